This design comes from an exercise in tuning for small area, a short achievable clock period and few clock cycles per item on the open sky130 flow, not from production work. The RTL was checked by simulation tests, not by an equivalence proof against the original design. The runs stand in the order in which they began. Some may have run side by side, so a run need not build on the results above it, and the first need not be the original design. Not every run is shown, and edits may drop behaviour that the tests do not exercise. Power and IR drop assume default switching activity.

<file path="design.v">
module binary_adder(a, b, c);
input [15:0] a, b;
output [15:0] c;
assign c = a ^ b;
endmodule
module adder_subtracter(a, b, carry_in, add_sub, s, carry_out);
input [15:0] a, b;
input carry_in;
input add_sub; 			 
output [15:0] s;
output carry_out;
wire [15:0] w1;
wire [16:0] w2;
assign w1 = (add_sub==0) ? b : ~b;
assign w2 = a + w1 + (carry_in ^ add_sub);
assign carry_out = w2[16] ^ add_sub;
assign s = w2[15:0];
endmodule
module mux2(in1, in2, sel, out);
input [15:0] in1, in2;
input sel;
output [15:0] out;
assign out = (sel) ? in2 : in1;
endmodule
module sb16(a,b,c);
input wire [15:0]a;
input wire [15:0]b;
output wire [30:0]c;
assign c[0]=(a[0] & b[0]);
assign c[1]=(a[0] & b[1])^(a[1] & b[0]);
assign c[2]=(a[0] & b[2])^(a[1] & b[1])^(a[2] & b[0]);
assign c[3]=(a[0] & b[3])^(a[1] & b[2])^(a[2] & b[1])^(a[3] & b[0]);
assign c[4]=(a[0] & b[4])^(a[1] & b[3])^(a[2] & b[2])^(a[3] & b[1])^(a[4] & b[0]);
assign c[5]=(a[0] & b[5])^(a[1] & b[4])^(a[2] & b[3])^(a[3] & b[2])^(a[4] & b[1])^(a[5] & b[0]);
assign c[6]=(a[0] & b[6])^(a[1] & b[5])^(a[2] & b[4])^(a[3] & b[3])^(a[4] & b[2])^(a[5] & b[1])^(a[6] & b[0]);
assign c[7]=(a[0] & b[7])^(a[1] & b[6])^(a[2] & b[5])^(a[3] & b[4])^(a[4] & b[3])^(a[5] & b[2])^(a[6] & b[1])^(a[7] & b[0]);
assign c[8]=(a[0] & b[8])^(a[1] & b[7])^(a[2] & b[6])^(a[3] & b[5])^(a[4] & b[4])^(a[5] & b[3])^(a[6] & b[2])^(a[7] & b[1])^(a[8] & b[0]);
assign c[9]=(a[0] & b[9])^(a[1] & b[8])^(a[2] & b[7])^(a[3] & b[6])^(a[4] & b[5])^(a[5] & b[4])^(a[6] & b[3])^(a[7] & b[2])^(a[8] & b[1])^(a[9] & b[0]);
assign c[10]=(a[0] & b[10])^(a[1] & b[9])^(a[2] & b[8])^(a[3] & b[7])^(a[4] & b[6])^(a[5] & b[5])^(a[6] & b[4])^(a[7] & b[3])^(a[8] & b[2])^(a[9] & b[1])^(a[10] & b[0]);
assign c[11]=(a[0] & b[11])^(a[1] & b[10])^(a[2] & b[9])^(a[3] & b[8])^(a[4] & b[7])^(a[5] & b[6])^(a[6] & b[5])^(a[7] & b[4])^(a[8] & b[3])^(a[9] & b[2])^(a[10] & b[1])^(a[11] & b[0]);
assign c[12]=(a[0] & b[12])^(a[1] & b[11])^(a[2] & b[10])^(a[3] & b[9])^(a[4] & b[8])^(a[5] & b[7])^(a[6] & b[6])^(a[7] & b[5])^(a[8] & b[4])^(a[9] & b[3])^(a[10] & b[2])^(a[11] & b[1])^(a[12] & b[0]);
assign c[13]=(a[0] & b[13])^(a[1] & b[12])^(a[2] & b[11])^(a[3] & b[10])^(a[4] & b[9])^(a[5] & b[8])^(a[6] & b[7])^(a[7] & b[6])^(a[8] & b[5])^(a[9] & b[4])^(a[10] & b[3])^(a[11] & b[2])^(a[12] & b[1])^(a[13] & b[0]);
assign c[14]=(a[0] & b[14])^(a[1] & b[13])^(a[2] & b[12])^(a[3] & b[11])^(a[4] & b[10])^(a[5] & b[9])^(a[6] & b[8])^(a[7] & b[7])^(a[8] & b[6])^(a[9] & b[5])^(a[10] & b[4])^(a[11] & b[3])^(a[12] & b[2])^(a[13] & b[1])^(a[14] & b[0]);
assign c[15]=(a[0] & b[15])^(a[1] & b[14])^(a[2] & b[13])^(a[3] & b[12])^(a[4] & b[11])^(a[5] & b[10])^(a[6] & b[9])^(a[7] & b[8])^(a[8] & b[7])^(a[9] & b[6])^(a[10] & b[5])^(a[11] & b[4])^(a[12] & b[3])^(a[13] & b[2])^(a[14] & b[1])^(a[15] & b[0]);
assign c[16]=(a[1] & b[15])^(a[2] & b[14])^(a[3] & b[13])^(a[4] & b[12])^(a[5] & b[11])^(a[6] & b[10])^(a[7] & b[9])^(a[8] & b[8])^(a[9] & b[7])^(a[10] & b[6])^(a[11] & b[5])^(a[12] & b[4])^(a[13] & b[3])^(a[14] & b[2])^(a[15] & b[1]);
assign c[17]=(a[2] & b[15])^(a[3] & b[14])^(a[4] & b[13])^(a[5] & b[12])^(a[6] & b[11])^(a[7] & b[10])^(a[8] & b[9])^(a[9] & b[8])^(a[10] & b[7])^(a[11] & b[6])^(a[12] & b[5])^(a[13] & b[4])^(a[14] & b[3])^(a[15] & b[2]);
assign c[18]=(a[3] & b[15])^(a[4] & b[14])^(a[5] & b[13])^(a[6] & b[12])^(a[7] & b[11])^(a[8] & b[10])^(a[9] & b[9])^(a[10] & b[8])^(a[11] & b[7])^(a[12] & b[6])^(a[13] & b[5])^(a[14] & b[4])^(a[15] & b[3]);
assign c[19]=(a[4] & b[15])^(a[5] & b[14])^(a[6] & b[13])^(a[7] & b[12])^(a[8] & b[11])^(a[9] & b[10])^(a[10] & b[9])^(a[11] & b[8])^(a[12] & b[7])^(a[13] & b[6])^(a[14] & b[5])^(a[15] & b[4]);
assign c[20]=(a[5] & b[15])^(a[6] & b[14])^(a[7] & b[13])^(a[8] & b[12])^(a[9] & b[11])^(a[10] & b[10])^(a[11] & b[9])^(a[12] & b[8])^(a[13] & b[7])^(a[14] & b[6])^(a[15] & b[5]);
assign c[21]=(a[6] & b[15])^(a[7] & b[14])^(a[8] & b[13])^(a[9] & b[12])^(a[10] & b[11])^(a[11] & b[10])^(a[12] & b[9])^(a[13] & b[8])^(a[14] & b[7])^(a[15] & b[6]);
assign c[22]=(a[7] & b[15])^(a[8] & b[14])^(a[9] & b[13])^(a[10] & b[12])^(a[11] & b[11])^(a[12] & b[10])^(a[13] & b[9])^(a[14] & b[8])^(a[15] & b[7]);
assign c[23]=(a[8] & b[15])^(a[9] & b[14])^(a[10] & b[13])^(a[11] & b[12])^(a[12] & b[11])^(a[13] & b[10])^(a[14] & b[9])^(a[15] & b[8]);
assign c[24]=(a[9] & b[15])^(a[10] & b[14])^(a[11] & b[13])^(a[12] & b[12])^(a[13] & b[11])^(a[14] & b[10])^(a[15] & b[9]);
assign c[25]=(a[10] & b[15])^(a[11] & b[14])^(a[12] & b[13])^(a[13] & b[12])^(a[14] & b[11])^(a[15] & b[10]);
assign c[26]=(a[11] & b[15])^(a[12] & b[14])^(a[13] & b[13])^(a[14] & b[12])^(a[15] & b[11]);
assign c[27]=(a[12] & b[15])^(a[13] & b[14])^(a[14] & b[13])^(a[15] & b[12]);
assign c[28]=(a[13] & b[15])^(a[14] & b[14])^(a[15] & b[13]);
assign c[29]=(a[14] & b[15])^(a[15] & b[14]);
assign c[30]=(a[15] & b[15]);
endmodule
module ROM1(address, dout);
input [2:0] address;
output reg [15:0] dout;
always @*
begin
	case(address)
	3'd0 : dout <= 16'd0;
	3'd1 : dout <= 16'd1;
	3'd2 : dout <= 16'd32;
	3'd3 : dout <= 16'd128;		
	3'd4 : dout <= 16'd4096;
	default : dout <= 16'd0;
	endcase
end	
endmodule
module ROM2(address, dout);
input [3:0] address;
output reg [7:0] dout;
always @*
begin
	case(address)
	4'd0 : dout <= 8'd00;
	4'd1 : dout <= 8'd18;
	4'd2 : dout <= 8'd36;
	4'd3 : dout <= 8'd54;
	4'd4 : dout <= 8'd72;
	4'd5 : dout <= 8'd90;
	4'd6 : dout <= 8'd108;
	4'd7 : dout <= 8'd126;
	4'd8 : dout <= 8'd144;
	4'd9 : dout <= 8'd162;	
	4'd10 : dout <= 8'd180;
	4'd11 : dout <= 8'd198;
	4'd12 : dout <= 8'd216;
	4'd13 : dout <= 8'd234;	
	default : dout <= 8'd0;
	endcase
end	
endmodule
module mask_d(clk, rst, mask_d_en, R2_1, R1_0, dout_lsb, Tbit_sign, terminal_condition,
				  R2_1_masked, R1_0_masked, d_carry, Tbit, Tbit_no_sign);
input clk, rst;
input mask_d_en;
input R2_1, R1_0, dout_lsb, Tbit_sign, terminal_condition;
output R2_1_masked, R1_0_masked;
output reg d_carry;
output reg Tbit, Tbit_no_sign;
wire Tbit_wire;
wire d_carry_wire;
reg mask_d_en_delayed;
assign R2_1_masked = (mask_d_en & (!R2_1) & (!(dout_lsb^d_carry))) ? 1'b1 : R2_1;
assign d_carry_wire = (mask_d_en & R2_1 & (dout_lsb^d_carry));
assign R1_0_masked = (d_carry_wire) ? 1'b0 : R1_0;
assign Tbit_wire = (mask_d_en & (R2_1^dout_lsb^d_carry)) ? 1'b1 : 1'b0;
always @(posedge clk)
begin
	if(rst)
		d_carry <= 1'b0;
	else if(mask_d_en & mask_d_en_delayed)	 
		d_carry <= d_carry_wire;
	else 
		d_carry <= d_carry;
end
always @(posedge clk)
begin
	if(rst)
		Tbit<=1'b0;
	else if((mask_d_en & mask_d_en_delayed) | (mask_d_en & terminal_condition))	
		Tbit<=Tbit_wire^Tbit_sign;
	else
		Tbit<=Tbit;
end
always @(posedge clk)
begin
	if(mask_d_en & mask_d_en_delayed)
		Tbit_no_sign <= Tbit_wire;
	else 	
		Tbit_no_sign <= Tbit_no_sign;
end
always @(posedge clk)	
mask_d_en_delayed <= mask_d_en;
endmodule
module ACC(clk, rst, rst_d_carry, en1, en2, clr1, clr2, R1set, lsb_en, lsb_en_mode, carry_en, mode, sel1, sel2, add, 
			  sel3, sel4, sel5, sel6, sel7, Tbit_sign,  mask, mask_d_en, Cen, Cshift, 
			  terminal_condition, ROM_sel, enable_flag_adjustment,
			  LSB_store, Tbit_no_sign, doutb, dina, b0_one, b1_zero, Tbit_pair, M4_out0, flag_adjustment,
			  CL, R2, R1);
input clk, rst, rst_d_carry;
input en1, en2, clr1, clr2, R1set, lsb_en, lsb_en_mode;
input [1:0] sel2, carry_en, mode;
input sel1, sel3, sel4, sel5, sel6, sel7, Tbit_sign, mask, mask_d_en, add, Cen, Cshift, terminal_condition, enable_flag_adjustment;
input [2:0] ROM_sel;
output LSB_store;				 
output Tbit_no_sign; 				 
input [15:0] doutb;
output [15:0] dina;
output b0_one, b1_zero; 	 
output [1:0] Tbit_pair;		 
output M4_out0;				 
output reg [1:0] flag_adjustment;	 
output [15:0] CL, R2, R1;
reg [15:0] R1, R2, CL, CU;
reg [4:0] T;
reg LSB_store, LSB_store_delayed, carryout1, carryout2;
reg d0_even;
wire [15:0] M1_out, M2_out, M3_out, M4_out, M5_out, sum_out, badd_out1, badd_out2, ROM_out;
wire [30:0] mult_out;
wire carry_in, carry_out, R1_lsb, R2_1_masked, R1_0_masked, R_carry, Tbit, Tbit_R_carry, Tbit_R_carry_d0_even, M4_out_lsb, en_T;
wire [4:0] masked_CL;
always @(posedge clk)
begin
	if(clr1) R1<=16'd0;
	else if(en1) R1<=doutb;
	else R1<=R1;
end	
always @(posedge clk)
begin
	if(clr2) R2<=16'd0;
	else if(en2) R2<=doutb;
	else R2<=R2;
end
always @(posedge clk)
begin
	if(lsb_en)
		LSB_store <= (lsb_en_mode) ? doutb[15] : doutb[0];
	else
		LSB_store <= LSB_store;
end
always @(posedge clk)
begin
	if(lsb_en)
		LSB_store_delayed <= LSB_store;
	else
		LSB_store_delayed <= LSB_store_delayed;
end
always @(posedge clk)
begin
	if(carry_en[0]==1'b1) carryout1<=carry_out;
	else carryout1<=carryout1;
end
always @(posedge clk)
begin
	if(carry_en==2'd2) carryout2<=carry_out;
	else carryout2<=carryout2;
end
always @(posedge clk)
begin
	if(carry_en==2'd3) d0_even <= ~doutb[0];
	else d0_even<=d0_even;
end
mask_d	mskd(clk, rst_d_carry, mask_d_en, R2[1], R1[0], doutb[0], Tbit_sign, terminal_condition,
				  R2_1_masked, R1_0_masked, R_carry, Tbit, Tbit_no_sign);
mux2 M1({R2[15:2],R2_1_masked,R2[0]}, {LSB_store,R2[15:2],R2_1_masked}, sel1, M1_out);
assign Tbit_R_carry = (sel7) ? Tbit : R_carry;
assign Tbit_R_carry_d0_even = ((sel7==1'b1) && (carry_en==2'd3)) ? d0_even : Tbit_R_carry;
assign carry_in = (sel2==2'd2) ? carryout2 
		 :(sel2==2'd1) ? carryout1
		 :(sel2==2'd0) ? 1'b0
		 :Tbit_R_carry_d0_even;
assign R1_lsb = (R1set) ? 1'b1 : R1_0_masked;
adder_subtracter	AS(M1_out, {R1[15:1],R1_lsb}, carry_in, add, sum_out, carry_out);
ROM1 RM(ROM_sel, ROM_out);
mux2 M2(R1, ROM_out, sel4, M2_out);
sb16 sb(R2, M2_out, mult_out);
mux2 M3(16'd0, CL, sel5, M3_out);
binary_adder badd1(mult_out[15:0], M3_out, badd_out1);
mux2 M4(sum_out, badd_out1, sel3, M4_out);
assign M4_out0 = M4_out[0];
assign M4_out_lsb = M4_out[0]^enable_flag_adjustment;
mux2 M5(16'd0, CU, sel5, M5_out);
binary_adder badd2({1'b0,mult_out[30:16]}, M5_out, badd_out2);
assign b0_one = (R2[7:0]==8'd1 || R2[7:0]==8'd255) ? 1'b1 : 1'b0;
assign b1_zero = ((R1[7:0]==8'd0)&(R_carry==1'b0))||((R1[7:0]==8'd255)&(R_carry==1'b1)) ? 1'b1 : 1'b0;
always @(posedge clk)
begin
	if(Cshift)
		{CU, CL} <= {16'd0, CU};
	else if (Cen)	
		{CU, CL} <= {badd_out2, M4_out[15:1], M4_out_lsb};
	else
		{CU, CL} <= {CU, CL};
end	
assign en_T = ((mode==2'd1) & (Cshift|Cen)) | ((mode==2'd0) & (Cshift));
always @(posedge clk)
begin
	if(en_T)
		T <= CL[15:11];
	else
		T <= T;
end		
always @(posedge clk)
begin
	if(rst)
		flag_adjustment <= 2'd0;
	else if(enable_flag_adjustment)
		flag_adjustment <= {flag_adjustment[0],M4_out_lsb};
	else	
		flag_adjustment <= flag_adjustment;
end
assign masked_CL = (mask) ? 5'd0 : CL[15:11];
assign dina = (sel6) ? {CL[10:0],T} : {masked_CL,CL[10:0]};
assign Tbit_pair = {LSB_store, LSB_store_delayed};
endmodule
module top_ALU(clk, rst, rst_d_carry, control_group1, control_group2, mode, sel4, sel5, ROM_sel, 
	       LSB_store, Tbit_no_sign, doutb, dina, b0_one, b1_zero, Tbit_pair, M4_out0, flag_adjustment,
		CL, R2, R1);
input clk, rst, rst_d_carry;
input [8:0] control_group1;
input [13:0] control_group2;
input sel4, sel5;
input [1:0] mode;
input [2:0] ROM_sel;
output LSB_store;				 
output Tbit_no_sign;
input [15:0] doutb;
output [15:0] dina;
output b0_one, b1_zero; 	 
output [1:0] Tbit_pair;		 
output M4_out0;				 
output [1:0] flag_adjustment;	 
output [15:0] CL, R2, R1;
wire en1, en2, clr1, clr2, R1set, lsb_en, lsb_en_mode;
wire [1:0] sel2, carry_en;
wire sel1, sel3, sel4, sel5, sel6, sel7, Tbit_sign, mask, mask_d_en, add_sub, Cen, Cshift, terminal_condition, enable_flag_adjustment;
wire [2:0] ROM_sel;
assign {en1, en2, clr1, clr2, sel3, sel6, mask, Cen, Cshift}= control_group1; 
assign {sel1, sel2, sel7, Tbit_sign, mask_d_en, enable_flag_adjustment, add_sub, 
		  carry_en, lsb_en, lsb_en_mode, R1set, terminal_condition} = control_group2;
ACC		AL(clk, rst, rst_d_carry, en1, en2, clr1, clr2, R1set, lsb_en, lsb_en_mode, carry_en, mode, sel1, sel2, add_sub, 
			  sel3, sel4, sel5, sel6, sel7, Tbit_sign,  mask, mask_d_en, Cen, Cshift, 
			  terminal_condition, ROM_sel, enable_flag_adjustment,
			  LSB_store, Tbit_no_sign, doutb, dina, b0_one, b1_zero, Tbit_pair, M4_out0, flag_adjustment,
			  CL, R2, R1);
endmodule
module addressb(clk, rst, RdOffset, WtOffset, SCOffset, suspend,
					ROMBaseSel, BaseSel, OffsetSel, Baseen, address_carryin, 
					address);
input clk;
input rst;			 
input [4:0] RdOffset;
input [5:0] WtOffset;
input [4:0] SCOffset;
input suspend;
input [3:0] ROMBaseSel;
input [2:0] BaseSel;
input OffsetSel;
input [1:0] Baseen;
input address_carryin;		 
output [7:0] address;
reg [7:0] RdBase1, RdBase2;
wire [7:0] BasePointer, BaseAddress;
wire [5:0] Offset;
ROM2 BASEPOINTER(ROMBaseSel, BasePointer);
always @(posedge clk)
begin
	if(rst)
		RdBase1 <= 8'd0;
	else if(Baseen==2'd1)
		RdBase1 <= BasePointer;
	else 	
		RdBase1 <= RdBase1;
end
always @(posedge clk)
begin
	if(rst)
		RdBase2 <= 8'd0;
	else if(Baseen==2'd2)
		RdBase2 <= BasePointer;
	else 	
		RdBase2 <= RdBase2;
end
assign BaseAddress = (BaseSel==3'd0) ? RdBase1
                    :(BaseSel==3'd1) ? RdBase2
                    :(BaseSel==3'd2) ? 8'd234
						  :(BaseSel==3'd3) ? BasePointer
                    :(BaseSel==3'd4) ? 8'd243
						  :(BaseSel==3'd5) ? 8'd63
						  :(BaseSel==3'd6) ? 8'd72
						  : 8'd81;						  
assign Offset = (suspend==1'b0) ? {1'b0,SCOffset} 
					:(OffsetSel) ? WtOffset 
					: {1'b0,RdOffset};						  
assign address = BaseAddress + Offset + address_carryin; 
endmodule
module primitives(clk, rst, mode,
						en1, en2, clr1, clr2, sel3, sel6, mask, Cen, Cshift, wea, BaseSel,
					   sel4, sel5, OffsetSel, RdOffset, WtOffset, ROM_sel, done, state);
input clk, rst;
input [1:0] mode;		 
output reg en1, en2, clr1, clr2, sel3, sel4, sel5, sel6, mask, Cen, Cshift, wea;
output reg [2:0] ROM_sel;
output reg [1:0] BaseSel;
output reg OffsetSel;
output [4:0] RdOffset;
output [5:0] WtOffset;
output done;
output [5:0] state;
reg [5:0] C1;
reg [4:0] C2;
reg C1inc, C2inc, C2init, RdOffsetSel, C1sel;
reg [5:0] state, nextstate;
reg [3:0] C2initR;
reg C1rst, C2rst;
reg flag;
wire [5:0] C1_plus1, C1_wire;
wire [4:0] C1_sub_17, C1_sub_C2, C2_initial, C1_minus18;
wire carry, C1_half, C1_full, C2_full, C1_minus18_carry;
assign {carry, C1_sub_17} = C1_plus1 - 5'd17;
assign C2_initial = (carry) ? 5'd0 : C1_sub_17;
assign C1_wire = (C1sel) ? C1_plus1 : C1;
assign C1_sub_C2 = C1_wire - C2;
assign RdOffset = (RdOffsetSel) ? C1_sub_C2 : C2;
assign {C1_minus18_carry,C1_minus18} = C1 - 5'd18;
assign WtOffset = (C1_minus18_carry) ? C1 : C1_minus18;
assign C1_plus1 = C1 + 1'b1;
always @(posedge clk)
begin
	if(C2rst)
		C2 <= 5'd0;
	else if(C2init)
		C2 <= C2_initial;
	else if(C2inc)
		C2 <= C2 + 1'b1;
	else
		C2 <= C2;
end
always @(posedge clk)
begin
	if(C1rst)
		C1 <= 6'd0;
	else if(C1inc)
		C1 <= C1_plus1;
	else
		C1 <= C1;
end		
always @(posedge clk)
begin
	if(rst)
		C2initR <= 4'b0000;
	else
		C2initR <= {C2initR[2:0],C2init};
end		
always @(posedge clk)
begin
	if(rst || (state==6'd4))
		flag <= 1'b0;
	else if(state==6'd7 || state==6'd27 || state==6'd33)
		flag <= 1'b1;
	else
		flag <= flag;
end
always @(posedge clk)
begin
	if(rst)
		state <= 6'd0;
	else
		state <= nextstate;
end		
assign C1_full = (C1==6'd34) ? 1'b1 : 1'b0;
assign C2_full = ((C2==5'd17) | (C2==C1)) ? 1'b1 : 1'b0;
assign C1_half = (C1==6'd17) ? 1'b1 : 1'b0;
always @(state or C1_half or C2_full or C2initR or C1_minus18_carry or flag or mode)
begin
	case(state)
	6'd0: begin   
				C1inc<=1'b0; C2inc<=1'b0; C2init<=1'b0; C1rst<=1'b1; C2rst<=1'b1;
				RdOffsetSel<=1'b0; BaseSel<=2'd0; OffsetSel<=1'b0; C1sel<=1'b0;
				en1<=1'b0; en2<=1'b0; clr1<=1'b1; clr2<=1'b1; ROM_sel<=3'd0;
				sel3<=1'b1; sel4<=1'b1; sel5<=1'b0; sel6<=1'b0; mask<=1'b0; Cen<=1'b1; Cshift<=1'b0; wea<=1'b0;
			end
	6'd1: begin   
				C1inc<=1'b0; C2inc<=1'b0; C2init<=1'b0; C1rst<=1'b0; C2rst<=1'b0;
				RdOffsetSel<=1'b0; BaseSel<=2'd0; OffsetSel<=1'b0; C1sel<=1'b0;
				en1<=1'b0; clr1<=1'b0; clr2<=1'b0; ROM_sel<=3'd0;
				sel3<=1'b1; sel4<=1'b1; sel5<=1'b0; sel6<=1'b0; mask<=1'b0; Cen<=1'b0; Cshift<=1'b0; wea<=1'b0;
				if(C2initR[3]) en2<=1'b0; else en2<=1'b1;
			end
	6'd2: begin   
				C1inc<=1'b0;  C1rst<=1'b0; C2rst<=1'b0;
				RdOffsetSel<=1'b1; BaseSel<=2'd1; OffsetSel<=1'b0;
				en1<=1'b1; en2<=1'b0; clr1<=1'b0; clr2<=1'b0; ROM_sel<=3'd1;
				sel3<=1'b1; sel4<=1'b0; sel5<=1'b1; sel6<=1'b0; mask<=1'b0; Cen<=1'b1; Cshift<=1'b0; wea<=1'b0;
				if(C2_full && C2initR[1]==1'b0) begin C2inc<=1'b0; C2init<=1'b1; end
				else begin C2inc<=1'b1; C2init<=1'b0; end
				if(C2initR[1]) C1sel<=1'b1; else C1sel<=1'b0;
			end
	6'd3: begin   
				C1inc<=1'b1; C2inc<=1'b0; C2init<=1'b0;  C1rst<=1'b0; C2rst<=1'b0;
				RdOffsetSel<=1'b0; OffsetSel<=1'b1; C1sel<=1'b0;
				en1<=1'b0; en2<=1'b1; clr1<=1'b0; clr2<=1'b0; ROM_sel<=3'd0;
				sel3<=1'b1; sel4<=1'b1; sel5<=1'b0; Cen<=1'b0; Cshift<=1'b1; wea<=1'b1;
				if(C1_minus18_carry) begin BaseSel<=2'd2; sel6<=1'b0; end 
				else begin BaseSel<=2'd3; sel6<=1'b1; end 
				if(C1_half) mask<=1'b1; else mask<=1'b0; 
			end
	6'd4: begin   
				C1inc<=1'b0; C2inc<=1'b0; C2init<=1'b0;  C1rst<=1'b0; C2rst<=1'b0;
				RdOffsetSel<=1'b1; BaseSel<=2'd3; OffsetSel<=1'b1; C1sel<=1'b0;
				en1<=1'b0; en2<=1'b0; clr1<=1'b0; clr2<=1'b0; ROM_sel<=3'd0;
				sel3<=1'b1; sel4<=1'b1; sel5<=1'b0; sel6<=1'b1; mask<=1'b0; Cen<=1'b0; Cshift<=1'b1; wea<=1'b1;
			end
	6'd5: begin   
				C1inc<=1'b0; C2inc<=1'b0; C2init<=1'b0;  C1rst<=1'b1; C2rst<=1'b1;
				RdOffsetSel<=1'b0; BaseSel<=2'd3; OffsetSel<=1'b0; C1sel<=1'b0;
				en1<=1'b0; en2<=1'b0; clr1<=1'b0; clr2<=1'b0; ROM_sel<=3'd0;
				sel3<=1'b1; sel4<=1'b1; sel5<=1'b0; sel6<=1'b0; mask<=1'b0; Cen<=1'b1; Cshift<=1'b0; wea<=1'b0;
			end
	6'd6: begin   
				C1inc<=1'b0; C2inc<=1'b0; C2init<=1'b0;  C1rst<=1'b0; C2rst<=1'b0;
				RdOffsetSel<=1'b0; BaseSel<=2'd2; OffsetSel<=1'b0; C1sel<=1'b0;
				en1<=1'b0; en2<=1'b0; clr1<=1'b0; clr2<=1'b0; ROM_sel<=3'd0;
				sel3<=1'b1; sel4<=1'b1; sel5<=1'b1; sel6<=1'b0; mask<=1'b0; Cen<=1'b0; Cshift<=1'b0; wea<=1'b0;
			end			
	6'd7: begin   
				C1inc<=1'b0; C2inc<=1'b0; C2init<=1'b0;  C1rst<=1'b0; C2rst<=1'b0;
				RdOffsetSel<=1'b0; BaseSel<=2'd3; OffsetSel<=1'b0; C1sel<=1'b0;
				en1<=1'b0; clr1<=1'b0; clr2<=1'b0; ROM_sel<=3'd0;
				sel3<=1'b1; sel4<=1'b1; sel5<=1'b1; sel6<=1'b0; mask<=1'b0; Cen<=1'b0; Cshift<=1'b0; wea<=1'b0;
				if(flag) en2<=1'b0; else en2<=1'b1; 
			end			
	6'd8: begin   
				C1inc<=1'b0; C2inc<=1'b0; C2init<=1'b0;  C1rst<=1'b0; C2rst<=1'b0;
				RdOffsetSel<=1'b0; BaseSel<=2'd3; OffsetSel<=1'b0; C1sel<=1'b0;
				en1<=1'b0; en2<=1'b1; clr1<=1'b0; clr2<=1'b0; ROM_sel<=3'd1;
				sel3<=1'b1; sel4<=1'b1; sel5<=1'b1; sel6<=1'b0; mask<=1'b0; Cen<=1'b1; Cshift<=1'b0; wea<=1'b0;
			end			
	6'd9: begin   
				C1inc<=1'b0; C2inc<=1'b0; C2init<=1'b0;  C1rst<=1'b0; C2rst<=1'b0;
				RdOffsetSel<=1'b0; BaseSel<=2'd3; OffsetSel<=1'b0; C1sel<=1'b0;
				en1<=1'b0; en2<=1'b0; clr1<=1'b0; clr2<=1'b0; ROM_sel<=3'd1;
				sel3<=1'b1; sel4<=1'b1; sel5<=1'b1; sel6<=1'b0; mask<=1'b0; Cen<=1'b1; Cshift<=1'b0; wea<=1'b0;
			end
	6'd10: begin   
				C1inc<=1'b0; C2inc<=1'b0; C2init<=1'b0;  C1rst<=1'b0; C2rst<=1'b0;
				RdOffsetSel<=1'b0; BaseSel<=2'd3; OffsetSel<=1'b0; C1sel<=1'b0;
				en1<=1'b0; en2<=1'b0; clr1<=1'b0; clr2<=1'b0; ROM_sel<=3'd2;
				sel3<=1'b1; sel4<=1'b1; sel5<=1'b1; sel6<=1'b0; mask<=1'b0; Cen<=1'b1; Cshift<=1'b0; wea<=1'b0;
			end
	6'd11: begin   
				C1inc<=1'b0; C2inc<=1'b1; C2init<=1'b0;  C1rst<=1'b0; C2rst<=1'b0;
				RdOffsetSel<=1'b0; BaseSel<=2'd3; OffsetSel<=1'b0; C1sel<=1'b0;
				en1<=1'b0; en2<=1'b0; clr1<=1'b0; clr2<=1'b0; ROM_sel<=3'd3;
				sel3<=1'b1; sel4<=1'b1; sel5<=1'b1; sel6<=1'b0; mask<=1'b0; Cen<=1'b1; Cshift<=1'b0; wea<=1'b0;
			end			
	6'd12: begin   
				C1inc<=1'b0; C2inc<=1'b0; C2init<=1'b0;  C1rst<=1'b0; C2rst<=1'b0;
				RdOffsetSel<=1'b0; BaseSel<=2'd2; OffsetSel<=1'b0; C1sel<=1'b0;
				en1<=1'b0; en2<=1'b0; clr1<=1'b0; clr2<=1'b0; ROM_sel<=3'd4;
				sel3<=1'b1; sel4<=1'b1; sel5<=1'b1; sel6<=1'b0; mask<=1'b0; Cen<=1'b1; Cshift<=1'b0; wea<=1'b0;
			end
	6'd13: begin   
				C1inc<=1'b1; C2inc<=1'b0; C2init<=1'b0; 
				RdOffsetSel<=1'b0; BaseSel<=2'd3; OffsetSel<=1'b1; C1sel<=1'b0;	 
				en1<=1'b0; en2<=1'b1; clr1<=1'b0; clr2<=1'b0; ROM_sel<=3'd4;
				sel3<=1'b1; sel4<=1'b1; sel5<=1'b1; sel6<=1'b0; Cen<=1'b0; Cshift<=1'b1; wea<=1'b1;
				if(C1_half) begin mask<=1'b1; C1rst<=1'b1; C2rst<=1'b1; end
				else begin mask<=1'b0; C1rst<=1'b0; C2rst<=1'b0; end
			end
	6'd14: begin   
				C1inc<=1'b0; C2inc<=1'b0; C2init<=1'b0; C1rst<=1'b0; C2rst<=1'b0;
				RdOffsetSel<=1'b0; BaseSel<=2'd2; OffsetSel<=1'b1; C1sel<=1'b0;	 
				en1<=1'b0; en2<=1'b0; clr1<=1'b0; clr2<=1'b0; ROM_sel<=3'd0;
				sel3<=1'b1; sel4<=1'b1; sel5<=1'b0; sel6<=1'b1; mask<=1'b0; Cen<=1'b1; Cshift<=1'b0; wea<=1'b1;
			end
	6'd15: begin   
				C1inc<=1'b0; C2inc<=1'b0; C2init<=1'b0; C1rst<=1'b0; C2rst<=1'b0;
				RdOffsetSel<=1'b0; BaseSel<=2'd3; OffsetSel<=1'b0; C1sel<=1'b0;	 
				en1<=1'b0; en2<=1'b0; clr1<=1'b0; clr2<=1'b0; ROM_sel<=3'd0;
				sel3<=1'b1; sel4<=1'b1; sel5<=1'b1; sel6<=1'b0; mask<=1'b0; Cen<=1'b0; Cshift<=1'b0; wea<=1'b0;
			end
	6'd16: begin   
				C1inc<=1'b0; C2inc<=1'b0; C2init<=1'b0; C1rst<=1'b0; C2rst<=1'b0;
				RdOffsetSel<=1'b0; BaseSel<=2'd2; OffsetSel<=1'b0; C1sel<=1'b0;	 
				en1<=1'b0; en2<=1'b1; clr1<=1'b0; clr2<=1'b0; ROM_sel<=3'd0;
				sel3<=1'b1; sel4<=1'b1; sel5<=1'b1; sel6<=1'b0; mask<=1'b0; Cen<=1'b0; Cshift<=1'b0; wea<=1'b0;
			end
	6'd17: begin   
				C1inc<=1'b0; C2inc<=1'b0; C2init<=1'b0; C1rst<=1'b0; C2rst<=1'b0;
				RdOffsetSel<=1'b0; BaseSel<=2'd3; OffsetSel<=1'b0; C1sel<=1'b0;
				en1<=1'b0; en2<=1'b1; clr1<=1'b0; clr2<=1'b0; ROM_sel<=3'd1;
				sel3<=1'b1; sel4<=1'b1; sel5<=1'b1; sel6<=1'b0; mask<=1'b0; Cen<=1'b1; Cshift<=1'b0; wea<=1'b0;
			end
	6'd18: begin   
				C1inc<=1'b0; C2inc<=1'b0; C2init<=1'b0; C1rst<=1'b0; C2rst<=1'b0;
				RdOffsetSel<=1'b0; BaseSel<=2'd3; OffsetSel<=1'b0; C1sel<=1'b0;
				en1<=1'b0; en2<=1'b0; clr1<=1'b0; clr2<=1'b0; ROM_sel<=3'd1;
				sel3<=1'b1; sel4<=1'b1; sel5<=1'b1; sel6<=1'b0; mask<=1'b0; Cen<=1'b1; Cshift<=1'b0; wea<=1'b0;
			end
	6'd19: begin   
				C1inc<=1'b0; C2inc<=1'b0; C2init<=1'b0; C1rst<=1'b0; C2rst<=1'b0;
				RdOffsetSel<=1'b0; BaseSel<=2'd3; OffsetSel<=1'b0; C1sel<=1'b0;
				en1<=1'b0; en2<=1'b0; clr1<=1'b0; clr2<=1'b0; ROM_sel<=3'd2;
				sel3<=1'b1; sel4<=1'b1; sel5<=1'b1; sel6<=1'b0; mask<=1'b0; Cen<=1'b1; Cshift<=1'b0; wea<=1'b0;
			end
	6'd20: begin   
				C1inc<=1'b0; C2inc<=1'b1; C2init<=1'b0; C1rst<=1'b0; C2rst<=1'b0;
				RdOffsetSel<=1'b0; BaseSel<=2'd3; OffsetSel<=1'b0; C1sel<=1'b0;
				en1<=1'b0; en2<=1'b0; clr1<=1'b0; clr2<=1'b0; ROM_sel<=3'd3;
				sel3<=1'b1; sel4<=1'b1; sel5<=1'b1; sel6<=1'b0; mask<=1'b0; Cen<=1'b1; Cshift<=1'b0; wea<=1'b0;
			end
	6'd21: begin   
				C1inc<=1'b0; C2inc<=1'b0; C2init<=1'b0; C1rst<=1'b0; C2rst<=1'b0;
				RdOffsetSel<=1'b0; BaseSel<=2'd3; OffsetSel<=1'b0; C1sel<=1'b0;	 
				en1<=1'b0; en2<=1'b0; clr1<=1'b0; clr2<=1'b0; ROM_sel<=3'd4;
				sel3<=1'b1; sel4<=1'b1; sel5<=1'b1; sel6<=1'b0; mask<=1'b0; Cen<=1'b1; Cshift<=1'b0; wea<=1'b0;
			end
	6'd22: begin   
				C1inc<=1'b1; C2inc<=1'b0; C2init<=1'b0; C1rst<=1'b0; C2rst<=1'b0;
				RdOffsetSel<=1'b0; BaseSel<=2'd3; OffsetSel<=1'b1; C1sel<=1'b0;	 
				en1<=1'b0; en2<=1'b1; clr1<=1'b0; clr2<=1'b0; ROM_sel<=3'd4;
				sel3<=1'b1; sel4<=1'b1; sel5<=1'b1; sel6<=1'b0; mask<=1'b0; Cen<=1'b0; Cshift<=1'b1; wea<=1'b1;
			end			
	6'd23: begin   
				C1inc<=1'b0; C2inc<=1'b0; C2init<=1'b0; C1rst<=1'b0; C2rst<=1'b0;
				RdOffsetSel<=1'b0; BaseSel<=2'd3; OffsetSel<=1'b0; C1sel<=1'b0;
				en1<=1'b0; en2<=1'b0; clr1<=1'b0; clr2<=1'b0; ROM_sel<=3'd1;
				sel3<=1'b1; sel4<=1'b1; sel5<=1'b1; sel6<=1'b0; mask<=1'b0; Cen<=1'b1; Cshift<=1'b0; wea<=1'b0;
			end
	6'd24: begin   
				C1inc<=1'b0; C2inc<=1'b0; C2init<=1'b0; C1rst<=1'b1; C2rst<=1'b1;
				RdOffsetSel<=1'b0; BaseSel<=2'd3; OffsetSel<=1'b1; C1sel<=1'b0;	 
				en1<=1'b0; en2<=1'b1; clr1<=1'b0; clr2<=1'b0; ROM_sel<=3'd0;
				sel3<=1'b1; sel4<=1'b1; sel5<=1'b1; sel6<=1'b0; mask<=1'b0; Cen<=1'b1; Cshift<=1'b0; wea<=1'b1;
			end			
	6'd25: begin   
 				C1inc<=1'b0; C2inc<=1'b0; C2init<=1'b0; C1rst<=1'b0; C2rst<=1'b0;
				RdOffsetSel<=1'b0; BaseSel<=2'd0; OffsetSel<=1'b0; C1sel<=1'b0;
				en1<=1'b0; en2<=1'b0; clr1<=1'b0; clr2<=1'b0; ROM_sel<=3'd0;
				sel3<=1'b1; sel4<=1'b0; sel5<=1'b0; sel6<=1'b1; mask<=1'b0; Cen<=1'b0; Cshift<=1'b0; wea<=1'b0;
			end
	6'd26: begin   
 				C2inc<=1'b0; C2init<=1'b0; C1rst<=1'b0; C2rst<=1'b0;
				RdOffsetSel<=1'b0; OffsetSel<=1'b1; C1sel<=1'b0;
				en1<=1'b1; en2<=1'b1; clr1<=1'b0; clr2<=1'b0; ROM_sel<=3'd0;
				sel3<=1'b1; sel4<=1'b0; sel5<=1'b0; Cen<=1'b0; 
				if(flag) begin wea<=1'b1; C1inc<=1'b1; Cshift<=1'b1; end 
				else begin wea<=1'b0; C1inc<=1'b0; Cshift<=1'b0; end		
				if(C1_minus18_carry) begin BaseSel<=2'd2; sel6<=1'b0; end 
				else begin BaseSel<=2'd3; sel6<=1'b1; end 
				if(C1_half) mask<=1'b1; else mask<=1'b0; 				
			end
	6'd27: begin   
 				C2inc<=1'b1; C2init<=1'b0; C1rst<=1'b0; C2rst<=1'b0;
				RdOffsetSel<=1'b0; OffsetSel<=1'b1; C1sel<=1'b0;
				en1<=1'b0; en2<=1'b0; clr1<=1'b0; clr2<=1'b0; ROM_sel<=3'd0;
				sel3<=1'b1; sel4<=1'b0; sel5<=1'b0; Cen<=1'b1; Cshift<=1'b0;
				if(flag) begin wea<=1'b1; C1inc<=1'b1; end
				else begin wea<=1'b0; C1inc<=1'b0; end
				if(C1_minus18_carry) begin BaseSel<=2'd2; sel6<=1'b0; end 
				else begin BaseSel<=2'd3; sel6<=1'b1; end 
				if(C1_half) mask<=1'b1; else mask<=1'b0; 				
			end
	6'd28: begin   
 				C1inc<=1'b0; C2inc<=1'b0; C2init<=1'b0; C1rst<=1'b0; C2rst<=1'b0;
				RdOffsetSel<=1'b0; BaseSel<=2'd0; OffsetSel<=1'b0; C1sel<=1'b0;
				en1<=1'b0; en2<=1'b0; clr1<=1'b0; clr2<=1'b0; ROM_sel<=3'd1;
				sel3<=1'b1; sel4<=1'b1; sel5<=1'b1; sel6<=1'b0; mask<=1'b0; Cen<=1'b1; Cshift<=1'b0; wea<=1'b0;
			end
	6'd29: begin   
 				C2init<=1'b0; C1rst<=1'b0; C2rst<=1'b0;
				RdOffsetSel<=1'b0; BaseSel<=2'd3; OffsetSel<=1'b1; C1sel<=1'b0;	 
				en1<=1'b0; en2<=1'b1; clr1<=1'b0; clr2<=1'b0; ROM_sel<=3'd1;
				sel3<=1'b1; sel4<=1'b1; sel5<=1'b0; sel6<=1'b0; mask<=1'b0; Cen<=1'b0; Cshift<=1'b0; 
				if(flag & (mode==2'd2)) begin wea<=1'b1; C1inc<=1'b1; end
				else begin wea<=1'b0; C1inc<=1'b0; end
				if(mode==2'd3) C2inc<=1'b1; else C2inc<=1'b0;  
			end
	6'd30: begin   
 				C1inc<=1'b0; C2inc<=1'b1; C2init<=1'b0; C1rst<=1'b0; C2rst<=1'b0;
				RdOffsetSel<=1'b0; BaseSel<=2'd1; OffsetSel<=1'b0; C1sel<=1'b0;
				en1<=1'b0; en2<=1'b0; clr1<=1'b0; clr2<=1'b0; ROM_sel<=3'd1;
				sel3<=1'b1; sel4<=1'b1; sel5<=1'b0; sel6<=1'b0; mask<=1'b0; Cen<=1'b0; Cshift<=1'b0; wea<=1'b0;
			end			
	6'd31: begin   
 				C1inc<=1'b0; C2inc<=1'b0; C2init<=1'b0; C1rst<=1'b0; C2rst<=1'b0;
				RdOffsetSel<=1'b0; BaseSel<=2'd0; OffsetSel<=1'b0; C1sel<=1'b0;
				en1<=1'b0; en2<=1'b1; clr1<=1'b0; clr2<=1'b0; ROM_sel<=3'd1;
				sel3<=1'b1; sel4<=1'b1; sel5<=1'b0; sel6<=1'b0; mask<=1'b0; Cen<=1'b1; Cshift<=1'b0; wea<=1'b0;
			end
	6'd32: begin   
 				C1inc<=1'b0; C2init<=1'b0; C1rst<=1'b0; C2rst<=1'b0;
				RdOffsetSel<=1'b0; BaseSel<=2'd1; OffsetSel<=1'b0; C1sel<=1'b0;
				en1<=1'b0; en2<=1'b1; clr1<=1'b0; clr2<=1'b0; ROM_sel<=3'd1;
				sel3<=1'b1; sel4<=1'b1; sel6<=1'b0; mask<=1'b0; Cen<=1'b1; Cshift<=1'b0; wea<=1'b0;
				if(mode==2'd2) begin C2inc<=1'b1;  sel5<=1'b1; end
				else begin C2inc<=1'b0; sel5<=1'b0; end
			end
	6'd33: begin   
 				C1inc<=1'b1; C2inc<=1'b0; C2init<=1'b0; C1rst<=1'b0; C2rst<=1'b0;
				RdOffsetSel<=1'b0; BaseSel<=2'd3; OffsetSel<=1'b1; C1sel<=1'b0;	 
				en1<=1'b0; en2<=1'b1; clr1<=1'b0; clr2<=1'b0; ROM_sel<=3'd1;
				sel3<=1'b1; sel4<=1'b1; sel5<=1'b0; sel6<=1'b0; mask<=1'b0; Cen<=1'b1; Cshift<=1'b0; wea<=1'b1;
			end			
	6'd63: begin   
				C1inc<=1'b0; C2inc<=1'b0; C2init<=1'b0;  C1rst<=1'b0; C2rst<=1'b0;
				RdOffsetSel<=1'b1; BaseSel<=2'd0; OffsetSel<=1'b0; C1sel<=1'b1; 
				en1<=1'b0; en2<=1'b0; clr1<=1'b0; clr2<=1'b0; ROM_sel<=3'd0;
				sel3<=1'b1; sel4<=1'b1; sel5<=1'b1; sel6<=1'b0; mask<=1'b0; Cen<=1'b0; Cshift<=1'b0; wea<=1'b0;
			end
	default: begin
				C1inc<=1'b0; C2inc<=1'b0; C2init<=1'b0; C1rst<=1'b0; C2rst<=1'b0;
				RdOffsetSel<=1'b1; BaseSel<=2'd0; OffsetSel<=1'b0; C1sel<=1'b1; 
				en1<=1'b0; en2<=1'b0; clr1<=1'b0; clr2<=1'b0; ROM_sel<=3'd0;
				sel3<=1'b1; sel4<=1'b1; sel5<=1'b1; sel6<=1'b0; mask<=1'b0; Cen<=1'b0; Cshift<=1'b0; wea<=1'b0;
			end
	endcase
end
always @(state or mode or C1_full or C2initR or C1_half or flag)
begin	
	case(state)
	6'd0 : begin 
				if(mode==2'd0) 
					nextstate <= 6'd1;
				else if(mode==2'd1)
					nextstate <= 6'd25;
				else	 
					nextstate <= 6'd28;
			end		
	6'd1 : nextstate <= 6'd2;
	6'd2 : begin
				if(C2initR[1] | C1_full)
					nextstate <= 6'd3;
				else
					nextstate <= 6'd1;
			end
	6'd3 : begin
				if(C1_full)
					nextstate <= 6'd4;
				else
					nextstate <= 6'd1;
			end		
	6'd4: nextstate <= 6'd5;
	6'd5: nextstate <= 6'd6;
	6'd6: nextstate <= 6'd7;
	6'd7: nextstate <= 6'd8;
	6'd8: nextstate <= 6'd9;
	6'd9: nextstate <= 6'd10;
	6'd10: nextstate <= 6'd11;	
	6'd11: nextstate <= 6'd12;
	6'd12: nextstate <= 6'd13;
	6'd13 : begin
				if(C1_half)
					nextstate <= 6'd14;
				else
					nextstate <= 6'd7;
			end
	6'd14: nextstate <= 6'd15;	
	6'd15: nextstate <= 6'd16;	
	6'd16: nextstate <= 6'd17;	
	6'd17: nextstate <= 6'd18;	
	6'd18: nextstate <= 6'd19;	
	6'd19: nextstate <= 6'd20;		
	6'd20: nextstate <= 6'd21;	
	6'd21: nextstate <= 6'd22;	
	6'd22: nextstate <= 6'd23;
	6'd23: nextstate <= 6'd24;
	6'd24: nextstate <= 6'd63;
	6'd25: nextstate <= 6'd26;	
	6'd26: begin
				if(C1_full)
					nextstate <= 6'd4;	 
				else
					nextstate <= 6'd27;
			end	
	6'd27: nextstate <= 6'd25;
	6'd28: nextstate <= 6'd29;
	6'd29: begin
				if(C1_half & (mode==2'd2))
					nextstate <= 6'd63;
				else if(mode==2'd3)
					nextstate <= 6'd32;
				else
					nextstate <= 6'd30;
			end		
	6'd30: nextstate <= 6'd31;
	6'd31: nextstate <= 6'd32;
	6'd32: nextstate <= 6'd33;
	6'd33: begin
				if(C1_half & (mode==2'd3))
					nextstate <= 6'd63;
				else
					nextstate <= 6'd28;
			end
	6'd63: nextstate <= 6'd63;	
	default: nextstate <= 6'd63;
	endcase
end
assign done = (state==6'd63) ? 1'b1 : 1'b0;	
endmodule
module top_primitives(clk, rst, mode,
							ALU_control_group1, sel4, sel5, ROM_sel, wea, BaseSel,
							RdOffset, WtOffset, OffsetSel, done, state);
input clk, rst;
input [1:0] mode;		 
output [8:0] ALU_control_group1;
output sel4, sel5;
output [2:0] ROM_sel;
output wea; 
output [2:0] BaseSel;
output [4:0] RdOffset;
output [5:0] WtOffset;
output OffsetSel;
output done;
output [5:0] state;
wire en1, en2, clr1, clr2, sel3, sel6, mask, Cen, Cshift, wea;
wire [1:0] BaseSel1;
wire [2:0] BaseSel;
assign BaseSel = {1'b0, BaseSel1};
primitives	 prim(clk, rst, mode,
						en1, en2, clr1, clr2, sel3, sel6, mask, Cen, Cshift, wea, BaseSel1,
					   sel4, sel5, OffsetSel, RdOffset, WtOffset, ROM_sel, done, state);
assign ALU_control_group1 = {en1, en2, clr1, clr2, sel3, sel6, mask, Cen, Cshift};
endmodule
module inversion_rom(address, dout);
input [3:0] address;
output reg [7:0] dout;
always @*
begin
	case(address)
	4'd0 : dout <= 8'd1;
	4'd1 : dout <= 8'd2;
	4'd2 : dout <= 8'd4;
	4'd3 : dout <= 8'd8;
	4'd4 : dout <= 8'd1;
	4'd5 : dout <= 8'd17;
	4'd6 : dout <= 8'd1;
	4'd7 : dout <= 8'd35;
	4'd8 : dout <= 8'd70;
	4'd9 : dout <= 8'd1;
	4'd10 : dout <= 8'd141;	
	default : dout <= 8'd1;
	endcase
end
endmodule
module inversion_new(clk, rst, done_primitive, 
							control_group3, done_inversion, 
							state, inv_rom_dout, count);
input clk, rst;
input done_primitive;	 
output [8:0] control_group3;
output done_inversion;		
output [2:0] state;
output [7:0] inv_rom_dout;
output [7:0] count;
wire [3:0] BasePtSel;
reg [1:0] Base_en, mode;
reg en_primitive;
reg [3:0] inv_rom_address;
wire [7:0] inv_rom_dout;
reg [7:0] count;
wire count_one, chain_end, inv_rom_dout_one;
reg [2:0] BasePtSel1;
reg inc_rom_address, count_init, count_dec;
reg [2:0] state, nextstate;
reg first_run;
inversion_rom	inv_rom(inv_rom_address, inv_rom_dout);
assign BasePtSel = {1'b0, BasePtSel1};
assign control_group3 = {BasePtSel, Base_en, mode, en_primitive};
always @(posedge clk)
begin
	if(rst)
		inv_rom_address <= 4'd0;
	else if(inc_rom_address)
		inv_rom_address <= inv_rom_address + 1'b1;
	else
		inv_rom_address <= inv_rom_address;
end
always @(posedge clk)
begin
	if(count_init)
		count <= inv_rom_dout;
	else if(count_dec)
		count <= count - 1'b1;
	else
		count <= count;
end		
assign count_one = (count==8'd1) ? 1'b1 : 1'b0;
assign chain_end = (inv_rom_address==4'd11) ? 1'b1 : 1'b0;
assign inv_rom_dout_one = (inv_rom_dout==4'd1) ? 1'b1 : 1'b0;
always @(posedge clk)
begin
	if(rst)
		state<=3'd0;
	else
		state<=nextstate;
end		
always @(posedge clk)
begin
	if(rst)
		first_run<=1'b1;
	else if(state==3'd5)
		first_run<=1'b0;
	else
		first_run<=first_run;
end		
always @(state or first_run or inv_rom_dout_one)
begin
	case(state)
	3'd0: begin  
				BasePtSel1<=3'd0; Base_en<=2'd0; mode<=2'd0; en_primitive<=1'b0;
				inc_rom_address<=1'b0; count_init<=1'b0; count_dec<=1'b0;
			end
	3'd1: begin  
				Base_en<=2'd1; mode<=2'd0; en_primitive<=1'b0;
				inc_rom_address<=1'b0; count_init<=1'b1; count_dec<=1'b0;
				if(first_run) BasePtSel1<=3'd6; else BasePtSel1<=3'd7;  
			end
	3'd2: begin  
				BasePtSel1<=3'd1; Base_en<=2'd0; mode<=2'd1; en_primitive<=1'b1;
				inc_rom_address<=1'b0; count_init<=1'b0; count_dec<=1'b0;
			end			
	3'd3: begin  
				BasePtSel1<=3'd1; Base_en<=2'd1; mode<=2'd1; en_primitive<=1'b0;
				inc_rom_address<=1'b0; count_init<=1'b0; count_dec<=1'b1;
			end			
	3'd4: begin  
				Base_en<=2'd2; mode<=2'd0; en_primitive<=1'b0;
				inc_rom_address<=1'b1; count_init<=1'b0; count_dec<=1'b0;
				if(inv_rom_dout_one) BasePtSel1<=3'd6; else BasePtSel1<=3'd7;
			end
	3'd5: begin  
				BasePtSel1<=3'd7; Base_en<=2'd0; mode<=2'd0; en_primitive<=1'b1;
				inc_rom_address<=1'b0; count_init<=1'b0; count_dec<=1'b0;
			end
	3'd6: begin  
				BasePtSel1<=3'd7; Base_en<=2'd0; mode<=2'd1; en_primitive<=1'b1;
				inc_rom_address<=1'b0; count_init<=1'b0; count_dec<=1'b0;
			end			
	3'd7: begin  
				BasePtSel1<=3'd1; Base_en<=2'd0; mode<=2'd0; en_primitive<=1'b0;
				inc_rom_address<=1'b0; count_init<=1'b0; count_dec<=1'b0;
			end
	default: begin  
				BasePtSel1<=3'd1; Base_en<=2'd0; mode<=2'd0; en_primitive<=1'b0;
				inc_rom_address<=1'b0; count_init<=1'b0; count_dec<=1'b0;
			end	
	endcase
end
always @(state or done_primitive or count_one or chain_end)
begin
	case(state)
	3'd0: nextstate<=3'd1;
	3'd1: begin
				if(chain_end & done_primitive)
					nextstate<=3'd6;
				else
					nextstate<=3'd2;
			end
	3'd2: begin
				if(done_primitive)
					nextstate<=3'd3;
				else
					nextstate<=3'd2;
			end		
	3'd3: begin
				if(count_one)
					nextstate<=3'd4;
				else
					nextstate<=3'd2;
			end		
	3'd4: nextstate<=3'd5;
	3'd5: begin
				if(done_primitive)
					nextstate<=3'd1;
				else
					nextstate<=3'd5;
			end
	3'd6: begin
				if(done_primitive)
					nextstate<=3'd7;
				else
					nextstate<=3'd6;			
			end
	3'd7: nextstate<=3'd7;
	default: nextstate<=3'd1;	
	endcase
end	
assign done_inversion = (state==3'd7) ? 1'b1 : 1'b0;
endmodule
module instruction_decoder(clk, rst, instruction_ready, Tbit_ready, 
									instruction, op0, op1, op2, done_primitive, done_inversion,
									control_group3, en_invert, suspend,
									instruction_executed);
input clk, rst;
input instruction_ready, Tbit_ready;
input [2:0] instruction;
input [3:0] op0, op1, op2;
input done_primitive, done_inversion;
output [8:0] control_group3;	 
output en_invert, suspend;
output instruction_executed;
wire [3:0] BasePtSel;
reg [1:0] base_en;
wire [1:0] mode;
wire en_primitive;
reg [1:0] op_sel;
reg decode_enable;
wire move_to_done_state;
assign control_group3 = {BasePtSel, base_en, mode, en_primitive};
assign BasePtSel = (op_sel==2'd0) ? op0 : (op_sel==2'd1) ? op1 : op2;
assign en_primitive = ((instruction==3'd1||instruction==3'd2||instruction==3'd3||instruction==3'd5)&decode_enable) ? 1'b1 : 1'b0; 
assign en_invert = (instruction==3'd4 && decode_enable==1'b1) ? 1'b1 : 1'b0;
assign move_to_done_state = (en_primitive & done_primitive) | (en_invert & done_inversion) | (Tbit_ready & suspend==1'b0);
assign mode =   (instruction==3'd1) ? 2'd2	 
					:(instruction==3'd2) ? 2'd0    
					:(instruction==3'd3) ? 2'd1    
					: 2'd3;								 
assign suspend = ((instruction==3'd7) & decode_enable) ? 1'b0 : 1'b1;
reg [1:0] state, nextstate;
always @(posedge clk)
begin
	if(rst)
		state<=2'd0;
	else
		state<=nextstate;
end		
always @(state)
begin	
	case(state)
	2'd0: begin	op_sel<=2'd0; base_en<=2'd0; decode_enable<=1'b0; end
	2'd1: begin	op_sel<=2'd1; base_en<=2'd1; decode_enable<=1'b0; end	 
	2'd2: begin	op_sel<=2'd2; base_en<=2'd2; decode_enable<=1'b0; end	 
	2'd3: begin	op_sel<=2'd0; base_en<=2'd0; decode_enable<=1'b1; end	 
	default: begin	op_sel<=2'd0; base_en<=2'd0; decode_enable<=1'b0; end
	endcase
end
always @(state or instruction_ready or move_to_done_state)
begin
	case(state)
	2'd0: begin
				if(instruction_ready)
					nextstate <= 2'd1;
				else
					nextstate <= 2'd0;
			end			
	2'd1: nextstate <= 2'd2;
	2'd2: nextstate <= 2'd3;
	2'd3: begin
				if(move_to_done_state)
					nextstate <= 3'd0;
				else
					nextstate <= 2'd3;
			end	
	default: nextstate <= 2'd0;
	endcase
end
assign instruction_executed = move_to_done_state;
endmodule
module scalarconv_tnaf(clk, rst, suspend, Tbit_no_sign, b0_one, b1_zero, M4_out0, flag_adjustment,
			rst_d_carry, en1, en2, clr1, clr2, sel1, sel2, sel3, sel6, sel7, Tbit_sign, mask, mask_d_en, enable_flag_adjustment,
			add_sub, carry_en, lsb_en, lsb_en_mode, address_carryin, R1set, Cen, Cshift, terminal_condition,
			BaseSel, SCOffset, wea, length_even, Tbit_ready, done, 
			state, length_counter);
input clk, rst;
input suspend;		 
input Tbit_no_sign;	 
input b0_one, b1_zero;  
input M4_out0;				 
input [1:0] flag_adjustment;
output reg rst_d_carry, en1, en2, clr1, clr2, sel1, sel7, R1set, Cen, Cshift;
output terminal_condition, enable_flag_adjustment;
output reg add_sub, lsb_en, address_carryin, wea, mask_d_en;
output reg [1:0] sel2, carry_en;
output reg [2:0] BaseSel; 
output [4:0] SCOffset;
output sel3, sel6, Tbit_sign, mask, lsb_en_mode;
output reg length_even;	 
output Tbit_ready;
output reg done;
output [5:0] state;
output [8:0] length_counter;
assign {sel3, sel6, mask} = 3'b000;
reg [4:0] word_counter;
reg [8:0] length_counter;
reg [5:0] state, nextstate;
reg clr_wc, inc_wc, dec_length;
wire wc_full, wc_half, wc_zero, lc_full;
wire length_counter_large, terminal_condition_wire;	 
reg terminal_condition;
wire done_wire;
wire rst_or_state_is30;
always @(posedge clk)
begin
	if(clr_wc)
		word_counter<=5'd0;
	else if(inc_wc)
		word_counter<=word_counter+1'b1;
	else
		word_counter<=word_counter;
end
always @(posedge clk)
begin
	if(rst_or_state_is30)
		length_counter <= 9'd0;
	else if(dec_length)
		length_counter <= length_counter - 1'b1;	
	else if((state==6'd22 || state==6'd35) & wc_half)
		length_counter <= length_counter + 1'b1;
	else
		length_counter <= length_counter;
end
assign wc_full = (word_counter==6'd17) ? 1'b1 : 1'b0;
assign wc_half = (word_counter==6'd8) ? 1'b1 : 1'b0;
assign wc_zero = (word_counter==6'd0) ? 1'b1 : 1'b0;
assign lc_full = (length_counter==9'd282) ? 1'b1 : 1'b0;
assign lsb_en_mode = (wc_full & (state==6'd13)) | (wc_half & (state==6'd32));
assign length_counter_large = (length_counter>9'd280) ? 1'b1 : 1'b0;
assign terminal_condition_wire = wc_zero & length_counter_large & b0_one & b1_zero & (state==6'd35);
assign Tbit_sign = length_counter[0];
assign enable_flag_adjustment = (((state==6'd26 && M4_out0==1'b0)|(state==6'd28 && flag_adjustment[0]==1'b1)) & wc_zero)? 1'b1 : 1'b0;
assign rst_or_state_is30 = (rst | (state==6'd30)) ? 1'b1 : 1'b0;
always @(posedge clk)
rst_d_carry <= rst_or_state_is30;
always @(posedge clk)	 
begin
	if(rst_or_state_is30)
		terminal_condition<=1'b0;
	else if(terminal_condition_wire)
		terminal_condition<=1'b1;
	else 
		terminal_condition<=terminal_condition;
end
always @(posedge clk)
begin
	if(clr_wc)	 
		length_even<=length_counter[0];
	else	
		length_even<=length_even;
end
always @(posedge clk)
begin
	if(rst)
		state<=6'd0;
	else if(suspend)
		state<=state;
	else
		state<=nextstate;
end		
always @(state or wc_full or wc_half or wc_zero or M4_out0 or flag_adjustment[0] or Tbit_no_sign)
begin
	case(state)
	6'd0: begin		 
			en1<=1'b0; en2<=1'b0; clr1<=1'b1; clr2<=1'b1; clr_wc<=1'b1; inc_wc<=1'b0; dec_length<=1'b0;
			BaseSel<=3'd0; sel1<=1'b0; sel2<=2'd0; sel7<=1'b0; add_sub<=1'b0; carry_en<=2'd0; lsb_en<=1'b0;
			R1set<=1'b0; Cen<=1'b1; Cshift<=1'b0; address_carryin<=1'b0; wea<=1'b0; mask_d_en<=1'b0;
			end
	6'd1: begin		 
			en1<=1'b0; en2<=1'b0; clr1<=1'b0; clr2<=1'b0; inc_wc<=1'b1; dec_length<=1'b0;
			BaseSel<=3'd1; sel1<=1'b0; sel2<=2'd0; sel7<=1'b0; add_sub<=1'b0; carry_en<=2'd0; lsb_en<=1'b0;
			R1set<=1'b0; Cen<=1'b0; Cshift<=1'b0; address_carryin<=1'b0; wea<=1'b1; mask_d_en<=1'b0;
			if(wc_full) clr_wc<=1'b1; else clr_wc<=1'b0;
			end
	6'd2: begin		 
			en1<=1'b0; en2<=1'b0; clr1<=1'b0; clr2<=1'b0; inc_wc<=1'b1; dec_length<=1'b0;
			BaseSel<=3'd2; sel1<=1'b0; sel2<=2'd0; sel7<=1'b0; add_sub<=1'b0; carry_en<=2'd0; lsb_en<=1'b0;
			R1set<=1'b0; Cen<=1'b1; Cshift<=1'b0; address_carryin<=1'b0; wea<=1'b1; mask_d_en<=1'b0;
			if(wc_full) begin clr_wc<=1'b1; R1set<=1'b1; end
			else begin clr_wc<=1'b0; R1set<=1'b0; end
			end
	6'd3: begin		 
			en1<=1'b0; en2<=1'b0; clr1<=1'b0; clr2<=1'b0; inc_wc<=1'b1; clr_wc<=1'b0; dec_length<=1'b0;
			BaseSel<=3'd3; sel1<=1'b0; sel2<=2'd0; sel7<=1'b0; add_sub<=1'b0; carry_en<=2'd0; lsb_en<=1'b0;
			R1set<=1'b0; Cen<=1'b1; Cshift<=1'b0; address_carryin<=1'b0; wea<=1'b1; mask_d_en<=1'b0;
			if(wc_full) clr_wc<=1'b1; else clr_wc<=1'b0;
			end
	6'd4: begin		 
			en1<=1'b0; en2<=1'b0; clr1<=1'b0; clr2<=1'b0; clr_wc<=1'b0; inc_wc<=1'b0; dec_length<=1'b0;
			BaseSel<=3'd0; sel1<=1'b0; sel2<=2'd0; sel7<=1'b0; add_sub<=1'b0; carry_en<=2'd0; lsb_en<=1'b0;
			R1set<=1'b0; Cen<=1'b0; Cshift<=1'b0; address_carryin<=1'b0; wea<=1'b0; mask_d_en<=1'b0;
			end
	6'd62: begin	 
			en1<=1'b0; en2<=1'b0; clr1<=1'b0; clr2<=1'b0; clr_wc<=1'b0; inc_wc<=1'b0; dec_length<=1'b0;
			BaseSel<=3'd0; sel1<=1'b0; sel2<=2'd0; sel7<=1'b0; add_sub<=1'b0; carry_en<=2'd3; lsb_en<=1'b0;
			R1set<=1'b0; Cen<=1'b0; Cshift<=1'b0; address_carryin<=1'b0; wea<=1'b0; mask_d_en<=1'b0;
			end
	6'd5: begin		 
			en1<=1'b0; en2<=1'b0; clr1<=1'b0; clr2<=1'b0; clr_wc<=1'b0; inc_wc<=1'b0; dec_length<=1'b0;
			BaseSel<=3'd2; sel1<=1'b0; sel2<=2'd0; sel7<=1'b0; add_sub<=1'b0; carry_en<=2'd0; lsb_en<=1'b0;
			R1set<=1'b0; Cen<=1'b0; Cshift<=1'b0; address_carryin<=1'b0; wea<=1'b0; mask_d_en<=1'b0;
			end
	6'd6: begin		 
			en1<=1'b0; en2<=1'b1; clr1<=1'b0; clr2<=1'b0; clr_wc<=1'b0; inc_wc<=1'b0; dec_length<=1'b0;
			BaseSel<=3'd3; sel1<=1'b0; sel2<=2'd0; sel7<=1'b0; add_sub<=1'b0; carry_en<=2'd0; lsb_en<=1'b0;
			R1set<=1'b0; Cen<=1'b0; Cshift<=1'b0; address_carryin<=1'b0; wea<=1'b0; mask_d_en<=1'b0;
			end
	6'd7: begin		 
			en1<=1'b1; en2<=1'b0; clr1<=1'b0; clr2<=1'b0; clr_wc<=1'b0; inc_wc<=1'b0; dec_length<=1'b0;
			BaseSel<=3'd4; sel1<=1'b0; sel2<=2'd0; sel7<=1'b0; add_sub<=1'b0; carry_en<=2'd0; lsb_en<=1'b0;
			R1set<=1'b0; Cen<=1'b0; Cshift<=1'b0; address_carryin<=1'b0; wea<=1'b0; mask_d_en<=1'b0;
			end
	6'd8: begin		 
			en1<=1'b0; en2<=1'b1; clr1<=1'b0; clr2<=1'b0; clr_wc<=1'b0; inc_wc<=1'b0; dec_length<=1'b0;
			BaseSel<=3'd5; sel1<=1'b0; sel7<=1'b0; carry_en<=2'd1; lsb_en<=1'b0;
			R1set<=1'b0; Cen<=1'b1; Cshift<=1'b0; address_carryin<=1'b0; wea<=1'b0; mask_d_en<=1'b0;
			if(wc_zero) sel2<=2'd0; else sel2<=2'd1;
			if(Tbit_no_sign) add_sub<=1'b0; else add_sub<=1'b1;
			end
	6'd9: begin		 
			en1<=1'b1; en2<=1'b0; clr1<=1'b0; clr2<=1'b0; clr_wc<=1'b0; inc_wc<=1'b0; dec_length<=1'b0;
			BaseSel<=3'd2; sel1<=1'b0; sel2<=2'd0; sel7<=1'b0; add_sub<=1'b0; carry_en<=2'd0; lsb_en<=1'b0;
			R1set<=1'b0; Cen<=1'b0; Cshift<=1'b0; address_carryin<=1'b0; wea<=1'b1; mask_d_en<=1'b0;
			end
	6'd10:begin		 
			en1<=1'b0; en2<=1'b0; clr1<=1'b0; clr2<=1'b0; clr_wc<=1'b0; inc_wc<=1'b0; dec_length<=1'b0;
			BaseSel<=3'd5; sel1<=1'b0; sel7<=1'b0; carry_en<=2'd2; lsb_en<=1'b0;
			R1set<=1'b0; Cen<=1'b1; Cshift<=1'b0; address_carryin<=1'b0; wea<=1'b0; mask_d_en<=1'b0;
			if(wc_zero) sel2<=2'd0; else sel2<=2'd2;
			if(Tbit_no_sign) add_sub<=1'b0; else add_sub<=1'b1;
			end
	6'd11:begin		 
			en1<=1'b0; en2<=1'b0; clr1<=1'b0; clr2<=1'b0; inc_wc<=1'b1; dec_length<=1'b0;
			BaseSel<=3'd4; sel1<=1'b0; sel2<=2'd0; sel7<=1'b0; add_sub<=1'b0; carry_en<=2'd0; lsb_en<=1'b0;
			R1set<=1'b0; Cen<=1'b0; Cshift<=1'b0; address_carryin<=1'b0; wea<=1'b1; mask_d_en<=1'b0;
			if(wc_half) clr_wc<=1'b1; else clr_wc<=1'b0; 	
			end
	6'd12: begin		 
			en1<=1'b0; en2<=1'b0; clr1<=1'b0; clr2<=1'b0; clr_wc<=1'b0; inc_wc<=1'b0; dec_length<=1'b0;
			BaseSel<=3'd0; sel1<=1'b0; sel2<=2'd0; sel7<=1'b0; add_sub<=1'b0; carry_en<=2'd0; lsb_en<=1'b0;
			R1set<=1'b0; Cen<=1'b0; Cshift<=1'b0; address_carryin<=1'b0; wea<=1'b0; mask_d_en<=1'b0;
			end
	6'd13: begin		 
			en1<=1'b0; en2<=1'b1; clr1<=1'b0; clr2<=1'b0; clr_wc<=1'b0; inc_wc<=1'b0; dec_length<=1'b0;
			BaseSel<=3'd0; sel1<=1'b0; sel2<=2'd0; sel7<=1'b0; add_sub<=1'b0; carry_en<=2'd0; lsb_en<=1'b0^wc_full;
			R1set<=1'b0; Cen<=1'b0; Cshift<=1'b0; address_carryin<=1'b1; wea<=1'b0; mask_d_en<=1'b0;
			end
	6'd14: begin		 
			en1<=1'b0; en2<=1'b0; clr1<=1'b1; clr2<=1'b0; clr_wc<=1'b0; inc_wc<=1'b0; dec_length<=1'b0;
			BaseSel<=3'd1; sel1<=1'b0; sel2<=2'd0; sel7<=1'b0; add_sub<=1'b0; carry_en<=2'd0; lsb_en<=1'b1^wc_full;
			R1set<=1'b0; Cen<=1'b0; Cshift<=1'b0; address_carryin<=1'b0; wea<=1'b0; mask_d_en<=1'b0;
			end
	6'd15: begin		 
			en1<=1'b1; en2<=1'b0; clr1<=1'b0; clr2<=1'b0; clr_wc<=1'b0; inc_wc<=1'b0; dec_length<=1'b0;
			BaseSel<=3'd1; sel1<=1'b1; sel2<=2'd0; sel7<=1'b0; add_sub<=1'b0; carry_en<=2'd0; lsb_en<=1'b0;
			R1set<=1'b0; Cen<=1'b1; Cshift<=1'b0; address_carryin<=1'b0; wea<=1'b0;
				if(wc_zero) mask_d_en<=1'b1; else mask_d_en<=1'b0;
			end
	6'd16: begin		 
			en1<=1'b0; en2<=1'b0; clr1<=1'b0; clr2<=1'b0; clr_wc<=1'b0; inc_wc<=1'b0; dec_length<=1'b0;
			BaseSel<=3'd1; sel1<=1'b1; sel7<=1'b0; add_sub<=1'b1; carry_en<=2'd1; lsb_en<=1'b0;
			R1set<=1'b0; Cen<=1'b1; Cshift<=1'b0; address_carryin<=1'b0; wea<=1'b1;
			if(wc_zero) begin mask_d_en<=1'b1; sel2<=2'd3;	end
			else begin mask_d_en<=1'b0; sel2<=2'd1;	end
			end
	6'd17: begin		 
			en1<=1'b0; en2<=1'b0; clr1<=1'b0; clr2<=1'b0; inc_wc<=1'b1; dec_length<=1'b0;
			BaseSel<=3'd0; sel1<=1'b1; sel7<=1'b0; add_sub<=1'b1; carry_en<=2'd0; lsb_en<=1'b0;
			R1set<=1'b0; Cen<=1'b0; Cshift<=1'b0; address_carryin<=1'b0; wea<=1'b1; mask_d_en<=1'b0;
			if(wc_full) clr_wc<=1'b1; else clr_wc<=1'b0;
			if(wc_zero) sel2<=2'd0;	else sel2<=2'd1;
			end
	6'd18:begin		 
			en1<=1'b0; en2<=1'b0; clr1<=1'b0; clr2<=1'b0; clr_wc<=1'b0; inc_wc<=1'b0; dec_length<=1'b0;
			BaseSel<=3'd5; sel1<=1'b0; sel2<=2'd0; sel7<=1'b0; add_sub<=1'b0; carry_en<=2'd0; lsb_en<=1'b0;
			R1set<=1'b0; Cen<=1'b0; Cshift<=1'b0; address_carryin<=1'b0; wea<=1'b0; mask_d_en<=1'b0;
			end
	6'd19:begin		 
			en1<=1'b1; en2<=1'b1; clr1<=1'b0; clr2<=1'b0; clr_wc<=1'b0; inc_wc<=1'b0; dec_length<=1'b0;
			BaseSel<=3'd3; sel1<=1'b0; sel2<=2'd0; sel7<=1'b0; add_sub<=1'b0; carry_en<=2'd0; lsb_en<=1'b0;
			R1set<=1'b0; Cen<=1'b0; Cshift<=1'b0; address_carryin<=1'b0; wea<=1'b0; mask_d_en<=1'b0;
			end
	6'd20:begin		 
			en1<=1'b1; en2<=1'b0; clr1<=1'b0; clr2<=1'b0; clr_wc<=1'b0; inc_wc<=1'b0; dec_length<=1'b0;
			BaseSel<=3'd3; sel1<=1'b0; sel7<=1'b0; add_sub<=1'b0; carry_en<=2'd1; lsb_en<=1'b0;
			R1set<=1'b0; Cen<=1'b1; Cshift<=1'b0; address_carryin<=1'b0; wea<=1'b0; mask_d_en<=1'b0;
			if(wc_zero) sel2<=2'd0; else sel2<=2'd1;
			end
	6'd21:begin		 
			en1<=1'b0; en2<=1'b0; clr1<=1'b0; clr2<=1'b0; clr_wc<=1'b0; inc_wc<=1'b0; dec_length<=1'b0;
			BaseSel<=3'd3; sel1<=1'b0; sel7<=1'b0; add_sub<=1'b1; carry_en<=2'd2; lsb_en<=1'b0;
			R1set<=1'b0; Cen<=1'b1; Cshift<=1'b0; address_carryin<=1'b0; wea<=1'b1; mask_d_en<=1'b0;
			if(wc_zero) sel2<=2'd0; else sel2<=2'd2;
			end
	6'd22:begin		 
			en1<=1'b0; en2<=1'b0; clr1<=1'b0; clr2<=1'b0; inc_wc<=1'b1; dec_length<=1'b0;
			BaseSel<=3'd5; sel1<=1'b0; sel2<=2'd0; sel7<=1'b0; add_sub<=1'b1; carry_en<=2'd0; lsb_en<=1'b0;
			R1set<=1'b0; Cen<=1'b0; Cshift<=1'b0; address_carryin<=1'b0; wea<=1'b1; mask_d_en<=1'b0;
			if(wc_half) clr_wc<=1'b1; else clr_wc<=1'b0;
			end			
	6'd23:begin		 
			en1<=1'b0; en2<=1'b0; clr1<=1'b0; clr2<=1'b0; clr_wc<=1'b0; inc_wc<=1'b0; dec_length<=1'b0;
			BaseSel<=3'd2; sel1<=1'b0; sel2<=2'd0; sel7<=1'b0; add_sub<=1'b0; carry_en<=2'd0; lsb_en<=1'b0;
			R1set<=1'b0; Cen<=1'b0; Cshift<=1'b0; address_carryin<=1'b0; wea<=1'b0; mask_d_en<=1'b0;
			end
	6'd24:begin		 
			en1<=1'b0; en2<=1'b1; clr1<=1'b0; clr2<=1'b0; clr_wc<=1'b0; inc_wc<=1'b0; dec_length<=1'b0;
			BaseSel<=3'd0; sel1<=1'b0; sel2<=2'd0; sel7<=1'b0; add_sub<=1'b0; carry_en<=2'd0; lsb_en<=1'b0;
			R1set<=1'b0; Cen<=1'b0; Cshift<=1'b0; address_carryin<=1'b0; wea<=1'b0; mask_d_en<=1'b0;
			end
	6'd25:begin		 
			en1<=1'b1; en2<=1'b0; clr1<=1'b0; clr2<=1'b0; clr_wc<=1'b0; inc_wc<=1'b0; dec_length<=1'b0;
			BaseSel<=3'd4; sel1<=1'b0; sel2<=2'd0; sel7<=1'b0; add_sub<=1'b0; carry_en<=2'd0; lsb_en<=1'b0; 
			R1set<=1'b0; Cen<=1'b0; Cshift<=1'b0; address_carryin<=1'b0; wea<=1'b0; mask_d_en<=1'b0;
			end
	6'd26:begin		 
			en1<=1'b0; en2<=1'b1; clr1<=1'b0; clr2<=1'b0; clr_wc<=1'b0; inc_wc<=1'b0; dec_length<=1'b0;
			BaseSel<=3'd1; sel1<=1'b0; sel7<=1'b1; add_sub<=1'b1; lsb_en<=1'b0;
			R1set<=1'b0; Cen<=1'b1; Cshift<=1'b0; address_carryin<=1'b0; wea<=1'b0; mask_d_en<=1'b0;
			if(wc_zero) begin sel2<=2'd3; carry_en<=2'd3; end
			else begin sel2<=2'd1; carry_en<=2'd1; end
			end
	6'd27:begin		 
			en1<=1'b1; en2<=1'b0; clr1<=1'b0; clr2<=1'b0; clr_wc<=1'b0; inc_wc<=1'b0; dec_length<=1'b0;
			BaseSel<=3'd2; sel1<=1'b0; sel2<=2'd0; sel7<=1'b0; add_sub<=1'b0; carry_en<=2'd0; lsb_en<=1'b0;
			R1set<=1'b0; Cen<=1'b0; Cshift<=1'b0; address_carryin<=1'b0; wea<=1'b1; mask_d_en<=1'b0;
			end
	6'd28:begin		 
			en1<=1'b0; en2<=1'b0; clr1<=1'b0; clr2<=1'b0; clr_wc<=1'b0; inc_wc<=1'b0; dec_length<=1'b0;
			BaseSel<=3'd5; sel1<=1'b0; sel7<=1'b0; add_sub<=1'b1; carry_en<=2'd2; lsb_en<=1'b0;
			R1set<=1'b0; Cen<=1'b1; Cshift<=1'b0; address_carryin<=1'b0; wea<=1'b0; mask_d_en<=1'b0;
			if(wc_zero) sel2<=2'd0; else sel2<=2'd2;
			end
	6'd29:begin		 
			en1<=1'b0; en2<=1'b0; clr1<=1'b0; clr2<=1'b0; inc_wc<=1'b1; dec_length<=1'b0;
			BaseSel<=3'd4; sel1<=1'b0; sel2<=2'd0; sel7<=1'b0; add_sub<=1'b0; carry_en<=2'd0; lsb_en<=1'b0;
			R1set<=1'b0; Cen<=1'b0; Cshift<=1'b0; address_carryin<=1'b0; wea<=1'b1; mask_d_en<=1'b0;
			if(wc_half) clr_wc<=1'b1; else clr_wc<=1'b0; 	
			end
	6'd30:begin		 
			en1<=1'b0; en2<=1'b0; clr1<=1'b1; clr2<=1'b1; clr_wc<=1'b1; inc_wc<=1'b0; dec_length<=1'b0;
			BaseSel<=3'd2; sel1<=1'b0; sel2<=2'd0; sel7<=1'b0; add_sub<=1'b0; carry_en<=2'd0; lsb_en<=1'b0;
			R1set<=1'b0; Cen<=1'b0; Cshift<=1'b1; address_carryin<=1'b0; wea<=1'b0; mask_d_en<=1'b0;
			end
	6'd31:begin		 
			en1<=1'b0; en2<=1'b0; clr1<=1'b0; clr2<=1'b0; clr_wc<=1'b0; inc_wc<=1'b0; dec_length<=1'b0;
			BaseSel<=3'd2; sel1<=1'b0; sel2<=2'd0; sel7<=1'b0; add_sub<=1'b0; carry_en<=2'd0; lsb_en<=1'b0;
			R1set<=1'b0; Cen<=1'b0; Cshift<=1'b0; address_carryin<=1'b0; wea<=1'b0; mask_d_en<=1'b0;
			end
	6'd32:begin		 
			en1<=1'b0; en2<=1'b1; clr1<=1'b0; clr2<=1'b0; clr_wc<=1'b0; inc_wc<=1'b0; dec_length<=1'b0;
			BaseSel<=3'd2; sel1<=1'b0; sel2<=2'd0; sel7<=1'b0; add_sub<=1'b0; carry_en<=2'd0; lsb_en<=1'b0^wc_half;
			R1set<=1'b0; Cen<=1'b0; Cshift<=1'b0; address_carryin<=1'b1; wea<=1'b0; mask_d_en<=1'b0;
			end
	6'd33:begin		 
			en1<=1'b0; en2<=1'b0; clr1<=1'b1; clr2<=1'b0; clr_wc<=1'b0; inc_wc<=1'b0; dec_length<=1'b0;
			BaseSel<=3'd4; sel1<=1'b0; sel2<=2'd0; sel7<=1'b0; add_sub<=1'b0; carry_en<=2'd0; lsb_en<=1'b1^wc_half;
			R1set<=1'b0; Cen<=1'b0; Cshift<=1'b0; address_carryin<=1'b0; wea<=1'b0; mask_d_en<=1'b0;
			end
	6'd34:begin		 
			en1<=1'b1; en2<=1'b0; clr1<=1'b0; clr2<=1'b0; clr_wc<=1'b0; inc_wc<=1'b0; dec_length<=1'b0;
			BaseSel<=3'd4; sel1<=1'b1; sel2<=2'd0; sel7<=1'b0; add_sub<=1'b0; carry_en<=2'd0; lsb_en<=1'b0;
			R1set<=1'b0; Cen<=1'b1; Cshift<=1'b0; address_carryin<=1'b0; wea<=1'b0;
				if(wc_zero) mask_d_en<=1'b1; else mask_d_en<=1'b0; 
			end
	6'd35:begin		 
			en1<=1'b0; en2<=1'b0; clr1<=1'b0; clr2<=1'b0; clr_wc<=1'b0; inc_wc<=1'b0; dec_length<=1'b0;
			BaseSel<=3'd4; sel1<=1'b1; sel7<=1'b0; add_sub<=1'b1; carry_en<=2'd1; lsb_en<=1'b0;
			R1set<=1'b0; Cen<=1'b1; Cshift<=1'b0; address_carryin<=1'b0; wea<=1'b1;
				if(wc_zero) begin mask_d_en<=1'b1; sel2<=2'd3; end
				else begin mask_d_en<=1'b0; sel2<=2'd1; end
			end
	6'd36:begin		 
			en1<=1'b0; en2<=1'b0; clr1<=1'b0; clr2<=1'b0; dec_length<=1'b0;
			BaseSel<=3'd2; sel1<=1'b1; sel7<=1'b0; add_sub<=1'b1; carry_en<=2'd0; lsb_en<=1'b0;
			R1set<=1'b0; Cen<=1'b0; Cshift<=1'b0; address_carryin<=1'b0; wea<=1'b1; mask_d_en<=1'b0;
			if(wc_half) clr_wc<=1'b1; else clr_wc<=1'b0;
			if(wc_zero) begin sel2<=2'd0; inc_wc<=1'b0; end 
			else begin sel2<=2'd1; inc_wc<=1'b1; end
			end
	6'd37:begin		 
			en1<=1'b0; en2<=1'b0; clr1<=1'b0; clr2<=1'b0; clr_wc<=1'b1; inc_wc<=1'b0; dec_length<=1'b0;
			BaseSel<=3'd2; sel1<=1'b1; sel2<=2'd0; sel7<=1'b0; add_sub<=1'b1; carry_en<=2'd0; lsb_en<=1'b0;
			R1set<=1'b0; Cen<=1'b0; Cshift<=1'b0; address_carryin<=1'b0; wea<=1'b0; mask_d_en<=1'b1;
			end
	6'd38: begin		 
			en1<=1'b0; en2<=1'b0; clr1<=1'b0; clr2<=1'b0; clr_wc<=1'b0; inc_wc<=1'b0; dec_length<=1'b0;
			BaseSel<=3'd0; sel1<=1'b0; sel2<=2'd0; sel7<=1'b0; add_sub<=1'b0; carry_en<=2'd0; lsb_en<=1'b0;
			R1set<=1'b0; Cen<=1'b0; Cshift<=1'b0; address_carryin<=1'b0; wea<=1'b0; mask_d_en<=1'b0;
			end
	6'd39: begin		 
			en1<=1'b1; en2<=1'b1; clr1<=1'b0; clr2<=1'b0; clr_wc<=1'b0; inc_wc<=1'b0; dec_length<=1'b0;
			BaseSel<=3'd0; sel1<=1'b0; sel2<=2'd0; sel7<=1'b0; add_sub<=1'b0; carry_en<=2'd0; lsb_en<=1'b0;
			R1set<=1'b0; Cen<=1'b0; Cshift<=1'b0; address_carryin<=1'b0; wea<=1'b0; mask_d_en<=1'b0;
			end
	6'd40: begin		 
			en1<=1'b0; en2<=1'b0; clr1<=1'b0; clr2<=1'b0; clr_wc<=1'b0; inc_wc<=1'b0; dec_length<=1'b0;
			BaseSel<=3'd0; sel1<=1'b0; sel2<=2'd3; sel7<=1'b1; add_sub<=1'b0; carry_en<=2'd0; lsb_en<=1'b0;
			R1set<=1'b0; Cen<=1'b1; Cshift<=1'b0; address_carryin<=1'b0; wea<=1'b0; mask_d_en<=1'b0;
			end
	6'd41: begin		 
			en1<=1'b0; en2<=1'b0; clr1<=1'b0; clr2<=1'b0; clr_wc<=1'b0; inc_wc<=1'b1; dec_length<=1'b0;
			BaseSel<=3'd0; sel1<=1'b1; sel2<=2'd0; sel7<=1'b0; add_sub<=1'b0; carry_en<=2'd0; lsb_en<=1'b0;
			R1set<=1'b0; Cen<=1'b1; Cshift<=1'b0; address_carryin<=1'b0; wea<=1'b1; mask_d_en<=1'b0;
			end
	6'd42: begin		 
			en1<=1'b0; en2<=1'b0; clr1<=1'b0; clr2<=1'b0; clr_wc<=1'b1; inc_wc<=1'b0; dec_length<=1'b0;
			BaseSel<=3'd0; sel1<=1'b0; sel2<=2'd0; sel7<=1'b0; add_sub<=1'b0; carry_en<=2'd0; lsb_en<=1'b0;
			R1set<=1'b0; Cen<=1'b0; Cshift<=1'b0; address_carryin<=1'b0; wea<=1'b0; mask_d_en<=1'b0;
			end
	6'd47:begin		 
			en1<=1'b0; en2<=1'b0; clr1<=1'b1; clr2<=1'b0; clr_wc<=1'b0; inc_wc<=1'b0; dec_length<=1'b0;
			BaseSel<=3'd0; sel1<=1'b0; sel2<=2'd0; sel7<=1'b0; add_sub<=1'b0; carry_en<=2'd0; lsb_en<=1'b0;
			R1set<=1'b0; Cen<=1'b0; Cshift<=1'b0; address_carryin<=1'b0; wea<=1'b0; mask_d_en<=1'b0;
			end
	6'd48:begin		 
			en1<=1'b0; en2<=1'b1; clr1<=1'b0; clr2<=1'b0; clr_wc<=1'b0; inc_wc<=1'b0; dec_length<=1'b0;
			BaseSel<=3'd0; sel1<=1'b0; sel2<=2'd0; sel7<=1'b0; add_sub<=1'b0; carry_en<=2'd0; lsb_en<=1'b1;
			R1set<=1'b0; Cen<=1'b0; Cshift<=1'b0; address_carryin<=1'b0; wea<=1'b0; mask_d_en<=1'b0;
			end
	6'd49:begin		 
			en1<=1'b0; en2<=1'b0; clr1<=1'b0; clr2<=1'b0; clr_wc<=1'b0; inc_wc<=1'b0; dec_length<=1'b0;
			BaseSel<=3'd0; sel1<=1'b1; sel2<=2'd0; sel7<=1'b1; add_sub<=1'b0; carry_en<=2'd0; lsb_en<=1'b0;
			R1set<=1'b0; Cen<=1'b1; Cshift<=1'b0; address_carryin<=1'b0; wea<=1'b0; mask_d_en<=1'b0;
			end
	6'd50:begin		 
			en1<=1'b0; en2<=1'b0; clr1<=1'b0; clr2<=1'b0; clr_wc<=1'b0; inc_wc<=1'b0; dec_length<=1'b1;
			BaseSel<=3'd0; sel1<=1'b1; sel2<=2'd0; sel7<=1'b0; add_sub<=1'b0; carry_en<=2'd0; lsb_en<=1'b0;
			R1set<=1'b0; Cen<=1'b1; Cshift<=1'b0; address_carryin<=1'b0; wea<=1'b1; mask_d_en<=1'b0;
			end	
	6'd51:begin		 
			en1<=1'b0; en2<=1'b0; clr1<=1'b0; clr2<=1'b0; clr_wc<=1'b0; inc_wc<=1'b0; dec_length<=1'b0;
			BaseSel<=3'd0; sel1<=1'b0; sel2<=2'd0; sel7<=1'b0; add_sub<=1'b0; carry_en<=2'd0; lsb_en<=1'b0;
			R1set<=1'b0; Cen<=1'b0; Cshift<=1'b0; address_carryin<=1'b0; wea<=1'b0; mask_d_en<=1'b0;
			end
	6'd52:begin		 
			en1<=1'b0; en2<=1'b1; clr1<=1'b0; clr2<=1'b0; clr_wc<=1'b0; inc_wc<=1'b0; dec_length<=1'b0;
			BaseSel<=3'd0; sel1<=1'b0; sel2<=2'd0; sel7<=1'b0; add_sub<=1'b0; carry_en<=2'd0; lsb_en<=1'b1;
			R1set<=1'b0; Cen<=1'b0; Cshift<=1'b0; address_carryin<=1'b0; wea<=1'b0; mask_d_en<=1'b0;
			end
	6'd53:begin		 
			en1<=1'b0; en2<=1'b0; clr1<=1'b0; clr2<=1'b0; clr_wc<=1'b0; inc_wc<=1'b0; dec_length<=1'b0;
			BaseSel<=3'd0; sel1<=1'b1; sel2<=2'd0; sel7<=1'b1; add_sub<=1'b0; carry_en<=2'd0; lsb_en<=1'b0;
			R1set<=1'b0; Cen<=1'b1; Cshift<=1'b0; address_carryin<=1'b0; wea<=1'b0; mask_d_en<=1'b0;
			end
	6'd54:begin		 
			en1<=1'b0; en2<=1'b0; clr1<=1'b0; clr2<=1'b0; clr_wc<=1'b0; inc_wc<=1'b0; dec_length<=1'b1;
			BaseSel<=3'd0; sel1<=1'b1; sel2<=2'd0; sel7<=1'b0; add_sub<=1'b0; carry_en<=2'd0; lsb_en<=1'b0;
			R1set<=1'b0; Cen<=1'b1; Cshift<=1'b0; address_carryin<=1'b0; wea<=1'b1; mask_d_en<=1'b0;
			end
	6'd55:begin		 
			en1<=1'b0; en2<=1'b0; clr1<=1'b0; clr2<=1'b0; clr_wc<=1'b0; inc_wc<=1'b0; dec_length<=1'b0;
			BaseSel<=3'd0; sel1<=1'b1; sel2<=2'd0; sel7<=1'b0; add_sub<=1'b0; carry_en<=2'd0; lsb_en<=1'b0;
			R1set<=1'b0; Cen<=1'b0; Cshift<=1'b0; address_carryin<=1'b0; wea<=1'b0; mask_d_en<=1'b0;
			end
	6'd63:begin		 
			en1<=1'b0; en2<=1'b0; clr1<=1'b0; clr2<=1'b0; clr_wc<=1'b0; inc_wc<=1'b0; dec_length<=1'b0;
			BaseSel<=3'd0; sel1<=1'b0; sel2<=2'd0; sel7<=1'b0; add_sub<=1'b0; carry_en<=2'd0; lsb_en<=1'b0;
			R1set<=1'b0; Cen<=1'b0; Cshift<=1'b0; address_carryin<=1'b0; wea<=1'b0; mask_d_en<=1'b0;
			end
	default: begin		 
			en1<=1'b0; en2<=1'b0; clr1<=1'b0; clr2<=1'b0; clr_wc<=1'b0; inc_wc<=1'b0; dec_length<=1'b0;
			BaseSel<=3'd0; sel1<=1'b0; sel2<=2'd0; sel7<=1'b0; add_sub<=1'b0; carry_en<=2'd0; lsb_en<=1'b0;
			R1set<=1'b0; Cen<=1'b0; Cshift<=1'b0; address_carryin<=1'b0; wea<=1'b0; mask_d_en<=1'b0;
			end
	endcase
end	
always @(state or wc_zero or wc_full or wc_half or lc_full or terminal_condition
			or length_even or length_counter[0])
begin
	case(state)
	6'd0: nextstate<=6'd1;
	6'd1: begin	 
				if(wc_full)
					nextstate<=6'd2;
				else	
					nextstate<=6'd1;
			end	
	6'd2: begin  
				if(wc_full)
					nextstate<=6'd3;
				else
					nextstate<=6'd2;
			end
	6'd3: begin  
				if(wc_full)
					nextstate<=6'd4;
				else
					nextstate<=6'd3;
			end	
	6'd4: nextstate<=6'd62;
	6'd62: nextstate<=6'd12;
	6'd5: nextstate<=6'd6;
	6'd6: nextstate<=6'd7;
	6'd7: nextstate<=6'd8;
	6'd8: nextstate<=6'd9;
	6'd9: nextstate<=6'd10;
	6'd10: nextstate<=6'd11;
	6'd11: begin
				if(wc_half)
					nextstate<=6'd18;
				else
					nextstate<=6'd5;
			end
	6'd12: nextstate<=6'd13;
	6'd13: nextstate<=6'd14;
	6'd14: nextstate<=6'd15;
	6'd15: nextstate<=6'd16;
	6'd16: nextstate<=6'd17;
	6'd17: begin
				if(wc_full)
					nextstate<=6'd5;
				else	
					nextstate<=6'd12;
			end	
	6'd18: nextstate<=6'd19;
	6'd19: nextstate<=6'd20;
	6'd20: nextstate<=6'd21;
	6'd21: nextstate<=6'd22;	
	6'd22: begin
				if(lc_full & wc_half)
					nextstate<=6'd23;
				else if(wc_half)
					nextstate<=6'd12;
				else	
					nextstate<=6'd18;
			end
	6'd23: nextstate<=6'd24;
	6'd24: nextstate<=6'd25;
	6'd25: nextstate<=6'd26;
	6'd26: nextstate<=6'd27;
	6'd27: nextstate<=6'd28;
	6'd28: nextstate<=6'd29;
	6'd29: begin
				if(wc_half)
					nextstate<=6'd30;
				else
					nextstate<=6'd23;
			end
	6'd30: nextstate<=6'd31;
	6'd31: nextstate<=6'd32;
	6'd32: nextstate<=6'd33;
	6'd33: nextstate<=6'd34;
	6'd34: nextstate<=6'd35;
	6'd35: nextstate<=6'd36;
	6'd36: begin
				if(terminal_condition)
					nextstate<=6'd37;
				else if(wc_zero)
					nextstate<=6'd38;
				else
					nextstate<=6'd31;
			end
	6'd37: nextstate<=6'd38;
	6'd38: nextstate<=6'd39;
	6'd39: nextstate<=6'd40;
	6'd40: nextstate<=6'd41;
	6'd41: begin
				if(terminal_condition)
					nextstate<=6'd42;
				else
					nextstate<=6'd31;
			end
	6'd42: nextstate<=6'd47;			
	6'd47: begin
				if(length_even)
					nextstate<=6'd51;	
				else			
					nextstate<=6'd48;
			end			
	6'd48: nextstate<=6'd49;
	6'd49: nextstate<=6'd50;
	6'd50: nextstate<=6'd63;			 
	6'd51: nextstate<=6'd52;
	6'd52: nextstate<=6'd53;
	6'd53: nextstate<=6'd54;
	6'd54: nextstate<=6'd55;
	6'd55: begin
				if(length_counter[0])
					nextstate<=6'd63;		 
				else			
					nextstate<=6'd51;
			end
	6'd63: nextstate<=6'd51;
	default: nextstate<=6'd63;
	endcase
end
assign SCOffset = (state>6'd37) ? length_counter[8:4] : word_counter;
assign Tbit_ready = (state==6'd63) ? 1'b1 : 1'b0;
assign done_wire = (Tbit_ready & (length_counter==9'd511)) ? 1'b1 : 1'b0;
always @(posedge clk)
begin
	if(rst)
		done<=1'b0;
	else
		done<= done_wire | done;
end		
endmodule
module scalarconv_top(clk, rst, suspend, Tbit_no_sign, b0_one, b1_zero, M4_out0, flag_adjustment,
         		rst_d_carry, control_group1, control_group2, wea, address_carryin, BaseSel, SCOffset,
			length_even, Tbit_ready, done,
			state, length_counter);
input clk, rst;
input suspend;		 
input Tbit_no_sign;
input b0_one, b1_zero;  
input M4_out0;				 
input [1:0] flag_adjustment;
output rst_d_carry;
output [8:0] control_group1;
output [13:0] control_group2;
output wea, address_carryin;
output [2:0] BaseSel;
output [4:0] SCOffset;
output length_even;
output Tbit_ready, done;
output [5:0] state;
output [8:0] length_counter;
wire en1, en2, clr1, clr2, sel1, sel7, R1set, Cen, Cshift;
wire terminal_condition, enable_flag_adjustment;
wire add_sub, lsb_en, address_carryin, wea, mask_d_en;
wire [1:0] sel2, carry_en;
wire [2:0] BaseSel; 
wire sel3, sel6, Tbit_sign, mask, lsb_en_mode;
wire length_even;	 
wire Tbit_ready, done;
scalarconv_tnaf	SC(clk, rst, suspend, Tbit_no_sign, b0_one, b1_zero, M4_out0, flag_adjustment,
			rst_d_carry, en1, en2, clr1, clr2, sel1, sel2, sel3, sel6, sel7, Tbit_sign, mask, mask_d_en, enable_flag_adjustment,
			add_sub, carry_en, lsb_en, lsb_en_mode, address_carryin, R1set, Cen, Cshift, terminal_condition,
			BaseSel, SCOffset, wea, length_even, Tbit_ready, done,
			state, length_counter);
assign control_group1 = {en1, en2, clr1, clr2, sel3, sel6, mask, Cen, Cshift}; 
assign control_group2 = {sel1, sel2, sel7, Tbit_sign, mask_d_en, enable_flag_adjustment, add_sub, 
									  carry_en, lsb_en, lsb_en_mode, R1set, terminal_condition};
endmodule
module 	processor(clk, rst, instruction_ready, instruction, op0, op1, op2,
			address, doutb, dina, wea, length_even, done_SC, Tbit_pair, flag_adjustment, instruction_executed,
			state_SC);
input clk, rst;
input instruction_ready;
input [2:0] instruction;
input [3:0] op0, op1, op2;
output [7:0] address;
input [15:0] doutb;
output [15:0] dina;
output wea;
output length_even, done_SC;
output [1:0] Tbit_pair, flag_adjustment;
output instruction_executed;
output [5:0] state_SC;
wire [5:0] state_SC, state_PR;
wire [8:0] length_counter;
wire [15:0] CL, R2, R1;
wire [2:0]state_inv;
wire [7:0] inv_rom_dout;
wire [7:0] count;
wire done_primitive, done_inversion;
wire [8:0] control_group3, control_group3_ins, control_group3_inv;
wire [3:0] BasePtSel;
wire [1:0] Base_en, mode;
wire en_primitive, en_invert, suspend;
wire sel4, sel5, OffsetSel;
wire [4:0] RdOffset, SCOffset;
wire [5:0] WtOffset;
wire [2:0] ROM_sel;
wire [2:0] BaseSel, BaseSel_SC, BaseSel_PR;
wire [8:0] control_group1, control_group1_SC, control_group1_PR;
wire [13:0] control_group2, control_group2_SC;
wire b0_one, b1_zero, M4_out0;				
wire [1:0] Tbit_pair, flag_adjustment;
wire wea, wea_SC, wea_PR, address_carryin;
wire Tbit_no_sign, rst_d_carry, LSB_store;
instruction_decoder  INS_DEC(clk, rst, instruction_ready, Tbit_ready,
									  instruction, op0, op1, op2, done_primitive, done_inversion,
							 		  control_group3_ins, en_invert, suspend,
									  instruction_executed);
scalarconv_top	 SC(clk, rst, suspend, Tbit_no_sign, b0_one, b1_zero, M4_out0, flag_adjustment,
	  	 rst_d_carry, control_group1_SC, control_group2_SC, wea_SC, address_carryin, BaseSel_SC, SCOffset,
		 length_even, Tbit_ready, done_SC,
		 state_SC, length_counter);
inversion_new	IN(clk, ~en_invert, done_primitive, 
							control_group3_inv, done_inversion, 
							state_inv, inv_rom_dout, count);
top_primitives	 PR(clk, ~en_primitive, mode,
							control_group1_PR, sel4, sel5, ROM_sel, wea_PR, BaseSel_PR,
							RdOffset, WtOffset, OffsetSel, done_primitive, state_PR);
top_ALU			ALU(clk, rst, rst_d_carry, control_group1, control_group2, mode, sel4, sel5, ROM_sel, 
			    LSB_store, Tbit_no_sign, doutb, dina, b0_one, b1_zero, Tbit_pair, M4_out0, flag_adjustment,
       			    CL, R2, R1);
addressb		ADDR(clk, rst, RdOffset, WtOffset, SCOffset, suspend,
			     BasePtSel, BaseSel, OffsetSel, Base_en, address_carryin, address);					  
assign control_group1 = (suspend==1'b0) ? control_group1_SC : control_group1_PR;
assign control_group2 = control_group2_SC;
assign control_group3 = (en_invert) ? control_group3_inv : control_group3_ins;
assign wea = (suspend==1'b0) ? wea_SC: wea_PR;					  
assign BaseSel = (suspend==1'b0) ? BaseSel_SC : BaseSel_PR;
assign {BasePtSel, Base_en, mode, en_primitive} = control_group3;
endmodule
module program_rom(prog_addr, inst, addr_opa, addr_opb, addr_res);
input  [6:0] prog_addr;
output [2:0] inst;
output [3:0] addr_opa, addr_opb, addr_res;
reg [14:0] word;
always @*
begin
  case(prog_addr)
    7'd0: word = {3'b111, 4'd3, 4'd0, 4'd1};  
    7'd1: word = {3'b011, 4'd6, 4'd10, 4'd0};  
    7'd2: word = {3'b011, 4'd8, 4'd11, 4'd0};  
    7'd3: word = {3'b001, 4'd6, 4'd10, 4'd6};  
    7'd4: word = {3'b100, 4'd7, 4'd6, 4'd0};  
    7'd5: word = {3'b001, 4'd1, 4'd11, 4'd8};  
    7'd6: word = {3'b010, 4'd9, 4'd1, 4'd7};  
    7'd7: word = {3'b011, 4'd1, 4'd9, 4'd0};  
    7'd8: word = {3'b001, 4'd1, 4'd1, 4'd9};  
    7'd9: word = {3'b001, 4'd6, 4'd6, 4'd1};  
    7'd10: word = {3'b001, 4'd1, 4'd6, 4'd10};  
    7'd11: word = {3'b010, 4'd8, 4'd9, 4'd1};  
    7'd12: word = {3'b001, 4'd8, 4'd8, 4'd6};  
    7'd13: word = {3'b001, 4'd8, 4'd8, 4'd11};  
    7'd14: word = {3'b010, 4'd7, 4'd7, 4'd10};  
    7'd15: word = {3'b001, 4'd9, 4'd9, 4'd7};  
    7'd16: word = {3'b011, 4'd1, 4'd7, 4'd0};  
    7'd17: word = {3'b001, 4'd7, 4'd7, 4'd1};  
    7'd18: word = {3'b001, 4'd7, 4'd7, 4'd6};  
    7'd19: word = {3'b001, 4'd1, 4'd7, 4'd10};  
    7'd20: word = {3'b010, 4'd9, 4'd9, 4'd1};  
    7'd21: word = {3'b001, 4'd9, 4'd9, 4'd7};  
    7'd22: word = {3'b001, 4'd9, 4'd9, 4'd11};  
    7'd23: word = {3'b001, 4'd9, 4'd9, 4'd10};  
    7'd24: word = {3'b001, 4'd11, 4'd10, 4'd11};  
    7'd25: word = {3'b001, 4'd1, 4'd10, 4'd11};  
    7'd26: word = {3'b010, 4'd10, 4'd10, 4'd12};  
    7'd27: word = {3'b011, 4'd1, 4'd12, 4'd0};  
    7'd28: word = {3'b010, 4'd11, 4'd11, 4'd1};  
    7'd29: word = {3'b011, 4'd11, 4'd11, 4'd0};  
    7'd30: word = {3'b011, 4'd11, 4'd11, 4'd0};  
    7'd31: word = {3'b011, 4'd10, 4'd10, 4'd0};  
    7'd32: word = {3'b011, 4'd10, 4'd10, 4'd0};  
    7'd33: word = {3'b011, 4'd12, 4'd12, 4'd0};  
    7'd34: word = {3'b011, 4'd12, 4'd12, 4'd0};  
    7'd35: word = {3'b101, 4'd3, 4'd6, 4'd0};  
    7'd36: word = {3'b101, 4'd4, 4'd8, 4'd0};  
    7'd37: word = {3'b001, 4'd5, 4'd6, 4'd8};  
    7'd38: word = {3'b101, 4'd3, 4'd7, 4'd0};  
    7'd39: word = {3'b101, 4'd4, 4'd9, 4'd0};  
    7'd40: word = {3'b001, 4'd5, 4'd7, 4'd9};  
    7'd41: word = {3'b101, 4'd3, 4'd6, 4'd0};  
    7'd42: word = {3'b101, 4'd5, 4'd8, 4'd0};  
    7'd43: word = {3'b001, 4'd4, 4'd6, 4'd8};  
    7'd44: word = {3'b101, 4'd3, 4'd7, 4'd0};  
    7'd45: word = {3'b101, 4'd5, 4'd9, 4'd0};  
    7'd46: word = {3'b001, 4'd4, 4'd7, 4'd9};  
    7'd47: word = {3'b011, 4'd1, 4'd12, 4'd0};  
    7'd48: word = {3'b010, 4'd1, 4'd1, 4'd4};  
    7'd49: word = {3'b001, 4'd1, 4'd1, 4'd11};  
    7'd50: word = {3'b010, 4'd2, 4'd12, 4'd3};  
    7'd51: word = {3'b001, 4'd2, 4'd2, 4'd10};  
    7'd52: word = {3'b011, 4'd10, 4'd2, 4'd0};  
    7'd53: word = {3'b001, 4'd10, 4'd10, 4'd1};  
    7'd54: word = {3'b010, 4'd2, 4'd2, 4'd12};  
    7'd55: word = {3'b010, 4'd10, 4'd10, 4'd2};  
    7'd56: word = {3'b010, 4'd11, 4'd1, 4'd2};  
    7'd57: word = {3'b011, 4'd1, 4'd1, 4'd0};  
    7'd58: word = {3'b001, 4'd10, 4'd10, 4'd1};  
    7'd59: word = {3'b011, 4'd12, 4'd2, 4'd0};  
    7'd60: word = {3'b010, 4'd2, 4'd3, 4'd12};  
    7'd61: word = {3'b001, 4'd2, 4'd2, 4'd10};  
    7'd62: word = {3'b001, 4'd11, 4'd11, 4'd12};  
    7'd63: word = {3'b010, 4'd11, 4'd11, 4'd2};  
    7'd64: word = {3'b011, 4'd1, 4'd12, 4'd0};  
    7'd65: word = {3'b010, 4'd1, 4'd1, 4'd5};  
    7'd66: word = {3'b001, 4'd11, 4'd11, 4'd1};  
    7'd67: word = {3'b101, 4'd6, 4'd12, 4'd0};  
    7'd68: word = {3'b100, 4'd7, 4'd6, 4'd0};  
    7'd69: word = {3'b010, 4'd10, 4'd10, 4'd7};  
    7'd70: word = {3'b011, 4'd7, 4'd7, 4'd0};  
    7'd71: word = {3'b010, 4'd11, 4'd11, 4'd7};  
    7'd72: word = {3'b101, 4'd10, 4'd6, 4'd0};  
    7'd73: word = {3'b101, 4'd11, 4'd8, 4'd0};  
    7'd74: word = {3'b101, 4'd10, 4'd7, 4'd0};  
    7'd75: word = {3'b101, 4'd11, 4'd9, 4'd0};  
    7'd76: word = {3'b101, 4'd1, 4'd6, 4'd0};  
    7'd77: word = {3'b101, 4'd2, 4'd8, 4'd0};  
    default: word = 15'd0;
  endcase
end
assign inst     = word[14:12];
assign addr_res = word[11:8];
assign addr_opa = word[7:4];
assign addr_opb = word[3:0];
endmodule
module ecsm_fsm(clk, rst, en_ecsm, en_primitive, done_primitive, done_ecsm,
                k_even, done_k, k_bits, k_end, prog_addr);
input clk, rst;
input en_ecsm;
output reg en_primitive;
input done_primitive;
output done_ecsm;
input k_even, done_k;
input [1:0] k_bits, k_end;
output [6:0] prog_addr;
localparam [6:0] PNTR_GET_K         = 7'd0;
localparam [6:0] PNTR_PRECOMP_B     = 7'd1;
localparam [6:0] PNTR_PRECOMP_E     = 7'd23;
localparam [6:0] PNTR_FLIP_R_B      = 7'd24;
localparam [6:0] PNTR_FLIP_D_B      = 7'd25;
localparam [6:0] PNTR_RANDBASE_B    = 7'd26;
localparam [6:0] PNTR_RANDBASE_E    = 7'd28;
localparam [6:0] PNTR_FROBMAP_B     = 7'd29;
localparam [6:0] PNTR_FROBMAP_E     = 7'd34;
localparam [6:0] PNTR_ADDINIT_P_B   = 7'd35;
localparam [6:0] PNTR_ADDINIT_P_E   = 7'd37;
localparam [6:0] PNTR_ADDINIT_M_B   = 7'd38;
localparam [6:0] PNTR_ADDINIT_M_E   = 7'd40;
localparam [6:0] PNTR_SUBINIT_P_B   = 7'd41;
localparam [6:0] PNTR_SUBINIT_P_E   = 7'd43;
localparam [6:0] PNTR_SUBINIT_M_B   = 7'd44;
localparam [6:0] PNTR_SUBINIT_M_E   = 7'd46;
localparam [6:0] PNTR_ADDSUB_B      = 7'd47;
localparam [6:0] PNTR_ADDSUB_E      = 7'd66;
localparam [6:0] PNTR_AFFINE_B      = 7'd67;
localparam [6:0] PNTR_AFFINE_E      = 7'd71;
localparam [6:0] PNTR_CHGBASE_P_R_B = 7'd72;
localparam [6:0] PNTR_CHGBASE_P_R_E = 7'd73;
localparam [6:0] PNTR_CHGBASE_M_R_B = 7'd74;
localparam [6:0] PNTR_CHGBASE_M_R_E = 7'd75;
localparam [6:0] PNTR_CHGBASE_D_B   = 7'd76;
localparam [6:0] PNTR_CHGBASE_D_E   = 7'd77;
localparam [5:0] ST_IDLE = 6'd0, ST_GET_MSB_E = 6'd1,
  ST_PRECOMP_B = 6'd2, ST_PRECOMP_C = 6'd3, ST_PRECOMP_E = 6'd4,
  ST_CHGBASE_P_R_B = 6'd5, ST_CHGBASE_P_R_C = 6'd6, ST_CHGBASE_P_R_E = 6'd7,
  ST_CHGBASE_M_R_B = 6'd8, ST_CHGBASE_M_R_C = 6'd9, ST_CHGBASE_M_R_E = 6'd10,
  ST_CHGBASE_D_B = 6'd11, ST_CHGBASE_D_C = 6'd12, ST_CHGBASE_D_E = 6'd13,
  ST_FLIP_R_B = 6'd14, ST_FLIP_R_E = 6'd15,
  ST_FLIP_D_B = 6'd16, ST_FLIP_D_E = 6'd17,
  ST_RANDBASE_B = 6'd18, ST_RANDBASE_C = 6'd19, ST_RANDBASE_E = 6'd20,
  ST_GET_K_B = 6'd21, ST_GET_K_E = 6'd22,
  ST_FROB_B = 6'd23, ST_FROB_C = 6'd24, ST_FROB_E = 6'd25,
  ST_PADD_P_B = 6'd26, ST_PADD_P_C = 6'd27, ST_PADD_P_E = 6'd28,
  ST_PADD_M_B = 6'd29, ST_PADD_M_C = 6'd30, ST_PADD_M_E = 6'd31,
  ST_PSUB_P_B = 6'd32, ST_PSUB_P_C = 6'd33, ST_PSUB_P_E = 6'd34,
  ST_PSUB_M_B = 6'd35, ST_PSUB_M_C = 6'd36, ST_PSUB_M_E = 6'd37,
  ST_PADDSUB_B = 6'd38, ST_PADDSUB_C = 6'd39, ST_PADDSUB_E = 6'd40,
  ST_END = 6'd41,
  ST_AFFINE_B = 6'd42, ST_AFFINE_C = 6'd43, ST_AFFINE_E = 6'd44;
reg [5:0] state;
reg [6:0] cntr, cntr_value;
reg cntr_set, cntr_up;
reg final_proc;
always @(posedge clk)
begin
  if(rst)
    cntr <= 7'd0;
  else if(cntr_set)
    cntr <= cntr_value;
  else if(cntr_up)
    cntr <= cntr + 1'b1;
end
always @(posedge clk)
begin
  if(rst)
    final_proc <= 1'b1;
  else if(state == ST_IDLE)
    final_proc <= 1'b0;
  else if(state == ST_END)
    final_proc <= 1'b1;
end
always @*
begin
  en_primitive = 1'b0;
  cntr_value = PNTR_GET_K;
  cntr_set = 1'b0;
  cntr_up = 1'b0;
  case(state)
    ST_IDLE:          begin cntr_value = PNTR_GET_K; cntr_set = 1'b1; end
    ST_GET_MSB_E:     en_primitive = 1'b1;
    ST_PRECOMP_B:     begin cntr_value = PNTR_PRECOMP_B; cntr_set = 1'b1; end
    ST_CHGBASE_P_R_B: begin cntr_value = PNTR_CHGBASE_P_R_B; cntr_set = 1'b1; end
    ST_CHGBASE_M_R_B: begin cntr_value = PNTR_CHGBASE_M_R_B; cntr_set = 1'b1; end
    ST_CHGBASE_D_B:   begin cntr_value = PNTR_CHGBASE_D_B; cntr_set = 1'b1; end
    ST_FLIP_R_B:      begin cntr_value = PNTR_FLIP_R_B; cntr_set = 1'b1; end
    ST_FLIP_D_B:      begin cntr_value = PNTR_FLIP_D_B; cntr_set = 1'b1; end
    ST_RANDBASE_B:    begin cntr_value = PNTR_RANDBASE_B; cntr_set = 1'b1; end
    ST_FROB_B:        begin cntr_value = PNTR_FROBMAP_B; cntr_set = 1'b1; end
    ST_GET_K_B:       begin cntr_value = PNTR_GET_K; cntr_set = 1'b1; end
    ST_PADD_P_B:      begin cntr_value = PNTR_ADDINIT_P_B; cntr_set = 1'b1; end
    ST_PADD_M_B:      begin cntr_value = PNTR_ADDINIT_M_B; cntr_set = 1'b1; end
    ST_PSUB_P_B:      begin cntr_value = PNTR_SUBINIT_P_B; cntr_set = 1'b1; end
    ST_PSUB_M_B:      begin cntr_value = PNTR_SUBINIT_M_B; cntr_set = 1'b1; end
    ST_PADDSUB_B:     begin cntr_value = PNTR_ADDSUB_B; cntr_set = 1'b1; end
    ST_AFFINE_B:      begin cntr_value = PNTR_AFFINE_B; cntr_set = 1'b1; end
    ST_PRECOMP_C, ST_CHGBASE_P_R_C, ST_CHGBASE_M_R_C, ST_CHGBASE_D_C, ST_RANDBASE_C,
    ST_FROB_C, ST_PADD_P_C, ST_PADD_M_C, ST_PSUB_P_C, ST_PSUB_M_C, ST_PADDSUB_C,
    ST_AFFINE_C:      cntr_up = 1'b1;
    ST_PRECOMP_E, ST_CHGBASE_P_R_E, ST_CHGBASE_M_R_E, ST_CHGBASE_D_E, ST_FLIP_R_E,
    ST_FLIP_D_E, ST_RANDBASE_E, ST_GET_K_E, ST_FROB_E, ST_PADD_P_E, ST_PADD_M_E,
    ST_PSUB_P_E, ST_PSUB_M_E, ST_PADDSUB_E,
    ST_AFFINE_E:      en_primitive = 1'b1;
    default: ;
  endcase
end
always @(posedge clk)
begin
  if(rst)
    state <= ST_IDLE;
  else
    case(state)
      ST_IDLE:      if(en_ecsm) state <= ST_GET_MSB_E;
      ST_GET_MSB_E: if(done_primitive) state <= ST_PRECOMP_B;
      ST_PRECOMP_B, ST_PRECOMP_C: state <= ST_PRECOMP_E;
      ST_PRECOMP_E:
        if(done_primitive) begin
          if(cntr == PNTR_PRECOMP_E) begin
            if(k_even) begin
              if(k_bits[0] ^ k_bits[1]) state <= ST_CHGBASE_M_R_B;
              else state <= ST_CHGBASE_P_R_B;
            end else
              state <= ST_CHGBASE_D_B;
          end else
            state <= ST_PRECOMP_C;
        end
      ST_CHGBASE_P_R_B, ST_CHGBASE_P_R_C: state <= ST_CHGBASE_P_R_E;
      ST_CHGBASE_P_R_E:
        if(done_primitive) begin
          if(cntr == PNTR_CHGBASE_P_R_E) state <= k_bits[0] ? ST_FLIP_D_B : ST_FLIP_R_B;
          else state <= ST_CHGBASE_P_R_C;
        end
      ST_CHGBASE_M_R_B, ST_CHGBASE_M_R_C: state <= ST_CHGBASE_M_R_E;
      ST_CHGBASE_M_R_E:
        if(done_primitive) begin
          if(cntr == PNTR_CHGBASE_M_R_E) state <= k_bits[0] ? ST_FLIP_D_B : ST_FLIP_R_B;
          else state <= ST_CHGBASE_M_R_C;
        end
      ST_CHGBASE_D_B, ST_CHGBASE_D_C: state <= ST_CHGBASE_D_E;
      ST_CHGBASE_D_E:
        if(done_primitive) begin
          if(cntr == PNTR_CHGBASE_D_E) state <= k_bits[1] ? ST_FLIP_D_B : ST_FLIP_R_B;
          else state <= ST_CHGBASE_D_C;
        end
      ST_FLIP_R_B: state <= ST_FLIP_R_E;
      ST_FLIP_R_E: if(done_primitive) state <= ST_RANDBASE_B;
      ST_FLIP_D_B: state <= ST_FLIP_D_E;
      ST_FLIP_D_E: if(done_primitive) state <= ST_RANDBASE_B;
      ST_RANDBASE_B, ST_RANDBASE_C: state <= ST_RANDBASE_E;
      ST_RANDBASE_E:
        if(done_primitive) begin
          if(cntr == PNTR_RANDBASE_E) state <= ST_FROB_B;
          else state <= ST_RANDBASE_C;
        end
      ST_GET_K_B: state <= ST_GET_K_E;
      ST_GET_K_E:
        if(done_primitive) begin
          if(k_bits[0]) state <= k_bits[1] ? ST_PADD_P_B : ST_PADD_M_B;
          else          state <= k_bits[1] ? ST_PSUB_M_B : ST_PSUB_P_B;
        end
      ST_FROB_B, ST_FROB_C: state <= ST_FROB_E;
      ST_FROB_E:
        if(done_primitive) begin
          if(cntr == PNTR_FROBMAP_E) state <= ST_GET_K_B;
          else state <= ST_FROB_C;
        end
      ST_PADD_P_B, ST_PADD_P_C: state <= ST_PADD_P_E;
      ST_PADD_P_E:
        if(done_primitive) begin
          if(cntr == PNTR_ADDINIT_P_E) state <= ST_PADDSUB_B;
          else state <= ST_PADD_P_C;
        end
      ST_PADD_M_B, ST_PADD_M_C: state <= ST_PADD_M_E;
      ST_PADD_M_E:
        if(done_primitive) begin
          if(cntr == PNTR_ADDINIT_M_E) state <= ST_PADDSUB_B;
          else state <= ST_PADD_M_C;
        end
      ST_PSUB_P_B, ST_PSUB_P_C: state <= ST_PSUB_P_E;
      ST_PSUB_P_E:
        if(done_primitive) begin
          if(cntr == PNTR_SUBINIT_P_E) state <= ST_PADDSUB_B;
          else state <= ST_PSUB_P_C;
        end
      ST_PSUB_M_B, ST_PSUB_M_C: state <= ST_PSUB_M_E;
      ST_PSUB_M_E:
        if(done_primitive) begin
          if(cntr == PNTR_SUBINIT_M_E) state <= ST_PADDSUB_B;
          else state <= ST_PSUB_M_C;
        end
      ST_PADDSUB_B, ST_PADDSUB_C: state <= ST_PADDSUB_E;
      ST_PADDSUB_E:
        if(done_primitive) begin
          if(cntr == PNTR_ADDSUB_E) state <= done_k ? ST_END : ST_FROB_B;
          else state <= ST_PADDSUB_C;
        end
      ST_END:
        if(!final_proc && k_end[1]) state <= k_end[0] ? ST_PSUB_P_B : ST_PADD_M_B;
        else state <= ST_AFFINE_B;
      ST_AFFINE_B, ST_AFFINE_C: state <= ST_AFFINE_E;
      ST_AFFINE_E:
        if(done_primitive) begin
          if(cntr == PNTR_AFFINE_E) state <= ST_IDLE;
          else state <= ST_AFFINE_C;
        end
      default: state <= ST_IDLE;
    endcase
end
assign done_ecsm = (state == ST_IDLE);
assign prog_addr = cntr;
endmodule
module ecsm_processor(clk, rst, en_ecsm, done_ecsm, addr, doutb, dina, wea);
input clk, rst;
input en_ecsm;
output done_ecsm;
output [7:0] addr;
input [15:0] doutb;
output [15:0] dina;
output wea;
wire [6:0] prog_addr;
wire [2:0] inst;
wire [3:0] addr_opa, addr_opb, addr_res;
wire en_primitive, done_primitive;
wire done_k, k_even;
wire [1:0] k_bits, k_end;
wire [5:0] state_SC;
wire proc_rst = rst | done_ecsm;
ecsm_fsm i_ecsm_fsm(.clk(clk), .rst(rst), .en_ecsm(en_ecsm), .en_primitive(en_primitive),
                    .done_primitive(done_primitive), .done_ecsm(done_ecsm), .k_even(k_even),
                    .done_k(done_k), .k_bits(k_bits), .k_end(k_end), .prog_addr(prog_addr));
program_rom i_program_rom(.prog_addr(prog_addr), .inst(inst), .addr_opa(addr_opa),
                          .addr_opb(addr_opb), .addr_res(addr_res));
processor i_processor(clk, proc_rst, en_primitive, inst, addr_res, addr_opa, addr_opb, addr, doutb, dina, wea,
                      k_even, done_k, k_bits, k_end, done_primitive, state_SC);
endmodule
</file>
<file path="run.sh">
#!/bin/bash
# synth_recipe.tcl (not shown) runs the flow's synth.tcl, then flattens the netlist and writes it again
# the make line also repeats each setting of config.mk as NAME=value (left out here)
make -C /OpenROAD-flow-scripts/flow DESIGN_CONFIG=/design/flow/config.mk WORK_HOME=/design/flow/orfs CLKGATE_MAP_FILE= SYNTH_SCRIPT=/design/flow/synth_recipe.tcl finish
</file>
<file path="config.mk">
export PLATFORM = sky130hd
export DESIGN_NAME = ecsm_processor
export DESIGN_NICKNAME = ecsm_processor
export VERILOG_FILES = /design/flow/design.v
export SDC_FILE = /design/flow/constraint.sdc
export NUM_CORES = 4
export LEC_CHECK = 0
export CAP_MARGIN = 20
export CORE_MARGIN = 2
export CORE_UTILIZATION = 40
export SLEW_MARGIN = 20
</file>
<file path="constraint.sdc">
create_clock -name core_clock -period 10.0 [get_ports {clk}]
set_input_delay 2.0000 -clock core_clock [delete_from_list [all_inputs] [get_ports {clk}]]
set_output_delay 2.0000 -clock core_clock [all_outputs]
set_load 0.01 [all_outputs]
</file>
==> results of run 1 <==
-- cell families after synthesis --
kind of cell	Yosys count	synth area share
AO/OA/AOI/OAI	782	0.231
XOR/XNOR	322	0.141
adder cells (fa/ha/maj)	81	0.0486
buffers and inverters	350	0.0628
flip-flops	204	0.205
multiplexers	104	0.0497
AND/OR/NAND/NOR	1226	0.263
-- cell usage after synthesis (all sizes together), types with 16 or more instances --
cell      n  area share
a211oi   26      0.0090
a21o     21      0.0073
a21oi   197       0.045
a22oi    30       0.010
a31oi    42       0.012
a32oi    16      0.0068
and2     21      0.0061
and3     25      0.0072
buf      66       0.014
clkbuf  189       0.033
dfxtp   168        0.15
edfxtp   36       0.050
ha       74       0.043
inv      92       0.016
mux2     31       0.016
mux2i    73       0.034
nand2   502       0.087
nand2b   35       0.011
nand3   124       0.029
nand4    20      0.0061
nor2    276       0.048
nor2b    43       0.012
nor3     51       0.012
nor4     24      0.0072
o211ai   45       0.016
o21ai   202       0.047
o22ai    34      0.0098
o31ai    17      0.0059
or2      18      0.0052
xnor2   210       0.085
xor2     95       0.038
-- metal layers --
layer | vias to the layer above | part of all wire | GRT usage
met5 | - | 0 | 0
met2 | 1152 | 0.43 | 0.407
met1 | 10599 | 0.45 | 0.382
met4 | 0 | 0.024 | 0.0710
li1 | 10574 | - | -
met3 | 139 | 0.089 | 0.0419
-- flip-flops by register name, indices dropped and copies added, names as in the netlist, 6 cells and up --
signal / cells
i_processor.ALU.AL.R1: 16
i_processor.PR.prim.state: 6
i_processor.ADDR.RdBase2: 7
i_ecsm_fsm.state: 6
i_processor.SC.SC.length_counter: 9
i_processor.ALU.AL.CL: 16
i_processor.IN.inv_rom_dout: 8
i_processor.PR.prim.C1: 6
i_processor.ALU.AL.R2: 16
i_processor.ADDR.RdBase1: 7
i_processor.SC.SC.state: 6
i_ecsm_fsm.cntr: 7
i_program_rom.word: 15
i_processor.IN.count: 8
i_processor.ALU.AL.CU: 15
i_ecsm_fsm.cntr_value: 7
-- layout by cell type, fill, tap and decap left out, types with 27 or more instances in the layout --
master           instances
nand2_1                502
nand2b_1                33
buf_4                   64
ha_1                    74
dfxtp_1                167
xnor2_1                210
xor2_1                  95
a31oi_1                 42
a22oi_1                 30
o21ai_0                193
a21oi_1                195
o22ai_1                 34
nor2b_1                 43
mux2i_1                 73
clkbuf_16               27
mux2_2                  31
o211ai_1                44
inv_1                   88
nor3_1                  49
nor2_1                 275
nand3_1                124
clkdlybuf4s50_1         44
edfxtp_1                36
-- report_power, final --
part           total [mW]  internal, mW  leakage, nW  switching, mW
Combinational        1.48         0.525         6.23          0.953
Sequential          0.994         0.922         1.74         0.0723
Clock                1.02         0.628        0.448          0.395
Total                3.50          2.07         8.42           1.42
-- cell type report --
type	count	share of cell area
Clock buffer	36	0.0319
Tap cell	696	0.0371
Inverter	95	0.0152
Timing Repair Buffer	108	0.0392
Sequential cell	204	0.189
Multi-Input combinational cell	2515	0.679
Clock inverter	14	0.00778
-- worst min-delay path by stage --
stage / start / end / slack, ps / cells past startpoint
after CTS: i_processor.SC.SC.rst_d_carry$_DFF_P_ / i_processor.ALU.AL.mskd.Tbit$_SDFFE_PP0P_ / 420 / 1
after global placement: i_processor.SC.SC.rst_d_carry$_DFF_P_ / i_processor.ALU.AL.mskd.d_carry$_SDFFE_PP0P_ / 410 / 1
final: i_processor.SC.SC.rst_d_carry$_DFF_P_ / i_processor.ALU.AL.mskd.Tbit$_SDFFE_PP0P_ / 420 / 1
after floorplan: i_processor.SC.SC.rst_d_carry$_DFF_P_ / i_processor.ALU.AL.mskd.d_carry$_SDFFE_PP0P_ / 390 / 1
after global routing: i_processor.SC.SC.rst_d_carry$_DFF_P_ / i_processor.ALU.AL.mskd.Tbit$_SDFFE_PP0P_ / 420 / 1
after detailed placement: i_processor.SC.SC.rst_d_carry$_DFF_P_ / i_processor.ALU.AL.mskd.Tbit$_SDFFE_PP0P_ / 410 / 1
==> flow_metrics.py, run 1 <==
metrics = {
    "placed_design": {
        "dp.cells": 3618,
        "hpwl_um": 54300,
        "placed_area_mm2": 0.0225,
        "io_buffers": 44,
        "place_congestion": 0.952,
        "place_ws_ps": 1830,
    },
    "worst_setup_path": {
        "cp.depth": 23,
        "crit_chain": "or4b_2, a21oi_1, nor2_1, a21oi_1, mux2i_1, inv_1, fa_1, inv_1, a21o_1, a21oi_1, xor2_1, or3_1, a21oi_1, xnor2_1, a21o_1, o21ai_0, ha_1, inv_1, o21ai_0, a21oi_1, nor2b_1, xnor2_1, clkdlybuf4s50_1",
        "cp.required_ps": 8000,
        "ff2ff_setup_slack_ps": 3740,
        "cpPeakStageDelay_ps": 850,
        "critPathLaunchType": "flop",
        "r2r_end": "i_processor.ALU.AL.CL[14]$_DFFE_PN_",
        "rr_worst_depth": 19,
        "crit_buf_inv": 4,
        "critical_path_arrival_ps": 6740,
        "critical-path-top-delay-family": "compound AO/OA/AOI/OAI gates",
        "crit_end": "addr[7]",
        "critPathMostFrequentCell": "a21oi_1",
        "crit_start": "i_processor.PR.prim.state[5]$_SDFF_PN0_",
        "rr_startpoint": "i_processor.SC.SC.state[0]$_SDFFE_PP0P_",
        "cp_max_fo": 27,
        "cp-end-kind": "output port",
        "path_class": "flop to output port",
        "critPathSlowestCell": "or4b_2",
    },
    "sta": {
        "finClkSkew_ps": 29.5,
        "min_period_ps": 8740,
        "max_freq_ghz": 0.114,
        "fin_tns_setup_ps": 0,
        "whs_ps": 417,
        "finalSetupViolCount": 0,
        "post-route-period-util": 0.874,
        "finalHoldViolCount": 0,
        "rsz0062_at_grt": "no",
        "slew_headroom": 0.262,
        "setup_ws_ps": 1260,
        "slew_viol_final": 0,
        "tightestPinTransition_ps": 1090,
    },
    "die": {
        "die_h_um": 237,
        "chipWidth_um": 237,
        "core_mm2": 0.0537,
        "die-area_mm2": 0.0562,
        "io_pins": 45,
        "rows": 85,
        "initial_core_util": 0.404,
    },
    "layout": {
        "regArea_mm2": 0.00445,
        "utilization": 0.437,
        "nets": 3050,
        "drive_gt1_frac": 0.0646,
        "stdcell_area_mm2": 0.0235,
        "syn2layout_area_growth_pct": 8.14,
        "nFillCells": 5382,
        "stdcell_count": 3668,
        "multi_input_area_mm2": 0.0160,
        "antennaDiodeCount": 0,
    },
    "pwr": {
        "powerDensity_mw_per_mm2": 149,
        "p_leak_nw": 8.42,
        "peakVddDrop_v": 0.000161,
        "power.total_mw": 3.50,
    },
    "cts": {
        "cts_resized": 0,
        "cts_tree": "done",
        "clockBufferDepth": 3,
        "clock_latency_ps": 580,
        "clock-sinks": 204,
        "cts.clk_slew.worst_paths_ps": 70,
        "cts_buffers": 27,
        "clockRootBuffer": "clkbuf_16",
        "hold_buffers": 0,
        "cts-htree-levels": 1,
        "cts_setup_buffers": 0,
    },
    "route": {
        "drtIter0Drc": 2893,
        "viasPerCell": 6.12,
        "dr_total_vias": 22464,
        "antenna_left": 0,
        "first_pass_iters": 6,
        "wl_um": 76700,
        "post_drt_wl_per_cell_um": 20.9,
        "drc": 0,
    },
    "yosys": {
        "syn_inst": 3069,
        "synth-main-ff-cell": "dfxtp_1",
        "synth_fp_nets": 3168,
        "ys_seq_area_frac": 0.205,
        "yosysWarnings": 13,
        "synth_edf_count": 36,
        "synth_area_mm2": 0.0217,
        "synth_cell_types": 98,
        "syn_area_per_cell_um2": 7.08,
        "async_flop_share": 0,
        "synth_seq_cells": 204,
    },
    "global_routing": {
        "grt_use_total": 0.264,
        "grt_start_max_net_pins": 68,
        "grt_pass1_wl_um": 120000,
        "grt_overflow_total": 0,
        "antenna_found_initial": 3,
        "grt_pass1_vias": 20893,
    },
    "hold_path": {
        "min_path_type": "flop to flop",
    },
    "status": {
        "outcome": "timing/DRC/antenna clean",
    },
    "job": {
        "cap_violations": 0,
    },
}
Testbench counts, summed over its fixed seeds: cycles 18,784,258, items 12.
==> run 2: changes to the inputs <==
--- a/design.v
+++ b/design.v
@@ -296,3 +296,3 @@
 					ROMBaseSel, BaseSel, OffsetSel, Baseen, address_carryin, 
-					address);
+					address, RdBase1, RdBase2, BasePointer);
 input clk;
@@ -309,4 +309,5 @@
 output [7:0] address;
-reg [7:0] RdBase1, RdBase2;
-wire [7:0] BasePointer, BaseAddress;
+output reg [7:0] RdBase1, RdBase2;
+output [7:0] BasePointer;
+wire [7:0] BaseAddress;
 wire [5:0] Offset;
@@ -344,430 +345,263 @@
 endmodule
-module primitives(clk, rst, mode,
-						en1, en2, clr1, clr2, sel3, sel6, mask, Cen, Cshift, wea, BaseSel,
-					   sel4, sel5, OffsetSel, RdOffset, WtOffset, ROM_sel, done, state);
+module fau(clk, rst, mode, baseA, baseB, baseD, doutb, addr, dina, wea, done);
 input clk, rst;
-input [1:0] mode;		 
-output reg en1, en2, clr1, clr2, sel3, sel4, sel5, sel6, mask, Cen, Cshift, wea;
-output reg [2:0] ROM_sel;
-output reg [1:0] BaseSel;
-output reg OffsetSel;
-output [4:0] RdOffset;
-output [5:0] WtOffset;
+input [1:0] mode;
+input [7:0] baseA, baseB, baseD;
+input [15:0] doutb;
+output [7:0] addr;
+output reg [15:0] dina;
+output wea;
 output done;
-output [5:0] state;
-reg [5:0] C1;
-reg [4:0] C2;
-reg C1inc, C2inc, C2init, RdOffsetSel, C1sel;
-reg [5:0] state, nextstate;
-reg [3:0] C2initR;
-reg C1rst, C2rst;
-reg flag;
-wire [5:0] C1_plus1, C1_wire;
-wire [4:0] C1_sub_17, C1_sub_C2, C2_initial, C1_minus18;
-wire carry, C1_half, C1_full, C2_full, C1_minus18_carry;
-assign {carry, C1_sub_17} = C1_plus1 - 5'd17;
-assign C2_initial = (carry) ? 5'd0 : C1_sub_17;
-assign C1_wire = (C1sel) ? C1_plus1 : C1;
-assign C1_sub_C2 = C1_wire - C2;
-assign RdOffset = (RdOffsetSel) ? C1_sub_C2 : C2;
-assign {C1_minus18_carry,C1_minus18} = C1 - 5'd18;
-assign WtOffset = (C1_minus18_carry) ? C1 : C1_minus18;
-assign C1_plus1 = C1 + 1'b1;
-always @(posedge clk)
+localparam [7:0] TEMP = 8'd234;
+localparam [3:0] S_IDLE = 4'd0, S_MUL = 4'd1, S_MULEND = 4'd2, S_SQR = 4'd3, S_ADD = 4'd4,
+                 S_CPY = 4'd5, S_REDP = 4'd6, S_RED = 4'd7, S_DONE = 4'd8;
+localparam [3:0] T_NONE = 4'd0, T_RD = 4'd1, T_PE = 4'd2, T_PO = 4'd3, T_RDB = 4'd4,
+                 T_RDC = 4'd5, T_P34 = 4'd6, T_P35 = 4'd7, T_P17 = 4'd8, T_RH = 4'd9,
+                 T_MW0 = 4'd10, T_MW1 = 4'd11, T_SW0 = 4'd12, T_SW1 = 4'd13, T_SQL = 4'd14,
+                 T_WX = 4'd15;
+reg [3:0] state;
+reg [4:0] i, ia, jb, p;
+reg [1:0] slot;
+reg nxtA, bnd, podd, firstel;
+reg [1:0] wq;
+reg [7:0] addr_r;
+reg we_r;
+reg [3:0] tag1, tag2;
+reg [1:0] gs1, gs2;      
+reg [7:0] n_addr;
+reg n_we;
+reg [3:0] n_tag;
+reg [1:0] n_gs;
+assign addr = addr_r;
+assign wea = we_r;
+assign done = (state == S_DONE);
+function [7:0] loc;
+input [5:0] w;
+input [7:0] bd;
 begin
-	if(C2rst)
-		C2 <= 5'd0;
-	else if(C2init)
-		C2 <= C2_initial;
-	else if(C2inc)
-		C2 <= C2 + 1'b1;
-	else
-		C2 <= C2;
+  if (w < 6'd18) loc = TEMP + {2'b00, w};
+  else loc = bd + {2'b00, w} - 8'd18;
 end
-always @(posedge clk)
-begin
-	if(C1rst)
-		C1 <= 6'd0;
-	else if(C1inc)
-		C1 <= C1_plus1;
-	else
-		C1 <= C1;
-end		
-always @(posedge clk)
-begin
-	if(rst)
-		C2initR <= 4'b0000;
-	else
-		C2initR <= {C2initR[2:0],C2init};
-end		
-always @(posedge clk)
-begin
-	if(rst || (state==6'd4))
-		flag <= 1'b0;
-	else if(state==6'd7 || state==6'd27 || state==6'd33)
-		flag <= 1'b1;
-	else
-		flag <= flag;
+endfunction
+wire [5:0] cw = {p, 1'b0};              
+wire [4:0] pn = p + 5'd1;
+wire [5:0] cn = {pn, 1'b0} - 6'd17;    
+wire elemA = nxtA;
+wire is_bnd = nxtA ? (ia == 5'd17) : (jb == 5'd0);
+wire last_el = bnd;
+always @* begin
+  n_addr = addr_r;
+  n_we = 1'b0;
+  n_tag = T_NONE;
+  n_gs = 2'd0;
+  case (state)
+    S_MUL: begin
+      if (wq != 2'd0) begin
+        n_we = 1'b1;
+        if (wq == 2'd2) begin n_tag = T_MW0; n_addr = loc(cw - 6'd2, baseD); end
+        else begin n_tag = T_MW1; n_addr = loc(cw - 6'd1, baseD); end
+      end else begin
+        n_addr = nxtA ? (baseA + {3'b000, ia}) : (baseB + {3'b000, jb});
+        n_tag = firstel ? T_RD : (podd ? T_PO : T_PE);
+      end
+    end
+    S_MULEND: begin
+      if (slot == 2'd1) begin n_we = 1'b1; n_tag = T_MW0; n_addr = loc(cw, baseD); end
+      else if (slot == 2'd2) begin n_we = 1'b1; n_tag = T_MW1; n_addr = loc(cw + 6'd1, baseD); end
+    end
+    S_SQR: begin
+      if (slot == 2'd0) begin
+        if (i != 5'd18) begin n_tag = T_RD; n_addr = baseA + {3'b000, i}; end
+      end else if (slot == 2'd1) begin
+        if (i != 5'd0) begin n_we = 1'b1; n_tag = T_SW0; n_addr = loc({i, 1'b0} - 6'd2, baseD); end
+      end else begin
+        if (i != 5'd0) begin n_we = 1'b1; n_tag = T_SW1; n_addr = loc({i, 1'b0} - 6'd1, baseD); end
+        else n_tag = T_SQL;
+      end
+    end
+    S_ADD: begin
+      if (slot == 2'd0) begin
+        if (i != 5'd18) begin n_tag = T_RD; n_addr = baseA + {3'b000, i}; end
+      end else if (slot == 2'd1) begin
+        if (i != 5'd18) begin n_tag = T_RDB; n_addr = baseB + {3'b000, i}; end
+      end else begin
+        if (i != 5'd0) begin n_we = 1'b1; n_tag = T_WX; n_addr = baseD + {3'b000, i} - 8'd1; end
+      end
+    end
+    S_CPY: begin
+      if (slot == 2'd0) begin
+        if (i != 5'd18) begin n_tag = T_RDC; n_addr = baseA + {3'b000, i}; end
+      end else begin
+        if (i != 5'd0) begin n_we = 1'b1; n_tag = T_WX; n_addr = baseD + {3'b000, i} - 8'd1; end
+      end
+    end
+    S_REDP: begin
+      case (slot)
+        2'd0: begin n_tag = T_RD;  n_addr = baseD + 8'd15; end
+        2'd1: begin n_tag = T_P34; n_addr = baseD + 8'd16; end
+        2'd2: begin n_tag = T_P35; n_addr = baseD + 8'd17; end
+        default: begin n_tag = T_P17; n_addr = TEMP + 8'd17; end
+      endcase
+    end
+    S_RED: begin
+      if (slot == 2'd0) begin
+        if (i != 5'd18) begin n_tag = T_RD; n_addr = TEMP + {3'b000, i}; end
+      end else if (slot == 2'd1) begin
+        if (i != 5'd18) begin
+          n_tag = T_RH; n_addr = baseD + {3'b000, i};
+          n_gs = (i == 5'd0) ? 2'd1 : (i == 5'd1) ? 2'd2 : (i == 5'd17) ? 2'd3 : 2'd0;
+        end
+      end else begin
+        if (i != 5'd0) begin n_we = 1'b1; n_tag = T_WX; n_addr = baseD + {3'b000, i} - 8'd1; end
+      end
+    end
+    default: ;
+  endcase
 end
-always @(posedge clk)
-begin
-	if(rst)
-		state <= 6'd0;
-	else
-		state <= nextstate;
-end		
-assign C1_full = (C1==6'd34) ? 1'b1 : 1'b0;
-assign C2_full = ((C2==5'd17) | (C2==C1)) ? 1'b1 : 1'b0;
-assign C1_half = (C1==6'd17) ? 1'b1 : 1'b0;
-always @(state or C1_half or C2_full or C2initR or C1_minus18_carry or flag or mode)
+always @(posedge clk) begin
+  if (rst) begin
+    state <= S_IDLE;
+    i <= 5'd0; slot <= 2'd0; p <= 5'd0;
+    ia <= 5'd0; jb <= 5'd1; nxtA <= 1'b0; bnd <= 1'b0; podd <= 1'b1; firstel <= 1'b1;
+    wq <= 2'd0;
+  end else begin
+    case (state)
+      S_IDLE: begin
+        i <= 5'd0; slot <= 2'd0; p <= 5'd0;
+        ia <= 5'd0; jb <= 5'd1; nxtA <= 1'b0; bnd <= 1'b0; podd <= 1'b1; firstel <= 1'b1;
+        wq <= 2'd0;
+        case (mode)
+          2'd0: state <= S_MUL;
+          2'd1: state <= S_SQR;
+          2'd2: state <= S_ADD;
+          default: state <= S_CPY;
+        endcase
+      end
+      S_MUL: begin
+        if (wq != 2'd0) wq <= wq - 2'd1;
+        else begin
+          if (nxtA) ia <= ia + 5'd1; else jb <= jb - 5'd1;
+          nxtA <= ~nxtA;
+          if (!firstel) podd <= ~podd;
+          firstel <= 1'b0;
+          if (is_bnd) bnd <= 1'b1;
+          if (last_el) begin
+            bnd <= 1'b0;
+            firstel <= 1'b1;
+            if (p == 5'd17) begin
+              state <= S_MULEND; slot <= 2'd0;
+            end else begin
+              p <= p + 5'd1;
+              wq <= 2'd0;
+              if (pn <= 5'd8) begin
+                nxtA <= 1'b0; ia <= 5'd0; jb <= {pn[3:0], 1'b1}; podd <= 1'b1;
+              end else begin
+                nxtA <= 1'b1; ia <= cn[4:0]; jb <= 5'd17; podd <= 1'b0;
+              end
+            end
+          end else if (firstel && p != 5'd0) begin
+            wq <= 2'd2;
+          end
+        end
+      end
+      S_MULEND: begin
+        if (slot == 2'd2) begin state <= S_REDP; slot <= 2'd0; end
+        else slot <= slot + 2'd1;
+      end
+      S_SQR: begin
+        if (slot == 2'd2) begin
+          slot <= 2'd0;
+          if (i == 5'd18) begin state <= S_REDP; i <= 5'd0; end
+          else i <= i + 5'd1;
+        end else slot <= slot + 2'd1;
+      end
+      S_ADD: begin
+        if (slot == 2'd2) begin
+          slot <= 2'd0;
+          if (i == 5'd18) state <= S_DONE;
+          else i <= i + 5'd1;
+        end else slot <= slot + 2'd1;
+      end
+      S_CPY: begin
+        if (slot == 2'd1) begin
+          slot <= 2'd0;
+          if (i == 5'd18) state <= S_DONE;
+          else i <= i + 5'd1;
+        end else slot <= slot + 2'd1;
+      end
+      S_REDP: begin
+        if (slot == 2'd3) begin state <= S_RED; slot <= 2'd0; i <= 5'd0; end
+        else slot <= slot + 2'd1;
+      end
+      S_RED: begin
+        if (slot == 2'd2) begin
+          slot <= 2'd0;
+          if (i == 5'd18) state <= S_DONE;
+          else i <= i + 5'd1;
+        end else slot <= slot + 2'd1;
+      end
+      default: ;
+    endcase
+  end
+end
+always @(posedge clk) begin
+  if (rst) begin
+    we_r <= 1'b0; tag1 <= T_NONE; tag2 <= T_NONE; gs1 <= 2'd0; gs2 <= 2'd0;
+  end else begin
+    we_r <= n_we; tag1 <= n_tag; tag2 <= tag1; gs1 <= n_gs; gs2 <= gs1;
+  end
+  addr_r <= n_addr;
+end
+reg [15:0] W, X, SQ, Hm;
+reg [30:0] acc_e, acc_o;
+reg [14:0] prev_hi;
+reg [10:0] G;
+wire [30:0] prod;
+sb16 mul(W, doutb, prod);
+wire [15:0] Ht = {doutb[10:0], SQ[15:11]};             
+wire [15:0] Ft = Ht ^ {Ht[10:0], Hm[15:11]} ^ {Ht[8:0], Hm[15:9]} ^ {Ht[3:0], Hm[15:4]};
+wire [15:0] H17 = {doutb[10:0], W[15:11]};            
+wire [15:0] F17 = H17 ^ {H17[10:0], Hm[15:11]} ^ {H17[8:0], Hm[15:9]} ^ {H17[3:0], Hm[15:4]};
+wire [15:0] F18w = (H17 >> 11) ^ (H17 >> 9) ^ (H17 >> 4);
+wire [5:0]  F18 = F18w[5:0];
+wire [15:0] Gf0 = {5'd0, G} ^ {G, 5'd0} ^ {G[8:0], 7'd0} ^ {G[3:0], 12'd0};
+wire [15:0] Gf1 = {14'd0, G[10:9]} ^ {9'd0, G[10:4]};
+wire [15:0] Rt0 = W ^ Ft ^ ((gs2 == 2'd1) ? Gf0 : (gs2 == 2'd2) ? Gf1 : 16'd0);
+wire [15:0] Rt = (gs2 == 2'd3) ? {5'd0, Rt0[10:0]} : Rt0;
+always @(posedge clk) begin
+  case (tag2)
+    T_RD:  W <= doutb;
+    T_PE: begin acc_e <= acc_e ^ prod; W <= doutb; end
+    T_PO: begin acc_o <= acc_o ^ prod; W <= doutb; end
+    T_RDB: X <= W ^ doutb;
+    T_RDC: X <= doutb;
+    T_P34: begin Hm <= {doutb[10:0], W[15:11]}; W <= doutb; end
+    T_P35: G <= {F18, F17[15:11]};
+    T_P17: begin SQ <= doutb; Hm <= 16'd0; end
+    T_RH: begin X <= Rt; Hm <= Ht; SQ <= doutb; end
+    default: ;
+  endcase
+  if (tag1 == T_MW1 || rst) begin
+    acc_e <= 31'd0; acc_o <= 31'd0;
+    prev_hi <= rst ? 15'd0 : acc_o[30:16];
+  end
+  if (tag1 == T_SW1 || tag1 == T_SQL) SQ <= W;
+end
+function [15:0] spread8;
+input [7:0] a;
+integer k;
 begin
-	case(state)
-	6'd0: begin   
-				C1inc<=1'b0; C2inc<=1'b0; C2init<=1'b0; C1rst<=1'b1; C2rst<=1'b1;
-				RdOffsetSel<=1'b0; BaseSel<=2'd0; OffsetSel<=1'b0; C1sel<=1'b0;
-				en1<=1'b0; en2<=1'b0; clr1<=1'b1; clr2<=1'b1; ROM_sel<=3'd0;
-				sel3<=1'b1; sel4<=1'b1; sel5<=1'b0; sel6<=1'b0; mask<=1'b0; Cen<=1'b1; Cshift<=1'b0; wea<=1'b0;
-			end
-	6'd1: begin   
-				C1inc<=1'b0; C2inc<=1'b0; C2init<=1'b0; C1rst<=1'b0; C2rst<=1'b0;
-				RdOffsetSel<=1'b0; BaseSel<=2'd0; OffsetSel<=1'b0; C1sel<=1'b0;
-				en1<=1'b0; clr1<=1'b0; clr2<=1'b0; ROM_sel<=3'd0;
-				sel3<=1'b1; sel4<=1'b1; sel5<=1'b0; sel6<=1'b0; mask<=1'b0; Cen<=1'b0; Cshift<=1'b0; wea<=1'b0;
-				if(C2initR[3]) en2<=1'b0; else en2<=1'b1;
-			end
-	6'd2: begin   
-				C1inc<=1'b0;  C1rst<=1'b0; C2rst<=1'b0;
-				RdOffsetSel<=1'b1; BaseSel<=2'd1; OffsetSel<=1'b0;
-				en1<=1'b1; en2<=1'b0; clr1<=1'b0; clr2<=1'b0; ROM_sel<=3'd1;
-				sel3<=1'b1; sel4<=1'b0; sel5<=1'b1; sel6<=1'b0; mask<=1'b0; Cen<=1'b1; Cshift<=1'b0; wea<=1'b0;
-				if(C2_full && C2initR[1]==1'b0) begin C2inc<=1'b0; C2init<=1'b1; end
-				else begin C2inc<=1'b1; C2init<=1'b0; end
-				if(C2initR[1]) C1sel<=1'b1; else C1sel<=1'b0;
-			end
-	6'd3: begin   
-				C1inc<=1'b1; C2inc<=1'b0; C2init<=1'b0;  C1rst<=1'b0; C2rst<=1'b0;
-				RdOffsetSel<=1'b0; OffsetSel<=1'b1; C1sel<=1'b0;
-				en1<=1'b0; en2<=1'b1; clr1<=1'b0; clr2<=1'b0; ROM_sel<=3'd0;
-				sel3<=1'b1; sel4<=1'b1; sel5<=1'b0; Cen<=1'b0; Cshift<=1'b1; wea<=1'b1;
-				if(C1_minus18_carry) begin BaseSel<=2'd2; sel6<=1'b0; end 
-				else begin BaseSel<=2'd3; sel6<=1'b1; end 
-				if(C1_half) mask<=1'b1; else mask<=1'b0; 
-			end
-	6'd4: begin   
-				C1inc<=1'b0; C2inc<=1'b0; C2init<=1'b0;  C1rst<=1'b0; C2rst<=1'b0;
-				RdOffsetSel<=1'b1; BaseSel<=2'd3; OffsetSel<=1'b1; C1sel<=1'b0;
-				en1<=1'b0; en2<=1'b0; clr1<=1'b0; clr2<=1'b0; ROM_sel<=3'd0;
-				sel3<=1'b1; sel4<=1'b1; sel5<=1'b0; sel6<=1'b1; mask<=1'b0; Cen<=1'b0; Cshift<=1'b1; wea<=1'b1;
-			end
-	6'd5: begin   
-				C1inc<=1'b0; C2inc<=1'b0; C2init<=1'b0;  C1rst<=1'b1; C2rst<=1'b1;
-				RdOffsetSel<=1'b0; BaseSel<=2'd3; OffsetSel<=1'b0; C1sel<=1'b0;
-				en1<=1'b0; en2<=1'b0; clr1<=1'b0; clr2<=1'b0; ROM_sel<=3'd0;
-				sel3<=1'b1; sel4<=1'b1; sel5<=1'b0; sel6<=1'b0; mask<=1'b0; Cen<=1'b1; Cshift<=1'b0; wea<=1'b0;
-			end
-	6'd6: begin   
-				C1inc<=1'b0; C2inc<=1'b0; C2init<=1'b0;  C1rst<=1'b0; C2rst<=1'b0;
-				RdOffsetSel<=1'b0; BaseSel<=2'd2; OffsetSel<=1'b0; C1sel<=1'b0;
-				en1<=1'b0; en2<=1'b0; clr1<=1'b0; clr2<=1'b0; ROM_sel<=3'd0;
-				sel3<=1'b1; sel4<=1'b1; sel5<=1'b1; sel6<=1'b0; mask<=1'b0; Cen<=1'b0; Cshift<=1'b0; wea<=1'b0;
-			end			
-	6'd7: begin   
-				C1inc<=1'b0; C2inc<=1'b0; C2init<=1'b0;  C1rst<=1'b0; C2rst<=1'b0;
-				RdOffsetSel<=1'b0; BaseSel<=2'd3; OffsetSel<=1'b0; C1sel<=1'b0;
-				en1<=1'b0; clr1<=1'b0; clr2<=1'b0; ROM_sel<=3'd0;
-				sel3<=1'b1; sel4<=1'b1; sel5<=1'b1; sel6<=1'b0; mask<=1'b0; Cen<=1'b0; Cshift<=1'b0; wea<=1'b0;
-				if(flag) en2<=1'b0; else en2<=1'b1; 
-			end			
-	6'd8: begin   
-				C1inc<=1'b0; C2inc<=1'b0; C2init<=1'b0;  C1rst<=1'b0; C2rst<=1'b0;
-				RdOffsetSel<=1'b0; BaseSel<=2'd3; OffsetSel<=1'b0; C1sel<=1'b0;
-				en1<=1'b0; en2<=1'b1; clr1<=1'b0; clr2<=1'b0; ROM_sel<=3'd1;
-				sel3<=1'b1; sel4<=1'b1; sel5<=1'b1; sel6<=1'b0; mask<=1'b0; Cen<=1'b1; Cshift<=1'b0; wea<=1'b0;
-			end			
-	6'd9: begin   
-				C1inc<=1'b0; C2inc<=1'b0; C2init<=1'b0;  C1rst<=1'b0; C2rst<=1'b0;
-				RdOffsetSel<=1'b0; BaseSel<=2'd3; OffsetSel<=1'b0; C1sel<=1'b0;
-				en1<=1'b0; en2<=1'b0; clr1<=1'b0; clr2<=1'b0; ROM_sel<=3'd1;
-				sel3<=1'b1; sel4<=1'b1; sel5<=1'b1; sel6<=1'b0; mask<=1'b0; Cen<=1'b1; Cshift<=1'b0; wea<=1'b0;
-			end
-	6'd10: begin   
-				C1inc<=1'b0; C2inc<=1'b0; C2init<=1'b0;  C1rst<=1'b0; C2rst<=1'b0;
-				RdOffsetSel<=1'b0; BaseSel<=2'd3; OffsetSel<=1'b0; C1sel<=1'b0;
-				en1<=1'b0; en2<=1'b0; clr1<=1'b0; clr2<=1'b0; ROM_sel<=3'd2;
-				sel3<=1'b1; sel4<=1'b1; sel5<=1'b1; sel6<=1'b0; mask<=1'b0; Cen<=1'b1; Cshift<=1'b0; wea<=1'b0;
-			end
-	6'd11: begin   
-				C1inc<=1'b0; C2inc<=1'b1; C2init<=1'b0;  C1rst<=1'b0; C2rst<=1'b0;
-				RdOffsetSel<=1'b0; BaseSel<=2'd3; OffsetSel<=1'b0; C1sel<=1'b0;
-				en1<=1'b0; en2<=1'b0; clr1<=1'b0; clr2<=1'b0; ROM_sel<=3'd3;
-				sel3<=1'b1; sel4<=1'b1; sel5<=1'b1; sel6<=1'b0; mask<=1'b0; Cen<=1'b1; Cshift<=1'b0; wea<=1'b0;
-			end			
-	6'd12: begin   
-				C1inc<=1'b0; C2inc<=1'b0; C2init<=1'b0;  C1rst<=1'b0; C2rst<=1'b0;
-				RdOffsetSel<=1'b0; BaseSel<=2'd2; OffsetSel<=1'b0; C1sel<=1'b0;
-				en1<=1'b0; en2<=1'b0; clr1<=1'b0; clr2<=1'b0; ROM_sel<=3'd4;
-				sel3<=1'b1; sel4<=1'b1; sel5<=1'b1; sel6<=1'b0; mask<=1'b0; Cen<=1'b1; Cshift<=1'b0; wea<=1'b0;
-			end
-	6'd13: begin   
-				C1inc<=1'b1; C2inc<=1'b0; C2init<=1'b0; 
-				RdOffsetSel<=1'b0; BaseSel<=2'd3; OffsetSel<=1'b1; C1sel<=1'b0;	 
-				en1<=1'b0; en2<=1'b1; clr1<=1'b0; clr2<=1'b0; ROM_sel<=3'd4;
-				sel3<=1'b1; sel4<=1'b1; sel5<=1'b1; sel6<=1'b0; Cen<=1'b0; Cshift<=1'b1; wea<=1'b1;
-				if(C1_half) begin mask<=1'b1; C1rst<=1'b1; C2rst<=1'b1; end
-				else begin mask<=1'b0; C1rst<=1'b0; C2rst<=1'b0; end
-			end
-	6'd14: begin   
-				C1inc<=1'b0; C2inc<=1'b0; C2init<=1'b0; C1rst<=1'b0; C2rst<=1'b0;
-				RdOffsetSel<=1'b0; BaseSel<=2'd2; OffsetSel<=1'b1; C1sel<=1'b0;	 
-				en1<=1'b0; en2<=1'b0; clr1<=1'b0; clr2<=1'b0; ROM_sel<=3'd0;
-				sel3<=1'b1; sel4<=1'b1; sel5<=1'b0; sel6<=1'b1; mask<=1'b0; Cen<=1'b1; Cshift<=1'b0; wea<=1'b1;
-			end
-	6'd15: begin   
-				C1inc<=1'b0; C2inc<=1'b0; C2init<=1'b0; C1rst<=1'b0; C2rst<=1'b0;
-				RdOffsetSel<=1'b0; BaseSel<=2'd3; OffsetSel<=1'b0; C1sel<=1'b0;	 
-				en1<=1'b0; en2<=1'b0; clr1<=1'b0; clr2<=1'b0; ROM_sel<=3'd0;
-				sel3<=1'b1; sel4<=1'b1; sel5<=1'b1; sel6<=1'b0; mask<=1'b0; Cen<=1'b0; Cshift<=1'b0; wea<=1'b0;
-			end
-	6'd16: begin   
-				C1inc<=1'b0; C2inc<=1'b0; C2init<=1'b0; C1rst<=1'b0; C2rst<=1'b0;
-				RdOffsetSel<=1'b0; BaseSel<=2'd2; OffsetSel<=1'b0; C1sel<=1'b0;	 
-				en1<=1'b0; en2<=1'b1; clr1<=1'b0; clr2<=1'b0; ROM_sel<=3'd0;
-				sel3<=1'b1; sel4<=1'b1; sel5<=1'b1; sel6<=1'b0; mask<=1'b0; Cen<=1'b0; Cshift<=1'b0; wea<=1'b0;
-			end
-	6'd17: begin   
-				C1inc<=1'b0; C2inc<=1'b0; C2init<=1'b0; C1rst<=1'b0; C2rst<=1'b0;
-				RdOffsetSel<=1'b0; BaseSel<=2'd3; OffsetSel<=1'b0; C1sel<=1'b0;
-				en1<=1'b0; en2<=1'b1; clr1<=1'b0; clr2<=1'b0; ROM_sel<=3'd1;
-				sel3<=1'b1; sel4<=1'b1; sel5<=1'b1; sel6<=1'b0; mask<=1'b0; Cen<=1'b1; Cshift<=1'b0; wea<=1'b0;
-			end
-	6'd18: begin   
-				C1inc<=1'b0; C2inc<=1'b0; C2init<=1'b0; C1rst<=1'b0; C2rst<=1'b0;
-				RdOffsetSel<=1'b0; BaseSel<=2'd3; OffsetSel<=1'b0; C1sel<=1'b0;
-				en1<=1'b0; en2<=1'b0; clr1<=1'b0; clr2<=1'b0; ROM_sel<=3'd1;
-				sel3<=1'b1; sel4<=1'b1; sel5<=1'b1; sel6<=1'b0; mask<=1'b0; Cen<=1'b1; Cshift<=1'b0; wea<=1'b0;
-			end
-	6'd19: begin   
-				C1inc<=1'b0; C2inc<=1'b0; C2init<=1'b0; C1rst<=1'b0; C2rst<=1'b0;
-				RdOffsetSel<=1'b0; BaseSel<=2'd3; OffsetSel<=1'b0; C1sel<=1'b0;
-				en1<=1'b0; en2<=1'b0; clr1<=1'b0; clr2<=1'b0; ROM_sel<=3'd2;
-				sel3<=1'b1; sel4<=1'b1; sel5<=1'b1; sel6<=1'b0; mask<=1'b0; Cen<=1'b1; Cshift<=1'b0; wea<=1'b0;
-			end
-	6'd20: begin   
-				C1inc<=1'b0; C2inc<=1'b1; C2init<=1'b0; C1rst<=1'b0; C2rst<=1'b0;
-				RdOffsetSel<=1'b0; BaseSel<=2'd3; OffsetSel<=1'b0; C1sel<=1'b0;
-				en1<=1'b0; en2<=1'b0; clr1<=1'b0; clr2<=1'b0; ROM_sel<=3'd3;
-				sel3<=1'b1; sel4<=1'b1; sel5<=1'b1; sel6<=1'b0; mask<=1'b0; Cen<=1'b1; Cshift<=1'b0; wea<=1'b0;
-			end
-	6'd21: begin   
-				C1inc<=1'b0; C2inc<=1'b0; C2init<=1'b0; C1rst<=1'b0; C2rst<=1'b0;
-				RdOffsetSel<=1'b0; BaseSel<=2'd3; OffsetSel<=1'b0; C1sel<=1'b0;	 
-				en1<=1'b0; en2<=1'b0; clr1<=1'b0; clr2<=1'b0; ROM_sel<=3'd4;
-				sel3<=1'b1; sel4<=1'b1; sel5<=1'b1; sel6<=1'b0; mask<=1'b0; Cen<=1'b1; Cshift<=1'b0; wea<=1'b0;
-			end
-	6'd22: begin   
-				C1inc<=1'b1; C2inc<=1'b0; C2init<=1'b0; C1rst<=1'b0; C2rst<=1'b0;
-				RdOffsetSel<=1'b0; BaseSel<=2'd3; OffsetSel<=1'b1; C1sel<=1'b0;	 
-				en1<=1'b0; en2<=1'b1; clr1<=1'b0; clr2<=1'b0; ROM_sel<=3'd4;
-				sel3<=1'b1; sel4<=1'b1; sel5<=1'b1; sel6<=1'b0; mask<=1'b0; Cen<=1'b0; Cshift<=1'b1; wea<=1'b1;
-			end			
-	6'd23: begin   
-				C1inc<=1'b0; C2inc<=1'b0; C2init<=1'b0; C1rst<=1'b0; C2rst<=1'b0;
-				RdOffsetSel<=1'b0; BaseSel<=2'd3; OffsetSel<=1'b0; C1sel<=1'b0;
-				en1<=1'b0; en2<=1'b0; clr1<=1'b0; clr2<=1'b0; ROM_sel<=3'd1;
-				sel3<=1'b1; sel4<=1'b1; sel5<=1'b1; sel6<=1'b0; mask<=1'b0; Cen<=1'b1; Cshift<=1'b0; wea<=1'b0;
-			end
-	6'd24: begin   
-				C1inc<=1'b0; C2inc<=1'b0; C2init<=1'b0; C1rst<=1'b1; C2rst<=1'b1;
-				RdOffsetSel<=1'b0; BaseSel<=2'd3; OffsetSel<=1'b1; C1sel<=1'b0;	 
-				en1<=1'b0; en2<=1'b1; clr1<=1'b0; clr2<=1'b0; ROM_sel<=3'd0;
-				sel3<=1'b1; sel4<=1'b1; sel5<=1'b1; sel6<=1'b0; mask<=1'b0; Cen<=1'b1; Cshift<=1'b0; wea<=1'b1;
-			end			
-	6'd25: begin   
- 				C1inc<=1'b0; C2inc<=1'b0; C2init<=1'b0; C1rst<=1'b0; C2rst<=1'b0;
-				RdOffsetSel<=1'b0; BaseSel<=2'd0; OffsetSel<=1'b0; C1sel<=1'b0;
-				en1<=1'b0; en2<=1'b0; clr1<=1'b0; clr2<=1'b0; ROM_sel<=3'd0;
-				sel3<=1'b1; sel4<=1'b0; sel5<=1'b0; sel6<=1'b1; mask<=1'b0; Cen<=1'b0; Cshift<=1'b0; wea<=1'b0;
-			end
-	6'd26: begin   
- 				C2inc<=1'b0; C2init<=1'b0; C1rst<=1'b0; C2rst<=1'b0;
-				RdOffsetSel<=1'b0; OffsetSel<=1'b1; C1sel<=1'b0;
-				en1<=1'b1; en2<=1'b1; clr1<=1'b0; clr2<=1'b0; ROM_sel<=3'd0;
-				sel3<=1'b1; sel4<=1'b0; sel5<=1'b0; Cen<=1'b0; 
-				if(flag) begin wea<=1'b1; C1inc<=1'b1; Cshift<=1'b1; end 
-				else begin wea<=1'b0; C1inc<=1'b0; Cshift<=1'b0; end		
-				if(C1_minus18_carry) begin BaseSel<=2'd2; sel6<=1'b0; end 
-				else begin BaseSel<=2'd3; sel6<=1'b1; end 
-				if(C1_half) mask<=1'b1; else mask<=1'b0; 				
-			end
-	6'd27: begin   
- 				C2inc<=1'b1; C2init<=1'b0; C1rst<=1'b0; C2rst<=1'b0;
-				RdOffsetSel<=1'b0; OffsetSel<=1'b1; C1sel<=1'b0;
-				en1<=1'b0; en2<=1'b0; clr1<=1'b0; clr2<=1'b0; ROM_sel<=3'd0;
-				sel3<=1'b1; sel4<=1'b0; sel5<=1'b0; Cen<=1'b1; Cshift<=1'b0;
-				if(flag) begin wea<=1'b1; C1inc<=1'b1; end
-				else begin wea<=1'b0; C1inc<=1'b0; end
-				if(C1_minus18_carry) begin BaseSel<=2'd2; sel6<=1'b0; end 
-				else begin BaseSel<=2'd3; sel6<=1'b1; end 
-				if(C1_half) mask<=1'b1; else mask<=1'b0; 				
-			end
-	6'd28: begin   
- 				C1inc<=1'b0; C2inc<=1'b0; C2init<=1'b0; C1rst<=1'b0; C2rst<=1'b0;
-				RdOffsetSel<=1'b0; BaseSel<=2'd0; OffsetSel<=1'b0; C1sel<=1'b0;
-				en1<=1'b0; en2<=1'b0; clr1<=1'b0; clr2<=1'b0; ROM_sel<=3'd1;
-				sel3<=1'b1; sel4<=1'b1; sel5<=1'b1; sel6<=1'b0; mask<=1'b0; Cen<=1'b1; Cshift<=1'b0; wea<=1'b0;
-			end
-	6'd29: begin   
- 				C2init<=1'b0; C1rst<=1'b0; C2rst<=1'b0;
-				RdOffsetSel<=1'b0; BaseSel<=2'd3; OffsetSel<=1'b1; C1sel<=1'b0;	 
-				en1<=1'b0; en2<=1'b1; clr1<=1'b0; clr2<=1'b0; ROM_sel<=3'd1;
-				sel3<=1'b1; sel4<=1'b1; sel5<=1'b0; sel6<=1'b0; mask<=1'b0; Cen<=1'b0; Cshift<=1'b0; 
-				if(flag & (mode==2'd2)) begin wea<=1'b1; C1inc<=1'b1; end
-				else begin wea<=1'b0; C1inc<=1'b0; end
-				if(mode==2'd3) C2inc<=1'b1; else C2inc<=1'b0;  
-			end
-	6'd30: begin   
- 				C1inc<=1'b0; C2inc<=1'b1; C2init<=1'b0; C1rst<=1'b0; C2rst<=1'b0;
-				RdOffsetSel<=1'b0; BaseSel<=2'd1; OffsetSel<=1'b0; C1sel<=1'b0;
-				en1<=1'b0; en2<=1'b0; clr1<=1'b0; clr2<=1'b0; ROM_sel<=3'd1;
-				sel3<=1'b1; sel4<=1'b1; sel5<=1'b0; sel6<=1'b0; mask<=1'b0; Cen<=1'b0; Cshift<=1'b0; wea<=1'b0;
-			end			
-	6'd31: begin   
- 				C1inc<=1'b0; C2inc<=1'b0; C2init<=1'b0; C1rst<=1'b0; C2rst<=1'b0;
-				RdOffsetSel<=1'b0; BaseSel<=2'd0; OffsetSel<=1'b0; C1sel<=1'b0;
-				en1<=1'b0; en2<=1'b1; clr1<=1'b0; clr2<=1'b0; ROM_sel<=3'd1;
-				sel3<=1'b1; sel4<=1'b1; sel5<=1'b0; sel6<=1'b0; mask<=1'b0; Cen<=1'b1; Cshift<=1'b0; wea<=1'b0;
-			end
-	6'd32: begin   
- 				C1inc<=1'b0; C2init<=1'b0; C1rst<=1'b0; C2rst<=1'b0;
-				RdOffsetSel<=1'b0; BaseSel<=2'd1; OffsetSel<=1'b0; C1sel<=1'b0;
-				en1<=1'b0; en2<=1'b1; clr1<=1'b0; clr2<=1'b0; ROM_sel<=3'd1;
-				sel3<=1'b1; sel4<=1'b1; sel6<=1'b0; mask<=1'b0; Cen<=1'b1; Cshift<=1'b0; wea<=1'b0;
-				if(mode==2'd2) begin C2inc<=1'b1;  sel5<=1'b1; end
-				else begin C2inc<=1'b0; sel5<=1'b0; end
-			end
-	6'd33: begin   
- 				C1inc<=1'b1; C2inc<=1'b0; C2init<=1'b0; C1rst<=1'b0; C2rst<=1'b0;
-				RdOffsetSel<=1'b0; BaseSel<=2'd3; OffsetSel<=1'b1; C1sel<=1'b0;	 
-				en1<=1'b0; en2<=1'b1; clr1<=1'b0; clr2<=1'b0; ROM_sel<=3'd1;
-				sel3<=1'b1; sel4<=1'b1; sel5<=1'b0; sel6<=1'b0; mask<=1'b0; Cen<=1'b1; Cshift<=1'b0; wea<=1'b1;
-			end			
-	6'd63: begin   
-				C1inc<=1'b0; C2inc<=1'b0; C2init<=1'b0;  C1rst<=1'b0; C2rst<=1'b0;
-				RdOffsetSel<=1'b1; BaseSel<=2'd0; OffsetSel<=1'b0; C1sel<=1'b1; 
-				en1<=1'b0; en2<=1'b0; clr1<=1'b0; clr2<=1'b0; ROM_sel<=3'd0;
-				sel3<=1'b1; sel4<=1'b1; sel5<=1'b1; sel6<=1'b0; mask<=1'b0; Cen<=1'b0; Cshift<=1'b0; wea<=1'b0;
-			end
-	default: begin
-				C1inc<=1'b0; C2inc<=1'b0; C2init<=1'b0; C1rst<=1'b0; C2rst<=1'b0;
-				RdOffsetSel<=1'b1; BaseSel<=2'd0; OffsetSel<=1'b0; C1sel<=1'b1; 
-				en1<=1'b0; en2<=1'b0; clr1<=1'b0; clr2<=1'b0; ROM_sel<=3'd0;
-				sel3<=1'b1; sel4<=1'b1; sel5<=1'b1; sel6<=1'b0; mask<=1'b0; Cen<=1'b0; Cshift<=1'b0; wea<=1'b0;
-			end
-	endcase
+  spread8 = 16'd0;
+  for (k = 0; k < 8; k = k + 1) spread8[2*k] = a[k];
 end
-always @(state or mode or C1_full or C2initR or C1_half or flag)
-begin	
-	case(state)
-	6'd0 : begin 
-				if(mode==2'd0) 
-					nextstate <= 6'd1;
-				else if(mode==2'd1)
-					nextstate <= 6'd25;
-				else	 
-					nextstate <= 6'd28;
-			end		
-	6'd1 : nextstate <= 6'd2;
-	6'd2 : begin
-				if(C2initR[1] | C1_full)
-					nextstate <= 6'd3;
-				else
-					nextstate <= 6'd1;
-			end
-	6'd3 : begin
-				if(C1_full)
-					nextstate <= 6'd4;
-				else
-					nextstate <= 6'd1;
-			end		
-	6'd4: nextstate <= 6'd5;
-	6'd5: nextstate <= 6'd6;
-	6'd6: nextstate <= 6'd7;
-	6'd7: nextstate <= 6'd8;
-	6'd8: nextstate <= 6'd9;
-	6'd9: nextstate <= 6'd10;
-	6'd10: nextstate <= 6'd11;	
-	6'd11: nextstate <= 6'd12;
-	6'd12: nextstate <= 6'd13;
-	6'd13 : begin
-				if(C1_half)
-					nextstate <= 6'd14;
-				else
-					nextstate <= 6'd7;
-			end
-	6'd14: nextstate <= 6'd15;	
-	6'd15: nextstate <= 6'd16;	
-	6'd16: nextstate <= 6'd17;	
-	6'd17: nextstate <= 6'd18;	
-	6'd18: nextstate <= 6'd19;	
-	6'd19: nextstate <= 6'd20;		
-	6'd20: nextstate <= 6'd21;	
-	6'd21: nextstate <= 6'd22;	
-	6'd22: nextstate <= 6'd23;
-	6'd23: nextstate <= 6'd24;
-	6'd24: nextstate <= 6'd63;
-	6'd25: nextstate <= 6'd26;	
-	6'd26: begin
-				if(C1_full)
-					nextstate <= 6'd4;	 
-				else
-					nextstate <= 6'd27;
-			end	
-	6'd27: nextstate <= 6'd25;
-	6'd28: nextstate <= 6'd29;
-	6'd29: begin
-				if(C1_half & (mode==2'd2))
-					nextstate <= 6'd63;
-				else if(mode==2'd3)
-					nextstate <= 6'd32;
-				else
-					nextstate <= 6'd30;
-			end		
-	6'd30: nextstate <= 6'd31;
-	6'd31: nextstate <= 6'd32;
-	6'd32: nextstate <= 6'd33;
-	6'd33: begin
-				if(C1_half & (mode==2'd3))
-					nextstate <= 6'd63;
-				else
-					nextstate <= 6'd28;
-			end
-	6'd63: nextstate <= 6'd63;	
-	default: nextstate <= 6'd63;
-	endcase
+endfunction
+always @* begin
+  case (tag1)
+    T_MW0: dina = acc_e[15:0] ^ {1'b0, prev_hi};
+    T_MW1: dina = acc_o[15:0] ^ {1'b0, acc_e[30:16]};
+    T_SW0: dina = spread8(SQ[7:0]);
+    T_SW1: dina = spread8(SQ[15:8]);
+    default: dina = X;
+  endcase
 end
-assign done = (state==6'd63) ? 1'b1 : 1'b0;	
-endmodule
-module top_primitives(clk, rst, mode,
-							ALU_control_group1, sel4, sel5, ROM_sel, wea, BaseSel,
-							RdOffset, WtOffset, OffsetSel, done, state);
-input clk, rst;
-input [1:0] mode;		 
-output [8:0] ALU_control_group1;
-output sel4, sel5;
-output [2:0] ROM_sel;
-output wea; 
-output [2:0] BaseSel;
-output [4:0] RdOffset;
-output [5:0] WtOffset;
-output OffsetSel;
-output done;
-output [5:0] state;
-wire en1, en2, clr1, clr2, sel3, sel6, mask, Cen, Cshift, wea;
-wire [1:0] BaseSel1;
-wire [2:0] BaseSel;
-assign BaseSel = {1'b0, BaseSel1};
-primitives	 prim(clk, rst, mode,
-						en1, en2, clr1, clr2, sel3, sel6, mask, Cen, Cshift, wea, BaseSel1,
-					   sel4, sel5, OffsetSel, RdOffset, WtOffset, ROM_sel, done, state);
-assign ALU_control_group1 = {en1, en2, clr1, clr2, sel3, sel6, mask, Cen, Cshift};
 endmodule
@@ -1588,6 +1422,6 @@
 output [5:0] state_SC;
-wire [5:0] state_SC, state_PR;
+wire [5:0] state_SC;
 wire [8:0] length_counter;
 wire [15:0] CL, R2, R1;
-wire [2:0]state_inv;
+wire [2:0] state_inv;
 wire [7:0] inv_rom_dout;
@@ -1599,17 +1433,19 @@
 wire en_primitive, en_invert, suspend;
-wire sel4, sel5, OffsetSel;
-wire [4:0] RdOffset, SCOffset;
-wire [5:0] WtOffset;
-wire [2:0] ROM_sel;
-wire [2:0] BaseSel, BaseSel_SC, BaseSel_PR;
-wire [8:0] control_group1, control_group1_SC, control_group1_PR;
+wire [4:0] SCOffset;
+wire [2:0] BaseSel_SC;
+wire [8:0] control_group1, control_group1_SC;
 wire [13:0] control_group2, control_group2_SC;
-wire b0_one, b1_zero, M4_out0;				
+wire b0_one, b1_zero, M4_out0;
 wire [1:0] Tbit_pair, flag_adjustment;
-wire wea, wea_SC, wea_PR, address_carryin;
+wire wea_SC, address_carryin;
 wire Tbit_no_sign, rst_d_carry, LSB_store;
+wire [7:0] address_SC, RdBase1, RdBase2, BasePointer;
+wire [15:0] dina_ALU;
+wire [7:0] address_F;
+wire [15:0] dina_F;
+wire wea_F;
 instruction_decoder  INS_DEC(clk, rst, instruction_ready, Tbit_ready,
-									  instruction, op0, op1, op2, done_primitive, done_inversion,
-							 		  control_group3_ins, en_invert, suspend,
-									  instruction_executed);
+				  instruction, op0, op1, op2, done_primitive, done_inversion,
+				  control_group3_ins, en_invert, suspend,
+				  instruction_executed);
 scalarconv_top	 SC(clk, rst, suspend, Tbit_no_sign, b0_one, b1_zero, M4_out0, flag_adjustment,
@@ -1618,19 +1454,20 @@
 		 state_SC, length_counter);
-inversion_new	IN(clk, ~en_invert, done_primitive, 
-							control_group3_inv, done_inversion, 
-							state_inv, inv_rom_dout, count);
-top_primitives	 PR(clk, ~en_primitive, mode,
-							control_group1_PR, sel4, sel5, ROM_sel, wea_PR, BaseSel_PR,
-							RdOffset, WtOffset, OffsetSel, done_primitive, state_PR);
-top_ALU			ALU(clk, rst, rst_d_carry, control_group1, control_group2, mode, sel4, sel5, ROM_sel, 
-			    LSB_store, Tbit_no_sign, doutb, dina, b0_one, b1_zero, Tbit_pair, M4_out0, flag_adjustment,
+inversion_new	IN(clk, ~en_invert, done_primitive,
+				control_group3_inv, done_inversion,
+				state_inv, inv_rom_dout, count);
+fau		FU(clk, rst | ~en_primitive, mode, RdBase1, RdBase2, BasePointer,
+		   doutb, address_F, dina_F, wea_F, done_primitive);
+top_ALU			ALU(clk, rst, rst_d_carry, control_group1, control_group2, mode, 1'b1, 1'b0, 3'd0,
+			    LSB_store, Tbit_no_sign, doutb, dina_ALU, b0_one, b1_zero, Tbit_pair, M4_out0, flag_adjustment,
        			    CL, R2, R1);
-addressb		ADDR(clk, rst, RdOffset, WtOffset, SCOffset, suspend,
-			     BasePtSel, BaseSel, OffsetSel, Base_en, address_carryin, address);					  
-assign control_group1 = (suspend==1'b0) ? control_group1_SC : control_group1_PR;
+addressb		ADDR(clk, rst, 5'd0, 6'd0, SCOffset, suspend,
+			     BasePtSel, (suspend==1'b0) ? BaseSel_SC : 3'd0, 1'b0, Base_en, address_carryin, address_SC,
+			     RdBase1, RdBase2, BasePointer);
+assign control_group1 = (suspend==1'b0) ? control_group1_SC : 9'b001110010;
 assign control_group2 = control_group2_SC;
 assign control_group3 = (en_invert) ? control_group3_inv : control_group3_ins;
-assign wea = (suspend==1'b0) ? wea_SC: wea_PR;					  
-assign BaseSel = (suspend==1'b0) ? BaseSel_SC : BaseSel_PR;
 assign {BasePtSel, Base_en, mode, en_primitive} = control_group3;
+assign address = (suspend==1'b0) ? address_SC : address_F;
+assign dina = (suspend==1'b0) ? dina_ALU : dina_F;
+assign wea = (suspend==1'b0) ? wea_SC : wea_F;
 endmodule
==> run 2 against run 1 <==
Critical path type unchanged. Synthesized area rose by 43%. Synthesized cell count rose by 30%. Combinational power rose by 71%. Cell count rose by 34%. Flip-flop and latch count rose by 159. Largest power group unchanged. Maximum frequency rose by 8.8%. Sequential share of layout area rose by 6.4 points. Non-clock buffer count rose by 2. Register-to-register slack improved by 90 ps. Critical endpoint unchanged. Clock power rose by 65%. Still clean on timing, DRC and antenna.
==> flow_metrics.py, run 2 <==
metrics = {
    "die": {
        "die-area_mm2": 0.0798,
        "chipWidth_um": 283,
        "initial_core_util": 0.402,
        "io_pins": 45,
        "rows": 102,
        "die_h_um": 283,
        "core_mm2": 0.0771,
    },
    "hold_path": {
        "worstHoldPathCells": 1,
        "whs_endpoint": "i_processor.ALU.AL.mskd.d_carry$_SDFFE_PP0P_",
        "holdCritStartpoint": "i_processor.SC.SC.rst_d_carry$_DFF_P_",
        "min_path_type": "flop to flop",
    },
    "placed_design": {
        "place_congestion": 0.963,
        "hpwl_um": 72900,
        "dp.cells": 4843,
        "io_buffers": 44,
    },
    "layout": {
        "nets": 4036,
        "nFillCells": 7865,
        "syn2layout_area_growth_pct": 8.58,
        "drive_gt1_frac": 0.0641,
        "stdcell_count": 4927,
        "final_common_cell": "nand2_1",
        "final_cell_mix": "nand2_1, nor2_1, xnor2_1",
        "antennaDiodeCount": 0,
    },
    "pwr": {
        "sw_frac_of_total": 0.406,
        "seqPwrFrac": 0.285,
        "p_clk_frac": 0.285,
        "powerDensity_mw_per_mm2": 175,
        "p_switching_mw": 2.39,
        "internal-power_mw": 3.50,
        "peakVddDrop_v": 0.000176,
        "p_leak_nw": 12.8,
        "pwr-share-comb": 0.430,
    },
    "sta": {
        "finalHoldViolCount": 0,
        "post-route-period-util": 0.804,
        "fin_tns_setup_ps": 0,
        "tightestPinTransition_ps": 1100,
        "finalSetupViolCount": 0,
        "min_period_ps": 8040,
        "max_freq_ghz": 0.124,
        "slew_viol_final": 0,
        "finClkSkew_ps": 79.2,
        "slew_headroom": 0.265,
        "rsz0062_at_grt": "no",
    },
    "yosys": {
        "ys_seq_area_frac": 0.275,
        "yosysWarnings": 13,
        "synth.area.top_cells": "dfxtp_1, edfxtp_1, xnor2_1",
        "synth_fp_nets": 4163,
        "synth_seq_cells": 363,
        "synth_area_mm2": 0.0310,
        "async_flop_share": 0,
        "synth_common_cells": "nand2_1, nor2_1, xnor2_1",
        "syn_inst": 3977,
        "yosys.area.top_type_share": 0.154,
        "yosysTopAreaCell": "dfxtp_1",
        "yosysMostFrequentCell": "nand2_1",
        "synth-main-ff-cell": "dfxtp_1",
        "synth_cell_types": 109,
        "synth_edf_count": 125,
        "syn_area_per_cell_um2": 7.80,
    },
    "route": {
        "wl_um": 106000,
        "first_pass_iters": 8,
        "drc": 0,
        "drtIter0Drc": 3448,
        "antenna_left": 0,
        "dr_total_vias": 29349,
        "post_drt_wl_per_cell_um": 21.5,
        "viasPerCell": 5.96,
    },
    "global_routing": {
        "antenna_found_initial": 1,
        "grt_use_total": 0.260,
        "grt_overflow_total": 0,
        "grt_start_max_net_pins": 78,
        "grt_pass1_vias": 27026,
        "grt_pass1_wl_um": 163000,
    },
    "cts": {
        "cts_tree": "done",
        "clockBufferDepth": 3,
        "clock-sinks": 363,
        "clock_latency_ps": 630,
        "cts-htree-levels": 2,
        "hold_buffers": 0,
        "cts_resized": 0,
        "clockRootBuffer": "clkbuf_16",
        "cts_setup_buffers": 0,
        "cts_buffers": 45,
        "cts.clk_slew.worst_paths_ps": 60,
    },
    "job": {
        "cap_violations": 0,
    },
    "worst_setup_path": {
        "cp-end-kind": "output port",
        "rr_startpoint": "i_processor.SC.SC.state[1]$_SDFFE_PP0P_",
        "cp_max_fo": 17,
        "critPathMostFrequentCell": "a21o_1",
        "crit_chain": "ha_1, and4bb_1, o211ai_1, o21ai_1, inv_1, ha_1, a211o_1, o31ai_2, buf_4, a31oi_1, o21ai_0, nand2_1, ha_1, a21o_1, a21o_1, a21o_1, a21o_1, nor4b_1, xor2_1, o21ai_1, clkdlybuf4s50_1",
        "cpPeakStageDelay_ps": 620,
        "critPathSlowestCell": "and4bb_1",
        "path_class": "flop to output port",
        "r2r_end": "i_processor.ALU.AL.carryout1$_DFFE_PP_",
        "critPathLaunchType": "flop",
        "critical_path_arrival_ps": 6040,
        "rr_worst_depth": 19,
        "cp.required_ps": 8000,
        "ff2ff_setup_slack_ps": 3830,
    },
    "status": {
        "outcome": "timing/DRC/antenna clean",
    },
}
[run 2: cells by family (layout without fill, tap and decap cells)]
group                    count (synthesis)  after routing  share of synthesized area
AO/OA/AOI/OAI                          958            958                      0.199
XOR/XNOR                               531            531                      0.150
adder cells (fa/ha/maj)                168            168                     0.0708
buffers and inverters                  415            325                     0.0538
flip-flops                             363            363                      0.275
multiplexers                           109            109                     0.0369
AND/OR/NAND/NOR                       1433           1433                      0.215
[run 2: how the worst max path moves through the flow]
stage / startpoint / end / slack (ps) / cells past startpoint
finish: i_processor.INS_DEC.state[1]$_SDFF_PP0_ / addr[7] / 1960 / 21
global placement: i_processor.INS_DEC.state[1]$_SDFF_PP0_ / addr[7] / 2650 / 21
CTS: i_processor.INS_DEC.state[1]$_SDFF_PP0_ / addr[7] / 2030 / 21
detailed placement: i_processor.INS_DEC.state[1]$_SDFF_PP0_ / addr[7] / 2630 / 21
global route: i_processor.INS_DEC.state[1]$_SDFF_PP0_ / addr[6] / 1580 / 21
floorplan: i_processor.INS_DEC.state[1]$_SDFF_PP0_ / addr[7] / 3930 / 20
[run 2: metal layers]
layer  share of wire  global-route usage
met1            0.44               0.375
met2            0.43               0.394
met3           0.091              0.0395
met4           0.032              0.0836
met5               0                   0
[run 2: power by group through the flow]
stage | clock network [mW] | logic, mW | registers [mW]
6_report | 1.68 | 2.53 | 1.68
5_1_grt | 1.78 | 2.77 | 1.68
4_1_cts | 1.72 | 2.48 | 1.68
3_5_place_dp | 0 | 2.46 | 1.71
3_3_place_gp | 0 | 2.46 | 1.71
2_1_floorplan | 0 | 1.88 | 1.65
[run 2: worst max-delay path, delay by kind of cell (launching register included)]
family                   cells  cell delay [ps]
AO/OA/AOI/OAI               11             2250
XOR/XNOR                     1              180
flip-flops                   1              390
AND/OR/NAND/NOR              3              890
adder cells (fa/ha/maj)      3              820
buffers and inverters        3              940
[run 2: layout make-up]
class | count | area [um^2] | share of cell area
clock inverter | 27 | 288 | 0.00854
multi-input combinational | 3199 | 20900 | 0.621
inverter | 131 | 492 | 0.0146
tap | 1040 | 1300 | 0.0386
clock buffer | 57 | 1230 | 0.0366
timing repair buffer | 110 | 931 | 0.0276
sequential | 363 | 8520 | 0.253
[run 2: stage by stage]
stage | util | setup WS (ps) | power [mW] | cell area, um^2 | hold WS, ps
after floorplan | - | 3930 | 3.53 | 31000 | 389
after global placement | 0.417 | 2650 | 4.16 | 32100 | 406
after detailed placement | 0.417 | 2630 | 4.17 | 32100 | 406
after CTS | 0.437 | 2030 | 5.87 | 33700 | 423
after global routing | 0.437 | 1580 | 6.23 | 33700 | 439
final | 0.437 | 1960 | 5.88 | 33700 | 417
Testbench counts for the RTL of run 2, summed over its fixed seeds: cycles 11,328,828, items 12.
==> run 3: changes to the inputs <==
--- a/design.v
+++ b/design.v
@@ -356,7 +356,8 @@
 localparam [3:0] S_IDLE = 4'd0, S_MUL = 4'd1, S_MULEND = 4'd2, S_SQR = 4'd3, S_ADD = 4'd4,
-                 S_CPY = 4'd5, S_REDP = 4'd6, S_RED = 4'd7, S_DONE = 4'd8;
-localparam [3:0] T_NONE = 4'd0, T_RD = 4'd1, T_PE = 4'd2, T_PO = 4'd3, T_RDB = 4'd4,
-                 T_RDC = 4'd5, T_P34 = 4'd6, T_P35 = 4'd7, T_P17 = 4'd8, T_RH = 4'd9,
-                 T_MW0 = 4'd10, T_MW1 = 4'd11, T_SW0 = 4'd12, T_SW1 = 4'd13, T_SQL = 4'd14,
-                 T_WX = 4'd15;
+                 S_CPY = 4'd5, S_REDP = 4'd6, S_RED = 4'd7, S_DONE = 4'd8,
+                 S_SQP = 4'd9, S_SQC = 4'd10;
+localparam [4:0] T_NONE = 5'd0, T_RD = 5'd1, T_PE = 5'd2, T_PO = 5'd3, T_RDB = 5'd4,
+                 T_RDC = 5'd5, T_P34 = 5'd6, T_P35 = 5'd7, T_P17 = 5'd8, T_RH = 5'd9,
+                 T_MW0 = 5'd10, T_MW1 = 5'd11, T_WH = 5'd12, T_SG = 5'd13, T_SQH = 5'd14,
+                 T_WX = 5'd15;
 reg [3:0] state;
@@ -368,3 +369,3 @@
 reg we_r;
-reg [3:0] tag1, tag2;
+reg [4:0] tag1, tag2;
 reg [1:0] gs1, gs2;      
@@ -372,3 +373,3 @@
 reg n_we;
-reg [3:0] n_tag;
+reg [4:0] n_tag;
 reg [1:0] n_gs;
@@ -411,10 +412,34 @@
     end
+    S_SQP: begin
+      case (slot)
+        2'd0: begin n_tag = T_RD;  n_addr = baseA + 8'd16; end
+        2'd1: begin n_tag = T_SG;  n_addr = baseA + 8'd17; end
+        2'd2: begin n_tag = T_P17; n_addr = baseA + 8'd8; end
+        default: begin n_tag = T_RD; n_addr = baseA; end
+      endcase
+    end
     S_SQR: begin
+      case (slot)
+        2'd0: begin
+          n_tag = T_SQH; n_addr = baseA + 8'd9 + {3'b000, i};
+          n_gs = (i == 5'd0) ? 2'd1 : (i == 5'd8) ? 2'd3 : 2'd0;
+        end
+        2'd1: begin
+          if (i != 5'd8) begin n_tag = T_RD; n_addr = baseA + {3'b000, i} + 8'd1; end
+        end
+        2'd2: begin
+          n_we = 1'b1; n_tag = T_WX;
+          n_addr = ((i <= 5'd4) ? TEMP : baseD) + {2'b00, i, 1'b0};
+        end
+        default: begin
+          n_we = 1'b1; n_tag = T_WH;
+          n_addr = ((i <= 5'd4) ? TEMP : baseD) + {2'b00, i, 1'b1};
+        end
+      endcase
+    end
+    S_SQC: begin
       if (slot == 2'd0) begin
-        if (i != 5'd18) begin n_tag = T_RD; n_addr = baseA + {3'b000, i}; end
-      end else if (slot == 2'd1) begin
-        if (i != 5'd0) begin n_we = 1'b1; n_tag = T_SW0; n_addr = loc({i, 1'b0} - 6'd2, baseD); end
+        if (i != 5'd10) begin n_tag = T_RDC; n_addr = TEMP + {3'b000, i}; end
       end else begin
-        if (i != 5'd0) begin n_we = 1'b1; n_tag = T_SW1; n_addr = loc({i, 1'b0} - 6'd1, baseD); end
-        else n_tag = T_SQL;
+        if (i != 5'd0) begin n_we = 1'b1; n_tag = T_WX; n_addr = baseD + {3'b000, i} - 8'd1; end
       end
@@ -474,3 +499,3 @@
           2'd0: state <= S_MUL;
-          2'd1: state <= S_SQR;
+          2'd1: state <= S_SQP;
           2'd2: state <= S_ADD;
@@ -510,6 +535,17 @@
       end
+      S_SQP: begin
+        if (slot == 2'd3) begin state <= S_SQR; slot <= 2'd0; i <= 5'd0; end
+        else slot <= slot + 2'd1;
+      end
       S_SQR: begin
-        if (slot == 2'd2) begin
+        slot <= slot + 2'd1;
+        if (slot == 2'd3) begin
+          if (i == 5'd8) begin state <= S_SQC; i <= 5'd0; slot <= 2'd0; end
+          else i <= i + 5'd1;
+        end
+      end
+      S_SQC: begin
+        if (slot == 2'd1) begin
           slot <= 2'd0;
-          if (i == 5'd18) begin state <= S_REDP; i <= 5'd0; end
+          if (i == 5'd10) state <= S_DONE;
           else i <= i + 5'd1;
@@ -560,6 +596,33 @@
 sb16 mul(W, doutb, prod);
+function [15:0] fold;    
+input [15:0] h, hp;
+begin
+  fold = h ^ {h[10:0], hp[15:11]} ^ {h[8:0], hp[15:9]} ^ {h[3:0], hp[15:4]};
+end
+endfunction
+function [15:0] spread8;
+input [7:0] a;
+integer k;
+begin
+  spread8 = 16'd0;
+  for (k = 0; k < 8; k = k + 1) spread8[2*k] = a[k];
+end
+endfunction
+wire is_sq = (tag2 == T_SQH) || (tag2 == T_SG);
+wire [15:0] lo_in = spread8(doutb[7:0]);
+wire [15:0] hi_in = spread8(doutb[15:8]);
+wire [15:0] loS = spread8(SQ[7:0]);
+wire [15:0] hiS = spread8(SQ[15:8]);
+wire [15:0] loW = spread8(W[7:0]);
+wire [15:0] hiW = spread8(W[15:8]);
+wire [15:0] hiWv = spread8(W[15:8]);
+wire [15:0] Hsq_m1 = (gs2 == 2'd1) ? 16'd0 : {hiS[10:0], loS[15:11]};    
+wire [15:0] Hsq_0  = {lo_in[10:0], hiS[15:11]};                         
+wire [15:0] Hsq_1  = {hi_in[10:0], lo_in[15:11]};                       
 wire [15:0] Ht = {doutb[10:0], SQ[15:11]};             
-wire [15:0] Ft = Ht ^ {Ht[10:0], Hm[15:11]} ^ {Ht[8:0], Hm[15:9]} ^ {Ht[3:0], Hm[15:4]};
-wire [15:0] H17 = {doutb[10:0], W[15:11]};            
-wire [15:0] F17 = H17 ^ {H17[10:0], Hm[15:11]} ^ {H17[8:0], Hm[15:9]} ^ {H17[3:0], Hm[15:4]};
+wire [15:0] fa = is_sq ? fold(Hsq_0, Hsq_m1) : fold(Ht, Hm);
+wire [15:0] fb = fold(Hsq_1, Hsq_0);
+wire [15:0] H16 = is_sq ? {lo_in[10:0], hiWv[15:11]} : Hm;
+wire [15:0] H17 = is_sq ? {hi_in[10:0], lo_in[15:11]} : {doutb[10:0], W[15:11]};
+wire [15:0] F17 = fold(H17, H16);
 wire [15:0] F18w = (H17 >> 11) ^ (H17 >> 9) ^ (H17 >> 4);
@@ -568,4 +631,8 @@
 wire [15:0] Gf1 = {14'd0, G[10:9]} ^ {9'd0, G[10:4]};
-wire [15:0] Rt0 = W ^ Ft ^ ((gs2 == 2'd1) ? Gf0 : (gs2 == 2'd2) ? Gf1 : 16'd0);
+wire [15:0] g0 = (gs2 == 2'd1) ? Gf0 : (gs2 == 2'd2) ? Gf1 : 16'd0;
+wire [15:0] Rt0 = W ^ fa ^ g0;
 wire [15:0] Rt = (gs2 == 2'd3) ? {5'd0, Rt0[10:0]} : Rt0;
+wire [15:0] Rs0 = loW ^ fa ^ ((gs2 == 2'd1) ? Gf0 : 16'd0);
+wire [15:0] Rs1a = hiW ^ fb ^ ((gs2 == 2'd1) ? Gf1 : 16'd0);
+wire [15:0] Rs1 = (gs2 == 2'd3) ? {5'd0, Rs1a[10:0]} : Rs1a;
 always @(posedge clk) begin
@@ -578,3 +645,4 @@
     T_P34: begin Hm <= {doutb[10:0], W[15:11]}; W <= doutb; end
-    T_P35: G <= {F18, F17[15:11]};
+    T_P35, T_SG: G <= {F18, F17[15:11]};
+    T_SQH: begin X <= Rs0; Hm <= Rs1; SQ <= doutb; end
     T_P17: begin SQ <= doutb; Hm <= 16'd0; end
@@ -587,12 +655,3 @@
   end
-  if (tag1 == T_SW1 || tag1 == T_SQL) SQ <= W;
 end
-function [15:0] spread8;
-input [7:0] a;
-integer k;
-begin
-  spread8 = 16'd0;
-  for (k = 0; k < 8; k = k + 1) spread8[2*k] = a[k];
-end
-endfunction
 always @* begin
@@ -601,4 +660,3 @@
     T_MW1: dina = acc_o[15:0] ^ {1'b0, acc_e[30:16]};
-    T_SW0: dina = spread8(SQ[7:0]);
-    T_SW1: dina = spread8(SQ[15:8]);
+    T_WH: dina = Hm;
     default: dina = X;
==> run 3 against run 2 <==
Global-route usage up 0.62 points. Combinational power down 57%. Register-to-register slack better by 30 ps. Clock-buffer cell count down 4. Clock power up 2%. Critical endpoint unchanged. Largest cell class unchanged. Largest power group is now clock.
==> flow_metrics.py, run 3 <==
metrics = {
    "route": {
        "viasPerCell": 5.97,
        "first_pass_iters": 7,
        "drc": 0,
        "wl_um": 114000,
        "dr_total_vias": 31470,
        "post_drt_wl_per_cell_um": 21.7,
        "drtIter0Drc": 3914,
        "antenna_left": 0,
    },
    "worst_setup_path": {
        "rr_startpoint": "i_processor.SC.SC.state[0]$_SDFFE_PP0P_",
        "cpPeakStageDelay_ps": 680,
        "critical_path_arrival_ps": 5830,
        "cp-end-kind": "output port",
        "cp_max_fo": 50,
        "critical-path-top-delay-family": "compound AO/OA/AOI/OAI gates",
        "critPathLaunchType": "flop",
        "crit_chain": "buf_4, nor2b_1, o2bb2ai_1, mux2_2, a21oi_1, nand2_1, o21ai_1, nand2_1, o21ai_0, ha_1, a21o_1, a21oi_1, o21bai_1, a21oi_1, nor3_1, xor2_1, o21ai_1, clkdlybuf4s50_1",
        "ff2ff_setup_slack_ps": 3860,
        "r2r_end": "i_processor.ALU.AL.carryout1$_DFFE_PP_",
        "crit_buf_inv": 2,
        "rr_worst_depth": 24,
        "cp.required_ps": 8000,
        "critPathSlowestCell": "a21oi_1",
        "path_class": "flop to output port",
        "cp.depth": 18,
        "critPathMostFrequentCell": "a21oi_1",
    },
    "yosys": {
        "syn_area_per_cell_um2": 7.50,
        "synth_seq_cells": 359,
        "ys_seq_area_frac": 0.259,
        "yosys.area.top_type_share": 0.147,
        "synth_edf_count": 121,
        "synth_area_mm2": 0.0324,
        "yosysMostFrequentCell": "nand2_1",
        "synth_common_cells": "nand2_1, nor2_1, xnor2_1",
        "syn_inst": 4328,
        "yosysTopAreaCell": "dfxtp_1",
        "yosysWarnings": 13,
        "async_flop_share": 0,
        "synth_fp_nets": 4516,
        "synth-main-ff-cell": "dfxtp_1",
        "synth_cell_types": 97,
        "synth.area.top_cells": "dfxtp_1, edfxtp_1, xnor2_1",
    },
    "sta": {
        "min_period_ps": 7830,
        "max_freq_ghz": 0.128,
        "finalHoldViolCount": 0,
        "slew_viol_final": 0,
        "slew_headroom": 0.200,
        "rsz0062_at_grt": "no",
        "post-route-period-util": 0.783,
        "finClkSkew_ps": 50.2,
        "finalSetupViolCount": 0,
        "tightestPinTransition_ps": 1200,
        "fin_tns_setup_ps": 0,
    },
    "cts": {
        "hold_buffers": 0,
        "cts_setup_buffers": 0,
        "cts_buffers": 45,
        "clock_latency_ps": 620,
        "clockBufferDepth": 3,
        "cts_resized": 0,
        "cts.clk_slew.worst_paths_ps": 70,
        "clockRootBuffer": "clkbuf_16",
        "cts_tree": "done",
        "clock-sinks": 359,
        "cts-htree-levels": 2,
    },
    "status": {
        "outcome": "timing/DRC/antenna clean",
    },
    "global_routing": {
        "antenna_found_initial": 0,
        "grt_pass1_vias": 28859,
        "grt_start_max_net_pins": 72,
        "grt_overflow_total": 0,
        "grt_use_total": 0.266,
        "grt_pass1_wl_um": 175000,
    },
    "layout": {
        "regArea_mm2": 0.00840,
        "stdcell_area_mm2": 0.0351,
        "multi_input_area_mm2": 0.0223,
        "utilization": 0.437,
        "syn2layout_area_growth_pct": 8.31,
        "nets": 4359,
        "nFillCells": 8169,
        "antennaDiodeCount": 0,
        "stdcell_count": 5268,
        "final_cell_mix": "nand2_1, nor2_1, xnor2_1",
        "final_common_cell": "nand2_1",
        "drive_gt1_frac": 0.0558,
    },
    "hold_path": {
        "min_path_type": "flop to flop",
        "holdCritStartpoint": "i_processor.SC.SC.rst_d_carry$_DFF_P_",
        "whs_endpoint": "i_processor.ALU.AL.mskd.d_carry$_SDFFE_PP0P_",
        "worstHoldPathCells": 1,
    },
    "pwr": {
        "power.total_mw": 4.37,
        "p_leak_nw": 12.9,
        "peakVddDrop_v": 0.000172,
        "powerDensity_mw_per_mm2": 124,
    },
    "placed_design": {
        "placed_area_mm2": 0.0336,
        "hpwl_um": 79200,
        "dp.cells": 5183,
        "place_congestion": 1.01,
        "io_buffers": 44,
    },
    "die": {
        "rows": 104,
        "io_pins": 45,
        "die-area_mm2": 0.0834,
        "initial_core_util": 0.404,
        "chipWidth_um": 289,
        "core_mm2": 0.0804,
        "die_h_um": 289,
    },
    "job": {
        "cap_violations": 0,
    },
}
## run 3: worst max path at each step
stage / start / end / slack [ps]
floorplan: doutb[0] / i_processor.ALU.AL.carryout1$_DFFE_PP_ / 4030
global placement: i_processor.SC.SC.state[4]$_SDFFE_PP0P_ / addr[6] / 2930
detailed placement: i_processor.SC.SC.state[4]$_SDFFE_PP0P_ / addr[6] / 2820
CTS: i_processor.SC.SC.state[4]$_SDFFE_PP0P_ / addr[6] / 2180
global route: i_processor.SC.SC.state[0]$_SDFFE_PP0P_ / addr[6] / 1680
finish: i_processor.SC.SC.state[4]$_SDFFE_PP0P_ / addr[7] / 2170
## run 3: per-layer routing
metal | vias up | routed length [um] | track usage | share of wire
li1 | 14855 | - | - | -
met1 | 14936 | 50700 | 0.380 | 0.44
met2 | 1475 | 49800 | 0.409 | 0.44
met4 | 0 | 3470 | 0.0825 | 0.030
met5 | - | 0 | 0 | 0
met3 | 204 | 10100 | 0.0418 | 0.089
## run 3: final cells by class
| class | instances | area share |
|---|---|---|
| well taps | 1060 | 0.0377 |
| repair buffers | 124 | 0.0296 |
| clock buffers | 53 | 0.0344 |
| clock inverters | 31 | 0.0103 |
| multi-input cells | 3508 | 0.635 |
| inverters | 133 | 0.0142 |
| flip-flops and latches | 359 | 0.239 |
## run 3: worst reg2reg max path, stage by stage, from the launching register on
cell      delay [ps]
dfxtp_1          790
buf_4            400
clkinv_1         110
buf_4            210
nor2_1           320
nand3_1          160
a21o_1           200
o31a_1           100
o32ai_1          310
nand3_1          140
a22oi_1          190
xnor2_1          170
fa_1             220
inv_1             50
fa_1             400
a21o_1           170
a21o_1           190
a21oi_1          180
o21ai_0          150
a41oi_1          300
a21oi_1          150
a311o_1          420
a21o_1           190
a21oi_1          200
xor2_1           210
## run 3: kinds of logic after synthesis
kind of cell / after synthesis / synth area share
mux: 66 / 0.0213
simple gates: 1552 / 0.215
compound gates: 1111 / 0.216
flops: 359 / 0.259
buf+inv: 461 / 0.0550
fa+ha+maj: 169 / 0.0686
xor+xnor: 610 / 0.165
## run 3: report_power, final
group / switching (mW) / leakage (nW) / internal [mW] / total [mW]
clock network: 0.731 / 0.762 / 0.993 / 1.72
logic: 0.674 / 9.04 / 0.404 / 1.08
registers: 0.0390 / 3.15 / 1.53 / 1.57
total: 1.44 / 12.9 / 2.93 / 4.37
## run 3: per-stage QoR
| stage | hold WS, ps | setup WS (ps) |
|---|---|---|
| 2_1_floorplan | 389 | 4030 |
| 3_3_place_gp | 417 | 2930 |
| 3_5_place_dp | 424 | 2820 |
| 4_1_cts | 433 | 2180 |
| 5_1_grt | 457 | 1680 |
| 6_report | 430 | 2170 |
Testbench counts for the RTL of run 3, summed over its fixed seeds: cycles 9,902,116, items 12.
## Run 4: large edit since run 3, in outline
design.v: 1864 -> 1927 lines; modules unchanged: 12
  mask_d: edited, 43 -> 45 lines
  ACC: edited, 121 -> 122 lines
  top_ALU: edited, 31 -> 32 lines
  addressb: edited, 51 -> 54 lines
  instruction_decoder: edited, 69 -> 71 lines
  scalarconv_tnaf: edited, 528 -> 559 lines, shown in part
  scalarconv_top: edited, 37 -> 41 lines
  processor: edited, 66 -> 85 lines, not shown
==> module mask_d, changes in run 4 <==
@@ -1,3 +1,3 @@
 module mask_d(clk, rst, mask_d_en, R2_1, R1_0, dout_lsb, Tbit_sign, terminal_condition,
-				  R2_1_masked, R1_0_masked, d_carry, Tbit, Tbit_no_sign);
+				  R2_1_masked, R1_0_masked, d_carry, Tbit, Tbit_no_sign, Tbit_no_sign_n);
 input clk, rst;
@@ -8,2 +8,4 @@
 output reg Tbit, Tbit_no_sign;
+output Tbit_no_sign_n;
+assign Tbit_no_sign_n = (mask_d_en & mask_d_en_delayed) ? Tbit_wire : Tbit_no_sign;
 wire Tbit_wire;
==> module ACC, changes in run 4 <==
@@ -4,3 +4,3 @@
 			  LSB_store, Tbit_no_sign, doutb, dina, b0_one, b1_zero, Tbit_pair, M4_out0, flag_adjustment,
-			  CL, R2, R1);
+			  CL, R2, R1, Tbit_no_sign_n);
 input clk, rst, rst_d_carry;
@@ -19,2 +19,3 @@
 output [15:0] CL, R2, R1;
+output Tbit_no_sign_n;
 reg [15:0] R1, R2, CL, CU;
@@ -69,3 +70,3 @@
 mask_d	mskd(clk, rst_d_carry, mask_d_en, R2[1], R1[0], doutb[0], Tbit_sign, terminal_condition,
-				  R2_1_masked, R1_0_masked, R_carry, Tbit, Tbit_no_sign);
+				  R2_1_masked, R1_0_masked, R_carry, Tbit, Tbit_no_sign, Tbit_no_sign_n);
 mux2 M1({R2[15:2],R2_1_masked,R2[0]}, {LSB_store,R2[15:2],R2_1_masked}, sel1, M1_out);
==> module top_ALU, changes in run 4 <==
@@ -2,3 +2,3 @@
 	       LSB_store, Tbit_no_sign, doutb, dina, b0_one, b1_zero, Tbit_pair, M4_out0, flag_adjustment,
-		CL, R2, R1);
+		CL, R2, R1, Tbit_no_sign_n);
 input clk, rst, rst_d_carry;
@@ -18,2 +18,3 @@
 output [15:0] CL, R2, R1;
+output Tbit_no_sign_n;
 wire en1, en2, clr1, clr2, R1set, lsb_en, lsb_en_mode;
@@ -29,3 +30,3 @@
 			  LSB_store, Tbit_no_sign, doutb, dina, b0_one, b1_zero, Tbit_pair, M4_out0, flag_adjustment,
-			  CL, R2, R1);
+			  CL, R2, R1, Tbit_no_sign_n);
 endmodule
==> module addressb, changes in run 4 <==
@@ -2,3 +2,3 @@
 					ROMBaseSel, BaseSel, OffsetSel, Baseen, address_carryin, 
-					address, RdBase1, RdBase2, BasePointer);
+					address, RdBase1, RdBase2, BasePointer, RdBase1_n, RdBase2_n);
 input clk;
@@ -17,2 +17,5 @@
 output [7:0] BasePointer;
+output [7:0] RdBase1_n, RdBase2_n;	 
+assign RdBase1_n = rst ? 8'd0 : (Baseen==2'd1) ? BasePointer : RdBase1;
+assign RdBase2_n = rst ? 8'd0 : (Baseen==2'd2) ? BasePointer : RdBase2;
 wire [7:0] BaseAddress;
==> module instruction_decoder, changes in run 4 <==
@@ -3,3 +3,3 @@
 									control_group3, en_invert, suspend,
-									instruction_executed);
+									instruction_executed, suspend_n);
 input clk, rst;
@@ -12,2 +12,3 @@
 output instruction_executed;
+output suspend_n;		 
 wire [3:0] BasePtSel;
@@ -67,2 +68,3 @@
 end
+assign suspend_n = ~((instruction==3'd7) & (nextstate==2'd3) & ~rst);
 assign instruction_executed = move_to_done_state;
==> module scalarconv_tnaf, changes in run 4, first 40 of 557 lines <==
@@ -4,3 +4,3 @@
 			BaseSel, SCOffset, wea, length_even, Tbit_ready, done, 
-			state, length_counter);
+			state, length_counter, Tbit_no_sign_n, BaseSel_n, SCOffset_n, address_carryin_n);
 input clk, rst;
@@ -11,2 +11,6 @@
 input [1:0] flag_adjustment;
+input Tbit_no_sign_n;		 
+output [2:0] BaseSel_n;		 
+output [4:0] SCOffset_n;
+output address_carryin_n;
 output reg rst_d_carry, en1, en2, clr1, clr2, sel1, sel7, R1set, Cen, Cshift;
@@ -16,4 +20,5 @@
 output reg [2:0] BaseSel; 
-output [4:0] SCOffset;
-output sel3, sel6, Tbit_sign, mask, lsb_en_mode;
+output reg [4:0] SCOffset;
+output sel3, sel6, Tbit_sign, mask;
+output reg lsb_en_mode;
 output reg length_even;	 
@@ -57,3 +62,2 @@
 assign lc_full = (length_counter==9'd282) ? 1'b1 : 1'b0;
-assign lsb_en_mode = (wc_full & (state==6'd13)) | (wc_half & (state==6'd32));
 assign length_counter_large = (length_counter>9'd280) ? 1'b1 : 1'b0;
@@ -90,306 +94,334 @@
 end		
-always @(state or wc_full or wc_half or wc_zero or M4_out0 or flag_adjustment[0] or Tbit_no_sign)
+wire [5:0] ns_eff = rst ? 6'd0 : (suspend ? state : nextstate);
+wire [4:0] wc_n = clr_wc ? 5'd0 : (inc_wc ? word_counter + 1'b1 : word_counter);
+wire nwc_full = (wc_n == 5'd17);
+wire nwc_half = (wc_n == 5'd8);
+wire nwc_zero = (wc_n == 5'd0);
+wire [8:0] lc_n = rst_or_state_is30 ? 9'd0 :
+                  dec_length ? length_counter - 1'b1 :
+                  ((state==6'd22 || state==6'd35) & wc_half) ? length_counter + 1'b1 : length_counter;
+reg n_en1, n_en2, n_clr1, n_clr2, n_clr_wc, n_inc_wc, n_dec_length, n_sel1, n_sel7, n_add_sub, n_lsb_en,
+    n_R1set, n_Cen, n_Cshift, n_address_carryin, n_wea, n_mask_d_en;
+reg [2:0] n_BaseSel;
+reg [1:0] n_sel2, n_carry_en;
+wire n_lsb_en_mode = (nwc_full & (ns_eff==6'd13)) | (nwc_half & (ns_eff==6'd32));
==> module scalarconv_top, changes in run 4 <==
@@ -3,3 +3,3 @@
 			length_even, Tbit_ready, done,
-			state, length_counter);
+			state, length_counter, Tbit_no_sign_n, BaseSel_n, SCOffset_n, address_carryin_n);
 input clk, rst;
@@ -20,2 +20,6 @@
 output [8:0] length_counter;
+input Tbit_no_sign_n;
+output [2:0] BaseSel_n;
+output [4:0] SCOffset_n;
+output address_carryin_n;
 wire en1, en2, clr1, clr2, sel1, sel7, R1set, Cen, Cshift;
@@ -32,3 +36,3 @@
 			BaseSel, SCOffset, wea, length_even, Tbit_ready, done,
-			state, length_counter);
+			state, length_counter, Tbit_no_sign_n, BaseSel_n, SCOffset_n, address_carryin_n);
 assign control_group1 = {en1, en2, clr1, clr2, sel3, sel6, mask, Cen, Cshift}; 
==> run 4 against run 3 <==
Combinational power is 22% higher. Synthesized cell count grew 2.8%. Power is 12% higher. Clock power grew 8%. Die area is 4.7% higher. Wire length rose by 1.4%. Maximum frequency increased by 2.3%. Synthesized area up 4.8%. Core utilization is 0.16 points higher.
==> flow_metrics.py, run 4 <==
metrics = {
    "status": {
        "outcome": "timing/DRC/antenna clean",
    },
    "sta": {
        "rsz0062_at_grt": "no",
        "finalHoldViolCount": 0,
        "max_freq_ghz": 0.131,
        "finClkSkew_ps": 38.6,
        "tightestPinTransition_ps": 1120,
        "post-route-period-util": 0.765,
        "min_period_ps": 7650,
        "slew_viol_final": 0,
        "fin_tns_setup_ps": 0,
        "finalSetupViolCount": 0,
        "slew_headroom": 0.253,
    },
    "cts": {
        "cts_buffers": 49,
        "hold_buffers": 0,
        "cts_resized": 0,
        "cts-htree-levels": 2,
        "cts_tree": "done",
        "clockRootBuffer": "clkbuf_16",
        "clock_latency_ps": 630,
        "cts_setup_buffers": 0,
        "clock-sinks": 391,
        "cts.clk_slew.worst_paths_ps": 60,
        "clockBufferDepth": 3,
    },
    "yosys": {
        "synth.area.top_cells": "dfxtp_1, edfxtp_1, xnor2_1",
        "synth_seq_cells": 391,
        "yosysWarnings": 14,
        "synth_fp_nets": 4645,
        "async_flop_share": 0,
        "yosysMostFrequentCell": "nand2_1",
        "synth_cell_types": 111,
        "yosys.area.top_type_share": 0.160,
        "syn_area_per_cell_um2": 7.64,
        "synth_area_mm2": 0.0340,
        "synth-main-ff-cell": "dfxtp_1",
        "synth_common_cells": "nand2_1, nor2_1, xnor2_1",
        "yosysTopAreaCell": "dfxtp_1",
        "syn_inst": 4449,
        "synth_edf_count": 120,
        "ys_seq_area_frac": 0.266,
    },
    "pwr": {
        "peakVddDrop_v": 0.000120,
        "powerDensity_mw_per_mm2": 133,
        "p_leak_nw": 13.5,
    },
    "worst_setup_path": {
        "critPathSlowestCell": "a21bo_2",
        "critPathLaunchType": "input port",
        "cp_max_fo": 28,
        "path_class": "input port to flop",
        "crit_buf_inv": 4,
        "critical_path_arrival_ps": 8120,
        "cpPeakStageDelay_ps": 550,
        "cp.depth": 25,
        "cp.required_ps": 10470,
        "critical-path-top-delay-family": "compound AO/OA/AOI/OAI gates",
        "cp-end-kind": "flop",
        "rr_worst_depth": 24,
        "critPathMostFrequentCell": "a21oi_1",
    },
    "layout": {
        "final_common_cell": "nand2_1",
        "drive_gt1_frac": 0.0611,
        "stdcell_count": 5458,
        "nets": 4480,
        "antennaDiodeCount": 0,
        "syn2layout_area_growth_pct": 8.29,
        "final_cell_mix": "nand2_1, nor2_1, xnor2_1",
        "nFillCells": 8433,
    },
    "hold_path": {
        "worstHoldPathCells": 0,
        "min_path_type": "flop to flop",
    },
    "global_routing": {
        "grt_pass1_vias": 29384,
        "grt_use_total": 0.257,
        "grt_start_max_net_pins": 78,
        "grt_overflow_total": 0,
        "grt_pass1_wl_um": 178000,
        "antenna_found_initial": 0,
    },
    "route": {
        "wl_met2_um": 51100,
        "dr_total_vias": 32219,
        "wl_met1_um": 50900,
        "dr_wl_met3_um": 9460,
        "drc": 0,
        "viasPerCell": 5.90,
        "post_drt_wl_per_cell_um": 21.2,
        "first_pass_iters": 8,
        "top_layer_used": "met4",
        "wl_um": 116000,
        "antenna_left": 0,
        "drtIter0Drc": 3479,
    },
    "placed_design": {
        "hpwl_um": 79800,
        "place_congestion": 0.981,
        "dp.cells": 5367,
        "io_buffers": 44,
    },
    "die": {
        "initial_core_util": 0.405,
        "chipWidth_um": 296,
        "die_h_um": 296,
        "core_mm2": 0.0840,
        "die-area_mm2": 0.0874,
        "rows": 106,
        "io_pins": 45,
    },
    "job": {
        "cap_violations": 0,
    },
}
[run 4: cell count changes in the layout (fill, tap and decap cells not counted), sizes merged, moves of 16 or more]
cell / delta
a211oi: +22
o22ai: -20
nor3: +24
a31oi: -25
xnor2: -37
and2: +22
a21oi: +37
mux2i: +30
or3: +16
nand2: -43
dfxtp: +33
xor2: +20
[run 4: power by group]
part | internal (mW) | switching (mW)
Clock | 1.12 | 0.749
Combinational | 0.496 | 0.826
Sequential | 1.66 | 0.0513
Total | 3.27 | 1.63
[run 4: worst register-to-register path, stage by stage, from the launching register on]
cell	delay, ps
dfxtp_1	760
nor2b_1	300
and3_1	290
a21oi_1	240
nor4b_2	410
a21bo_2	570
clkinv_2	530
nor3_2	540
nor4_4	90
o21a_2	270
nor3_1	320
o21ai_0	130
a211oi_1	320
fa_1	290
a21o_1	130
a21oi_1	80
o21bai_1	140
a21oi_1	130
a211oi_1	330
o221ai_1	190
nor3b_1	240
nand4_1	180
a21oi_1	210
xor2_1	200
a211oi_2	50
[run 4: stage by stage]
stage	util	area [um^2]	hold slack, ps	total power, mW	setup WS [ps]
global route	0.439	36800	432	5.12	1870
CTS	0.438	36800	411	4.91	2480
floorplan	-	34000	373	2.69	3880
detailed placement	0.418	35100	409	3.04	1900
global placement	0.418	35100	405	3.04	1900
finish	0.439	36800	411	4.90	2350
[run 4: cell families (layout without fill, tap and decap cells)]
group / Yosys count / after routing / share of synthesized area
AO/OA/AOI/OAI: 1124 / 1124 / 0.211
buffers and inverters: 485 / 360 / 0.0561
multiplexers: 110 / 110 / 0.0336
AND/OR/NAND/NOR: 1570 / 1570 / 0.213
adder cells (fa/ha/maj): 177 / 177 / 0.0684
flip-flops: 391 / 391 / 0.266
XOR/XNOR: 592 / 592 / 0.152
[run 4: final timing paths]
path / startpoint / end / slack (ps)
setup / recovery: rst / i_processor.address_SC_r[7]$_DFF_P_ / 2350
hold / removal: i_processor.SC.SC.mask_d_en$_DFF_P_ / i_processor.ALU.AL.mskd.mask_d_en_delayed$_DFF_P_ / 410
setup reg to reg: i_processor.SC.SC.state[5]$_DFF_P_ / i_processor.address_SC_r[7]$_DFF_P_ / 2890
hold reg to reg: i_processor.SC.SC.mask_d_en$_DFF_P_ / i_processor.ALU.AL.mskd.mask_d_en_delayed$_DFF_P_ / 410
[run 4: area by class of cell]
type	count	area, um^2	area share
Inverter	151	577	0.0157
Tap cell	1134	1420	0.0385
Clock inverter	30	353	0.00958
Multi-Input combinational cell	3573	23100	0.627
Sequential cell	391	9030	0.245
Clock buffer	61	1340	0.0365
Timing Repair Buffer	118	996	0.0270
[run 4: layer usage]
metal | up-vias | GRT usage
met5 | - | 0
met4 | 0 | 0.0896
met3 | 276 | 0.0350
met2 | 1523 | 0.407
met1 | 15149 | 0.357
li1 | 15271 | -
Testbench counts for the RTL of run 4, summed over its fixed seeds: cycles 9,902,116, items 12.
==> run 5: changes to the inputs <==
--- a/design.v
+++ b/design.v
@@ -362,11 +362,14 @@
 localparam [7:0] TEMP = 8'd234;
-localparam [3:0] S_IDLE = 4'd0, S_MUL = 4'd1, S_MULEND = 4'd2, S_SQR = 4'd3, S_ADD = 4'd4,
-                 S_CPY = 4'd5, S_REDP = 4'd6, S_RED = 4'd7, S_DONE = 4'd8,
-                 S_SQP = 4'd9, S_SQC = 4'd10;
-localparam [4:0] T_NONE = 5'd0, T_RD = 5'd1, T_PE = 5'd2, T_PO = 5'd3, T_RDB = 5'd4,
-                 T_RDC = 5'd5, T_P34 = 5'd6, T_P35 = 5'd7, T_P17 = 5'd8, T_RH = 5'd9,
-                 T_MW0 = 5'd10, T_MW1 = 5'd11, T_WH = 5'd12, T_SG = 5'd13, T_SQH = 5'd14,
-                 T_WX = 5'd15;
+localparam [3:0] S_IDLE = 4'd0, S_MUL = 4'd1, S_MULEND = 4'd2, S_SQP = 4'd3, S_SQR = 4'd4,
+                 S_SQC = 4'd5, S_ADD = 4'd6, S_CPY = 4'd7, S_REDP = 4'd8, S_RED = 4'd9,
+                 S_DONE = 4'd10;
+localparam [3:0] T_NONE = 4'd0, T_RD = 4'd1, T_PE = 4'd2, T_PO = 4'd3, T_RDB = 4'd4,
+                 T_RDC = 4'd5, T_P34 = 4'd6, T_P35 = 4'd7, T_P17 = 4'd8, T_RH = 4'd9,
+                 T_MW0 = 4'd10, T_MW1 = 4'd11, T_WH = 4'd12, T_SG = 4'd13, T_SQH = 4'd14,
+                 T_WX = 4'd15;
+localparam [1:0] B_A = 2'd0, B_B = 2'd1, B_D = 2'd2, B_T = 2'd3;
+localparam [1:0] O_IA = 2'd0, O_JB = 2'd1, O_I = 2'd2, O_WC = 2'd3;
 reg [3:0] state;
-reg [4:0] i, ia, jb, p;
+reg [4:0] i, ia, jb, p, wc;
+reg whi;
 reg [1:0] slot;
@@ -376,7 +379,7 @@
 reg we_r;
-reg [4:0] tag1, tag2;
+reg [3:0] tag1, tag2;
 reg [1:0] gs1, gs2;      
-reg [7:0] n_addr;
+reg [1:0] n_bs, n_os;
 reg n_we;
-reg [4:0] n_tag;
+reg [3:0] n_tag;
 reg [1:0] n_gs;
@@ -385,18 +388,9 @@
 assign done = (state == S_DONE);
-function [7:0] loc;
-input [5:0] w;
-input [7:0] bd;
-begin
-  if (w < 6'd18) loc = TEMP + {2'b00, w};
-  else loc = bd + {2'b00, w} - 8'd18;
-end
-endfunction
-wire [5:0] cw = {p, 1'b0};              
+wire is_bnd = nxtA ? (ia == 5'd17) : (jb == 5'd0);
 wire [4:0] pn = p + 5'd1;
 wire [5:0] cn = {pn, 1'b0} - 6'd17;    
-wire elemA = nxtA;
-wire is_bnd = nxtA ? (ia == 5'd17) : (jb == 5'd0);
-wire last_el = bnd;
+wire wbs_hi = whi;
 always @* begin
-  n_addr = addr_r;
+  n_bs = B_D;
+  n_os = O_WC;
   n_we = 1'b0;
@@ -407,7 +401,6 @@
       if (wq != 2'd0) begin
-        n_we = 1'b1;
-        if (wq == 2'd2) begin n_tag = T_MW0; n_addr = loc(cw - 6'd2, baseD); end
-        else begin n_tag = T_MW1; n_addr = loc(cw - 6'd1, baseD); end
+        n_we = 1'b1; n_bs = whi ? B_D : B_T; n_os = O_WC;
+        n_tag = (wq == 2'd2) ? T_MW0 : T_MW1;
       end else begin
-        n_addr = nxtA ? (baseA + {3'b000, ia}) : (baseB + {3'b000, jb});
+        n_bs = nxtA ? B_A : B_B; n_os = nxtA ? O_IA : O_JB;
         n_tag = firstel ? T_RD : (podd ? T_PO : T_PE);
@@ -416,11 +409,14 @@
     S_MULEND: begin
-      if (slot == 2'd1) begin n_we = 1'b1; n_tag = T_MW0; n_addr = loc(cw, baseD); end
-      else if (slot == 2'd2) begin n_we = 1'b1; n_tag = T_MW1; n_addr = loc(cw + 6'd1, baseD); end
+      if (slot != 2'd0) begin
+        n_we = 1'b1; n_bs = B_D; n_os = O_WC;
+        n_tag = (slot == 2'd1) ? T_MW0 : T_MW1;
+      end
     end
     S_SQP: begin
+      n_bs = B_A;
       case (slot)
-        2'd0: begin n_tag = T_RD;  n_addr = baseA + 8'd16; end
-        2'd1: begin n_tag = T_SG;  n_addr = baseA + 8'd17; end
-        2'd2: begin n_tag = T_P17; n_addr = baseA + 8'd8; end
-        default: begin n_tag = T_RD; n_addr = baseA; end
+        2'd0: begin n_tag = T_RD;  n_os = O_IA; end    
+        2'd1: begin n_tag = T_SG;  n_os = O_IA; end    
+        2'd2: begin n_tag = T_P17; n_os = O_IA; end    
+        default: begin n_tag = T_RD; n_os = O_JB; end  
       endcase
@@ -430,3 +426,3 @@
         2'd0: begin
-          n_tag = T_SQH; n_addr = baseA + 8'd9 + {3'b000, i};
+          n_tag = T_SQH; n_bs = B_A; n_os = O_IA;
           n_gs = (i == 5'd0) ? 2'd1 : (i == 5'd8) ? 2'd3 : 2'd0;
@@ -434,12 +430,7 @@
         2'd1: begin
-          if (i != 5'd8) begin n_tag = T_RD; n_addr = baseA + {3'b000, i} + 8'd1; end
-        end
-        2'd2: begin
-          n_we = 1'b1; n_tag = T_WX;
-          n_addr = ((i <= 5'd4) ? TEMP : baseD) + {2'b00, i, 1'b0};
-        end
-        default: begin
-          n_we = 1'b1; n_tag = T_WH;
-          n_addr = ((i <= 5'd4) ? TEMP : baseD) + {2'b00, i, 1'b1};
+          n_bs = B_A; n_os = O_JB;
+          if (i != 5'd8) n_tag = T_RD;
         end
+        2'd2: begin n_we = 1'b1; n_tag = T_WX; n_bs = whi ? B_D : B_T; n_os = O_WC; end
+        default: begin n_we = 1'b1; n_tag = T_WH; n_bs = whi ? B_D : B_T; n_os = O_WC; end
       endcase
@@ -448,5 +439,6 @@
       if (slot == 2'd0) begin
-        if (i != 5'd10) begin n_tag = T_RDC; n_addr = TEMP + {3'b000, i}; end
+        n_bs = B_T; n_os = O_I;
+        if (i != 5'd10) n_tag = T_RDC;
       end else begin
-        if (i != 5'd0) begin n_we = 1'b1; n_tag = T_WX; n_addr = baseD + {3'b000, i} - 8'd1; end
+        if (i != 5'd0) begin n_we = 1'b1; n_tag = T_WX; end
       end
@@ -455,7 +447,9 @@
       if (slot == 2'd0) begin
-        if (i != 5'd18) begin n_tag = T_RD; n_addr = baseA + {3'b000, i}; end
+        n_bs = B_A; n_os = O_I;
+        if (i != 5'd18) n_tag = T_RD;
       end else if (slot == 2'd1) begin
-        if (i != 5'd18) begin n_tag = T_RDB; n_addr = baseB + {3'b000, i}; end
+        n_bs = B_B; n_os = O_I;
+        if (i != 5'd18) n_tag = T_RDB;
       end else begin
-        if (i != 5'd0) begin n_we = 1'b1; n_tag = T_WX; n_addr = baseD + {3'b000, i} - 8'd1; end
+        if (i != 5'd0) begin n_we = 1'b1; n_tag = T_WX; end
       end
@@ -464,5 +458,6 @@
       if (slot == 2'd0) begin
-        if (i != 5'd18) begin n_tag = T_RDC; n_addr = baseA + {3'b000, i}; end
+        n_bs = B_A; n_os = O_I;
+        if (i != 5'd18) n_tag = T_RDC;
       end else begin
-        if (i != 5'd0) begin n_we = 1'b1; n_tag = T_WX; n_addr = baseD + {3'b000, i} - 8'd1; end
+        if (i != 5'd0) begin n_we = 1'b1; n_tag = T_WX; end
       end
@@ -470,7 +465,8 @@
     S_REDP: begin
+      n_os = O_I;
       case (slot)
-        2'd0: begin n_tag = T_RD;  n_addr = baseD + 8'd15; end
-        2'd1: begin n_tag = T_P34; n_addr = baseD + 8'd16; end
-        2'd2: begin n_tag = T_P35; n_addr = baseD + 8'd17; end
-        default: begin n_tag = T_P17; n_addr = TEMP + 8'd17; end
+        2'd0: begin n_tag = T_RD;  n_bs = B_D; end    
+        2'd1: begin n_tag = T_P34; n_bs = B_D; end    
+        2'd2: begin n_tag = T_P35; n_bs = B_D; end    
+        default: begin n_tag = T_P17; n_bs = B_T; end  
       endcase
@@ -479,6 +475,8 @@
       if (slot == 2'd0) begin
-        if (i != 5'd18) begin n_tag = T_RD; n_addr = TEMP + {3'b000, i}; end
+        n_bs = B_T; n_os = O_I;
+        if (i != 5'd18) n_tag = T_RD;
       end else if (slot == 2'd1) begin
+        n_bs = B_D; n_os = O_I;
         if (i != 5'd18) begin
-          n_tag = T_RH; n_addr = baseD + {3'b000, i};
+          n_tag = T_RH;
           n_gs = (i == 5'd0) ? 2'd1 : (i == 5'd1) ? 2'd2 : (i == 5'd17) ? 2'd3 : 2'd0;
@@ -486,3 +484,3 @@
       end else begin
-        if (i != 5'd0) begin n_we = 1'b1; n_tag = T_WX; n_addr = baseD + {3'b000, i} - 8'd1; end
+        if (i != 5'd0) begin n_we = 1'b1; n_tag = T_WX; end
       end
@@ -492,2 +490,4 @@
 end
+wire [7:0] n_base = (n_bs == B_A) ? baseA : (n_bs == B_B) ? baseB : (n_bs == B_D) ? baseD : TEMP;
+wire [4:0] n_off = (n_os == O_IA) ? ia : (n_os == O_JB) ? jb : (n_os == O_I) ? i : wc;
 always @(posedge clk) begin
@@ -495,3 +495,3 @@
     state <= S_IDLE;
-    i <= 5'd0; slot <= 2'd0; p <= 5'd0;
+    i <= 5'd0; slot <= 2'd0; p <= 5'd0; wc <= 5'd0; whi <= 1'b0;
     ia <= 5'd0; jb <= 5'd1; nxtA <= 1'b0; bnd <= 1'b0; podd <= 1'b1; firstel <= 1'b1;
@@ -499,12 +499,10 @@
   end else begin
+    if (n_we) wc <= wc + 5'd1;
     case (state)
       S_IDLE: begin
-        i <= 5'd0; slot <= 2'd0; p <= 5'd0;
-        ia <= 5'd0; jb <= 5'd1; nxtA <= 1'b0; bnd <= 1'b0; podd <= 1'b1; firstel <= 1'b1;
-        wq <= 2'd0;
         case (mode)
-          2'd0: state <= S_MUL;
-          2'd1: state <= S_SQP;
-          2'd2: state <= S_ADD;
-          default: state <= S_CPY;
+          2'd0: begin state <= S_MUL; whi <= 1'b0; end
+          2'd1: begin state <= S_SQP; whi <= 1'b0; ia <= 5'd16; jb <= 5'd0; end
+          2'd2: begin state <= S_ADD; whi <= 1'b1; end
+          default: begin state <= S_CPY; whi <= 1'b1; end
         endcase
@@ -512,4 +510,6 @@
       S_MUL: begin
-        if (wq != 2'd0) wq <= wq - 2'd1;
-        else begin
+        if (wq != 2'd0) begin
+          wq <= wq - 2'd1;
+          if (wc == 5'd17) begin wc <= 5'd0; whi <= 1'b1; end
+        end else begin
           if (nxtA) ia <= ia + 5'd1; else jb <= jb - 5'd1;
@@ -519,3 +519,3 @@
           if (is_bnd) bnd <= 1'b1;
-          if (last_el) begin
+          if (bnd) begin
             bnd <= 1'b0;
@@ -525,4 +525,3 @@
             end else begin
-              p <= p + 5'd1;
-              wq <= 2'd0;
+              p <= pn;
               if (pn <= 5'd8) begin
@@ -539,3 +538,3 @@
       S_MULEND: begin
-        if (slot == 2'd2) begin state <= S_REDP; slot <= 2'd0; end
+        if (slot == 2'd2) begin state <= S_REDP; slot <= 2'd0; i <= 5'd15; wc <= 5'd0; end
         else slot <= slot + 2'd1;
@@ -543,4 +542,9 @@
       S_SQP: begin
-        if (slot == 2'd3) begin state <= S_SQR; slot <= 2'd0; i <= 5'd0; end
-        else slot <= slot + 2'd1;
+        slot <= slot + 2'd1;
+        case (slot)
+          2'd0: ia <= 5'd17;
+          2'd1: ia <= 5'd8;
+          2'd2: ia <= 5'd9;
+          default: begin jb <= 5'd1; state <= S_SQR; i <= 5'd0; end
+        endcase
       end
@@ -548,4 +552,7 @@
         slot <= slot + 2'd1;
+        if (slot == 2'd0) ia <= ia + 5'd1;
+        if (slot == 2'd1) jb <= jb + 5'd1;
+        if (slot == 2'd3 && wc == 5'd9) whi <= 1'b1;
         if (slot == 2'd3) begin
-          if (i == 5'd8) begin state <= S_SQC; i <= 5'd0; slot <= 2'd0; end
+          if (i == 5'd8) begin state <= S_SQC; i <= 5'd0; slot <= 2'd0; wc <= 5'd0; end
           else i <= i + 5'd1;
@@ -575,4 +582,5 @@
       S_REDP: begin
+        slot <= slot + 2'd1;
+        if (slot < 2'd2) i <= i + 5'd1;
         if (slot == 2'd3) begin state <= S_RED; slot <= 2'd0; i <= 5'd0; end
-        else slot <= slot + 2'd1;
       end
@@ -595,3 +603,3 @@
   end
-  addr_r <= n_addr;
+  addr_r <= n_base + {3'b000, n_off};
 end
@@ -599,3 +607,2 @@
 reg [30:0] acc_e, acc_o;
-reg [14:0] prev_hi;
 reg [10:0] G;
@@ -624,3 +631,2 @@
 wire [15:0] hiW = spread8(W[15:8]);
-wire [15:0] hiWv = spread8(W[15:8]);
 wire [15:0] Hsq_m1 = (gs2 == 2'd1) ? 16'd0 : {hiS[10:0], loS[15:11]};    
@@ -631,3 +637,3 @@
 wire [15:0] fb = fold(Hsq_1, Hsq_0);
-wire [15:0] H16 = is_sq ? {lo_in[10:0], hiWv[15:11]} : Hm;
+wire [15:0] H16 = is_sq ? {lo_in[10:0], hiW[15:11]} : Hm;
 wire [15:0] H17 = is_sq ? {hi_in[10:0], lo_in[15:11]} : {doutb[10:0], W[15:11]};
@@ -653,5 +659,5 @@
     T_P35, T_SG: G <= {F18, F17[15:11]};
-    T_SQH: begin X <= Rs0; Hm <= Rs1; SQ <= doutb; end
     T_P17: begin SQ <= doutb; Hm <= 16'd0; end
     T_RH: begin X <= Rt; Hm <= Ht; SQ <= doutb; end
+    T_SQH: begin X <= Rs0; Hm <= Rs1; SQ <= doutb; end
     default: ;
@@ -659,4 +665,4 @@
   if (tag1 == T_MW1 || rst) begin
-    acc_e <= 31'd0; acc_o <= 31'd0;
-    prev_hi <= rst ? 15'd0 : acc_o[30:16];
+    acc_e <= rst ? 31'd0 : {16'd0, acc_o[30:16]};
+    acc_o <= 31'd0;
   end
@@ -665,3 +671,3 @@
   case (tag1)
-    T_MW0: dina = acc_e[15:0] ^ {1'b0, prev_hi};
+    T_MW0: dina = acc_e[15:0];
     T_MW1: dina = acc_o[15:0] ^ {1'b0, acc_e[30:16]};
==> run 5 against run 4 <==
Combinational power is 14% lower. Cell count shrank 13%. Still clean on timing, DRC and antenna. Global-route usage is 1.4 points lower. Flip-flop and latch count down 9. Critical path depth decreased by 4. Die area fell by 11%. Sequential power about the same. Register-to-register slack improved by 940 ps.
==> flow_metrics.py, run 5 <==
metrics = {
    "status": {
        "outcome": "timing/DRC/antenna clean",
    },
    "placed_design": {
        "placed_area_mm2": 0.0311,
        "io_buffers": 44,
        "hpwl_um": 66000,
        "place_congestion": 0.923,
    },
    "job": {
        "cap_violations": 0,
    },
    "die": {
        "die_h_um": 279,
        "rows": 100,
        "io_pins": 45,
        "core_mm2": 0.0746,
        "die-area_mm2": 0.0776,
        "initial_core_util": 0.405,
        "chipWidth_um": 279,
    },
    "worst_setup_path": {
        "path_class": "input port to flop",
        "r2r_end": "i_processor.address_SC_r[7]$_DFF_P_",
        "crit_start": "rst",
        "cp-end-kind": "flop",
        "ff2ff_setup_slack_ps": 3830,
        "critPathLaunchType": "input port",
        "cp_max_fo": 28,
        "rr_startpoint": "i_processor.SC.SC.state[0]$_DFF_P_",
        "cp.required_ps": 10530,
        "crit_end": "i_processor.address_SC_r[7]$_DFF_P_",
        "rr_worst_depth": 19,
        "critical_path_arrival_ps": 7000,
    },
    "yosys": {
        "synth_cell_types": 97,
        "yosysWarnings": 14,
        "yosysMostFrequentCell": "nand2_1",
        "synth_common_cells": "nand2_1, nor2_1, xnor2_1",
        "async_flop_share": 0,
        "synth_edf_count": 128,
        "synth-main-ff-cell": "dfxtp_1",
        "synth_area_mm2": 0.0302,
        "syn_inst": 3892,
        "syn_area_per_cell_um2": 7.75,
        "yosysTopAreaCell": "dfxtp_1",
        "synth_seq_cells": 382,
        "ys_seq_area_frac": 0.296,
        "yosys.area.top_type_share": 0.169,
        "synth.area.top_cells": "dfxtp_1, edfxtp_1, xnor2_1",
        "synth_fp_nets": 4023,
    },
    "hold_path": {
        "worstHoldPathCells": 0,
        "min_path_type": "flop to flop",
    },
    "cts": {
        "cts.clk_slew.worst_paths_ps": 60,
        "hold_buffers": 0,
        "cts_resized": 0,
        "cts_buffers": 47,
        "clock_latency_ps": 610,
        "clockBufferDepth": 3,
        "clock-sinks": 382,
        "clockRootBuffer": "clkbuf_16",
        "cts_tree": "done",
        "cts-htree-levels": 2,
        "cts_setup_buffers": 0,
    },
    "route": {
        "first_pass_iters": 7,
        "wl_um": 97200,
        "antenna_left": 0,
        "drc": 0,
        "dr_total_vias": 27745,
        "drtIter0Drc": 3230,
        "viasPerCell": 5.83,
        "post_drt_wl_per_cell_um": 20.4,
    },
    "sta": {
        "finClkSkew_ps": 47.7,
        "finalSetupViolCount": 0,
        "max_freq_ghz": 0.155,
        "fin_tns_setup_ps": 0,
        "tightestPinTransition_ps": 1150,
        "slew_headroom": 0.233,
        "slew_viol_final": 0,
        "min_period_ps": 6470,
        "rsz0062_at_grt": "no",
        "post-route-period-util": 0.647,
        "whs_ps": 412,
        "finalHoldViolCount": 0,
    },
    "global_routing": {
        "antenna_found_initial": 3,
        "grt_use_total": 0.243,
        "grt_start_max_net_pins": 56,
        "grt_pass1_wl_um": 151000,
        "grt_pass1_vias": 25557,
        "grt_overflow_total": 0,
    },
    "layout": {
        "stdcell_area_mm2": 0.0328,
        "final_common_cell": "nand2_1",
        "antennaDiodeCount": 0,
        "syn2layout_area_growth_pct": 8.83,
        "nets": 3883,
        "final_cell_mix": "nand2_1, nor2_1, xnor2_1",
        "drive_gt1_frac": 0.0612,
    },
    "pwr": {
        "peakVddDrop_v": 0.000125,
        "p_leak_nw": 11.8,
        "power.total_mw": 4.69,
        "powerDensity_mw_per_mm2": 143,
    },
}
[run 5: worst min path at each step]
| stage | from | endpoint | slack (ps) |
|---|---|---|---|
| after global routing | i_processor.SC.SC.mask_d_en$_DFF_P_ | i_processor.ALU.AL.mskd.mask_d_en_delayed$_DFF_P_ | 430 |
| after CTS | i_processor.SC.SC.mask_d_en$_DFF_P_ | i_processor.ALU.AL.mskd.mask_d_en_delayed$_DFF_P_ | 410 |
| after floorplan | i_processor.SC.SC.mask_d_en$_DFF_P_ | i_processor.ALU.AL.mskd.mask_d_en_delayed$_DFF_P_ | 370 |
| after detailed placement | i_processor.SC.SC.mask_d_en$_DFF_P_ | i_processor.ALU.AL.mskd.mask_d_en_delayed$_DFF_P_ | 400 |
| after global placement | i_processor.SC.SC.mask_d_en$_DFF_P_ | i_processor.ALU.AL.mskd.mask_d_en_delayed$_DFF_P_ | 400 |
| final | i_processor.SC.SC.mask_d_en$_DFF_P_ | i_processor.ALU.AL.mskd.mask_d_en_delayed$_DFF_P_ | 410 |
[run 5: area by class of cell]
class                           count  area [um^2]
Timing Repair Buffer              107          913
Multi-Input combinational cell   3104        19700
Fill cell                        7563        41700
Clock inverter                     24          283
Clock buffer                       64         1410
Tap cell                          969         1210
Sequential cell                   382         8930
Inverter                          110          413
[run 5: metal layers]
metal	GRT usage	routed length [um]	vias up
met4	0.0742	2620	2
met1	0.354	44600	13065
met5	0	13	-
met2	0.367	41700	1243
li1	-	-	13244
met3	0.0370	8280	191
[run 5: worst max-delay path: stages]
cell and delay, ps:
clkdlybuf4s50_1 450, buf_4 310, nand2b_1 160, buf_4 320
a21oi_1 120, o31ai_4 240, inv_2 270, nand2_1 280
or3_1 190, a31o_2 190, nand3_1 160, or4_1 700
o221ai_1 310, fa_1 260, inv_1 50, a21o_1 160
a21oi_1 230, o21bai_1 90, a21o_1 200, o2111ai_1 120
xor2_1 160
[run 5: kinds of logic (layout without fill, tap and decap cells)]
logic type / Yosys count / in the layout / synth area share
flops: 382 / 382 / 0.296
buf+inv: 406 / 305 / 0.0524
simple gates: 1466 / 1466 / 0.221
mux: 112 / 112 / 0.0385
compound gates: 864 / 864 / 0.185
fa+ha+maj: 112 / 112 / 0.0477
xor+xnor: 550 / 550 / 0.160
[run 5: through the flow]
stage	utilization	instances	setup WS, ps
final	0.440	4760	3530
after global routing	0.440	4760	3250
after CTS	0.440	4760	3620
after detailed placement	0.418	4672	3000
after global placement	0.418	4672	3040
after floorplan	-	3892	3730
[run 5: power breakdown]
part	internal, mW	leakage [nW]	switching, mW
registers	1.66	3.37	0.0574
logic	0.440	7.64	0.700
clock network	1.10	0.833	0.735
total	3.20	11.8	1.49
Testbench counts for the RTL of run 5, summed over its fixed seeds: cycles 9,902,116, items 12.
==> run 6: changes to the inputs <==
--- a/design.v
+++ b/design.v
@@ -316,4 +316,4 @@
 output [7:0] RdBase1_n, RdBase2_n;	 
-assign RdBase1_n = rst ? 8'd0 : (Baseen==2'd1) ? BasePointer : RdBase1;
-assign RdBase2_n = rst ? 8'd0 : (Baseen==2'd2) ? BasePointer : RdBase2;
+assign RdBase1_n = (Baseen==2'd1) ? BasePointer : RdBase1;
+assign RdBase2_n = (Baseen==2'd2) ? BasePointer : RdBase2;
 wire [7:0] BaseAddress;
@@ -377,3 +377,4 @@
 reg [1:0] wq;
-reg [7:0] addr_r;
+reg [7:0] addr_r, bD;
+reg s_mw0, s_mw1, s_wh;    
 reg we_r;
@@ -490,3 +491,3 @@
 end
-wire [7:0] n_base = (n_bs == B_A) ? baseA : (n_bs == B_B) ? baseB : (n_bs == B_D) ? baseD : TEMP;
+wire [7:0] n_base = (n_bs == B_A) ? baseA : (n_bs == B_B) ? baseB : (n_bs == B_D) ? bD : TEMP;
 wire [4:0] n_off = (n_os == O_IA) ? ia : (n_os == O_JB) ? jb : (n_os == O_I) ? i : wc;
@@ -502,2 +503,3 @@
       S_IDLE: begin
+        bD <= baseD;
         case (mode)
@@ -603,2 +605,5 @@
   end
+  s_mw0 <= (n_tag == T_MW0);
+  s_mw1 <= (n_tag == T_MW1);
+  s_wh <= (n_tag == T_WH);
   addr_r <= n_base + {3'b000, n_off};
@@ -670,8 +675,6 @@
 always @* begin
-  case (tag1)
-    T_MW0: dina = acc_e[15:0];
-    T_MW1: dina = acc_o[15:0] ^ {1'b0, acc_e[30:16]};
-    T_WH: dina = Hm;
-    default: dina = X;
-  endcase
+  if (s_mw0) dina = acc_e[15:0];
+  else if (s_mw1) dina = acc_o[15:0] ^ {1'b0, acc_e[30:16]};
+  else if (s_wh) dina = Hm;
+  else dina = X;
 end
@@ -912,3 +915,3 @@
 end
-assign suspend_n = ~((instruction==3'd7) & (nextstate==2'd3) & ~rst);
+assign suspend_n = ~((instruction==3'd7) & (nextstate==2'd3));
 assign instruction_executed = move_to_done_state;
@@ -1009,3 +1012,3 @@
 end		
-wire [5:0] ns_eff = rst ? 6'd0 : (suspend ? state : nextstate);
+wire [5:0] ns_eff = suspend ? state : nextstate;
 wire [4:0] wc_n = clr_wc ? 5'd0 : (inc_wc ? word_counter + 1'b1 : word_counter);
@@ -1014,3 +1017,3 @@
 wire nwc_zero = (wc_n == 5'd0);
-wire [8:0] lc_n = rst_or_state_is30 ? 9'd0 :
+wire [8:0] lc_n = (state==6'd30) ? 9'd0 :
                   dec_length ? length_counter - 1'b1 :
@@ -1027,2 +1030,10 @@
 begin
+	if(rst) begin	 
+	{en1, en2, clr1, clr2, clr_wc, inc_wc, dec_length, sel1, sel7, add_sub, lsb_en,
+	 R1set, Cen, Cshift, address_carryin, wea, mask_d_en} <= 17'b00111000000010000;
+	BaseSel <= 3'd0;
+	sel2 <= 2'd0;
+	carry_en <= 2'd0;
+	lsb_en_mode <= 1'b0;
+	end else begin
 	{en1, en2, clr1, clr2, clr_wc, inc_wc, dec_length, sel1, sel7, add_sub, lsb_en,
@@ -1035,2 +1046,3 @@
 	lsb_en_mode <= n_lsb_en_mode;
+	end
 	SCOffset <= SCOffset_n;
@@ -1565,3 +1577,3 @@
 always @(posedge clk)
-	suspend_r <= suspend_n;
+	suspend_r <= rst | suspend_n;
 scalarconv_top	 SC(clk, rst, suspend_r, Tbit_no_sign, b0_one, b1_zero, M4_out0, flag_adjustment,
==> run 6 against run 5 <==
Clock power is essentially flat. Worst hold slack lost 35 ps. Wire length grew 3.9%. Non-clock buffer count grew 9. Via count grew 3.2%. Synthesized cell count grew 2.7%. Final area grew 3.0%. Critical path type unchanged.
==> flow_metrics.py, run 6 <==
metrics = {
    "global_routing": {
        "grt_use_total": 0.247,
        "grt_pass1_vias": 26194,
        "antenna_found_initial": 0,
        "grt_overflow_total": 0,
        "grt_start_max_net_pins": 54,
        "grt_pass1_wl_um": 156000,
    },
    "route": {
        "drc": 0,
        "viasPerCell": 5.80,
        "antenna_left": 0,
        "wl_um": 101000,
        "drtIter0Drc": 3012,
        "dr_total_vias": 28628,
        "first_pass_iters": 6,
        "post_drt_wl_per_cell_um": 20.5,
    },
    "sta": {
        "finalHoldViolCount": 0,
        "min_period_ps": 6550,
        "fin_tns_setup_ps": 0,
        "finalSetupViolCount": 0,
        "tightestPinTransition_ps": 1150,
        "slew_viol_final": 0,
        "rsz0062_at_grt": "no",
        "whs_ps": 377,
        "setup_ws_ps": 3450,
        "finClkSkew_ps": 42.2,
        "post-route-period-util": 0.655,
        "max_freq_ghz": 0.153,
        "slew_headroom": 0.230,
    },
    "worst_setup_path": {
        "rr_startpoint": "i_processor.SC.SC.length_counter[0]$_SDFF_PP0_",
        "crit_chain": "clkdlybuf4s50_1, buf_4, xnor2_1, nand3b_1, a21oi_1, xor2_1, fa_1, inv_1, fa_1, a21o_1, a21oi_1, o21ai_0, a21oi_1, o21ai_0, a21oi_1, o21ai_0, o41ai_1, o21ai_0, a21o_1, a21oi_1, xnor2_1",
        "rr_worst_depth": 23,
        "cp_max_fo": 29,
        "cpPeakStageDelay_ps": 460,
        "critPathSlowestCell": "clkdlybuf4s50_1",
        "critPathMostFrequentCell": "a21oi_1",
        "cp.required_ps": 10320,
        "ff2ff_setup_slack_ps": 4500,
        "critical_path_arrival_ps": 6870,
        "path_class": "input port to flop",
        "r2r_end": "i_processor.address_SC_r[6]$_DFF_P_",
        "critPathLaunchType": "input port",
        "cp-end-kind": "flop",
    },
    "die": {
        "core_mm2": 0.0772,
        "initial_core_util": 0.403,
        "rows": 102,
        "chipWidth_um": 283,
        "die_h_um": 283,
        "io_pins": 45,
        "die-area_mm2": 0.0800,
    },
    "yosys": {
        "ys_seq_area_frac": 0.296,
        "synth-main-ff-cell": "dfxtp_1",
        "syn_inst": 3998,
        "synth_area_mm2": 0.0311,
        "async_flop_share": 0,
        "yosysWarnings": 14,
        "yosys.area.top_type_share": 0.165,
        "synth_cell_types": 117,
        "yosysMostFrequentCell": "nand2_1",
        "yosysTopAreaCell": "dfxtp_1",
        "synth_common_cells": "nand2_1, nor2_1, xnor2_1",
        "synth_fp_nets": 4128,
        "synth.area.top_cells": "dfxtp_1, edfxtp_1, xnor2_1",
        "synth_seq_cells": 392,
        "synth_edf_count": 135,
        "syn_area_per_cell_um2": 7.78,
    },
    "cts": {
        "clock-sinks": 392,
        "cts_buffers": 47,
        "cts_setup_buffers": 0,
        "clockRootBuffer": "clkbuf_16",
        "cts_tree": "done",
        "cts.clk_slew.worst_paths_ps": 60,
        "cts_resized": 0,
        "cts-htree-levels": 2,
        "clock_latency_ps": 610,
        "clockBufferDepth": 3,
        "hold_buffers": 0,
    },
    "pwr": {
        "power.total_mw": 4.90,
        "powerDensity_mw_per_mm2": 145,
        "peakVddDrop_v": 0.000115,
        "p_leak_nw": 12.2,
    },
    "layout": {
        "regArea_mm2": 0.00920,
        "drive_gt1_frac": 0.0670,
        "final_cell_mix": "nand2_1, nor2_1, xnor2_1",
        "nFillCells": 7729,
        "syn2layout_area_growth_pct": 8.71,
        "stdcell_count": 4935,
        "nets": 3986,
        "final_common_cell": "nand2_1",
        "antennaDiodeCount": 0,
        "multi_input_area_mm2": 0.0203,
    },
    "placed_design": {
        "place_ws_ps": 2960,
        "io_buffers": 44,
        "place_congestion": 0.943,
        "hpwl_um": 68400,
        "dp.cells": 4847,
    },
    "hold_path": {
        "min_path_type": "flop to flop",
        "worstHoldPathCells": 1,
        "whs_endpoint": "i_processor.ALU.AL.mskd.d_carry$_SDFFE_PP0P_",
        "holdCritStartpoint": "i_processor.SC.SC.rst_d_carry$_DFF_P_",
    },
    "status": {
        "outcome": "timing/DRC/antenna clean",
    },
    "job": {
        "cap_violations": 0,
    },
}
## run 6: cell types whose count changed after synthesis, moves of 11 or more
cell / change
and3_1: +11
buf_1: +11
o22ai_1: +22
a22oi_1: +13
a221oi_1: -13
nor2b_1: +27
nand2_1: +15
nand4_1: -13
a21oi_1: +38
## run 6: final cells by class
type | instances | share of cell area
clock buffers | 64 | 0.0406
well taps | 1040 | 0.0385
multi-input cells | 3193 | 0.601
flip-flops and latches | 392 | 0.272
repair buffers | 116 | 0.0289
clock inverters | 24 | 0.00748
inverters | 106 | 0.0118
## run 6: cells by family (layout without fill, tap and decap cells)
kind of cell             Yosys count  count (layout)  synth area share
buffers and inverters            413             310            0.0527
multiplexers                     110             110            0.0377
adder cells (fa/ha/maj)          111             111            0.0459
AND/OR/NAND/NOR                 1481            1481             0.217
flip-flops                       392             392             0.296
XOR/XNOR                         547             547             0.154
AO/OA/AOI/OAI                    944             944             0.197
## run 6: stage by stage
stage	util	cell area, um^2
detailed placement	0.417	32200
floorplan	-	31100
global placement	0.417	32200
global route	0.438	33800
finish	0.438	33800
CTS	0.438	33800
## run 6: worst max-delay path, delay by kind of cell
| kind | cells | cell delay [ps] |
|---|---|---|
| buffers and inverters | 3 | 950 |
| AO/OA/AOI/OAI | 12 | 2550 |
| adder cells (fa/ha/maj) | 2 | 630 |
| AND/OR/NAND/NOR | 1 | 200 |
| XOR/XNOR | 3 | 510 |
## run 6: how the worst max path moves through the flow
stage | startpoint | cells after the start | endpoint
floorplan | doutb[0] | 20 | i_processor.ALU.AL.carryout1$_DFFE_PP_
global placement | doutb[0] | 21 | i_processor.ALU.AL.carryout1$_DFFE_PP_
detailed placement | doutb[0] | 21 | i_processor.ALU.AL.carryout1$_DFFE_PP_
CTS | doutb[0] | 21 | i_processor.ALU.AL.carryout2$_DFFE_PN_
global route | doutb[0] | 21 | i_processor.ALU.AL.carryout2$_DFFE_PN_
finish | doutb[0] | 21 | i_processor.ALU.AL.carryout2$_DFFE_PN_
## run 6: per-layer routing
metal,GRT usage,vias to the layer above,wire length [um]
li1,-,13625,-
met1,0.339,13496,44700
met2,0.388,1231,44400
met3,0.0369,276,7490
met4,0.0982,0,4330
met5,0,-,0
## run 6: where the power goes
group / internal, mW / leakage [nW] / switching, mW
clock network: 1.07 / 0.797 / 0.729
logic: 0.481 / 7.95 / 0.823
registers: 1.71 / 3.45 / 0.0848
total: 3.26 / 12.2 / 1.64
Testbench counts for the RTL of run 6, summed over its fixed seeds: cycles 9,902,116, items 12.
==> run 7: changes to the inputs <==
--- a/config.mk
+++ b/config.mk
@@ -7,2 +7,3 @@
 export LEC_CHECK = 0
+export ABC_AREA = 1
 export CAP_MARGIN = 20
==> run 7 against run 6 <==
Still clean. Setup slack improved by 850 ps. Global-route usage increased by 1.2 points. Sequential power about the same. Worst hold slack improved by 17 ps. Wire length increased by 2.0%. Final area decreased by 1.3%. Largest cell class unchanged.
==> flow_metrics.py, run 7 <==
metrics = {
    "status": {
        "outcome": "timing/DRC/antenna clean",
    },
    "worst_setup_path": {
        "cp-end-kind": "flop",
        "critPathLaunchType": "input port",
        "cp_max_fo": 26,
        "critPathMostFrequentCell": "nand2_1",
        "critPathSlowestCell": "clkdlybuf4s50_1",
        "critical_path_arrival_ps": 6040,
        "crit_buf_inv": 5,
        "cp.required_ps": 10340,
        "path_class": "input port to flop",
        "cpPeakStageDelay_ps": 450,
        "critical-path-top-delay-family": "compound AO/OA/AOI/OAI gates",
    },
    "route": {
        "first_pass_iters": 6,
        "antenna_left": 0,
        "wl_um": 103000,
        "dr_total_vias": 29926,
        "drtIter0Drc": 2927,
        "drc": 0,
        "post_drt_wl_per_cell_um": 18.8,
        "viasPerCell": 5.46,
    },
    "job": {
        "cap_violations": 0,
    },
    "pwr": {
        "p_leak_nw": 14.2,
        "powerDensity_mw_per_mm2": 137,
        "power.total_mw": 4.58,
        "peakVddDrop_v": 0.000165,
    },
    "layout": {
        "syn2layout_area_growth_pct": 9.38,
        "nets": 4589,
        "drive_gt1_frac": 0.0549,
        "final_common_cell": "nand2_1",
        "nFillCells": 7875,
        "final_cell_mix": "nand2_1, nor2_1, inv_1",
        "antennaDiodeCount": 0,
        "utilization": 0.441,
    },
    "yosys": {
        "synth_area_mm2": 0.0305,
        "synth_fp_nets": 4630,
        "yosysTopAreaCell": "dfxtp_1",
        "synth_seq_cells": 392,
        "async_flop_share": 0,
        "ys_seq_area_frac": 0.301,
        "syn_inst": 4500,
        "yosysWarnings": 14,
        "syn_area_per_cell_um2": 6.78,
        "yosys.area.top_type_share": 0.169,
        "synth_edf_count": 135,
        "synth-main-ff-cell": "dfxtp_1",
        "yosysMostFrequentCell": "nand2_1",
        "synth_cell_types": 73,
        "synth_common_cells": "nand2_1, nor2_1, inv_1",
        "synth.area.top_cells": "dfxtp_1, edfxtp_1, nand2_1",
    },
    "sta": {
        "finalHoldViolCount": 0,
        "tightestPinTransition_ps": 1110,
        "post-route-period-util": 0.570,
        "finClkSkew_ps": 43.8,
        "rsz0062_at_grt": "no",
        "finalSetupViolCount": 0,
        "slew_headroom": 0.258,
        "max_freq_ghz": 0.175,
        "fin_tns_setup_ps": 0,
        "slew_viol_final": 0,
        "whs_ps": 394,
        "min_period_ps": 5700,
    },
    "cts": {
        "clock-sinks": 392,
        "cts.clk_slew.worst_paths_ps": 60,
        "cts_buffers": 49,
        "cts_tree": "done",
        "clockBufferDepth": 3,
        "hold_buffers": 0,
        "clock_latency_ps": 610,
        "cts-htree-levels": 2,
        "cts_setup_buffers": 0,
        "cts_resized": 0,
        "clockRootBuffer": "clkbuf_16",
    },
    "placed_design": {
        "place_congestion": 0.974,
        "io_buffers": 44,
        "hpwl_um": 74600,
    },
    "die": {
        "rows": 101,
        "initial_core_util": 0.403,
        "die_h_um": 280,
        "die-area_mm2": 0.0785,
        "chipWidth_um": 280,
        "core_mm2": 0.0757,
        "io_pins": 45,
    },
    "global_routing": {
        "grt_use_total": 0.259,
        "grt_pass1_vias": 28297,
        "grt_overflow_total": 0,
        "antenna_found_initial": 0,
        "grt_pass1_wl_um": 161000,
        "grt_start_max_net_pins": 48,
    },
    "hold_path": {
        "min_path_type": "flop to flop",
    },
}
-- run 7: changes by cell type after synthesis, moves of 66 or more --
cell | previous run | this run
nand2_1 | 569 | 1065
inv_1 | 101 | 478
nand3_1 | 71 | 212
xnor2_1 | 359 | 236
nor2_1 | 429 | 543
o21ai_0 | 220 | 314
clkbuf_1 | 229 | 142
mux2i_1 | 74 | 4
nor2b_1 | 66 | 0
-- run 7: through the flow --
step,setup WS (ps),instances,cell area [um^2]
finish,4300,5477,33400
detailed placement,3630,5385,31800
floorplan,4890,4500,30500
CTS,4280,5476,33400
global placement,3710,5385,31800
global route,3780,5477,33400
-- run 7: area by class of cell --
| cell class | instances | area, um^2 | share of cell area |
|---|---|---|---|
| multi-input combinational | 3416 | 18700 | 0.560 |
| sequential | 392 | 9200 | 0.276 |
| inverter | 512 | 1920 | 0.0576 |
| clock buffer | 68 | 1400 | 0.0419 |
| tap | 978 | 1220 | 0.0367 |
| timing repair buffer | 88 | 791 | 0.0237 |
| clock inverter | 23 | 166 | 0.00498 |
-- run 7: path summary, 6_finish.rpt --
path,cells past startpoint,endpoint,startpoint,slack [ps]
worst max-delay path,26,i_processor.ALU.AL.CL[12]$_SDFFCE_PP0P_,doutb[0],4300
worst min register to register,0,i_processor.ALU.AL.mskd.mask_d_en_delayed$_DFF_P_,i_processor.SC.SC.mask_d_en$_SDFF_PP0_,390
worst max register to register,27,i_processor.address_SC_r[6]$_DFF_P_,i_processor.SC.SC.state[5]$_SDFF_PP0_,4900
worst min-delay path,0,i_processor.ALU.AL.mskd.mask_d_en_delayed$_DFF_P_,i_processor.SC.SC.mask_d_en$_SDFF_PP0_,390
-- run 7: routing by layer --
| layer | vias to the layer above | global-route usage | wire length, um | share of wire |
|---|---|---|---|---|
| met5 | - | 0 | 0 | 0 |
| met4 | 0 | 0.125 | 5210 | 0.051 |
| met3 | 244 | 0.0306 | 6810 | 0.066 |
| met2 | 1214 | 0.431 | 47300 | 0.46 |
| met1 | 13783 | 0.332 | 43600 | 0.42 |
| li1 | 14685 | - | - | - |
-- run 7: kinds of logic after synthesis --
group | share of synthesized area
buffers and inverters | 0.0873
xor gates and xnor gates | 0.119
and+or+nand+nor | 0.280
adders and majority gates | 0.0467
DFF | 0.301
muxes | 0.00131
AOI/OAI and AO/OA | 0.164
-- run 7: report_power, final --
part,internal (mW),leakage (nW),switching (mW)
logic,0.334,9.95,0.744
clock network,1.00,0.774,0.735
registers,1.71,3.45,0.0552
total,3.04,14.2,1.53
-- run 7: worst reg2reg max path, stage by stage (launching register included) --
cell and delay (ps):
dfxtp_1 590, inv_2 80, nor2_2 440, nand3_1 240, nand2_1 170, nor2_1 80
nand3_1 140, nor2_4 60, nand2_8 110, a21oi_4 90, nor2_2 470, inv_1 210
o21ai_1 260, inv_2 90, nand2_2 130, nor2_1 90, nand2_2 110, nor2_4 50
o21ai_1 70, nand2_1 90, inv_1 90, fa_1 190, inv_1 60, fa_1 390
o21ai_0 290, a21o_1 180, nand2_1 60, xor2_1 160
==> run 8: changes to the inputs <==
--- a/design.v
+++ b/design.v
@@ -363,8 +363,7 @@
 localparam [3:0] S_IDLE = 4'd0, S_MUL = 4'd1, S_MULEND = 4'd2, S_SQP = 4'd3, S_SQR = 4'd4,
-                 S_SQC = 4'd5, S_ADD = 4'd6, S_CPY = 4'd7, S_REDP = 4'd8, S_RED = 4'd9,
-                 S_DONE = 4'd10;
-localparam [3:0] T_NONE = 4'd0, T_RD = 4'd1, T_PE = 4'd2, T_PO = 4'd3, T_RDB = 4'd4,
-                 T_RDC = 4'd5, T_P34 = 4'd6, T_P35 = 4'd7, T_P17 = 4'd8, T_RH = 4'd9,
-                 T_MW0 = 4'd10, T_MW1 = 4'd11, T_WH = 4'd12, T_SG = 4'd13, T_SQH = 4'd14,
-                 T_WX = 4'd15;
+                 S_SQC = 4'd5, S_ADD = 4'd6, S_CPY = 4'd7, S_DONE = 4'd10;
+localparam [4:0] T_NONE = 5'd0, T_RD = 5'd1, T_PE = 5'd2, T_PO = 5'd3, T_RDB = 5'd4,
+                 T_RDC = 5'd5, T_L0 = 5'd6, T_L1 = 5'd7, T_FX0 = 5'd8, T_FX1 = 5'd9,
+                 T_MW0 = 5'd10, T_MW1 = 5'd11, T_WH = 5'd12, T_SG = 5'd13, T_SQH = 5'd14,
+                 T_WX = 5'd15, T_SQ8 = 5'd16;
 localparam [1:0] B_A = 2'd0, B_B = 2'd1, B_D = 2'd2, B_T = 2'd3;
@@ -376,3 +375,5 @@
 reg nxtA, bnd, podd, firstel;
-reg [1:0] wq;
+reg [2:0] wq;
+reg qhi;                 
+reg [3:0] ms;            
 reg [7:0] addr_r, bD;
@@ -380,3 +381,3 @@
 reg we_r;
-reg [3:0] tag1, tag2;
+reg [4:0] tag1, tag2;
 reg [1:0] gs1, gs2;      
@@ -384,3 +385,3 @@
 reg n_we;
-reg [3:0] n_tag;
+reg [4:0] n_tag;
 reg [1:0] n_gs;
@@ -401,5 +402,13 @@
     S_MUL: begin
-      if (wq != 2'd0) begin
-        n_we = 1'b1; n_bs = whi ? B_D : B_T; n_os = O_WC;
-        n_tag = (wq == 2'd2) ? T_MW0 : T_MW1;
+      if (wq != 3'd0) begin
+        if (!qhi) begin
+          n_we = 1'b1; n_bs = B_T; n_os = O_WC;
+          n_tag = (wq == 3'd2) ? T_MW0 : T_MW1;
+        end else if (wq[2]) begin
+          n_bs = B_T; n_os = O_I; n_tag = T_L0; n_gs = (i == 5'd0) ? 2'd1 : 2'd0;
+        end else if (wq == 3'd3) begin
+          n_bs = B_T; n_os = O_I; n_tag = T_L1;
+        end else begin
+          n_we = 1'b1; n_bs = B_D; n_os = O_WC; n_tag = (wq == 3'd2) ? T_WX : T_WH;
+        end
       end else begin
@@ -410,6 +419,13 @@
     S_MULEND: begin
-      if (slot != 2'd0) begin
-        n_we = 1'b1; n_bs = B_D; n_os = O_WC;
-        n_tag = (slot == 2'd1) ? T_MW0 : T_MW1;
-      end
+      case (ms)
+        4'd1: begin n_bs = B_T; n_os = O_I; n_tag = T_L0; end
+        4'd2: begin n_bs = B_T; n_os = O_I; n_tag = T_L1; n_gs = 2'd3; end
+        4'd3: begin n_we = 1'b1; n_tag = T_WX; end
+        4'd4: begin n_we = 1'b1; n_tag = T_WH; end
+        4'd5: begin n_bs = B_D; n_os = O_I; n_tag = T_FX0; end
+        4'd6: begin n_bs = B_D; n_os = O_I; n_tag = T_FX1; end
+        4'd7: begin n_we = 1'b1; n_tag = T_WX; end
+        4'd8: begin n_we = 1'b1; n_tag = T_WH; end
+        default: ;
+      endcase
     end
@@ -420,3 +436,3 @@
         2'd1: begin n_tag = T_SG;  n_os = O_IA; end    
-        2'd2: begin n_tag = T_P17; n_os = O_IA; end    
+        2'd2: begin n_tag = T_SQ8; n_os = O_IA; end    
         default: begin n_tag = T_RD; n_os = O_JB; end  
@@ -465,25 +481,2 @@
     end
-    S_REDP: begin
-      n_os = O_I;
-      case (slot)
-        2'd0: begin n_tag = T_RD;  n_bs = B_D; end    
-        2'd1: begin n_tag = T_P34; n_bs = B_D; end    
-        2'd2: begin n_tag = T_P35; n_bs = B_D; end    
-        default: begin n_tag = T_P17; n_bs = B_T; end  
-      endcase
-    end
-    S_RED: begin
-      if (slot == 2'd0) begin
-        n_bs = B_T; n_os = O_I;
-        if (i != 5'd18) n_tag = T_RD;
-      end else if (slot == 2'd1) begin
-        n_bs = B_D; n_os = O_I;
-        if (i != 5'd18) begin
-          n_tag = T_RH;
-          n_gs = (i == 5'd0) ? 2'd1 : (i == 5'd1) ? 2'd2 : (i == 5'd17) ? 2'd3 : 2'd0;
-        end
-      end else begin
-        if (i != 5'd0) begin n_we = 1'b1; n_tag = T_WX; end
-      end
-    end
     default: ;
@@ -498,3 +491,3 @@
     ia <= 5'd0; jb <= 5'd1; nxtA <= 1'b0; bnd <= 1'b0; podd <= 1'b1; firstel <= 1'b1;
-    wq <= 2'd0;
+    wq <= 3'd0; qhi <= 1'b0; ms <= 4'd0;
   end else begin
@@ -512,5 +505,6 @@
       S_MUL: begin
-        if (wq != 2'd0) begin
-          wq <= wq - 2'd1;
-          if (wc == 5'd17) begin wc <= 5'd0; whi <= 1'b1; end
+        if (wq != 3'd0) begin
+          wq <= wq - 3'd1;
+          if (!qhi && wc == 5'd17) wc <= 5'd0;
+          if (qhi && wq[2:1] != 2'd1) i <= i + 5'd1;
         end else begin
@@ -525,3 +519,3 @@
             if (p == 5'd17) begin
-              state <= S_MULEND; slot <= 2'd0;
+              state <= S_MULEND; ms <= 4'd0;
             end else begin
@@ -535,3 +529,4 @@
           end else if (firstel && p != 5'd0) begin
-            wq <= 2'd2;
+            wq <= (p >= 5'd10) ? 3'd4 : 3'd2;
+            qhi <= (p >= 5'd10);
           end
@@ -540,4 +535,8 @@
       S_MULEND: begin
-        if (slot == 2'd2) begin state <= S_REDP; slot <= 2'd0; i <= 5'd15; wc <= 5'd0; end
-        else slot <= slot + 2'd1;
+        ms <= ms + 4'd1;
+        if (ms == 4'd1) i <= i + 5'd1;
+        if (ms == 4'd2) i <= 5'd0;
+        if (ms == 4'd4) wc <= 5'd0;
+        if (ms == 4'd5) i <= i + 5'd1;
+        if (ms == 4'd8) state <= S_DONE;
       end
@@ -583,14 +582,2 @@
       end
-      S_REDP: begin
-        slot <= slot + 2'd1;
-        if (slot < 2'd2) i <= i + 5'd1;
-        if (slot == 2'd3) begin state <= S_RED; slot <= 2'd0; i <= 5'd0; end
-      end
-      S_RED: begin
-        if (slot == 2'd2) begin
-          slot <= 2'd0;
-          if (i == 5'd18) state <= S_DONE;
-          else i <= i + 5'd1;
-        end else slot <= slot + 2'd1;
-      end
       default: ;
@@ -610,3 +597,3 @@
 end
-reg [15:0] W, X, SQ, Hm;
+reg [15:0] W, X, SQ, Hm, Pm1, Pm2;
 reg [30:0] acc_e, acc_o;
@@ -636,2 +623,4 @@
 wire [15:0] hiW = spread8(W[15:8]);
+wire [15:0] Pw0 = acc_e[15:0];
+wire [15:0] Pw1 = acc_o[15:0] ^ {1'b0, acc_e[30:16]};
 wire [15:0] Hsq_m1 = (gs2 == 2'd1) ? 16'd0 : {hiS[10:0], loS[15:11]};    
@@ -639,7 +628,9 @@
 wire [15:0] Hsq_1  = {hi_in[10:0], lo_in[15:11]};                       
-wire [15:0] Ht = {doutb[10:0], SQ[15:11]};             
-wire [15:0] fa = is_sq ? fold(Hsq_0, Hsq_m1) : fold(Ht, Hm);
-wire [15:0] fb = fold(Hsq_1, Hsq_0);
-wire [15:0] H16 = is_sq ? {lo_in[10:0], hiW[15:11]} : Hm;
-wire [15:0] H17 = is_sq ? {hi_in[10:0], lo_in[15:11]} : {doutb[10:0], W[15:11]};
+wire [15:0] Hm_m1 = (gs2 == 2'd1) ? 16'd0 : {Pm1[10:0], Pm2[15:11]};    
+wire [15:0] Hm_0  = {Pw0[10:0], Pm1[15:11]};                            
+wire [15:0] Hm_1  = {Pw1[10:0], Pw0[15:11]};                            
+wire [15:0] fa = is_sq ? fold(Hsq_0, Hsq_m1) : fold(Hm_0, Hm_m1);
+wire [15:0] fb = is_sq ? fold(Hsq_1, Hsq_0) : fold(Hm_1, Hm_0);
+wire [15:0] H16 = is_sq ? {lo_in[10:0], hiW[15:11]} : Hm_0;
+wire [15:0] H17 = is_sq ? {hi_in[10:0], lo_in[15:11]} : Hm_1;
 wire [15:0] F17 = fold(H17, H16);
@@ -649,5 +640,4 @@
 wire [15:0] Gf1 = {14'd0, G[10:9]} ^ {9'd0, G[10:4]};
-wire [15:0] g0 = (gs2 == 2'd1) ? Gf0 : (gs2 == 2'd2) ? Gf1 : 16'd0;
-wire [15:0] Rt0 = W ^ fa ^ g0;
-wire [15:0] Rt = (gs2 == 2'd3) ? {5'd0, Rt0[10:0]} : Rt0;
+wire [15:0] Rm1a = doutb ^ fb;
+wire [15:0] Rm1 = (gs2 == 2'd3) ? {5'd0, Rm1a[10:0]} : Rm1a;
 wire [15:0] Rs0 = loW ^ fa ^ ((gs2 == 2'd1) ? Gf0 : 16'd0);
@@ -662,6 +652,8 @@
     T_RDC: X <= doutb;
-    T_P34: begin Hm <= {doutb[10:0], W[15:11]}; W <= doutb; end
-    T_P35, T_SG: G <= {F18, F17[15:11]};
-    T_P17: begin SQ <= doutb; Hm <= 16'd0; end
-    T_RH: begin X <= Rt; Hm <= Ht; SQ <= doutb; end
+    T_L0: begin X <= doutb ^ fa; G <= {F18, F17[15:11]}; end
+    T_L1: Hm <= Rm1;
+    T_FX0: X <= doutb ^ Gf0;
+    T_FX1: Hm <= doutb ^ Gf1;
+    T_SG: G <= {F18, F17[15:11]};
+    T_SQ8: SQ <= doutb;
     T_SQH: begin X <= Rs0; Hm <= Rs1; SQ <= doutb; end
@@ -669,5 +661,7 @@
   endcase
-  if (tag1 == T_MW1 || rst) begin
+  if (tag1 == T_MW1 || tag1 == T_WH || rst) begin
     acc_e <= rst ? 31'd0 : {16'd0, acc_o[30:16]};
     acc_o <= 31'd0;
+    Pm2 <= Pw0;
+    Pm1 <= Pw1;
   end
==> run 8 against run 7 <==
Highest routed layer is now met5. Cell count rose by 4.6%. Non-clock buffer count is 5 higher. Clock skew rose by 1.5 ps. Power rose by 4.9%. Die area increased by 4.6%. Wire length grew 6.2%. Sequential share of layout area rose by 0.91 points. Critical path depth grew 1. Largest power group is now clock. Clock power increased by 15%. Global-route usage grew 0.22 points.
==> flow_metrics.py, run 8 <==
metrics = {
    "status": {
        "outcome": "timing/DRC/antenna clean",
    },
    "pwr": {
        "p_leak_nw": 15.0,
        "sw_frac_of_total": 0.312,
        "peakVddDrop_v": 0.000135,
        "p_clk_frac": 0.417,
        "internal-power_mw": 3.30,
        "seqPwrFrac": 0.391,
        "pwr-share-comb": 0.192,
        "p_switching_mw": 1.50,
        "powerDensity_mw_per_mm2": 136,
    },
    "route": {
        "antenna_left": 0,
        "drc": 0,
        "first_pass_iters": 8,
        "wl_um": 109000,
        "dr_total_vias": 31379,
        "post_drt_wl_per_cell_um": 19.1,
        "viasPerCell": 5.48,
        "drtIter0Drc": 3237,
    },
    "yosys": {
        "yosys.area.top_type_share": 0.171,
        "yosysWarnings": 14,
        "synth-main-ff-cell": "dfxtp_1",
        "synth_area_mm2": 0.0319,
        "synth.area.top_cells": "dfxtp_1, edfxtp_1, nand2_1",
        "synth_seq_cells": 425,
        "syn_area_per_cell_um2": 6.84,
        "synth_edf_count": 152,
        "ys_seq_area_frac": 0.314,
        "synth_fp_nets": 4791,
        "synth_common_cells": "nand2_1, nor2_1, inv_1",
        "yosysMostFrequentCell": "nand2_1",
        "async_flop_share": 0,
        "syn_inst": 4667,
        "synth_cell_types": 63,
        "yosysTopAreaCell": "dfxtp_1",
    },
    "die": {
        "io_pins": 45,
        "chipWidth_um": 287,
        "initial_core_util": 0.404,
        "die_h_um": 287,
        "core_mm2": 0.0790,
        "rows": 103,
        "die-area_mm2": 0.0821,
    },
    "worst_setup_path": {
        "critical_path_arrival_ps": 6090,
        "cp_max_fo": 26,
        "path_class": "input port to flop",
        "critPathLaunchType": "input port",
        "rr_startpoint": "i_processor.SC.SC.state[1]$_SDFF_PP0_",
        "cpPeakStageDelay_ps": 450,
        "cp.required_ps": 10450,
        "crit_start": "doutb[0]",
        "critPathSlowestCell": "clkdlybuf4s50_1",
        "cp-end-kind": "flop",
        "critPathMostFrequentCell": "nand2_1",
    },
    "sta": {
        "max_freq_ghz": 0.177,
        "slew_headroom": 0.243,
        "tightestPinTransition_ps": 1130,
        "min_period_ps": 5640,
        "post-route-period-util": 0.564,
        "finClkSkew_ps": 45.3,
        "finalHoldViolCount": 0,
        "slew_viol_final": 0,
        "finalSetupViolCount": 0,
        "rsz0062_at_grt": "no",
        "fin_tns_setup_ps": 0,
    },
    "cts": {
        "cts.clk_slew.worst_paths_ps": 60,
        "cts_setup_buffers": 0,
        "hold_buffers": 0,
        "cts-htree-levels": 2,
        "clock-sinks": 425,
        "cts_resized": 0,
        "clock_latency_ps": 630,
        "cts_buffers": 51,
        "clockRootBuffer": "clkbuf_16",
        "cts_tree": "done",
        "clockBufferDepth": 3,
    },
    "layout": {
        "final_common_cell": "nand2_1",
        "stdcell_area_mm2": 0.0352,
        "drive_gt1_frac": 0.0498,
        "nets": 4761,
        "final_cell_mix": "nand2_1, nor2_1, inv_1",
        "nFillCells": 8216,
        "syn2layout_area_growth_pct": 10.3,
    },
    "hold_path": {
        "holdCritStartpoint": "i_processor.FU.gs1[0]$_SDFF_PP0_",
        "min_path_type": "flop to flop",
    },
    "global_routing": {
        "grt_start_max_net_pins": 52,
        "antenna_found_initial": 1,
        "grt_overflow_total": 0,
        "grt_pass1_wl_um": 170000,
        "grt_pass1_vias": 29323,
        "grt_use_total": 0.261,
    },
    "placed_design": {
        "io_buffers": 44,
        "place_congestion": 0.971,
        "placed_area_mm2": 0.0334,
        "hpwl_um": 79700,
    },
    "job": {
        "cap_violations": 0,
    },
}
-- run 8: cells by family (layout without fill, tap and decap cells) --
group | after synthesis | count (layout) | share of synthesized area
buffers and inverters | 715 | 728 | 0.0848
flip-flops | 425 | 425 | 0.314
AO/OA/AOI/OAI | 837 | 837 | 0.155
adder cells (fa/ha/maj) | 105 | 105 | 0.0423
AND/OR/NAND/NOR | 2121 | 2121 | 0.276
other | 0 | 1 | 0
multiplexers | 6 | 6 | 0.00188
XOR/XNOR | 458 | 458 | 0.126
-- run 8: area by class of cell --
cell class	instances	area (um^2)	share of cell area
Multi-Input combinational cell	3527	19200	0.546
Sequential cell	425	10000	0.285
Inverter	539	2020	0.0574
Clock buffer	75	1530	0.0434
Tap cell	1050	1310	0.0373
Timing Repair Buffer	93	816	0.0232
Clock inverter	21	295	0.00838
Antenna cell	1	2.50	0.0000710
-- run 8: power by group through the flow --
| stage | logic (mW) | clock network, mW | registers [mW] |
|---|---|---|---|
| global route | 1.02 | 2.10 | 1.88 |
| CTS | 0.902 | 2.04 | 1.88 |
| detailed placement | 0.897 | 0 | 1.92 |
| finish | 0.922 | 2.00 | 1.88 |
| global placement | 0.912 | 0 | 1.92 |
| floorplan | 0.641 | 0 | 1.90 |
-- run 8: path summary, 6_finish.rpt --
kind / endpoint / slack (ps) / cells after the start
worst max-delay path: i_processor.ALU.AL.CL[12]$_SDFFCE_PP0P_ / 4360 / 27
worst min-delay path: i_processor.FU.gs2[0]$_SDFF_PP0_ / 400 / 2
worst max register to register: i_processor.address_SC_r[5]$_DFF_P_ / 4980 / 27
worst min register to register: i_processor.FU.gs2[0]$_SDFF_PP0_ / 400 / 2
-- run 8: routing by layer --
layer	wire (um)	share of wire	global-route usage	up-vias
met5	13	0.00012	0	-
met4	3130	0.029	0.0758	2
met3	8510	0.078	0.0386	218
met2	48200	0.44	0.411	1311
met1	49500	0.45	0.369	14582
li1	-	-	-	15266
-- run 8: critical path: cells and delay by family --
kind	cells	cell delay, ps
adders and majority gates	2	590
and+or+nand+nor	11	860
buffers and inverters	4	960
AOI/OAI and AO/OA	8	1180
xor gates and xnor gates	2	510
-- run 8: stage by stage --
step	cells	setup slack [ps]	utilization	total power [mW]	hold WS, ps
after global routing	5730	3960	0.446	5.00	420
after detailed placement	5633	3850	0.423	2.81	403
after CTS	5729	4440	0.446	4.82	404
after floorplan	4667	4830	-	2.54	364
final	5731	4360	0.446	4.80	400
after global placement	5633	3830	0.423	2.83	405
Testbench counts for the RTL of run 8, summed over its fixed seeds: cycles 9,358,612, items 12.
==> run 9: changes to the inputs <==
--- a/design.v
+++ b/design.v
@@ -12,7 +12,21 @@
 wire [15:0] w1;
-wire [16:0] w2;
 assign w1 = (add_sub==0) ? b : ~b;
-assign w2 = a + w1 + (carry_in ^ add_sub);
-assign carry_out = w2[16] ^ add_sub;
-assign s = w2[15:0];
+reg [16:0] G, P;
+integer d, i;
+always @* begin
+  G[0] = carry_in ^ add_sub;
+  P[0] = 1'b0;
+  for (i = 0; i < 16; i = i + 1) begin
+    G[i+1] = a[i] & w1[i];
+    P[i+1] = a[i] ^ w1[i];
+  end
+  for (d = 1; d < 17; d = d * 2)
+    for (i = 16; i >= 1; i = i - 1)
+      if (i >= d) begin
+        G[i] = G[i] | (P[i] & G[i-d]);
+        P[i] = P[i] & P[i-d];
+      end
+end
+assign s = a ^ w1 ^ G[15:0];
+assign carry_out = G[16] ^ add_sub;
 endmodule
@@ -1760,5 +1774,3 @@
 begin
-  if(rst)
-    cntr <= 7'd0;
-  else if(cntr_set)
+  if(cntr_set)
     cntr <= cntr_value;
@@ -1930,3 +1942,3 @@
 wire [5:0] state_SC;
-wire proc_rst = rst | done_ecsm;
+wire proc_rst = done_ecsm;	 
 ecsm_fsm i_ecsm_fsm(.clk(clk), .rst(rst), .en_ecsm(en_ecsm), .en_primitive(en_primitive),
==> run 9 against run 8 <==
Still clean on timing, DRC and antenna. Clock power hardly changed. Clock skew decreased by 6.8 ps. Power increased by 32%. Global-route usage fell by 0.35 points. Sequential power increased by 6%. First-iteration DRC count rose by 7.5%. Cell count is 0.44% higher. Critical path depth grew 1. Sequential share of layout area increased by 0.051 points. Core utilization is 0.085 points higher. Largest cell class unchanged.
==> flow_metrics.py, run 9 <==
metrics = {
    "status": {
        "outcome": "timing/DRC/antenna clean",
    },
    "global_routing": {
        "grt_use_total": 0.258,
        "grt_pass1_wl_um": 170000,
        "grt_start_max_net_pins": 49,
        "antenna_found_initial": 1,
        "grt_overflow_total": 0,
        "grt_pass1_vias": 29219,
        "use_met2": 0.398,
        "gr-usage-met3": 0.0477,
        "top_usage_layer": "met2",
        "grtUsageMet1": 0.367,
    },
    "cts": {
        "hold_buffers": 0,
        "cts_resized": 0,
        "cts.clk_slew.worst_paths_ps": 60,
        "clockRootBuffer": "clkbuf_16",
        "clock_latency_ps": 630,
        "clock-sinks": 425,
        "cts_setup_buffers": 0,
        "cts_buffers": 51,
        "clockBufferDepth": 3,
        "cts-htree-levels": 2,
        "cts_tree": "done",
    },
    "die": {
        "core_mm2": 0.0793,
        "die_h_um": 288,
        "io_pins": 45,
        "chipWidth_um": 288,
        "die-area_mm2": 0.0827,
        "initial_core_util": 0.406,
        "rows": 103,
    },
    "worst_setup_path": {
        "critPathSlowestCell": "fa_1",
        "cp.required_ps": 10340,
        "cpPeakStageDelay_ps": 470,
        "r2r_end": "i_processor.address_SC_r[6]$_DFF_P_",
        "crit_start": "doutb[0]",
        "rr_worst_depth": 30,
        "critPathMostFrequentCell": "nand2_1",
        "crit_buf_inv": 3,
        "cp-end-kind": "flop",
        "critical_path_arrival_ps": 5920,
        "rr_startpoint": "i_processor.SC.SC.state[2]$_SDFF_PP0_",
        "path_class": "input port to flop",
        "cp_max_fo": 27,
        "ff2ff_setup_slack_ps": 4770,
        "critical-path-top-delay-family": "simple AND/OR/NAND/NOR gates",
        "critPathLaunchType": "input port",
    },
    "job": {
        "cap_violations": 0,
    },
    "placed_design": {
        "io_buffers": 44,
        "hpwl_um": 78900,
        "place_congestion": 1.01,
    },
    "sta": {
        "whs_ps": 369,
        "post-route-period-util": 0.558,
        "slew_headroom": 0.288,
        "rsz0062_at_grt": "no",
        "finalHoldViolCount": 0,
        "tightestPinTransition_ps": 1060,
        "finClkSkew_ps": 38.5,
        "finalSetupViolCount": 0,
        "fin_tns_setup_ps": 0,
        "max_freq_ghz": 0.179,
        "min_period_ps": 5580,
        "slew_viol_final": 0,
    },
    "route": {
        "viasPerCell": 5.49,
        "antenna_left": 0,
        "wl_um": 108000,
        "post_drt_wl_per_cell_um": 18.8,
        "drtIter0Drc": 3481,
        "drc": 0,
        "first_pass_iters": 9,
        "dr_total_vias": 31628,
    },
    "yosys": {
        "synth.area.top_cells": "dfxtp_1, edfxtp_1, nand2_1",
        "yosys.area.top_type_share": 0.166,
        "synth_edf_count": 159,
        "yosysTopAreaCell": "dfxtp_1",
        "syn_area_per_cell_um2": 6.84,
        "ys_seq_area_frac": 0.314,
        "synth_fp_nets": 4823,
        "synth_area_mm2": 0.0322,
        "synth_cell_types": 67,
        "synth-main-ff-cell": "dfxtp_1",
        "synth_seq_cells": 425,
        "async_flop_share": 0,
        "yosysWarnings": 15,
        "synth_common_cells": "nand2_1, nor2_1, inv_1",
        "syn_inst": 4702,
        "yosysMostFrequentCell": "nand2_1",
    },
    "layout": {
        "antennaDiodeCount": 0,
        "final_cell_mix": "nand2_1, nor2_1, inv_1",
        "syn2layout_area_growth_pct": 10.1,
        "final_common_cell": "nand2_1",
        "drive_gt1_frac": 0.0491,
        "nets": 4785,
    },
    "pwr": {
        "p_leak_nw": 15.0,
        "powerDensity_mw_per_mm2": 180,
        "peakVddDrop_v": 0.000184,
        "power.total_mw": 6.36,
    },
    "hold_path": {
        "whs_endpoint": "i_processor.ALU.AL.mskd.mask_d_en_delayed$_DFF_P_",
        "min_path_type": "flop to flop",
        "worstHoldPathCells": 0,
        "holdCritStartpoint": "i_processor.SC.SC.mask_d_en$_SDFF_PN0_",
    },
}
-- run 9: cell types whose count changed in the layout (fill, tap and decap cells not counted), moves of 7 or more --
cell	before	now
nand2_1	1096	1120
o21ai_0	308	318
nor4_1	18	27
dfxtp_1	273	266
edfxtp_1	152	159
nand3_1	249	222
o31ai_1	11	20
o21ai_1	4	18
o211ai_1	46	36
inv_2	20	13
nor3_1	81	92
-- run 9: per-layer routing --
metal / vias to the layer above / wire length (um)
met5: - / 11
met4: 2 / 2780
met2: 1339 / 46700
met1: 14676 / 49500
met3: 201 / 9420
li1: 15410 / -
-- run 9: cells by family (layout without fill, tap and decap cells) --
kind of cell    Yosys count  in the layout  share of synthesized area
simple gates           2137           2137                      0.277
compound gates          859            859                      0.158
buf+inv                 718            722                     0.0852
xor+xnor                458            458                      0.125
flops                   425            425                      0.314
fa+ha+maj               102            102                     0.0406
mux                       3              3                   0.000934
-- run 9: cell type report --
cell class / count / area (um^2)
clock inverters: 25 / 288
multi-input cells: 3559 / 19400
well taps: 1050 / 1310
clock buffers: 70 / 1520
fillers: 8237 / 43800
repair buffers: 97 / 838
inverters: 530 / 1990
flip-flops and latches: 425 / 10100
-- run 9: stage by stage --
step | area (um^2) | setup WS (ps) | util | cells
floorplan | 32200 | 4930 | - | 4702
global placement | 33600 | 3870 | 0.424 | 5660
detailed placement | 33600 | 3870 | 0.424 | 5661
CTS | 35400 | 4470 | 0.447 | 5756
global route | 35400 | 3980 | 0.447 | 5756
finish | 35400 | 4420 | 0.447 | 5756
-- run 9: power breakdown --
part,internal [mW],switching [mW]
Clock,1.19,0.782
Combinational,0.710,1.67
Sequential,1.92,0.0767
Total,3.83,2.53
-- run 9: how the worst max path moves through the flow --
stage,slack [ps],cells after the start,endpoint
after floorplan,4930,27,i_processor.ALU.AL.CL[13]$_SDFFCE_PP0P_
after global routing,3980,28,i_processor.ALU.AL.CL[13]$_SDFFCE_PP0P_
final,4420,28,i_processor.ALU.AL.CL[13]$_SDFFCE_PP0P_
after CTS,4470,28,i_processor.ALU.AL.CL[13]$_SDFFCE_PP0P_
after detailed placement,3870,28,i_processor.ALU.AL.CL[13]$_SDFFCE_PP0P_
after global placement,3870,28,i_processor.ALU.AL.CL[13]$_SDFFCE_PP0P_
Testbench counts for the RTL of run 9, summed over its fixed seeds: cycles 9,358,612, items 12.
==> run 10: changes to the inputs <==
--- a/design.v
+++ b/design.v
@@ -178,3 +178,4 @@
 output Tbit_no_sign_n;
-reg [15:0] R1, R2, CL, CU;
+reg [15:0] R1, R2, CL;
+wire [15:0] CU = 16'd0;	 
 reg [4:0] T;
@@ -253,7 +254,7 @@
 	if(Cshift)
-		{CU, CL} <= {16'd0, CU};
+		CL <= CU;
 	else if (Cen)	
-		{CU, CL} <= {badd_out2, M4_out[15:1], M4_out_lsb};
+		CL <= {M4_out[15:1], M4_out_lsb};
 	else
-		{CU, CL} <= {CU, CL};
+		CL <= CL;
 end	
@@ -386,3 +387,4 @@
 reg [4:0] i, ia, jb, p, wc;
-reg whi;
+reg whi;                 
+reg sqd;                 
 reg [1:0] slot;
@@ -392,2 +394,3 @@
 reg [3:0] ms;            
+wire is_mul = (state == S_MUL) || (state == S_MULEND);
 reg [7:0] addr_r, bD;
@@ -513,3 +516,3 @@
           2'd0: begin state <= S_MUL; whi <= 1'b0; end
-          2'd1: begin state <= S_SQP; whi <= 1'b0; ia <= 5'd16; jb <= 5'd0; end
+          2'd1: begin state <= S_SQP; whi <= (baseA != baseD); sqd <= (baseA != baseD); ia <= 5'd16; jb <= 5'd0; end
           2'd2: begin state <= S_ADD; whi <= 1'b1; end
@@ -571,3 +574,3 @@
         if (slot == 2'd3) begin
-          if (i == 5'd8) begin state <= S_SQC; i <= 5'd0; slot <= 2'd0; wc <= 5'd0; end
+          if (i == 5'd8) begin state <= sqd ? S_DONE : S_SQC; i <= 5'd0; slot <= 2'd0; wc <= 5'd0; end
           else i <= i + 5'd1;
@@ -611,3 +614,5 @@
 end
-reg [15:0] W, X, SQ, Hm, Pm1, Pm2;
+reg [15:0] W, X, SQ, Hm;
+reg [4:0] Pm2;          
+wire [15:0] Pm1 = SQ;
 reg [30:0] acc_e, acc_o;
@@ -642,3 +647,3 @@
 wire [15:0] Hsq_1  = {hi_in[10:0], lo_in[15:11]};                       
-wire [15:0] Hm_m1 = (gs2 == 2'd1) ? 16'd0 : {Pm1[10:0], Pm2[15:11]};    
+wire [15:0] Hm_m1 = (gs2 == 2'd1) ? 16'd0 : {Pm1[10:0], Pm2};           
 wire [15:0] Hm_0  = {Pw0[10:0], Pm1[15:11]};                            
@@ -675,7 +680,7 @@
   endcase
-  if (tag1 == T_MW1 || tag1 == T_WH || rst) begin
+  if (tag1 == T_MW1 || (tag1 == T_WH && is_mul) || rst) begin
     acc_e <= rst ? 31'd0 : {16'd0, acc_o[30:16]};
     acc_o <= 31'd0;
-    Pm2 <= Pw0;
-    Pm1 <= Pw1;
+    Pm2 <= Pw0[15:11];
+    SQ <= Pw1;
   end
@@ -1657,8 +1662,8 @@
     7'd28: word = {3'b010, 4'd11, 4'd11, 4'd1};  
-    7'd29: word = {3'b011, 4'd11, 4'd11, 4'd0};  
-    7'd30: word = {3'b011, 4'd11, 4'd11, 4'd0};  
-    7'd31: word = {3'b011, 4'd10, 4'd10, 4'd0};  
-    7'd32: word = {3'b011, 4'd10, 4'd10, 4'd0};  
-    7'd33: word = {3'b011, 4'd12, 4'd12, 4'd0};  
-    7'd34: word = {3'b011, 4'd12, 4'd12, 4'd0};  
+    7'd29: word = {3'b011, 4'd1, 4'd11, 4'd0};  
+    7'd30: word = {3'b011, 4'd11, 4'd1, 4'd0};  
+    7'd31: word = {3'b011, 4'd1, 4'd10, 4'd0};  
+    7'd32: word = {3'b011, 4'd10, 4'd1, 4'd0};  
+    7'd33: word = {3'b011, 4'd1, 4'd12, 4'd0};  
+    7'd34: word = {3'b011, 4'd12, 4'd1, 4'd0};  
     7'd35: word = {3'b101, 4'd3, 4'd6, 4'd0};  
==> run 10 against run 9 <==
Still clean on timing, DRC and antenna. Final area down 0.28%. Clock skew up 1.5 ps. Synthesized area about the same. Die area about the same. Register-to-register slack worse by 180 ps. Synthesized cell count up 1.3%. Critical path type unchanged.
==> flow_metrics.py, run 10 <==
metrics = {
    "layout": {
        "nFillCells": 8306,
        "syn2layout_area_growth_pct": 9.77,
        "final_cell_mix": "nand2_1, nor2_1, inv_1",
        "antennaDiodeCount": 0,
        "utilization": 0.446,
        "nets": 4843,
        "final_common_cell": "nand2_1",
        "drive_gt1_frac": 0.0525,
    },
    "job": {
        "cap_violations": 0,
    },
    "yosys": {
        "synth_xor_area_frac": 0.126,
        "async_flop_share": 0,
        "yosysTopAreaCell": "dfxtp_1",
        "synth_top_family_by_area": "simple AND/OR/NAND/NOR gates",
        "synth.area.mux_share": 0.00159,
        "synth_compound_area_frac": 0.164,
        "synth-simple-area-share": 0.279,
        "yosys.area.top_type_share": 0.175,
        "synth-main-ff-cell": "dfxtp_1",
        "syn_inst": 4765,
        "synth_area_mm2": 0.0322,
        "ys_seq_area_frac": 0.302,
        "synth_cell_types": 71,
        "synth_common_cells": "nand2_1, nor2_1, inv_1",
        "syn_area_per_cell_um2": 6.75,
        "yosysWarnings": 15,
        "synth_edf_count": 136,
        "synth_fp_nets": 4888,
        "synth_fa_ha_area_frac": 0.0414,
        "synth.area.top_cells": "dfxtp_1, nand2_1, edfxtp_1",
        "synth_seq_cells": 418,
        "yosysMostFrequentCell": "nand2_1",
    },
    "sta": {
        "min_period_ps": 5420,
        "tightestPinTransition_ps": 1060,
        "slew_headroom": 0.292,
        "rsz0062_at_grt": "no",
        "fin_tns_setup_ps": 0,
        "max_freq_ghz": 0.185,
        "finClkSkew_ps": 40.0,
        "finalSetupViolCount": 0,
        "post-route-period-util": 0.542,
        "slew_viol_final": 0,
        "finalHoldViolCount": 0,
    },
    "pwr": {
        "sw_frac_of_total": 0.411,
        "p_switching_mw": 2.55,
        "powerDensity_mw_per_mm2": 176,
        "internal-power_mw": 3.65,
        "seqPwrFrac": 0.316,
        "pwr-share-comb": 0.381,
        "p_leak_nw": 15.1,
        "peakVddDrop_v": 0.000233,
        "p_clk_frac": 0.303,
        "power.total_mw": 6.20,
    },
    "die": {
        "die_h_um": 288,
        "initial_core_util": 0.406,
        "chipWidth_um": 288,
        "rows": 103,
        "core_mm2": 0.0793,
        "io_pins": 45,
        "die-area_mm2": 0.0827,
    },
    "cts": {
        "clockRootBuffer": "clkbuf_16",
        "clock-sinks": 418,
        "cts-htree-levels": 2,
        "cts.clk_slew.worst_paths_ps": 60,
        "cts_tree": "done",
        "hold_buffers": 0,
        "cts_setup_buffers": 0,
        "cts_resized": 0,
        "cts_buffers": 51,
        "clockBufferDepth": 3,
        "clock_latency_ps": 630,
    },
    "worst_setup_path": {
        "critPathLaunchType": "input port",
        "cp_max_fo": 27,
        "critical_path_arrival_ps": 5720,
        "path_class": "input port to flop",
        "cp.required_ps": 10310,
        "cp-end-kind": "flop",
    },
    "global_routing": {
        "grt_start_max_net_pins": 70,
        "grt_pass1_vias": 29140,
        "antenna_found_initial": 0,
        "grt_use_total": 0.262,
        "grt_pass1_wl_um": 171000,
        "grt_overflow_total": 0,
    },
    "route": {
        "wl_um": 110000,
        "drtIter0Drc": 3555,
        "dr_total_vias": 31917,
        "viasPerCell": 5.49,
        "first_pass_iters": 6,
        "post_drt_wl_per_cell_um": 19.0,
        "antenna_left": 0,
        "drc": 0,
    },
    "placed_design": {
        "hpwl_um": 80500,
        "io_buffers": 44,
        "place_congestion": 0.990,
    },
    "status": {
        "outcome": "timing/DRC/antenna clean",
    },
    "hold_path": {
        "min_path_type": "flop to flop",
    },
}
## run 10: cell count changes after synthesis, sizes merged, moves of 7 or more
cell    before   now
nand4       45    37
edfxtp     159   136
nor2       557   590
clkbuf     145   160
o31ai       20    13
buf         43    34
nand2     1141  1161
nand3      229   213
dfxtp      266   282
nor4        27    20
a21oi      235   246
o21ai      338   345
## run 10: final timing paths
path,from,endpoint,slack (ps),cells past startpoint
worst min register to register,i_processor.SC.SC.mask_d_en$_SDFF_PN0_,i_processor.ALU.AL.mskd.mask_d_en_delayed$_DFF_P_,370,0
worst max register to register,i_processor.SC.SC.state[4]$_SDFF_PP0_,i_processor.address_SC_r[6]$_DFF_P_,4590,31
worst min-delay path,i_processor.SC.SC.mask_d_en$_SDFF_PN0_,i_processor.ALU.AL.mskd.mask_d_en_delayed$_DFF_P_,370,0
worst max-delay path,doutb[0],i_processor.ALU.AL.carryout2$_DFFE_PN_,4580,19
## run 10: layout make-up
type	count	area [um^2]	share of cell area
multi-input cells	3618	19700	0.559
flip-flops and latches	418	9730	0.276
inverters	535	2010	0.0569
clock buffers	60	1410	0.0398
well taps	1050	1310	0.0372
repair buffers	96	843	0.0239
clock inverters	35	278	0.00787
## run 10: metrics by stage
stage          hold WS [ps]  cell area (um^2)  worst slack (ps)  cells
2_1_floorplan           351             32200              5150   4765
3_3_place_gp            363             33600              4020   5715
3_5_place_dp            362             33600              3980   5716
4_1_cts                 367             35300              4610   5811
5_1_grt                 383             35300              4170   5812
6_report                367             35300              4580   5812
## run 10: layer usage
| layer | vias to the layer above | track usage | part of all wire |
|---|---|---|---|
| li1 | 15539 | - | - |
| met1 | 14813 | 0.385 | 0.46 |
| met4 | 0 | 0.0633 | 0.023 |
| met5 | - | 0 | 0 |
| met3 | 178 | 0.0373 | 0.084 |
| met2 | 1387 | 0.400 | 0.43 |
## run 10: kinds of logic after synthesis
family,count (synthesis)
AND/OR/NAND/NOR,2162
flip-flops,418
buffers and inverters,729
multiplexers,5
adder cells (fa/ha/maj),104
XOR/XNOR,461
AO/OA/AOI/OAI,886
## run 10: power groups by stage
stage	Combinational [mW]	Sequential, mW	Clock (mW)
2_1_floorplan	1.60	1.96	0
3_3_place_gp	2.30	2.00	0
3_5_place_dp	2.26	2.00	0
4_1_cts	2.27	1.96	1.91
5_1_grt	2.61	1.98	1.98
6_report	2.36	1.96	1.88
## run 10: critical path, cell delays in order
cell	delay, ps
clkdlybuf4s50_1	460
buf_4	400
xor2_1	250
nand2_1	140
o21ai_0	160
nand2_1	80
xor2_1	170
ha_1	340
nand2_1	40
o21ai_0	310
inv_1	70
o21ai_0	360
inv_1	80
o21ai_0	330
nand4_1	170
nand2_1	130
nand2_1	60
nand2_1	70
xor2_1	80
Testbench counts for the RTL of run 10, summed over its fixed seeds: cycles 8,978,804, items 12.
==> run 11: changes to the inputs <==
--- a/design.v
+++ b/design.v
@@ -230,3 +230,11 @@
 				  R2_1_masked, R1_0_masked, R_carry, Tbit, Tbit_no_sign, Tbit_no_sign_n);
-mux2 M1({R2[15:2],R2_1_masked,R2[0]}, {LSB_store,R2[15:2],R2_1_masked}, sel1, M1_out);
+wire x_in = doutb[0] ^ R_carry;
+wire R2_1_m0 = (mask_d_en & !R2[1]) ? 1'b1 : R2[1];
+wire R2_1_m1 = R2[1];
+wire R1_0_m0 = R1[0];
+wire R1_0_m1 = (mask_d_en & R2[1]) ? 1'b0 : R1[0];
+wire [15:0] M1_out0, M1_out1, sum_out0, sum_out1;
+wire carry_out0, carry_out1;
+mux2 M1a({R2[15:2],R2_1_m0,R2[0]}, {LSB_store,R2[15:2],R2_1_m0}, sel1, M1_out0);
+mux2 M1b({R2[15:2],R2_1_m1,R2[0]}, {LSB_store,R2[15:2],R2_1_m1}, sel1, M1_out1);
 assign Tbit_R_carry = (sel7) ? Tbit : R_carry;
@@ -237,4 +245,6 @@
 		 :Tbit_R_carry_d0_even;
-assign R1_lsb = (R1set) ? 1'b1 : R1_0_masked;
-adder_subtracter	AS(M1_out, {R1[15:1],R1_lsb}, carry_in, add, sum_out, carry_out);
+adder_subtracter	AS0(M1_out0, {R1[15:1], R1set | R1_0_m0}, carry_in, add, sum_out0, carry_out0);
+adder_subtracter	AS1(M1_out1, {R1[15:1], R1set | R1_0_m1}, carry_in, add, sum_out1, carry_out1);
+assign sum_out = x_in ? sum_out1 : sum_out0;
+assign carry_out = x_in ? carry_out1 : carry_out0;
 ROM1 RM(ROM_sel, ROM_out);
@@ -367,3 +377,3 @@
 endmodule
-module fau(clk, rst, mode, baseA, baseB, baseD, doutb, addr, dina, wea, done);
+module fau(clk, rst, mode, baseA, baseB, baseD, doutb, addr, dina, wea, done, addr_n, wea_n);
 input clk, rst;
@@ -374,2 +384,4 @@
 output reg [15:0] dina;
+output [7:0] addr_n;     
+output wea_n;
 output wea;
@@ -396,3 +408,2 @@
 reg [7:0] addr_r, bD;
-reg s_mw0, s_mw1, s_wh;    
 reg we_r;
@@ -501,2 +512,4 @@
 end
+assign addr_n = n_base + {3'b000, n_off};
+assign wea_n = n_we & ~rst;
 wire [7:0] n_base = (n_bs == B_A) ? baseA : (n_bs == B_B) ? baseB : (n_bs == B_D) ? bD : TEMP;
@@ -609,6 +622,3 @@
   end
-  s_mw0 <= (n_tag == T_MW0);
-  s_mw1 <= (n_tag == T_MW1);
-  s_wh <= (n_tag == T_WH);
-  addr_r <= n_base + {3'b000, n_off};
+  addr_r <= addr_n;
 end
@@ -664,16 +674,29 @@
 wire [15:0] Rs1 = (gs2 == 2'd3) ? {5'd0, Rs1a[10:0]} : Rs1a;
+reg [30:0] acc_e_n, acc_o_n;
+reg [15:0] X_n, Hm_n;
+always @* begin
+  acc_e_n = acc_e; acc_o_n = acc_o; X_n = X; Hm_n = Hm;
+  case (tag2)
+    T_PE: acc_e_n = acc_e ^ prod;
+    T_PO: acc_o_n = acc_o ^ prod;
+    T_RDB: X_n = W ^ doutb;
+    T_RDC: X_n = doutb;
+    T_L0: X_n = doutb ^ fa;
+    T_L1: Hm_n = Rm1;
+    T_FX0: X_n = doutb ^ Gf0;
+    T_FX1: Hm_n = doutb ^ Gf1;
+    T_SQH: begin X_n = Rs0; Hm_n = Rs1; end
+    default: ;
+  endcase
+  if (tag1 == T_MW1 || (tag1 == T_WH && is_mul) || rst) begin
+    acc_e_n = rst ? 31'd0 : {16'd0, acc_o[30:16]};
+    acc_o_n = 31'd0;
+  end
+end
 always @(posedge clk) begin
+  acc_e <= acc_e_n; acc_o <= acc_o_n; X <= X_n; Hm <= Hm_n;
   case (tag2)
-    T_RD:  W <= doutb;
-    T_PE: begin acc_e <= acc_e ^ prod; W <= doutb; end
-    T_PO: begin acc_o <= acc_o ^ prod; W <= doutb; end
-    T_RDB: X <= W ^ doutb;
-    T_RDC: X <= doutb;
-    T_L0: begin X <= doutb ^ fa; G <= {F18, F17[15:11]}; end
-    T_L1: Hm <= Rm1;
-    T_FX0: X <= doutb ^ Gf0;
-    T_FX1: Hm <= doutb ^ Gf1;
-    T_SG: G <= {F18, F17[15:11]};
-    T_SQ8: SQ <= doutb;
-    T_SQH: begin X <= Rs0; Hm <= Rs1; SQ <= doutb; end
+    T_RD, T_PE, T_PO: W <= doutb;
+    T_L0, T_SG: G <= {F18, F17[15:11]};
+    T_SQ8, T_SQH: SQ <= doutb;
     default: ;
@@ -681,4 +704,2 @@
   if (tag1 == T_MW1 || (tag1 == T_WH && is_mul) || rst) begin
-    acc_e <= rst ? 31'd0 : {16'd0, acc_o[30:16]};
-    acc_o <= 31'd0;
     Pm2 <= Pw0[15:11];
@@ -687,8 +708,6 @@
 end
-always @* begin
-  if (s_mw0) dina = acc_e[15:0];
-  else if (s_mw1) dina = acc_o[15:0] ^ {1'b0, acc_e[30:16]};
-  else if (s_wh) dina = Hm;
-  else dina = X;
-end
+always @(posedge clk)
+  dina <= (n_tag == T_MW0) ? acc_e_n[15:0] :
+          (n_tag == T_MW1) ? (acc_o_n[15:0] ^ {1'b0, acc_e_n[30:16]}) :
+          (n_tag == T_WH) ? Hm_n : X_n;
 endmodule
@@ -935,3 +954,3 @@
 			BaseSel, SCOffset, wea, length_even, Tbit_ready, done, 
-			state, length_counter, Tbit_no_sign_n, BaseSel_n, SCOffset_n, address_carryin_n);
+			state, length_counter, Tbit_no_sign_n, BaseSel_n, SCOffset_n, address_carryin_n, wea_n);
 input clk, rst;
@@ -946,2 +965,3 @@
 output address_carryin_n;
+output wea_n;			 
 output reg rst_d_carry, en1, en2, clr1, clr2, sel1, sel7, R1set, Cen, Cshift;
@@ -1041,2 +1061,3 @@
 assign address_carryin_n = n_address_carryin;
+assign wea_n = n_wea & ~rst;
 always @(posedge clk)
@@ -1502,3 +1523,3 @@
 			length_even, Tbit_ready, done,
-			state, length_counter, Tbit_no_sign_n, BaseSel_n, SCOffset_n, address_carryin_n);
+			state, length_counter, Tbit_no_sign_n, BaseSel_n, SCOffset_n, address_carryin_n, wea_n);
 input clk, rst;
@@ -1523,2 +1544,3 @@
 output address_carryin_n;
+output wea_n;
 wire en1, en2, clr1, clr2, sel1, sel7, R1set, Cen, Cshift;
@@ -1535,3 +1557,3 @@
 			BaseSel, SCOffset, wea, length_even, Tbit_ready, done,
-			state, length_counter, Tbit_no_sign_n, BaseSel_n, SCOffset_n, address_carryin_n);
+			state, length_counter, Tbit_no_sign_n, BaseSel_n, SCOffset_n, address_carryin_n, wea_n);
 assign control_group1 = {en1, en2, clr1, clr2, sel3, sel6, mask, Cen, Cshift}; 
@@ -1582,5 +1604,7 @@
 wire [15:0] dina_ALU;
-wire [7:0] address_F;
+wire [7:0] address_F, address_F_n;
 wire [15:0] dina_F;
-wire wea_F;
+wire wea_F, wea_F_n, wea_SC_n;
+reg [7:0] address_r;
+reg wea_r;
 instruction_decoder  INS_DEC(clk, rst, instruction_ready, Tbit_ready,
@@ -1594,3 +1618,3 @@
 		 length_even, Tbit_ready, done_SC,
-		 state_SC, length_counter, Tbit_no_sign_n, BaseSel_n, SCOffset_n, address_carryin_n);
+		 state_SC, length_counter, Tbit_no_sign_n, BaseSel_n, SCOffset_n, address_carryin_n, wea_SC_n);
 inversion_new	IN(clk, ~en_invert, done_primitive,
@@ -1599,3 +1623,3 @@
 fau		FU(clk, rst | ~en_primitive, mode, RdBase1, RdBase2, BasePointer,
-		   doutb, address_F, dina_F, wea_F, done_primitive);
+		   doutb, address_F, dina_F, wea_F, done_primitive, address_F_n, wea_F_n);
 top_ALU			ALU(clk, rst, rst_d_carry, control_group1, control_group2, mode, 1'b1, 1'b0, 3'd0,
@@ -1615,4 +1639,10 @@
                       : 8'd81;
+wire [7:0] address_SC_n = base_SC_n + {3'b000, SCOffset_n} + address_carryin_n;
 always @(posedge clk)
-	address_SC_r <= base_SC_n + {3'b000, SCOffset_n} + address_carryin_n;
+	address_SC_r <= address_SC_n;
+wire suspend_nx = rst | suspend_n;
+always @(posedge clk) begin
+	address_r <= suspend_nx ? address_F_n : address_SC_n;
+	wea_r <= suspend_nx ? wea_F_n : wea_SC_n;
+end
 assign control_group1 = (suspend_r==1'b0) ? control_group1_SC : 9'b001110010;
@@ -1621,5 +1651,5 @@
 assign {BasePtSel, Base_en, mode, en_primitive} = control_group3;
-assign address = (suspend_r==1'b0) ? address_SC_r : address_F;
+assign address = address_r;
 assign dina = (suspend_r==1'b0) ? dina_ALU : dina_F;
-assign wea = (suspend_r==1'b0) ? wea_SC : wea_F;
+assign wea = wea_r;
 endmodule
@@ -1929,3 +1959,12 @@
 end
-assign done_ecsm = (state == ST_IDLE);
+reg idle_r;
+always @(posedge clk)
+begin
+  if(rst)
+    idle_r <= 1'b1;
+  else
+    idle_r <= (state == ST_IDLE && !en_ecsm) ||
+              (state == ST_AFFINE_E && done_primitive && cntr == PNTR_AFFINE_E);
+end
+assign done_ecsm = idle_r;
 assign prog_addr = cntr;
==> run 11 against run 10 <==
Non-clock buffer count decreased by 7. Sequential power decreased by 3%. Register-to-register slack improved by 80 ps. Cell count increased by 4.1%. Critical path depth increased by 12. Highest routed layer is now met5.
==> flow_metrics.py, run 11 <==
metrics = {
    "status": {
        "outcome": "timing/DRC/antenna clean",
    },
    "yosys": {
        "synth.area.top_cells": "dfxtp_1, nand2_1, edfxtp_1",
        "syn_inst": 4995,
        "yosysWarnings": 15,
        "syn_area_per_cell_um2": 6.46,
        "synth_fp_nets": 5119,
        "yosysTopAreaCell": "dfxtp_1",
        "synth_cell_types": 59,
        "synth-main-ff-cell": "dfxtp_1",
        "ys_seq_area_frac": 0.285,
        "synth_edf_count": 73,
        "yosys.area.top_type_share": 0.217,
        "synth_common_cells": "nand2_1, nor2_1, inv_1",
        "yosysMostFrequentCell": "nand2_1",
        "async_flop_share": 0,
        "synth_seq_cells": 423,
        "synth_area_mm2": 0.0323,
    },
    "global_routing": {
        "grt_pass1_vias": 30477,
        "gr-usage-met3": 0.0417,
        "top_usage_layer": "met2",
        "grt_overflow_total": 0,
        "antenna_found_initial": 3,
        "grtUsageMet1": 0.388,
        "grt_pass1_wl_um": 178000,
        "grt_use_total": 0.271,
        "grt_start_max_net_pins": 52,
        "use_met2": 0.418,
    },
    "cts": {
        "cts_setup_buffers": 0,
        "cts_buffers": 52,
        "cts_tree": "done",
        "cts_resized": 0,
        "clockBufferDepth": 3,
        "clock_latency_ps": 660,
        "clockRootBuffer": "clkbuf_16",
        "cts-htree-levels": 2,
        "cts.clk_slew.worst_paths_ps": 60,
        "clock-sinks": 423,
        "hold_buffers": 0,
    },
    "sta": {
        "min_period_ps": 5330,
        "max_freq_ghz": 0.188,
        "slew_headroom": 0.203,
        "setup_ws_ps": 4670,
        "rsz0062_at_grt": "no",
        "finalSetupViolCount": 0,
        "finClkSkew_ps": 72.7,
        "fin_tns_setup_ps": 0,
        "tightestPinTransition_ps": 1180,
        "post-route-period-util": 0.533,
        "whs_ps": 407,
        "slew_viol_final": 0,
        "finalHoldViolCount": 0,
    },
    "placed_design": {
        "place_congestion": 1.01,
        "place_ws_ps": 4540,
        "hpwl_um": 84600,
        "io_buffers": 44,
    },
    "worst_setup_path": {
        "cp-end-kind": "flop",
        "cpPeakStageDelay_ps": 700,
        "cp.required_ps": 10510,
        "critPathLaunchType": "flop",
        "critPathSlowestCell": "nor2_1",
        "critPathMostFrequentCell": "nor2_1",
        "critical_path_arrival_ps": 5850,
        "cp_max_fo": 13,
        "path_class": "flop to flop",
    },
    "die": {
        "die_h_um": 288,
        "rows": 104,
        "chipWidth_um": 288,
        "io_pins": 45,
        "die-area_mm2": 0.0830,
        "core_mm2": 0.0802,
        "initial_core_util": 0.403,
    },
    "route": {
        "first_pass_iters": 6,
        "wl_um": 116000,
        "drc": 0,
        "post_drt_wl_per_cell_um": 19.1,
        "antenna_left": 0,
        "viasPerCell": 5.51,
        "drtIter0Drc": 3424,
        "dr_total_vias": 33321,
    },
    "pwr": {
        "powerDensity_mw_per_mm2": 170,
        "p_leak_nw": 15.2,
        "peakVddDrop_v": 0.000208,
    },
    "hold_path": {
        "min_path_type": "flop to flop",
    },
    "layout": {
        "final_cell_mix": "nand2_1, nor2_1, inv_1",
        "nets": 5072,
        "syn2layout_area_growth_pct": 9.75,
        "drive_gt1_frac": 0.0453,
        "final_common_cell": "nand2_1",
    },
    "job": {
        "cap_violations": 0,
    },
}
-- run 11: changes by cell type in the layout (fill, tap and decap cells not counted), moves of 24 or more --
cell	delta
dfxtp_1	+68
nand3_1	+47
o21ai_0	+42
nand2_1	+118
xnor2_1	-25
o2111ai_1	+29
edfxtp_1	-63
inv_1	+59
o221ai_1	-24
-- run 11: path summary, 6_finish.rpt --
| path | slack [ps] | endpoint | depth (start not counted) | startpoint |
|---|---|---|---|---|
| setup reg to reg | 4670 | i_processor.address_r[7]$_DFF_P_ | 31 | i_processor.SC.SC.state[4]$_SDFF_PP0_ |
| hold reg to reg | 410 | i_processor.FU.gs2[0]$_SDFF_PP0_ | 2 | i_processor.FU.gs1[0]$_SDFF_PP0_ |
| setup / recovery | 4670 | i_processor.address_r[7]$_DFF_P_ | 31 | i_processor.SC.SC.state[4]$_SDFF_PP0_ |
| hold / removal | 410 | i_processor.FU.gs2[0]$_SDFF_PP0_ | 2 | i_processor.FU.gs1[0]$_SDFF_PP0_ |
-- run 11: power by group --
group / leakage, nW / internal [mW] / switching (mW)
sequential: 3.58 / 1.84 / 0.0698
clock: 0.848 / 1.11 / 0.822
combinational: 10.7 / 0.637 / 1.55
-- run 11: per-layer routing --
layer  part of all wire  routed length (um)
met1               0.45               52600
met2               0.43               49800
met3              0.086                9920
met4              0.030                3530
met5            0.00011                  13
-- run 11: cell type report --
type	instances	area, um^2
inverters	590	2210
well taps	1060	1330
repair buffers	89	778
flip-flops and latches	423	9200
multi-input cells	3792	20200
clock inverters	28	290
clock buffers	69	1450
fillers	8576	44700
diodes	1	2.50
-- run 11: kinds of logic after synthesis --
family,Yosys count,synth area share
simple gates,2329,0.298
mux,2,0.000620
xor+xnor,437,0.119
buf+inv,780,0.0915
fa+ha+maj,105,0.0419
flops,423,0.285
compound gates,919,0.165
-- run 11: through the flow --
| step | cells | utilization | instance area (um^2) | total power, mW |
|---|---|---|---|---|
| 3_5_place_dp | 5954 | 0.420 | 33700 | 4.06 |
| 5_1_grt | 6051 | 0.442 | 35400 | 6.37 |
| 3_3_place_gp | 5954 | 0.420 | 33700 | 4.10 |
| 4_1_cts | 6051 | 0.442 | 35400 | 6.00 |
| 6_report | 6052 | 0.442 | 35400 | 6.03 |
| 2_1_floorplan | 4995 | - | 32300 | 3.41 |
-- run 11: worst max-delay path: cells and delay by family, from the launching register on --
kind                       cells  cell delay (ps)
buffers and inverters          5              430
AOI/OAI and AO/OA              4              980
and+or+nand+nor               21             3080
adders and majority gates      1              310
DFF                            1              440
Testbench counts for the RTL of run 11, summed over its fixed seeds: cycles 8,978,804, items 12.
==> run 12: changes to the inputs <==
--- a/config.mk
+++ b/config.mk
@@ -7,3 +7,4 @@
 export LEC_CHECK = 0
-export ABC_AREA = 1
+export ABC_AREA = 0
+export ABC_CLOCK_PERIOD_IN_PS = 3500
 export CAP_MARGIN = 20
==> run 12 against run 11 <==
Still clean. Sequential share of layout area decreased by 0.073 points. Clock skew decreased by 35 ps. Die area increased by 1.4%. Worst hold slack improved by 17 ps. Clock-buffer cell count unchanged. Clock power about the same. Setup slack got worse by 600 ps. Maximum frequency decreased by 10%. Cell count decreased by 14%. Synthesized cell count decreased by 15%. Non-clock buffer count increased by 19.
==> flow_metrics.py, run 12 <==
metrics = {
    "status": {
        "outcome": "timing/DRC/antenna clean",
    },
    "yosys": {
        "synth_area_mm2": 0.0327,
        "async_flop_share": 0,
        "synth_compound_area_frac": 0.182,
        "synth_edf_count": 73,
        "synth_cell_types": 107,
        "yosysTopAreaCell": "dfxtp_1",
        "synth_common_cells": "nand2_1, nor2_1, xnor2_1",
        "ys_seq_area_frac": 0.281,
        "yosysMostFrequentCell": "nand2_1",
        "synth_fa_ha_area_frac": 0.0413,
        "syn_area_per_cell_um2": 7.67,
        "synth-simple-area-share": 0.226,
        "yosysWarnings": 15,
        "syn_inst": 4263,
        "synth.area.top_cells": "dfxtp_1, xnor2_1, nand2_1",
        "synth.area.mux_share": 0.0585,
        "synth-main-ff-cell": "dfxtp_1",
        "synth_top_family_by_area": "simple AND/OR/NAND/NOR gates",
        "synth_fp_nets": 4387,
        "synth_xor_area_frac": 0.159,
        "yosys.area.top_type_share": 0.214,
        "synth_seq_cells": 423,
    },
    "worst_setup_path": {
        "critPathLaunchType": "flop",
        "critical-path-top-delay-family": "compound AO/OA/AOI/OAI gates",
        "crit_chain": "nand2b_4, o22ai_1, a32o_2, nor3_1, a32oi_2, nand2_1, inv_1, nand2_1, nand3_1, a21oi_1, mux2i_1, fa_1, a21o_1, a21oi_1, nor2b_1, o21ai_0, nand2b_1, a311oi_1, a221oi_2",
        "critPathSlowestCell": "dfxtp_1",
        "critical_path_arrival_ps": 6390,
        "crit_buf_inv": 1,
        "cp_max_fo": 26,
        "cpPeakStageDelay_ps": 920,
        "path_class": "flop to flop",
        "cp.required_ps": 10460,
        "cp-end-kind": "flop",
    },
    "route": {
        "first_pass_iters": 6,
        "antenna_left": 0,
        "dr_total_vias": 29947,
        "wl_um": 106000,
        "viasPerCell": 5.75,
        "drc": 0,
        "drtIter0Drc": 2817,
        "post_drt_wl_per_cell_um": 20.5,
    },
    "pwr": {
        "powerDensity_mw_per_mm2": 174,
        "internal-power_mw": 3.78,
        "power.total_mw": 6.16,
        "seqPwrFrac": 0.321,
        "p_clk_frac": 0.318,
        "p_leak_nw": 13.1,
        "sw_frac_of_total": 0.386,
        "peakVddDrop_v": 0.000243,
        "p_switching_mw": 2.38,
        "pwr-share-comb": 0.361,
    },
    "sta": {
        "tightestPinTransition_ps": 1100,
        "fin_tns_setup_ps": 0,
        "slew_headroom": 0.267,
        "min_period_ps": 5930,
        "finClkSkew_ps": 37.6,
        "slew_viol_final": 0,
        "rsz0062_at_grt": "no",
        "max_freq_ghz": 0.169,
        "whs_ps": 424,
        "finalHoldViolCount": 0,
        "post-route-period-util": 0.593,
        "finalSetupViolCount": 0,
    },
    "die": {
        "chipWidth_um": 290,
        "die-area_mm2": 0.0841,
        "io_pins": 45,
        "rows": 104,
        "initial_core_util": 0.405,
        "die_h_um": 290,
        "core_mm2": 0.0808,
    },
    "cts": {
        "clockBufferDepth": 3,
        "cts_setup_buffers": 0,
        "hold_buffers": 0,
        "clockRootBuffer": "clkbuf_16",
        "cts_resized": 0,
        "cts_tree": "done",
        "cts.clk_slew.worst_paths_ps": 60,
        "clock_latency_ps": 620,
        "clock-sinks": 423,
        "cts_buffers": 50,
        "cts-htree-levels": 2,
    },
    "placed_design": {
        "hpwl_um": 74000,
        "io_buffers": 44,
        "placed_area_mm2": 0.0337,
        "place_congestion": 0.946,
    },
    "hold_path": {
        "min_path_type": "flop to flop",
    },
    "global_routing": {
        "grt_start_max_net_pins": 72,
        "grt_use_total": 0.246,
        "grt_pass1_vias": 27924,
        "grt_pass1_wl_um": 167000,
        "grt_overflow_total": 0,
        "antenna_found_initial": 1,
    },
    "layout": {
        "drive_gt1_frac": 0.0695,
        "regArea_mm2": 0.00920,
        "stdcell_area_mm2": 0.0355,
        "final_cell_mix": "nand2_1, nor2_1, xnor2_1",
        "nFillCells": 8106,
        "final_common_cell": "nand2_1",
        "nets": 4227,
        "multi_input_area_mm2": 0.0219,
        "utilization": 0.440,
        "syn2layout_area_growth_pct": 8.59,
    },
    "job": {
        "cap_violations": 0,
    },
}
==> run 12: cell families (layout without fill, tap and decap cells) <==
group,Yosys count,after routing
AND/OR/NAND/NOR,1642,1642
flip-flops,423,423
multiplexers,176,176
other,0,1
adder cells (fa/ha/maj),105,105
buffers and inverters,424,306
AO/OA/AOI/OAI,900,900
XOR/XNOR,593,593
==> run 12: layout make-up <==
class / count / area share
clock buffers: 69 / 0.0431
clock inverters: 25 / 0.00729
flip-flops and latches: 423 / 0.259
diodes: 1 / 0.0000704
repair buffers: 108 / 0.0259
inverters: 104 / 0.0110
multi-input cells: 3416 / 0.616
well taps: 1060 / 0.0373
==> run 12: worst paths after layout <==
check,cells past startpoint,to,startpoint,slack [ps]
max,19,i_processor.address_r[7]$_DFF_P_,i_processor.SC.SC.state[2]$_SDFF_PP0_,4070
min,1,i_processor.ALU.AL.mskd.d_carry$_SDFFE_PP0P_,i_processor.SC.SC.rst_d_carry$_DFF_P_,420
max reg2reg,19,i_processor.address_r[7]$_DFF_P_,i_processor.SC.SC.state[2]$_SDFF_PP0_,4070
min reg2reg,1,i_processor.ALU.AL.mskd.d_carry$_SDFFE_PP0P_,i_processor.SC.SC.rst_d_carry$_DFF_P_,420
==> run 12: layer usage <==
metal,global-route usage,share of wire
met4,0.0904,0.037
met2,0.381,0.44
met3,0.0299,0.067
met5,0,0
met1,0.349,0.46
==> run 12: worst reg2reg max path, cell delays in order, from the launching register on <==
cell and delay (ps):
dfxtp_1 920, nand2b_4 340, o22ai_1 100, a32o_2 350, nor3_1 520, a32oi_2 420, nand2_1 360, inv_1 100
nand2_1 170, nand3_1 100, a21oi_1 560, mux2i_1 220, fa_1 470, a21o_1 170, a21oi_1 220, nor2b_1 70
o21ai_0 150, nand2b_1 120, a311oi_1 350, a221oi_2 60
==> run 12: power by group through the flow <==
| stage | logic (mW) | registers, mW | clock network, mW |
|---|---|---|---|
| global route | 2.45 | 2.00 | 2.06 |
| finish | 2.22 | 1.98 | 1.96 |
| global placement | 2.17 | 2.01 | 0 |
| floorplan | 1.67 | 1.91 | 0 |
| detailed placement | 2.17 | 2.02 | 0 |
| CTS | 2.18 | 1.98 | 2.00 |
==> run 12: per-stage QoR <==
step,cells,worst slack [ps]
final,5206,4070
after global routing,5205,3500
after CTS,5205,4140
after detailed placement,5111,4080
after global placement,5111,4140
after floorplan,4263,5360
==> run 13: changes to the inputs <==
--- a/config.mk
+++ b/config.mk
@@ -7,4 +7,3 @@
 export LEC_CHECK = 0
-export ABC_AREA = 0
-export ABC_CLOCK_PERIOD_IN_PS = 3500
+export ABC_AREA = 1
 export CAP_MARGIN = 20
@@ -12,2 +11,3 @@
 export CORE_UTILIZATION = 40
+export SETUP_SLACK_MARGIN = 5
 export SLEW_MARGIN = 20
==> run 13 against run 12 <==
Clock power hardly changed. Non-clock buffer count did not move. Final area increased by 1.1%. Combinational power about the same. Largest cell class unchanged. Cell count increased by 17%. Critical path depth fell by 7.
==> flow_metrics.py, run 13 <==
metrics = {
    "route": {
        "drtIter0Drc": 3396,
        "antenna_left": 0,
        "wl_um": 117000,
        "post_drt_wl_per_cell_um": 19.2,
        "dr_total_vias": 33566,
        "viasPerCell": 5.53,
        "drc": 0,
        "first_pass_iters": 6,
    },
    "worst_setup_path": {
        "path_class": "input port to flop",
        "cpPeakStageDelay_ps": 450,
        "critPathSlowestCell": "clkdlybuf4s50_1",
        "cp_max_fo": 25,
        "cp-end-kind": "flop",
        "critical_path_arrival_ps": 5240,
        "crit_chain": "clkdlybuf4s50_1, buf_4, clkinv_1, nand2_1, a31oi_1, xnor2_1, xor2_1, o2111ai_1, nor2_1, nor2_1, o21ai_0, a31oi_1",
        "critPathLaunchType": "input port",
        "cp.required_ps": 10560,
    },
    "layout": {
        "utilization": 0.448,
        "drive_gt1_frac": 0.0619,
        "stdcell_area_mm2": 0.0359,
        "final_common_cell": "nand2_1",
        "nets": 5093,
        "syn2layout_area_growth_pct": 11.3,
        "nFillCells": 8512,
        "final_cell_mix": "nand2_1, inv_1, nor2_1",
    },
    "pwr": {
        "p_leak_nw": 15.3,
        "pwr-share-comb": 0.364,
        "p_clk_frac": 0.319,
        "internal-power_mw": 3.59,
        "sw_frac_of_total": 0.406,
        "peakVddDrop_v": 0.000209,
        "powerDensity_mw_per_mm2": 168,
        "p_switching_mw": 2.45,
        "seqPwrFrac": 0.317,
    },
    "cts": {
        "clock-sinks": 423,
        "cts_buffers": 52,
        "cts.clk_slew.worst_paths_ps": 60,
        "clockBufferDepth": 3,
        "clock_latency_ps": 660,
        "clockRootBuffer": "clkbuf_16",
        "cts_tree": "done",
        "cts-htree-levels": 2,
        "hold_buffers": 0,
    },
    "global_routing": {
        "grt_pass1_wl_um": 178000,
        "grt_pass1_vias": 30482,
        "antenna_found_initial": 3,
        "grt_start_max_net_pins": 52,
        "grt_overflow_total": 0,
        "grt_use_total": 0.271,
    },
    "sta": {
        "rsz0062_at_grt": "yes",
        "slew_headroom": 0.249,
        "fin_tns_setup_ps": 0,
        "post-route-period-util": 0.468,
        "max_freq_ghz": 0.214,
        "tightestPinTransition_ps": 1110,
        "slew_viol_final": 0,
        "finalHoldViolCount": 0,
        "finClkSkew_ps": 72.1,
        "finalSetupViolCount": 0,
        "min_period_ps": 4680,
    },
    "placed_design": {
        "place_congestion": 1.01,
        "io_buffers": 44,
        "placed_area_mm2": 0.0337,
        "hpwl_um": 84600,
    },
    "yosys": {
        "syn_area_per_cell_um2": 6.46,
        "synth_area_mm2": 0.0323,
        "synth_fp_nets": 5119,
        "synth-main-ff-cell": "dfxtp_1",
        "ys_seq_area_frac": 0.285,
        "synth_edf_count": 73,
        "synth.area.top_cells": "dfxtp_1, nand2_1, edfxtp_1",
        "synth_cell_types": 59,
        "yosysTopAreaCell": "dfxtp_1",
        "synth_common_cells": "nand2_1, nor2_1, inv_1",
        "yosysMostFrequentCell": "nand2_1",
        "async_flop_share": 0,
        "yosys.area.top_type_share": 0.217,
        "yosysWarnings": 15,
        "synth_seq_cells": 423,
        "syn_inst": 4995,
    },
    "die": {
        "rows": 104,
        "core_mm2": 0.0802,
        "chipWidth_um": 288,
        "io_pins": 45,
        "initial_core_util": 0.403,
        "die-area_mm2": 0.0830,
        "die_h_um": 288,
    },
    "status": {
        "outcome": "timing/DRC/antenna clean",
    },
    "job": {
        "cap_violations": 0,
    },
    "hold_path": {
        "min_path_type": "flop to flop",
    },
}
-- run 13: cell types whose count changed after synthesis, sizes merged, moves of 107 or more --
cell,change
mux2i,-107
nand2,+641
nand3,+174
inv,+477
o21ai,+170
xnor2,-172
-- run 13: through the flow --
stage / power (mW) / worst slack (ps) / instances / hold slack [ps]
2_1_floorplan: 3.41 / 5830 / 4995 / 376
3_3_place_gp: 4.10 / 4520 / 5954 / 400
3_5_place_dp: 4.06 / 4540 / 5954 / 403
4_1_cts: 6.00 / 4990 / 6051 / 410
5_1_grt: 6.37 / 4930 / 6072 / 434
6_report: 6.04 / 5320 / 6074 / 407
-- run 13: kinds of logic (layout without fill, tap and decap cells) --
logic type      after synthesis  count (layout)  synth area share
simple gates               2329            2330             0.298
compound gates              919             919             0.165
buf+inv                     780             796            0.0915
xor+xnor                    437             437             0.119
flops                       423             423             0.285
fa+ha+maj                   105             105            0.0419
mux                           2               2          0.000620
other cells                   0               2                 0
-- run 13: worst paths after layout --
check,startpoint,endpoint,slack (ps),cells after the start
setup / recovery,doutb[2],i_processor.FU.dina[0]$_DFF_P_,5320,12
hold / removal,i_processor.FU.gs1[0]$_SDFF_PP0_,i_processor.FU.gs2[0]$_SDFF_PP0_,410,2
setup reg to reg,i_processor.SC.SC.state[5]$_SDFF_PP0_,i_processor.address_r[6]$_DFF_P_,5370,32
hold reg to reg,i_processor.FU.gs1[0]$_SDFF_PP0_,i_processor.FU.gs2[0]$_SDFF_PP0_,410,2
-- run 13: power by group through the flow --
stage                     Combinational (mW)  Clock [mW]  Sequential (mW)
after floorplan                         1.49           0             1.92
after global placement                  2.15           0             1.95
after detailed placement                2.11           0             1.95
after CTS                               2.13        1.96             1.91
after global routing                    2.42        2.03             1.92
final                                   2.20        1.93             1.91
-- run 13: what timing repair did --
| item | in CTS | in global routing |
|---|---|---|
| cloned | 0 | 2 |
| gates resized for setup | 8 | 92 |
| pin swaps | 0 | 10 |
| endpoints found under the setup margin | 8 | 32 |
| setup buffers | 0 | 19 |
-- run 13: routing by layer --
layer | up-vias | track usage | part of all wire
met3 | 243 | 0.0417 | 0.087
met4 | 2 | 0.0823 | 0.031
met5 | - | 0 | 0.00011
li1 | 16237 | - | -
met2 | 1511 | 0.419 | 0.43
met1 | 15573 | 0.387 | 0.45
-- run 13: final cells by class --
class	count	area, um^2	area share
repair inverters	1	7.51	0.000209
repair buffers	108	942	0.0262
diodes	2	5.00	0.000139
clock inverters	28	290	0.00808
clock buffers	69	1450	0.0403
flip-flops and latches	423	9220	0.256
multi-input cells	3793	20500	0.570
inverters	590	2230	0.0622
well taps	1060	1330	0.0369
-- run 13: worst max-delay path: cells and delay by family --
family	cells	cell delay [ps]
AO/OA/AOI/OAI	4	1170
XOR/XNOR	2	410
AND/OR/NAND/NOR	3	400
buffers and inverters	3	1230
==> run 14: changes to the inputs <==
--- a/config.mk
+++ b/config.mk
@@ -10,3 +10,3 @@
 export CORE_MARGIN = 2
-export CORE_UTILIZATION = 40
+export CORE_UTILIZATION = 60
 export SETUP_SLACK_MARGIN = 5
==> run 14 against run 13 <==
Still clean. Wire length decreased by 5.0%. Power shrank 2.1%. Final area decreased by 1.9%. Synthesized area is the same. Core utilization is 22 points higher. Maximum frequency down 2.9%. Clock power decreased by 4%. Setup slack got worse by 140 ps. Clock-buffer cell count decreased by 4. Largest power group unchanged.
==> flow_metrics.py, run 14 <==
metrics = {
    "sta": {
        "slew_viol_final": 0,
        "fin_tns_setup_ps": 0,
        "whs_ps": 409,
        "finClkSkew_ps": 19.8,
        "rsz0062_at_grt": "yes",
        "slew_headroom": 0.246,
        "post-route-period-util": 0.481,
        "min_period_ps": 4810,
        "finalSetupViolCount": 0,
        "max_freq_ghz": 0.208,
        "finalHoldViolCount": 0,
        "tightestPinTransition_ps": 1130,
    },
    "pwr": {
        "p_leak_nw": 15.3,
        "powerDensity_mw_per_mm2": 168,
        "peakVddDrop_v": 0.000349,
    },
    "cts": {
        "clockRootBuffer": "clkbuf_16",
        "cts-htree-levels": 2,
        "cts_tree": "done",
        "clockBufferDepth": 3,
        "cts.clk_slew.worst_paths_ps": 60,
        "cts_buffers": 48,
        "clock_latency_ps": 620,
        "clock-sinks": 423,
    },
    "hold_path": {
        "holdCritStartpoint": "i_processor.FU.gs1[0]$_SDFF_PP0_",
        "min_path_type": "flop to flop",
        "whs_endpoint": "i_processor.FU.gs2[0]$_SDFF_PP0_",
        "worstHoldPathCells": 2,
    },
    "route": {
        "drc": 0,
        "dr_total_vias": 33986,
        "first_pass_iters": 7,
        "wl_um": 111000,
        "antenna_left": 0,
        "drtIter0Drc": 4221,
        "viasPerCell": 5.97,
        "post_drt_wl_per_cell_um": 19.5,
    },
    "yosys": {
        "yosysMostFrequentCell": "nand2_1",
        "synth_edf_count": 73,
        "synth_fp_nets": 5119,
        "synth-main-ff-cell": "dfxtp_1",
        "yosysTopAreaCell": "dfxtp_1",
        "synth.area.mux_share": 0.000620,
        "synth.area.top_cells": "dfxtp_1, nand2_1, edfxtp_1",
        "synth_area_mm2": 0.0323,
        "synth_seq_cells": 423,
        "synth_cell_types": 59,
        "synth_common_cells": "nand2_1, nor2_1, inv_1",
        "synth-simple-area-share": 0.298,
        "synth_top_family_by_area": "simple AND/OR/NAND/NOR gates",
        "ys_seq_area_frac": 0.285,
        "synth_compound_area_frac": 0.165,
        "synth_xor_area_frac": 0.119,
        "syn_inst": 4995,
        "yosysWarnings": 15,
        "async_flop_share": 0,
        "yosys.area.top_type_share": 0.217,
        "synth_fa_ha_area_frac": 0.0419,
        "syn_area_per_cell_um2": 6.46,
    },
    "layout": {
        "nets": 5088,
        "nFillCells": 4889,
        "drive_gt1_frac": 0.0560,
        "stdcell_count": 5692,
        "final_common_cell": "nand2_1",
        "multi_input_area_mm2": 0.0203,
        "regArea_mm2": 0.00922,
        "utilization": 0.667,
        "syn2layout_area_growth_pct": 9.22,
        "antennaDiodeCount": 0,
        "stdcell_area_mm2": 0.0352,
        "final_cell_mix": "nand2_1, inv_1, nor2_1",
    },
    "placed_design": {
        "dp.cells": 5579,
        "placed_area_mm2": 0.0332,
        "place_congestion": 1.05,
        "hpwl_um": 80600,
        "io_buffers": 44,
    },
    "worst_setup_path": {
        "critical_path_arrival_ps": 5290,
        "cp.required_ps": 10470,
        "critPathLaunchType": "input port",
        "ff2ff_setup_slack_ps": 5280,
        "cp-end-kind": "flop",
        "cp_max_fo": 21,
        "rr_worst_depth": 16,
        "path_class": "input port to flop",
        "r2r_end": "i_processor.FU.dina[5]$_DFF_P_",
        "rr_startpoint": "i_processor.IN.state[0]$_SDFF_PN0_",
    },
    "die": {
        "io_pins": 45,
        "core_mm2": 0.0529,
        "initial_core_util": 0.610,
        "rows": 84,
        "die-area_mm2": 0.0557,
        "die_h_um": 236,
        "chipWidth_um": 236,
    },
    "global_routing": {
        "grt_use_total": 0.385,
        "grt_pass1_wl_um": 172000,
        "grt_pass1_vias": 31088,
        "grt_start_max_net_pins": 52,
        "grt_overflow_total": 0,
        "antenna_found_initial": 2,
    },
    "job": {
        "cap_violations": 0,
    },
    "status": {
        "outcome": "timing/DRC/antenna clean",
    },
}
==> run 14: cell counts after synthesis <==
No cell type changed its count.
==> run 14: through the flow <==
step                total power, mW  setup slack, ps
floorplan                      3.41             5830
global placement               3.99             4700
detailed placement             3.99             4590
CTS                            5.83             5020
global route                   6.21             4860
finish                         5.91             5190
==> run 14: worst max path at each step <==
stage	start	endpoint	cells past startpoint
finish	doutb[14]	i_processor.FU.dina[5]$_DFF_P_	13
global route	i_processor.SC.SC.state[1]$_SDFF_PP0_	i_processor.address_r[7]$_DFF_P_	37
CTS	i_processor.SC.SC.state[3]$_SDFF_PP0_	i_processor.address_r[7]$_DFF_P_	34
detailed placement	doutb[0]	i_processor.ALU.AL.CL[15]$_SDFFE_PP0P_	20
global placement	doutb[0]	i_processor.ALU.AL.CL[15]$_SDFFE_PP0P_	20
floorplan	doutb[7]	i_processor.FU.dina[9]$_DFF_P_	16
==> run 14: report_power, final <==
part           leakage [nW]  internal [mW]  switching, mW
Clock                 0.810           1.09          0.768
Sequential             3.59           1.84         0.0675
Combinational          10.9          0.640           1.50
Total                  15.3           3.57           2.34
==> run 14: worst max-delay path: stages <==
cell             delay (ps)
clkdlybuf4s50_1        1120
nand2_1                 150
xnor2_1                 230
xnor2_1                 150
xor2_1                  180
xor2_1                  240
inv_1                    90
nor2_1                  130
nand2_1                  70
nand2_1                  60
inv_1                    60
o21ai_0                 630
a31oi_1                 170
==> run 14: metal layers <==
metal | track usage | share of wire | vias to the layer above | wire length (um)
met5 | 0 | 0.00023 | - | 25
met4 | 0.167 | 0.047 | 4 | 5210
met3 | 0.0857 | 0.12 | 392 | 13000
met2 | 0.592 | 0.43 | 1975 | 47600
met1 | 0.518 | 0.41 | 15390 | 45000
li1 | - | - | 16225 | -
==> run 14: kinds of logic (layout without fill, tap and decap cells) <==
kind of cell / Yosys count / count (layout)
XOR/XNOR: 437 / 437
AO/OA/AOI/OAI: 919 / 919
AND/OR/NAND/NOR: 2329 / 2331
multiplexers: 2 / 2
flip-flops: 423 / 423
adder cells (fa/ha/maj): 105 / 105
buffers and inverters: 780 / 787
==> run 14: repair_timing <==
item | CTS | global route
pin swaps | 0 | 12
hold buffers | 0 | 0
hold endpoints to repair | 0 | 0
setup buffers | 0 | 20
setup endpoints to repair | 4 | 28
resized for setup | 8 | 69
gates cloned | 0 | 2
==> run 14: layout make-up <==
cell class                      instances  area share
Multi-Input combinational cell       3794       0.577
Sequential cell                       423       0.262
Inverter                              590      0.0633
Clock buffer                           65      0.0388
Timing Repair Buffer                  107      0.0271
Tap cell                              688      0.0244
Clock inverter                         25     0.00749
==> run 15: changes to the inputs <==
--- a/design.v
+++ b/design.v
@@ -755,2 +755,3 @@
 reg first_run;
+reg pp;		 
 inversion_rom	inv_rom(inv_rom_address, inv_rom_dout);
@@ -789,2 +790,9 @@
 	if(rst)
+		pp<=1'b0;
+	else if(state==3'd3)
+		pp<=~pp;
+end
+always @(posedge clk)
+begin
+	if(rst)
 		first_run<=1'b1;
@@ -795,3 +803,3 @@
 end		
-always @(state or first_run or inv_rom_dout_one)
+always @*
 begin
@@ -808,3 +816,3 @@
 	3'd2: begin  
-				BasePtSel1<=3'd1; Base_en<=2'd0; mode<=2'd1; en_primitive<=1'b1;
+				BasePtSel1<=pp ? 3'd2 : 3'd1; Base_en<=2'd0; mode<=2'd1; en_primitive<=1'b1;
 				inc_rom_address<=1'b0; count_init<=1'b0; count_dec<=1'b0;
@@ -812,3 +820,3 @@
 	3'd3: begin  
-				BasePtSel1<=3'd1; Base_en<=2'd1; mode<=2'd1; en_primitive<=1'b0;
+				BasePtSel1<=pp ? 3'd2 : 3'd1; Base_en<=2'd1; mode<=2'd1; en_primitive<=1'b0;
 				inc_rom_address<=1'b0; count_init<=1'b0; count_dec<=1'b1;
--- a/config.mk
+++ b/config.mk
@@ -10,3 +10,3 @@
 export CORE_MARGIN = 2
-export CORE_UTILIZATION = 60
+export CORE_UTILIZATION = 40
 export SETUP_SLACK_MARGIN = 5
==> run 15 against run 14 <==
Synthesized cell count hardly changed. Maximum frequency is 2.2% higher. Combinational power is 5% higher. Power is 5.7% higher. Clock-buffer cell count stayed put. First-iteration DRC count is 17% lower. Cell count is 6.8% higher. Critical path type is now flop to flop. Critical endpoint is now i_processor.address_r[6]$_DFF_P_.
==> flow_metrics.py, run 15 <==
metrics = {
    "yosys": {
        "synth-main-ff-cell": "dfxtp_1",
        "yosys.area.top_type_share": 0.216,
        "ys_seq_area_frac": 0.284,
        "synth_seq_cells": 424,
        "synth_top_family_by_area": "simple AND/OR/NAND/NOR gates",
        "synth_xor_area_frac": 0.121,
        "yosysTopAreaCell": "dfxtp_1",
        "synth.area.top_cells": "dfxtp_1, nand2_1, edfxtp_1",
        "synth_area_mm2": 0.0325,
        "syn_inst": 4994,
        "synth_fa_ha_area_frac": 0.0424,
        "synth.area.mux_share": 0,
        "yosysMostFrequentCell": "nand2_1",
        "synth_compound_area_frac": 0.168,
        "synth-simple-area-share": 0.291,
        "synth_cell_types": 74,
        "yosysWarnings": 15,
        "async_flop_share": 0,
        "synth_edf_count": 73,
        "syn_area_per_cell_um2": 6.51,
        "synth_common_cells": "nand2_1, inv_1, nor2_1",
        "synth_fp_nets": 5120,
    },
    "global_routing": {
        "grt_use_total": 0.269,
        "grt_pass1_vias": 30651,
        "antenna_found_initial": 1,
        "grt_overflow_total": 0,
        "grt_start_max_net_pins": 63,
        "grt_pass1_wl_um": 178000,
    },
    "worst_setup_path": {
        "ff2ff_setup_slack_ps": 5290,
        "critPathSlowestCell": "dfxtp_2",
        "cp_max_fo": 12,
        "critPathMostFrequentCell": "nand3_1",
        "critPathLaunchType": "flop",
        "cp-end-kind": "flop",
        "critical_path_arrival_ps": 5250,
        "path_class": "flop to flop",
        "critical-path-top-delay-family": "simple AND/OR/NAND/NOR gates",
        "cp.required_ps": 10540,
        "crit_buf_inv": 6,
        "cpPeakStageDelay_ps": 460,
    },
    "layout": {
        "antennaDiodeCount": 0,
        "stdcell_area_mm2": 0.0363,
        "nFillCells": 8321,
        "final_cell_mix": "nand2_1, inv_1, nor2_1",
        "nets": 5104,
        "drive_gt1_frac": 0.0677,
        "final_common_cell": "nand2_1",
        "syn2layout_area_growth_pct": 11.7,
    },
    "sta": {
        "tightestPinTransition_ps": 1180,
        "fin_tns_setup_ps": 0,
        "finalHoldViolCount": 0,
        "finalSetupViolCount": 0,
        "finClkSkew_ps": 36.3,
        "slew_viol_final": 0,
        "max_freq_ghz": 0.212,
        "slew_headroom": 0.215,
        "rsz0062_at_grt": "yes",
        "setup_ws_ps": 5290,
        "post-route-period-util": 0.471,
        "min_period_ps": 4710,
    },
    "cts": {
        "clock_latency_ps": 620,
        "cts_tree": "done",
        "clock-sinks": 424,
        "clockRootBuffer": "clkbuf_16",
        "cts.clk_slew.worst_paths_ps": 60,
        "clockBufferDepth": 3,
        "cts-htree-levels": 2,
        "cts_buffers": 52,
        "hold_buffers": 0,
    },
    "status": {
        "outcome": "timing/DRC/antenna clean",
    },
    "placed_design": {
        "hpwl_um": 84000,
        "io_buffers": 44,
        "place_ws_ps": 4550,
        "place_congestion": 1.01,
        "placed_area_mm2": 0.0339,
    },
    "pwr": {
        "powerDensity_mw_per_mm2": 172,
        "sw_frac_of_total": 0.395,
        "peakVddDrop_v": 0.000133,
        "internal-power_mw": 3.78,
        "pwr-share-comb": 0.359,
        "p_leak_nw": 15.6,
        "p_clk_frac": 0.333,
        "p_switching_mw": 2.47,
        "power.total_mw": 6.25,
        "seqPwrFrac": 0.308,
    },
    "die": {
        "core_mm2": 0.0804,
        "initial_core_util": 0.404,
        "die_h_um": 289,
        "chipWidth_um": 289,
        "io_pins": 45,
        "die-area_mm2": 0.0835,
        "rows": 104,
    },
    "route": {
        "first_pass_iters": 10,
        "post_drt_wl_per_cell_um": 18.9,
        "drc": 0,
        "antenna_left": 0,
        "viasPerCell": 5.48,
        "wl_um": 115000,
        "drtIter0Drc": 3501,
        "dr_total_vias": 33343,
    },
    "job": {
        "cap_violations": 0,
    },
    "hold_path": {
        "min_path_type": "flop to flop",
    },
}
## run 15: cell count changes in the layout (fill, tap and decap cells not counted), moves of 6 or more
| cell | previous run | this run |
|---|---|---|
| xnor2_1 | 202 | 213 |
| o31ai_1 | 18 | 7 |
| nor2_1 | 554 | 542 |
| inv_1 | 561 | 573 |
| dfxtp_2 | 8 | 2 |
| nand4_1 | 52 | 42 |
| nand3_1 | 253 | 228 |
| buf_4 | 57 | 81 |
| o21ai_1 | 19 | 13 |
| nand2_1 | 1245 | 1211 |
| o21ai_0 | 369 | 383 |
## run 15: worst paths after layout
| check | from | end | cells past startpoint |
|---|---|---|---|
| worst max-delay path | i_processor.SC.SC.state[4]$_SDFF_PP0_ | i_processor.address_r[6]$_DFF_P_ | 32 |
| worst min-delay path | i_processor.SC.SC.mask_d_en$_SDFF_PP0_ | i_processor.ALU.AL.mskd.mask_d_en_delayed$_DFF_P_ | 0 |
| worst max register to register | i_processor.SC.SC.state[4]$_SDFF_PP0_ | i_processor.address_r[6]$_DFF_P_ | 32 |
| worst min register to register | i_processor.SC.SC.mask_d_en$_SDFF_PP0_ | i_processor.ALU.AL.mskd.mask_d_en_delayed$_DFF_P_ | 0 |
## run 15: timing repair
action,4_1_cts,5_1_grt
endpoints found under the setup margin,4,11
resized for setup,10,72
buffers inserted,2,31
cloned,0,3
pin swaps,1,13
## run 15: cell type report
type	count	area, um^2	area share
Timing Repair Buffer	129	1100	0.0302
Inverter	599	2260	0.0624
Multi-Input combinational cell	3772	20500	0.565
Clock inverter	32	423	0.0117
Clock buffer	65	1430	0.0395
Sequential cell	424	9240	0.255
Tap cell	1060	1330	0.0365
## run 15: logic make-up after synthesis
logic type	Yosys count
and+or+nand+nor	2268
AOI/OAI and AO/OA	944
buffers and inverters	801
xor gates and xnor gates	450
DFF	424
adders and majority gates	107
## run 15: stage by stage
step                hold slack (ps)  cells  utilization
finish                          407   6081        0.451
CTS                             409   6046        0.445
global placement                402   5947        0.421
floorplan                       376   4994            -
detailed placement              401   5947        0.421
global route                    424   6081        0.451
## run 15: worst register-to-register path: cells and delay by family (launching register included)
family,cells,cell delay (ps)
flops,1,460
simple gates,21,2320
fa+ha+maj,2,760
buf+inv,6,710
compound gates,3,430
## run 15: metal layers
metal  global-route usage  up-vias  share of wire
li1                     -    16228              -
met1                0.379    15288           0.45
met2                0.422     1542           0.43
met3               0.0417      283          0.086
met4               0.0826        2          0.033
met5                    0        -        0.00011
## run 15: power by group through the flow
| stage | Clock [mW] | Sequential, mW | Combinational (mW) |
|---|---|---|---|
| 2_1_floorplan | 0 | 1.93 | 1.53 |
| 3_3_place_gp | 0 | 1.96 | 2.20 |
| 3_5_place_dp | 0 | 1.96 | 2.15 |
| 4_1_cts | 2.11 | 1.92 | 2.16 |
| 5_1_grt | 2.18 | 1.93 | 2.47 |
| 6_report | 2.08 | 1.93 | 2.24 |
Testbench counts for the RTL of run 15, summed over its fixed seeds: cycles 8,836,244, items 12.
==> run 16: changes to the inputs <==
==> flow/run.sh (new file) <==
#!/bin/bash
set -euo pipefail
sed 's/SETUP_SLACK_MARGIN=5/SETUP_SLACK_MARGIN=6/' standard.sh > standard_m6.sh
grep -q 'SETUP_SLACK_MARGIN=6' standard_m6.sh
bash standard_m6.sh > standard.log 2>&1
==> standard.sh (new file) <==
#!/bin/bash
# synth_recipe.tcl (not shown) runs the flow's synth.tcl, then flattens the netlist and writes it again
# the make line also repeats each setting of config.mk as NAME=value (left out here)
make -C /OpenROAD-flow-scripts/flow DESIGN_CONFIG=/design/flow/config.mk WORK_HOME=/design/flow/orfs CLKGATE_MAP_FILE= SYNTH_SCRIPT=/design/flow/synth_recipe.tcl "${@:-finish}"
removed: run.sh
==> run 16 against run 15 <==
Still clean. Clock-buffer cell count up 5. Critical path depth is 3 lower. Power up 0.44%. Largest cell class unchanged.
==> flow_metrics.py, run 16 <==
metrics = {
    "worst_setup_path": {
        "cpPeakStageDelay_ps": 410,
        "crit_buf_inv": 5,
        "crit_start": "i_processor.SC.SC.state[2]$_SDFF_PP0_",
        "rr_startpoint": "i_processor.SC.SC.state[2]$_SDFF_PP0_",
        "cp.depth": 29,
        "critical_path_arrival_ps": 4970,
        "ff2ff_setup_slack_ps": 5540,
        "cp-end-kind": "flop",
        "critPathLaunchType": "flop",
        "r2r_end": "i_processor.address_r[6]$_DFF_P_",
        "crit_end": "i_processor.address_r[6]$_DFF_P_",
        "critical-path-top-delay-family": "simple AND/OR/NAND/NOR gates",
        "cp.required_ps": 10510,
        "critPathSlowestCell": "dfxtp_4",
        "cp_max_fo": 8,
        "path_class": "flop to flop",
        "rr_worst_depth": 29,
    },
    "route": {
        "first_pass_iters": 9,
        "dr_wl_met3_um": 11600,
        "dr_total_vias": 34113,
        "drtIter0Drc": 3751,
        "antenna_left": 0,
        "post_drt_wl_per_cell_um": 20.2,
        "wl_um": 124000,
        "top_layer_used": "met5",
        "wl_met2_um": 53300,
        "viasPerCell": 5.53,
        "drc": 0,
        "wl_met1_um": 54600,
    },
    "global_routing": {
        "antenna_found_initial": 2,
        "grt_pass1_wl_um": 187000,
        "grt_overflow_total": 0,
        "grt_start_max_net_pins": 42,
        "grt_use_total": 0.286,
        "grt_pass1_vias": 31339,
    },
    "cts": {
        "hold_buffers": 0,
        "cts_buffers": 52,
        "cts.clk_slew.worst_paths_ps": 60,
        "clock_latency_ps": 660,
        "clock-sinks": 424,
        "cts-htree-levels": 2,
        "clockRootBuffer": "clkbuf_16",
        "cts_tree": "done",
        "clockBufferDepth": 3,
    },
    "yosys": {
        "synth_area_mm2": 0.0325,
        "syn_area_per_cell_um2": 6.51,
        "ys_seq_area_frac": 0.284,
        "synth.area.top_cells": "dfxtp_1, nand2_1, edfxtp_1",
        "synth_common_cells": "nand2_1, inv_1, nor2_1",
        "yosys.area.top_type_share": 0.216,
        "async_flop_share": 0,
        "yosysWarnings": 15,
        "synth_fp_nets": 5120,
        "syn_inst": 4994,
        "yosysTopAreaCell": "dfxtp_1",
        "synth_edf_count": 73,
        "yosysMostFrequentCell": "nand2_1",
        "synth_seq_cells": 424,
        "synth-main-ff-cell": "dfxtp_1",
        "synth_cell_types": 74,
    },
    "sta": {
        "slew_viol_final": 0,
        "finalSetupViolCount": 0,
        "min_period_ps": 4460,
        "fin_tns_setup_ps": 0,
        "slew_headroom": 0.261,
        "rsz0062_at_grt": "yes",
        "finClkSkew_ps": 61.8,
        "max_freq_ghz": 0.224,
        "finalHoldViolCount": 0,
        "tightestPinTransition_ps": 1110,
        "post-route-period-util": 0.446,
    },
    "die": {
        "rows": 104,
        "die_h_um": 289,
        "core_mm2": 0.0804,
        "io_pins": 45,
        "initial_core_util": 0.404,
        "die-area_mm2": 0.0835,
        "chipWidth_um": 289,
    },
    "hold_path": {
        "worstHoldPathCells": 2,
        "min_path_type": "flop to flop",
    },
    "placed_design": {
        "dp.cells": 5949,
        "placed_area_mm2": 0.0339,
        "io_buffers": 44,
        "place_congestion": 1.01,
        "hpwl_um": 85600,
    },
    "layout": {
        "final_common_cell": "nand2_1",
        "stdcell_area_mm2": 0.0385,
        "stdcell_count": 6168,
        "final_cell_mix": "nand2_1, inv_1, nor2_1",
        "syn2layout_area_growth_pct": 18.4,
        "nets": 5190,
        "nFillCells": 8182,
        "antennaDiodeCount": 0,
        "drive_gt1_frac": 0.117,
    },
    "job": {
        "cap_violations": 0,
    },
    "status": {
        "outcome": "timing/DRC/antenna clean",
    },
    "pwr": {
        "peakVddDrop_v": 0.000199,
        "p_leak_nw": 16.5,
        "powerDensity_mw_per_mm2": 163,
    },
}
-- run 16: cell count changes in the layout (fill, tap and decap cells not counted), sizes merged --
cell           change
buf               +74
bufbuf             +7
bufinv             -5
clkbuf            +19
clkdlybuf4s15      +1
clkdlybuf4s50     -32
clkinv             +4
clkinvlp           +5
dlygate4sd2       +16
dlymetal6s2s       +6
inv                -6
nor2               -2
-- run 16: kinds of logic after synthesis --
group	after synthesis	share of synthesized area
simple gates	2268	0.291
compound gates	944	0.168
buf+inv	801	0.0940
xor+xnor	450	0.121
flops	424	0.284
fa+ha+maj	107	0.0424
-- run 16: stage by stage --
step                 util  power (mW)  hold WS, ps  setup slack, ps
floorplan               -        3.46          376             5920
detailed placement  0.422        4.12          409             4750
global route        0.479        6.60          426             5290
finish              0.479        6.28          405             5540
global placement    0.422        4.18          402             4810
CTS                 0.467        6.15          412             5710
-- run 16: repair_timing --
item | in CTS | in global routing
setup endpoints to repair | 76 | 39
resized for setup | 294 | 144
pin swaps | 71 | 50
gates cloned | 9 | 8
setup buffers | 77 | 27
-- run 16: how the worst min path moves through the flow --
stage,from,endpoint,slack (ps)
global placement,i_processor.FU.gs1[0]$_SDFF_PP0_,i_processor.FU.gs2[0]$_SDFF_PP0_,400
global route,i_processor.FU.gs1[1]$_SDFF_PP0_,i_processor.FU.gs2[1]$_SDFF_PP0_,430
CTS,i_processor.FU.gs1[1]$_SDFF_PP0_,i_processor.FU.gs2[1]$_SDFF_PP0_,410
floorplan,i_processor.SC.SC.mask_d_en$_SDFF_PP0_,i_processor.ALU.AL.mskd.mask_d_en_delayed$_DFF_P_,380
detailed placement,i_processor.FU.gs1[1]$_SDFF_PP0_,i_processor.FU.gs2[1]$_SDFF_PP0_,410
finish,i_processor.FU.gs1[1]$_SDFF_PP0_,i_processor.FU.gs2[1]$_SDFF_PP0_,410
-- run 16: per-layer routing --
layer | vias to the layer above | GRT usage
met5 | - | 0
met3 | 319 | 0.0498
met4 | 2 | 0.0921
met2 | 1656 | 0.441
met1 | 15705 | 0.403
li1 | 16431 | -
-- run 16: final cells by class --
cell class	count	area, um^2	area share
repair buffers	215	2350	0.0611
multi-input cells	3770	21500	0.558
repair inverters	2	12.5	0.000325
inverters	599	2300	0.0598
clock buffers	70	1470	0.0382
clock inverters	28	317	0.00823
well taps	1060	1330	0.0345
flip-flops and latches	424	9250	0.240
-- run 16: worst min-delay path: cells and delay by family, from the launching register on --
kind / cells / cell delay [ps]
DFF: 1 / 300
buffers and inverters: 1 / 40
and+or+nand+nor: 1 / 30
-- run 16: where the power goes --
| group | switching, mW | internal (mW) |
|---|---|---|
| combinational | 1.62 | 0.752 |
| clock | 0.836 | 1.15 |
| sequential | 0.0769 | 1.85 |
--- run 17: outline of the changes from run 16 ---
design.v: 2003 -> 2023 lines; modules unchanged: 15
  fau: edited, 336 -> 354 lines, shown in part
  processor: edited, 93 -> 96 lines
  program_rom: edited, 94 -> 92 lines, not shown
  ecsm_fsm: edited, 222 -> 222 lines
  ecsm_processor: edited, 24 -> 25 lines
==> module fau, changes in run 17, first 46 of 133 lines <==
@@ -1,2 +1,2 @@
-module fau(clk, rst, mode, baseA, baseB, baseD, doutb, addr, dina, wea, done, addr_n, wea_n);
+module fau(clk, rst, mode, baseA, baseB, baseD, doutb, addr, dina, wea, done, addr_n, wea_n, baseC, fz);
 input clk, rst;
@@ -4,2 +4,4 @@
 input [7:0] baseA, baseB, baseD;
+input [7:0] baseC;       
+input fz;                
 input [15:0] doutb;
@@ -17,5 +19,5 @@
                  T_MW0 = 5'd10, T_MW1 = 5'd11, T_WH = 5'd12, T_SG = 5'd13, T_SQH = 5'd14,
-                 T_WX = 5'd15, T_SQ8 = 5'd16;
-localparam [1:0] B_A = 2'd0, B_B = 2'd1, B_D = 2'd2, B_T = 2'd3;
-localparam [1:0] O_IA = 2'd0, O_JB = 2'd1, O_I = 2'd2, O_WC = 2'd3;
+                 T_WX = 5'd15, T_SQ8 = 5'd16, T_C0 = 5'd17, T_C1 = 5'd18;
+localparam [2:0] B_A = 3'd0, B_B = 3'd1, B_D = 3'd2, B_T = 3'd3, B_C = 3'd4;
+localparam [2:0] O_IA = 3'd0, O_JB = 3'd1, O_I = 3'd2, O_WC = 3'd3, O_X = 3'd4;
 reg [3:0] state;
@@ -24,3 +26,3 @@
 reg sqd;                 
-reg [1:0] slot;
+reg [2:0] slot;
 reg nxtA, bnd, podd, firstel;
@@ -34,3 +36,5 @@
 reg [1:0] gs1, gs2;      
-reg [1:0] n_bs, n_os;
+reg [2:0] n_bs;
+reg [2:0] n_os;
+reg [4:0] n_offx;         
 reg n_we;
@@ -51,2 +55,3 @@
   n_gs = 2'd0;
+  n_offx = 5'd0;
   case (state)
@@ -57,6 +62,10 @@
           n_tag = (wq == 3'd2) ? T_MW0 : T_MW1;
-        end else if (wq[2]) begin
+        end else if (wq == (fz ? 3'd6 : 3'd4)) begin
           n_bs = B_T; n_os = O_I; n_tag = T_L0; n_gs = (i == 5'd0) ? 2'd1 : 2'd0;
-        end else if (wq == 3'd3) begin
+        end else if (wq == (fz ? 3'd5 : 3'd3)) begin
           n_bs = B_T; n_os = O_I; n_tag = T_L1;
+        end else if (fz && wq == 3'd4) begin
+          n_bs = B_C; n_os = O_WC; n_tag = T_C0;
+        end else if (fz && wq == 3'd3) begin
+          n_bs = B_C; n_os = O_I; n_tag = T_C1;
==> module processor, changes in run 17 <==
@@ -2,3 +2,3 @@
 			address, doutb, dina, wea, length_even, done_SC, Tbit_pair, flag_adjustment, instruction_executed,
-			state_SC);
+			state_SC, fuse, op3);
 input clk, rst;
@@ -15,2 +15,4 @@
 output [5:0] state_SC;
+input fuse;		 
+input [3:0] op3;
 wire [5:0] state_SC;
@@ -38,3 +40,3 @@
 wire [4:0] SCOffset_n;
-wire [7:0] op0_base;
+wire [7:0] op0_base, op3_base;
 reg suspend_r;
@@ -61,3 +63,3 @@
 fau		FU(clk, rst | ~en_primitive, mode, RdBase1, RdBase2, BasePointer,
-		   doutb, address_F, dina_F, wea_F, done_primitive, address_F_n, wea_F_n);
+		   doutb, address_F, dina_F, wea_F, done_primitive, address_F_n, wea_F_n, op3_base, fuse);
 top_ALU			ALU(clk, rst, rst_d_carry, control_group1, control_group2, mode, 1'b1, 1'b0, 3'd0,
@@ -69,2 +71,3 @@
 ROM2 OP0BASE(op0, op0_base);
+ROM2 OP3BASE(op3, op3_base);
 wire [7:0] base_SC_n = (BaseSel_n==3'd0) ? RdBase1_n
==> module ecsm_fsm, changes in run 17 <==
@@ -28,11 +28,11 @@
 localparam [6:0] PNTR_ADDSUB_B      = 7'd47;
-localparam [6:0] PNTR_ADDSUB_E      = 7'd66;
-localparam [6:0] PNTR_AFFINE_B      = 7'd67;
-localparam [6:0] PNTR_AFFINE_E      = 7'd71;
-localparam [6:0] PNTR_CHGBASE_P_R_B = 7'd72;
-localparam [6:0] PNTR_CHGBASE_P_R_E = 7'd73;
-localparam [6:0] PNTR_CHGBASE_M_R_B = 7'd74;
-localparam [6:0] PNTR_CHGBASE_M_R_E = 7'd75;
-localparam [6:0] PNTR_CHGBASE_D_B   = 7'd76;
-localparam [6:0] PNTR_CHGBASE_D_E   = 7'd77;
+localparam [6:0] PNTR_ADDSUB_E      = 7'd60;
+localparam [6:0] PNTR_AFFINE_B      = 7'd61;
+localparam [6:0] PNTR_AFFINE_E      = 7'd65;
+localparam [6:0] PNTR_CHGBASE_P_R_B = 7'd66;
+localparam [6:0] PNTR_CHGBASE_P_R_E = 7'd67;
+localparam [6:0] PNTR_CHGBASE_M_R_B = 7'd68;
+localparam [6:0] PNTR_CHGBASE_M_R_E = 7'd69;
+localparam [6:0] PNTR_CHGBASE_D_B   = 7'd70;
+localparam [6:0] PNTR_CHGBASE_D_E   = 7'd71;
 localparam [5:0] ST_IDLE = 6'd0, ST_GET_MSB_E = 6'd1,
==> module ecsm_processor, changes in run 17 <==
@@ -10,3 +10,4 @@
 wire [2:0] inst;
-wire [3:0] addr_opa, addr_opb, addr_res;
+wire [3:0] addr_opa, addr_opb, addr_res, addr_opc;
+wire fuse;
 wire en_primitive, done_primitive;
@@ -20,5 +21,5 @@
 program_rom i_program_rom(.prog_addr(prog_addr), .inst(inst), .addr_opa(addr_opa),
-                          .addr_opb(addr_opb), .addr_res(addr_res));
+                          .addr_opb(addr_opb), .addr_res(addr_res), .fuse(fuse), .addr_opc(addr_opc));
 processor i_processor(clk, proc_rst, en_primitive, inst, addr_res, addr_opa, addr_opb, addr, doutb, dina, wea,
-                      k_even, done_k, k_bits, k_end, done_primitive, state_SC);
+                      k_even, done_k, k_bits, k_end, done_primitive, state_SC, fuse, addr_opc);
 endmodule
removed: flow/run.sh
removed: standard.sh
==> run.sh (new file) <==
#!/bin/bash
# synth_recipe.tcl (not shown) runs the flow's synth.tcl, then flattens the netlist and writes it again
# the make line also repeats each setting of config.mk as NAME=value (left out here)
make -C /OpenROAD-flow-scripts/flow DESIGN_CONFIG=/design/flow/config.mk WORK_HOME=/design/flow/orfs CLKGATE_MAP_FILE= SYNTH_SCRIPT=/design/flow/synth_recipe.tcl finish
==> run 17 against run 16 <==
Still clean on timing, DRC and antenna. Worst hold slack better by 13 ps. Critical path depth is 13 lower. Combinational power is 32% lower. Power decreased by 12%. Clock skew is 30 ps lower. Setup slack got worse by 370 ps. Sequential share of layout area is 0.55 points higher. Via count increased by 3.1%. Core utilization is 3.1 points lower. Non-clock buffer count decreased by 84. Register-to-register slack worse by 370 ps. Synthesized cell count is 3.9% higher. Largest power group is now clock.
==> flow_metrics.py, run 17 <==
metrics = {
    "status": {
        "outcome": "timing/DRC/antenna clean",
    },
    "sta": {
        "post-route-period-util": 0.483,
        "max_freq_ghz": 0.207,
        "setup_ws_ps": 5170,
        "fin_tns_setup_ps": 0,
        "slew_headroom": 0.271,
        "tightestPinTransition_ps": 1090,
        "finalSetupViolCount": 0,
        "min_period_ps": 4830,
        "slew_viol_final": 0,
        "finalHoldViolCount": 0,
        "rsz0062_at_grt": "yes",
        "finClkSkew_ps": 32.0,
    },
    "die": {
        "chipWidth_um": 293,
        "die-area_mm2": 0.0861,
        "die_h_um": 293,
        "initial_core_util": 0.402,
        "core_mm2": 0.0833,
        "io_pins": 45,
        "rows": 106,
    },
    "worst_setup_path": {
        "path_class": "flop to flop",
        "cpPeakStageDelay_ps": 840,
        "critical_path_arrival_ps": 5370,
        "rr_startpoint": "i_processor.FU.tag2[2]$_SDFF_PP0_",
        "cp-end-kind": "flop",
        "ff2ff_setup_slack_ps": 5170,
        "r2r_end": "i_processor.FU.dina[7]$_DFF_P_",
        "cp.required_ps": 10540,
        "critPathMostFrequentCell": "inv_1",
        "critPathLaunchType": "flop",
        "critical-path-top-delay-family": "buffers and inverters",
        "cp_max_fo": 14,
        "critPathSlowestCell": "nor2_1",
        "crit_chain": "inv_1, nor3_1, inv_1, nor2_1, nor3_2, buf_4, inv_1, a21oi_1, inv_1, nor3_1, buf_4, inv_1, o21ai_0, a21oi_1, o21ai_0, a21oi_1",
        "crit_buf_inv": 7,
        "rr_worst_depth": 16,
    },
    "global_routing": {
        "grtUsageMet1": 0.399,
        "grt_start_max_net_pins": 46,
        "top_usage_layer": "met2",
        "grt_pass1_wl_um": 191000,
        "grt_pass1_vias": 32609,
        "grt_use_total": 0.280,
        "grt_overflow_total": 0,
        "gr-usage-met3": 0.0404,
        "antenna_found_initial": 2,
        "use_met2": 0.433,
    },
    "placed_design": {
        "io_buffers": 44,
        "hpwl_um": 91700,
        "place_ws_ps": 4470,
        "place_congestion": 1.01,
    },
    "pwr": {
        "p_leak_nw": 15.9,
        "powerDensity_mw_per_mm2": 148,
        "peakVddDrop_v": 0.000127,
    },
    "layout": {
        "antennaDiodeCount": 0,
        "regArea_mm2": 0.00916,
        "drive_gt1_frac": 0.0665,
        "multi_input_area_mm2": 0.0213,
        "nets": 5298,
        "nFillCells": 8815,
        "final_common_cell": "nand2_1",
        "final_cell_mix": "nand2_1, inv_1, nor2_1",
        "syn2layout_area_growth_pct": 11.2,
    },
    "cts": {
        "hold_buffers": 0,
        "clockRootBuffer": "clkbuf_16",
        "clockBufferDepth": 3,
        "cts.clk_slew.worst_paths_ps": 70,
        "cts_tree": "done",
        "cts-htree-levels": 2,
        "cts_buffers": 52,
        "clock-sinks": 420,
        "clock_latency_ps": 630,
    },
    "yosys": {
        "syn_inst": 5188,
        "synth_edf_count": 73,
        "async_flop_share": 0,
        "synth_fp_nets": 5312,
        "yosysTopAreaCell": "dfxtp_1",
        "synth_common_cells": "nand2_1, inv_1, nor2_1",
        "ys_seq_area_frac": 0.273,
        "synth.area.top_cells": "dfxtp_1, nand2_1, inv_1",
        "yosysWarnings": 15,
        "yosys.area.top_type_share": 0.207,
        "synth_seq_cells": 420,
        "synth_cell_types": 71,
        "synth-main-ff-cell": "dfxtp_1",
        "yosysMostFrequentCell": "nand2_1",
        "synth_area_mm2": 0.0335,
        "syn_area_per_cell_um2": 6.46,
    },
    "route": {
        "viasPerCell": 5.59,
        "wl_um": 124000,
        "antenna_left": 0,
        "dr_total_vias": 35185,
        "first_pass_iters": 8,
        "post_drt_wl_per_cell_um": 19.7,
        "drc": 0,
        "drtIter0Drc": 3937,
    },
    "job": {
        "cap_violations": 0,
    },
    "hold_path": {
        "whs_endpoint": "i_processor.FU.gs2[0]$_SDFF_PP0_",
        "holdCritStartpoint": "i_processor.FU.gs1[0]$_SDFF_PP0_",
        "min_path_type": "flop to flop",
        "worstHoldPathCells": 2,
    },
}
[run 17: logic make-up (layout without fill, tap and decap cells)]
logic type      Yosys count  count (layout)  share of synthesized area
xor+xnor                457             457                      0.120
fa+ha+maj               105             105                     0.0403
mux                       2               2                   0.000597
buf+inv                 857             884                     0.0977
compound gates          973             973                      0.171
flops                   420             420                      0.273
simple gates           2374            2377                      0.298
[run 17: tightest hold or removal path, delay by kind of cell, from the launching register on]
| family | cells | cell delay, ps |
|---|---|---|
| buf+inv | 1 | 40 |
| simple gates | 1 | 30 |
| flops | 1 | 300 |
[run 17: routing by layer]
layer / vias up / share of wire
li1: 16919 / -
met1: 16253 / 0.45
met2: 1714 / 0.43
met3: 297 / 0.087
met4: 2 / 0.036
met5: - / 0.00014
[run 17: power breakdown]
| part | leakage, nW | internal [mW] | switching (mW) |
|---|---|---|---|
| Sequential | 3.55 | 1.81 | 0.0761 |
| Clock | 0.900 | 1.21 | 0.815 |
| Combinational | 11.5 | 0.482 | 1.14 |
| Total | 15.9 | 3.49 | 2.03 |
[run 17: worst max-delay path by stage]
| stage | start | endpoint | slack [ps] | depth (start not counted) |
|---|---|---|---|---|
| finish | i_processor.FU.tag2[2]$_SDFF_PP0_ | i_processor.FU.dina[7]$_DFF_P_ | 5170 | 16 |
| global route | i_processor.SC.SC.state[1]$_SDFF_PP0_ | i_processor.address_r[7]$_DFF_P_ | 4930 | 34 |
| CTS | i_processor.suspend_r$_DFF_P_ | i_processor.address_r[7]$_DFF_P_ | 5020 | 31 |
| detailed placement | doutb[0] | i_processor.ALU.AL.CL[15]$_SDFFE_PP0P_ | 4470 | 19 |
| global placement | doutb[0] | i_processor.ALU.AL.CL[15]$_SDFFE_PP0P_ | 4550 | 19 |
| floorplan | doutb[0] | i_processor.ALU.AL.CL[15]$_SDFFE_PP0P_ | 5850 | 18 |
[run 17: per-stage QoR]
step | power [mW] | area (um^2) | hold WS [ps] | utilization | std cells
floorplan | 2.98 | 33500 | 376 | - | 5188
detailed placement | 3.48 | 35000 | 410 | 0.420 | 6169
global placement | 3.50 | 35000 | 414 | 0.420 | 6168
finish | 5.52 | 37300 | 418 | 0.448 | 6298
global route | 5.81 | 37300 | 449 | 0.448 | 6298
CTS | 5.51 | 36800 | 424 | 0.442 | 6267
[run 17: repair_timing]
action / in CTS / in global routing
resized for setup: 8 / 65
endpoints found under the setup margin: 5 / 14
gates cloned: 0 / 4
pin swaps: 0 / 13
setup buffers: 0 / 27
[run 17: area by class of cell]
class                   instances  share of cell area
clock inverters                27             0.00923
flip-flops and latches        420               0.246
repair buffers                131              0.0305
well taps                    1080              0.0363
repair inverters                1            0.000134
inverters                     654              0.0662
clock buffers                  71              0.0398
multi-input cells            3914               0.572
Testbench counts for the RTL of run 17, summed over its fixed seeds: cycles 8,340,720, items 12.
==> run 18: changes to the inputs <==
==> flow/run.sh (new file) <==
#!/bin/bash
set -euo pipefail
sed -e 's/SETUP_SLACK_MARGIN=5/SETUP_SLACK_MARGIN=6 BUFFER_PORTS_ARGS="-buffer_cell sky130_fd_sc_hd__buf_4"/' standard.sh > standard_mod.sh
grep -q 'SETUP_SLACK_MARGIN=6' standard_mod.sh
bash standard_mod.sh > standard.log 2>&1
==> standard.sh (new file) <==
#!/bin/bash
# synth_recipe.tcl (not shown) runs the flow's synth.tcl, then flattens the netlist and writes it again
# the make line also repeats each setting of config.mk as NAME=value (left out here)
make -C /OpenROAD-flow-scripts/flow DESIGN_CONFIG=/design/flow/config.mk WORK_HOME=/design/flow/orfs CLKGATE_MAP_FILE= SYNTH_SCRIPT=/design/flow/synth_recipe.tcl "${@:-finish}"
removed: run.sh
==> run 18 against run 17 <==
Flip-flop and latch count stayed put. Die area stayed put. Largest power group unchanged. Synthesized area stayed put. Still clean on timing, DRC and antenna. Core utilization is 2.5 points higher. Sequential share of layout area is 1.3 points lower.
==> flow_metrics.py, run 18 <==
metrics = {
    "status": {
        "outcome": "timing/DRC/antenna clean",
    },
    "die": {
        "die_h_um": 293,
        "die-area_mm2": 0.0861,
        "rows": 106,
        "initial_core_util": 0.402,
        "chipWidth_um": 293,
        "io_pins": 45,
        "core_mm2": 0.0833,
    },
    "worst_setup_path": {
        "r2r_end": "i_processor.address_r[7]$_DFF_P_",
        "critPathSlowestCell": "dfxtp_4",
        "rr_startpoint": "i_processor.SC.SC.state[5]$_SDFF_PP0_",
        "cpPeakStageDelay_ps": 370,
        "critPathLaunchType": "flop",
        "cp.required_ps": 10500,
        "cp-end-kind": "flop",
        "ff2ff_setup_slack_ps": 5750,
        "rr_worst_depth": 33,
        "cp_max_fo": 6,
        "path_class": "flop to flop",
        "critical_path_arrival_ps": 4750,
    },
    "route": {
        "wl_um": 126000,
        "viasPerCell": 5.57,
        "antenna_left": 0,
        "post_drt_wl_per_cell_um": 19.7,
        "first_pass_iters": 6,
        "dr_total_vias": 35602,
        "drc": 0,
        "drtIter0Drc": 4048,
    },
    "yosys": {
        "synth-main-ff-cell": "dfxtp_1",
        "syn_inst": 5188,
        "yosysTopAreaCell": "dfxtp_1",
        "yosysMostFrequentCell": "nand2_1",
        "synth_common_cells": "nand2_1, inv_1, nor2_1",
        "synth_area_mm2": 0.0335,
        "synth.area.top_cells": "dfxtp_1, nand2_1, inv_1",
        "ys_seq_area_frac": 0.273,
        "syn_area_per_cell_um2": 6.46,
        "yosysWarnings": 15,
        "synth_seq_cells": 420,
        "synth_cell_types": 71,
        "async_flop_share": 0,
        "yosys.area.top_type_share": 0.207,
        "synth_fp_nets": 5312,
        "synth_edf_count": 73,
    },
    "cts": {
        "clockBufferDepth": 3,
        "clockRootBuffer": "clkbuf_16",
        "clock_latency_ps": 630,
        "cts-htree-levels": 2,
        "clock-sinks": 420,
        "hold_buffers": 0,
        "cts.clk_slew.worst_paths_ps": 70,
        "cts_tree": "done",
        "cts_buffers": 52,
    },
    "global_routing": {
        "grt_pass1_wl_um": 192000,
        "grt_start_max_net_pins": 46,
        "grt_pass1_vias": 32499,
        "antenna_found_initial": 2,
        "grt_use_total": 0.282,
        "grt_overflow_total": 0,
    },
    "layout": {
        "antennaDiodeCount": 0,
        "drive_gt1_frac": 0.131,
        "utilization": 0.473,
        "nets": 5395,
        "final_cell_mix": "nand2_1, inv_1, nor2_1",
        "syn2layout_area_growth_pct": 17.5,
        "final_common_cell": "nand2_1",
    },
    "job": {
        "cap_violations": 0,
    },
    "pwr": {
        "powerDensity_mw_per_mm2": 141,
        "peakVddDrop_v": 0.000134,
        "p_leak_nw": 16.8,
    },
    "sta": {
        "finalHoldViolCount": 0,
        "slew_viol_final": 0,
        "fin_tns_setup_ps": 0,
        "post-route-period-util": 0.425,
        "rsz0062_at_grt": "yes",
        "tightestPinTransition_ps": 1050,
        "finalSetupViolCount": 0,
        "min_period_ps": 4250,
        "slew_headroom": 0.301,
        "max_freq_ghz": 0.235,
        "finClkSkew_ps": 34.6,
    },
    "placed_design": {
        "hpwl_um": 89800,
        "io_buffers": 44,
        "place_congestion": 1.05,
    },
    "hold_path": {
        "worstHoldPathCells": 0,
        "whs_endpoint": "i_processor.ALU.AL.mskd.mask_d_en_delayed$_DFF_P_",
        "holdCritStartpoint": "i_processor.SC.SC.mask_d_en$_SDFF_PP0_",
        "min_path_type": "flop to flop",
    },
}
[run 18: cell counts after synthesis]
Identical to the previous run, type by type.
[run 18: final cells by class]
cell class	instances	area, um^2
fillers	8518	43900
multi-input cells	3912	22400
flip-flops and latches	420	9190
inverters	654	2530
repair buffers	231	2080
clock buffers	70	1520
well taps	1080	1350
clock inverters	28	294
[run 18: layer usage]
| metal | vias up | GRT usage | wire [um] |
|---|---|---|---|
| met5 | - | 0 | 0 |
| met3 | 330 | 0.0367 | 10600 |
| met2 | 1690 | 0.435 | 54100 |
| li1 | 17130 | - | - |
| met1 | 16452 | 0.404 | 56100 |
| met4 | 0 | 0.0964 | 4990 |
[run 18: timing repair]
item	CTS	global route
buffers inserted	102	42
pin swaps	90	85
setup endpoints to repair	108	62
gates cloned	4	3
gates resized for setup	274	171
[run 18: cell families after synthesis]
kind of cell | count (synthesis) | synth area share
AOI/OAI and AO/OA | 973 | 0.171
muxes | 2 | 0.000597
adders and majority gates | 105 | 0.0403
DFF | 420 | 0.273
buffers and inverters | 857 | 0.0977
and+or+nand+nor | 2374 | 0.298
xor gates and xnor gates | 457 | 0.120
[run 18: critical path, delay by kind of cell (launching register included)]
kind | cells | cell delay, ps
AND/OR/NAND/NOR | 18 | 1870
buffers and inverters | 9 | 1040
AO/OA/AOI/OAI | 5 | 500
flip-flops | 1 | 370
adder cells (fa/ha/maj) | 1 | 320
[run 18: metrics by stage]
step           cells  instance area, um^2  worst slack (ps)  power (mW)  hold WS (ps)
6_report        6395                39400              5750        5.54           415
5_1_grt         6395                39400              5450        5.80           437
4_1_cts         6350                38300              5870        5.48           417
3_5_place_dp    6146                34700              4820        3.46           424
3_3_place_gp    6146                34700              4880        3.49           406
2_1_floorplan   5188                33500              5970        2.98           376
[run 18: worst max-delay path by stage]
stage | startpoint | end | slack, ps | cells after the start
floorplan | doutb[0] | i_processor.ALU.AL.CL[15]$_SDFFE_PP0P_ | 5970 | 18
global placement | i_processor.INS_DEC.state[0]$_SDFF_PP0_ | i_processor.FU.dina[5]$_DFF_P_ | 4880 | 18
detailed placement | i_processor.INS_DEC.state[0]$_SDFF_PP0_ | i_processor.FU.dina[5]$_DFF_P_ | 4820 | 18
CTS | i_processor.SC.SC.state[5]$_SDFF_PP0_ | i_processor.address_r[6]$_DFF_P_ | 5870 | 38
global route | i_processor.SC.SC.state[3]$_SDFF_PP0_ | i_processor.address_r[7]$_DFF_P_ | 5450 | 32
finish | i_processor.SC.SC.state[5]$_SDFF_PP0_ | i_processor.address_r[7]$_DFF_P_ | 5750 | 33
[run 18: report_power, final]
| part | switching (mW) | total (mW) | internal [mW] |
|---|---|---|---|
| clock network | 0.833 | 1.99 | 1.16 |
| registers | 0.0799 | 1.88 | 1.80 |
| logic | 1.16 | 1.66 | 0.501 |
| total | 2.07 | 5.54 | 3.46 |
==> run 19: changes to the inputs <==
--- a/design.v
+++ b/design.v
@@ -325,3 +325,3 @@
 					ROMBaseSel, BaseSel, OffsetSel, Baseen, address_carryin, 
-					address, RdBase1, RdBase2, BasePointer, RdBase1_n, RdBase2_n);
+					address, RdBase1, RdBase2, BasePointer, RdBase1_n, RdBase2_n, pvar);
 input clk;
@@ -333,2 +333,3 @@
 input [3:0] ROMBaseSel;
+input [1:0] pvar;		 
 input [2:0] BaseSel;
@@ -345,3 +346,7 @@
 wire [5:0] Offset;
-ROM2 BASEPOINTER(ROMBaseSel, BasePointer);
+wire [3:0] RegSel = (ROMBaseSel==4'd14) ? (pvar[0] ? 4'd7 : 4'd6)
+                   :(ROMBaseSel==4'd15) ? (pvar[1] ? (pvar[0] ? 4'd4 : 4'd3) : (pvar[0] ? 4'd9 : 4'd8))
+                   :(ROMBaseSel==4'd13) ? (pvar[1] ? (pvar[0] ? 4'd9 : 4'd8) : (pvar[0] ? 4'd4 : 4'd3))
+                   : ROMBaseSel;
+ROM2 BASEPOINTER(RegSel, BasePointer);
 always @(posedge clk)
@@ -1590,3 +1595,3 @@
 			address, doutb, dina, wea, length_even, done_SC, Tbit_pair, flag_adjustment, instruction_executed,
-			state_SC, fuse, op3);
+			state_SC, fuse, op3, pvar);
 input clk, rst;
@@ -1605,2 +1610,3 @@
 input [3:0] op3;
+input [1:0] pvar;	 
 wire [5:0] state_SC;
@@ -1657,3 +1663,3 @@
 			     BasePtSel, (suspend_r==1'b0) ? BaseSel_SC : 3'd0, 1'b0, Base_en, address_carryin, address_SC,
-			     RdBase1, RdBase2, BasePointer, RdBase1_n, RdBase2_n);
+			     RdBase1, RdBase2, BasePointer, RdBase1_n, RdBase2_n, pvar);
 ROM2 OP0BASE(op0, op0_base);
@@ -1718,50 +1724,40 @@
     7'd23: word = {1'b0, 4'd0, 3'b001, 4'd9, 4'd9, 4'd10};  
-    7'd24: word = {1'b0, 4'd0, 3'b001, 4'd11, 4'd10, 4'd11};  
-    7'd25: word = {1'b0, 4'd0, 3'b001, 4'd1, 4'd10, 4'd11};  
-    7'd26: word = {1'b0, 4'd0, 3'b010, 4'd10, 4'd10, 4'd12};  
-    7'd27: word = {1'b0, 4'd0, 3'b011, 4'd1, 4'd12, 4'd0};  
-    7'd28: word = {1'b0, 4'd0, 3'b010, 4'd11, 4'd11, 4'd1};  
-    7'd29: word = {1'b0, 4'd0, 3'b011, 4'd1, 4'd11, 4'd0};  
-    7'd30: word = {1'b0, 4'd0, 3'b011, 4'd11, 4'd1, 4'd0};  
-    7'd31: word = {1'b0, 4'd0, 3'b011, 4'd1, 4'd10, 4'd0};  
-    7'd32: word = {1'b0, 4'd0, 3'b011, 4'd10, 4'd1, 4'd0};  
-    7'd33: word = {1'b0, 4'd0, 3'b011, 4'd1, 4'd12, 4'd0};  
-    7'd34: word = {1'b0, 4'd0, 3'b011, 4'd12, 4'd1, 4'd0};  
-    7'd35: word = {1'b0, 4'd0, 3'b101, 4'd3, 4'd6, 4'd0};  
-    7'd36: word = {1'b0, 4'd0, 3'b101, 4'd4, 4'd8, 4'd0};  
-    7'd37: word = {1'b0, 4'd0, 3'b001, 4'd5, 4'd6, 4'd8};  
-    7'd38: word = {1'b0, 4'd0, 3'b101, 4'd3, 4'd7, 4'd0};  
-    7'd39: word = {1'b0, 4'd0, 3'b101, 4'd4, 4'd9, 4'd0};  
-    7'd40: word = {1'b0, 4'd0, 3'b001, 4'd5, 4'd7, 4'd9};  
-    7'd41: word = {1'b0, 4'd0, 3'b101, 4'd3, 4'd6, 4'd0};  
-    7'd42: word = {1'b0, 4'd0, 3'b101, 4'd5, 4'd8, 4'd0};  
-    7'd43: word = {1'b0, 4'd0, 3'b001, 4'd4, 4'd6, 4'd8};  
-    7'd44: word = {1'b0, 4'd0, 3'b101, 4'd3, 4'd7, 4'd0};  
-    7'd45: word = {1'b0, 4'd0, 3'b101, 4'd5, 4'd9, 4'd0};  
-    7'd46: word = {1'b0, 4'd0, 3'b001, 4'd4, 4'd7, 4'd9};  
-    7'd47: word = {1'b0, 4'd0, 3'b011, 4'd1, 4'd12, 4'd0};  
-    7'd48: word = {1'b1, 4'd11, 3'b010, 4'd1, 4'd1, 4'd4};  
-    7'd49: word = {1'b1, 4'd10, 3'b010, 4'd2, 4'd12, 4'd3};  
-    7'd50: word = {1'b1, 4'd1, 3'b011, 4'd10, 4'd2, 4'd0};  
-    7'd51: word = {1'b0, 4'd0, 3'b010, 4'd2, 4'd2, 4'd12};  
-    7'd52: word = {1'b0, 4'd0, 3'b010, 4'd10, 4'd10, 4'd2};  
-    7'd53: word = {1'b0, 4'd0, 3'b010, 4'd11, 4'd1, 4'd2};  
-    7'd54: word = {1'b1, 4'd10, 3'b011, 4'd10, 4'd1, 4'd0};  
-    7'd55: word = {1'b0, 4'd0, 3'b011, 4'd12, 4'd2, 4'd0};  
-    7'd56: word = {1'b1, 4'd10, 3'b010, 4'd2, 4'd3, 4'd12};  
-    7'd57: word = {1'b0, 4'd0, 3'b001, 4'd11, 4'd11, 4'd12};  
-    7'd58: word = {1'b0, 4'd0, 3'b010, 4'd11, 4'd11, 4'd2};  
-    7'd59: word = {1'b0, 4'd0, 3'b011, 4'd1, 4'd12, 4'd0};  
-    7'd60: word = {1'b1, 4'd11, 3'b010, 4'd11, 4'd1, 4'd5};  
-    7'd61: word = {1'b0, 4'd0, 3'b101, 4'd6, 4'd12, 4'd0};  
-    7'd62: word = {1'b0, 4'd0, 3'b100, 4'd7, 4'd6, 4'd0};  
-    7'd63: word = {1'b0, 4'd0, 3'b010, 4'd10, 4'd10, 4'd7};  
-    7'd64: word = {1'b0, 4'd0, 3'b011, 4'd7, 4'd7, 4'd0};  
-    7'd65: word = {1'b0, 4'd0, 3'b010, 4'd11, 4'd11, 4'd7};  
-    7'd66: word = {1'b0, 4'd0, 3'b101, 4'd10, 4'd6, 4'd0};  
-    7'd67: word = {1'b0, 4'd0, 3'b101, 4'd11, 4'd8, 4'd0};  
-    7'd68: word = {1'b0, 4'd0, 3'b101, 4'd10, 4'd7, 4'd0};  
-    7'd69: word = {1'b0, 4'd0, 3'b101, 4'd11, 4'd9, 4'd0};  
-    7'd70: word = {1'b0, 4'd0, 3'b101, 4'd1, 4'd6, 4'd0};  
-    7'd71: word = {1'b0, 4'd0, 3'b101, 4'd2, 4'd8, 4'd0};  
+    7'd24: word = {1'b0, 4'd0, 3'b001, 4'd3, 4'd6, 4'd8};  
+    7'd25: word = {1'b0, 4'd0, 3'b001, 4'd4, 4'd7, 4'd9};  
+    7'd26: word = {1'b0, 4'd0, 3'b001, 4'd11, 4'd10, 4'd11};  
+    7'd27: word = {1'b0, 4'd0, 3'b001, 4'd1, 4'd10, 4'd11};  
+    7'd28: word = {1'b0, 4'd0, 3'b010, 4'd10, 4'd10, 4'd12};  
+    7'd29: word = {1'b0, 4'd0, 3'b011, 4'd1, 4'd12, 4'd0};  
+    7'd30: word = {1'b0, 4'd0, 3'b010, 4'd11, 4'd11, 4'd1};  
+    7'd31: word = {1'b0, 4'd0, 3'b011, 4'd1, 4'd11, 4'd0};  
+    7'd32: word = {1'b0, 4'd0, 3'b011, 4'd11, 4'd1, 4'd0};  
+    7'd33: word = {1'b0, 4'd0, 3'b011, 4'd1, 4'd10, 4'd0};  
+    7'd34: word = {1'b0, 4'd0, 3'b011, 4'd10, 4'd1, 4'd0};  
+    7'd35: word = {1'b0, 4'd0, 3'b011, 4'd1, 4'd12, 4'd0};  
+    7'd36: word = {1'b0, 4'd0, 3'b011, 4'd12, 4'd1, 4'd0};  
+    7'd37: word = {1'b0, 4'd0, 3'b011, 4'd1, 4'd12, 4'd0};  
+    7'd38: word = {1'b1, 4'd11, 3'b010, 4'd1, 4'd1, 4'd15};  
+    7'd39: word = {1'b1, 4'd10, 3'b010, 4'd2, 4'd12, 4'd14};  
+    7'd40: word = {1'b1, 4'd1, 3'b011, 4'd10, 4'd2, 4'd0};  
+    7'd41: word = {1'b0, 4'd0, 3'b010, 4'd2, 4'd2, 4'd12};  
+    7'd42: word = {1'b0, 4'd0, 3'b010, 4'd10, 4'd10, 4'd2};  
+    7'd43: word = {1'b0, 4'd0, 3'b010, 4'd11, 4'd1, 4'd2};  
+    7'd44: word = {1'b1, 4'd10, 3'b011, 4'd10, 4'd1, 4'd0};  
+    7'd45: word = {1'b0, 4'd0, 3'b011, 4'd12, 4'd2, 4'd0};  
+    7'd46: word = {1'b1, 4'd10, 3'b010, 4'd2, 4'd14, 4'd12};  
+    7'd47: word = {1'b0, 4'd0, 3'b001, 4'd11, 4'd11, 4'd12};  
+    7'd48: word = {1'b0, 4'd0, 3'b010, 4'd11, 4'd11, 4'd2};  
+    7'd49: word = {1'b0, 4'd0, 3'b011, 4'd1, 4'd12, 4'd0};  
+    7'd50: word = {1'b1, 4'd11, 3'b010, 4'd11, 4'd1, 4'd13};  
+    7'd51: word = {1'b0, 4'd0, 3'b101, 4'd6, 4'd12, 4'd0};  
+    7'd52: word = {1'b0, 4'd0, 3'b100, 4'd7, 4'd6, 4'd0};  
+    7'd53: word = {1'b0, 4'd0, 3'b010, 4'd10, 4'd10, 4'd7};  
+    7'd54: word = {1'b0, 4'd0, 3'b011, 4'd7, 4'd7, 4'd0};  
+    7'd55: word = {1'b0, 4'd0, 3'b010, 4'd11, 4'd11, 4'd7};  
+    7'd56: word = {1'b0, 4'd0, 3'b101, 4'd10, 4'd6, 4'd0};  
+    7'd57: word = {1'b0, 4'd0, 3'b101, 4'd11, 4'd8, 4'd0};  
+    7'd58: word = {1'b0, 4'd0, 3'b101, 4'd10, 4'd7, 4'd0};  
+    7'd59: word = {1'b0, 4'd0, 3'b101, 4'd11, 4'd9, 4'd0};  
+    7'd60: word = {1'b0, 4'd0, 3'b101, 4'd1, 4'd6, 4'd0};  
+    7'd61: word = {1'b0, 4'd0, 3'b101, 4'd2, 4'd8, 4'd0};  
     default: word = 20'd0;
@@ -1777,3 +1773,3 @@
 module ecsm_fsm(clk, rst, en_ecsm, en_primitive, done_primitive, done_ecsm,
-                k_even, done_k, k_bits, k_end, prog_addr);
+                k_even, done_k, k_bits, k_end, prog_addr, pvar);
 input clk, rst;
@@ -1786,11 +1782,12 @@
 output [6:0] prog_addr;
+output reg [1:0] pvar;
 localparam [6:0] PNTR_GET_K         = 7'd0;
 localparam [6:0] PNTR_PRECOMP_B     = 7'd1;
-localparam [6:0] PNTR_PRECOMP_E     = 7'd23;
-localparam [6:0] PNTR_FLIP_R_B      = 7'd24;
-localparam [6:0] PNTR_FLIP_D_B      = 7'd25;
-localparam [6:0] PNTR_RANDBASE_B    = 7'd26;
-localparam [6:0] PNTR_RANDBASE_E    = 7'd28;
-localparam [6:0] PNTR_FROBMAP_B     = 7'd29;
-localparam [6:0] PNTR_FROBMAP_E     = 7'd34;
+localparam [6:0] PNTR_PRECOMP_E     = 7'd25;
+localparam [6:0] PNTR_FLIP_R_B      = 7'd26;
+localparam [6:0] PNTR_FLIP_D_B      = 7'd27;
+localparam [6:0] PNTR_RANDBASE_B    = 7'd28;
+localparam [6:0] PNTR_RANDBASE_E    = 7'd30;
+localparam [6:0] PNTR_FROBMAP_B     = 7'd31;
+localparam [6:0] PNTR_FROBMAP_E     = 7'd36;
 localparam [6:0] PNTR_ADDINIT_P_B   = 7'd35;
@@ -1803,12 +1800,12 @@
 localparam [6:0] PNTR_SUBINIT_M_E   = 7'd46;
-localparam [6:0] PNTR_ADDSUB_B      = 7'd47;
-localparam [6:0] PNTR_ADDSUB_E      = 7'd60;
-localparam [6:0] PNTR_AFFINE_B      = 7'd61;
-localparam [6:0] PNTR_AFFINE_E      = 7'd65;
-localparam [6:0] PNTR_CHGBASE_P_R_B = 7'd66;
-localparam [6:0] PNTR_CHGBASE_P_R_E = 7'd67;
-localparam [6:0] PNTR_CHGBASE_M_R_B = 7'd68;
-localparam [6:0] PNTR_CHGBASE_M_R_E = 7'd69;
-localparam [6:0] PNTR_CHGBASE_D_B   = 7'd70;
-localparam [6:0] PNTR_CHGBASE_D_E   = 7'd71;
+localparam [6:0] PNTR_ADDSUB_B      = 7'd37;
+localparam [6:0] PNTR_ADDSUB_E      = 7'd50;
+localparam [6:0] PNTR_AFFINE_B      = 7'd51;
+localparam [6:0] PNTR_AFFINE_E      = 7'd55;
+localparam [6:0] PNTR_CHGBASE_P_R_B = 7'd56;
+localparam [6:0] PNTR_CHGBASE_P_R_E = 7'd57;
+localparam [6:0] PNTR_CHGBASE_M_R_B = 7'd58;
+localparam [6:0] PNTR_CHGBASE_M_R_E = 7'd59;
+localparam [6:0] PNTR_CHGBASE_D_B   = 7'd60;
+localparam [6:0] PNTR_CHGBASE_D_E   = 7'd61;
 localparam [5:0] ST_IDLE = 6'd0, ST_GET_MSB_E = 6'd1,
@@ -1886,5 +1883,6 @@
 begin
-  if(rst)
+  if(rst) begin
     state <= ST_IDLE;
-  else
+    pvar <= 2'd0;
+  end else
     case(state)
@@ -1935,4 +1933,4 @@
         if(done_primitive) begin
-          if(k_bits[0]) state <= k_bits[1] ? ST_PADD_P_B : ST_PADD_M_B;
-          else          state <= k_bits[1] ? ST_PSUB_M_B : ST_PSUB_P_B;
+          state <= ST_PADDSUB_B;
+          pvar <= {~k_bits[0], k_bits[0] ^ k_bits[1]};
         end
@@ -1975,3 +1973,6 @@
       ST_END:
-        if(!final_proc && k_end[1]) state <= k_end[0] ? ST_PSUB_P_B : ST_PADD_M_B;
+        if(!final_proc && k_end[1]) begin
+          state <= ST_PADDSUB_B;
+          pvar <= k_end[0] ? 2'd2 : 2'd1;
+        end
         else state <= ST_AFFINE_B;
@@ -2010,2 +2011,3 @@
 wire fuse;
+wire [1:0] pvar;
 wire en_primitive, done_primitive;
@@ -2017,3 +2019,3 @@
                     .done_primitive(done_primitive), .done_ecsm(done_ecsm), .k_even(k_even),
-                    .done_k(done_k), .k_bits(k_bits), .k_end(k_end), .prog_addr(prog_addr));
+                    .done_k(done_k), .k_bits(k_bits), .k_end(k_end), .prog_addr(prog_addr), .pvar(pvar));
 program_rom i_program_rom(.prog_addr(prog_addr), .inst(inst), .addr_opa(addr_opa),
@@ -2021,3 +2023,3 @@
 processor i_processor(clk, proc_rst, en_primitive, inst, addr_res, addr_opa, addr_opb, addr, doutb, dina, wea,
-                      k_even, done_k, k_bits, k_end, done_primitive, state_SC, fuse, addr_opc);
+                      k_even, done_k, k_bits, k_end, done_primitive, state_SC, fuse, addr_opc, pvar);
 endmodule
==> run.sh (new file) <==
#!/bin/bash
# synth_recipe.tcl (not shown) runs the flow's synth.tcl, then flattens the netlist and writes it again
# the make line also repeats each setting of config.mk as NAME=value (left out here)
make -C /OpenROAD-flow-scripts/flow DESIGN_CONFIG=/design/flow/config.mk WORK_HOME=/design/flow/orfs CLKGATE_MAP_FILE= SYNTH_SCRIPT=/design/flow/synth_recipe.tcl finish
removed: flow/run.sh
removed: standard.sh
==> run 19 against run 18 <==
Register-to-register slack worse by 560 ps. Via count is 2.4% lower. Synthesized area is 0.23% lower. Critical endpoint is now i_processor.FU.dina[6]$_DFF_P_. Still clean. Critical path depth is 18 lower. Power is 15% higher. Worst hold slack worse by 6.5 ps. Final area is 5.4% lower. Non-clock buffer count is 99 lower. Clock skew is 3.8 ps higher. Synthesized cell count is 0.50% lower. Global-route usage is 0.22 points lower.
==> flow_metrics.py, run 19 <==
metrics = {
    "worst_setup_path": {
        "critical-path-top-delay-family": "compound AO/OA/AOI/OAI gates",
        "path_class": "flop to flop",
        "cpPeakStageDelay_ps": 750,
        "critPathSlowestCell": "o21ai_0",
        "cp_max_fo": 14,
        "crit_buf_inv": 5,
        "critPathLaunchType": "flop",
        "crit_start": "i_processor.FU.tag2[0]$_SDFF_PP0_",
        "crit_chain": "nor2_1, nand2_1, inv_1, nor3_1, inv_1, a21oi_1, clkinvlp_4, nor3_1, buf_4, inv_1, o21ai_0, nor2_1, nor2_1, o21ai_0, a21oi_1",
        "cp-end-kind": "flop",
        "cp.required_ps": 10560,
        "critical_path_arrival_ps": 5370,
        "rr_startpoint": "i_processor.FU.tag2[0]$_SDFF_PP0_",
    },
    "yosys": {
        "async_flop_share": 0,
        "synth.area.top_cells": "dfxtp_1, nand2_1, nor2_1",
        "synth_cell_types": 69,
        "synth_area_mm2": 0.0334,
        "synth_seq_cells": 421,
        "yosys.area.top_type_share": 0.208,
        "synth_common_cells": "nand2_1, nor2_1, inv_1",
        "yosysMostFrequentCell": "nand2_1",
        "yosysWarnings": 15,
        "synth-main-ff-cell": "dfxtp_1",
        "syn_area_per_cell_um2": 6.48,
        "syn_inst": 5162,
        "synth_fp_nets": 5290,
        "ys_seq_area_frac": 0.274,
        "yosysTopAreaCell": "dfxtp_1",
        "synth_edf_count": 73,
    },
    "sta": {
        "slew_headroom": 0.256,
        "min_period_ps": 4810,
        "finalHoldViolCount": 0,
        "post-route-period-util": 0.481,
        "max_freq_ghz": 0.208,
        "finalSetupViolCount": 0,
        "whs_ps": 408,
        "rsz0062_at_grt": "yes",
        "fin_tns_setup_ps": 0,
        "slew_viol_final": 0,
        "finClkSkew_ps": 38.4,
        "tightestPinTransition_ps": 1110,
    },
    "global_routing": {
        "grt_pass1_vias": 32206,
        "grt_overflow_total": 0,
        "grt_pass1_wl_um": 189000,
        "antenna_found_initial": 0,
        "grt_start_max_net_pins": 78,
        "grt_use_total": 0.280,
    },
    "layout": {
        "final_cell_mix": "nand2_1, inv_1, nor2_1",
        "stdcell_count": 6276,
        "antennaDiodeCount": 0,
        "final_common_cell": "nand2_1",
        "nFillCells": 8758,
        "utilization": 0.448,
        "stdcell_area_mm2": 0.0373,
        "syn2layout_area_growth_pct": 11.4,
        "nets": 5281,
        "drive_gt1_frac": 0.0702,
    },
    "cts": {
        "clockBufferDepth": 3,
        "cts_tree": "done",
        "clockRootBuffer": "clkbuf_16",
        "cts_buffers": 53,
        "cts-htree-levels": 2,
        "hold_buffers": 0,
        "clock-sinks": 421,
        "cts.clk_slew.worst_paths_ps": 60,
        "clock_latency_ps": 630,
    },
    "hold_path": {
        "holdCritStartpoint": "i_processor.FU.gs1[0]$_SDFF_PP0_",
        "min_path_type": "flop to flop",
    },
    "die": {
        "die-area_mm2": 0.0859,
        "initial_core_util": 0.402,
        "die_h_um": 293,
        "rows": 106,
        "io_pins": 45,
        "chipWidth_um": 293,
        "core_mm2": 0.0832,
    },
    "route": {
        "post_drt_wl_per_cell_um": 19.7,
        "viasPerCell": 5.54,
        "antenna_left": 0,
        "drtIter0Drc": 3648,
        "first_pass_iters": 6,
        "wl_um": 124000,
        "dr_total_vias": 34738,
        "drc": 0,
    },
    "placed_design": {
        "hpwl_um": 90500,
        "io_buffers": 44,
        "place_congestion": 1.01,
        "placed_area_mm2": 0.0349,
        "dp.cells": 6149,
    },
    "status": {
        "outcome": "timing/DRC/antenna clean",
    },
    "pwr": {
        "peakVddDrop_v": 0.000245,
        "p_leak_nw": 15.9,
        "powerDensity_mw_per_mm2": 171,
    },
    "job": {
        "cap_violations": 0,
    },
}
-- run 19: kinds of logic (layout without fill, tap and decap cells) --
group,count (synthesis),after routing,share of synthesized area
AO/OA/AOI/OAI,917,917,0.162
XOR/XNOR,484,484,0.127
adder cells (fa/ha/maj),109,109,0.0419
buffers and inverters,820,853,0.0936
flip-flops,421,421,0.274
multiplexers,4,4,0.00120
AND/OR/NAND/NOR,2407,2408,0.301
-- run 19: repair_timing --
action | CTS | global route
endpoints found under the setup margin | 4 | 9
gates cloned | 0 | 2
buffers inserted | 0 | 27
pin swaps | 0 | 7
gates resized for setup | 10 | 82
-- run 19: final cells by class --
type / instances / area (um^2) / area share
Clock buffer: 79 / 1620 / 0.0434
Clock inverter: 19 / 170 / 0.00457
Inverter: 622 / 2360 / 0.0633
Multi-Input combinational cell: 3922 / 21500 / 0.576
Sequential cell: 421 / 9180 / 0.246
Tap cell: 1080 / 1350 / 0.0363
Timing Repair Buffer: 132 / 1110 / 0.0297
Timing Repair inverter: 1 / 5.00 / 0.000134
-- run 19: path summary, 6_finish.rpt --
path / endpoint / slack, ps / depth (start not counted)
setup reg to reg: i_processor.FU.dina[6]$_DFF_P_ / 5190 / 15
hold / removal: i_processor.FU.gs2[0]$_SDFF_PP0_ / 410 / 2
hold reg to reg: i_processor.FU.gs2[0]$_SDFF_PP0_ / 410 / 2
setup / recovery: i_processor.FU.dina[6]$_DFF_P_ / 5190 / 15
-- run 19: layer usage --
| metal | GRT usage | share of wire | vias up |
|---|---|---|---|
| met2 | 0.442 | 0.44 | 1585 |
| met4 | 0.112 | 0.042 | 0 |
| met1 | 0.381 | 0.43 | 16081 |
| met5 | 0 | 0 | - |
| li1 | - | - | 16804 |
| met3 | 0.0458 | 0.087 | 268 |
-- run 19: per-stage QoR --
stage	total power, mW	setup WS [ps]
final	6.38	5190
after global routing	6.78	4900
after CTS	6.33	5000
after detailed placement	4.35	4570
after global placement	4.37	4660
after floorplan	3.64	5750
-- run 19: worst register-to-register path, stage by stage, from the launching register on --
cell,delay (ps)
dfxtp_1,410
nor2_1,150
nand2_1,490
inv_1,350
nor3_1,260
inv_1,210
a21oi_1,610
clkinvlp_4,330
nor3_1,190
buf_4,290
inv_1,240
o21ai_0,750
nor2_1,90
nor2_1,110
o21ai_0,120
a21oi_1,140
-- run 19: power by group --
part           internal (mW)  switching (mW)  total (mW)  leakage [nW]
registers               1.85          0.0885        1.94          3.56
logic                  0.757            1.72        2.47          11.5
clock network           1.15           0.820        1.97         0.885
Testbench counts for the RTL of run 19, summed over its fixed seeds: cycles 8,085,985, items 12.
==> run 20: changes to the inputs <==
--- a/design.v
+++ b/design.v
@@ -1792,10 +1792,2 @@
 localparam [6:0] PNTR_FROBMAP_E     = 7'd36;
-localparam [6:0] PNTR_ADDINIT_P_B   = 7'd35;
-localparam [6:0] PNTR_ADDINIT_P_E   = 7'd37;
-localparam [6:0] PNTR_ADDINIT_M_B   = 7'd38;
-localparam [6:0] PNTR_ADDINIT_M_E   = 7'd40;
-localparam [6:0] PNTR_SUBINIT_P_B   = 7'd41;
-localparam [6:0] PNTR_SUBINIT_P_E   = 7'd43;
-localparam [6:0] PNTR_SUBINIT_M_B   = 7'd44;
-localparam [6:0] PNTR_SUBINIT_M_E   = 7'd46;
 localparam [6:0] PNTR_ADDSUB_B      = 7'd37;
@@ -1820,6 +1812,2 @@
   ST_FROB_B = 6'd23, ST_FROB_C = 6'd24, ST_FROB_E = 6'd25,
-  ST_PADD_P_B = 6'd26, ST_PADD_P_C = 6'd27, ST_PADD_P_E = 6'd28,
-  ST_PADD_M_B = 6'd29, ST_PADD_M_C = 6'd30, ST_PADD_M_E = 6'd31,
-  ST_PSUB_P_B = 6'd32, ST_PSUB_P_C = 6'd33, ST_PSUB_P_E = 6'd34,
-  ST_PSUB_M_B = 6'd35, ST_PSUB_M_C = 6'd36, ST_PSUB_M_E = 6'd37,
   ST_PADDSUB_B = 6'd38, ST_PADDSUB_C = 6'd39, ST_PADDSUB_E = 6'd40,
@@ -1865,6 +1853,2 @@
     ST_GET_K_B:       begin cntr_value = PNTR_GET_K; cntr_set = 1'b1; end
-    ST_PADD_P_B:      begin cntr_value = PNTR_ADDINIT_P_B; cntr_set = 1'b1; end
-    ST_PADD_M_B:      begin cntr_value = PNTR_ADDINIT_M_B; cntr_set = 1'b1; end
-    ST_PSUB_P_B:      begin cntr_value = PNTR_SUBINIT_P_B; cntr_set = 1'b1; end
-    ST_PSUB_M_B:      begin cntr_value = PNTR_SUBINIT_M_B; cntr_set = 1'b1; end
     ST_PADDSUB_B:     begin cntr_value = PNTR_ADDSUB_B; cntr_set = 1'b1; end
@@ -1872,7 +1856,6 @@
     ST_PRECOMP_C, ST_CHGBASE_P_R_C, ST_CHGBASE_M_R_C, ST_CHGBASE_D_C, ST_RANDBASE_C,
-    ST_FROB_C, ST_PADD_P_C, ST_PADD_M_C, ST_PSUB_P_C, ST_PSUB_M_C, ST_PADDSUB_C,
+    ST_FROB_C, ST_PADDSUB_C,
     ST_AFFINE_C:      cntr_up = 1'b1;
     ST_PRECOMP_E, ST_CHGBASE_P_R_E, ST_CHGBASE_M_R_E, ST_CHGBASE_D_E, ST_FLIP_R_E,
-    ST_FLIP_D_E, ST_RANDBASE_E, ST_GET_K_E, ST_FROB_E, ST_PADD_P_E, ST_PADD_M_E,
-    ST_PSUB_P_E, ST_PSUB_M_E, ST_PADDSUB_E,
+    ST_FLIP_D_E, ST_RANDBASE_E, ST_GET_K_E, ST_FROB_E, ST_PADDSUB_E,
     ST_AFFINE_E:      en_primitive = 1'b1;
@@ -1942,26 +1925,2 @@
         end
-      ST_PADD_P_B, ST_PADD_P_C: state <= ST_PADD_P_E;
-      ST_PADD_P_E:
-        if(done_primitive) begin
-          if(cntr == PNTR_ADDINIT_P_E) state <= ST_PADDSUB_B;
-          else state <= ST_PADD_P_C;
-        end
-      ST_PADD_M_B, ST_PADD_M_C: state <= ST_PADD_M_E;
-      ST_PADD_M_E:
-        if(done_primitive) begin
-          if(cntr == PNTR_ADDINIT_M_E) state <= ST_PADDSUB_B;
-          else state <= ST_PADD_M_C;
-        end
-      ST_PSUB_P_B, ST_PSUB_P_C: state <= ST_PSUB_P_E;
-      ST_PSUB_P_E:
-        if(done_primitive) begin
-          if(cntr == PNTR_SUBINIT_P_E) state <= ST_PADDSUB_B;
-          else state <= ST_PSUB_P_C;
-        end
-      ST_PSUB_M_B, ST_PSUB_M_C: state <= ST_PSUB_M_E;
-      ST_PSUB_M_E:
-        if(done_primitive) begin
-          if(cntr == PNTR_SUBINIT_M_E) state <= ST_PADDSUB_B;
-          else state <= ST_PSUB_M_C;
-        end
       ST_PADDSUB_B, ST_PADDSUB_C: state <= ST_PADDSUB_E;
==> flow/run.sh (new file) <==
#!/bin/bash
set -euo pipefail
sed -e 's/SETUP_SLACK_MARGIN=5/SETUP_SLACK_MARGIN=6 BUFFER_PORTS_ARGS="-buffer_cell sky130_fd_sc_hd__buf_4"/' standard.sh > standard_mod.sh
grep -q 'SETUP_SLACK_MARGIN=6' standard_mod.sh
bash standard_mod.sh > standard.log 2>&1
==> standard.sh (new file) <==
#!/bin/bash
# synth_recipe.tcl (not shown) runs the flow's synth.tcl, then flattens the netlist and writes it again
# the make line also repeats each setting of config.mk as NAME=value (left out here)
make -C /OpenROAD-flow-scripts/flow DESIGN_CONFIG=/design/flow/config.mk WORK_HOME=/design/flow/orfs CLKGATE_MAP_FILE= SYNTH_SCRIPT=/design/flow/synth_recipe.tcl "${@:-finish}"
removed: run.sh
==> run 20 against run 19 <==
Worst hold slack got worse by 16 ps. Synthesized cell count fell by 0.97%. Critical path depth rose by 18. Clock skew fell by 13 ps. Sequential power barely moved. First-iteration DRC count fell by 14%. Setup slack improved by 430 ps. Die area fell by 0.83%. Via count fell by 0.76%. Clock-buffer cell count fell by 13. Global-route usage fell by 0.57 points. Wire length fell by 0.83%. Critical path type unchanged. Highest routed layer unchanged.
==> flow_metrics.py, run 20 <==
metrics = {
    "status": {
        "outcome": "timing/DRC/antenna clean",
    },
    "yosys": {
        "synth_top_family_by_area": "simple AND/OR/NAND/NOR gates",
        "synth-main-ff-cell": "dfxtp_1",
        "synth_compound_area_frac": 0.165,
        "synth_common_cells": "nand2_1, nor2_1, inv_1",
        "synth_area_mm2": 0.0332,
        "synth_seq_cells": 421,
        "yosysWarnings": 15,
        "ys_seq_area_frac": 0.276,
        "synth_fp_nets": 5238,
        "synth_fa_ha_area_frac": 0.0415,
        "yosysTopAreaCell": "dfxtp_1",
        "synth_edf_count": 73,
        "synth_cell_types": 70,
        "yosysMostFrequentCell": "nand2_1",
        "yosys.area.top_type_share": 0.210,
        "synth.area.mux_share": 0.000906,
        "syn_inst": 5112,
        "syn_area_per_cell_um2": 6.49,
        "async_flop_share": 0,
        "synth_xor_area_frac": 0.121,
        "synth-simple-area-share": 0.301,
        "synth.area.top_cells": "dfxtp_1, nand2_1, nor2_1",
    },
    "sta": {
        "max_freq_ghz": 0.228,
        "slew_viol_final": 0,
        "finalHoldViolCount": 0,
        "finalSetupViolCount": 0,
        "post-route-period-util": 0.438,
        "tightestPinTransition_ps": 1040,
        "rsz0062_at_grt": "yes",
        "finClkSkew_ps": 25.7,
        "fin_tns_setup_ps": 0,
        "slew_headroom": 0.305,
        "min_period_ps": 4380,
        "setup_ws_ps": 5620,
    },
    "global_routing": {
        "grt_overflow_total": 0,
        "grt_use_total": 0.274,
        "antenna_found_initial": 0,
        "top_usage_layer": "met2",
        "grtUsageMet1": 0.356,
        "use_met2": 0.454,
        "grt_start_max_net_pins": 54,
        "gr-usage-met3": 0.0371,
        "grt_pass1_wl_um": 186000,
        "grt_pass1_vias": 31977,
    },
    "cts": {
        "hold_buffers": 0,
        "clockRootBuffer": "clkbuf_16",
        "cts.clk_slew.worst_paths_ps": 70,
        "clock_latency_ps": 640,
        "clockBufferDepth": 3,
        "cts_buffers": 52,
        "clock-sinks": 421,
        "cts_tree": "done",
        "cts-htree-levels": 2,
    },
    "worst_setup_path": {
        "path_class": "flop to flop",
        "critPathLaunchType": "flop",
        "critPathSlowestCell": "dfxtp_4",
        "ff2ff_setup_slack_ps": 5620,
        "critical_path_arrival_ps": 4890,
        "cp-end-kind": "flop",
        "cp_max_fo": 7,
        "cpPeakStageDelay_ps": 460,
        "cp.required_ps": 10510,
    },
    "pwr": {
        "peakVddDrop_v": 0.000249,
        "powerDensity_mw_per_mm2": 160,
        "p_leak_nw": 16.4,
    },
    "hold_path": {
        "min_path_type": "flop to flop",
    },
    "placed_design": {
        "io_buffers": 44,
        "place_ws_ps": 4730,
        "place_congestion": 0.982,
        "hpwl_um": 87900,
    },
    "layout": {
        "syn2layout_area_growth_pct": 16.9,
        "drive_gt1_frac": 0.130,
        "nets": 5302,
        "nFillCells": 8338,
        "final_common_cell": "nand2_1",
        "antennaDiodeCount": 0,
        "final_cell_mix": "nand2_1, nor2_1, inv_1",
    },
    "job": {
        "cap_violations": 0,
    },
    "route": {
        "viasPerCell": 5.48,
        "antenna_left": 0,
        "dr_total_vias": 34473,
        "post_drt_wl_per_cell_um": 19.5,
        "wl_um": 123000,
        "drtIter0Drc": 3147,
        "first_pass_iters": 5,
        "drc": 0,
    },
    "die": {
        "die-area_mm2": 0.0852,
        "chipWidth_um": 292,
        "core_mm2": 0.0821,
        "rows": 105,
        "io_pins": 45,
        "initial_core_util": 0.404,
        "die_h_um": 292,
    },
}
-- run 20: metal layers --
| layer | up-vias | wire length (um) |
|---|---|---|
| met5 | - | 0 |
| met3 | 321 | 8250 |
| met1 | 15945 | 52200 |
| li1 | 16834 | - |
| met2 | 1373 | 55900 |
| met4 | 0 | 6220 |
-- run 20: worst max-delay path, delay by kind of cell, from the launching register on --
kind,cells,cell delay [ps]
buffers and inverters,7,540
AOI/OAI and AO/OA,4,650
adders and majority gates,2,580
DFF,1,460
and+or+nand+nor,20,2000
-- run 20: cell families (layout without fill, tap and decap cells) --
| kind of cell | count (synthesis) | in the layout |
|---|---|---|
| compound gates | 933 | 934 |
| xor+xnor | 459 | 459 |
| fa+ha+maj | 107 | 107 |
| buf+inv | 817 | 920 |
| flops | 421 | 421 |
| mux | 3 | 3 |
| simple gates | 2372 | 2373 |
-- run 20: layout make-up --
cell class,instances,area (um^2),share of cell area
Timing Repair inverter,2,12.5,0.000323
Tap cell,1070,1340,0.0345
Sequential cell,421,9200,0.237
Clock buffer,66,1440,0.0370
Clock inverter,29,343,0.00884
Inverter,618,2430,0.0627
Timing Repair Buffer,205,1770,0.0457
Multi-Input combinational cell,3876,22200,0.574
-- run 20: path summary, 6_finish.rpt --
check,start,endpoint,depth (start not counted)
setup / recovery,i_processor.SC.SC.state[1]$_SDFF_PP0_,i_processor.address_r[4]$_DFF_P_,33
hold / removal,i_processor.FU.gs1[0]$_SDFF_PP0_,i_processor.FU.gs2[0]$_SDFF_PP0_,2
setup reg to reg,i_processor.SC.SC.state[1]$_SDFF_PP0_,i_processor.address_r[4]$_DFF_P_,33
hold reg to reg,i_processor.FU.gs1[0]$_SDFF_PP0_,i_processor.FU.gs2[0]$_SDFF_PP0_,2
-- run 20: timing repair --
item | 4_1_cts | 5_1_grt
gates resized for setup | 236 | 198
endpoints found under the setup margin | 92 | 55
pin swaps | 65 | 109
gates cloned | 4 | 4
setup buffers | 59 | 60
-- run 20: metrics by stage --
step	hold slack, ps	utilization	instance area, um^2	power [mW]	cells
floorplan	376	-	33200	3.43	5112
detailed placement	403	0.418	34300	4.06	6064
finish	393	0.472	38800	6.20	6287
global route	422	0.472	38800	6.54	6287
CTS	395	0.456	37500	6.12	6222
global placement	395	0.418	34300	4.10	6064
-- run 20: report_power, final --
group	switching, mW	total [mW]	internal [mW]
combinational	1.57	2.28	0.711
sequential	0.0770	1.92	1.84
clock	0.845	2.00	1.16
total	2.49	6.20	3.71
Testbench counts for the RTL of run 20, summed over its fixed seeds: cycles 8,085,985, items 12.
==> run 21: changes to the inputs <==
==> flow/run.sh (replaced) <==
#!/bin/bash
set -euo pipefail
sed -e 's/SETUP_SLACK_MARGIN=5/SETUP_SLACK_MARGIN=5 BUFFER_PORTS_ARGS="-buffer_cell sky130_fd_sc_hd__buf_4"/' standard.sh > standard_mod.sh
grep -q 'BUFFER_PORTS_ARGS' standard_mod.sh
bash standard_mod.sh > standard.log 2>&1
==> run 21 against run 20 <==
Cell count down 1.8%. Largest power group unchanged. Critical endpoint is now i_processor.address_r[7]$_DFF_P_. Worst hold slack gained 14 ps. Combinational power fell by 5%. Setup slack lost 240 ps. Synthesized cell count did not move. Via count is 1.6% lower. Flip-flop and latch count did not move. Synthesized area unchanged. Largest cell class unchanged. Clock-buffer cell count is 7 higher. Sequential power is essentially flat. Clock skew is 4.3 ps lower. Wire length shrank 3.5%. Still clean on timing, DRC and antenna.
==> flow_metrics.py, run 21 <==
metrics = {
    "cts": {
        "clockBufferDepth": 3,
        "clockRootBuffer": "clkbuf_16",
        "cts-htree-levels": 2,
        "clock_latency_ps": 640,
        "cts_buffers": 51,
        "cts_tree": "done",
        "hold_buffers": 0,
        "cts.clk_slew.worst_paths_ps": 60,
        "clock-sinks": 421,
    },
    "worst_setup_path": {
        "critPathLaunchType": "flop",
        "ff2ff_setup_slack_ps": 5370,
        "rr_startpoint": "i_processor.SC.SC.state[3]$_SDFF_PP0_",
        "cpPeakStageDelay_ps": 510,
        "critical-path-top-delay-family": "simple AND/OR/NAND/NOR gates",
        "cp.required_ps": 10570,
        "critical_path_arrival_ps": 5200,
        "path_class": "flop to flop",
        "cp_max_fo": 11,
        "r2r_end": "i_processor.address_r[7]$_DFF_P_",
        "critPathSlowestCell": "a21oi_2",
        "rr_worst_depth": 34,
        "crit_buf_inv": 5,
        "critPathMostFrequentCell": "nand2_1",
        "cp-end-kind": "flop",
    },
    "placed_design": {
        "dp.cells": 6063,
        "place_ws_ps": 4840,
        "io_buffers": 44,
        "placed_area_mm2": 0.0343,
        "hpwl_um": 87200,
        "place_congestion": 0.971,
    },
    "sta": {
        "finalSetupViolCount": 0,
        "fin_tns_setup_ps": 0,
        "min_period_ps": 4630,
        "post-route-period-util": 0.463,
        "max_freq_ghz": 0.216,
        "setup_ws_ps": 5370,
        "finalHoldViolCount": 0,
        "rsz0062_at_grt": "yes",
        "tightestPinTransition_ps": 1060,
        "slew_viol_final": 0,
        "whs_ps": 406,
        "slew_headroom": 0.292,
        "finClkSkew_ps": 21.4,
    },
    "layout": {
        "utilization": 0.443,
        "drive_gt1_frac": 0.0672,
        "nets": 5187,
        "stdcell_area_mm2": 0.0364,
        "antennaDiodeCount": 0,
        "final_cell_mix": "nand2_1, nor2_1, inv_1",
        "syn2layout_area_growth_pct": 9.74,
        "final_common_cell": "nand2_1",
        "stdcell_count": 6173,
    },
    "yosys": {
        "syn_area_per_cell_um2": 6.49,
        "synth_common_cells": "nand2_1, nor2_1, inv_1",
        "synth_cell_types": 70,
        "synth_edf_count": 73,
        "yosysTopAreaCell": "dfxtp_1",
        "syn_inst": 5112,
        "yosysMostFrequentCell": "nand2_1",
        "async_flop_share": 0,
        "yosysWarnings": 15,
        "synth-main-ff-cell": "dfxtp_1",
        "synth.area.top_cells": "dfxtp_1, nand2_1, nor2_1",
        "synth_seq_cells": 421,
        "yosys.area.top_type_share": 0.210,
        "synth_fp_nets": 5238,
        "synth_area_mm2": 0.0332,
        "ys_seq_area_frac": 0.276,
    },
    "die": {
        "die_h_um": 292,
        "rows": 105,
        "initial_core_util": 0.404,
        "io_pins": 45,
        "die-area_mm2": 0.0852,
        "chipWidth_um": 292,
        "core_mm2": 0.0821,
    },
    "route": {
        "first_pass_iters": 6,
        "wl_um": 118000,
        "drtIter0Drc": 3255,
        "dr_total_vias": 33905,
        "drc": 0,
        "post_drt_wl_per_cell_um": 19.2,
        "viasPerCell": 5.49,
        "antenna_left": 0,
    },
    "pwr": {
        "peakVddDrop_v": 0.000296,
        "p_leak_nw": 15.6,
        "powerDensity_mw_per_mm2": 166,
        "power.total_mw": 6.03,
    },
    "global_routing": {
        "grt_pass1_vias": 31445,
        "grt_use_total": 0.269,
        "antenna_found_initial": 1,
        "grt_pass1_wl_um": 182000,
        "grt_overflow_total": 0,
        "grt_start_max_net_pins": 53,
    },
    "hold_path": {
        "min_path_type": "flop to flop",
        "worstHoldPathCells": 2,
        "whs_endpoint": "i_processor.FU.gs2[0]$_SDFF_PP0_",
        "holdCritStartpoint": "i_processor.FU.gs1[0]$_SDFF_PP0_",
    },
    "job": {
        "cap_violations": 0,
    },
    "status": {
        "outcome": "timing/DRC/antenna clean",
    },
}
==> run 21: cell counts after synthesis <==
Identical to the previous run, type by type.
==> run 21: metal layers <==
metal  GRT usage  vias up  routed length, um
met1       0.351    15684              50600
met4       0.133        2               6210
met3      0.0316      304               8030
met2       0.440     1321              53400
li1            -    16594                  -
met5           0        -                 11
==> run 21: worst register-to-register path: cells and delay by family, from the launching register on <==
family / cells / cell delay [ps]
fa+ha+maj: 1 / 410
flops: 1 / 370
simple gates: 24 / 2520
buf+inv: 5 / 400
compound gates: 4 / 860
==> run 21: final cells by class <==
class | instances | area (um^2)
fillers | 8531 | 45700
repair inverters | 1 | 5.00
clock inverters | 22 | 255
well taps | 1070 | 1340
inverters | 618 | 2340
flip-flops and latches | 421 | 9180
clock buffers | 73 | 1490
multi-input cells | 3875 | 21100
repair buffers | 93 | 724
==> run 21: cell families (layout without fill, tap and decap cells) <==
logic type,after synthesis,count (layout),synth area share
muxes,3,3,0.000906
AOI/OAI and AO/OA,933,933,0.165
buffers and inverters,817,807,0.0941
DFF,421,421,0.276
adders and majority gates,107,107,0.0415
and+or+nand+nor,2372,2373,0.301
xor gates and xnor gates,459,459,0.121
==> run 21: what timing repair did <==
action	4_1_cts	5_1_grt
gates resized for setup	2	50
pin swaps	0	4
setup endpoints to repair	4	31
cloned	0	3
buffers inserted	0	12
==> run 21: power by group <==
group | internal, mW | switching, mW | total (mW)
Sequential | 1.85 | 0.0752 | 1.92
Combinational | 0.655 | 1.52 | 2.17
Clock | 1.10 | 0.831 | 1.93
Total | 3.60 | 2.43 | 6.03
==> run 21: worst max-delay path by stage <==
stage               cells past startpoint  slack (ps)                                endpoint                                    start
finish                                 34        5370        i_processor.address_r[7]$_DFF_P_    i_processor.SC.SC.state[3]$_SDFF_PP0_
global route                           33        4960        i_processor.address_r[7]$_DFF_P_  i_processor.INS_DEC.state[0]$_SDFF_PP0_
CTS                                    28        5080        i_processor.address_r[6]$_DFF_P_         i_ecsm_fsm.cntr[6]$_SDFFCE_PP0N_
detailed placement                     28        4840        i_processor.address_r[6]$_DFF_P_         i_ecsm_fsm.cntr[6]$_SDFFCE_PP0N_
global placement                       32        4880        i_processor.address_r[7]$_DFF_P_    i_processor.SC.SC.state[1]$_SDFF_PP0_
floorplan                              18        5760  i_processor.ALU.AL.CL[15]$_SDFFE_PP0P_                                 doutb[0]
==> run 22: changes to the inputs <==
==> flow/run.sh (replaced) <==
#!/bin/bash
set -euo pipefail
sed -e 's/SETUP_SLACK_MARGIN=5/SETUP_SLACK_MARGIN=6 BUFFER_PORTS_ARGS="-buffer_cell sky130_fd_sc_hd__buf_4"/' standard.sh > standard_mod.sh
grep -q 'SETUP_SLACK_MARGIN=6' standard_mod.sh
bash standard_mod.sh > standard.log 2>&1
--- a/config.mk
+++ b/config.mk
@@ -11,2 +11,3 @@
 export CORE_UTILIZATION = 40
+export CTS_BUF_LIST = sky130_fd_sc_hd__clkbuf_4 sky130_fd_sc_hd__clkbuf_8
 export SETUP_SLACK_MARGIN = 5
==> run 22 against run 21 <==
Setup slack better by 340 ps. Combinational power grew 4%. Register-to-register slack improved by 340 ps. Wire length increased by 4.0%. Maximum frequency rose by 7.8%. Die area unchanged. Clock power about the same. Global-route usage rose by 0.94 points. Synthesized cell count unchanged. Clock-buffer cell count rose by 49. Synthesized area did not move. Largest cell class unchanged. Largest power group unchanged. Highest routed layer is now met4.
==> flow_metrics.py, run 22 <==
metrics = {
    "status": {
        "outcome": "timing/DRC/antenna clean",
    },
    "sta": {
        "post-route-period-util": 0.429,
        "min_period_ps": 4290,
        "finalSetupViolCount": 0,
        "setup_ws_ps": 5710,
        "max_freq_ghz": 0.233,
        "whs_ps": 411,
        "slew_viol_final": 0,
        "finalHoldViolCount": 0,
        "rsz0062_at_grt": "yes",
        "fin_tns_setup_ps": 0,
        "finClkSkew_ps": 45.5,
        "slew_headroom": 0.298,
        "tightestPinTransition_ps": 1050,
    },
    "yosys": {
        "yosysWarnings": 15,
        "synth_edf_count": 73,
        "yosys.area.top_type_share": 0.210,
        "yosysTopAreaCell": "dfxtp_1",
        "synth.area.top_cells": "dfxtp_1, nand2_1, nor2_1",
        "yosysMostFrequentCell": "nand2_1",
        "synth_cell_types": 70,
        "async_flop_share": 0,
        "syn_inst": 5112,
        "synth-main-ff-cell": "dfxtp_1",
        "synth_area_mm2": 0.0332,
        "synth_fp_nets": 5238,
        "synth_common_cells": "nand2_1, nor2_1, inv_1",
        "ys_seq_area_frac": 0.276,
        "syn_area_per_cell_um2": 6.49,
        "synth_seq_cells": 421,
    },
    "layout": {
        "utilization": 0.472,
        "final_cell_mix": "nand2_1, nor2_1, inv_1",
        "nets": 5333,
        "syn2layout_area_growth_pct": 16.8,
        "final_common_cell": "nand2_1",
        "drive_gt1_frac": 0.140,
        "stdcell_area_mm2": 0.0387,
    },
    "worst_setup_path": {
        "cpPeakStageDelay_ps": 480,
        "critPathSlowestCell": "dfxtp_4",
        "critical-path-top-delay-family": "simple AND/OR/NAND/NOR gates",
        "cp.required_ps": 10620,
        "cp_max_fo": 7,
        "critPathMostFrequentCell": "nand2_1",
        "rr_startpoint": "i_processor.SC.SC.state[1]$_SDFF_PP0_",
        "rr_worst_depth": 37,
        "crit_end": "i_processor.address_r[7]$_DFF_P_",
        "critical_path_arrival_ps": 4910,
        "cp.depth": 37,
        "critPathLaunchType": "flop",
        "ff2ff_setup_slack_ps": 5710,
        "r2r_end": "i_processor.address_r[7]$_DFF_P_",
        "crit_buf_inv": 7,
        "cp-end-kind": "flop",
        "path_class": "flop to flop",
        "crit_start": "i_processor.SC.SC.state[1]$_SDFF_PP0_",
    },
    "route": {
        "first_pass_iters": 7,
        "post_drt_wl_per_cell_um": 19.4,
        "drc": 0,
        "wl_um": 123000,
        "drtIter0Drc": 3183,
        "viasPerCell": 5.49,
        "dr_total_vias": 34797,
        "antenna_left": 0,
    },
    "die": {
        "die_h_um": 292,
        "chipWidth_um": 292,
        "initial_core_util": 0.404,
        "io_pins": 45,
        "rows": 105,
        "core_mm2": 0.0821,
        "die-area_mm2": 0.0852,
    },
    "global_routing": {
        "grt_pass1_wl_um": 188000,
        "grt_overflow_total": 0,
        "grt_use_total": 0.279,
        "grt_start_max_net_pins": 54,
        "antenna_found_initial": 2,
        "grt_pass1_vias": 32689,
    },
    "cts": {
        "cts_buffers": 83,
        "clockBufferDepth": 3,
        "cts-htree-levels": 3,
        "clock-sinks": 421,
        "clockRootBuffer": "clkbuf_8",
        "clock_latency_ps": 700,
        "cts_tree": "done",
        "cts.clk_slew.worst_paths_ps": 60,
    },
    "placed_design": {
        "placed_area_mm2": 0.0343,
        "hpwl_um": 87900,
        "place_congestion": 0.982,
        "io_buffers": 44,
        "place_ws_ps": 4730,
    },
    "pwr": {
        "internal-power_mw": 3.66,
        "pwr-share-comb": 0.369,
        "peakVddDrop_v": 0.000250,
        "sw_frac_of_total": 0.404,
        "seqPwrFrac": 0.313,
        "p_leak_nw": 16.5,
        "p_clk_frac": 0.318,
        "p_switching_mw": 2.48,
        "powerDensity_mw_per_mm2": 158,
    },
    "job": {
        "cap_violations": 0,
    },
    "hold_path": {
        "min_path_type": "flop to flop",
    },
}
## run 22: per-layer routing
layer	routed length [um]	share of wire	GRT usage
met1	51600	0.42	0.353
met2	56000	0.45	0.457
met3	9270	0.075	0.0485
met4	6190	0.050	0.138
met5	0	0	0
## run 22: cell families (layout without fill, tap and decap cells)
group | Yosys count | count (layout) | share of synthesized area
other | 0 | 1 | 0
muxes | 3 | 3 | 0.000906
DFF | 421 | 421 | 0.276
buffers and inverters | 817 | 973 | 0.0941
adders and majority gates | 107 | 107 | 0.0415
and+or+nand+nor | 2372 | 2374 | 0.301
xor gates and xnor gates | 459 | 459 | 0.121
AOI/OAI and AO/OA | 933 | 934 | 0.165
## run 22: how the worst min path moves through the flow
| stage | start | to | slack [ps] | depth (start not counted) |
|---|---|---|---|---|
| 3_3_place_gp | i_processor.FU.gs1[0]$_SDFF_PP0_ | i_processor.FU.gs2[0]$_SDFF_PP0_ | 390 | 2 |
| 6_report | i_processor.FU.gs1[0]$_SDFF_PP0_ | i_processor.FU.gs2[0]$_SDFF_PP0_ | 410 | 2 |
| 4_1_cts | i_processor.FU.gs1[1]$_SDFF_PP0_ | i_processor.FU.gs2[1]$_SDFF_PP0_ | 410 | 2 |
| 5_1_grt | i_processor.FU.gs1[1]$_SDFF_PP0_ | i_processor.FU.gs2[1]$_SDFF_PP0_ | 420 | 2 |
| 3_5_place_dp | i_processor.FU.gs1[1]$_SDFF_PP0_ | i_processor.FU.gs2[1]$_SDFF_PP0_ | 400 | 2 |
| 2_1_floorplan | i_processor.SC.SC.mask_d_en$_SDFF_PP0_ | i_processor.ALU.AL.mskd.mask_d_en_delayed$_DFF_P_ | 380 | 0 |
## run 22: repair_timing
action,in CTS,in global routing
hold buffers,0,0
endpoints found under the setup margin,93,56
setup buffers,84,36
cloned,5,2
gates resized for setup,291,134
pin swaps,89,59
## run 22: per-stage QoR
step                      instances  power [mW]
after detailed placement       6064        4.06
after CTS                      6302        6.09
after global routing           6342        6.50
after global placement         6064        4.10
final                          6342        6.14
after floorplan                5112        3.43
## run 22: worst min-delay path, delay by kind of cell (launching register included)
family	cells	cell delay, ps
flops	1	300
buf+inv	1	40
simple gates	1	40
## run 22: area by class of cell
class                   count  area [um^2]
repair buffers            204         1710
fillers                  8366        43400
clock buffers             122         1530
repair inverters            2         12.5
well taps                1070         1340
flip-flops and latches    421         9210
inverters                 618         2420
clock inverters            27          295
diodes                      1         2.50
multi-input cells        3877        22200
## run 22: power by group through the flow
| stage | Sequential, mW | Clock, mW | Combinational [mW] |
|---|---|---|---|
| after CTS | 1.92 | 1.99 | 2.17 |
| after detailed placement | 1.96 | 0 | 2.10 |
| after global routing | 1.93 | 2.07 | 2.50 |
| final | 1.92 | 1.95 | 2.26 |
| after global placement | 1.96 | 0 | 2.14 |
| after floorplan | 1.92 | 0 | 1.51 |
==> run 23: changes to the inputs <==
==> flow/run.sh (replaced) <==
#!/bin/bash
set -euo pipefail
sed -e 's/SETUP_SLACK_MARGIN=5/SETUP_SLACK_MARGIN=5 BUFFER_PORTS_ARGS="-buffer_cell sky130_fd_sc_hd__buf_4"/' standard.sh > standard_mod.sh
grep -q 'BUFFER_PORTS_ARGS' standard_mod.sh
bash standard_mod.sh > standard.log 2>&1
==> run 23 against run 22 <==
Clock-buffer cell count unchanged. Sequential share of layout area grew 1.4 points. First-iteration DRC count is 0.50% higher. Combinational power down 4%. Largest power group unchanged. Worst hold slack lost 7.2 ps. Still clean. Global-route usage fell by 0.86 points. Clock power is 3% lower. Non-clock buffer count down 108. Final area fell by 5.9%.
==> flow_metrics.py, run 23 <==
metrics = {
    "cts": {
        "cts.clk_slew.worst_paths_ps": 70,
        "cts_tree": "done",
        "cts-htree-levels": 3,
        "cts_buffers": 81,
        "clockRootBuffer": "clkbuf_8",
        "clockBufferDepth": 3,
        "clock_latency_ps": 680,
        "clock-sinks": 421,
    },
    "die": {
        "io_pins": 45,
        "initial_core_util": 0.404,
        "die-area_mm2": 0.0852,
        "core_mm2": 0.0821,
        "rows": 105,
        "die_h_um": 292,
        "chipWidth_um": 292,
    },
    "sta": {
        "finClkSkew_ps": 32.2,
        "finalHoldViolCount": 0,
        "fin_tns_setup_ps": 0,
        "tightestPinTransition_ps": 1070,
        "rsz0062_at_grt": "no",
        "min_period_ps": 4590,
        "slew_headroom": 0.286,
        "slew_viol_final": 0,
        "max_freq_ghz": 0.218,
        "finalSetupViolCount": 0,
        "post-route-period-util": 0.459,
    },
    "yosys": {
        "synth_area_mm2": 0.0332,
        "synth_common_cells": "nand2_1, nor2_1, inv_1",
        "synth_seq_cells": 421,
        "yosysMostFrequentCell": "nand2_1",
        "yosysWarnings": 15,
        "synth_edf_count": 73,
        "yosysTopAreaCell": "dfxtp_1",
        "ys_seq_area_frac": 0.276,
        "syn_inst": 5112,
        "async_flop_share": 0,
        "synth_fp_nets": 5238,
        "synth.area.top_cells": "dfxtp_1, nand2_1, nor2_1",
        "yosys.area.top_type_share": 0.210,
        "synth_cell_types": 70,
        "syn_area_per_cell_um2": 6.49,
        "synth-main-ff-cell": "dfxtp_1",
    },
    "route": {
        "post_drt_wl_per_cell_um": 19.0,
        "first_pass_iters": 7,
        "viasPerCell": 5.46,
        "wl_um": 119000,
        "drtIter0Drc": 3199,
        "dr_total_vias": 34045,
        "antenna_left": 0,
        "drc": 0,
    },
    "job": {
        "cap_violations": 0,
    },
    "worst_setup_path": {
        "critPathSlowestCell": "a21oi_2",
        "cp_max_fo": 11,
        "critPathLaunchType": "flop",
        "critPathMostFrequentCell": "nand2_1",
        "rr_startpoint": "i_processor.SC.SC.state[5]$_SDFF_PP0_",
        "path_class": "flop to flop",
        "cp.required_ps": 10540,
        "cpPeakStageDelay_ps": 470,
        "cp-end-kind": "flop",
        "ff2ff_setup_slack_ps": 5410,
        "critical_path_arrival_ps": 5140,
        "rr_worst_depth": 31,
        "r2r_end": "i_processor.address_r[6]$_DFF_P_",
    },
    "layout": {
        "drive_gt1_frac": 0.0799,
        "stdcell_area_mm2": 0.0365,
        "final_cell_mix": "nand2_1, nor2_1, inv_1",
        "final_common_cell": "nand2_1",
        "syn2layout_area_growth_pct": 9.97,
        "nets": 5220,
    },
    "status": {
        "outcome": "timing/DRC/antenna clean",
    },
    "pwr": {
        "peakVddDrop_v": 0.000299,
        "powerDensity_mw_per_mm2": 164,
        "p_leak_nw": 15.7,
    },
    "hold_path": {
        "holdCritStartpoint": "i_processor.FU.gs1[0]$_SDFF_PP0_",
        "whs_endpoint": "i_processor.FU.gs2[0]$_SDFF_PP0_",
        "min_path_type": "flop to flop",
        "worstHoldPathCells": 2,
    },
    "global_routing": {
        "grt_overflow_total": 0,
        "antenna_found_initial": 1,
        "grt_start_max_net_pins": 53,
        "grt_use_total": 0.270,
        "grt_pass1_wl_um": 183000,
        "grt_pass1_vias": 31720,
    },
    "placed_design": {
        "hpwl_um": 87200,
        "place_congestion": 0.971,
        "io_buffers": 44,
        "placed_area_mm2": 0.0343,
    },
}
## run 23: changes by cell type in the layout (fill, tap and decap cells not counted), sizes merged
cell	change
buf	-107
clkinvlp	-4
inv	+3
a21oi	-1
bufinv	-1
clkbuf	-1
nor2	-1
## run 23: metal layers
metal  vias up  global-route usage  share of wire
met1     15717               0.351           0.43
met5         -                   0              0
li1      16666                   -              -
met3       278              0.0352          0.070
met2      1384               0.445           0.46
met4         0               0.125          0.045
## run 23: how the worst max path moves through the flow
stage | slack [ps] | from | cells past startpoint | to
floorplan | 5760 | doutb[0] | 18 | i_processor.ALU.AL.CL[15]$_SDFFE_PP0P_
global placement | 4880 | i_processor.SC.SC.state[1]$_SDFF_PP0_ | 32 | i_processor.address_r[7]$_DFF_P_
detailed placement | 4840 | i_ecsm_fsm.cntr[6]$_SDFFCE_PP0N_ | 28 | i_processor.address_r[6]$_DFF_P_
CTS | 5070 | i_ecsm_fsm.cntr[6]$_SDFFCE_PP0N_ | 28 | i_processor.address_r[6]$_DFF_P_
global route | 4990 | i_processor.SC.SC.state[1]$_SDFF_PP0_ | 37 | i_processor.address_r[7]$_DFF_P_
finish | 5410 | i_processor.SC.SC.state[5]$_SDFF_PP0_ | 31 | i_processor.address_r[6]$_DFF_P_
## run 23: logic make-up (layout without fill, tap and decap cells)
family,Yosys count,after routing,synth area share
xor+xnor,459,459,0.121
other cells,0,1,0
flops,421,421,0.276
buf+inv,817,863,0.0941
compound gates,933,933,0.165
fa+ha+maj,107,107,0.0415
mux,3,3,0.000906
simple gates,2372,2373,0.301
## run 23: timing repair
action / in CTS / in global routing
gates resized for setup: 2 / 62
setup buffers: 0 / 14
endpoints found under the hold margin: 0 / 0
endpoints found under the setup margin: 4 / 31
pin swaps: 0 / 4
cloned: 0 / 3
hold buffers: 0 / 0
## run 23: where the power goes
| part | switching [mW] | internal (mW) |
|---|---|---|
| Clock | 0.796 | 1.09 |
| Sequential | 0.0755 | 1.85 |
| Combinational | 1.53 | 0.655 |
## run 23: through the flow
step | setup slack, ps | utilization | std cells | power (mW) | hold slack, ps
6_report | 5410 | 0.444 | 6230 | 5.99 | 404
2_1_floorplan | 5760 | - | 5112 | 3.43 | 376
5_1_grt | 4990 | 0.444 | 6230 | 6.34 | 421
3_3_place_gp | 4880 | 0.418 | 6063 | 4.09 | 405
3_5_place_dp | 4840 | 0.418 | 6063 | 4.05 | 398
4_1_cts | 5070 | 0.440 | 6211 | 5.96 | 402
## run 23: final cells by class
cell class	count	area (um^2)
clock inverter	26	251
clock buffer	122	1540
timing repair buffer	96	722
multi-input combinational	3875	21100
antenna	1	2.50
fill	8556	45600
timing repair inverter	1	5.00
inverter	618	2340
sequential	421	9180
tap	1070	1340
## run 23: worst max-delay path, delay by kind of cell (launching register included)
family	cells	cell delay, ps
AOI/OAI and AO/OA	5	930
adders and majority gates	2	600
buffers and inverters	5	540
DFF	1	360
and+or+nand+nor	19	2030
==> run 24: changes to the inputs <==
--- a/design.v
+++ b/design.v
@@ -985,3 +985,4 @@
 			BaseSel, SCOffset, wea, length_even, Tbit_ready, done, 
-			state, length_counter, Tbit_no_sign_n, BaseSel_n, SCOffset_n, address_carryin_n, wea_n);
+			state, length_counter, Tbit_no_sign_n, BaseSel_n, SCOffset_n, address_carryin_n, wea_n,
+			wc_n, lc_hi_n, ns_hi);
 input clk, rst;
@@ -997,2 +998,4 @@
 output wea_n;			 
+output [4:0] wc_n, lc_hi_n;	 
+output ns_hi;			 
 output reg rst_d_carry, en1, en2, clr1, clr2, sel1, sel7, R1set, Cen, Cshift;
@@ -1077,3 +1080,3 @@
 wire [5:0] ns_eff = suspend ? state : nextstate;
-wire [4:0] wc_n = clr_wc ? 5'd0 : (inc_wc ? word_counter + 1'b1 : word_counter);
+assign wc_n = clr_wc ? 5'd0 : (inc_wc ? word_counter + 1'b1 : word_counter);
 wire nwc_full = (wc_n == 5'd17);
@@ -1089,3 +1092,5 @@
 wire n_lsb_en_mode = (nwc_full & (ns_eff==6'd13)) | (nwc_half & (ns_eff==6'd32));
-assign SCOffset_n = (ns_eff>6'd37) ? lc_n[8:4] : wc_n;
+assign ns_hi = (ns_eff>6'd37);
+assign lc_hi_n = lc_n[8:4];
+assign SCOffset_n = ns_hi ? lc_hi_n : wc_n;
 assign BaseSel_n = n_BaseSel;
@@ -1554,3 +1559,4 @@
 			length_even, Tbit_ready, done,
-			state, length_counter, Tbit_no_sign_n, BaseSel_n, SCOffset_n, address_carryin_n, wea_n);
+			state, length_counter, Tbit_no_sign_n, BaseSel_n, SCOffset_n, address_carryin_n, wea_n,
+			wc_n, lc_hi_n, ns_hi);
 input clk, rst;
@@ -1576,2 +1582,4 @@
 output wea_n;
+output [4:0] wc_n, lc_hi_n;
+output ns_hi;
 wire en1, en2, clr1, clr2, sel1, sel7, R1set, Cen, Cshift;
@@ -1588,3 +1596,4 @@
 			BaseSel, SCOffset, wea, length_even, Tbit_ready, done,
-			state, length_counter, Tbit_no_sign_n, BaseSel_n, SCOffset_n, address_carryin_n, wea_n);
+			state, length_counter, Tbit_no_sign_n, BaseSel_n, SCOffset_n, address_carryin_n, wea_n,
+			wc_n, lc_hi_n, ns_hi);
 assign control_group1 = {en1, en2, clr1, clr2, sel3, sel6, mask, Cen, Cshift}; 
@@ -1635,2 +1644,4 @@
 wire [7:0] op0_base, op3_base;
+wire [4:0] wc_SC_n, lc_hi_SC_n;
+wire ns_hi_SC;
 reg suspend_r;
@@ -1652,3 +1663,4 @@
 		 length_even, Tbit_ready, done_SC,
-		 state_SC, length_counter, Tbit_no_sign_n, BaseSel_n, SCOffset_n, address_carryin_n, wea_SC_n);
+		 state_SC, length_counter, Tbit_no_sign_n, BaseSel_n, SCOffset_n, address_carryin_n, wea_SC_n,
+		 wc_SC_n, lc_hi_SC_n, ns_hi_SC);
 inversion_new	IN(clk, ~en_invert, done_primitive,
@@ -1666,11 +1678,28 @@
 ROM2 OP3BASE(op3, op3_base);
-wire [7:0] base_SC_n = (BaseSel_n==3'd0) ? RdBase1_n
-                      :(BaseSel_n==3'd1) ? RdBase2_n
-                      :(BaseSel_n==3'd2) ? 8'd234
-                      :(BaseSel_n==3'd3) ? op0_base
-                      :(BaseSel_n==3'd4) ? 8'd243
-                      :(BaseSel_n==3'd5) ? 8'd63
-                      :(BaseSel_n==3'd6) ? 8'd72
-                      : 8'd81;
-wire [7:0] address_SC_n = base_SC_n + {3'b000, SCOffset_n} + address_carryin_n;
+wire [7:0] wc8 = {3'b000, wc_SC_n};
+wire [7:0] s_b0 = RdBase1_n + wc8;
+wire [7:0] s_b0c = RdBase1_n + wc8 + 8'd1;
+wire [7:0] s_b1 = RdBase2_n + wc8;
+wire [7:0] s_b2 = 8'd234 + wc8;
+wire [7:0] s_b2c = 8'd235 + wc8;
+wire [7:0] s_b3 = op0_base + wc8;
+wire [7:0] s_b4 = 8'd243 + wc8;
+wire [7:0] s_b5 = 8'd63 + wc8;
+wire [7:0] s_b6 = 8'd72 + wc8;
+wire [7:0] s_b7 = 8'd81 + wc8;
+wire [7:0] s_hi = RdBase1_n + {3'b000, lc_hi_SC_n};
+reg [7:0] address_SC_n;
+always @* begin
+	if (ns_hi_SC) address_SC_n = s_hi;
+	else case (BaseSel_n)
+		3'd0: address_SC_n = address_carryin_n ? s_b0c : s_b0;
+		3'd1: address_SC_n = s_b1;
+		3'd2: address_SC_n = address_carryin_n ? s_b2c : s_b2;
+		3'd3: address_SC_n = s_b3;
+		3'd4: address_SC_n = s_b4;
+		3'd5: address_SC_n = s_b5;
+		3'd6: address_SC_n = s_b6;
+		default: address_SC_n = s_b7;
+	endcase
+end
 always @(posedge clk)
==> flow/run.sh (replaced) <==
#!/bin/bash
set -euo pipefail
sed -e 's/SETUP_SLACK_MARGIN=5/SETUP_SLACK_MARGIN=6 BUFFER_PORTS_ARGS="-buffer_cell sky130_fd_sc_hd__buf_4"/' standard.sh > standard_mod.sh
grep -q 'SETUP_SLACK_MARGIN=6' standard_mod.sh
bash standard_mod.sh > standard.log 2>&1
==> run 24 against run 23 <==
Still clean. Maximum frequency grew 12%. Flip-flop and latch count is the same. Die area grew 4.2%. Global-route usage grew 0.19 points. Largest cell class unchanged.
==> flow_metrics.py, run 24 <==
metrics = {
    "yosys": {
        "ys_seq_area_frac": 0.265,
        "synth-main-ff-cell": "dfxtp_1",
        "synth_area_mm2": 0.0346,
        "synth.area.top_cells": "dfxtp_1, nand2_1, xor2_1",
        "yosysTopAreaCell": "dfxtp_1",
        "syn_inst": 5366,
        "synth_cell_types": 68,
        "synth_seq_cells": 421,
        "synth_common_cells": "nand2_1, inv_1, nor2_1",
        "yosys.area.top_type_share": 0.202,
        "async_flop_share": 0,
        "synth_edf_count": 73,
        "synth_fp_nets": 5522,
        "yosysWarnings": 15,
        "syn_area_per_cell_um2": 6.44,
        "yosysMostFrequentCell": "nand2_1",
    },
    "die": {
        "core_mm2": 0.0854,
        "io_pins": 45,
        "die-area_mm2": 0.0888,
        "rows": 107,
        "die_h_um": 298,
        "chipWidth_um": 298,
        "initial_core_util": 0.405,
    },
    "pwr": {
        "p_leak_nw": 17.3,
        "peakVddDrop_v": 0.000186,
        "powerDensity_mw_per_mm2": 149,
        "power.total_mw": 5.91,
    },
    "route": {
        "dr_total_vias": 36377,
        "viasPerCell": 5.48,
        "first_pass_iters": 8,
        "post_drt_wl_per_cell_um": 18.9,
        "drc": 0,
        "wl_um": 126000,
        "antenna_left": 0,
        "drtIter0Drc": 3999,
    },
    "cts": {
        "cts_buffers": 83,
        "cts_tree": "done",
        "hold_buffers": 0,
        "clock-sinks": 421,
        "cts-htree-levels": 3,
        "clockRootBuffer": "clkbuf_8",
        "clockBufferDepth": 3,
        "clock_latency_ps": 740,
        "cts.clk_slew.worst_paths_ps": 60,
    },
    "layout": {
        "regArea_mm2": 0.00918,
        "stdcell_area_mm2": 0.0396,
        "multi_input_area_mm2": 0.0232,
        "nFillCells": 8914,
        "stdcell_count": 6638,
        "utilization": 0.464,
        "drive_gt1_frac": 0.126,
        "syn2layout_area_growth_pct": 14.6,
        "final_cell_mix": "nand2_1, inv_1, nor2_1",
        "nets": 5579,
        "final_common_cell": "nand2_1",
    },
    "worst_setup_path": {
        "cpPeakStageDelay_ps": 510,
        "critPathLaunchType": "flop",
        "path_class": "flop to flop",
        "critical-path-top-delay-family": "compound AO/OA/AOI/OAI gates",
        "cp.required_ps": 10630,
        "rr_startpoint": "i_ecsm_fsm.cntr[6]$_SDFFCE_PP0N_",
        "critPathSlowestCell": "edfxtp_1",
        "ff2ff_setup_slack_ps": 5880,
        "cp_max_fo": 5,
        "crit_chain": "buf_6, nor2_4, buf_6, nand3_4, xor2_4, buf_4, nand2_1, nand2_1, o211ai_1, nand2_2, inv_2, nor2_4, inv_1, o221ai_2, a31oi_4, ha_2, inv_1, fa_2, o21ai_1, nand2_1, a21oi_1, a21oi_1, o21ai_0, nand2_1",
        "crit_buf_inv": 6,
        "r2r_end": "i_processor.address_r[6]$_DFF_P_",
        "critPathMostFrequentCell": "nand2_1",
        "rr_worst_depth": 24,
        "critical_path_arrival_ps": 4740,
        "cp-end-kind": "flop",
    },
    "sta": {
        "finalSetupViolCount": 0,
        "slew_headroom": 0.173,
        "finalHoldViolCount": 0,
        "min_period_ps": 4120,
        "max_freq_ghz": 0.243,
        "slew_viol_final": 0,
        "fin_tns_setup_ps": 0,
        "rsz0062_at_grt": "yes",
        "tightestPinTransition_ps": 1230,
        "post-route-period-util": 0.412,
        "finClkSkew_ps": 51.4,
    },
    "placed_design": {
        "hpwl_um": 91000,
        "dp.cells": 6387,
        "place_congestion": 1.02,
        "placed_area_mm2": 0.0358,
        "io_buffers": 44,
    },
    "hold_path": {
        "whs_endpoint": "i_processor.FU.gs2[1]$_SDFF_PP0_",
        "worstHoldPathCells": 2,
        "min_path_type": "flop to flop",
        "holdCritStartpoint": "i_processor.FU.gs1[1]$_SDFF_PP0_",
    },
    "job": {
        "cap_violations": 0,
    },
    "global_routing": {
        "grt_pass1_vias": 34061,
        "grt_pass1_wl_um": 193000,
        "grt_use_total": 0.272,
        "grt_start_max_net_pins": 64,
        "grt_overflow_total": 0,
        "antenna_found_initial": 3,
    },
    "status": {
        "outcome": "timing/DRC/antenna clean",
    },
}
[run 24: cell count changes after synthesis, moves of 12 or more]
cell | previous run | this run
xnor2_1 | 213 | 240
nor2_1 | 623 | 599
ha_1 | 102 | 130
nand2_1 | 1176 | 1363
xor2_1 | 246 | 261
inv_1 | 586 | 604
a221oi_1 | 7 | 19
a21oi_1 | 274 | 289
nor3_1 | 92 | 77
o221ai_1 | 23 | 10
[run 24: worst max-delay path by stage]
stage,startpoint,end,cells past startpoint
after detailed placement,doutb[0],i_processor.ALU.AL.CL[13]$_SDFFE_PP0P_,17
after floorplan,doutb[0],i_processor.ALU.AL.CL[13]$_SDFFE_PP0P_,16
after global placement,doutb[0],i_processor.ALU.AL.CL[13]$_SDFFE_PP0P_,17
final,i_ecsm_fsm.cntr[6]$_SDFFCE_PP0N_,i_processor.address_r[6]$_DFF_P_,24
after global routing,i_processor.INS_DEC.state[1]$_SDFF_PP0_,i_processor.address_r[5]$_DFF_P_,35
after CTS,i_ecsm_fsm.cntr[6]$_SDFFCE_PP0N_,i_processor.address_r[5]$_DFF_P_,34
[run 24: report_power, final]
group          total [mW]  internal, mW  switching, mW
registers            1.89          1.82         0.0702
clock network        1.99          1.16          0.830
logic                2.03         0.673           1.36
total                5.91          3.65           2.26
[run 24: repair_timing]
| item | in CTS | in global routing |
|---|---|---|
| setup endpoints to repair | 82 | 40 |
| pin swaps | 67 | 79 |
| buffers inserted | 52 | 40 |
| gates resized for setup | 192 | 153 |
| hold endpoints to repair | 0 | 0 |
| cloned | 2 | 1 |
[run 24: logic make-up after synthesis]
kind of cell	after synthesis	synth area share
AND/OR/NAND/NOR	2517	0.303
AO/OA/AOI/OAI	944	0.159
buffers and inverters	844	0.0939
XOR/XNOR	501	0.127
flip-flops	421	0.265
adder cells (fa/ha/maj)	137	0.0511
multiplexers	2	0.000615
[run 24: worst register-to-register path, cell delays in order (launching register included)]
cell and delay [ps]:
edfxtp_1 510, buf_6 180, nor2_4 170, buf_6 130, nand3_4 110, xor2_4 180, buf_4 140, nand2_1 70
nand2_1 100, o211ai_1 280, nand2_2 220, inv_2 120, nor2_4 50, inv_1 100, o221ai_2 120, a31oi_4 270
ha_2 200, inv_1 60, fa_2 360, o21ai_1 150, nand2_1 100, a21oi_1 180, a21oi_1 80, o21ai_0 90
nand2_1 70
[run 24: through the flow]
step                hold slack, ps  setup WS (ps)
finish                         408           5880
global route                   429           5630
CTS                            409           5940
detailed placement             401           4810
global placement               398           4830
floorplan                      376           5960
[run 24: layer usage]
metal / vias to the layer above / GRT usage / wire, um
li1: 17587 / - / -
met1: 16871 / 0.367 / 54700
met2: 1609 / 0.433 / 55200
met3: 306 / 0.0470 / 10800
met4: 4 / 0.101 / 4850
met5: - / 0 / 27
[run 24: cell type report]
type	count	area share
clock inverters	28	0.00771
repair buffers	171	0.0359
flip-flops and latches	421	0.232
diodes	2	0.000126
clock buffers	126	0.0395
inverters	642	0.0623
repair inverters	2	0.000253
multi-input cells	4102	0.586
well taps	1144	0.0361
Testbench counts for the RTL of run 24, summed over its fixed seeds: cycles 8,085,985, items 12.
==> run 25: changes to the inputs <==
==> flow/run.sh (replaced) <==
#!/bin/bash
set -euo pipefail
sed -e 's/SETUP_SLACK_MARGIN=5/SETUP_SLACK_MARGIN=7 BUFFER_PORTS_ARGS="-buffer_cell sky130_fd_sc_hd__buf_4"/' standard.sh > standard_mod.sh
grep -q 'SETUP_SLACK_MARGIN=7' standard_mod.sh
bash standard_mod.sh > standard.log 2>&1
==> run 25 against run 24 <==
Register-to-register slack lost 200 ps. Power grew 8.0%. Global-route usage grew 3.6 points. Final area grew 19%. Worst hold slack lost 7.7 ps. Clock skew shrank 11 ps. Via count grew 7.1%. Flip-flop and latch count is the same. Critical path type unchanged. Combinational power grew 23%. Still clean on timing, DRC and antenna. Die area is the same.
==> flow_metrics.py, run 25 <==
metrics = {
    "status": {
        "outcome": "timing/DRC/antenna clean",
    },
    "worst_setup_path": {
        "critPathSlowestCell": "edfxtp_1",
        "cp_max_fo": 5,
        "cp-end-kind": "flop",
        "path_class": "flop to flop",
        "critPathLaunchType": "flop",
        "critical_path_arrival_ps": 4910,
        "cpPeakStageDelay_ps": 460,
        "cp.required_ps": 10590,
    },
    "pwr": {
        "p_clk_frac": 0.311,
        "internal-power_mw": 3.92,
        "pwr-share-comb": 0.392,
        "powerDensity_mw_per_mm2": 135,
        "seqPwrFrac": 0.297,
        "sw_frac_of_total": 0.386,
        "power.total_mw": 6.38,
        "peakVddDrop_v": 0.000198,
        "p_leak_nw": 20.8,
        "p_switching_mw": 2.46,
    },
    "yosys": {
        "syn_inst": 5366,
        "synth-main-ff-cell": "dfxtp_1",
        "synth_fp_nets": 5522,
        "synth_cell_types": 68,
        "syn_area_per_cell_um2": 6.44,
        "yosysWarnings": 15,
        "async_flop_share": 0,
        "yosysTopAreaCell": "dfxtp_1",
        "synth_edf_count": 73,
        "synth_common_cells": "nand2_1, inv_1, nor2_1",
        "synth_area_mm2": 0.0346,
        "yosys.area.top_type_share": 0.202,
        "yosysMostFrequentCell": "nand2_1",
        "ys_seq_area_frac": 0.265,
        "synth.area.top_cells": "dfxtp_1, nand2_1, xor2_1",
        "synth_seq_cells": 421,
    },
    "die": {
        "chipWidth_um": 298,
        "initial_core_util": 0.405,
        "core_mm2": 0.0854,
        "rows": 107,
        "io_pins": 45,
        "die_h_um": 298,
        "die-area_mm2": 0.0888,
    },
    "route": {
        "drc": 0,
        "first_pass_iters": 7,
        "post_drt_wl_per_cell_um": 20.8,
        "antenna_left": 0,
        "drtIter0Drc": 4501,
        "viasPerCell": 5.61,
        "dr_total_vias": 38957,
        "wl_um": 145000,
    },
    "layout": {
        "final_cell_mix": "nand2_1, inv_1, nor2_1",
        "syn2layout_area_growth_pct": 36.8,
        "nFillCells": 8103,
        "stdcell_area_mm2": 0.0473,
        "drive_gt1_frac": 0.277,
        "stdcell_count": 6948,
        "nets": 5890,
        "utilization": 0.554,
        "final_common_cell": "nand2_1",
    },
    "sta": {
        "finalHoldViolCount": 0,
        "post-route-period-util": 0.432,
        "finClkSkew_ps": 40.8,
        "setup_ws_ps": 5680,
        "rsz0062_at_grt": "yes",
        "slew_viol_final": 0,
        "finalSetupViolCount": 0,
        "slew_headroom": 0.126,
        "min_period_ps": 4320,
        "whs_ps": 400,
        "fin_tns_setup_ps": 0,
        "max_freq_ghz": 0.232,
        "tightestPinTransition_ps": 1310,
    },
    "global_routing": {
        "grt_overflow_total": 0,
        "grt_start_max_net_pins": 39,
        "grt_pass1_vias": 36111,
        "antenna_found_initial": 3,
        "grt_use_total": 0.308,
        "grt_pass1_wl_um": 215000,
    },
    "job": {
        "cap_violations": 0,
    },
    "placed_design": {
        "placed_area_mm2": 0.0371,
        "place_congestion": 0.998,
        "hpwl_um": 93200,
        "io_buffers": 44,
        "place_ws_ps": 5040,
        "dp.cells": 6399,
    },
    "cts": {
        "cts-htree-levels": 3,
        "clock_latency_ps": 730,
        "cts.clk_slew.worst_paths_ps": 70,
        "clock-sinks": 421,
        "cts_buffers": 81,
        "clockBufferDepth": 3,
        "cts_tree": "done",
        "clockRootBuffer": "clkbuf_8",
    },
    "hold_path": {
        "min_path_type": "flop to flop",
    },
}
run 25: cell counts after synthesis:
Identical to the previous run, type by type.
run 25: power by group through the flow:
stage | Sequential, mW | Clock, mW | Combinational (mW)
3_5_place_dp | 1.93 | 0 | 1.82
3_3_place_gp | 1.93 | 0 | 1.83
4_1_cts | 1.89 | 2.02 | 2.18
6_report | 1.89 | 1.99 | 2.50
5_1_grt | 1.90 | 2.09 | 2.71
2_1_floorplan | 1.89 | 0 | 1.37
run 25: critical path, delay by kind of cell (launching register included):
family / cells / cell delay (ps)
and+or+nand+nor: 17 / 1750
AOI/OAI and AO/OA: 7 / 1140
buffers and inverters: 5 / 590
DFF: 1 / 460
adders and majority gates: 1 / 210
run 25: final timing paths:
| kind | from | to | slack, ps | cells after the start |
|---|---|---|---|---|
| max | i_ecsm_fsm.cntr[6]$_SDFFCE_PP0N_ | i_processor.address_r[7]$_DFF_P_ | 5680 | 30 |
| min | i_processor.FU.gs1[1]$_SDFF_PP0_ | i_processor.FU.gs2[1]$_SDFF_PP0_ | 400 | 2 |
| max reg2reg | i_ecsm_fsm.cntr[6]$_SDFFCE_PP0N_ | i_processor.address_r[7]$_DFF_P_ | 5680 | 30 |
| min reg2reg | i_processor.FU.gs1[1]$_SDFF_PP0_ | i_processor.FU.gs2[1]$_SDFF_PP0_ | 400 | 2 |
run 25: repair_timing:
item	in CTS	in global routing
gates resized for setup	690	416
pin swaps	215	227
hold endpoints to repair	0	0
buffers inserted	235	120
cloned	35	4
setup endpoints to repair	305	154
hold buffers	0	0
run 25: final cells by class:
cell class | count | area, um^2 | area share
Antenna cell | 2 | 5.00 | 0.000106
Clock buffer | 127 | 1580 | 0.0334
Clock inverter | 24 | 273 | 0.00577
Inverter | 642 | 2620 | 0.0554
Multi-Input combinational cell | 4102 | 26700 | 0.564
Sequential cell | 421 | 9240 | 0.195
Tap cell | 1144 | 1430 | 0.0303
Timing Repair Buffer | 482 | 5420 | 0.115
Timing Repair inverter | 4 | 65.1 | 0.00138
run 25: kinds of logic after synthesis:
family,share of synthesized area
compound gates,0.159
buf+inv,0.0939
mux,0.000615
xor+xnor,0.127
simple gates,0.303
fa+ha+maj,0.0511
flops,0.265
run 25: per-layer routing:
layer	wire length [um]	track usage	share of wire
met5	24	0	0.00017
met4	7470	0.130	0.052
met2	64400	0.487	0.45
met1	59100	0.410	0.41
met3	13700	0.0571	0.095
==> run 26: changes to the inputs <==
--- a/design.v
+++ b/design.v
@@ -382,3 +382,3 @@
 endmodule
-module fau(clk, rst, mode, baseA, baseB, baseD, doutb, addr, dina, wea, done, addr_n, wea_n, baseC, fz);
+module fau(clk, rst, mode, baseA, baseB, baseD, doutb, addr, dina, wea, done, addr_n, wea_n, baseC, fz_in);
 input clk, rst;
@@ -387,3 +387,4 @@
 input [7:0] baseC;       
-input fz;                
+input fz_in;             
+reg fz;                  
 input [15:0] doutb;
@@ -414,3 +415,3 @@
 wire is_mul = (state == S_MUL) || (state == S_MULEND);
-reg [7:0] addr_r, bD;
+reg [7:0] addr_r, bD, bC;    
 reg we_r;
@@ -534,3 +535,3 @@
 assign wea_n = n_we & ~rst;
-wire [7:0] n_base = (n_bs == B_A) ? baseA : (n_bs == B_B) ? baseB : (n_bs == B_D) ? bD : (n_bs == B_C) ? baseC : TEMP;
+wire [7:0] n_base = (n_bs == B_A) ? baseA : (n_bs == B_B) ? baseB : (n_bs == B_D) ? bD : (n_bs == B_C) ? bC : TEMP;
 wire [4:0] n_off = (n_os == O_IA) ? ia : (n_os == O_JB) ? jb : (n_os == O_I) ? i : (n_os == O_WC) ? wc : n_offx;
@@ -547,2 +548,4 @@
         bD <= baseD;
+        bC <= baseC;
+        fz <= fz_in;
         case (mode)
==> flow/run.sh (replaced) <==
#!/bin/bash
set -euo pipefail
sed -e 's/SETUP_SLACK_MARGIN=5/SETUP_SLACK_MARGIN=6 BUFFER_PORTS_ARGS="-buffer_cell sky130_fd_sc_hd__buf_4"/' standard.sh > standard_mod.sh
grep -q 'SETUP_SLACK_MARGIN=6' standard_mod.sh
bash standard_mod.sh > standard.log 2>&1
==> run 26 against run 25 <==
Still clean. Clock skew up 11 ps. Maximum frequency down 0.81%. Power is 5.4% higher. Synthesized area rose by 0.34%. Critical path type unchanged.
==> flow_metrics.py, run 26 <==
metrics = {
    "placed_design": {
        "place_ws_ps": 4900,
        "place_congestion": 1.02,
        "dp.cells": 6400,
        "hpwl_um": 90100,
        "io_buffers": 44,
        "placed_area_mm2": 0.0361,
    },
    "pwr": {
        "p_leak_nw": 17.2,
        "power.total_mw": 6.73,
        "powerDensity_mw_per_mm2": 171,
        "peakVddDrop_v": 0.000280,
    },
    "die": {
        "rows": 108,
        "die-area_mm2": 0.0891,
        "die_h_um": 298,
        "initial_core_util": 0.402,
        "io_pins": 45,
        "chipWidth_um": 298,
        "core_mm2": 0.0863,
    },
    "layout": {
        "final_common_cell": "nand2_1",
        "nets": 5564,
        "stdcell_area_mm2": 0.0393,
        "syn2layout_area_growth_pct": 13.2,
        "final_cell_mix": "nand2_1, inv_1, nor2_1",
        "drive_gt1_frac": 0.102,
        "stdcell_count": 6634,
        "utilization": 0.455,
    },
    "cts": {
        "clockRootBuffer": "clkbuf_8",
        "cts_buffers": 85,
        "hold_buffers": 0,
        "cts-htree-levels": 3,
        "clock_latency_ps": 730,
        "cts_tree": "done",
        "clock-sinks": 427,
        "cts.clk_slew.worst_paths_ps": 60,
        "clockBufferDepth": 3,
    },
    "route": {
        "drc": 0,
        "viasPerCell": 5.41,
        "first_pass_iters": 6,
        "drtIter0Drc": 3357,
        "dr_total_vias": 35908,
        "antenna_left": 0,
        "wl_um": 124000,
        "post_drt_wl_per_cell_um": 18.7,
    },
    "sta": {
        "slew_headroom": 0.262,
        "min_period_ps": 4350,
        "finalHoldViolCount": 0,
        "slew_viol_final": 0,
        "post-route-period-util": 0.435,
        "finClkSkew_ps": 51.7,
        "finalSetupViolCount": 0,
        "fin_tns_setup_ps": 0,
        "max_freq_ghz": 0.230,
        "tightestPinTransition_ps": 1110,
        "rsz0062_at_grt": "yes",
        "setup_ws_ps": 5650,
        "whs_ps": 409,
    },
    "yosys": {
        "synth_edf_count": 79,
        "synth_compound_area_frac": 0.161,
        "synth-main-ff-cell": "dfxtp_1",
        "synth.area.mux_share": 0.000902,
        "synth_xor_area_frac": 0.126,
        "syn_inst": 5362,
        "syn_area_per_cell_um2": 6.47,
        "yosysTopAreaCell": "dfxtp_1",
        "synth_fa_ha_area_frac": 0.0513,
        "ys_seq_area_frac": 0.269,
        "yosysWarnings": 15,
        "synth_cell_types": 76,
        "synth_area_mm2": 0.0347,
        "yosys.area.top_type_share": 0.201,
        "synth_seq_cells": 427,
        "synth.area.top_cells": "dfxtp_1, nand2_1, inv_1",
        "synth_common_cells": "nand2_1, inv_1, nor2_1",
        "synth_top_family_by_area": "simple AND/OR/NAND/NOR gates",
        "synth_fp_nets": 5519,
        "async_flop_share": 0,
        "yosysMostFrequentCell": "nand2_1",
        "synth-simple-area-share": 0.297,
    },
    "worst_setup_path": {
        "critical_path_arrival_ps": 4950,
        "cp-end-kind": "flop",
        "cpPeakStageDelay_ps": 470,
        "critPathLaunchType": "flop",
        "cp.required_ps": 10590,
        "critPathMostFrequentCell": "inv_2",
        "critPathSlowestCell": "edfxtp_1",
        "path_class": "flop to flop",
        "cp_max_fo": 5,
    },
    "global_routing": {
        "grt_start_max_net_pins": 82,
        "grt_pass1_vias": 33719,
        "grt_overflow_total": 0,
        "grt_use_total": 0.269,
        "grt_pass1_wl_um": 191000,
        "antenna_found_initial": 2,
    },
    "status": {
        "outcome": "timing/DRC/antenna clean",
    },
    "hold_path": {
        "min_path_type": "flop to flop",
    },
    "job": {
        "cap_violations": 0,
    },
}
[run 26: layout make-up]
class / instances / area (um^2)
Multi-Input combinational cell: 4072 / 22700
Fill cell: 8911 / 47100
Inverter: 661 / 2520
Sequential cell: 427 / 9360
Tap cell: 1155 / 1450
Timing Repair inverter: 2 / 12.5
Antenna cell: 2 / 5.00
Clock inverter: 35 / 422
Timing Repair Buffer: 158 / 1280
Clock buffer: 122 / 1550
[run 26: power breakdown]
part	internal [mW]	switching (mW)	total, mW
Combinational	0.896	1.77	2.67
Clock	1.22	0.875	2.09
Sequential	1.88	0.0808	1.96
[run 26: what timing repair did]
item	4_1_cts	5_1_grt
gates cloned	0	2
endpoints found under the setup margin	49	51
pin swaps	31	37
buffers inserted	40	33
gates resized for setup	105	99
[run 26: worst max-delay path, delay by kind of cell (launching register included)]
| family | cells | cell delay, ps |
|---|---|---|
| and+or+nand+nor | 12 | 1280 |
| adders and majority gates | 3 | 770 |
| xor gates and xnor gates | 1 | 170 |
| buffers and inverters | 10 | 930 |
| AOI/OAI and AO/OA | 4 | 630 |
| DFF | 1 | 470 |
[run 26: logic make-up after synthesis]
kind of cell,after synthesis
adder cells (fa/ha/maj),138
AND/OR/NAND/NOR,2485
multiplexers,3
AO/OA/AOI/OAI,947
buffers and inverters,863
flip-flops,427
XOR/XNOR,499
[run 26: metal layers]
layer	part of all wire	vias to the layer above	GRT usage	wire length [um]
met4	0.053	0	0.133	6510
met3	0.076	319	0.0417	9460
met2	0.45	1526	0.437	55700
met1	0.42	16505	0.347	52300
met5	0	-	0	0
li1	-	17558	-	-
[run 26: final timing paths]
check | startpoint | endpoint | slack, ps | depth (start not counted)
worst max-delay path | i_ecsm_fsm.cntr[6]$_SDFFCE_PP0N_ | i_processor.address_r[4]$_DFF_P_ | 5650 | 30
worst min-delay path | i_processor.FU.gs1[1]$_SDFF_PP0_ | i_processor.FU.gs2[1]$_SDFF_PP0_ | 410 | 2
worst max register to register | i_ecsm_fsm.cntr[6]$_SDFFCE_PP0N_ | i_processor.address_r[4]$_DFF_P_ | 5650 | 30
worst min register to register | i_processor.FU.gs1[1]$_SDFF_PP0_ | i_processor.FU.gs2[1]$_SDFF_PP0_ | 410 | 2
Testbench counts for the RTL of run 26, summed over its fixed seeds: cycles 8,085,985, items 12.
==> run 27: changes to the inputs <==
==> flow/run.sh (replaced) <==
#!/bin/bash
set -euo pipefail
sed -e 's/SETUP_SLACK_MARGIN=5/SETUP_SLACK_MARGIN=5.5 BUFFER_PORTS_ARGS="-buffer_cell sky130_fd_sc_hd__buf_4"/' standard.sh > standard_mod.sh
grep -q 'SETUP_SLACK_MARGIN=5.5' standard_mod.sh
bash standard_mod.sh > standard.log 2>&1
==> run 27 against run 26 <==
Clock power is essentially flat. Largest power group unchanged. Critical path type is now flop to output port. Critical endpoint is now dina[5]. Non-clock buffer count shrank 44. Final area shrank 1.7%. Cell count shrank 0.71%. Maximum frequency grew 0.67%. Still clean. Synthesized cell count is the same.
==> flow_metrics.py, run 27 <==
metrics = {
    "yosys": {
        "synth.area.top_cells": "dfxtp_1, nand2_1, inv_1",
        "yosysWarnings": 15,
        "synth_cell_types": 76,
        "ys_seq_area_frac": 0.269,
        "synth_fp_nets": 5519,
        "yosys.area.top_type_share": 0.201,
        "synth_area_mm2": 0.0347,
        "async_flop_share": 0,
        "syn_inst": 5362,
        "yosysMostFrequentCell": "nand2_1",
        "synth_common_cells": "nand2_1, inv_1, nor2_1",
        "synth_edf_count": 79,
        "synth-main-ff-cell": "dfxtp_1",
        "synth_seq_cells": 427,
        "syn_area_per_cell_um2": 6.47,
        "yosysTopAreaCell": "dfxtp_1",
    },
    "layout": {
        "drive_gt1_frac": 0.0845,
        "nets": 5518,
        "syn2layout_area_growth_pct": 11.3,
        "final_common_cell": "nand2_1",
        "final_cell_mix": "nand2_1, inv_1, nor2_1",
    },
    "die": {
        "io_pins": 45,
        "die-area_mm2": 0.0891,
        "chipWidth_um": 298,
        "initial_core_util": 0.402,
        "core_mm2": 0.0863,
        "die_h_um": 298,
        "rows": 108,
    },
    "pwr": {
        "powerDensity_mw_per_mm2": 171,
        "p_leak_nw": 16.9,
        "peakVddDrop_v": 0.000212,
    },
    "placed_design": {
        "place_congestion": 0.988,
        "place_ws_ps": 4540,
        "hpwl_um": 91100,
        "io_buffers": 44,
    },
    "worst_setup_path": {
        "critical-path-top-delay-family": "buffers and inverters",
        "crit_start": "i_processor.suspend_r$_DFF_P_",
        "path_class": "flop to output port",
        "cp.required_ps": 8000,
        "cp-end-kind": "output port",
        "rr_worst_depth": 12,
        "cp.depth": 4,
        "crit_chain": "clkinv_1, nand2_1, nand2_1, buf_4",
        "critPathSlowestCell": "clkinv_1",
        "cp_max_fo": 28,
        "cpPeakStageDelay_ps": 700,
        "crit_buf_inv": 2,
        "critPathLaunchType": "flop",
        "critPathMostFrequentCell": "nand2_1",
        "critical_path_arrival_ps": 2320,
        "rr_startpoint": "i_processor.FU.tag2[0]$_SDFF_PP0_",
        "ff2ff_setup_slack_ps": 5730,
    },
    "hold_path": {
        "holdCritStartpoint": "i_processor.FU.gs1[1]$_SDFF_PP0_",
        "worstHoldPathCells": 2,
        "min_path_type": "flop to flop",
    },
    "route": {
        "first_pass_iters": 6,
        "viasPerCell": 5.41,
        "drtIter0Drc": 3314,
        "post_drt_wl_per_cell_um": 18.9,
        "wl_um": 124000,
        "antenna_left": 0,
        "drc": 0,
        "dr_total_vias": 35660,
    },
    "cts": {
        "clockBufferDepth": 3,
        "cts.clk_slew.worst_paths_ps": 60,
        "hold_buffers": 0,
        "cts_tree": "done",
        "clockRootBuffer": "clkbuf_8",
        "cts-htree-levels": 3,
        "clock-sinks": 427,
        "cts_buffers": 84,
        "clock_latency_ps": 740,
    },
    "sta": {
        "slew_viol_final": 0,
        "setup_ws_ps": 5680,
        "post-route-period-util": 0.432,
        "rsz0062_at_grt": "yes",
        "finClkSkew_ps": 76.2,
        "max_freq_ghz": 0.231,
        "min_period_ps": 4320,
        "slew_headroom": 0.223,
        "tightestPinTransition_ps": 1160,
        "finalHoldViolCount": 0,
        "finalSetupViolCount": 0,
        "fin_tns_setup_ps": 0,
    },
    "global_routing": {
        "grtUsageMet1": 0.350,
        "grt_start_max_net_pins": 82,
        "grt_use_total": 0.270,
        "grt_overflow_total": 0,
        "gr-usage-met3": 0.0391,
        "grt_pass1_vias": 33420,
        "antenna_found_initial": 2,
        "top_usage_layer": "met2",
        "grt_pass1_wl_um": 191000,
        "use_met2": 0.443,
    },
    "job": {
        "cap_violations": 0,
    },
    "status": {
        "outcome": "timing/DRC/antenna clean",
    },
}
==> run 27: cell types whose count changed in the layout (fill, tap and decap cells not counted), sizes merged <==
| cell | change |
|---|---|
| buf | -44 |
| bufinv | +1 |
| clkbuf | -1 |
| clkinv | -3 |
| clkinvlp | -3 |
| inv | +3 |
==> run 27: final cells by class <==
cell class              count  area [um^2]
fillers                  9063        47800
multi-input cells        4072        22500
flip-flops and latches    427         9350
inverters                 661         2490
clock buffers             121         1510
well taps                1155         1450
repair buffers            114          867
clock inverters            34          458
repair inverters            1         7.51
diodes                      2         5.00
==> run 27: where the power goes <==
group          leakage (nW)  switching (mW)  internal, mW
Sequential             3.63          0.0839          1.88
Clock                  1.02           0.877          1.22
Combinational          12.2            1.74         0.811
Total                  16.9            2.70          3.91
==> run 27: path summary, 6_finish.rpt <==
| check | to |
|---|---|
| worst min-delay path | i_processor.FU.gs2[1]$_SDFF_PP0_ |
| worst min register to register | i_processor.FU.gs2[1]$_SDFF_PP0_ |
| worst max-delay path | dina[5] |
| worst max register to register | i_processor.FU.dina[13]$_DFF_P_ |
==> run 27: repair_timing <==
item | CTS | global route
pin swaps | 5 | 28
gates resized for setup | 23 | 101
setup endpoints to repair | 15 | 29
gates cloned | 0 | 1
buffers inserted | 8 | 23
==> run 27: tightest hold or removal path, delay by kind of cell, from the launching register on <==
family                 cells  cell delay, ps
DFF                        1             300
buffers and inverters      1              40
and+or+nand+nor            1              30
==> run 27: cell families (layout without fill, tap and decap cells) <==
kind of cell,Yosys count,in the layout,share of synthesized area
buf+inv,863,931,0.0948
compound gates,947,947,0.161
flops,427,427,0.269
xor+xnor,499,499,0.126
mux,3,3,0.000902
other cells,0,2,0
simple gates,2485,2485,0.297
fa+ha+maj,138,138,0.0513
==> run 27: per-stage QoR <==
stage	power [mW]	instances	instance area [um^2]	hold slack, ps	util
2_1_floorplan	3.66	5362	34700	376	-
3_3_place_gp	4.35	6398	36000	403	0.417
3_5_place_dp	4.33	6398	36000	402	0.417
4_1_cts	6.48	6561	38100	414	0.441
5_1_grt	7.02	6587	38600	426	0.447
6_report	6.62	6587	38600	411	0.447
==> run 27: layer usage <==
metal  routed length, um  part of all wire
met1               53300              0.43
met2               56200              0.45
met3                9120             0.073
met4                5770             0.046
met5                  12          0.000096
==> run 28: changes to the inputs <==
--- a/design.v
+++ b/design.v
@@ -1681,9 +1681,10 @@
 ROM2 OP3BASE(op3, op3_base);
+localparam [7:0] SC_RDBASE1 = 8'd0, SC_RDBASE2 = 8'd18, SC_WTBASE = 8'd54;
 wire [7:0] wc8 = {3'b000, wc_SC_n};
-wire [7:0] s_b0 = RdBase1_n + wc8;
-wire [7:0] s_b0c = RdBase1_n + wc8 + 8'd1;
-wire [7:0] s_b1 = RdBase2_n + wc8;
+wire [7:0] s_b0 = SC_RDBASE1 + wc8;
+wire [7:0] s_b0c = SC_RDBASE1 + wc8 + 8'd1;
+wire [7:0] s_b1 = SC_RDBASE2 + wc8;
 wire [7:0] s_b2 = 8'd234 + wc8;
 wire [7:0] s_b2c = 8'd235 + wc8;
-wire [7:0] s_b3 = op0_base + wc8;
+wire [7:0] s_b3 = SC_WTBASE + wc8;
 wire [7:0] s_b4 = 8'd243 + wc8;
@@ -1692,3 +1693,3 @@
 wire [7:0] s_b7 = 8'd81 + wc8;
-wire [7:0] s_hi = RdBase1_n + {3'b000, lc_hi_SC_n};
+wire [7:0] s_hi = SC_RDBASE1 + {3'b000, lc_hi_SC_n};
 reg [7:0] address_SC_n;
==> flow/run.sh (replaced) <==
#!/bin/bash
set -euo pipefail
sed -e 's/SETUP_SLACK_MARGIN=5/SETUP_SLACK_MARGIN=6 BUFFER_PORTS_ARGS="-buffer_cell sky130_fd_sc_hd__buf_4"/' standard.sh > standard_mod.sh
grep -q 'SETUP_SLACK_MARGIN=6' standard_mod.sh
bash standard_mod.sh > standard.log 2>&1
==> run 28 against run 27 <==
Still clean on timing, DRC and antenna. Largest cell class unchanged. Sequential power about the same. Cell count decreased by 4.1%. First-iteration DRC count increased by 6.5%. Clock-buffer cell count increased by 4. Critical path depth increased by 11. Setup slack improved by 370 ps. Via count decreased by 3.3%. Synthesized area decreased by 3.0%. Clock power decreased by 5%. Core utilization increased by 0.19 points. Sequential share of layout area increased by 0.65 points. Synthesized cell count decreased by 3.6%.
==> flow_metrics.py, run 28 <==
metrics = {
    "worst_setup_path": {
        "critPathLaunchType": "input port",
        "critPathMostFrequentCell": "nand2_1",
        "rr_worst_depth": 27,
        "r2r_end": "i_processor.address_r[7]$_DFF_P_",
        "cpPeakStageDelay_ps": 350,
        "cp-end-kind": "flop",
        "critPathSlowestCell": "o21ai_0",
        "path_class": "input port to flop",
        "crit_buf_inv": 2,
        "ff2ff_setup_slack_ps": 6160,
        "cp_max_fo": 24,
        "crit_chain": "buf_4, nand2_1, o21ai_0, xor2_1, xor2_2, inv_1, nand2_1, nand3_1, nand3_1, o21ai_0, o21ai_0, nand2_1, nand2_1, nand2_1, nand2_1",
        "critical_path_arrival_ps": 4580,
        "rr_startpoint": "i_processor.FU.fz$_SDFFCE_PP0P_",
        "cp.required_ps": 10620,
        "critical-path-top-delay-family": "simple AND/OR/NAND/NOR gates",
    },
    "route": {
        "drtIter0Drc": 3530,
        "wl_um": 118000,
        "viasPerCell": 5.46,
        "drc": 0,
        "first_pass_iters": 6,
        "post_drt_wl_per_cell_um": 18.7,
        "antenna_left": 0,
        "dr_total_vias": 34500,
    },
    "hold_path": {
        "worstHoldPathCells": 2,
        "holdCritStartpoint": "i_processor.FU.gs1[0]$_SDFF_PP0_",
        "min_path_type": "flop to flop",
        "whs_endpoint": "i_processor.FU.gs2[0]$_SDFF_PP0_",
    },
    "yosys": {
        "syn_area_per_cell_um2": 6.51,
        "synth_edf_count": 79,
        "synth_cell_types": 69,
        "yosysTopAreaCell": "dfxtp_1",
        "synth_fp_nets": 5297,
        "ys_seq_area_frac": 0.276,
        "synth_common_cells": "nand2_1, inv_1, nor2_1",
        "yosysMostFrequentCell": "nand2_1",
        "synth.area.top_cells": "dfxtp_1, nand2_1, edfxtp_1",
        "yosys.area.top_type_share": 0.206,
        "yosysWarnings": 15,
        "synth_seq_cells": 425,
        "synth-main-ff-cell": "dfxtp_1",
        "synth_area_mm2": 0.0337,
        "syn_inst": 5167,
        "async_flop_share": 0,
    },
    "sta": {
        "slew_viol_final": 0,
        "tightestPinTransition_ps": 1030,
        "min_period_ps": 3950,
        "slew_headroom": 0.316,
        "finClkSkew_ps": 38.2,
        "fin_tns_setup_ps": 0,
        "max_freq_ghz": 0.253,
        "finalSetupViolCount": 0,
        "whs_ps": 407,
        "finalHoldViolCount": 0,
        "rsz0062_at_grt": "yes",
        "post-route-period-util": 0.395,
        "setup_ws_ps": 6050,
    },
    "layout": {
        "utilization": 0.449,
        "stdcell_count": 6314,
        "final_cell_mix": "nand2_1, inv_1, nor2_1",
        "regArea_mm2": 0.00932,
        "multi_input_area_mm2": 0.0215,
        "nFillCells": 8653,
        "nets": 5297,
        "final_common_cell": "nand2_1",
        "syn2layout_area_growth_pct": 11.3,
        "drive_gt1_frac": 0.0990,
    },
    "job": {
        "cap_violations": 0,
    },
    "cts": {
        "cts_tree": "done",
        "clock_latency_ps": 700,
        "cts-htree-levels": 3,
        "cts_buffers": 83,
        "clockRootBuffer": "clkbuf_8",
        "clock-sinks": 425,
        "cts.clk_slew.worst_paths_ps": 60,
        "clockBufferDepth": 3,
        "hold_buffers": 0,
    },
    "global_routing": {
        "grt_use_total": 0.266,
        "grt_overflow_total": 0,
        "grt_start_max_net_pins": 52,
        "grt_pass1_vias": 31819,
        "grt_pass1_wl_um": 183000,
        "antenna_found_initial": 3,
    },
    "pwr": {
        "powerDensity_mw_per_mm2": 162,
        "p_leak_nw": 16.3,
        "peakVddDrop_v": 0.000336,
    },
    "placed_design": {
        "dp.cells": 6129,
        "place_ws_ps": 5070,
        "place_congestion": 0.988,
        "io_buffers": 44,
        "hpwl_um": 85400,
    },
    "die": {
        "io_pins": 45,
        "chipWidth_um": 294,
        "initial_core_util": 0.403,
        "rows": 106,
        "die_h_um": 294,
        "die-area_mm2": 0.0865,
        "core_mm2": 0.0834,
    },
    "status": {
        "outcome": "timing/DRC/antenna clean",
    },
}
==> run 28: changes by cell type after synthesis, moves of 14 or more <==
cell / previous run / this run
clkbuf_1: 159 / 145
nand3_1: 281 / 305
nor3_1: 90 / 62
inv_2: 12 / 30
inv_1: 638 / 584
nor2_1: 604 / 541
ha_1: 131 / 108
nand2_1: 1341 / 1279
xnor2_1: 243 / 220
==> run 28: kinds of logic (layout without fill, tap and decap cells) <==
family / after synthesis / after routing / share of synthesized area
AND/OR/NAND/NOR: 2388 / 2389 / 0.300
AO/OA/AOI/OAI: 942 / 942 / 0.164
buffers and inverters: 835 / 900 / 0.0966
XOR/XNOR: 465 / 465 / 0.121
flip-flops: 425 / 425 / 0.276
adder cells (fa/ha/maj): 111 / 111 / 0.0419
multiplexers: 1 / 1 / 0.000297
other: 0 / 1 / 0
==> run 28: worst register-to-register path, cell delays in order (launching register included) <==
cell	delay [ps]
edfxtp_1	480
inv_2	140
nor2_2	170
o21ai_4	100
or2_1	230
o21ai_2	100
inv_2	90
nand2_1	100
nor2_2	50
nand2_2	90
o21ai_2	70
or2_2	290
nand2_2	110
nor2_1	70
nand2_2	110
inv_1	100
a21oi_2	150
ha_2	190
inv_1	50
fa_2	350
o21ai_2	130
a21oi_1	70
inv_1	70
nand3b_1	120
nor2_1	110
nand2_1	50
nand3_1	90
nand2_1	50
==> run 28: cell type report <==
cell class,instances,area share
multi-input cells,3908,0.574
repair buffers,117,0.0253
clock buffers,125,0.0419
flip-flops and latches,425,0.249
inverters,632,0.0652
well taps,1080,0.0361
diodes,1,0.0000668
clock inverters,26,0.00845
==> run 28: timing repair <==
action                     4_1_cts  5_1_grt
gates cloned                     0        2
gates resized for setup         44      109
hold endpoints to repair         0        0
buffers inserted                 3       28
setup endpoints to repair       89       72
pin swaps                        2       15
==> run 28: how the worst max path moves through the flow <==
stage	from	to	slack (ps)	cells past startpoint
2_1_floorplan	doutb[1]	i_processor.FU.dina[12]$_DFF_P_	5980	12
3_3_place_gp	doutb[0]	i_processor.ALU.AL.CL[15]$_SDFFE_PP0P_	5130	17
3_5_place_dp	doutb[0]	i_processor.ALU.AL.CL[15]$_SDFFE_PP0P_	5070	17
4_1_cts	i_ecsm_fsm.cntr[6]$_SDFFCE_PP0N_	i_processor.FU.dina[5]$_DFF_P_	5890	18
5_1_grt	i_processor.FU.ms[1]$_SDFFE_PP0P_	i_processor.address_r[6]$_DFF_P_	5900	28
6_report	doutb[10]	i_processor.FU.dina[14]$_DFF_P_	6050	15
==> run 28: through the flow <==
step | cell area, um^2 | power (mW)
finish | 37400 | 6.05
global route | 37400 | 6.41
CTS | 36800 | 6.02
detailed placement | 34800 | 3.99
global placement | 34800 | 4.01
floorplan | 33700 | 3.42
==> run 28: report_power, final <==
part	switching, mW	leakage [nW]	internal, mW	total (mW)
combinational	1.47	11.7	0.631	2.10
sequential	0.0726	3.61	1.87	1.95
clock	0.816	1.00	1.19	2.00
total	2.36	16.3	3.69	6.05
==> run 28: layer usage <==
metal	GRT usage	vias to the layer above	share of wire
li1	-	16834	-
met5	0	-	0.00016
met1	0.358	16028	0.44
met2	0.424	1368	0.45
met3	0.0375	266	0.073
met4	0.117	4	0.044
Testbench counts for the RTL of run 28, summed over its fixed seeds: cycles 8,085,985, items 12.
==> run 29: changes to the inputs <==
--- a/design.v
+++ b/design.v
@@ -443,4 +443,6 @@
         if (!qhi) begin
-          n_we = 1'b1; n_bs = B_T; n_os = O_WC;
-          n_tag = (wq == 3'd2) ? T_MW0 : T_MW1;
+          if (wq != 3'd3) begin
+            n_we = 1'b1; n_bs = B_T; n_os = O_WC;
+            n_tag = (wq == 3'd2) ? T_MW0 : T_MW1;
+          end
         end else if (wq == (fz ? 3'd6 : 3'd4)) begin
@@ -582,3 +584,3 @@
           end else if (firstel && p != 5'd0) begin
-            wq <= (p >= 5'd10) ? (fz ? 3'd6 : 3'd4) : 3'd2;
+            wq <= (p >= 5'd10) ? (fz ? 3'd6 : 3'd4) : 3'd3;
             qhi <= (p >= 5'd10);
@@ -735,4 +737,4 @@
 always @(posedge clk)
-  dina <= (n_tag == T_MW0) ? acc_e_n[15:0] :
-          (n_tag == T_MW1) ? (acc_o_n[15:0] ^ {1'b0, acc_e_n[30:16]}) :
+  dina <= (n_tag == T_MW0) ? acc_e[15:0] :
+          (n_tag == T_MW1) ? (acc_o[15:0] ^ {1'b0, acc_e[30:16]}) :
           (n_tag == T_WH) ? Hm_n : X_n;
==> run 29 against run 28 <==
Register-to-register slack got worse by 50 ps. Synthesized cell count shrank 1.1%. Critical path depth down 9. Synthesized area is 0.32% lower. Combinational power is 24% lower. Power fell by 7.4%. Worst hold slack worse by 16 ps. Highest routed layer is now met4.
==> flow_metrics.py, run 29 <==
metrics = {
    "status": {
        "outcome": "timing/DRC/antenna clean",
    },
    "yosys": {
        "yosys.area.top_type_share": 0.188,
        "synth.area.top_cells": "dfxtp_1, nand2_1, edfxtp_1",
        "synth_cell_types": 73,
        "yosysMostFrequentCell": "nand2_1",
        "synth_seq_cells": 425,
        "synth_compound_area_frac": 0.164,
        "synth_xor_area_frac": 0.122,
        "synth.area.mux_share": 0.000298,
        "synth_edf_count": 110,
        "syn_inst": 5110,
        "ys_seq_area_frac": 0.286,
        "synth_common_cells": "nand2_1, inv_1, nor2_1",
        "synth-simple-area-share": 0.293,
        "synth-main-ff-cell": "dfxtp_1",
        "async_flop_share": 0,
        "synth_fp_nets": 5238,
        "syn_area_per_cell_um2": 6.56,
        "yosysTopAreaCell": "dfxtp_1",
        "synth_fa_ha_area_frac": 0.0413,
        "synth_top_family_by_area": "simple AND/OR/NAND/NOR gates",
        "synth_area_mm2": 0.0335,
        "yosysWarnings": 15,
    },
    "global_routing": {
        "antenna_found_initial": 2,
        "grt_pass1_wl_um": 186000,
        "grt_start_max_net_pins": 62,
        "grt_overflow_total": 0,
        "grt_use_total": 0.275,
        "grt_pass1_vias": 32052,
    },
    "cts": {
        "clockBufferDepth": 3,
        "cts_buffers": 82,
        "hold_buffers": 0,
        "cts-htree-levels": 3,
        "clock_latency_ps": 710,
        "clock-sinks": 425,
        "cts.clk_slew.worst_paths_ps": 60,
        "cts_tree": "done",
        "clockRootBuffer": "clkbuf_8",
    },
    "job": {
        "cap_violations": 0,
    },
    "worst_setup_path": {
        "path_class": "flop to output port",
        "crit_chain": "buf_12, clkinvlp_4, buf_4, nand2_1, nand2_1, buf_4",
        "cpPeakStageDelay_ps": 400,
        "rr_worst_depth": 29,
        "cp.depth": 6,
        "cp-end-kind": "output port",
        "critical_path_arrival_ps": 1920,
        "critPathSlowestCell": "dfxtp_4",
        "crit_buf_inv": 4,
        "ff2ff_setup_slack_ps": 6110,
        "cp.required_ps": 8000,
        "critPathLaunchType": "flop",
        "cp_max_fo": 13,
        "critical-path-top-delay-family": "buffers and inverters",
    },
    "sta": {
        "min_period_ps": 3920,
        "finClkSkew_ps": 37.9,
        "tightestPinTransition_ps": 1170,
        "fin_tns_setup_ps": 0,
        "post-route-period-util": 0.392,
        "rsz0062_at_grt": "yes",
        "slew_viol_final": 0,
        "max_freq_ghz": 0.255,
        "slew_headroom": 0.223,
        "whs_ps": 391,
        "finalHoldViolCount": 0,
        "finalSetupViolCount": 0,
    },
    "layout": {
        "utilization": 0.451,
        "syn2layout_area_growth_pct": 11.9,
        "drive_gt1_frac": 0.0932,
        "final_cell_mix": "nand2_1, inv_1, nor2_1",
        "nets": 5251,
        "final_common_cell": "nand2_1",
    },
    "pwr": {
        "p_leak_nw": 16.2,
        "pwr-share-comb": 0.285,
        "sw_frac_of_total": 0.360,
        "p_clk_frac": 0.372,
        "internal-power_mw": 3.59,
        "seqPwrFrac": 0.344,
        "powerDensity_mw_per_mm2": 149,
        "p_switching_mw": 2.01,
        "power.total_mw": 5.60,
        "peakVddDrop_v": 0.000218,
    },
    "route": {
        "first_pass_iters": 7,
        "drtIter0Drc": 3213,
        "antenna_left": 0,
        "dr_total_vias": 34282,
        "post_drt_wl_per_cell_um": 19.4,
        "drc": 0,
        "viasPerCell": 5.47,
        "wl_um": 122000,
    },
    "die": {
        "rows": 106,
        "chipWidth_um": 294,
        "die_h_um": 294,
        "core_mm2": 0.0833,
        "initial_core_util": 0.403,
        "die-area_mm2": 0.0862,
        "io_pins": 45,
    },
    "hold_path": {
        "worstHoldPathCells": 2,
        "min_path_type": "flop to flop",
    },
    "placed_design": {
        "io_buffers": 44,
        "place_congestion": 1.00,
        "hpwl_um": 88600,
    },
}
## run 29: cell types whose count changed after synthesis, sizes merged, moves of 28 or more
cell / change
dfxtp: -31
edfxtp: +31
nand2: -29
nand3: -45
nor2: +30
nor3: +28
## run 29: layer usage
layer	vias up	GRT usage	share of wire
met5	-	0	0
met4	0	0.123	0.045
met3	290	0.0381	0.076
met2	1430	0.436	0.44
met1	15845	0.371	0.43
li1	16717	-	-
## run 29: kinds of logic after synthesis
logic type               count (synthesis)
adder cells (fa/ha/maj)                109
flip-flops                             425
AO/OA/AOI/OAI                          940
multiplexers                             1
buffers and inverters                  813
AND/OR/NAND/NOR                       2356
XOR/XNOR                               466
## run 29: cell type report
class | instances | area [um^2]
timing repair buffer | 129 | 1040
clock inverter | 33 | 428
antenna | 1 | 2.50
inverter | 611 | 2330
timing repair inverter | 1 | 7.51
multi-input combinational | 3873 | 21200
tap | 1080 | 1350
clock buffer | 119 | 1540
fill | 8670 | 45800
sequential | 425 | 9630
## run 29: metrics by stage
| stage | worst slack (ps) | std cells | instance area, um^2 |
|---|---|---|---|
| 4_1_cts | 6000 | 6237 | 37000 |
| 2_1_floorplan | 6020 | 5110 | 33500 |
| 5_1_grt | 5820 | 6272 | 37500 |
| 3_5_place_dp | 5050 | 6075 | 34800 |
| 3_3_place_gp | 5250 | 6075 | 34800 |
| 6_report | 6080 | 6272 | 37500 |
## run 29: worst reg2reg max path: cells and delay by family, from the launching register on
kind / cells / cell delay [ps]
adder cells (fa/ha/maj): 3 / 760
buffers and inverters: 9 / 840
AND/OR/NAND/NOR: 14 / 1340
AO/OA/AOI/OAI: 2 / 250
XOR/XNOR: 1 / 200
flip-flops: 1 / 360
## run 29: worst paths after layout
check	startpoint	end
setup / recovery	i_processor.suspend_r$_DFF_P_	dina[13]
hold / removal	i_processor.FU.gs1[0]$_SDFF_PP0_	i_processor.FU.gs2[0]$_SDFF_PP0_
setup reg to reg	i_processor.FU.ms[1]$_SDFFE_PP0P_	i_processor.address_r[7]$_DFF_P_
hold reg to reg	i_processor.FU.gs1[0]$_SDFF_PP0_	i_processor.FU.gs2[0]$_SDFF_PP0_
## run 29: what timing repair did
action / in CTS / in global routing
buffers inserted: 7 / 34
cloned: 3 / 0
resized for setup: 44 / 80
pin swaps: 7 / 21
endpoints found under the setup margin: 54 / 54
## run 29: power groups by stage
stage | sequential (mW) | combinational (mW) | clock (mW)
2_1_floorplan | 1.94 | 1.13 | 0
3_3_place_gp | 1.96 | 1.56 | 0
3_5_place_dp | 1.96 | 1.55 | 0
4_1_cts | 1.93 | 1.55 | 2.13
5_1_grt | 1.93 | 1.77 | 2.21
6_report | 1.92 | 1.59 | 2.08
Testbench counts for the RTL of run 29, summed over its fixed seeds: cycles 8,211,409, items 12.

[port drivers added, routing unchanged]
Ports are ideal in the flow. The routed layouts listed here were re-timed in OpenROAD. Step 1, drivers: a clkbuf_16 drives clk and a buf_2 each remaining input, both assumed. Step 2 times the ports against the registers' clock, not the clock port: input delays grow and output delays shrink by t, the midpoint of the rising clock arrivals with the driver on. Slacks: ideal ports / drivers / drivers and shift; pairs: ideal ports / drivers.
run | t, ns | setup slack, ns | latest minus earliest clock arrival (ns) | pins driven straight from the clock port
run 1 | 0.635 | 1.255 / 1.188 / 1.824 | 0.029 / 0.029 | 1
run 2 | 0.658 | 1.964 / 1.893 / 2.551 | 0.079 / 0.079 | 1
run 3 | 0.668 | 2.171 / 2.103 / 2.771 | 0.052 / 0.052 | 1
run 4 | 0.682 | 2.347 / 2.397 / 1.715 | 0.040 / 0.040 | 1
run 5 | 0.653 | 3.530 / 3.575 / 2.922 | 0.052 / 0.052 | 1
run 6 | 0.656 | 3.450 / 3.488 / 2.832 | 0.044 / 0.044 | 1
run 7 | 0.661 | 4.300 / 4.342 / 3.681 | 0.044 / 0.044 | 1
run 8 | 0.679 | 4.358 / 4.367 / 3.711 | 0.046 / 0.047 | 1
run 9 | 0.673 | 4.416 / 4.458 / 3.784 | 0.046 / 0.045 | 1
run 10 | 0.676 | 4.583 / 4.589 / 3.949 | 0.042 / 0.042 | 1
run 11 | 0.692 | 4.669 / 4.669 / 4.455 | 0.073 / 0.073 | 1
run 12 | 0.675 | 4.071 / 4.071 / 4.071 | 0.037 / 0.037 | 1
run 13 | 0.693 | 5.323 / 5.360 / 4.667 | 0.073 / 0.073 | 1
run 14 | 0.675 | 5.186 / 5.212 / 4.537 | 0.024 / 0.024 | 1
run 15 | 0.665 | 5.288 / 5.288 / 4.805 | 0.040 / 0.041 | 1
run 16 | 0.703 | 5.536 / 5.536 / 5.469 | 0.064 / 0.063 | 1
run 17 | 0.694 | 5.170 / 5.170 / 4.686 | 0.034 / 0.034 | 1
run 18 | 0.686 | 5.752 / 5.752 / 5.439 | 0.035 / 0.035 | 1
run 19 | 0.683 | 5.188 / 5.188 / 4.757 | 0.039 / 0.039 | 1
run 20 | 0.699 | 5.618 / 5.618 / 5.412 | 0.026 / 0.027 | 1
run 21 | 0.695 | 5.375 / 5.375 / 5.039 | 0.022 / 0.022 | 1
run 22 | 0.741 | 5.711 / 5.711 / 5.354 | 0.047 / 0.048 | 1
run 23 | 0.728 | 5.405 / 5.405 / 5.060 | 0.033 / 0.033 | 1
run 24 | 0.779 | 5.884 / 5.884 / 5.334 | 0.056 / 0.056 | 1
run 25 | 0.772 | 5.682 / 5.682 / 5.553 | 0.042 / 0.042 | 1
run 26 | 0.755 | 5.647 / 5.647 / 5.299 | 0.062 / 0.062 | 1
run 27 | 0.768 | 5.676 / 5.609 / 5.082 | 0.078 / 0.078 | 1
run 28 | 0.741 | 6.049 / 6.050 / 5.344 | 0.038 / 0.038 | 1
run 29 | 0.760 | 6.084 / 6.019 / 5.433 | 0.043 / 0.043 | 1
After both steps every run listed still meets setup and hold. For run 28, which loses most, drivers alone change the setup slack by +0.001 ns; drivers and shift together by -0.705 ns.
